From an optimization exercise on the open Yosys and OpenROAD flow, aimed at small area, a short achievable clock period and few clock cycles per item; shortcuts taken in it are not production practice.
RTL that was checked went through simulation tests only; none was proved equivalent to the original.
Order is by start time. A run may have started before the one above it ended, and the first run may already hold edits.
The series may have gaps, and a smaller design here may also do less where the tests do not look.
Function not checked in runs 13 to 15, 17, 20 to 22, 24, 32 and 33: the RTL went through the layout flow alone.
No activity file was given, so power comes from the tool's default toggle rates.

$ cat design/flow/constraint.sdc
create_clock -name core_clock -period 8.0 [get_ports {clk}]
set_input_delay 1.6000 -clock core_clock [delete_from_list [all_inputs] [get_ports {clk}]]
set_output_delay 1.6000 -clock core_clock [all_outputs]
set_load 0.01 [all_outputs]
$ cat design/flow/run.sh
#!/bin/bash
# synth_recipe.tcl (not shown) runs the flow's synth.tcl, then flattens the netlist and writes it again
# the make line also repeats each setting of config.mk as NAME=value (left out here)
make -C /OpenROAD-flow-scripts/flow DESIGN_CONFIG=/design/flow/config.mk WORK_HOME=/design/flow/orfs CLKGATE_MAP_FILE= SYNTH_SCRIPT=/design/flow/synth_recipe.tcl finish
$ cat design/flow/config.mk
export PLATFORM = sky130hd
export DESIGN_NAME = axis_matvec_mul
export DESIGN_NICKNAME = axis_matvec_mul
export VERILOG_FILES = /design/flow/design.v
export SDC_FILE = /design/flow/constraint.sdc
export NUM_CORES = 4
export LEC_CHECK = 0
export CAP_MARGIN = 20
export CORE_MARGIN = 2
export CORE_UTILIZATION = 40
export SLEW_MARGIN = 20
$ cat design/flow/design.v
module matvec_mul #(
    parameter R=8, C=8, W_X=4, W_K=3,
    localparam W_Y = W_X + W_K + $clog2(C)
  )(
    input  logic [R*C*W_K-1:0] k,
    input  logic [C*W_X-1:0]   x,
    output logic [R*W_Y-1:0]   y
  );
  always_comb begin
    for (int r = 0; r < R; r++) begin
      logic signed [W_Y-1:0] acc;
      acc = '0;
      for (int c = 0; c < C; c++)
        acc = acc + $signed(k[(r*C+c)*W_K +: W_K]) * $signed(x[c*W_X +: W_X]);
      y[r*W_Y +: W_Y] = acc;
    end
  end
endmodule
module axis_matvec_mul #(
    parameter R=8, C=8, W_X=4, W_K=3,
    localparam W_Y = W_X + W_K + $clog2(C)
)(
    input  logic clk, rstn,
    output logic s_axis_kx_tready,
    input  logic s_axis_kx_tvalid,
    input  logic [R*C*W_K + C*W_X -1:0] s_axis_kx_tdata,
    input  logic m_axis_y_tready,
    output logic m_axis_y_tvalid,
    output logic [R*W_Y-1:0] m_axis_y_tdata
);
    logic [R*W_Y-1:0] y;
    matvec_mul #(
        .R(R), .C(C), .W_X(W_X), .W_K(W_K)
    ) MATVEC (
        .k(s_axis_kx_tdata[R*C*W_K-1:0]),
        .x(s_axis_kx_tdata[R*C*W_K +: C*W_X]),
        .y(y)
    );
    assign s_axis_kx_tready = !m_axis_y_tvalid || m_axis_y_tready;
    always_ff @(posedge clk or negedge rstn) begin
        if (!rstn)
            m_axis_y_tvalid <= 1'b0;
        else if (s_axis_kx_tready)
            m_axis_y_tvalid <= s_axis_kx_tvalid;
    end
    always_ff @(posedge clk) begin
        if (s_axis_kx_tready)
            m_axis_y_tdata <= y;
    end
endmodule
==> qor.yml, run 1 <==
outcome:
  outcome: "complete, no violations"
timing:
  fin_skew_ps: 14.2
  slew_viol_final: 0
  slew_headroom_pct: 42.5
  finalSetupTns_ps: 0
  setup_viol: 0
  rsz0062_at_grt: "no"
  period_share_pct: 93.1
  min_period_ps: 7450
  max_freq_mhz: 134
  worstMarginPinSlew_ps: 863
  finalHoldViolations: 0
routing:
  routed_via_density: 4.74
  dr.pass1.iters: 5
  wl_um: 95400
  vias: 24800
  routedWlPerCell_um: 18.3
  remaining_drc_errors: 0
  ant_nets: 0
  drt_iter0_markers: 1181
setup_path:
  worstSetupPathType: "in -> reg"
  reg2regPathDepth: 2
  required_ps: 8160
  worstSetupEndpointType: "flip-flop"
  cp_slowest_stage_delay_ps: 550
  arrival_ps: 7610
  crit_fanout: 15
  critPathLaunchType: "primary input"
  cpMostUsedCell: "fa_1"
  crit_chain: "clkdlybuf4s50_1, buf_4, and2_1, fa_1, ha_1, ha_1, fa_1, xor2_1, fa_1, fa_1, fa_1, inv_1, fa_1, inv_1, ha_1, a21o_1, a21oi_1, a31oi_1, nor2_1, xnor2_1"
  cp_slowest_cell: "clkdlybuf4s50_1"
yosys:
  yosys_warnings: 2
  ys_ff_latch: 81
  syn_area_um2: 36000
  avgSynthCellArea_um2: 9.67
  synthFlopType: "edfxtp_1"
  ys_seq_area_share_pct: 6.74
  synthArstFlopShare_pct: 1.23
  ys_types: 42
  synth_cells: 3724
  synth_edf_count: 80
die:
  ios: 310
  die_x_um: 304
  core_um2: 89600
  rows: 110
  start_util_pct: 40.2
  die_area_um2: 92400
  die_h_um: 304
global_routing:
  busiest_layer: "met2"
  grt.met3_usage_pct: 5.22
  use_met2_pct: 34.5
  antenna_found_initial: 31
  grt_pass1_vias: 26900
  grt-ovfl-total: 0
  grt_max_degree: 47
  grtUsageTotal_pct: 21.8
  gr-usage-met1_pct: 29.7
  grt_first_pass_wirelength_um: 152000
clock_network:
  cts_max_level: 3
  cts_resized: 0
  cts_buffer_depth: 2
  clock_latency_ps: 430
  cts_setup_buffers: 0
  cts_tree: "done"
  cts_sinks: 81
  hold_buffers: 0
  clkTransAtPathRegs_ps: 70
  cts_root_buf: "clkbuf_16"
  numCtsBuffers: 9
cells_and_area:
  fin_cells: 5223
  fillCellCount: 8565
  fin_nets: 5529
  drive_above_1_share_pct: 3.35
  syn_to_final_growth_pct: 14.0
place:
  io_buffer_count: 309
  dp.final_hpwl_um: 83400
  dpl.cell_count: 5194
  routabilityCongestion: 0.877
hold_path:
  hold_class: "reg -> reg"
  hold_depth: 2
flow_run:
  max_cap_viol_count: 0
==> worst paths after layout <==
kind | start | endpoint | slack, ps
max | s_axis_kx_tdata[215] | m_axis_y_tdata[79] | 550
min | m_axis_y_tvalid | m_axis_y_tvalid | 980
max reg2reg | m_axis_y_tvalid | m_axis_y_tdata[7] | 5950
min reg2reg | m_axis_y_tvalid | m_axis_y_tvalid | 980
max in group asynchronous | rstn | m_axis_y_tvalid | 6590
min in group asynchronous | rstn | m_axis_y_tvalid | 1320
==> state kept, by name, indices dropped and copies added, names as in the netlist <==
| name | flops |
|---|---|
| m_axis_y_tdata | 80 |
| m_axis_y_tvalid | 1 |
==> through the flow <==
stage	instance area, um2	setup WS (ps)	util (%)	hold WS (ps)
after global placement	40700	189	45.4	1010
final	41100	550	45.8	979
after detailed placement	40700	132	45.4	1020
after global routing	41000	240	45.8	1070
after CTS	41000	586	45.8	1040
after floorplan	36000	845	-	1300
==> routing by layer <==
metal / vias up / part of all wire (%)
met4: 36 / 2.4
met3: 111 / 7.0
met2: 480 / 45
li1: 11900 / -
met1: 12300 / 45
met5: - / 0.23
==> cell usage in the layout, fill, tap and decap left out, types with 4 or more instances in the layout <==
cell	n
a21o_1	68
a21oi_1	88
a221oi_1	5
a311oi_2	4
and2_1	299
and3_1	4
buf_12	11
buf_2	26
buf_4	38
clkbuf_16	9
clkbuf_8	4
clkdlybuf4s50_1	283
diode_2	13
edfxtp_1	80
fa_1	680
ha_1	592
inv_1	930
mux2_2	22
nand2_1	221
nand2b_1	104
nand3_1	7
nor2_1	79
nor2b_1	61
nor3_1	9
o21ai_0	40
o21ai_1	4
o21bai_1	8
xnor2_1	197
xor2_1	118
==> worst max-delay path: cells and delay by family <==
family | cells | cell delay (ps)
and+or+nand+nor | 2 | 380
buffers and inverters | 4 | 940
xor gates and xnor gates | 2 | 330
adders and majority gates | 9 | 3810
AOI/OAI and AO/OA | 3 | 510
==> cell usage after synthesis, types with 7 or more instances <==
cell type | instances | area [um2]
a21oi_1 | 88 | 440
inv_1 | 930 | 3490
clkbuf_1 | 63 | 236
a21o_1 | 68 | 510
ha_1 | 592 | 7410
xor2_1 | 118 | 1030
o21bai_1 | 8 | 60.1
fa_1 | 680 | 13600
nand2b_1 | 105 | 657
mux2_2 | 22 | 248
nand3_1 | 7 | 35.0
nor2_1 | 79 | 297
nand2_1 | 221 | 830
nor3_1 | 9 | 45.0
and2_1 | 299 | 1870
nor2b_1 | 61 | 382
edfxtp_1 | 80 | 2400
xnor2_1 | 197 | 1730
o21ai_0 | 40 | 200
==> kinds of logic (layout without fill, tap and decap cells) <==
kind of cell	after synthesis	in the layout	synth area share, %
adders and majority gates	1272	1272	58.4
AOI/OAI and AO/OA	237	237	4.24
xor gates and xnor gates	315	315	7.66
other	0	13	0
DFF	81	81	6.74
buffers and inverters	994	1304	10.4
and+or+nand+nor	801	801	11.9
muxes	24	24	0.744
==> area by class of cell <==
class	count	area, um2	share of cell area (%)
multi-input combinational	2649	29900	72.7
clock inverter	2	35.0	0.0853
timing repair buffer	358	3470	8.45
clock buffer	14	284	0.692
tap	1176	1470	3.58
inverter	930	3490	8.50
sequential	81	2430	5.91
antenna	13	32.5	0.0792
Testbench counts, summed over its fixed seeds: cycles 520, items 512.
Power of run 1 is not shown: default switching activity piles up to over one toggle a cycle in this logic, so the estimate is an artifact.
==> run 2: changes to the inputs <==
--- a/design/flow/design.v
+++ b/design/flow/design.v
@@ -1,3 +1,491 @@
+module fa (input logic a, b, c, output logic s, co);
+  assign {co, s} = a + b + c;
+endmodule
+module matvec_row (
+    input  logic [23:0] k,
+    input  logic [31:0] x,
+    output logic [9:0]  y
+);
+    logic p1;
+    logic p2;
+    logic p3;
+    logic p4;
+    logic p5;
+    logic p6;
+    logic p7;
+    logic p8;
+    logic p9;
+    logic p10;
+    logic p11;
+    logic p12;
+    logic p13;
+    logic p14;
+    logic p15;
+    logic p16;
+    logic p17;
+    logic p18;
+    logic p19;
+    logic p20;
+    logic p21;
+    logic p22;
+    logic p23;
+    logic p24;
+    logic p25;
+    logic p26;
+    logic p27;
+    logic p28;
+    logic p29;
+    logic p30;
+    logic p31;
+    logic p32;
+    logic p33;
+    logic p34;
+    logic p35;
+    logic p36;
+    logic p37;
+    logic p38;
+    logic p39;
+    logic p40;
+    logic p41;
+    logic p42;
+    logic p43;
+    logic p44;
+    logic p45;
+    logic p46;
+    logic p47;
+    logic p48;
+    logic p49;
+    logic p50;
+    logic p51;
+    logic p52;
+    logic p53;
+    logic p54;
+    logic p55;
+    logic p56;
+    logic p57;
+    logic p58;
+    logic p59;
+    logic p60;
+    logic p61;
+    logic p62;
+    logic p63;
+    logic p64;
+    logic p65;
+    logic p66;
+    logic p67;
+    logic p68;
+    logic p69;
+    logic p70;
+    logic p71;
+    logic p72;
+    logic p73;
+    logic p74;
+    logic p75;
+    logic p76;
+    logic p77;
+    logic p78;
+    logic p79;
+    logic p80;
+    logic p81;
+    logic p82;
+    logic p83;
+    logic p84;
+    logic p85;
+    logic p86;
+    logic p87;
+    logic p88;
+    logic p89;
+    logic p90;
+    logic p91;
+    logic p92;
+    logic p93;
+    logic p94;
+    logic p95;
+    logic p96;
+    logic s97;
+    logic c98;
+    logic s99;
+    logic c100;
+    logic s101;
+    logic c102;
+    logic s103;
+    logic c104;
+    logic s105;
+    logic c106;
+    logic s107;
+    logic c108;
+    logic s109;
+    logic c110;
+    logic s111;
+    logic c112;
+    logic s113;
+    logic c114;
+    logic s115;
+    logic c116;
+    logic s117;
+    logic c118;
+    logic s119;
+    logic c120;
+    logic s121;
+    logic c122;
+    logic s123;
+    logic c124;
+    logic s125;
+    logic c126;
+    logic s127;
+    logic c128;
+    logic s129;
+    logic c130;
+    logic s131;
+    logic c132;
+    logic s133;
+    logic c134;
+    logic s135;
+    logic c136;
+    logic s137;
+    logic c138;
+    logic s139;
+    logic c140;
+    logic s141;
+    logic c142;
+    logic s143;
+    logic c144;
+    logic s145;
+    logic c146;
+    logic s147;
+    logic c148;
+    logic s149;
+    logic c150;
+    logic s151;
+    logic c152;
+    logic s153;
+    logic c154;
+    logic s155;
+    logic c156;
+    logic s157;
+    logic c158;
+    logic s159;
+    logic c160;
+    logic s161;
+    logic c162;
+    logic s163;
+    logic c164;
+    logic s165;
+    logic c166;
+    logic s167;
+    logic c168;
+    logic s169;
+    logic c170;
+    logic s171;
+    logic c172;
+    logic s173;
+    logic c174;
+    logic s175;
+    logic c176;
+    logic s177;
+    logic c178;
+    logic s179;
+    logic c180;
+    logic s181;
+    logic c182;
+    logic s183;
+    logic c184;
+    logic s185;
+    logic c186;
+    logic s187;
+    logic c188;
+    logic s189;
+    logic c190;
+    logic s191;
+    logic c192;
+    logic s193;
+    logic c194;
+    logic s195;
+    logic c196;
+    logic s197;
+    logic c198;
+    logic s199;
+    logic c200;
+    logic s201;
+    logic c202;
+    logic s203;
+    logic c204;
+    logic s205;
+    logic c206;
+    logic s207;
+    logic c208;
+    logic s209;
+    logic c210;
+    logic s211;
+    logic c212;
+    logic s213;
+    logic c214;
+    logic s215;
+    logic c216;
+    logic s217;
+    logic c218;
+    logic s219;
+    logic c220;
+    logic s221;
+    logic c222;
+    logic s223;
+    logic c224;
+    logic s225;
+    logic c226;
+    logic s227;
+    logic c228;
+    logic s229;
+    logic c230;
+    logic s231;
+    logic c232;
+    logic s233;
+    logic c234;
+    logic s235;
+    logic c236;
+    logic s237;
+    logic c238;
+    logic s239;
+    logic c240;
+    logic s241;
+    logic c242;
+    logic s243;
+    logic c244;
+    logic s245;
+    logic c246;
+    logic s247;
+    logic c248;
+    logic s249;
+    logic c250;
+    logic s251;
+    logic c252;
+    logic s253;
+    logic c254;
+    logic s255;
+    logic c256;
+    logic s257;
+    logic c258;
+    logic s259;
+    logic c260;
+    logic s261;
+    logic c262;
+    logic s263;
+    logic c264;
+    logic s265;
+    logic c266;
+    logic s267;
+    logic c268;
+    logic s269;
+    logic c270;
+    logic s271;
+    logic c272;
+    logic s273;
+    logic c274;
+    logic s275;
+    logic c276;
+    logic s277;
+    logic c278;
+    logic s279;
+    logic c280;
+    logic s281;
+    logic c282;
+    logic s283;
+    assign p1 = k[0] & x[0];
+    assign p2 = k[0] & x[1];
+    assign p3 = k[0] & x[2];
+    assign p4 = ~(k[0] & x[3]);
+    assign p5 = k[1] & x[0];
+    assign p6 = k[1] & x[1];
+    assign p7 = k[1] & x[2];
+    assign p8 = ~(k[1] & x[3]);
+    assign p9 = ~(k[2] & x[0]);
+    assign p10 = ~(k[2] & x[1]);
+    assign p11 = ~(k[2] & x[2]);
+    assign p12 = k[2] & x[3];
+    assign p13 = k[3] & x[4];
+    assign p14 = k[3] & x[5];
+    assign p15 = k[3] & x[6];
+    assign p16 = ~(k[3] & x[7]);
+    assign p17 = k[4] & x[4];
+    assign p18 = k[4] & x[5];
+    assign p19 = k[4] & x[6];
+    assign p20 = ~(k[4] & x[7]);
+    assign p21 = ~(k[5] & x[4]);
+    assign p22 = ~(k[5] & x[5]);
+    assign p23 = ~(k[5] & x[6]);
+    assign p24 = k[5] & x[7];
+    assign p25 = k[6] & x[8];
+    assign p26 = k[6] & x[9];
+    assign p27 = k[6] & x[10];
+    assign p28 = ~(k[6] & x[11]);
+    assign p29 = k[7] & x[8];
+    assign p30 = k[7] & x[9];
+    assign p31 = k[7] & x[10];
+    assign p32 = ~(k[7] & x[11]);
+    assign p33 = ~(k[8] & x[8]);
+    assign p34 = ~(k[8] & x[9]);
+    assign p35 = ~(k[8] & x[10]);
+    assign p36 = k[8] & x[11];
+    assign p37 = k[9] & x[12];
+    assign p38 = k[9] & x[13];
+    assign p39 = k[9] & x[14];
+    assign p40 = ~(k[9] & x[15]);
+    assign p41 = k[10] & x[12];
+    assign p42 = k[10] & x[13];
+    assign p43 = k[10] & x[14];
+    assign p44 = ~(k[10] & x[15]);
+    assign p45 = ~(k[11] & x[12]);
+    assign p46 = ~(k[11] & x[13]);
+    assign p47 = ~(k[11] & x[14]);
+    assign p48 = k[11] & x[15];
+    assign p49 = k[12] & x[16];
+    assign p50 = k[12] & x[17];
+    assign p51 = k[12] & x[18];
+    assign p52 = ~(k[12] & x[19]);
+    assign p53 = k[13] & x[16];
+    assign p54 = k[13] & x[17];
+    assign p55 = k[13] & x[18];
+    assign p56 = ~(k[13] & x[19]);
+    assign p57 = ~(k[14] & x[16]);
+    assign p58 = ~(k[14] & x[17]);
+    assign p59 = ~(k[14] & x[18]);
+    assign p60 = k[14] & x[19];
+    assign p61 = k[15] & x[20];
+    assign p62 = k[15] & x[21];
+    assign p63 = k[15] & x[22];
+    assign p64 = ~(k[15] & x[23]);
+    assign p65 = k[16] & x[20];
+    assign p66 = k[16] & x[21];
+    assign p67 = k[16] & x[22];
+    assign p68 = ~(k[16] & x[23]);
+    assign p69 = ~(k[17] & x[20]);
+    assign p70 = ~(k[17] & x[21]);
+    assign p71 = ~(k[17] & x[22]);
+    assign p72 = k[17] & x[23];
+    assign p73 = k[18] & x[24];
+    assign p74 = k[18] & x[25];
+    assign p75 = k[18] & x[26];
+    assign p76 = ~(k[18] & x[27]);
+    assign p77 = k[19] & x[24];
+    assign p78 = k[19] & x[25];
+    assign p79 = k[19] & x[26];
+    assign p80 = ~(k[19] & x[27]);
+    assign p81 = ~(k[20] & x[24]);
+    assign p82 = ~(k[20] & x[25]);
+    assign p83 = ~(k[20] & x[26]);
+    assign p84 = k[20] & x[27];
+    assign p85 = k[21] & x[28];
+    assign p86 = k[21] & x[29];
+    assign p87 = k[21] & x[30];
+    assign p88 = ~(k[21] & x[31]);
+    assign p89 = k[22] & x[28];
+    assign p90 = k[22] & x[29];
+    assign p91 = k[22] & x[30];
+    assign p92 = ~(k[22] & x[31]);
+    assign p93 = ~(k[23] & x[28]);
+    assign p94 = ~(k[23] & x[29]);
+    assign p95 = ~(k[23] & x[30]);
+    assign p96 = k[23] & x[31];
+    fa u_fa1 (.a(p1), .b(p13), .c(p25), .s(s97), .co(c98));
+    fa u_fa2 (.a(p37), .b(p49), .c(p61), .s(s99), .co(c100));
+    fa u_fa3 (.a(p73), .b(p85), .c(s97), .s(s101), .co(c102));
+    assign s103 = s99 ^ s101;
+    assign c104 = s99 & s101;
+    fa u_fa4 (.a(p14), .b(p17), .c(p2), .s(s105), .co(c106));
+    fa u_fa5 (.a(p26), .b(p29), .c(p38), .s(s107), .co(c108));
+    fa u_fa6 (.a(p41), .b(p5), .c(p50), .s(s109), .co(c110));
+    fa u_fa7 (.a(p53), .b(p62), .c(p65), .s(s111), .co(c112));
+    fa u_fa8 (.a(p74), .b(p77), .c(p86), .s(s113), .co(c114));
+    fa u_fa9 (.a(p89), .b(c100), .c(c98), .s(s115), .co(c116));
+    fa u_fa10 (.a(s105), .b(s107), .c(s109), .s(s117), .co(c118));
+    fa u_fa11 (.a(s111), .b(s113), .c(c102), .s(s119), .co(c120));
+    fa u_fa12 (.a(s115), .b(s117), .c(c104), .s(s121), .co(c122));
+    assign s123 = s119 ^ s121;
+    assign c124 = s119 & s121;
+    fa u_fa13 (.a(p21), .b(p33), .c(p45), .s(s125), .co(c126));
+    fa u_fa14 (.a(p57), .b(p69), .c(p81), .s(s127), .co(c128));
+    fa u_fa15 (.a(p9), .b(p93), .c(p15), .s(s129), .co(c130));
+    fa u_fa16 (.a(p18), .b(p27), .c(p3), .s(s131), .co(c132));
+    fa u_fa17 (.a(p30), .b(p39), .c(p42), .s(s133), .co(c134));
+    fa u_fa18 (.a(p51), .b(p54), .c(p6), .s(s135), .co(c136));
+    fa u_fa19 (.a(p63), .b(p66), .c(p75), .s(s137), .co(c138));
+    fa u_fa20 (.a(p78), .b(p87), .c(p90), .s(s139), .co(c140));
+    fa u_fa21 (.a(c106), .b(c108), .c(c110), .s(s141), .co(c142));
+    fa u_fa22 (.a(c112), .b(c114), .c(s125), .s(s143), .co(c144));
+    fa u_fa23 (.a(s127), .b(s129), .c(s131), .s(s145), .co(c146));
+    fa u_fa24 (.a(s133), .b(s135), .c(s137), .s(s147), .co(c148));
+    fa u_fa25 (.a(s139), .b(c116), .c(c118), .s(s149), .co(c150));
+    fa u_fa26 (.a(s141), .b(s143), .c(s145), .s(s151), .co(c152));
+    fa u_fa27 (.a(s147), .b(c120), .c(s149), .s(s153), .co(c154));
+    fa u_fa28 (.a(s151), .b(c122), .c(c124), .s(s155), .co(c156));
+    assign s157 = s153 ^ s155;
+    assign c158 = s153 & s155;
+    fa u_fa29 (.a(p10), .b(p16), .c(p22), .s(s159), .co(c160));
+    fa u_fa30 (.a(p28), .b(p34), .c(p4), .s(s161), .co(c162));
+    fa u_fa31 (.a(p40), .b(p46), .c(p52), .s(s163), .co(c164));
+    fa u_fa32 (.a(p58), .b(p64), .c(p70), .s(s165), .co(c166));
+    fa u_fa33 (.a(p76), .b(p82), .c(p88), .s(s167), .co(c168));
+    fa u_fa34 (.a(p94), .b(p19), .c(p31), .s(s169), .co(c170));
+    fa u_fa35 (.a(p43), .b(p55), .c(p67), .s(s171), .co(c172));
+    fa u_fa36 (.a(p7), .b(p79), .c(p91), .s(s173), .co(c174));
+    fa u_fa37 (.a(c126), .b(c128), .c(c130), .s(s175), .co(c176));
+    fa u_fa38 (.a(c132), .b(c134), .c(c136), .s(s177), .co(c178));
+    fa u_fa39 (.a(c138), .b(c140), .c(s159), .s(s179), .co(c180));
+    fa u_fa40 (.a(s161), .b(s163), .c(s165), .s(s181), .co(c182));
+    fa u_fa41 (.a(s167), .b(s169), .c(s171), .s(s183), .co(c184));
+    fa u_fa42 (.a(s173), .b(c142), .c(c144), .s(s185), .co(c186));
+    fa u_fa43 (.a(c146), .b(c148), .c(s175), .s(s187), .co(c188));
+    fa u_fa44 (.a(s177), .b(s179), .c(s181), .s(s189), .co(c190));
+    fa u_fa45 (.a(s183), .b(c150), .c(s185), .s(s191), .co(c192));
+    fa u_fa46 (.a(s187), .b(s189), .c(c152), .s(s193), .co(c194));
+    fa u_fa47 (.a(c154), .b(s191), .c(s193), .s(s195), .co(c196));
+    fa u_fa48 (.a(c156), .b(s195), .c(c158), .s(s197), .co(c198));
+    fa u_fa49 (.a(p11), .b(p20), .c(p23), .s(s199), .co(c200));
+    fa u_fa50 (.a(p32), .b(p35), .c(p44), .s(s201), .co(c202));
+    fa u_fa51 (.a(p47), .b(p56), .c(p59), .s(s203), .co(c204));
+    fa u_fa52 (.a(p68), .b(p71), .c(p8), .s(s205), .co(c206));
+    fa u_fa53 (.a(p80), .b(p83), .c(p92), .s(s207), .co(c208));
+    fa u_fa54 (.a(p95), .b(c160), .c(c162), .s(s209), .co(c210));
+    fa u_fa55 (.a(c164), .b(c166), .c(c168), .s(s211), .co(c212));
+    fa u_fa56 (.a(c170), .b(c172), .c(c174), .s(s213), .co(c214));
+    fa u_fa57 (.a(s199), .b(s201), .c(s203), .s(s215), .co(c216));
+    fa u_fa58 (.a(s205), .b(s207), .c(s209), .s(s217), .co(c218));
+    fa u_fa59 (.a(s211), .b(c176), .c(c178), .s(s219), .co(c220));
+    fa u_fa60 (.a(c180), .b(c182), .c(c184), .s(s221), .co(c222));
+    fa u_fa61 (.a(s213), .b(s215), .c(c186), .s(s223), .co(c224));
+    fa u_fa62 (.a(c188), .b(c190), .c(s217), .s(s225), .co(c226));
+    fa u_fa63 (.a(s219), .b(s221), .c(s223), .s(s227), .co(c228));
+    fa u_fa64 (.a(c192), .b(s225), .c(c194), .s(s229), .co(c230));
+    fa u_fa65 (.a(s227), .b(c196), .c(s229), .s(s231), .co(c232));
+    assign s233 = c198 ^ s231;
+    assign c234 = c198 & s231;
+    fa u_fa66 (.a(1'b1), .b(p12), .c(p24), .s(s235), .co(c236));
+    fa u_fa67 (.a(p36), .b(p48), .c(p60), .s(s237), .co(c238));
+    fa u_fa68 (.a(p72), .b(p84), .c(p96), .s(s239), .co(c240));
+    fa u_fa69 (.a(c200), .b(c202), .c(c204), .s(s241), .co(c242));
+    fa u_fa70 (.a(c206), .b(c208), .c(s235), .s(s243), .co(c244));
+    fa u_fa71 (.a(s237), .b(s239), .c(c210), .s(s245), .co(c246));
+    fa u_fa72 (.a(c212), .b(s241), .c(c214), .s(s247), .co(c248));
+    fa u_fa73 (.a(c216), .b(s243), .c(c218), .s(s249), .co(c250));
+    fa u_fa74 (.a(c220), .b(s245), .c(c222), .s(s251), .co(c252));
+    fa u_fa75 (.a(s247), .b(c224), .c(c226), .s(s253), .co(c254));
+    fa u_fa76 (.a(s249), .b(s251), .c(c228), .s(s255), .co(c256));
+    fa u_fa77 (.a(c230), .b(s253), .c(s255), .s(s257), .co(c258));
+    fa u_fa78 (.a(c232), .b(s257), .c(c234), .s(s259), .co(c260));
+    fa u_fa79 (.a(1'b1), .b(c236), .c(c238), .s(s261), .co(c262));
+    fa u_fa80 (.a(c240), .b(c242), .c(c244), .s(s263), .co(c264));
+    fa u_fa81 (.a(s261), .b(c246), .c(c248), .s(s265), .co(c266));
+    fa u_fa82 (.a(s263), .b(c250), .c(c252), .s(s267), .co(c268));
+    fa u_fa83 (.a(s265), .b(c254), .c(s267), .s(s269), .co(c270));
+    fa u_fa84 (.a(c256), .b(s269), .c(c258), .s(s271), .co(c272));
+    assign s273 = c260 ^ s271;
+    assign c274 = c260 & s271;
+    fa u_fa85 (.a(c262), .b(c264), .c(c266), .s(s275), .co(c276));
+    fa u_fa86 (.a(c268), .b(s275), .c(c270), .s(s277), .co(c278));
+    fa u_fa87 (.a(s277), .b(c272), .c(c274), .s(s279), .co(c280));
+    fa u_fa88 (.a(c276), .b(c278), .c(c280), .s(s281), .co(c282));
+    assign s283 = 1'b1 ^ c282;
+    assign y = {s283, s281, s279, s273, s259, s233, s197, s157, s123, s103};
+endmodule
 module matvec_mul #(
     parameter R=8, C=8, W_X=4, W_K=3,
     localparam W_Y = W_X + W_K + $clog2(C)
@@ -6,14 +494,9 @@
     input  logic [C*W_X-1:0]   x,
     output logic [R*W_Y-1:0]   y
   );
-  always_comb begin
-    for (int r = 0; r < R; r++) begin
-      logic signed [W_Y-1:0] acc;
-      acc = '0;
-      for (int c = 0; c < C; c++)
-        acc = acc + $signed(k[(r*C+c)*W_K +: W_K]) * $signed(x[c*W_X +: W_X]);
-      y[r*W_Y +: W_Y] = acc;
-    end
+  genvar r;
+  for (r = 0; r < R; r = r + 1) begin : g_row
+    matvec_row u_row (.k(k[r*C*W_K +: C*W_K]), .x(x), .y(y[r*W_Y +: W_Y]));
   end
 endmodule
 module axis_matvec_mul #(
--- a/design/flow/config.mk
+++ b/design/flow/config.mk
@@ -9,3 +9,5 @@
 export CORE_MARGIN = 2
 export CORE_UTILIZATION = 40
 export SLEW_MARGIN = 20
+export SYNTH_HIERARCHICAL = 1
+export SYNTH_MINIMUM_KEEP_SIZE = 0
==> run 2 against run 1 <==
Against the previous run:
- global-route usage rose by 5.6 points
- critical endpoint is now m_axis_y_tdata[8]
- first-iteration DRC count fell by 10%
- highest routed layer unchanged
- synthesized area fell by 39%
- critical path type unchanged
- synthesized cell count fell by 55%
- still clean on timing, DRC and antenna
==> qor.yml, run 2 <==
clock_network:
  hold_buffers: 0  # unchanged
  clock_latency_ps: 390  # was 430 ps
  cts_root_buf: "clkbuf_16"  # unchanged
  clkTransAtPathRegs_ps: 80  # was 70 ps
  numCtsBuffers: 9  # unchanged
  cts_setup_buffers: 0  # unchanged
  cts_buffer_depth: 2  # unchanged
  cts_resized: 0  # unchanged
  cts_tree: "done"  # unchanged
  cts_max_level: 3  # unchanged
  cts_sinks: 81  # unchanged
timing:
  slew_viol_final: 0  # unchanged
  fin_skew_ps: 10.4  # was 14.2 ps
  slew_headroom_pct: 45.9  # was 42.5%
  setup_viol: 0  # unchanged
  worstMarginPinSlew_ps: 812  # was 863 ps
  rsz0062_at_grt: "no"  # unchanged
  finalHoldViolations: 0  # unchanged
  min_period_ps: 7130  # was 7450 ps
  period_share_pct: 89.1  # was 93.1%
  setup_slack_ps: 874  # was 550 ps
  max_freq_mhz: 140  # was 134 MHz
  finalSetupTns_ps: 0  # unchanged
yosys:
  synth_edf_count: 80  # unchanged
  yosysTopAreaCell: "fa_1"  # unchanged
  synthTopCellsByArea: "fa_1 (64%), edfxtp_1 (11%), and2_1 (9.4%), nand2_1 (5.5%), and2_2 (4.1%)"  # was fa_1 (38%), ha_1 (21%), inv_1 (9.7%), edfxtp_1 (6.7%), and2_1 (5.2%)
  synthFlopType: "edfxtp_1"  # unchanged
  synth_commonest_cells: "fa_1 (704), and2_1 (328), nand2_1 (320), and2_2 (120)"  # was inv_1 (930), fa_1 (680), ha_1 (592), and2_1 (299), nand2_1 (221)
  synthArstFlopShare_pct: 1.23  # unchanged
  yosysMostFrequentCell: "fa_1"  # was inv_1
  ys_ff_latch: 81  # unchanged
  ys_types: 12  # was 42
  yosys_warnings: 7  # was 2
  ys_seq_area_share_pct: 11.1  # was 6.74%
  syn_area_um2: 21900  # was 36,000 um2
  yosys.area.top_type_share_pct: 64.5  # was 37.8%
  avgSynthCellArea_um2: 12.9  # was 9.67 um2
  synth_cells: 1691  # was 3,724
cells_and_area:
  multi_input_area_um2: 18800  # was 29,900 um2
  final_cell_mix: "fa_1 (704), and2_1 (328), nand2_1 (320)"  # was inv_1 (930), fa_1 (680), ha_1 (592)
  design_area_um2: 26100  # was 41,100 um2
  syn_to_final_growth_pct: 19.6  # was 14.0%
  seq_area_um2: 2430  # unchanged
  regMostFlops: "m_axis_y_tdata"  # unchanged
  drive_above_1_share_pct: 8.65  # was 3.35%
  fillCellCount: 4779  # was 8,565
  largest_reg_flops: 80  # unchanged
  fin_nets: 2945  # was 5,529
  final_common_cell: "fa_1"  # was inv_1
  top_regs: "m_axis_y_tdata: 80 flops, m_axis_y_tvalid: 1 flops"  # unchanged
place:
  pre_cts_ws_ps: 478  # was 132 ps
  routabilityCongestion: 0.933  # was 0.877
  io_buffer_count: 309  # unchanged
  placed_area_um2: 25800  # was 40,700 um2
  dp.final_hpwl_um: 55400  # was 83,400 um
die:
  die_x_um: 238  # was 304 um
  core_um2: 53900  # was 89,600 um2
  die_area_um2: 56500  # was 92,400 um2
  die_h_um: 238  # was 304 um
  ios: 310  # unchanged
  rows: 85  # was 110
  start_util_pct: 40.5  # was 40.2%
setup_path:
  cpMostUsedCell: "fa_1"  # unchanged
  cp_slowest_cell: "fa_1"  # was clkdlybuf4s50_1
  critPathLaunchType: "primary input"  # unchanged
  critPathTopFamily: "adder cells"  # unchanged
  arrival_ps: 7260  # was 7610 ps
  worstSetupEndpointType: "flip-flop"  # unchanged
  worstSetupPathType: "in -> reg"  # unchanged
  cp_num_buf_inv: 2  # was 4
  cp_slowest_stage_delay_ps: 620  # was 550 ps
  required_ps: 8130  # was 8160 ps
  crit_fanout: 24  # was 15
  crit_chain: "clkdlybuf4s50_1, buf_4, nand2_1, fa_1, fa_1, fa_1, fa_1, fa_1, fa_1, ha_1, fa_1, ha_1, fa_1, fa_1"  # was clkdlybuf4s50_1, buf_4, and2_1, fa_1, ha_1, ha_1, fa_1, xor2_1, fa_1, fa_1, fa_1, inv_1, fa_1, inv_1, ha_1, a21o_1, a21oi_1, a31oi_1, nor2_1, xnor2_1
routing:
  dr.pass1.iters: 6  # was 5
  ant_nets: 0  # unchanged
  routed_via_density: 5.41  # was 4.74
  drt_iter0_markers: 1062  # was 1,181
  routedWlPerCell_um: 27.1  # was 18.3 um
  remaining_drc_errors: 0  # unchanged
  vias: 14500  # was 24,800
  wl_um: 72600  # was 95,400 um
power_and_ir_drop:
  combPwrFrac_pct: 77.3
  clockPowerShare_pct: 5.9
  internal_power_mw: 5.35
  swShare_pct: 42.2
  power_frac_seq_pct: 16.8
  ir_worst_vdd_mv: 0.240
  p_per_area_nw_per_um2: 355
  p_leak_nw: 10.2
  p_sw_mw: 3.92
global_routing:
  grt_pass1_vias: 17700  # was 26,900
  antenna_found_initial: 15  # was 31
  grt-ovfl-total: 0  # unchanged
  grt_max_degree: 45  # was 47
  grtUsageTotal_pct: 27.4  # was 21.8%
  grt_first_pass_wirelength_um: 111000  # was 152,000 um
outcome:
  outcome: "complete, no violations"  # unchanged
flow_run:
  max_cap_viol_count: 0  # unchanged
hold_path:
  hold_class: "reg -> reg"  # unchanged
-- run 2: cell types whose count changed after synthesis, moves of 99 or more --
cell,before,now
inv_1,930,8
ha_1,592,40
xnor2_1,197,0
and2_2,0,120
xor2_1,118,0
nand2b_1,105,0
nand2_1,221,320
-- run 2: per-layer routing --
metal / track usage [%] / routed length, um / up-vias
li1: - / - / 5666
met1: 35.7 / 27900 / 7865
met2: 44.9 / 35200 / 792
met3: 6.56 / 6830 / 163
met4: 9.64 / 2560 / 16
met5: 0 / 98 / -
-- run 2: cell type report --
cell class	count	share of cell area (%)
Multi-Input combinational cell	1530	72.0
Timing Repair Buffer	343	13.8
Sequential cell	81	9.29
Tap cell	696	3.33
Clock buffer	11	0.890
Clock inverter	5	0.488
Inverter	8	0.115
Antenna cell	6	0.0574
-- run 2: per-stage QoR --
step,total power [mW],instances,hold slack [ps],utilization [%]
6_report,9.27,2680,1100,48.5
5_1_grt,10.6,2676,1210,48.5
4_1_cts,9.58,2674,1160,48.5
3_5_place_dp,9.01,2658,1140,47.8
3_3_place_gp,8.80,2658,1120,47.8
2_1_floorplan,9.75,1699,1120,-
-- run 2: modules after synthesis, one instance, submodules excluded, excerpt --
module	area, um2	flip-flops and latches	cells	copies in the design
axis_matvec_mul	2450	81	83	1
fa	20.0	0	1	704
matvec_row	664	0	113	8
-- run 2: final timing paths --
check	start	to	slack [ps]	cells after the start
max	s_axis_kx_tdata[193]	m_axis_y_tdata[8]	870	14
max reg2reg	m_axis_y_tvalid	m_axis_y_tdata[50]	6070	2
min	m_axis_y_tvalid	m_axis_y_tdata[20]	1100	1
min in group asynchronous	rstn	m_axis_y_tvalid	1340	1
min reg2reg	m_axis_y_tvalid	m_axis_y_tdata[20]	1100	1
max in group asynchronous	rstn	m_axis_y_tvalid	6560	1
-- run 2: power groups by stage --
stage               clock network, mW  logic (mW)  registers, mW
floorplan                           0        8.07           1.68
global placement                    0        7.23           1.57
detailed placement                  0        7.44           1.57
CTS                             0.559        7.46           1.56
global route                    0.570        8.49           1.58
finish                          0.545        7.17           1.56
-- run 2: cells by family after synthesis --
family        count (synthesis)  synth area share [%]
simple gates                770                  19.1
fa+ha+maj                   744                  66.8
buf+inv                      88                  2.88
flops                        81                  11.1
other cells                   8                 0.137
Testbench counts for the RTL of run 2, summed over its fixed seeds: cycles 520, items 512.
==> run 3: changes to the inputs <==
==> design/flow/design.v (replaced) <==
module fa (input logic a, b, c, output logic s, co);
    assign {co, s} = a + b + c;
endmodule
module matvec_row (
    input  logic [23:0] k,
    input  logic [31:0] x,
    output logic [9:0]  y
);
    logic s97;
    logic c97;
    logic s98;
    logic c98;
    logic s99;
    logic c99;
    logic s100;
    logic c100;
    logic s101;
    logic c101;
    logic s102;
    logic c102;
    logic s103;
    logic c103;
    logic s104;
    logic c104;
    logic s105;
    logic c105;
    logic s106;
    logic c106;
    logic s107;
    logic c107;
    logic s108;
    logic c108;
    logic s109;
    logic c109;
    logic s110;
    logic c110;
    logic s111;
    logic c111;
    logic s112;
    logic c112;
    logic s113;
    logic c113;
    logic s114;
    logic c114;
    logic s115;
    logic c115;
    logic s116;
    logic c116;
    logic s117;
    logic c117;
    logic s118;
    logic c118;
    logic s119;
    logic c119;
    logic s120;
    logic c120;
    logic s121;
    logic c121;
    logic s122;
    logic c122;
    logic s123;
    logic c123;
    logic s124;
    logic c124;
    logic s125;
    logic c125;
    logic s126;
    logic c126;
    logic s127;
    logic c127;
    logic s128;
    logic c128;
    logic s129;
    logic c129;
    logic s130;
    logic c130;
    logic s131;
    logic c131;
    logic s132;
    logic c132;
    logic s133;
    logic c133;
    logic s134;
    logic c134;
    logic s135;
    logic c135;
    logic s136;
    logic c136;
    logic s137;
    logic c137;
    logic s138;
    logic c138;
    logic s139;
    logic c139;
    logic s140;
    logic c140;
    logic s141;
    logic c141;
    logic s142;
    logic c142;
    logic s143;
    logic c143;
    logic s144;
    logic c144;
    logic s145;
    logic c145;
    logic s146;
    logic c146;
    logic s147;
    logic c147;
    logic s148;
    logic c148;
    logic s149;
    logic c149;
    logic s150;
    logic c150;
    logic s151;
    logic c151;
    logic s152;
    logic c152;
    logic s153;
    logic c153;
    logic s154;
    logic c154;
    logic s155;
    logic c155;
    logic s156;
    logic c156;
    logic s157;
    logic c157;
    logic s158;
    logic c158;
    logic s159;
    logic c159;
    logic s160;
    logic c160;
    logic s161;
    logic c161;
    logic s162;
    logic c162;
    logic s163;
    logic c163;
    logic s164;
    logic c164;
    logic s165;
    logic c165;
    logic s166;
    logic c166;
    logic s167;
    logic c167;
    logic s168;
    logic c168;
    logic s169;
    logic c169;
    logic s170;
    logic c170;
    logic s171;
    logic c171;
    logic s172;
    logic c172;
    logic s173;
    logic c173;
    logic s174;
    logic c174;
    logic s175;
    logic c175;
    logic s176;
    logic c176;
    logic s177;
    logic c177;
    logic s178;
    logic c178;
    logic s179;
    logic c179;
    logic s180;
    logic c180;
    logic pr0;
    logic pr1;
    logic pr2;
    logic pr3;
    logic pr4;
    logic pr5;
    logic pr6;
    logic pr7;
    logic pr8;
    logic pr9;
    logic pr10;
    logic pv11;
    logic pr12;
    logic pr13;
    logic pr14;
    logic pr15;
    logic pr16;
    logic pr17;
    logic pr18;
    logic pr19;
    logic pr20;
    logic pr21;
    logic pr22;
    logic pv23;
    logic pr24;
    logic pr25;
    logic pr26;
    logic pr27;
    logic pr28;
    logic pr29;
    logic pr30;
    logic pr31;
    logic pr32;
    logic pr33;
    logic pr34;
    logic pr35;
    logic pr36;
    logic pr37;
    logic pr38;
    logic pr39;
    logic pr40;
    logic pr41;
    logic pr42;
    logic pr43;
    logic pr44;
    logic pr45;
    logic pr46;
    logic pr47;
    logic pr48;
    logic pr49;
    logic pr50;
    logic pr51;
    logic pr52;
    logic pr53;
    logic pr54;
    logic pr55;
    logic pr56;
    logic pr57;
    logic pr58;
    logic pr59;
    logic pr60;
    logic pr61;
    logic pr62;
    logic pr63;
    logic pr64;
    logic pr65;
    logic pr66;
    logic pr67;
    logic pr68;
    logic pr69;
    logic pr70;
    logic pr71;
    logic pr72;
    logic pr73;
    logic pr74;
    logic pr75;
    logic pr76;
    logic pr77;
    logic pr78;
    logic pr79;
    logic pr80;
    logic pr81;
    logic pr82;
    logic pr83;
    logic pr84;
    logic pr85;
    logic pr86;
    logic pr87;
    logic pr88;
    logic pr89;
    logic pr90;
    logic pr91;
    logic pr92;
    logic pr93;
    logic pr94;
    logic pr95;
    logic [9:0] ya;
    logic [9:0] yb;
    assign pr0 = ~(k[0] & x[0]);
    assign pr1 = ~(k[0] & x[1]);
    assign pr2 = ~(k[0] & x[2]);
    assign pr3 = k[0] & x[3];
    assign pr4 = ~(k[1] & x[0]);
    assign pr5 = ~(k[1] & x[1]);
    assign pr6 = ~(k[1] & x[2]);
    assign pr7 = ~(k[1] & x[3]);
    assign pr8 = k[2] & x[0];
    assign pr9 = k[2] & x[1];
    assign pr10 = ~(k[2] & x[2]);
    assign pv11 = k[2] & x[3];
    assign pr12 = ~(k[3] & x[4]);
    assign pr13 = ~(k[3] & x[5]);
    assign pr14 = ~(k[3] & x[6]);
    assign pr15 = k[3] & x[7];
    assign pr16 = ~(k[4] & x[4]);
    assign pr17 = ~(k[4] & x[5]);
    assign pr18 = ~(k[4] & x[6]);
    assign pr19 = ~(k[4] & x[7]);
    assign pr20 = k[5] & x[4];
    assign pr21 = k[5] & x[5];
    assign pr22 = ~(k[5] & x[6]);
    assign pv23 = k[5] & x[7];
    assign pr24 = ~(k[6] & x[8]);
    assign pr25 = ~(k[6] & x[9]);
    assign pr26 = ~(k[6] & x[10]);
    assign pr27 = k[6] & x[11];
    assign pr28 = ~(k[7] & x[8]);
    assign pr29 = ~(k[7] & x[9]);
    assign pr30 = ~(k[7] & x[10]);
    assign pr31 = ~(k[7] & x[11]);
    assign pr32 = k[8] & x[8];
    assign pr33 = k[8] & x[9];
    assign pr34 = ~(k[8] & x[10]);
    assign pr35 = ~(k[8] & x[11]);
    assign pr36 = ~(k[9] & x[12]);
    assign pr37 = ~(k[9] & x[13]);
    assign pr38 = ~(k[9] & x[14]);
    assign pr39 = k[9] & x[15];
    assign pr40 = ~(k[10] & x[12]);
    assign pr41 = ~(k[10] & x[13]);
    assign pr42 = ~(k[10] & x[14]);
    assign pr43 = ~(k[10] & x[15]);
    assign pr44 = k[11] & x[12];
    assign pr45 = k[11] & x[13];
    assign pr46 = ~(k[11] & x[14]);
    assign pr47 = ~(k[11] & x[15]);
    assign pr48 = ~(k[12] & x[16]);
    assign pr49 = ~(k[12] & x[17]);
    assign pr50 = ~(k[12] & x[18]);
    assign pr51 = k[12] & x[19];
    assign pr52 = ~(k[13] & x[16]);
    assign pr53 = ~(k[13] & x[17]);
    assign pr54 = ~(k[13] & x[18]);
    assign pr55 = ~(k[13] & x[19]);
    assign pr56 = k[14] & x[16];
    assign pr57 = k[14] & x[17];
    assign pr58 = ~(k[14] & x[18]);
    assign pr59 = ~(k[14] & x[19]);
    assign pr60 = ~(k[15] & x[20]);
    assign pr61 = ~(k[15] & x[21]);
    assign pr62 = ~(k[15] & x[22]);
    assign pr63 = k[15] & x[23];
    assign pr64 = ~(k[16] & x[20]);
    assign pr65 = ~(k[16] & x[21]);
    assign pr66 = ~(k[16] & x[22]);
    assign pr67 = ~(k[16] & x[23]);
    assign pr68 = k[17] & x[20];
    assign pr69 = k[17] & x[21];
    assign pr70 = ~(k[17] & x[22]);
    assign pr71 = ~(k[17] & x[23]);
    assign pr72 = ~(k[18] & x[24]);
    assign pr73 = ~(k[18] & x[25]);
    assign pr74 = ~(k[18] & x[26]);
    assign pr75 = k[18] & x[27];
    assign pr76 = ~(k[19] & x[24]);
    assign pr77 = ~(k[19] & x[25]);
    assign pr78 = ~(k[19] & x[26]);
    assign pr79 = ~(k[19] & x[27]);
    assign pr80 = k[20] & x[24];
    assign pr81 = k[20] & x[25];
    assign pr82 = ~(k[20] & x[26]);
    assign pr83 = ~(k[20] & x[27]);
    assign pr84 = ~(k[21] & x[28]);
    assign pr85 = ~(k[21] & x[29]);
    assign pr86 = ~(k[21] & x[30]);
    assign pr87 = k[21] & x[31];
    assign pr88 = ~(k[22] & x[28]);
    assign pr89 = ~(k[22] & x[29]);
    assign pr90 = ~(k[22] & x[30]);
    assign pr91 = ~(k[22] & x[31]);
    assign pr92 = k[23] & x[28];
    assign pr93 = k[23] & x[29];
    assign pr94 = k[23] & x[30];
    assign pr95 = ~(k[23] & x[31]);
    fa u_fa97 (.a(pr0), .b(pr12), .c(pr24), .s(s97), .co(c97));
    fa u_fa98 (.a(pr36), .b(pr48), .c(pr60), .s(s98), .co(c98));
    fa u_fa99 (.a(pr72), .b(pr84), .c(s97), .s(s99), .co(c99));
    fa u_fa100 (.a(pr1), .b(pr4), .c(pr13), .s(s100), .co(c100));
    fa u_fa101 (.a(pr16), .b(pr25), .c(pr28), .s(s101), .co(c101));
    fa u_fa102 (.a(pr37), .b(pr40), .c(pr49), .s(s102), .co(c102));
    fa u_fa103 (.a(pr52), .b(pr61), .c(pr64), .s(s103), .co(c103));
    fa u_fa104 (.a(pr73), .b(pr76), .c(pr85), .s(s104), .co(c104));
    fa u_fa105 (.a(pr88), .b(c97), .c(c98), .s(s105), .co(c105));
    fa u_fa106 (.a(s100), .b(s101), .c(s102), .s(s106), .co(c106));
    fa u_fa107 (.a(s103), .b(s104), .c(c99), .s(s107), .co(c107));
    fa u_fa108 (.a(s105), .b(s106), .c(s107), .s(s108), .co(c108));
    fa u_fa109 (.a(pr2), .b(pr5), .c(pr8), .s(s109), .co(c109));
    fa u_fa110 (.a(pr14), .b(pr17), .c(pr20), .s(s110), .co(c110));
    fa u_fa111 (.a(pr26), .b(pr29), .c(pr32), .s(s111), .co(c111));
    fa u_fa112 (.a(pr38), .b(pr41), .c(pr44), .s(s112), .co(c112));
    fa u_fa113 (.a(pr50), .b(pr53), .c(pr56), .s(s113), .co(c113));
    fa u_fa114 (.a(pr62), .b(pr65), .c(pr68), .s(s114), .co(c114));
    fa u_fa115 (.a(pr74), .b(pr77), .c(pr80), .s(s115), .co(c115));
    fa u_fa116 (.a(pr86), .b(pr89), .c(pr92), .s(s116), .co(c116));
    fa u_fa117 (.a(c100), .b(c101), .c(c102), .s(s117), .co(c117));
    fa u_fa118 (.a(c103), .b(c104), .c(s109), .s(s118), .co(c118));
    fa u_fa119 (.a(s110), .b(s111), .c(s112), .s(s119), .co(c119));
    fa u_fa120 (.a(s113), .b(s114), .c(s115), .s(s120), .co(c120));
    fa u_fa121 (.a(s116), .b(c105), .c(c106), .s(s121), .co(c121));
    fa u_fa122 (.a(s117), .b(s118), .c(s119), .s(s122), .co(c122));
    fa u_fa123 (.a(s120), .b(c107), .c(s121), .s(s123), .co(c123));
    fa u_fa124 (.a(s122), .b(c108), .c(s123), .s(s124), .co(c124));
    fa u_fa125 (.a(pr3), .b(pr6), .c(pr9), .s(s125), .co(c125));
    fa u_fa126 (.a(pr15), .b(pr18), .c(pr21), .s(s126), .co(c126));
    fa u_fa127 (.a(pr27), .b(pr30), .c(pr33), .s(s127), .co(c127));
    fa u_fa128 (.a(pr39), .b(pr42), .c(pr45), .s(s128), .co(c128));
    fa u_fa129 (.a(pr51), .b(pr54), .c(pr57), .s(s129), .co(c129));
    fa u_fa130 (.a(pr63), .b(pr66), .c(pr69), .s(s130), .co(c130));
    fa u_fa131 (.a(pr75), .b(pr78), .c(pr81), .s(s131), .co(c131));
    fa u_fa132 (.a(pr87), .b(pr90), .c(pr93), .s(s132), .co(c132));
    fa u_fa133 (.a(c109), .b(c110), .c(c111), .s(s133), .co(c133));
    fa u_fa134 (.a(c112), .b(c113), .c(c114), .s(s134), .co(c134));
    fa u_fa135 (.a(c115), .b(c116), .c(s125), .s(s135), .co(c135));
    fa u_fa136 (.a(s126), .b(s127), .c(s128), .s(s136), .co(c136));
    fa u_fa137 (.a(s129), .b(s130), .c(s131), .s(s137), .co(c137));
    fa u_fa138 (.a(s132), .b(c117), .c(c118), .s(s138), .co(c138));
    fa u_fa139 (.a(c119), .b(c120), .c(s133), .s(s139), .co(c139));
    fa u_fa140 (.a(s134), .b(s135), .c(s136), .s(s140), .co(c140));
    fa u_fa141 (.a(s137), .b(c121), .c(c122), .s(s141), .co(c141));
    fa u_fa142 (.a(s138), .b(s139), .c(s140), .s(s142), .co(c142));
    fa u_fa143 (.a(c123), .b(s141), .c(s142), .s(s143), .co(c143));
    fa u_fa144 (.a(pr7), .b(pr10), .c(pr19), .s(s144), .co(c144));
    fa u_fa145 (.a(pr22), .b(pr31), .c(pr34), .s(s145), .co(c145));
    fa u_fa146 (.a(pr43), .b(pr46), .c(pr55), .s(s146), .co(c146));
    fa u_fa147 (.a(pr58), .b(pr67), .c(pr70), .s(s147), .co(c147));
    fa u_fa148 (.a(pr79), .b(pr82), .c(pr91), .s(s148), .co(c148));
    fa u_fa149 (.a(pr94), .b(c125), .c(c126), .s(s149), .co(c149));
    fa u_fa150 (.a(c127), .b(c128), .c(c129), .s(s150), .co(c150));
    fa u_fa151 (.a(c130), .b(c131), .c(c132), .s(s151), .co(c151));
    fa u_fa152 (.a(s144), .b(s145), .c(s146), .s(s152), .co(c152));
    fa u_fa153 (.a(~s147), .b(~s148), .c(c133), .s(s153), .co(c153));
    fa u_fa154 (.a(c134), .b(c135), .c(c136), .s(s154), .co(c154));
    fa u_fa155 (.a(c137), .b(s149), .c(s150), .s(s155), .co(c155));
    fa u_fa156 (.a(s151), .b(~s152), .c(c138), .s(s156), .co(c156));
    fa u_fa157 (.a(c139), .b(s153), .c(c140), .s(s157), .co(c157));
    fa u_fa158 (.a(s154), .b(s155), .c(c141), .s(s158), .co(c158));
    fa u_fa159 (.a(s156), .b(c142), .c(s157), .s(s159), .co(c159));
    fa u_fa160 (.a(s158), .b(c143), .c(s159), .s(s160), .co(c160));
    assign s161 = ~(pv11 ^ pv23);
    assign c161 = pv11 | pv23;
    fa u_fa162 (.a(pr35), .b(pr47), .c(pr59), .s(s162), .co(c162));
    fa u_fa163 (.a(pr71), .b(pr83), .c(pr95), .s(s163), .co(c163));
    fa u_fa164 (.a(~s161), .b(~c144), .c(~c145), .s(s164), .co(c164));
    fa u_fa165 (.a(c146), .b(c147), .c(c148), .s(s165), .co(c165));
    fa u_fa166 (.a(s162), .b(s163), .c(c149), .s(s166), .co(c166));
    fa u_fa167 (.a(c150), .b(c151), .c(~c152), .s(s167), .co(c167));
    fa u_fa168 (.a(s164), .b(~s165), .c(c153), .s(s168), .co(c168));
    fa u_fa169 (.a(c154), .b(c155), .c(s166), .s(s169), .co(c169));
    fa u_fa170 (.a(s167), .b(c156), .c(s168), .s(s170), .co(c170));
    fa u_fa171 (.a(c157), .b(s169), .c(c158), .s(s171), .co(c171));
    fa u_fa172 (.a(s170), .b(c159), .c(s171), .s(s172), .co(c172));
    assign s173 = ~(c161 ^ ~c162);
    assign c173 = c161 | ~c162;
    fa u_fa174 (.a(c163), .b(~s173), .c(c164), .s(s174), .co(c174));
    fa u_fa175 (.a(~c165), .b(c166), .c(c167), .s(s175), .co(c175));
    fa u_fa176 (.a(s174), .b(c168), .c(c169), .s(s176), .co(c176));
    fa u_fa177 (.a(s175), .b(c170), .c(s176), .s(s177), .co(c177));
    fa u_fa178 (.a(c171), .b(s177), .c(c172), .s(s178), .co(c178));
    fa u_fa179 (.a(~c173), .b(c174), .c(c175), .s(s179), .co(c179));
    fa u_fa180 (.a(c176), .b(s179), .c(c177), .s(s180), .co(c180));
    assign ya = {1'b1, ~c179, ~c178, ~s178, ~c160, ~s160, ~c124, ~s124, ~s108, ~s98};
    assign yb = {1'b0, ~c180, ~s180, 1'b0, ~s172, 1'b0, ~s143, 1'b0, 1'b0, ~s99};
    assign y = ya + yb;
endmodule
module matvec_mul #(
    parameter R=8, C=8, W_X=4, W_K=3,
    localparam W_Y = W_X + W_K + $clog2(C)
  )(
    input  logic [R*C*W_K-1:0] k,
    input  logic [C*W_X-1:0]   x,
    output logic [R*W_Y-1:0]   y
  );
  genvar r;
  for (r = 0; r < R; r = r + 1) begin : g_row
    matvec_row u_row (.k(k[r*C*W_K +: C*W_K]), .x(x), .y(y[r*W_Y +: W_Y]));
  end
endmodule
module axis_matvec_mul #(
    parameter R=8, C=8, W_X=4, W_K=3,
    localparam W_Y = W_X + W_K + $clog2(C)
)(
    input  logic clk, rstn,
    output logic s_axis_kx_tready,
    input  logic s_axis_kx_tvalid,
    input  logic [R*C*W_K + C*W_X -1:0] s_axis_kx_tdata,
    input  logic m_axis_y_tready,
    output logic m_axis_y_tvalid,
    output logic [R*W_Y-1:0] m_axis_y_tdata
);
    logic [R*W_Y-1:0] y;
    matvec_mul #(
        .R(R), .C(C), .W_X(W_X), .W_K(W_K)
    ) MATVEC (
        .k(s_axis_kx_tdata[R*C*W_K-1:0]),
        .x(s_axis_kx_tdata[R*C*W_K +: C*W_X]),
        .y(y)
    );
    assign s_axis_kx_tready = !m_axis_y_tvalid || m_axis_y_tready;
    always_ff @(posedge clk or negedge rstn) begin
        if (!rstn)
            m_axis_y_tvalid <= 1'b0;
        else if (s_axis_kx_tready)
            m_axis_y_tvalid <= s_axis_kx_tvalid;
    end
    always_ff @(posedge clk) begin
        if (s_axis_kx_tready)
            m_axis_y_tdata <= y;
    end
endmodule
==> run 3 against run 2 <==
Against the previous run:
- global-route usage decreased by 0.86 points
- via count is 10% higher
- maximum frequency increased by 5.3%
- count of clock-buffer cells in the layout down 1
- highest routed layer unchanged
- critical path depth rose by 2
- sequential share of layout area shrank 0.098 points
- register-to-register slack got worse by 70 ps
- critical endpoint is now m_axis_y_tdata[7]
- still clean
==> qor.yml, run 3 <==
clock_network:
  cts_setup_buffers: 0  # unchanged
  cts_root_buf: "clkbuf_16"  # unchanged
  cts_buffer_depth: 2  # unchanged
  numCtsBuffers: 9  # unchanged
  hold_buffers: 0  # unchanged
  clkTransAtPathRegs_ps: 80  # about the same
  cts_max_level: 3  # unchanged
  clock_latency_ps: 400  # was 390 ps
  cts_sinks: 81  # unchanged
  cts_resized: 0  # unchanged
  cts_tree: "done"  # unchanged
setup_path:
  worstSetupPathType: "in -> reg"  # unchanged
  reg2reg_slack_ps: 6000  # was 6070 ps
  required_ps: 8130  # about the same
  arrival_ps: 6900  # was 7260 ps
  reg2regPathDepth: 2  # unchanged
  critPathLaunchType: "primary input"  # unchanged
  r2r-start: "m_axis_y_tvalid"  # unchanged
  r2r_end: "m_axis_y_tdata[8]"  # was m_axis_y_tdata[50]
  worstSetupEndpointType: "flip-flop"  # unchanged
  crit_fanout: 24  # unchanged
timing:
  slew_headroom_pct: 48.8  # was 45.9%
  period_share_pct: 84.6  # was 89.1%
  slew_viol_final: 0  # unchanged
  worstMarginPinSlew_ps: 769  # was 812 ps
  min_period_ps: 6760  # was 7130 ps
  setup_viol: 0  # unchanged
  fin_skew_ps: 21.2  # was 10.4 ps
  finalHoldViolations: 0  # unchanged
  max_freq_mhz: 148  # was 140 MHz
  finalSetupTns_ps: 0  # unchanged
  rsz0062_at_grt: "no"  # unchanged
outcome:
  outcome: "complete, no violations"  # unchanged
yosys:
  yosysMostFrequentCell: "fa_1"  # unchanged
  synthTopCellsByArea: "fa_1 (60%), edfxtp_1 (11%), nand2_1 (9.9%), and2_1 (5.7%), ha_1 (3.7%)"  # was fa_1 (64%), edfxtp_1 (11%), and2_1 (9.4%), nand2_1 (5.5%), and2_2 (4.1%)
  synth_top_family_by_area: "adder cells"  # unchanged
  synthSimpleGateAreaFrac_pct: 18.4  # was 19.1%
  syn_area_um2: 21800  # was 21,900 um2
  yosys_warnings: 7  # unchanged
  avgSynthCellArea_um2: 11.4  # was 12.9 um2
  synth_compound_area_share_pct: 1.74  # was 0%
  yosysTopAreaCell: "fa_1"  # unchanged
  yosys.area.top_type_share_pct: 60.1  # was 64.5%
  ys_seq_area_share_pct: 11.1  # about the same
  synthArstFlopShare_pct: 1.23  # unchanged
  synth-xor-area-share_pct: 2.24  # was 0%
  synthAdderAreaFrac_pct: 63.8  # was 66.8%
  synthFlopType: "edfxtp_1"  # unchanged
  synthMuxAreaShare_pct: 0  # unchanged
  synth_edf_count: 80  # unchanged
  ys_types: 24  # was 12
  synth_commonest_cells: "fa_1 (656), nand2_1 (576), and2_1 (200), inv_1 (160), edfxtp_1 (80)"  # was fa_1 (704), and2_1 (328), nand2_1 (320), and2_2 (120)
  synth_cells: 1923  # was 1,691
  ys_ff_latch: 81  # unchanged
global_routing:
  grtUsageTotal_pct: 26.5  # was 27.4%
  grt_pass1_vias: 18400  # was 17,700
  grt-ovfl-total: 0  # unchanged
  antenna_found_initial: 5  # was 15
  grt_max_degree: 51  # was 45
  grt_first_pass_wirelength_um: 109000  # was 111,000 um
cells_and_area:
  syn_to_final_growth_pct: 20.9  # was 19.6%
  drive_above_1_share_pct: 3.64  # was 8.65%
  final_util_pct: 49.0  # was 48.5%
  top_regs: "m_axis_y_tdata: 80 flops, m_axis_y_tvalid: 1 flops"  # unchanged
  regMostFlops: "m_axis_y_tdata"  # unchanged
  final_cell_mix: "fa_1 (656), nand2_1 (576), clkdlybuf4s50_1 (309)"  # was fa_1 (704), and2_1 (328), nand2_1 (320)
  fillCellCount: 4845  # was 4,779
  fin_nets: 3226  # was 2,945
  final_common_cell: "fa_1"  # unchanged
  largest_reg_flops: 80  # unchanged
die:
  die_x_um: 238  # about the same
  start_util_pct: 40.5  # about the same
  die_area_um2: 56500  # about the same
  core_um2: 53900  # unchanged
  die_h_um: 238  # about the same
  ios: 310  # unchanged
  rows: 85  # unchanged
routing:
  ant_nets: 0  # unchanged
  routedWlPerCell_um: 23.7  # was 27.1 um
  vias: 16000  # was 14,500
  remaining_drc_errors: 0  # unchanged
  wl_um: 70600  # was 72,600 um
  routed_via_density: 5.35  # was 5.41
  dr.pass1.iters: 5  # was 6
  drt_iter0_markers: 1038  # was 1,062
hold_path:
  holdPathEnd: "m_axis_y_tvalid"  # was m_axis_y_tdata[20]
  min-delay-start: "m_axis_y_tvalid"  # unchanged
  hold_depth: 2  # was 1
  hold_class: "reg -> reg"  # unchanged
flow_run:
  max_cap_viol_count: 0  # unchanged
place:
  io_buffer_count: 309  # unchanged
  routabilityCongestion: 0.900  # was 0.933
  dp.final_hpwl_um: 56400  # was 55,400 um
run 3: changes by cell type after synthesis, moves of 32 or more:
cell     change
nand2_1    +256
inv_1      +152
and2_1     -128
and2_2     -120
buf_4       -80
fa_1        -48
nor2_1      +32
xnor2_1     +32
run 3: per-stage QoR:
stage                     hold slack [ps]  instance area [um2]  cells  worst slack, ps
after global placement                885                26100   2963              941
final                                 892                26400   2981             1240
after CTS                             932                26400   2978             1270
after floorplan                      1120                21800   1923             2000
after global routing                  967                26400   2980             1000
after detailed placement              912                26100   2963              854
run 3: logic make-up (layout without fill, tap and decap cells):
logic type,Yosys count,after routing
other,0,3
AO/OA/AOI/OAI,40,40
flip-flops,81,81
AND/OR/NAND/NOR,866,866
XOR/XNOR,56,56
adder cells (fa/ha/maj),720,720
buffers and inverters,160,519
run 3: Yosys stat by module, one instance, submodules excluded, a selection:
module / cells / area (um2)
matvec_row: 148 / 783
axis_matvec_mul: 83 / 2450
fa: 1 / 20.0
run 3: how the worst max path moves through the flow:
stage / startpoint / to / slack, ps
2_1_floorplan: s_axis_kx_tdata[196] / m_axis_y_tdata[17] / 2000
4_1_cts: s_axis_kx_tdata[206] / m_axis_y_tdata[7] / 1270
3_3_place_gp: s_axis_kx_tdata[217] / m_axis_y_tdata[69] / 940
6_report: s_axis_kx_tdata[202] / m_axis_y_tdata[7] / 1240
5_1_grt: s_axis_kx_tdata[202] / m_axis_y_tdata[9] / 1000
3_5_place_dp: s_axis_kx_tdata[206] / m_axis_y_tdata[7] / 850
run 3: worst max-delay path, stage by stage:
cell	delay, ps
clkdlybuf4s50_1	480
buf_4	400
nand2_1	140
fa_1	580
fa_1	460
fa_1	420
fa_1	400
fa_1	400
fa_1	480
fa_1	490
inv_1	50
ha_1	290
nor2b_2	180
or2_4	240
o311a_1	130
xor2_1	150
run 3: layout make-up:
cell class | instances | area, um2 | share of cell area, %
inverter | 160 | 601 | 2.27
antenna | 3 | 7.51 | 0.0284
clock inverter | 5 | 81.3 | 0.308
sequential | 81 | 2430 | 9.19
timing repair buffer | 344 | 3380 | 12.8
tap | 696 | 871 | 3.30
multi-input combinational | 1682 | 18800 | 71.2
clock buffer | 10 | 229 | 0.867
run 3: layer usage:
layer | GRT usage, % | vias up | wire, um | share of wire, %
met4 | 9.53 | 2 | 2520 | 3.6
met2 | 43.4 | 903 | 34000 | 48
met3 | 6.48 | 115 | 7080 | 10
met1 | 34.5 | 8321 | 27000 | 38
li1 | - | 6621 | - | -
met5 | 0 | - | 16 | 0.023
Testbench counts for the RTL of run 3, summed over its fixed seeds: cycles 520, items 512.
Power of run 3 is not shown: the default activity estimate is doubtful for this run.
==> run 4: changes to the inputs <==
==> design/flow/flow/run.sh (new file) <==
#!/bin/bash
# The standard layout, with each port's buffer a sky130_fd_sc_hd__buf_1
# (the standard flow picks a larger delay buffer).  Each step's full output
# is in orfs/logs; make's own output is in make.log.
set -euo pipefail
export BUFFER_PORTS_ARGS="-buffer_cell sky130_fd_sc_hd__buf_1"
bash standard.sh finish > make.log 2>&1
==> design/flow/standard.sh (new file) <==
#!/bin/bash
# synth_recipe.tcl (not shown) runs the flow's synth.tcl, then flattens the netlist and writes it again
# the make line also repeats each setting of config.mk as NAME=value (left out here)
make -C /OpenROAD-flow-scripts/flow DESIGN_CONFIG=/design/flow/config.mk WORK_HOME=/design/flow/orfs CLKGATE_MAP_FILE= SYNTH_SCRIPT=/design/flow/synth_recipe.tcl "${@:-finish}"
removed: design/flow/run.sh
==> run 4 against run 3 <==
Against the previous run:
- non-clock buffer count shrank 11
- critical path depth down 2
- first-iteration DRC count is 1.4% higher
- cell count barely moved
- via count grew 0.45%
- count of clock-buffer cells in the layout increased by 1
- clock skew is 5.6 ps higher
- flip-flop and latch count unchanged
- die area stayed put
- sequential share of layout area rose by 0.75 points
- critical path type unchanged
- largest cell class unchanged
==> qor.yml, run 4 <==
hold_path:
  hold_class: "reg -> reg"  # unchanged
setup_path:
  reg2reg_slack_ps: 5980  # was 6000 ps
  critPathLaunchType: "primary input"  # unchanged
  required_ps: 8230  # was 8130 ps
  arrival_ps: 6790  # was 6900 ps
  worstSetupEndpointType: "flip-flop"  # unchanged
  crit_fanout: 24  # unchanged
  worstSetupPathType: "in -> reg"  # unchanged
clock_network:
  hold_buffers: 0  # unchanged
  cts_root_buf: "clkbuf_16"  # unchanged
  clkTransAtPathRegs_ps: 90  # was 80 ps
  numCtsBuffers: 9  # unchanged
  cts_max_level: 3  # unchanged
  clock_latency_ps: 420  # was 400 ps
  cts_buffer_depth: 2  # unchanged
  cts_setup_buffers: 0  # unchanged
  cts_tree: "done"  # unchanged
  cts_sinks: 81  # unchanged
  cts_resized: 0  # unchanged
yosys:
  synth_edf_count: 80  # unchanged
  synthFlopType: "edfxtp_1"  # unchanged
  ys_types: 24  # unchanged
  yosysTopAreaCell: "fa_1"  # unchanged
  synth_cells: 1923  # unchanged
  syn_area_um2: 21800  # unchanged
  avgSynthCellArea_um2: 11.4  # unchanged
  synthArstFlopShare_pct: 1.23  # unchanged
  synth_commonest_cells: "fa_1 (656), nand2_1 (576), and2_1 (200), inv_1 (160), edfxtp_1 (80)"  # unchanged
  yosysMostFrequentCell: "fa_1"  # unchanged
  ys_ff_latch: 81  # unchanged
  yosys.area.top_type_share_pct: 60.1  # unchanged
  yosys_warnings: 7  # unchanged
  synthTopCellsByArea: "fa_1 (60%), edfxtp_1 (11%), nand2_1 (9.9%), and2_1 (5.7%), ha_1 (3.7%)"  # unchanged
  ys_seq_area_share_pct: 11.1  # unchanged
timing:
  finalHoldViolations: 0  # unchanged
  min_period_ps: 6570  # was 6760 ps
  worstMarginPinSlew_ps: 983  # was 769 ps
  slew_viol_final: 0  # unchanged
  setup_slack_ps: 1430  # was 1240 ps
  setup_viol: 0  # unchanged
  rsz0062_at_grt: "no"  # unchanged
  fin_hold_ws_ps: 908  # was 892 ps
  slew_headroom_pct: 34.5  # was 48.8%
  finalSetupTns_ps: 0  # unchanged
  max_freq_mhz: 152  # was 148 MHz
  fin_skew_ps: 26.8  # was 21.2 ps
  period_share_pct: 82.1  # was 84.6%
routing:
  wl_um: 71900  # was 70,600 um
  vias: 16000  # about the same
  remaining_drc_errors: 0  # unchanged
  dr.pass1.iters: 5  # unchanged
  routedWlPerCell_um: 24.1  # was 23.7 um
  ant_nets: 0  # unchanged
  routed_via_density: 5.38  # was 5.35
  drt_iter0_markers: 1053  # was 1,038
die:
  ios: 310  # unchanged
  core_um2: 53900  # unchanged
  start_util_pct: 40.5  # unchanged
  die_x_um: 238  # unchanged
  die_h_um: 238  # unchanged
  rows: 85  # unchanged
  die_area_um2: 56500  # unchanged
global_routing:
  gr-usage-met1_pct: 35.9  # was 34.5%
  grt_max_degree: 51  # unchanged
  antenna_found_initial: 17  # was 5
  use_met2_pct: 43.9  # was 43.4%
  grt-ovfl-total: 0  # unchanged
  grt.met3_usage_pct: 5.60  # was 6.48%
  grt_first_pass_wirelength_um: 111000  # was 109,000 um
  busiest_layer: "met2"  # unchanged
  grtUsageTotal_pct: 27.0  # was 26.5%
  grt_pass1_vias: 18700  # was 18,400
cells_and_area:
  final_cell_mix: "fa_1 (656), nand2_1 (576), buf_1 (296)"  # was fa_1 (656), nand2_1 (576), clkdlybuf4s50_1 (309)
  drive_above_1_share_pct: 3.74  # was 3.64%
  syn_to_final_growth_pct: 11.8  # was 20.9%
  fillCellCount: 5124  # was 4,845
  fin_cells: 2983  # was 2,981
  final_common_cell: "fa_1"  # unchanged
  fin_nets: 3215  # was 3,226
  multi_input_area_um2: 18800  # unchanged
  regMostFlops: "m_axis_y_tdata"  # unchanged
  largest_reg_flops: 80  # unchanged
  top_regs: "m_axis_y_tdata: 80 flops, m_axis_y_tvalid: 1 flops"  # unchanged
  seq_area_um2: 2430  # unchanged
place:
  dp.final_hpwl_um: 57200  # was 56,400 um
  io_buffer_count: 309  # unchanged
  dpl.cell_count: 2952  # was 2,963
  routabilityCongestion: 0.874  # was 0.900
  pre_cts_ws_ps: 1030  # was 854 ps
outcome:
  outcome: "complete, no violations"  # unchanged
flow_run:
  max_cap_viol_count: 0  # unchanged
## run 4: cell families (layout without fill, tap and decap cells)
kind of cell | after synthesis | in the layout | synth area share [%]
AND/OR/NAND/NOR | 866 | 866 | 18.4
adder cells (fa/ha/maj) | 720 | 720 | 63.8
buffers and inverters | 160 | 509 | 2.75
flip-flops | 81 | 81 | 11.1
XOR/XNOR | 56 | 56 | 2.24
AO/OA/AOI/OAI | 40 | 40 | 1.74
other | 0 | 15 | 0
## run 4: critical path, stage by stage
cell and delay (ps):
clkbuf_2 650, nand2_1 190, fa_1 610, fa_1 440
fa_1 430, fa_1 410, fa_1 390, fa_1 480
fa_1 400, fa_1 370, inv_1 60, ha_1 270
a31o_2 250, a211oi_1 240
## run 4: final cells by class
class	count	area share [%]
Antenna cell	15	0.154
Clock buffer	11	0.953
Clock inverter	5	0.328
Inverter	160	2.46
Multi-Input combinational cell	1682	77.1
Sequential cell	81	9.94
Tap cell	696	3.57
Timing Repair Buffer	333	5.55
## run 4: modules after synthesis (local to each module, per instance), excerpt
module           area [um2]  copies in the design
matvec_row              783                     8
fa                     20.0                   656
axis_matvec_mul        2450                     1
## run 4: per-stage QoR
stage | area, um2 | utilization, %
floorplan | 21800 | -
CTS | 24400 | 45.2
detailed placement | 24100 | 44.7
finish | 24400 | 45.3
global route | 24400 | 45.3
global placement | 24100 | 44.7
## run 4: metal layers
| layer | vias up | wire length, um |
|---|---|---|
| met5 | - | 26 |
| met4 | 4 | 2310 |
| met3 | 104 | 5970 |
| met2 | 794 | 34900 |
| met1 | 8515 | 28700 |
| li1 | 6617 | - |
## run 4: worst paths after layout
kind	start	end	depth (start not counted)
worst min-delay path	m_axis_y_tvalid	m_axis_y_tvalid	2
min in group asynchronous	rstn	m_axis_y_tvalid	1
worst max register to register	m_axis_y_tvalid	m_axis_y_tdata[65]	2
worst max-delay path	s_axis_kx_tdata[194]	m_axis_y_tdata[9]	14
max in group asynchronous	rstn	m_axis_y_tvalid	1
worst min register to register	m_axis_y_tvalid	m_axis_y_tvalid	2
Power of run 4 is not shown: the default activity estimate is doubtful for this run.
==> run 5: changes to the inputs <==
--- a/design/flow/config.mk
+++ b/design/flow/config.mk
@@ -8,6 +8,7 @@
 export CAP_MARGIN = 20
 export CORE_MARGIN = 2
 export CORE_UTILIZATION = 40
+export SETUP_SLACK_MARGIN = 1.5
 export SLEW_MARGIN = 20
 export SYNTH_HIERARCHICAL = 1
 export SYNTH_MINIMUM_KEEP_SIZE = 0
==> run 5 against run 4 <==
Against the previous run:
- wire length up 0.17%
- critical path depth is 1 lower
- global-route usage unchanged
- critical path type unchanged
- register-to-register slack about the same
- clock skew rose by 0.97 ps
- synthesized cell count stayed put
- maximum frequency increased by 3.2%
- critical endpoint is now m_axis_y_tdata[79]
- first-iteration DRC count increased by 5.6%
- cell count barely moved
- synthesized area unchanged
- final area increased by 0.15%
- sequential share of layout area about the same
==> qor.yml, run 5 <==
outcome:
  outcome: "complete, no violations"  # unchanged
die:
  die_area_um2: 56500  # unchanged
  rows: 85  # unchanged
  start_util_pct: 40.5  # unchanged
  die_h_um: 238  # unchanged
  ios: 310  # unchanged
  core_um2: 53900  # unchanged
  die_x_um: 238  # unchanged
routing:
  routed_via_density: 5.38  # about the same
  drt_iter0_markers: 1112  # was 1,053
  wl_um: 72000  # was 71,900 um
  routedWlPerCell_um: 24.1  # about the same
  vias: 16100  # was 16,000
  remaining_drc_errors: 0  # unchanged
  dr.pass1.iters: 5  # unchanged
  ant_nets: 0  # unchanged
setup_path:
  worstSetupEndpointType: "flip-flop"  # unchanged
  required_ps: 8210  # was 8230 ps
  crit_fanout: 22  # was 24
  r2r_end: "m_axis_y_tdata[65]"  # unchanged
  cp_slowest_cell: "buf_2"  # was clkbuf_2
  reg2reg_slack_ps: 5980  # about the same
  crit_chain: "buf_2, nand2_1, fa_1, fa_1, fa_1, fa_1, fa_1, fa_1, fa_1, inv_1, ha_1, a31o_2, a211oi_1"  # was clkbuf_2, nand2_1, fa_1, fa_1, fa_1, fa_1, fa_1, fa_1, fa_1, fa_1, inv_1, ha_1, a31o_2, a211oi_1
  cp_slowest_stage_delay_ps: 630  # was 650 ps
  arrival_ps: 6570  # was 6790 ps
  cpMostUsedCell: "fa_1"  # unchanged
  r2r-start: "m_axis_y_tvalid"  # unchanged
  setup.worst_path.start: "s_axis_kx_tdata[222]"  # was s_axis_kx_tdata[194]
  reg2regPathDepth: 2  # unchanged
  worstSetupPathType: "in -> reg"  # unchanged
  critPathLaunchType: "primary input"  # unchanged
  crit_end: "m_axis_y_tdata[79]"  # was m_axis_y_tdata[9]
yosys:
  synthArstFlopShare_pct: 1.23  # unchanged
  syn_area_um2: 21800  # unchanged
  synth_cells: 1923  # unchanged
  yosysMostFrequentCell: "fa_1"  # unchanged
  synthFlopType: "edfxtp_1"  # unchanged
  yosys.area.top_type_share_pct: 60.1  # unchanged
  ys_ff_latch: 81  # unchanged
  synthTopCellsByArea: "fa_1 (60%), edfxtp_1 (11%), nand2_1 (9.9%), and2_1 (5.7%), ha_1 (3.7%)"  # unchanged
  yosys_warnings: 7  # unchanged
  synth_commonest_cells: "fa_1 (656), nand2_1 (576), and2_1 (200), inv_1 (160), edfxtp_1 (80)"  # unchanged
  avgSynthCellArea_um2: 11.4  # unchanged
  synth_edf_count: 80  # unchanged
  ys_seq_area_share_pct: 11.1  # unchanged
  yosysTopAreaCell: "fa_1"  # unchanged
  ys_types: 24  # unchanged
cells_and_area:
  fin_nets: 3215  # unchanged
  largest_reg_flops: 80  # unchanged
  final_cell_mix: "fa_1 (656), nand2_1 (576), buf_1 (296)"  # unchanged
  drive_above_1_share_pct: 3.74  # unchanged
  syn_to_final_growth_pct: 12.0  # was 11.8%
  final_util_pct: 45.4  # was 45.3%
  top_regs: "m_axis_y_tdata: 80 flops, m_axis_y_tvalid: 1 flops"  # unchanged
  regMostFlops: "m_axis_y_tdata"  # unchanged
  final_common_cell: "fa_1"  # unchanged
global_routing:
  grt-ovfl-total: 0  # unchanged
  grtUsageTotal_pct: 27.0  # unchanged
  grt_pass1_vias: 18700  # unchanged
  grt_max_degree: 51  # unchanged
  antenna_found_initial: 17  # unchanged
  grt_first_pass_wirelength_um: 111000  # unchanged
clock_network:
  numCtsBuffers: 9  # unchanged
  clkTransAtPathRegs_ps: 90  # about the same
  clock_latency_ps: 420  # about the same
  cts_buffer_depth: 2  # unchanged
  cts_tree: "done"  # unchanged
  hold_buffers: 0  # unchanged
  cts_max_level: 3  # unchanged
  cts_root_buf: "clkbuf_16"  # unchanged
  cts_setup_buffers: 0  # unchanged
  cts_sinks: 81  # unchanged
timing:
  min_period_ps: 6360  # was 6570 ps
  period_share_pct: 79.5  # was 82.1%
  rsz0062_at_grt: "no"  # unchanged
  slew_headroom_pct: 34.9  # was 34.5%
  fin_skew_ps: 27.8  # was 26.8 ps
  setup_viol: 0  # unchanged
  worstMarginPinSlew_ps: 976  # was 983 ps
  max_freq_mhz: 157  # was 152 MHz
  slew_viol_final: 0  # unchanged
  finalHoldViolations: 0  # unchanged
  finalSetupTns_ps: 0  # unchanged
flow_run:
  max_cap_viol_count: 0  # unchanged
place:
  routabilityCongestion: 0.874  # unchanged
  io_buffer_count: 309  # unchanged
  dp.final_hpwl_um: 57200  # unchanged
hold_path:
  hold_class: "reg -> reg"  # unchanged
run 5: worst min path at each step:
stage,startpoint,end,slack (ps),cells after the start
after floorplan,m_axis_y_tvalid,m_axis_y_tvalid,1120,2
after global placement,m_axis_y_tvalid,m_axis_y_tvalid,900,2
after detailed placement,m_axis_y_tvalid,m_axis_y_tvalid,930,2
after CTS,rstn,m_axis_y_tvalid,900,1
after global routing,rstn,m_axis_y_tvalid,920,1
final,m_axis_y_tvalid,m_axis_y_tvalid,910,2
run 5: per-layer routing:
layer	vias to the layer above	part of all wire, %	GRT usage (%)
met5	-	0.036	0
li1	6623	-	-
met1	8541	40	35.9
met4	4	3.1	10.0
met3	99	8.3	5.60
met2	792	49	43.9
run 5: per-module statistics from Yosys (local to each module, per instance), excerpt:
module / cells inside / cell area, um2 / times used
fa: 1 / 20.0 / 656
matvec_row: 148 / 783 / 8
axis_matvec_mul: 83 / 2450 / 1
run 5: repair_timing:
| action | CTS | global route |
|---|---|---|
| setup endpoints to repair | 1 | 24 |
| gates resized for setup | 1 | 19 |
| pin swaps | 0 | 0 |
run 5: worst max-delay path: cells and delay by family:
family	cells	cell delay, ps
AO/OA/AOI/OAI	2	510
AND/OR/NAND/NOR	1	180
adder cells (fa/ha/maj)	8	3540
buffers and inverters	2	710
run 5: cells by family (layout without fill, tap and decap cells):
logic type,count (synthesis),in the layout,share of synthesized area (%)
buffers and inverters,160,509,2.75
DFF,81,81,11.1
AOI/OAI and AO/OA,40,40,1.74
adders and majority gates,720,720,63.8
and+or+nand+nor,866,866,18.4
xor gates and xnor gates,56,56,2.24
other,0,16,0
run 5: per-stage QoR:
step	area, um2	std cells	hold WS [ps]	setup slack (ps)
floorplan	21800	1923	1120	2000
global placement	24100	2952	896	1140
detailed placement	24100	2952	932	1030
CTS	24400	2968	901	1500
global route	24500	2983	915	1500
finish	24500	2984	906	1640
run 5: final cells by class:
type	instances	area, um2
antenna	16	40.0
fill	5117	29500
timing repair buffer	333	1390
sequential	81	2430
clock buffer	11	233
inverter	160	601
clock inverter	5	80.1
tap	696	871
multi-input combinational	1682	18800
Power of run 5 is not shown: the default activity estimate is doubtful for this run.
==> run 6: changes to the inputs <==
--- a/design/flow/config.mk
+++ b/design/flow/config.mk
@@ -8,7 +8,7 @@
 export CAP_MARGIN = 20
 export CORE_MARGIN = 2
 export CORE_UTILIZATION = 40
-export SETUP_SLACK_MARGIN = 1.5
+export SETUP_SLACK_MARGIN = 3
 export SLEW_MARGIN = 20
 export SYNTH_HIERARCHICAL = 1
 export SYNTH_MINIMUM_KEEP_SIZE = 0
==> run 6 against run 5 <==
Against the previous run:
- critical path depth grew 3
- die area is the same
- via count grew 7.5%
- clock skew shrank 13 ps
- count of clock-buffer cells in the layout shrank 1
- final area grew 14%
- sequential share of layout area shrank 1.2 points
- utilization grew 6.2 points
- highest routed layer unchanged
- register-to-register slack gained 70 ps
==> qor.yml, run 6 <==
timing:
  max_freq_mhz: 170  # was 157 MHz
  rsz0062_at_grt: "yes"  # was no
  slew_viol_final: 0  # unchanged
  worstMarginPinSlew_ps: 692  # was 976 ps
  min_period_ps: 5880  # was 6360 ps
  fin_skew_ps: 14.4  # was 27.8 ps
  slew_headroom_pct: 53.9  # was 34.9%
  period_share_pct: 73.6  # was 79.5%
  setup_viol: 0  # unchanged
  finalSetupTns_ps: 0  # unchanged
  finalHoldViolations: 0  # unchanged
global_routing:
  grtUsageTotal_pct: 31.1  # was 27.0%
  antenna_found_initial: 26  # was 17
  grt_max_degree: 43  # was 51
  grt-ovfl-total: 0  # unchanged
  grt_pass1_vias: 19600  # was 18,700
  grt_first_pass_wirelength_um: 123000  # was 111,000 um
routing:
  wl_um: 86500  # was 72,000 um
  routedWlPerCell_um: 28.1  # was 24.1 um
  vias: 17300  # was 16,100
  ant_nets: 0  # unchanged
  dr.pass1.iters: 8  # was 5
  drt_iter0_markers: 1466  # was 1,112
  remaining_drc_errors: 0  # unchanged
  routed_via_density: 5.61  # was 5.38
clock_network:
  cts_tree: "done"  # unchanged
  cts_buffer_depth: 2  # unchanged
  cts_sinks: 81  # unchanged
  numCtsBuffers: 9  # unchanged
  clkTransAtPathRegs_ps: 70  # was 90 ps
  clock_latency_ps: 390  # was 420 ps
  cts_max_level: 3  # unchanged
  cts_root_buf: "clkbuf_16"  # unchanged
yosys:
  avgSynthCellArea_um2: 11.4  # unchanged
  synth_commonest_cells: "fa_1 (656), nand2_1 (576), and2_1 (200), inv_1 (160), edfxtp_1 (80)"  # unchanged
  yosys.area.top_type_share_pct: 60.1  # unchanged
  yosys_warnings: 7  # unchanged
  ys_ff_latch: 81  # unchanged
  synthTopCellsByArea: "fa_1 (60%), edfxtp_1 (11%), nand2_1 (9.9%), and2_1 (5.7%), ha_1 (3.7%)"  # unchanged
  synth_edf_count: 80  # unchanged
  synthFlopType: "edfxtp_1"  # unchanged
  yosysTopAreaCell: "fa_1"  # unchanged
  synth_cells: 1923  # unchanged
  yosysMostFrequentCell: "fa_1"  # unchanged
  ys_seq_area_share_pct: 11.1  # unchanged
  synthArstFlopShare_pct: 1.23  # unchanged
  syn_area_um2: 21800  # unchanged
  ys_types: 24  # unchanged
place:
  routabilityCongestion: 0.900  # was 0.874
  io_buffer_count: 309  # unchanged
  dpl.cell_count: 2955  # was 2,952
  dp.final_hpwl_um: 56600  # was 57,200 um
cells_and_area:
  final_cell_mix: "nand2_1 (569), fa_1 (489), buf_1 (269)"  # was fa_1 (656), nand2_1 (576), buf_1 (296)
  syn_to_final_growth_pct: 27.3  # was 12.0%
  fin_nets: 3301  # was 3,215
  final_util_pct: 51.6  # was 45.4%
  fillCellCount: 4787  # was 5,117
  drive_above_1_share_pct: 21.0  # was 3.74%
  final_common_cell: "nand2_1"  # was fa_1
  fin_cells: 3081  # was 2,984
  top_regs: "m_axis_y_tdata: 80 flops, m_axis_y_tvalid: 1 flops"  # unchanged
  regMostFlops: "m_axis_y_tdata"  # unchanged
  largest_reg_flops: 80  # unchanged
die:
  rows: 85  # unchanged
  core_um2: 53900  # unchanged
  start_util_pct: 40.5  # unchanged
  ios: 310  # unchanged
  die_area_um2: 56500  # unchanged
  die_h_um: 238  # unchanged
  die_x_um: 238  # unchanged
setup_path:
  critPathLaunchType: "primary input"  # unchanged
  crit_fanout: 6  # was 22
  crit_chain: "buf_12, buf_12, and2_4, fa_1, fa_1, fa_2, fa_2, fa_2, fa_1, fa_2, inv_2, ha_4, nor2b_4, or2_4, o311a_1, xor2_1"  # was buf_2, nand2_1, fa_1, fa_1, fa_1, fa_1, fa_1, fa_1, fa_1, inv_1, ha_1, a31o_2, a211oi_1
  r2r-start: "m_axis_y_tvalid"  # unchanged
  cp_slowest_cell: "fa_1"  # was buf_2
  cp_slowest_stage_delay_ps: 540  # was 630 ps
  required_ps: 8140  # was 8210 ps
  worstSetupPathType: "in -> reg"  # unchanged
  reg2regPathDepth: 2  # unchanged
  reg2reg_slack_ps: 6050  # was 5980 ps
  cpMostUsedCell: "fa_2"  # was fa_1
  worstSetupEndpointType: "flip-flop"  # unchanged
  arrival_ps: 6020  # was 6570 ps
  r2r_end: "m_axis_y_tdata[70]"  # was m_axis_y_tdata[65]
outcome:
  outcome: "complete, no violations"  # unchanged
flow_run:
  max_cap_viol_count: 0  # unchanged
hold_path:
  hold_class: "in -> async"  # was reg -> reg
run 6: cell counts after synthesis:
No cell type changed its count.
run 6: metrics by stage:
step,setup slack [ps],hold WS (ps),area (um2)
floorplan,2180,1120,22400
global placement,1350,1100,24600
CTS,2140,932,27000
detailed placement,1260,1120,24600
global route,2020,954,27800
finish,2120,951,27800
run 6: worst max-delay path: cells and delay by family:
kind | cells | cell delay, ps
AOI/OAI and AO/OA | 1 | 140
adders and majority gates | 8 | 3290
xor gates and xnor gates | 1 | 150
and+or+nand+nor | 3 | 530
buffers and inverters | 3 | 320
run 6: repair_timing:
item | in CTS | in global routing
setup endpoints to repair | 56 | 54
pin swaps | 97 | 76
hold buffers | 0 | 0
resized for setup | 314 | 108
cloned | 29 | 8
setup buffers | 24 | 22
run 6: modules after synthesis (local to each module, per instance), excerpt:
module           area, um2  flops+latches  times used  cells
fa                    20.0              0         656      1
axis_matvec_mul       2450             81           1     83
matvec_row             783              0           8    148
run 6: cells by family (layout without fill, tap and decap cells):
logic type                 after synthesis  after routing  share of synthesized area (%)
DFF                                     81             81                           11.1
other                                    0             27                              0
buffers and inverters                  160            595                           2.75
AOI/OAI and AO/OA                       40             40                           1.74
xor gates and xnor gates                56             56                           2.24
adders and majority gates              720            720                           63.8
and+or+nand+nor                        866            866                           18.4
run 6: how the worst max path moves through the flow:
stage | from | to | slack, ps | cells past startpoint
5_1_grt | s_axis_kx_tdata[200] | m_axis_y_tdata[67] | 2020 | 16
2_1_floorplan | s_axis_kx_tdata[204] | m_axis_y_tdata[17] | 2180 | 14
6_report | s_axis_kx_tdata[200] | m_axis_y_tdata[67] | 2120 | 16
3_5_place_dp | s_axis_kx_tdata[206] | m_axis_y_tdata[67] | 1260 | 15
3_3_place_gp | s_axis_kx_tdata[206] | m_axis_y_tdata[17] | 1350 | 15
4_1_cts | s_axis_kx_tdata[200] | m_axis_y_tdata[48] | 2140 | 16
run 6: per-layer routing:
layer	vias up	global-route usage [%]	share of wire, %
li1	6837	-	-
met1	8981	38.1	36
met2	1176	46.5	44
met3	262	13.9	14
met4	14	15.8	5.8
met5	-	0	0.11
run 6: area by class of cell:
cell class | count | area (um2) | area share (%)
sequential | 81 | 2430 | 8.73
antenna | 27 | 67.6 | 0.243
timing repair buffer | 419 | 3660 | 13.2
clock inverter | 6 | 25.0 | 0.0900
multi-input combinational | 1682 | 19900 | 71.7
tap | 696 | 871 | 3.13
clock buffer | 10 | 229 | 0.824
inverter | 160 | 603 | 2.17
Power of run 6 is not shown: the default activity estimate is doubtful for this run.
==> run 7: changes to the inputs <==
--- a/design/flow/config.mk
+++ b/design/flow/config.mk
@@ -8,7 +8,7 @@
 export CAP_MARGIN = 20
 export CORE_MARGIN = 2
 export CORE_UTILIZATION = 40
-export SETUP_SLACK_MARGIN = 3
+export SETUP_SLACK_MARGIN = 2
 export SLEW_MARGIN = 20
 export SYNTH_HIERARCHICAL = 1
 export SYNTH_MINIMUM_KEEP_SIZE = 0
==> run 7 against run 6 <==
Against the previous run:
- largest cell class unchanged
- maximum frequency is 1.7% lower
- still clean
- non-clock buffer count decreased by 43
- worst hold slack got worse by 45 ps
- clock skew grew 13 ps
==> qor.yml, run 7 <==
outcome:
  outcome: "complete, no violations"  # unchanged
yosys:
  yosysMostFrequentCell: "fa_1"  # unchanged
  synth_top_family_by_area: "adder cells"  # unchanged
  yosysTopAreaCell: "fa_1"  # unchanged
  yosys.area.top_type_share_pct: 60.1  # unchanged
  synthMuxAreaShare_pct: 0  # unchanged
  synthTopCellsByArea: "fa_1 (60%), edfxtp_1 (11%), nand2_1 (9.9%), and2_1 (5.7%), ha_1 (3.7%)"  # unchanged
  synth_cells: 1923  # unchanged
  ys_types: 24  # unchanged
  avgSynthCellArea_um2: 11.4  # unchanged
  synthArstFlopShare_pct: 1.23  # unchanged
  ys_seq_area_share_pct: 11.1  # unchanged
  synth_compound_area_share_pct: 1.74  # unchanged
  yosys_warnings: 7  # unchanged
  synth_edf_count: 80  # unchanged
  synthFlopType: "edfxtp_1"  # unchanged
  syn_area_um2: 21800  # unchanged
  synth-xor-area-share_pct: 2.24  # unchanged
  synthAdderAreaFrac_pct: 63.8  # unchanged
  synth_commonest_cells: "fa_1 (656), nand2_1 (576), and2_1 (200), inv_1 (160), edfxtp_1 (80)"  # unchanged
  synthSimpleGateAreaFrac_pct: 18.4  # unchanged
  ys_ff_latch: 81  # unchanged
die:
  start_util_pct: 40.5  # unchanged
  rows: 85  # unchanged
  ios: 310  # unchanged
  die_area_um2: 56500  # unchanged
  die_h_um: 238  # unchanged
  core_um2: 53900  # unchanged
  die_x_um: 238  # unchanged
timing:
  max_freq_mhz: 167  # was 170 MHz
  worstMarginPinSlew_ps: 885  # was 692 ps
  slew_viol_final: 0  # unchanged
  slew_headroom_pct: 41.0  # was 53.9%
  setup_viol: 0  # unchanged
  fin_hold_ws_ps: 906  # was 951 ps
  period_share_pct: 74.8  # was 73.6%
  min_period_ps: 5990  # was 5880 ps
  rsz0062_at_grt: "yes"  # unchanged
  finalHoldViolations: 0  # unchanged
  fin_skew_ps: 27.3  # was 14.4 ps
  finalSetupTns_ps: 0  # unchanged
  setup_slack_ps: 2010  # was 2120 ps
global_routing:
  gr-usage-met1_pct: 38.7  # was 38.1%
  grt.met3_usage_pct: 6.91  # was 13.9%
  busiest_layer: "met2"  # unchanged
  grtUsageTotal_pct: 29.0  # was 31.1%
  grt_max_degree: 51  # was 43
  antenna_found_initial: 19  # was 26
  grt_pass1_vias: 19000  # was 19,600
  grt_first_pass_wirelength_um: 117000  # was 123,000 um
  use_met2_pct: 46.3  # was 46.5%
  grt-ovfl-total: 0  # unchanged
clock_network:
  cts_max_level: 3  # unchanged
  cts_buffer_depth: 2  # unchanged
  cts_tree: "done"  # unchanged
  cts_root_buf: "clkbuf_16"  # unchanged
  cts_sinks: 81  # unchanged
  numCtsBuffers: 9  # unchanged
  clock_latency_ps: 420  # was 390 ps
  clkTransAtPathRegs_ps: 90  # was 70 ps
cells_and_area:
  seq_area_um2: 2430  # unchanged
  fillCellCount: 4965  # was 4,787
  final_cell_mix: "fa_1 (582), nand2_1 (576), buf_1 (278)"  # was nand2_1 (569), fa_1 (489), buf_1 (269)
  syn_to_final_growth_pct: 19.7  # was 27.3%
  final_common_cell: "fa_1"  # was nand2_1
  regMostFlops: "m_axis_y_tdata"  # unchanged
  multi_input_area_um2: 19200  # was 19,900 um2
  largest_reg_flops: 80  # unchanged
  fin_nets: 3258  # was 3,301
  drive_above_1_share_pct: 10.8  # was 21.0%
  top_regs: "m_axis_y_tdata: 80 flops, m_axis_y_tvalid: 1 flops"  # unchanged
routing:
  ant_nets: 0  # unchanged
  routed_via_density: 5.51  # was 5.61
  remaining_drc_errors: 0  # unchanged
  drt_iter0_markers: 1509  # was 1,466
  wl_um: 82300  # was 86,500 um
  vias: 16700  # was 17,300
  routedWlPerCell_um: 27.2  # was 28.1 um
  dr.pass1.iters: 7  # was 8
setup_path:
  arrival_ps: 6150  # was 6020 ps
  crit_fanout: 6  # unchanged
  reg2regPathDepth: 2  # unchanged
  worstSetupPathType: "in -> reg"  # unchanged
  critPathTopFamily: "adder cells"  # unchanged
  crit_chain: "buf_12, buf_12, and2_4, fa_1, fa_1, fa_2, fa_2, fa_2, fa_1, fa_2, inv_2, ha_4, nor2b_4, or2_4, o311a_1, xor2_1"  # unchanged
  r2r-start: "m_axis_y_tvalid"  # unchanged
  reg2reg_slack_ps: 5980  # was 6050 ps
  r2r_end: "m_axis_y_tdata[67]"  # was m_axis_y_tdata[70]
  cp_num_buf_inv: 3  # unchanged
  critPathLaunchType: "primary input"  # unchanged
  cp_slowest_stage_delay_ps: 560  # was 540 ps
  cpMostUsedCell: "fa_2"  # unchanged
  cp_slowest_cell: "fa_2"  # was fa_1
  cp_num_cells: 16  # unchanged
  worstSetupEndpointType: "flip-flop"  # unchanged
  required_ps: 8160  # was 8140 ps
hold_path:
  min-delay-start: "m_axis_y_tvalid"
  hold_depth: 2
  hold_class: "reg -> reg"  # was in -> async
  holdPathEnd: "m_axis_y_tvalid"
place:
  routabilityCongestion: 0.874  # was 0.900
  dp.final_hpwl_um: 57200  # was 56,600 um
  pre_cts_ws_ps: 1030  # was 1260 ps
  io_buffer_count: 309  # unchanged
flow_run:
  max_cap_viol_count: 0  # unchanged
-- run 7: how the worst max path moves through the flow --
stage	slack, ps	to	from
3_3_place_gp	1140	m_axis_y_tdata[67]	s_axis_kx_tdata[194]
3_5_place_dp	1030	m_axis_y_tdata[49]	s_axis_kx_tdata[194]
4_1_cts	1970	m_axis_y_tdata[7]	s_axis_kx_tdata[193]
2_1_floorplan	2000	m_axis_y_tdata[17]	s_axis_kx_tdata[196]
6_report	2010	m_axis_y_tdata[7]	s_axis_kx_tdata[196]
5_1_grt	1920	m_axis_y_tdata[7]	s_axis_kx_tdata[196]
-- run 7: modules after synthesis, one instance, submodules excluded, excerpt --
module,cells,copies in the design,cell area (um2)
axis_matvec_mul,83,1,2450
matvec_row,148,8,783
fa,1,656,20.0
-- run 7: layer usage --
layer / part of all wire (%) / wire [um]
met5: 0.045 / 37
met1: 38 / 31200
met3: 11 / 9140
met4: 4.1 / 3380
met2: 47 / 38500
-- run 7: kinds of logic (layout without fill, tap and decap cells) --
kind of cell	count (synthesis)	after routing
flip-flops	81	81
AO/OA/AOI/OAI	40	40
AND/OR/NAND/NOR	866	866
XOR/XNOR	56	56
other	0	17
adder cells (fa/ha/maj)	720	720
buffers and inverters	160	552
-- run 7: through the flow --
step,utilization (%),cells,area [um2]
floorplan,-,1923,21800
global placement,44.7,2952,24100
finish,48.5,3028,26200
detailed placement,44.7,2952,24100
global route,48.5,3024,26100
CTS,47.1,2991,25400
-- run 7: repair_timing --
action | in CTS | in global routing
buffers inserted | 9 | 7
resized for setup | 146 | 109
endpoints found under the setup margin | 32 | 24
cloned | 14 | 13
pin swaps | 23 | 47
hold buffers | 0 | 0
-- run 7: cell type report --
cell class	instances	share of cell area (%)
Tap cell	696	3.33
Timing Repair Buffer	376	10.2
Multi-Input combinational cell	1682	73.5
Clock buffer	11	0.890
Antenna cell	17	0.163
Inverter	160	2.30
Sequential cell	81	9.28
Clock inverter	5	0.306
-- run 7: worst register-to-register path: stages (launching register included) --
cell      delay, ps
dfrtp_1         420
nand2b_4        410
buf_4           660
Power of run 7 is not shown: the default activity estimate is doubtful for this run.
==> run 8: changes to the inputs <==
--- a/design/flow/config.mk
+++ b/design/flow/config.mk
@@ -7,8 +7,9 @@
 export LEC_CHECK = 0
 export CAP_MARGIN = 20
 export CORE_MARGIN = 2
-export CORE_UTILIZATION = 40
-export SETUP_SLACK_MARGIN = 2
+export CORE_UTILIZATION = 70
+export PLACE_DENSITY = 0.8
+export SETUP_SLACK_MARGIN = 1.5
 export SLEW_MARGIN = 20
 export SYNTH_HIERARCHICAL = 1
 export SYNTH_MINIMUM_KEEP_SIZE = 0
==> run 8 against run 7 <==
Against the previous run:
- worst hold slack worse by 2.2 ps
- utilization is 30 points higher
- critical path depth is 1 lower
- clock skew is 17 ps lower
- non-clock buffer count is 34 lower
- critical endpoint unchanged
==> qor.yml, run 8 <==
cells_and_area:
  design_area_um2: 24000  # was 26,200 um2
  syn_to_final_growth_pct: 10.1  # was 19.7%
  num_antenna_cells: 0  # was 17
  drive_above_1_share_pct: 3.51  # was 10.8%
  fin_nets: 3224  # was 3,258
  fin_cells: 2674  # was 3,028
  seq_area_um2: 2430  # unchanged
  fillCellCount: 2044  # was 4,965
  largest_reg_flops: 80  # unchanged
  top_regs: "m_axis_y_tdata: 80 flops, m_axis_y_tvalid: 1 flops"  # unchanged
  final_util_pct: 78.4  # was 48.5%
  final_cell_mix: "fa_1 (656), nand2_1 (576), buf_1 (309)"  # was fa_1 (582), nand2_1 (576), buf_1 (278)
  final_common_cell: "fa_1"  # unchanged
  multi_input_area_um2: 18800  # was 19,200 um2
  regMostFlops: "m_axis_y_tdata"  # unchanged
clock_network:
  numCtsBuffers: 9  # unchanged
  clock_latency_ps: 380  # was 420 ps
  cts_root_buf: "clkbuf_16"  # unchanged
  cts_buffer_depth: 2  # unchanged
  cts_max_level: 3  # unchanged
  cts_tree: "done"  # unchanged
  clkTransAtPathRegs_ps: 70  # was 90 ps
  cts_sinks: 81  # unchanged
yosys:
  yosys.area.top_type_share_pct: 60.1  # unchanged
  syn_area_um2: 21800  # unchanged
  yosys_warnings: 7  # unchanged
  synth_cells: 1923  # unchanged
  yosysTopAreaCell: "fa_1"  # unchanged
  yosysMostFrequentCell: "fa_1"  # unchanged
  synth_edf_count: 80  # unchanged
  ys_ff_latch: 81  # unchanged
  synthFlopType: "edfxtp_1"  # unchanged
  ys_seq_area_share_pct: 11.1  # unchanged
  avgSynthCellArea_um2: 11.4  # unchanged
  ys_types: 24  # unchanged
  synth_commonest_cells: "fa_1 (656), nand2_1 (576), and2_1 (200), inv_1 (160), edfxtp_1 (80)"  # unchanged
  synthTopCellsByArea: "fa_1 (60%), edfxtp_1 (11%), nand2_1 (9.9%), and2_1 (5.7%), ha_1 (3.7%)"  # unchanged
  synthArstFlopShare_pct: 1.23  # unchanged
die:
  ios: 310  # unchanged
  core_um2: 30700  # was 53,900 um2
  rows: 64  # was 85
  die_x_um: 181  # was 238 um
  die_h_um: 181  # was 238 um
  start_util_pct: 71.2  # was 40.5%
  die_area_um2: 32600  # was 56,500 um2
setup_path:
  r2r-start: "m_axis_y_tvalid"  # unchanged
  cpMostUsedCell: "fa_1"  # was fa_2
  cp_slowest_stage_delay_ps: 820  # was 560 ps
  critPathLaunchType: "primary input"  # unchanged
  worstSetupEndpointType: "flip-flop"  # unchanged
  worstSetupPathType: "in -> reg"  # unchanged
  crit_chain: "buf_1, buf_4, nand2_1, fa_1, fa_1, inv_1, fa_1, fa_1, fa_1, inv_1, ha_1, nor2b_2, or2_4, o311a_1, xor2_1"  # was buf_12, buf_12, and2_4, fa_1, fa_1, fa_2, fa_2, fa_2, fa_1, fa_2, inv_2, ha_4, nor2b_4, or2_4, o311a_1, xor2_1
  crit_fanout: 13  # was 6
  required_ps: 8110  # was 8160 ps
  setup.worst_path.start: "s_axis_kx_tdata[223]"  # was s_axis_kx_tdata[196]
  cp_slowest_cell: "buf_1"  # was fa_2
  arrival_ps: 6520  # was 6150 ps
place:
  placed_area_um2: 23800  # was 24,100 um2
  routabilityCongestion: 0.965  # was 0.874
  dp.final_hpwl_um: 48800  # was 57,200 um
  dpl.cell_count: 2661  # was 2,952
  io_buffer_count: 309  # unchanged
timing:
  max_freq_mhz: 156  # was 167 MHz
  finalHoldViolations: 0  # unchanged
  slew_headroom_pct: 24.1  # was 41.0%
  fin_skew_ps: 10.7  # was 27.3 ps
  slew_viol_final: 0  # unchanged
  period_share_pct: 80.1  # was 74.8%
  worstMarginPinSlew_ps: 1140  # was 885 ps
  rsz0062_at_grt: "yes"  # unchanged
  finalSetupTns_ps: 0  # unchanged
  min_period_ps: 6400  # was 5990 ps
  setup_viol: 0  # unchanged
routing:
  routed_via_density: 6.21  # was 5.51
  vias: 16600  # was 16,700
  routedWlPerCell_um: 23.4  # was 27.2 um
  remaining_drc_errors: 0  # unchanged
  drt_iter0_markers: 1669  # was 1,509
  wl_um: 62600  # was 82,300 um
  ant_nets: 0  # unchanged
  dr.pass1.iters: 6  # was 7
global_routing:
  grt_max_degree: 57  # was 51
  grt-ovfl-total: 0  # unchanged
  antenna_found_initial: 0  # was 19
  grtUsageTotal_pct: 41.3  # was 29.0%
  grt_first_pass_wirelength_um: 100000  # was 117,000 um
  grt_pass1_vias: 18900  # was 19,000
hold_path:
  min-delay-start: "m_axis_y_tvalid"  # unchanged
  hold_class: "reg -> reg"  # unchanged
outcome:
  outcome: "complete, no violations"  # unchanged
flow_run:
  max_cap_viol_count: 0  # unchanged
==> run 8: final timing paths <==
path                                       to  slack, ps  cells after the start
min                        m_axis_y_tdata[19]        900                      1
max in group asynchronous     m_axis_y_tvalid       6930                      1
min reg2reg                m_axis_y_tdata[19]        900                      1
max reg2reg                 m_axis_y_tdata[7]       6040                      2
min in group asynchronous     m_axis_y_tvalid        970                      1
max                         m_axis_y_tdata[7]       1600                     15
==> run 8: stage by stage <==
stage	hold WS [ps]	worst slack [ps]
4_1_cts	913	1640
2_1_floorplan	1120	2000
3_3_place_gp	883	1350
6_report	904	1600
3_5_place_dp	895	1260
5_1_grt	963	1490
==> run 8: worst max-delay path, delay by kind of cell <==
| family | cells | cell delay (ps) |
|---|---|---|
| AOI/OAI and AO/OA | 1 | 140 |
| adders and majority gates | 6 | 2750 |
| buffers and inverters | 4 | 1340 |
| and+or+nand+nor | 3 | 520 |
| xor gates and xnor gates | 1 | 160 |
==> run 8: cell type report <==
| cell class | count | share of cell area [%] |
|---|---|---|
| well taps | 396 | 2.06 |
| clock buffers | 9 | 0.937 |
| flip-flops and latches | 81 | 10.1 |
| inverters | 160 | 2.50 |
| repair buffers | 342 | 5.95 |
| clock inverters | 4 | 0.198 |
| multi-input cells | 1682 | 78.3 |
==> run 8: repair_timing <==
| item | 4_1_cts | 5_1_grt |
|---|---|---|
| setup buffers | 0 | 0 |
| resized for setup | 0 | 6 |
| endpoints found under the setup margin | 0 | 6 |
| hold buffers | 0 | 0 |
==> run 8: logic make-up after synthesis <==
family          synth area share [%]
buf+inv                         2.75
xor+xnor                        2.24
fa+ha+maj                       63.8
flops                           11.1
compound gates                  1.74
simple gates                    18.4
==> run 8: per-layer routing <==
metal  GRT usage, %  vias to the layer above  part of all wire, %
met3           13.9                      250                   15
met2           62.5                     1413                   46
li1               -                     6609                    -
met1           54.6                     8321                   33
met4           19.6                        0                  5.7
met5              0                        -                    0
==> run 8: Yosys stat by module, one instance, submodules excluded, excerpt <==
module | copies in the design | flip-flops and latches
axis_matvec_mul | 1 | 81
fa | 656 | 0
matvec_row | 8 | 0
Power of run 8 is not shown: the default activity estimate is doubtful for this run.
==> run 9: changes to the inputs <==
==> design/flow/flow/run.sh (replaced) <==
#!/bin/bash
# The standard layout, with each port's buffer a sky130_fd_sc_hd__buf_1
# (the standard flow picks a larger delay buffer), and timing repair limited
# to resizing and pin swaps.  Each step's full output is in orfs/logs;
# make's own output is in make.log.
set -euo pipefail
export BUFFER_PORTS_ARGS="-buffer_cell sky130_fd_sc_hd__buf_1"
export SETUP_MOVE_SEQUENCE="unbuffer,sizeup,swap"
export SKIP_GATE_CLONING=1
bash standard.sh finish > make.log 2>&1
--- a/design/flow/config.mk
+++ b/design/flow/config.mk
@@ -7,9 +7,8 @@
 export LEC_CHECK = 0
 export CAP_MARGIN = 20
 export CORE_MARGIN = 2
-export CORE_UTILIZATION = 70
-export PLACE_DENSITY = 0.8
-export SETUP_SLACK_MARGIN = 1.5
+export CORE_UTILIZATION = 40
+export SETUP_SLACK_MARGIN = 2
 export SLEW_MARGIN = 20
 export SYNTH_HIERARCHICAL = 1
 export SYNTH_MINIMUM_KEEP_SIZE = 0
==> run 9 against run 8 <==
Against the previous run:
- still clean
- die area up 73%
- sequential share of layout area is 0.48 points lower
- flip-flop and latch count did not move
- critical path depth up 1
- cell count up 12%
- utilization shrank 32 points
- register-to-register slack got worse by 60 ps
- maximum frequency up 7.4%
- setup slack improved by 440 ps
- via count is 2.8% lower
- synthesized area stayed put
==> qor.yml, run 9 <==
yosys:
  avgSynthCellArea_um2: 11.4  # unchanged
  synthSimpleGateAreaFrac_pct: 18.4  # unchanged
  synthMuxAreaShare_pct: 0  # unchanged
  yosys_warnings: 7  # unchanged
  synth_compound_area_share_pct: 1.74  # unchanged
  syn_area_um2: 21800  # unchanged
  synthFlopType: "edfxtp_1"  # unchanged
  synth_edf_count: 80  # unchanged
  synth_cells: 1923  # unchanged
  yosys.area.top_type_share_pct: 60.1  # unchanged
  ys_ff_latch: 81  # unchanged
  ys_seq_area_share_pct: 11.1  # unchanged
  synthAdderAreaFrac_pct: 63.8  # unchanged
  synth_commonest_cells: "fa_1 (656), nand2_1 (576), and2_1 (200), inv_1 (160), edfxtp_1 (80)"  # unchanged
  yosysMostFrequentCell: "fa_1"  # unchanged
  yosysTopAreaCell: "fa_1"  # unchanged
  synthArstFlopShare_pct: 1.23  # unchanged
  synth-xor-area-share_pct: 2.24  # unchanged
  synthTopCellsByArea: "fa_1 (60%), edfxtp_1 (11%), nand2_1 (9.9%), and2_1 (5.7%), ha_1 (3.7%)"  # unchanged
  ys_types: 24  # unchanged
  synth_top_family_by_area: "adder cells"  # unchanged
routing:
  remaining_drc_errors: 0  # unchanged
  routedWlPerCell_um: 24.3  # was 23.4 um
  routed_via_density: 5.41  # was 6.21
  dr.pass1.iters: 6  # unchanged
  ant_nets: 0  # unchanged
  vias: 16100  # was 16,600
  wl_um: 72500  # was 62,600 um
  drt_iter0_markers: 1028  # was 1,669
timing:
  finalHoldViolations: 0  # unchanged
  slew_viol_final: 0  # unchanged
  fin_skew_ps: 27.1  # was 10.7 ps
  rsz0062_at_grt: "yes"  # unchanged
  finalSetupTns_ps: 0  # unchanged
  period_share_pct: 74.5  # was 80.1%
  setup_viol: 0  # unchanged
  min_period_ps: 5960  # was 6400 ps
  max_freq_mhz: 168  # was 156 MHz
  worstMarginPinSlew_ps: 785  # was 1140 ps
  slew_headroom_pct: 47.7  # was 24.1%
die:
  ios: 310  # unchanged
  die_x_um: 238  # was 181 um
  die_area_um2: 56500  # was 32,600 um2
  core_um2: 53900  # was 30,700 um2
  start_util_pct: 40.5  # was 71.2%
  die_h_um: 238  # was 181 um
  rows: 85  # was 64
setup_path:
  cpMostUsedCell: "fa_2"  # was fa_1
  cp_slowest_cell: "fa_2"  # was buf_1
  arrival_ps: 6140  # was 6520 ps
  cp_slowest_stage_delay_ps: 540  # was 820 ps
  required_ps: 8180  # was 8110 ps
  crit_chain: "buf_2, buf_12, and2_4, fa_1, fa_1, fa_2, fa_2, fa_2, fa_1, fa_2, inv_2, ha_4, nor2b_4, or2_4, o311a_1, xor2_1"  # was buf_1, buf_4, nand2_1, fa_1, fa_1, inv_1, fa_1, fa_1, fa_1, inv_1, ha_1, nor2b_2, or2_4, o311a_1, xor2_1
  crit_fanout: 24  # was 13
  worstSetupEndpointType: "flip-flop"  # unchanged
  critPathLaunchType: "primary input"  # unchanged
  worstSetupPathType: "in -> reg"  # unchanged
place:
  routabilityCongestion: 0.874  # was 0.965
  io_buffer_count: 309  # unchanged
  dp.final_hpwl_um: 57200  # was 48,800 um
global_routing:
  grt_max_degree: 51  # was 57
  use_met2_pct: 44.0  # was 62.5%
  grt_pass1_vias: 18800  # was 18,900
  grt_first_pass_wirelength_um: 111000  # was 100,000 um
  antenna_found_initial: 16  # was 0
  gr-usage-met1_pct: 36.0  # was 54.6%
  busiest_layer: "met2"  # unchanged
  grt.met3_usage_pct: 5.24  # was 13.9%
  grtUsageTotal_pct: 27.0  # was 41.3%
  grt-ovfl-total: 0  # unchanged
clock_network:
  cts_sinks: 81  # unchanged
  clkTransAtPathRegs_ps: 90  # was 70 ps
  cts_max_level: 3  # unchanged
  cts_root_buf: "clkbuf_16"  # unchanged
  hold_buffers: 0  # unchanged
  clock_latency_ps: 420  # was 380 ps
  cts_tree: "done"  # unchanged
  numCtsBuffers: 9  # unchanged
  cts_buffer_depth: 2  # unchanged
  cts_setup_buffers: 0  # unchanged
cells_and_area:
  regMostFlops: "m_axis_y_tdata"  # unchanged
  syn_to_final_growth_pct: 15.6  # was 10.1%
  largest_reg_flops: 80  # unchanged
  top_regs: "m_axis_y_tdata: 80 flops, m_axis_y_tvalid: 1 flops"  # unchanged
  final_cell_mix: "fa_1 (579), nand2_1 (563), buf_1 (288)"  # was fa_1 (656), nand2_1 (576), buf_1 (309)
  fin_nets: 3215  # was 3,224
  drive_above_1_share_pct: 9.90  # was 3.51%
  final_common_cell: "fa_1"  # unchanged
  fillCellCount: 5049  # was 2,044
hold_path:
  hold_class: "reg -> reg"  # unchanged
outcome:
  outcome: "complete, no violations"  # unchanged
flow_run:
  max_cap_viol_count: 0  # unchanged
==> run 9: cell counts after synthesis <==
No cell type changed its count.
==> run 9: worst max-delay path: cells and delay by family <==
family	cells	cell delay [ps]
and+or+nand+nor	3	550
AOI/OAI and AO/OA	1	140
buffers and inverters	3	330
adders and majority gates	8	3350
xor gates and xnor gates	1	160
==> run 9: worst paths after layout <==
kind,start,end,slack (ps),cells past startpoint
setup / recovery,s_axis_kx_tdata[192],m_axis_y_tdata[37],2040,16
hold / removal,m_axis_y_tvalid,m_axis_y_tvalid,910,2
setup reg to reg,m_axis_y_tvalid,m_axis_y_tdata[68],5980,2
hold reg to reg,m_axis_y_tvalid,m_axis_y_tvalid,910,2
max in group asynchronous,rstn,m_axis_y_tvalid,6980,1
min in group asynchronous,rstn,m_axis_y_tvalid,920,1
==> run 9: through the flow <==
stage	hold slack [ps]	utilization [%]	setup slack (ps)	instance area (um2)	std cells
global placement	896	44.7	1140	24100	2952
global route	915	46.8	1920	25200	2983
floorplan	1120	-	2000	21800	1923
finish	909	46.8	2040	25200	2985
CTS	901	46.1	1990	24900	2968
detailed placement	932	44.7	1030	24100	2952
==> run 9: cells by family after synthesis <==
kind of cell	count (synthesis)
compound gates	40
simple gates	866
buf+inv	160
xor+xnor	56
flops	81
fa+ha+maj	720
==> run 9: layout make-up <==
class | instances | area, um2 | share of cell area, %
sequential | 81 | 2430 | 9.61
tap | 696 | 871 | 3.45
inverter | 160 | 601 | 2.38
timing repair buffer | 333 | 1710 | 6.78
clock inverter | 5 | 80.1 | 0.317
antenna | 17 | 42.5 | 0.168
clock buffer | 11 | 233 | 0.922
multi-input combinational | 1682 | 19300 | 76.4
==> run 9: Yosys stat by module, one instance, submodules excluded, a selection <==
module	flip-flops and latches	area [um2]
fa	0	20.0
axis_matvec_mul	81	2450
matvec_row	0	783
==> run 9: what timing repair did <==
| action | 4_1_cts | 5_1_grt |
|---|---|---|
| gates resized for setup | 141 | 92 |
| pin swaps | 23 | 45 |
| setup endpoints to repair | 32 | 24 |
==> run 9: per-layer routing <==
layer  vias up  wire, um
met3       116      5810
met4         2      2340
met1      8617     29000
met5         -        16
li1       6621         -
met2       779     35400
Power of run 9 is not shown: the default activity estimate is doubtful for this run.
==> run 10: changes to the inputs <==
--- a/design/flow/config.mk
+++ b/design/flow/config.mk
@@ -8,7 +8,7 @@
 export CAP_MARGIN = 20
 export CORE_MARGIN = 2
 export CORE_UTILIZATION = 40
-export SETUP_SLACK_MARGIN = 2
+export SETUP_SLACK_MARGIN = 3
 export SLEW_MARGIN = 20
 export SYNTH_HIERARCHICAL = 1
 export SYNTH_MINIMUM_KEEP_SIZE = 0
==> run 10 against run 9 <==
Against the previous run:
- flip-flop and latch count stayed put
- critical path type unchanged
- critical path depth unchanged
- clock skew fell by 13 ps
- global-route usage decreased by 0.56 points
- largest cell class unchanged
- non-clock buffer count increased by 3
- register-to-register slack improved by 80 ps
- die area unchanged
- cell count barely moved
- setup slack better by 77 ps
- synthesized cell count unchanged
==> qor.yml, run 10 <==
global_routing:
  grt-ovfl-total: 0  # unchanged
  antenna_found_initial: 22  # was 16
  grt_first_pass_wirelength_um: 109000  # was 111,000 um
  grt_pass1_vias: 19000  # was 18,800
  grt_max_degree: 43  # was 51
  grtUsageTotal_pct: 26.5  # was 27.0%
timing:
  rsz0062_at_grt: "yes"  # unchanged
  period_share_pct: 73.6  # was 74.5%
  worstMarginPinSlew_ps: 701  # was 785 ps
  setup_slack_ps: 2110  # was 2040 ps
  min_period_ps: 5890  # was 5960 ps
  finalSetupTns_ps: 0  # unchanged
  max_freq_mhz: 170  # was 168 MHz
  finalHoldViolations: 0  # unchanged
  fin_skew_ps: 13.9  # was 27.1 ps
  slew_viol_final: 0  # unchanged
  setup_viol: 0  # unchanged
  slew_headroom_pct: 53.2  # was 47.7%
yosys:
  synth_cells: 1923  # unchanged
  ys_types: 24  # unchanged
  ys_ff_latch: 81  # unchanged
  yosys_warnings: 7  # unchanged
  avgSynthCellArea_um2: 11.4  # unchanged
  ys_seq_area_share_pct: 11.1  # unchanged
  syn_area_um2: 21800  # unchanged
  synth_edf_count: 80  # unchanged
  synthArstFlopShare_pct: 1.23  # unchanged
  yosysTopAreaCell: "fa_1"  # unchanged
  synthFlopType: "edfxtp_1"  # unchanged
  yosys.area.top_type_share_pct: 60.1  # unchanged
  synth_commonest_cells: "fa_1 (656), nand2_1 (576), and2_1 (200), inv_1 (160), edfxtp_1 (80)"  # unchanged
  yosysMostFrequentCell: "fa_1"  # unchanged
  synthTopCellsByArea: "fa_1 (60%), edfxtp_1 (11%), nand2_1 (9.9%), and2_1 (5.7%), ha_1 (3.7%)"  # unchanged
cells_and_area:
  syn_to_final_growth_pct: 18.7  # was 15.6%
  final_common_cell: "nand2_1"  # was fa_1
  drive_above_1_share_pct: 17.0  # was 9.90%
  regMostFlops: "m_axis_y_tdata"  # unchanged
  final_cell_mix: "nand2_1 (556), fa_1 (523), buf_1 (280)"  # was fa_1 (579), nand2_1 (563), buf_1 (288)
  largest_reg_flops: 80  # unchanged
  top_regs: "m_axis_y_tdata: 80 flops, m_axis_y_tvalid: 1 flops"  # unchanged
  fin_nets: 3218  # was 3,215
die:
  ios: 310  # unchanged
  die_x_um: 238  # unchanged
  die_h_um: 238  # unchanged
  start_util_pct: 40.5  # unchanged
  core_um2: 53900  # unchanged
  rows: 85  # unchanged
  die_area_um2: 56500  # unchanged
setup_path:
  crit_fanout: 24  # unchanged
  cp_slowest_cell: "fa_2"  # unchanged
  reg2reg_slack_ps: 6060  # was 5980 ps
  critPathLaunchType: "primary input"  # unchanged
  worstSetupPathType: "in -> reg"  # unchanged
  cpMostUsedCell: "fa_2"  # unchanged
  crit_chain: "buf_6, buf_12, and2_4, fa_1, fa_1, fa_2, fa_2, fa_2, fa_1, fa_2, inv_2, ha_4, nor2b_4, or2_4, o311a_1, xor2_1"  # was buf_2, buf_12, and2_4, fa_1, fa_1, fa_2, fa_2, fa_2, fa_1, fa_2, inv_2, ha_4, nor2b_4, or2_4, o311a_1, xor2_1
  arrival_ps: 6030  # was 6140 ps
  worstSetupEndpointType: "flip-flop"  # unchanged
  cp_slowest_stage_delay_ps: 540  # about the same
  required_ps: 8140  # was 8180 ps
  reg2regPathDepth: 2  # unchanged
routing:
  drt_iter0_markers: 1265  # was 1,028
  ant_nets: 0  # unchanged
  routed_via_density: 5.41  # about the same
  routedWlPerCell_um: 23.9  # was 24.3 um
  vias: 16200  # was 16,100
  dr.pass1.iters: 8  # was 6
  remaining_drc_errors: 0  # unchanged
  wl_um: 71300  # was 72,500 um
clock_network:
  cts_root_buf: "clkbuf_16"  # unchanged
  cts_tree: "done"  # unchanged
  numCtsBuffers: 9  # unchanged
  hold_buffers: 0  # unchanged
  cts_sinks: 81  # unchanged
  clock_latency_ps: 390  # was 420 ps
  clkTransAtPathRegs_ps: 70  # was 90 ps
  cts_max_level: 3  # unchanged
  cts_buffer_depth: 2  # unchanged
outcome:
  outcome: "complete, no violations"  # unchanged
flow_run:
  max_cap_viol_count: 0  # unchanged
place:
  dp.final_hpwl_um: 56600  # was 57,200 um
  pre_cts_ws_ps: 1260  # was 1030 ps
  routabilityCongestion: 0.900  # was 0.874
  io_buffer_count: 309  # unchanged
hold_path:
  hold_class: "in -> async"  # was reg -> reg
## run 10: critical path: cells and delay by family
family | cells | cell delay [ps]
buffers and inverters | 3 | 300
XOR/XNOR | 1 | 140
AO/OA/AOI/OAI | 1 | 130
AND/OR/NAND/NOR | 3 | 550
adder cells (fa/ha/maj) | 8 | 3290
## run 10: metal layers
| layer | up-vias | global-route usage, % | wire length, um | share of wire (%) |
|---|---|---|---|---|
| met5 | - | 0 | 100 | 0.14 |
| met4 | 18 | 9.34 | 2380 | 3.3 |
| met3 | 133 | 6.67 | 6750 | 9.5 |
| met2 | 826 | 42.1 | 33700 | 47 |
| met1 | 8548 | 35.4 | 28400 | 40 |
| li1 | 6628 | - | - | - |
## run 10: worst paths after layout
kind,start,endpoint
worst max-delay path,s_axis_kx_tdata[192],m_axis_y_tdata[47]
worst min-delay path,rstn,m_axis_y_tvalid
worst max register to register,m_axis_y_tvalid,m_axis_y_tdata[70]
worst min register to register,m_axis_y_tvalid,m_axis_y_tdata[71]
max in group asynchronous,rstn,m_axis_y_tvalid
min in group core_clock,m_axis_y_tvalid,m_axis_y_tdata[71]
## run 10: per-module statistics from Yosys, one instance, submodules excluded, a selection
module / cells / times used / cell area, um2
axis_matvec_mul: 83 / 1 / 2450
fa: 1 / 656 / 20.0
matvec_row: 148 / 8 / 783
## run 10: final cells by class
type / count / area (um2)
Fill cell: 5034 / 28000
Multi-Input combinational cell: 1682 / 19900
Sequential cell: 81 / 2430
Timing Repair Buffer: 336 / 1890
Tap cell: 696 / 871
Inverter: 160 / 603
Clock buffer: 10 / 229
Antenna cell: 13 / 32.5
Clock inverter: 6 / 25.0
## run 10: repair_timing
action	CTS	global route
cloned	0	0
pin swaps	98	65
buffers inserted	0	0
setup endpoints to repair	56	49
resized for setup	227	73
## run 10: kinds of logic (layout without fill, tap and decap cells)
kind of cell | count (synthesis) | after routing | synth area share (%)
flops | 81 | 81 | 11.1
xor+xnor | 56 | 56 | 2.24
simple gates | 866 | 866 | 18.4
fa+ha+maj | 720 | 720 | 63.8
other cells | 0 | 13 | 0
buf+inv | 160 | 512 | 2.75
compound gates | 40 | 40 | 1.74
## run 10: stage by stage
stage                     hold WS (ps)  cell area (um2)  util (%)  std cells
final                              950            25900      48.1       2984
after global placement            1100            24600      45.6       2955
after CTS                          932            25700      47.7       2971
after floorplan                   1120            22400         -       1923
after detailed placement          1120            24600      45.6       2955
after global routing               956            25900      48.1       2981
Power of run 10 is not shown: the default activity estimate is doubtful for this run.
==> run 11: changes to the inputs <==
==> design/flow/design.v (replaced) <==
module fa (input logic a, b, c, output logic s, co);
    assign {co, s} = a + b + c;
endmodule
module matvec_row (
    input  logic [23:0] k,
    input  logic [31:0] x,
    input  logic [19:0] z,
    output logic [9:0]  y
);
    logic s97;
    logic c97;
    logic s98;
    logic c98;
    logic s99;
    logic c99;
    logic s100;
    logic c100;
    logic s101;
    logic c101;
    logic s102;
    logic c102;
    logic s103;
    logic c103;
    logic s104;
    logic c104;
    logic s105;
    logic c105;
    logic s106;
    logic c106;
    logic s107;
    logic c107;
    logic s108;
    logic c108;
    logic s109;
    logic c109;
    logic s110;
    logic c110;
    logic s111;
    logic c111;
    logic s112;
    logic c112;
    logic s113;
    logic c113;
    logic s114;
    logic c114;
    logic s115;
    logic c115;
    logic s116;
    logic c116;
    logic s117;
    logic c117;
    logic s118;
    logic c118;
    logic s119;
    logic c119;
    logic s120;
    logic c120;
    logic s121;
    logic c121;
    logic s122;
    logic c122;
    logic s123;
    logic c123;
    logic s124;
    logic c124;
    logic s125;
    logic c125;
    logic s126;
    logic c126;
    logic s127;
    logic c127;
    logic s128;
    logic c128;
    logic s129;
    logic c129;
    logic s130;
    logic c130;
    logic s131;
    logic c131;
    logic s132;
    logic c132;
    logic s133;
    logic c133;
    logic s134;
    logic c134;
    logic s135;
    logic c135;
    logic s136;
    logic c136;
    logic s137;
    logic c137;
    logic s138;
    logic c138;
    logic s139;
    logic c139;
    logic s140;
    logic c140;
    logic s141;
    logic c141;
    logic s142;
    logic c142;
    logic s143;
    logic c143;
    logic s144;
    logic c144;
    logic s145;
    logic c145;
    logic s146;
    logic c146;
    logic s147;
    logic c147;
    logic s148;
    logic c148;
    logic s149;
    logic c149;
    logic s150;
    logic c150;
    logic s151;
    logic c151;
    logic s152;
    logic c152;
    logic s153;
    logic c153;
    logic s154;
    logic c154;
    logic s155;
    logic c155;
    logic s156;
    logic c156;
    logic s157;
    logic c157;
    logic s158;
    logic c158;
    logic s159;
    logic c159;
    logic s160;
    logic c160;
    logic s161;
    logic c161;
    logic s162;
    logic c162;
    logic s163;
    logic c163;
    logic s164;
    logic c164;
    logic s165;
    logic c165;
    logic s166;
    logic c166;
    logic s167;
    logic c167;
    logic s168;
    logic c168;
    logic s169;
    logic c169;
    logic s170;
    logic c170;
    logic s171;
    logic c171;
    logic s172;
    logic c172;
    logic s173;
    logic c173;
    logic s174;
    logic c174;
    logic s175;
    logic c175;
    logic s176;
    logic c176;
    logic s177;
    logic c177;
    logic s178;
    logic c178;
    logic s179;
    logic c179;
    logic s180;
    logic c180;
    logic [9:0] ya;
    logic [9:0] yb;
    logic pr0;
    logic pr1;
    logic pr2;
    logic pr3;
    logic pr4;
    logic pr5;
    logic pr6;
    logic pr7;
    logic pr8;
    logic pr9;
    logic pr10;
    logic pr11;
    logic pr12;
    logic pr13;
    logic pr14;
    logic pr15;
    logic pr16;
    logic pr17;
    logic pr18;
    logic pr19;
    logic pr20;
    logic pr21;
    logic pr22;
    logic pr23;
    logic pr24;
    logic pr25;
    logic pr26;
    logic pr27;
    logic pr28;
    logic pr29;
    logic pr30;
    logic pr31;
    logic pr32;
    logic pr33;
    logic pr34;
    logic pr35;
    logic pr36;
    logic pr37;
    logic pr38;
    logic pr39;
    logic pr40;
    logic pr41;
    logic pr42;
    logic pr43;
    logic pr44;
    logic pr45;
    logic pr46;
    logic pr47;
    logic pr48;
    logic pr49;
    logic pr50;
    logic pr51;
    logic pr52;
    logic pr53;
    logic pr54;
    logic pr55;
    logic pr56;
    logic pr57;
    logic pr58;
    logic pr59;
    logic pr60;
    logic pr61;
    logic pr62;
    logic pr63;
    logic pr64;
    logic pr65;
    logic pr66;
    logic pv67;
    logic pr68;
    logic pr69;
    logic pr70;
    logic pv71;
    logic pr72;
    logic pr73;
    logic pr74;
    logic pr75;
    logic pr76;
    logic pr77;
    logic pr78;
    logic pr79;
    logic pr80;
    logic pr81;
    logic pr82;
    logic pr83;
    logic pr84;
    logic pr85;
    logic pr86;
    logic pr87;
    logic pr88;
    logic pr89;
    logic pr90;
    logic pr91;
    logic pr92;
    logic pr93;
    logic pr94;
    logic pr95;
    assign pr0 = ~(k[0] & x[0]);
    assign pr1 = ~(k[0] & x[1]);
    assign pr2 = ~(k[0] & x[2]);
    assign pr3 = ~(k[0] & x[3]);
    assign pr4 = ~(k[3] & x[4]);
    assign pr5 = ~(k[3] & x[5]);
    assign pr6 = ~(k[3] & x[6]);
    assign pr7 = ~(k[3] & x[7]);
    assign pr8 = ~(k[6] & x[8]);
    assign pr9 = ~(k[6] & x[9]);
    assign pr10 = ~(k[6] & x[10]);
    assign pr11 = ~(k[6] & x[11]);
    assign pr12 = ~(k[9] & x[12]);
    assign pr13 = ~(k[9] & x[13]);
    assign pr14 = ~(k[9] & x[14]);
    assign pr15 = ~(k[9] & x[15]);
    assign pr16 = ~(k[12] & x[16]);
    assign pr17 = ~(k[12] & x[17]);
    assign pr18 = ~(k[12] & x[18]);
    assign pr19 = ~(k[12] & x[19]);
    assign pr20 = ~(k[15] & x[20]);
    assign pr21 = ~(k[15] & x[21]);
    assign pr22 = ~(k[15] & x[22]);
    assign pr23 = ~(k[15] & x[23]);
    assign pr24 = ~(k[18] & x[24]);
    assign pr25 = ~(k[18] & x[25]);
    assign pr26 = ~(k[18] & x[26]);
    assign pr27 = ~(k[18] & x[27]);
    assign pr28 = ~(k[21] & x[28]);
    assign pr29 = ~(k[21] & x[29]);
    assign pr30 = ~(k[21] & x[30]);
    assign pr31 = ~(k[21] & x[31]);
    assign pr32 = ~(k[1] & x[0]);
    assign pr33 = ~(k[1] & x[1]);
    assign pr34 = (k[1] & x[2]);
    assign pr35 = ~(k[1] & x[3]);
    assign pr36 = ~(k[4] & x[4]);
    assign pr37 = ~(k[4] & x[5]);
    assign pr38 = ~(k[4] & x[6]);
    assign pr39 = ~(k[4] & x[7]);
    assign pr40 = ~(k[7] & x[8]);
    assign pr41 = ~(k[7] & x[9]);
    assign pr42 = ~(k[7] & x[10]);
    assign pr43 = ~(k[7] & x[11]);
    assign pr44 = ~(k[10] & x[12]);
    assign pr45 = ~(k[10] & x[13]);
    assign pr46 = ~(k[10] & x[14]);
    assign pr47 = ~(k[10] & x[15]);
    assign pr48 = ~(k[13] & x[16]);
    assign pr49 = ~(k[13] & x[17]);
    assign pr50 = ~(k[13] & x[18]);
    assign pr51 = ~(k[13] & x[19]);
    assign pr52 = ~(k[16] & x[20]);
    assign pr53 = ~(k[16] & x[21]);
    assign pr54 = ~(k[16] & x[22]);
    assign pr55 = ~(k[16] & x[23]);
    assign pr56 = ~(k[19] & x[24]);
    assign pr57 = ~(k[19] & x[25]);
    assign pr58 = ~(k[19] & x[26]);
    assign pr59 = ~(k[19] & x[27]);
    assign pr60 = ~(k[22] & x[28]);
    assign pr61 = (k[22] & x[29]);
    assign pr62 = (k[22] & x[30]);
    assign pr63 = ~(k[22] & x[31]);
    assign pr64 = ~(k[2] & x[0]);
    assign pr65 = ~(k[2] & x[1]);
    assign pr66 = ~(k[2] & x[2]);
    assign pv67 = (k[2] & x[3]);
    assign pr68 = ~(k[5] & x[4]);
    assign pr69 = ~(k[5] & x[5]);
    assign pr70 = ~(k[5] & x[6]);
    assign pv71 = (k[5] & x[7]);
    assign pr72 = ~(k[8] & x[8]);
    assign pr73 = ~(k[8] & x[9]);
    assign pr74 = ~(k[8] & x[10]);
    assign pr75 = ~(k[8] & x[11]);
    assign pr76 = ~(k[11] & x[12]);
    assign pr77 = ~(k[11] & x[13]);
    assign pr78 = ~(k[11] & x[14]);
    assign pr79 = ~(k[11] & x[15]);
    assign pr80 = ~(k[14] & x[16]);
    assign pr81 = ~(k[14] & x[17]);
    assign pr82 = ~(k[14] & x[18]);
    assign pr83 = ~(k[14] & x[19]);
    assign pr84 = ~(k[17] & x[20]);
    assign pr85 = ~(k[17] & x[21]);
    assign pr86 = ~(k[17] & x[22]);
    assign pr87 = ~(k[17] & x[23]);
    assign pr88 = ~(k[20] & x[24]);
    assign pr89 = ~(k[20] & x[25]);
    assign pr90 = ~(k[20] & x[26]);
    assign pr91 = ~(k[20] & x[27]);
    assign pr92 = ~(k[23] & x[28]);
    assign pr93 = ~(k[23] & x[29]);
    assign pr94 = ~(k[23] & x[30]);
    assign pr95 = ~(k[23] & x[31]);
    fa u_fa97 (.a(pr0), .b(pr4), .c(pr8), .s(s97), .co(c97));
    fa u_fa98 (.a(pr12), .b(pr16), .c(pr20), .s(s98), .co(c98));
    fa u_fa99 (.a(pr24), .b(pr28), .c(s97), .s(s99), .co(c99));
    fa u_fa100 (.a(pr1), .b(pr5), .c(pr9), .s(s100), .co(c100));
    fa u_fa101 (.a(pr13), .b(pr17), .c(pr21), .s(s101), .co(c101));
    fa u_fa102 (.a(pr25), .b(pr29), .c(pr32), .s(s102), .co(c102));
    fa u_fa103 (.a(pr36), .b(pr40), .c(pr44), .s(s103), .co(c103));
    fa u_fa104 (.a(pr48), .b(pr52), .c(pr56), .s(s104), .co(c104));
    fa u_fa105 (.a(pr60), .b(c97), .c(c98), .s(s105), .co(c105));
    fa u_fa106 (.a(s100), .b(s101), .c(s102), .s(s106), .co(c106));
    fa u_fa107 (.a(s103), .b(s104), .c(c99), .s(s107), .co(c107));
    fa u_fa108 (.a(s105), .b(s106), .c(s107), .s(s108), .co(c108));
    fa u_fa109 (.a(pr2), .b(pr6), .c(pr10), .s(s109), .co(c109));
    fa u_fa110 (.a(pr14), .b(pr18), .c(pr22), .s(s110), .co(c110));
    fa u_fa111 (.a(pr26), .b(pr30), .c(pr33), .s(s111), .co(c111));
    fa u_fa112 (.a(pr37), .b(pr41), .c(pr45), .s(s112), .co(c112));
    fa u_fa113 (.a(pr49), .b(pr53), .c(pr57), .s(s113), .co(c113));
    fa u_fa114 (.a(pr61), .b(pr64), .c(pr68), .s(s114), .co(c114));
    fa u_fa115 (.a(pr72), .b(pr76), .c(pr80), .s(s115), .co(c115));
    fa u_fa116 (.a(pr84), .b(pr88), .c(pr92), .s(s116), .co(c116));
    fa u_fa117 (.a(c100), .b(c101), .c(c102), .s(s117), .co(c117));
    fa u_fa118 (.a(c103), .b(c104), .c(s109), .s(s118), .co(c118));
    fa u_fa119 (.a(s110), .b(s111), .c(s112), .s(s119), .co(c119));
    fa u_fa120 (.a(~s113), .b(s114), .c(s115), .s(s120), .co(c120));
    fa u_fa121 (.a(s116), .b(~c105), .c(~c106), .s(s121), .co(c121));
    fa u_fa122 (.a(s117), .b(s118), .c(s119), .s(s122), .co(c122));
    fa u_fa123 (.a(s120), .b(~c107), .c(s121), .s(s123), .co(c123));
    fa u_fa124 (.a(~s122), .b(~c108), .c(s123), .s(s124), .co(c124));
    fa u_fa125 (.a(pr3), .b(pr7), .c(pr11), .s(s125), .co(c125));
    fa u_fa126 (.a(pr15), .b(pr19), .c(pr23), .s(s126), .co(c126));
    fa u_fa127 (.a(pr27), .b(pr31), .c(pr34), .s(s127), .co(c127));
    fa u_fa128 (.a(pr38), .b(pr42), .c(pr46), .s(s128), .co(c128));
    fa u_fa129 (.a(pr50), .b(pr54), .c(pr58), .s(s129), .co(c129));
    fa u_fa130 (.a(pr62), .b(pr65), .c(pr69), .s(s130), .co(c130));
    fa u_fa131 (.a(pr73), .b(pr77), .c(pr81), .s(s131), .co(c131));
    fa u_fa132 (.a(pr85), .b(pr89), .c(pr93), .s(s132), .co(c132));
    fa u_fa133 (.a(c109), .b(c110), .c(c111), .s(s133), .co(c133));
    fa u_fa134 (.a(~c112), .b(~c113), .c(c114), .s(s134), .co(c134));
    fa u_fa135 (.a(c115), .b(c116), .c(s125), .s(s135), .co(c135));
    fa u_fa136 (.a(s126), .b(s127), .c(~s128), .s(s136), .co(c136));
    fa u_fa137 (.a(~s129), .b(s130), .c(s131), .s(s137), .co(c137));
    fa u_fa138 (.a(s132), .b(~c117), .c(~c118), .s(s138), .co(c138));
    fa u_fa139 (.a(~c119), .b(c120), .c(~s133), .s(s139), .co(c139));
    fa u_fa140 (.a(s134), .b(s135), .c(s136), .s(s140), .co(c140));
    fa u_fa141 (.a(s137), .b(c121), .c(~c122), .s(s141), .co(c141));
    fa u_fa142 (.a(s138), .b(s139), .c(s140), .s(s142), .co(c142));
    fa u_fa143 (.a(c123), .b(s141), .c(s142), .s(s143), .co(c143));
    fa u_fa144 (.a(pr35), .b(pr39), .c(pr43), .s(s144), .co(c144));
    fa u_fa145 (.a(pr47), .b(pr51), .c(pr55), .s(s145), .co(c145));
    fa u_fa146 (.a(pr59), .b(pr63), .c(pr66), .s(s146), .co(c146));
    fa u_fa147 (.a(pr70), .b(pr74), .c(pr78), .s(s147), .co(c147));
    fa u_fa148 (.a(pr82), .b(pr86), .c(pr90), .s(s148), .co(c148));
    fa u_fa149 (.a(pr94), .b(c125), .c(c126), .s(s149), .co(c149));
    fa u_fa150 (.a(c127), .b(~c128), .c(~c129), .s(s150), .co(c150));
    fa u_fa151 (.a(c130), .b(c131), .c(c132), .s(s151), .co(c151));
    fa u_fa152 (.a(s144), .b(s145), .c(s146), .s(s152), .co(c152));
    fa u_fa153 (.a(s147), .b(s148), .c(~c133), .s(s153), .co(c153));
    fa u_fa154 (.a(c134), .b(c135), .c(c136), .s(s154), .co(c154));
    fa u_fa155 (.a(c137), .b(s149), .c(s150), .s(s155), .co(c155));
    fa u_fa156 (.a(s151), .b(s152), .c(c138), .s(s156), .co(c156));
    fa u_fa157 (.a(c139), .b(s153), .c(c140), .s(s157), .co(c157));
    fa u_fa158 (.a(s154), .b(s155), .c(c141), .s(s158), .co(c158));
    fa u_fa159 (.a(s156), .b(c142), .c(s157), .s(s159), .co(c159));
    fa u_fa160 (.a(s158), .b(c143), .c(s159), .s(s160), .co(c160));
    assign s161 = ~(pv67 ^ pv71);
    assign c161 = pv67 | pv71;
    fa u_fa162 (.a(pr75), .b(pr79), .c(pr83), .s(s162), .co(c162));
    fa u_fa163 (.a(pr87), .b(pr91), .c(pr95), .s(s163), .co(c163));
    fa u_fa164 (.a(s161), .b(c144), .c(c145), .s(s164), .co(c164));
    fa u_fa165 (.a(c146), .b(c147), .c(c148), .s(s165), .co(c165));
    fa u_fa166 (.a(~s162), .b(~s163), .c(c149), .s(s166), .co(c166));
    fa u_fa167 (.a(c150), .b(c151), .c(c152), .s(s167), .co(c167));
    fa u_fa168 (.a(s164), .b(s165), .c(c153), .s(s168), .co(c168));
    fa u_fa169 (.a(c154), .b(c155), .c(s166), .s(s169), .co(c169));
    fa u_fa170 (.a(s167), .b(c156), .c(s168), .s(s170), .co(c170));
    fa u_fa171 (.a(c157), .b(s169), .c(c158), .s(s171), .co(c171));
    fa u_fa172 (.a(s170), .b(c159), .c(s171), .s(s172), .co(c172));
    assign s173 = ~(c161 ^ ~c162);
    assign c173 = c161 | ~c162;
    fa u_fa174 (.a(~c163), .b(s173), .c(c164), .s(s174), .co(c174));
    fa u_fa175 (.a(c165), .b(c166), .c(c167), .s(s175), .co(c175));
    fa u_fa176 (.a(s174), .b(c168), .c(c169), .s(s176), .co(c176));
    fa u_fa177 (.a(s175), .b(c170), .c(s176), .s(s177), .co(c177));
    fa u_fa178 (.a(c171), .b(s177), .c(c172), .s(s178), .co(c178));
    fa u_fa179 (.a(c173), .b(c174), .c(c175), .s(s179), .co(c179));
    fa u_fa180 (.a(c176), .b(s179), .c(c177), .s(s180), .co(c180));
    assign ya = {1'b1, c179, c178, s178, c160, s160, c124, s124, ~s108, ~s98};
    assign yb = {1'b0, c180, s180, 1'b0, s172, 1'b0, s143, 1'b0, 1'b0, ~s99};
    assign y = ya + yb;
endmodule
module matvec_mul #(
    parameter R=8, C=8, W_X=4, W_K=3,
    localparam W_Y = W_X + W_K + $clog2(C)
  )(
    input  logic [R*C*W_K-1:0] k,
    input  logic [C*W_X-1:0]   x,
    output logic [R*W_Y-1:0]   y
  );
  genvar r;
  for (r = 0; r < R; r = r + 1) begin : g_row
    matvec_row u_row (.k(k[r*C*W_K +: C*W_K]), .x(x), .y(y[r*W_Y +: W_Y]));
  end
endmodule
module axis_matvec_mul #(
    parameter R=8, C=8, W_X=4, W_K=3,
    localparam W_Y = W_X + W_K + $clog2(C)
)(
    input  logic clk, rstn,
    output logic s_axis_kx_tready,
    input  logic s_axis_kx_tvalid,
    input  logic [R*C*W_K + C*W_X -1:0] s_axis_kx_tdata,
    input  logic m_axis_y_tready,
    output logic m_axis_y_tvalid,
    output logic [R*W_Y-1:0] m_axis_y_tdata
);
    logic [R*W_Y-1:0] y;
    matvec_mul #(
        .R(R), .C(C), .W_X(W_X), .W_K(W_K)
    ) MATVEC (
        .k(s_axis_kx_tdata[R*C*W_K-1:0]),
        .x(s_axis_kx_tdata[R*C*W_K +: C*W_X]),
        .y(y)
    );
    assign s_axis_kx_tready = !m_axis_y_tvalid || m_axis_y_tready;
    always_ff @(posedge clk or negedge rstn) begin
        if (!rstn)
            m_axis_y_tvalid <= 1'b0;
        else if (s_axis_kx_tready)
            m_axis_y_tvalid <= s_axis_kx_tvalid;
    end
    always_ff @(posedge clk) begin
        if (s_axis_kx_tready)
            m_axis_y_tdata <= y;
    end
endmodule
--- a/design/flow/config.mk
+++ b/design/flow/config.mk
@@ -8,7 +8,7 @@
 export CAP_MARGIN = 20
 export CORE_MARGIN = 2
 export CORE_UTILIZATION = 40
-export SETUP_SLACK_MARGIN = 3
+export SETUP_SLACK_MARGIN = 2
 export SLEW_MARGIN = 20
 export SYNTH_HIERARCHICAL = 1
 export SYNTH_MINIMUM_KEEP_SIZE = 0
==> run 11 against run 10 <==
Against the previous run:
- die area down 1.2%
- first-iteration DRC count up 18%
- wire length up 6.4%
- non-clock buffer count down 3
- worst hold slack better by 8.7 ps
- synthesized cell count up 1.2%
- clock skew about the same
- sequential share of layout area up 0.49 points
- count of clock-buffer cells in the layout unchanged
- setup slack worse by 18 ps
- critical path type unchanged
- critical endpoint is now m_axis_y_tdata[9]
==> qor.yml, run 11 <==
yosys:
  yosysMostFrequentCell: "nand2_1"  # was fa_1
  avgSynthCellArea_um2: 11.1  # was 11.4 um2
  synthFlopType: "edfxtp_1"  # unchanged
  synthArstFlopShare_pct: 1.23  # unchanged
  ys_seq_area_share_pct: 11.2  # was 11.1%
  synthTopCellsByArea: "fa_1 (61%), nand2_1 (13%), edfxtp_1 (11%), inv_1 (3.8%), ha_1 (3.7%)"  # was fa_1 (60%), edfxtp_1 (11%), nand2_1 (9.9%), and2_1 (5.7%), ha_1 (3.7%)
  syn_area_um2: 21600  # was 21,800 um2
  yosys_warnings: 7  # unchanged
  yosys.area.top_type_share_pct: 60.9  # was 60.1%
  synth_cells: 1947  # was 1,923
  synth_edf_count: 80  # unchanged
  ys_ff_latch: 81  # unchanged
  yosysTopAreaCell: "fa_1"  # unchanged
  ys_types: 23  # was 24
  synth_commonest_cells: "nand2_1 (744), fa_1 (656), inv_1 (216), edfxtp_1 (80), ha_1 (64)"  # was fa_1 (656), nand2_1 (576), and2_1 (200), inv_1 (160), edfxtp_1 (80)
die:
  rows: 85  # unchanged
  die_area_um2: 55800  # was 56,500 um2
  ios: 310  # unchanged
  start_util_pct: 40.3  # was 40.5%
  die_h_um: 236  # was 238 um
  core_um2: 53600  # was 53,900 um2
  die_x_um: 236  # was 238 um
cells_and_area:
  fin_cells: 3007  # was 2,984
  top_regs: "m_axis_y_tdata: 80 flops, m_axis_y_tvalid: 1 flops"  # unchanged
  drive_above_1_share_pct: 5.58  # was 17.0%
  multi_input_area_um2: 18500  # was 19,900 um2
  final_common_cell: "nand2_1"  # unchanged
  fillCellCount: 5098  # was 5,034
  largest_reg_flops: 80  # unchanged
  final_cell_mix: "nand2_1 (744), fa_1 (641), buf_1 (277)"  # was nand2_1 (556), fa_1 (523), buf_1 (280)
  syn_to_final_growth_pct: 14.2  # was 18.7%
  fin_nets: 3239  # was 3,218
  regMostFlops: "m_axis_y_tdata"  # unchanged
  seq_area_um2: 2430  # unchanged
setup_path:
  r2r-start: "m_axis_y_tvalid"  # unchanged
  reg2regPathDepth: 2  # unchanged
  worstSetupEndpointType: "flip-flop"  # unchanged
  cpMostUsedCell: "fa_1"  # was fa_2
  worstSetupPathType: "in -> reg"  # unchanged
  critPathTopFamily: "adder cells"  # unchanged
  crit_chain: "clkbuf_8, nand2_1, fa_1, inv_1, fa_1, fa_1, fa_1, fa_1, fa_1, fa_2, ha_4, a31o_2, a211oi_1"  # was buf_6, buf_12, and2_4, fa_1, fa_1, fa_2, fa_2, fa_2, fa_1, fa_2, inv_2, ha_4, nor2b_4, or2_4, o311a_1, xor2_1
  crit_fanout: 24  # unchanged
  cp_num_buf_inv: 2  # was 3
  critPathLaunchType: "primary input"  # unchanged
  cp_slowest_stage_delay_ps: 550  # was 540 ps
  cp_slowest_cell: "fa_1"  # was fa_2
  setup.worst_path.start: "s_axis_kx_tdata[209]"  # was s_axis_kx_tdata[192]
  arrival_ps: 6100  # was 6030 ps
  required_ps: 8200  # was 8140 ps
  cp_num_cells: 13  # was 16
timing:
  setup_viol: 0  # unchanged
  finalSetupTns_ps: 0  # unchanged
  max_freq_mhz: 169  # was 170 MHz
  finalHoldViolations: 0  # unchanged
  worstMarginPinSlew_ps: 757  # was 701 ps
  fin_skew_ps: 13.7  # was 13.9 ps
  period_share_pct: 73.8  # was 73.6%
  min_period_ps: 5900  # was 5890 ps
  slew_headroom_pct: 49.5  # was 53.2%
  slew_viol_final: 0  # unchanged
  rsz0062_at_grt: "yes"  # unchanged
routing:
  routedWlPerCell_um: 25.2  # was 23.9 um
  dr.pass1.iters: 5  # was 8
  remaining_drc_errors: 0  # unchanged
  wl_um: 75800  # was 71,300 um
  drt_iter0_markers: 1487  # was 1,265
  vias: 16800  # was 16,200
  ant_nets: 0  # unchanged
  routed_via_density: 5.58  # was 5.41
place:
  dpl.cell_count: 2976  # was 2,955
  io_buffer_count: 309  # unchanged
  routabilityCongestion: 0.928  # was 0.900
  dp.final_hpwl_um: 58200  # was 56,600 um
clock_network:
  clock_latency_ps: 390  # about the same
  cts_max_level: 3  # unchanged
  cts_sinks: 81  # unchanged
  cts_buffer_depth: 2  # unchanged
  numCtsBuffers: 9  # unchanged
  cts_root_buf: "clkbuf_16"  # unchanged
  cts_tree: "done"  # unchanged
  hold_buffers: 0  # unchanged
  cts_setup_buffers: 0  # unchanged
  clkTransAtPathRegs_ps: 60  # was 70 ps
hold_path:
  min-delay-start: "m_axis_y_tvalid"
  hold_depth: 1
  hold_class: "reg -> reg"  # was in -> async
flow_run:
  max_cap_viol_count: 0  # unchanged
global_routing:
  grt-ovfl-total: 0  # unchanged
  antenna_found_initial: 23  # was 22
  grt_first_pass_wirelength_um: 114000  # was 109,000 um
  grtUsageTotal_pct: 28.1  # was 26.5%
  grt_max_degree: 52  # was 43
  grt_pass1_vias: 18800  # was 19,000
outcome:
  outcome: "complete, no violations"  # unchanged
## run 11: cell types whose count changed after synthesis, sizes merged, moves of 32 or more
cell   previous run  this run
and2            200        24
nand2           576       744
inv             160       216
nor2             32         0
## run 11: modules after synthesis (local to each module, per instance), a selection
module	cells	copies in the design	cell area [um2]	flops+latches
fa	1	656	20.0	0
matvec_row	151	8	749	0
axis_matvec_mul	83	1	2450	81
## run 11: cells by family after synthesis
family | after synthesis | share of synthesized area (%)
AO/OA/AOI/OAI | 80 | 3.62
XOR/XNOR | 56 | 2.27
adder cells (fa/ha/maj) | 720 | 64.6
buffers and inverters | 216 | 3.76
flip-flops | 81 | 11.2
AND/OR/NAND/NOR | 794 | 14.5
## run 11: worst paths after layout
path / to / slack (ps)
setup / recovery: m_axis_y_tdata[9] / 2100
hold / removal: m_axis_y_tdata[20] / 960
setup reg to reg: m_axis_y_tdata[58] / 6090
hold reg to reg: m_axis_y_tdata[20] / 960
max in group asynchronous: m_axis_y_tvalid / 6930
min in group asynchronous: m_axis_y_tvalid / 970
## run 11: layout make-up
class                   count  share of cell area (%)
multi-input cells        1650                    75.1
flip-flops and latches     81                    9.85
clock buffers              10                   0.929
well taps                 696                    3.53
repair buffers            333                    6.97
inverters                 216                    3.29
diodes                     16                   0.163
clock inverters             5                   0.193
## run 11: per-layer routing
metal  wire [um]  vias to the layer above  track usage, %
met5         108                        -               0
met3        9170                      152            8.57
met2       36600                     1051            45.9
li1            -                     6705               -
met4        1950                       18            8.86
met1       28000                     8853            36.0
## run 11: what timing repair did
action,CTS,global route
pin swaps,0,8
gates resized for setup,76,41
endpoints found under the setup margin,32,23
## run 11: through the flow
| stage | hold WS (ps) | util (%) | instance area, um2 | setup slack (ps) |
|---|---|---|---|---|
| 3_5_place_dp | 975 | 44.5 | 23800 | 1050 |
| 4_1_cts | 954 | 45.7 | 24500 | 1970 |
| 5_1_grt | 959 | 45.9 | 24600 | 1990 |
| 3_3_place_gp | 958 | 44.5 | 23800 | 1120 |
| 6_report | 959 | 46.0 | 24600 | 2100 |
| 2_1_floorplan | 1120 | - | 21600 | 2190 |
Testbench counts for the RTL of run 11, summed over its fixed seeds: cycles 520, items 512.
Power of run 11 is not shown: the default activity estimate is doubtful for this run.
==> run 12: changes to the inputs <==
==> design/flow/design.v (replaced) <==
module fa (input logic a, b, c, output logic s, co);
    assign {co, s} = a + b + c;
endmodule
module matvec_row (
    input  logic [23:0] k,
    input  logic [31:0] x,
    output logic [15:0] q
);
    logic s97;
    logic c97;
    logic s98;
    logic c98;
    logic s99;
    logic c99;
    logic s102;
    logic c102;
    logic s103;
    logic c103;
    logic s104;
    logic c104;
    logic s105;
    logic c105;
    logic s106;
    logic c106;
    logic s107;
    logic c107;
    logic s108;
    logic c108;
    logic s109;
    logic c109;
    logic s110;
    logic c110;
    logic s112;
    logic c112;
    logic s113;
    logic c113;
    logic s114;
    logic c114;
    logic s115;
    logic c115;
    logic s116;
    logic c116;
    logic s117;
    logic c117;
    logic s118;
    logic c118;
    logic s119;
    logic c119;
    logic s120;
    logic c120;
    logic s121;
    logic c121;
    logic s122;
    logic c122;
    logic s123;
    logic c123;
    logic s124;
    logic c124;
    logic s125;
    logic c125;
    logic s126;
    logic c126;
    logic s127;
    logic c127;
    logic s129;
    logic c129;
    logic s130;
    logic c130;
    logic s131;
    logic c131;
    logic s132;
    logic c132;
    logic s133;
    logic c133;
    logic s134;
    logic c134;
    logic s135;
    logic c135;
    logic s136;
    logic c136;
    logic s137;
    logic c137;
    logic s138;
    logic c138;
    logic s139;
    logic c139;
    logic s140;
    logic c140;
    logic s141;
    logic c141;
    logic s142;
    logic c142;
    logic s143;
    logic c143;
    logic s144;
    logic c144;
    logic s145;
    logic c145;
    logic s146;
    logic c146;
    logic s147;
    logic c147;
    logic s150;
    logic c150;
    logic s151;
    logic c151;
    logic s152;
    logic c152;
    logic s153;
    logic c153;
    logic s154;
    logic c154;
    logic s155;
    logic c155;
    logic s156;
    logic c156;
    logic s157;
    logic c157;
    logic s158;
    logic c158;
    logic s159;
    logic c159;
    logic s160;
    logic c160;
    logic s161;
    logic c161;
    logic s162;
    logic c162;
    logic s163;
    logic c163;
    logic s164;
    logic c164;
    logic s165;
    logic c165;
    logic s166;
    logic c166;
    logic s168;
    logic c168;
    logic s169;
    logic c169;
    logic s170;
    logic c170;
    logic s171;
    logic c171;
    logic s172;
    logic c172;
    logic s173;
    logic c173;
    logic s174;
    logic c174;
    logic s175;
    logic c175;
    logic s176;
    logic c176;
    logic s177;
    logic c177;
    logic s178;
    logic c178;
    logic s182;
    logic c182;
    logic s183;
    logic c183;
    logic s184;
    logic c184;
    logic s185;
    logic c185;
    logic s189;
    logic c189;
    logic l0n;
    logic l1n;
    logic l2n;
    logic l3p;
    logic l4n;
    logic l5n;
    logic l6n;
    logic l7p;
    logic l8n;
    logic l9n;
    logic l10n;
    logic l11p;
    logic l12n;
    logic l13n;
    logic l14n;
    logic l15p;
    logic l16n;
    logic l17n;
    logic l18n;
    logic l19p;
    logic l20n;
    logic l21n;
    logic l22n;
    logic l23p;
    logic l24n;
    logic l25n;
    logic l26n;
    logic l27p;
    logic l28n;
    logic l29n;
    logic l30n;
    logic l31p;
    logic l32n;
    logic l33n;
    logic l34p;
    logic l35p;
    logic l36n;
    logic l37n;
    logic l38n;
    logic l39p;
    logic l40n;
    logic l41n;
    logic l42n;
    logic l43p;
    logic l44n;
    logic l45n;
    logic l46n;
    logic l47p;
    logic l48n;
    logic l49n;
    logic l50n;
    logic l51p;
    logic l52n;
    logic l53n;
    logic l54n;
    logic l55p;
    logic l56n;
    logic l57n;
    logic l58n;
    logic l59p;
    logic l60n;
    logic l61p;
    logic l62p;
    logic l63p;
    logic l64p;
    logic l65p;
    logic l66p;
    logic l67n;
    logic l68p;
    logic l69p;
    logic l70p;
    logic l71n;
    logic l72p;
    logic l73p;
    logic l74p;
    logic l75n;
    logic l76p;
    logic l77p;
    logic l78p;
    logic l79n;
    logic l80p;
    logic l81p;
    logic l82p;
    logic l83n;
    logic l84p;
    logic l85p;
    logic l86p;
    logic l87n;
    logic l88p;
    logic l89p;
    logic l90p;
    logic l91p;
    logic l92p;
    logic l93p;
    logic l94p;
    logic l95p;
    assign l95p = (k[23] & x[31]);
    assign l94p = ~(k[23] & x[30]);
    assign l93p = ~(k[23] & x[29]);
    assign l92p = ~(k[23] & x[28]);
    assign l91p = (k[20] & x[27]);
    assign l90p = ~(k[20] & x[26]);
    assign l89p = ~(k[20] & x[25]);
    assign l88p = ~(k[20] & x[24]);
    assign l87n = ~(k[17] & x[23]);
    assign l86p = ~(k[17] & x[22]);
    assign l85p = ~(k[17] & x[21]);
    assign l84p = ~(k[17] & x[20]);
    assign l83n = ~(k[14] & x[19]);
    assign l82p = ~(k[14] & x[18]);
    assign l81p = ~(k[14] & x[17]);
    assign l80p = ~(k[14] & x[16]);
    assign l79n = ~(k[11] & x[15]);
    assign l78p = ~(k[11] & x[14]);
    assign l77p = ~(k[11] & x[13]);
    assign l76p = ~(k[11] & x[12]);
    assign l75n = ~(k[8] & x[11]);
    assign l74p = ~(k[8] & x[10]);
    assign l73p = ~(k[8] & x[9]);
    assign l72p = ~(k[8] & x[8]);
    assign l71n = ~(k[5] & x[7]);
    assign l70p = ~(k[5] & x[6]);
    assign l69p = ~(k[5] & x[5]);
    assign l68p = ~(k[5] & x[4]);
    assign l67n = ~(k[2] & x[3]);
    assign l66p = ~(k[2] & x[2]);
    assign l65p = ~(k[2] & x[1]);
    assign l64p = ~(k[2] & x[0]);
    assign l63p = ~(k[22] & x[31]);
    assign l62p = (k[22] & x[30]);
    assign l61p = (k[22] & x[29]);
    assign l60n = ~(k[22] & x[28]);
    assign l59p = ~(k[19] & x[27]);
    assign l58n = ~(k[19] & x[26]);
    assign l57n = ~(k[19] & x[25]);
    assign l56n = ~(k[19] & x[24]);
    assign l55p = ~(k[16] & x[23]);
    assign l54n = ~(k[16] & x[22]);
    assign l53n = ~(k[16] & x[21]);
    assign l52n = ~(k[16] & x[20]);
    assign l51p = ~(k[13] & x[19]);
    assign l50n = ~(k[13] & x[18]);
    assign l49n = ~(k[13] & x[17]);
    assign l48n = ~(k[13] & x[16]);
    assign l47p = ~(k[10] & x[15]);
    assign l46n = ~(k[10] & x[14]);
    assign l45n = ~(k[10] & x[13]);
    assign l44n = ~(k[10] & x[12]);
    assign l43p = ~(k[7] & x[11]);
    assign l42n = ~(k[7] & x[10]);
    assign l41n = ~(k[7] & x[9]);
    assign l40n = ~(k[7] & x[8]);
    assign l39p = ~(k[4] & x[7]);
    assign l38n = ~(k[4] & x[6]);
    assign l37n = ~(k[4] & x[5]);
    assign l36n = ~(k[4] & x[4]);
    assign l35p = ~(k[1] & x[3]);
    assign l34p = (k[1] & x[2]);
    assign l33n = ~(k[1] & x[1]);
    assign l32n = ~(k[1] & x[0]);
    assign l31p = ~(k[21] & x[31]);
    assign l30n = ~(k[21] & x[30]);
    assign l29n = ~(k[21] & x[29]);
    assign l28n = ~(k[21] & x[28]);
    assign l27p = ~(k[18] & x[27]);
    assign l26n = ~(k[18] & x[26]);
    assign l25n = ~(k[18] & x[25]);
    assign l24n = ~(k[18] & x[24]);
    assign l23p = ~(k[15] & x[23]);
    assign l22n = ~(k[15] & x[22]);
    assign l21n = ~(k[15] & x[21]);
    assign l20n = ~(k[15] & x[20]);
    assign l19p = ~(k[12] & x[19]);
    assign l18n = ~(k[12] & x[18]);
    assign l17n = ~(k[12] & x[17]);
    assign l16n = ~(k[12] & x[16]);
    assign l15p = ~(k[9] & x[15]);
    assign l14n = ~(k[9] & x[14]);
    assign l13n = ~(k[9] & x[13]);
    assign l12n = ~(k[9] & x[12]);
    assign l11p = ~(k[6] & x[11]);
    assign l10n = ~(k[6] & x[10]);
    assign l9n = ~(k[6] & x[9]);
    assign l8n = ~(k[6] & x[8]);
    assign l7p = ~(k[3] & x[7]);
    assign l6n = ~(k[3] & x[6]);
    assign l5n = ~(k[3] & x[5]);
    assign l4n = ~(k[3] & x[4]);
    assign l3p = ~(k[0] & x[3]);
    assign l2n = ~(k[0] & x[2]);
    assign l1n = ~(k[0] & x[1]);
    assign l0n = ~(k[0] & x[0]);
    fa u_fa97 (.a(l0n), .b(l4n), .c(l8n), .s(s97), .co(c97));
    fa u_fa98 (.a(l12n), .b(l16n), .c(l20n), .s(s98), .co(c98));
    fa u_fa99 (.a(l24n), .b(l28n), .c(s97), .s(s99), .co(c99));
    fa u_fa102 (.a(l1n), .b(l5n), .c(l9n), .s(s102), .co(c102));
    fa u_fa103 (.a(l13n), .b(l17n), .c(l21n), .s(s103), .co(c103));
    fa u_fa104 (.a(l25n), .b(l29n), .c(l32n), .s(s104), .co(c104));
    fa u_fa105 (.a(l36n), .b(l40n), .c(l44n), .s(s105), .co(c105));
    fa u_fa106 (.a(l48n), .b(l52n), .c(l56n), .s(s106), .co(c106));
    fa u_fa107 (.a(l60n), .b(c97), .c(c98), .s(s107), .co(c107));
    fa u_fa108 (.a(s102), .b(s103), .c(s104), .s(s108), .co(c108));
    fa u_fa109 (.a(s105), .b(s106), .c(c99), .s(s109), .co(c109));
    fa u_fa110 (.a(s107), .b(s108), .c(s109), .s(s110), .co(c110));
    fa u_fa112 (.a(l2n), .b(l6n), .c(l10n), .s(s112), .co(c112));
    fa u_fa113 (.a(l14n), .b(l18n), .c(l22n), .s(s113), .co(c113));
    fa u_fa114 (.a(l26n), .b(l30n), .c(l33n), .s(s114), .co(c114));
    fa u_fa115 (.a(l37n), .b(l41n), .c(l45n), .s(s115), .co(c115));
    fa u_fa116 (.a(l49n), .b(l53n), .c(l57n), .s(s116), .co(c116));
    fa u_fa117 (.a(l61p), .b(l64p), .c(l68p), .s(s117), .co(c117));
    fa u_fa118 (.a(l72p), .b(l76p), .c(l80p), .s(s118), .co(c118));
    fa u_fa119 (.a(l84p), .b(l88p), .c(l92p), .s(s119), .co(c119));
    fa u_fa120 (.a(c102), .b(c103), .c(c104), .s(s120), .co(c120));
    fa u_fa121 (.a(c105), .b(c106), .c(s112), .s(s121), .co(c121));
    fa u_fa122 (.a(s113), .b(s114), .c(s115), .s(s122), .co(c122));
    fa u_fa123 (.a(~s116), .b(s117), .c(s118), .s(s123), .co(c123));
    fa u_fa124 (.a(s119), .b(~c107), .c(~c108), .s(s124), .co(c124));
    fa u_fa125 (.a(s120), .b(s121), .c(s122), .s(s125), .co(c125));
    fa u_fa126 (.a(s123), .b(~c109), .c(s124), .s(s126), .co(c126));
    fa u_fa127 (.a(~s125), .b(~c110), .c(s126), .s(s127), .co(c127));
    fa u_fa129 (.a(l3p), .b(l7p), .c(l11p), .s(s129), .co(c129));
    fa u_fa130 (.a(l15p), .b(l19p), .c(l23p), .s(s130), .co(c130));
    fa u_fa131 (.a(l27p), .b(l31p), .c(l34p), .s(s131), .co(c131));
    fa u_fa132 (.a(l38n), .b(l42n), .c(l46n), .s(s132), .co(c132));
    fa u_fa133 (.a(l50n), .b(l54n), .c(l58n), .s(s133), .co(c133));
    fa u_fa134 (.a(l62p), .b(l65p), .c(l69p), .s(s134), .co(c134));
    fa u_fa135 (.a(l73p), .b(l77p), .c(l81p), .s(s135), .co(c135));
    fa u_fa136 (.a(l85p), .b(l89p), .c(l93p), .s(s136), .co(c136));
    fa u_fa137 (.a(c112), .b(c113), .c(c114), .s(s137), .co(c137));
    fa u_fa138 (.a(~c115), .b(~c116), .c(c117), .s(s138), .co(c138));
    fa u_fa139 (.a(c118), .b(c119), .c(s129), .s(s139), .co(c139));
    fa u_fa140 (.a(s130), .b(s131), .c(~s132), .s(s140), .co(c140));
    fa u_fa141 (.a(~s133), .b(s134), .c(s135), .s(s141), .co(c141));
    fa u_fa142 (.a(s136), .b(~c120), .c(~c121), .s(s142), .co(c142));
    fa u_fa143 (.a(~c122), .b(c123), .c(~s137), .s(s143), .co(c143));
    fa u_fa144 (.a(s138), .b(s139), .c(s140), .s(s144), .co(c144));
    fa u_fa145 (.a(s141), .b(c124), .c(~c125), .s(s145), .co(c145));
    fa u_fa146 (.a(s142), .b(s143), .c(s144), .s(s146), .co(c146));
    fa u_fa147 (.a(c126), .b(s145), .c(s146), .s(s147), .co(c147));
    fa u_fa150 (.a(l35p), .b(l39p), .c(l43p), .s(s150), .co(c150));
    fa u_fa151 (.a(l47p), .b(l51p), .c(l55p), .s(s151), .co(c151));
    fa u_fa152 (.a(l59p), .b(l63p), .c(l66p), .s(s152), .co(c152));
    fa u_fa153 (.a(l70p), .b(l74p), .c(l78p), .s(s153), .co(c153));
    fa u_fa154 (.a(l82p), .b(l86p), .c(l90p), .s(s154), .co(c154));
    fa u_fa155 (.a(l94p), .b(c129), .c(c130), .s(s155), .co(c155));
    fa u_fa156 (.a(c131), .b(~c132), .c(~c133), .s(s156), .co(c156));
    fa u_fa157 (.a(c134), .b(c135), .c(c136), .s(s157), .co(c157));
    fa u_fa158 (.a(s150), .b(s151), .c(s152), .s(s158), .co(c158));
    fa u_fa159 (.a(s153), .b(s154), .c(~c137), .s(s159), .co(c159));
    fa u_fa160 (.a(c138), .b(c139), .c(c140), .s(s160), .co(c160));
    fa u_fa161 (.a(c141), .b(s155), .c(s156), .s(s161), .co(c161));
    fa u_fa162 (.a(s157), .b(s158), .c(c142), .s(s162), .co(c162));
    fa u_fa163 (.a(c143), .b(s159), .c(c144), .s(s163), .co(c163));
    fa u_fa164 (.a(s160), .b(s161), .c(c145), .s(s164), .co(c164));
    fa u_fa165 (.a(s162), .b(c146), .c(s163), .s(s165), .co(c165));
    fa u_fa166 (.a(s164), .b(c147), .c(s165), .s(s166), .co(c166));
    fa u_fa168 (.a(l67n), .b(l71n), .c(l75n), .s(s168), .co(c168));
    fa u_fa169 (.a(l79n), .b(l83n), .c(l87n), .s(s169), .co(c169));
    fa u_fa170 (.a(l91p), .b(l95p), .c(c150), .s(s170), .co(c170));
    fa u_fa171 (.a(c151), .b(c152), .c(c153), .s(s171), .co(c171));
    fa u_fa172 (.a(c154), .b(~s168), .c(~s169), .s(s172), .co(c172));
    fa u_fa173 (.a(c155), .b(c156), .c(c157), .s(s173), .co(c173));
    fa u_fa174 (.a(c158), .b(s170), .c(s171), .s(s174), .co(c174));
    fa u_fa175 (.a(s172), .b(c159), .c(c160), .s(s175), .co(c175));
    fa u_fa176 (.a(c161), .b(s173), .c(s174), .s(s176), .co(c176));
    fa u_fa177 (.a(c162), .b(c163), .c(s175), .s(s177), .co(c177));
    fa u_fa178 (.a(s176), .b(c164), .c(s177), .s(s178), .co(c178));
    fa u_fa182 (.a(~c168), .b(~c169), .c(c170), .s(s182), .co(c182));
    fa u_fa183 (.a(c171), .b(c172), .c(c173), .s(s183), .co(c183));
    fa u_fa184 (.a(c174), .b(s182), .c(c175), .s(s184), .co(c184));
    fa u_fa185 (.a(s183), .b(c176), .c(c177), .s(s185), .co(c185));
    fa u_fa189 (.a(c182), .b(c183), .c(c184), .s(s189), .co(c189));
    assign q = {c189, s189, c185, s185, c178, s184, c166, s178, c165, s166, s147, c127, s127, s110, s99, s98};
endmodule
module matvec_row_sum (
    input  logic [15:0] q,
    output logic [9:0]  y
);
    logic s193;
    logic c193;
    logic s194;
    logic c194;
    logic s195;
    logic c195;
    logic s196;
    logic c196;
    fa u_fa193 (.a(q[7]), .b(q[8]), .c(q[9]), .s(s193), .co(c193));
    fa u_fa194 (.a(q[10]), .b(q[11]), .c(q[12]), .s(s194), .co(c194));
    assign s195 = ~(c193 ^ s194);
    assign c195 = c193 | s194;
    fa u_fa196 (.a(q[13]), .b(q[14]), .c(c194), .s(s196), .co(c196));
    logic [9:0] ya, yb;
    assign ya = {1'b1, q[15], c195, s195, 1'b1, q[6], q[4], q[3], ~q[2], ~q[0]};
    assign yb = {1'b0, c196, s196, 1'b0, s193, 1'b0, q[5], 1'b0, 1'b0, ~q[1]};
    assign y = ya + yb;
endmodule
module matvec_mul #(
    parameter R=8, C=8, W_X=4, W_K=3,
    localparam NQ = 16
  )(
    input  logic [R*C*W_K-1:0] k,
    input  logic [C*W_X-1:0]   x,
    output logic [R*NQ-1:0]    q
  );
  genvar r;
  for (r = 0; r < R; r = r + 1) begin : g_row
    matvec_row u_row (.k(k[r*C*W_K +: C*W_K]), .x(x), .q(q[r*NQ +: NQ]));
  end
endmodule
module matvec_sum #(
    parameter R=8, C=8, W_X=4, W_K=3,
    localparam W_Y = W_X + W_K + $clog2(C),
    localparam NQ = 16
  )(
    input  logic [R*NQ-1:0]    q,
    output logic [R*W_Y-1:0]   y
  );
  genvar r;
  for (r = 0; r < R; r = r + 1) begin : g_row
    matvec_row_sum u_row (.q(q[r*NQ +: NQ]), .y(y[r*W_Y +: W_Y]));
  end
endmodule
module axis_matvec_mul #(
    parameter R=8, C=8, W_X=4, W_K=3,
    localparam W_Y = W_X + W_K + $clog2(C),
    localparam NQ = 16
)(
    input  logic clk, rstn,
    output logic s_axis_kx_tready,
    input  logic s_axis_kx_tvalid,
    input  logic [R*C*W_K + C*W_X -1:0] s_axis_kx_tdata,
    input  logic m_axis_y_tready,
    output logic m_axis_y_tvalid,
    output logic [R*W_Y-1:0] m_axis_y_tdata
);
    logic [R*NQ-1:0] q_d, q;
    matvec_mul #(
        .R(R), .C(C), .W_X(W_X), .W_K(W_K)
    ) MATVEC (
        .k(s_axis_kx_tdata[R*C*W_K-1:0]),
        .x(s_axis_kx_tdata[R*C*W_K +: C*W_X]),
        .q(q_d)
    );
    assign s_axis_kx_tready = !m_axis_y_tvalid || m_axis_y_tready;
    always_ff @(posedge clk or negedge rstn) begin
        if (!rstn)
            m_axis_y_tvalid <= 1'b0;
        else if (s_axis_kx_tready)
            m_axis_y_tvalid <= s_axis_kx_tvalid;
    end
    always_ff @(posedge clk) begin
        if (s_axis_kx_tready)
            q <= q_d;
    end
    matvec_sum #(
        .R(R), .C(C), .W_X(W_X), .W_K(W_K)
    ) SUM (
        .q(q),
        .y(m_axis_y_tdata)
    );
endmodule
--- a/design/flow/config.mk
+++ b/design/flow/config.mk
@@ -8,7 +8,7 @@
 export CAP_MARGIN = 20
 export CORE_MARGIN = 2
 export CORE_UTILIZATION = 40
-export SETUP_SLACK_MARGIN = 2
+export SETUP_SLACK_MARGIN = 3
 export SLEW_MARGIN = 20
 export SYNTH_HIERARCHICAL = 1
 export SYNTH_MINIMUM_KEEP_SIZE = 0
==> run 12 against run 11 <==
Against the previous run:
- first-iteration DRC count rose by 3.6%
- count of clock-buffer cells in the layout rose by 9
- still clean on timing, DRC and antenna
- synthesized area rose by 10%
- wire length rose by 4.6%
- register-to-register slack got worse by 670 ps
- utilization fell by 2.1 points
==> qor.yml, run 12 <==
outcome:
  outcome: "complete, no violations"  # unchanged
routing:
  ant_nets: 0  # unchanged
  routed_via_density: 5.41  # was 5.58
  remaining_drc_errors: 0  # unchanged
  drt_iter0_markers: 1540  # was 1,487
  routedWlPerCell_um: 25.1  # was 25.2 um
  vias: 17100  # was 16,800
  wl_um: 79300  # was 75,800 um
  dr.pass1.iters: 6  # was 5
die:
  ios: 310  # unchanged
  core_um2: 58900  # was 53,600 um2
  die_x_um: 248  # was 236 um
  start_util_pct: 40.4  # was 40.3%
  die_area_um2: 61500  # was 55,800 um2
  rows: 89  # was 85
  die_h_um: 248  # was 236 um
power_and_ir_drop:
  clockPowerShare_pct: 9.1
  p_per_area_nw_per_um2: 356
  p_leak_nw: 10.4
  ir_worst_vdd_mv: 0.717
  internal_power_mw: 4.78
  swShare_pct: 48.0
  power_frac_seq_pct: 17.8
  p_sw_mw: 4.42
  combPwrFrac_pct: 73.1
setup_path:
  cp_slowest_cell: "fa_1"  # unchanged
  cp_slowest_stage_delay_ps: 570  # was 550 ps
  crit_chain: "buf_4, nand2_1, fa_1, inv_1, fa_1, fa_1, fa_1, fa_1, fa_1"  # was clkbuf_8, nand2_1, fa_1, inv_1, fa_1, fa_1, fa_1, fa_1, fa_1, fa_2, ha_4, a31o_2, a211oi_1
  cpMostUsedCell: "fa_1"  # unchanged
  required_ps: 8240  # was 8200 ps
  critPathTopFamily: "adder cells"  # unchanged
  worstSetupEndpointType: "flip-flop"  # unchanged
  cp_num_cells: 9  # was 13
  crit_fanout: 24  # unchanged
  cp_num_buf_inv: 2  # unchanged
  worstSetupPathType: "in -> reg"  # unchanged
  reg2regPathDepth: 3  # was 2
  arrival_ps: 5200  # was 6100 ps
  critPathLaunchType: "primary input"  # unchanged
cells_and_area:
  design_area_um2: 25800  # was 24,600 um2
  syn_to_final_growth_pct: 8.59  # was 14.2%
  regMostFlops: "q"  # was m_axis_y_tdata
  final_common_cell: "nand2_1"  # unchanged
  fin_nets: 3300  # was 3,239
  final_util_pct: 43.9  # was 46.0%
  top_regs: "q: 128 flops, m_axis_y_tvalid: 1 flops"  # was m_axis_y_tdata: 80 flops, m_axis_y_tvalid: 1 flops
  final_cell_mix: "nand2_1 (736), fa_1 (664), buf_1 (277)"  # was nand2_1 (744), fa_1 (641), buf_1 (277)
  fillCellCount: 5609  # was 5,098
  largest_reg_flops: 128  # was 80
  drive_above_1_share_pct: 4.51  # was 5.58%
timing:
  finalHoldViolations: 0  # unchanged
  rsz0062_at_grt: "no"  # was yes
  max_freq_mhz: 202  # was 169 MHz
  min_period_ps: 4960  # was 5900 ps
  fin_hold_ws_ps: 851  # was 959 ps
  slew_viol_final: 0  # unchanged
  fin_skew_ps: 10.6  # was 13.7 ps
  slew_headroom_pct: 46.8  # was 49.5%
  setup_viol: 0  # unchanged
  worstMarginPinSlew_ps: 798  # was 757 ps
  period_share_pct: 62.0  # was 73.8%
  finalSetupTns_ps: 0  # unchanged
yosys:
  yosys.area.top_type_share_pct: 55.9  # was 60.9%
  ys_seq_area_share_pct: 16.3  # was 11.2%
  yosys_warnings: 7  # unchanged
  ys_ff_latch: 129  # was 81
  synth_edf_count: 128  # was 80
  avgSynthCellArea_um2: 11.1  # about the same
  synth_commonest_cells: "nand2_1 (736), fa_1 (664), inv_1 (232), buf_4 (128), edfxtp_1 (128)"  # was nand2_1 (744), fa_1 (656), inv_1 (216), edfxtp_1 (80), ha_1 (64)
  yosysMostFrequentCell: "nand2_1"  # unchanged
  synthArstFlopShare_pct: 0.775  # was 1.23%
  syn_area_um2: 23800  # was 21,600 um2
  yosysTopAreaCell: "fa_1"  # unchanged
  synthTopCellsByArea: "fa_1 (56%), edfxtp_1 (16%), nand2_1 (12%), buf_4 (4.0%), inv_1 (3.7%)"  # was fa_1 (61%), nand2_1 (13%), edfxtp_1 (11%), inv_1 (3.8%), ha_1 (3.7%)
  ys_types: 21  # was 23
  synth_cells: 2147  # was 1,947
  synthFlopType: "edfxtp_1"  # unchanged
clock_network:
  cts_max_level: 4  # was 3
  cts_setup_buffers: 0  # unchanged
  clock_latency_ps: 510  # was 390 ps
  numCtsBuffers: 17  # was 9
  clkTransAtPathRegs_ps: 60  # about the same
  cts_root_buf: "clkbuf_16"  # unchanged
  cts_buffer_depth: 2  # unchanged
  hold_buffers: 0  # unchanged
  cts_tree: "done"  # unchanged
  cts_sinks: 129  # was 81
place:
  placed_area_um2: 25100  # was 23,800 um2
  routabilityCongestion: 0.912  # was 0.928
  io_buffer_count: 309  # unchanged
  dp.final_hpwl_um: 60600  # was 58,200 um
flow_run:
  max_cap_viol_count: 0  # unchanged
global_routing:
  grt-ovfl-total: 0  # unchanged
  antenna_found_initial: 23  # unchanged
  grt_first_pass_wirelength_um: 119000  # was 114,000 um
  grt_pass1_vias: 19400  # was 18,800
  grt_max_degree: 53  # was 52
  grtUsageTotal_pct: 27.2  # was 28.1%
hold_path:
  hold_class: "in -> async"  # was reg -> reg
## run 12: layer usage
layer / vias to the layer above / routed length, um / global-route usage [%]
met5: - / 92 / 0
met3: 249 / 10200 / 9.12
met1: 8836 / 28300 / 33.9
met4: 14 / 3300 / 11.9
li1: 6814 / - / -
met2: 1205 / 37400 / 43.1
## run 12: cell families (layout without fill, tap and decap cells)
group | count (synthesis) | after routing | share of synthesized area, %
buffers and inverters | 360 | 586 | 7.70
other | 0 | 18 | 0
flip-flops | 129 | 129 | 16.3
adder cells (fa/ha/maj) | 712 | 712 | 58.4
XOR/XNOR | 56 | 56 | 2.06
AO/OA/AOI/OAI | 48 | 48 | 1.39
AND/OR/NAND/NOR | 842 | 842 | 14.2
## run 12: power groups by stage
| stage | clock network (mW) | logic, mW | registers [mW] |
|---|---|---|---|
| after floorplan | 0 | 6.25 | 1.61 |
| after global placement | 0 | 6.60 | 1.65 |
| after detailed placement | 0 | 6.83 | 1.66 |
| after CTS | 0.861 | 6.87 | 1.65 |
| after global routing | 0.882 | 7.70 | 1.68 |
| final | 0.834 | 6.73 | 1.64 |
## run 12: repair_timing
| action | 4_1_cts | 5_1_grt |
|---|---|---|
| pin swaps | 0 | 0 |
| endpoints found under the setup margin | 49 | 18 |
| gates resized for setup | 33 | 14 |
## run 12: final timing paths
kind	start	end	slack, ps
worst min register to register	m_axis_y_tvalid	q[3]	930
max in group asynchronous	rstn	m_axis_y_tvalid	7050
min in group core_clock	m_axis_y_tvalid	q[3]	930
worst max-delay path	s_axis_kx_tdata[198]	q[6]	3040
worst max register to register	m_axis_y_tvalid	q[43]	5420
worst min-delay path	rstn	m_axis_y_tvalid	850
## run 12: layout make-up
cell class	instances	area (um2)	share of cell area [%]
clock buffer	19	433	1.68
timing repair buffer	322	1400	5.41
antenna	18	45.0	0.174
inverter	232	871	3.37
clock inverter	13	161	0.625
sequential	129	3870	15.0
tap	773	967	3.74
multi-input combinational	1658	18100	70.0
## run 12: through the flow
| step | std cells | total power, mW | setup WS (ps) |
|---|---|---|---|
| after floorplan | 2147 | 7.86 | 3120 |
| after detailed placement | 3114 | 8.49 | 2170 |
| after global routing | 3153 | 10.3 | 3000 |
| after global placement | 3114 | 8.25 | 2250 |
| final | 3164 | 9.20 | 3040 |
| after CTS | 3146 | 9.37 | 2980 |
## run 12: Yosys stat by module (local to each module, per instance), a selection
module,flip-flops and latches,cell area (um2),times used
axis_matvec_mul,129,3890,1
matvec_row,0,576,8
matvec_row_sum,0,251,8
fa,0,20.0,664
Testbench counts for the RTL of run 12, summed over its fixed seeds: cycles 520, items 512.
==> run 13: changes to the inputs <==
--- a/design/flow/design.v
+++ b/design/flow/design.v
@@ -4,7 +4,7 @@
 module matvec_row (
     input  logic [23:0] k,
     input  logic [31:0] x,
-    output logic [15:0] q
+    output logic [19:0] q
 );
     logic s97;
     logic c97;
@@ -132,10 +132,6 @@
     logic c164;
     logic s165;
     logic c165;
-    logic s166;
-    logic c166;
-    logic s168;
-    logic c168;
     logic s169;
     logic c169;
     logic s170;
@@ -156,16 +152,12 @@
     logic c177;
     logic s178;
     logic c178;
-    logic s182;
-    logic c182;
     logic s183;
     logic c183;
     logic s184;
     logic c184;
     logic s185;
     logic c185;
-    logic s189;
-    logic c189;
     logic l0n;
     logic l1n;
     logic l2n;
@@ -421,27 +413,23 @@
     fa u_fa163 (.a(c143), .b(s159), .c(c144), .s(s163), .co(c163));
     fa u_fa164 (.a(s160), .b(s161), .c(c145), .s(s164), .co(c164));
     fa u_fa165 (.a(s162), .b(c146), .c(s163), .s(s165), .co(c165));
-    fa u_fa166 (.a(s164), .b(c147), .c(s165), .s(s166), .co(c166));
-    fa u_fa168 (.a(l67n), .b(l71n), .c(l75n), .s(s168), .co(c168));
-    fa u_fa169 (.a(l79n), .b(l83n), .c(l87n), .s(s169), .co(c169));
-    fa u_fa170 (.a(l91p), .b(l95p), .c(c150), .s(s170), .co(c170));
-    fa u_fa171 (.a(c151), .b(c152), .c(c153), .s(s171), .co(c171));
-    fa u_fa172 (.a(c154), .b(~s168), .c(~s169), .s(s172), .co(c172));
-    fa u_fa173 (.a(c155), .b(c156), .c(c157), .s(s173), .co(c173));
-    fa u_fa174 (.a(c158), .b(s170), .c(s171), .s(s174), .co(c174));
-    fa u_fa175 (.a(s172), .b(c159), .c(c160), .s(s175), .co(c175));
-    fa u_fa176 (.a(c161), .b(s173), .c(s174), .s(s176), .co(c176));
-    fa u_fa177 (.a(c162), .b(c163), .c(s175), .s(s177), .co(c177));
-    fa u_fa178 (.a(s176), .b(c164), .c(s177), .s(s178), .co(c178));
-    fa u_fa182 (.a(~c168), .b(~c169), .c(c170), .s(s182), .co(c182));
-    fa u_fa183 (.a(c171), .b(c172), .c(c173), .s(s183), .co(c183));
-    fa u_fa184 (.a(c174), .b(s182), .c(c175), .s(s184), .co(c184));
-    fa u_fa185 (.a(s183), .b(c176), .c(c177), .s(s185), .co(c185));
-    fa u_fa189 (.a(c182), .b(c183), .c(c184), .s(s189), .co(c189));
-    assign q = {c189, s189, c185, s185, c178, s184, c166, s178, c165, s166, s147, c127, s127, s110, s99, s98};
+    fa u_fa169 (.a(l67n), .b(l71n), .c(l75n), .s(s169), .co(c169));
+    fa u_fa170 (.a(l79n), .b(l83n), .c(l87n), .s(s170), .co(c170));
+    fa u_fa171 (.a(l91p), .b(l95p), .c(c150), .s(s171), .co(c171));
+    fa u_fa172 (.a(c151), .b(c152), .c(c153), .s(s172), .co(c172));
+    fa u_fa173 (.a(c154), .b(~s169), .c(~s170), .s(s173), .co(c173));
+    fa u_fa174 (.a(c155), .b(c156), .c(c157), .s(s174), .co(c174));
+    fa u_fa175 (.a(c158), .b(s171), .c(s172), .s(s175), .co(c175));
+    fa u_fa176 (.a(s173), .b(c159), .c(c160), .s(s176), .co(c176));
+    fa u_fa177 (.a(c161), .b(s174), .c(s175), .s(s177), .co(c177));
+    fa u_fa178 (.a(c162), .b(c163), .c(s176), .s(s178), .co(c178));
+    fa u_fa183 (.a(~c169), .b(~c170), .c(c171), .s(s183), .co(c183));
+    fa u_fa184 (.a(c172), .b(c173), .c(c174), .s(s184), .co(c184));
+    fa u_fa185 (.a(c175), .b(s183), .c(c176), .s(s185), .co(c185));
+    assign q = {c185, c184, c183, s185, c178, c177, s184, c165, s178, c164, s177, s165, c147, s164, s147, c127, s127, s110, s99, s98};
 endmodule
 module matvec_row_sum (
-    input  logic [15:0] q,
+    input  logic [19:0] q,
     output logic [9:0]  y
 );
     logic s193;
@@ -452,19 +440,32 @@
     logic c195;
     logic s196;
     logic c196;
-    fa u_fa193 (.a(q[7]), .b(q[8]), .c(q[9]), .s(s193), .co(c193));
-    fa u_fa194 (.a(q[10]), .b(q[11]), .c(q[12]), .s(s194), .co(c194));
-    assign s195 = ~(c193 ^ s194);
-    assign c195 = c193 | s194;
-    fa u_fa196 (.a(q[13]), .b(q[14]), .c(c194), .s(s196), .co(c196));
+    logic s197;
+    logic c197;
+    logic s198;
+    logic c198;
+    logic s199;
+    logic c199;
+    logic s200;
+    logic c200;
+    fa u_fa193 (.a(q[6]), .b(q[7]), .c(q[8]), .s(s193), .co(c193));
+    fa u_fa194 (.a(q[9]), .b(q[10]), .c(q[11]), .s(s194), .co(c194));
+    assign s195 = ~(q[12] ^ c193);
+    assign c195 = q[12] | c193;
+    fa u_fa196 (.a(q[13]), .b(q[14]), .c(q[15]), .s(s196), .co(c196));
+    assign s197 = ~(q[16] ^ c194);
+    assign c197 = q[16] | c194;
+    fa u_fa198 (.a(s196), .b(c195), .c(s197), .s(s198), .co(c198));
+    fa u_fa199 (.a(q[17]), .b(q[18]), .c(q[19]), .s(s199), .co(c199));
+    fa u_fa200 (.a(c196), .b(s199), .c(c197), .s(s200), .co(c200));
     logic [9:0] ya, yb;
-    assign ya = {1'b1, q[15], c195, s195, 1'b1, q[6], q[4], q[3], ~q[2], ~q[0]};
-    assign yb = {1'b0, c196, s196, 1'b0, s193, 1'b0, q[5], 1'b0, 1'b0, ~q[1]};
+    assign ya = {1'b1, c199, c198, s198, s194, s193, q[4], q[3], ~q[2], ~q[0]};
+    assign yb = {1'b0, c200, s200, 1'b0, s195, 1'b0, q[5], 1'b0, 1'b0, ~q[1]};
     assign y = ya + yb;
 endmodule
 module matvec_mul #(
     parameter R=8, C=8, W_X=4, W_K=3,
-    localparam NQ = 16
+    localparam NQ = 20
   )(
     input  logic [R*C*W_K-1:0] k,
     input  logic [C*W_X-1:0]   x,
@@ -478,7 +479,7 @@
 module matvec_sum #(
     parameter R=8, C=8, W_X=4, W_K=3,
     localparam W_Y = W_X + W_K + $clog2(C),
-    localparam NQ = 16
+    localparam NQ = 20
   )(
     input  logic [R*NQ-1:0]    q,
     output logic [R*W_Y-1:0]   y
@@ -491,7 +492,7 @@
 module axis_matvec_mul #(
     parameter R=8, C=8, W_X=4, W_K=3,
     localparam W_Y = W_X + W_K + $clog2(C),
-    localparam NQ = 16
+    localparam NQ = 20
 )(
     input  logic clk, rstn,
     output logic s_axis_kx_tready,
==> run 13 against run 12 <==
Against the previous run:
- sequential power grew 9%
- register-to-register slack gained 390 ps
- final area grew 5.0%
- worst hold slack lost 4.3 ps
- global-route usage shrank 0.79 points
- largest cell class unchanged
- largest power group unchanged
==> qor.yml, run 13 <==
outcome:
  outcome: "complete, no violations"  # unchanged
timing:
  fin_hold_ws_ps: 847  # was 851 ps
  setup_slack_ps: 3060  # was 3040 ps
  min_period_ps: 4940  # was 4960 ps
  max_freq_mhz: 202  # about the same
  finalHoldViolations: 0  # unchanged
  period_share_pct: 61.8  # was 62.0%
  setup_viol: 0  # unchanged
  slew_viol_final: 0  # unchanged
  rsz0062_at_grt: "no"  # unchanged
  finalSetupTns_ps: 0  # unchanged
  worstMarginPinSlew_ps: 1120  # was 798 ps
  fin_skew_ps: 7.22  # was 10.6 ps
  slew_headroom_pct: 25.2  # was 46.8%
cells_and_area:
  largest_reg_flops: 160  # was 128
  final_common_cell: "nand2_1"  # unchanged
  fillCellCount: 6017  # was 5,609
  syn_to_final_growth_pct: 6.81  # was 8.59%
  fin_nets: 3364  # was 3,300
  design_area_um2: 27100  # was 25,800 um2
  final_util_pct: 43.1  # was 43.9%
  regMostFlops: "q"  # unchanged
  final_cell_mix: "nand2_1 (728), fa_1 (656), buf_1 (277)"  # was nand2_1 (736), fa_1 (664), buf_1 (277)
  fin_cells: 3287  # was 3,164
  drive_above_1_share_pct: 4.41  # was 4.51%
  top_regs: "q: 160 flops, m_axis_y_tvalid: 1 flops"  # was q: 128 flops, m_axis_y_tvalid: 1 flops
die:
  die_area_um2: 65500  # was 61,500 um2
  start_util_pct: 40.3  # was 40.4%
  core_um2: 63000  # was 58,900 um2
  ios: 310  # unchanged
  die_h_um: 256  # was 248 um
  rows: 92  # was 89
  die_x_um: 256  # was 248 um
yosys:
  yosys_warnings: 7  # unchanged
  ys_seq_area_share_pct: 19.0  # was 16.3%
  avgSynthCellArea_um2: 11.4  # was 11.1 um2
  synthFlopType: "edfxtp_1"  # unchanged
  synthTopCellsByArea: "fa_1 (52%), edfxtp_1 (19%), nand2_1 (11%), buf_4 (4.7%), inv_1 (3.9%)"  # was fa_1 (56%), edfxtp_1 (16%), nand2_1 (12%), buf_4 (4.0%), inv_1 (3.7%)
  synth_edf_count: 160  # was 128
  synth_commonest_cells: "nand2_1 (728), fa_1 (656), inv_1 (264), buf_4 (160), edfxtp_1 (160)"  # was nand2_1 (736), fa_1 (664), inv_1 (232), buf_4 (128), edfxtp_1 (128)
  ys_ff_latch: 161  # was 129
  synth_cells: 2235  # was 2,147
  yosys.area.top_type_share_pct: 51.7  # was 55.9%
  synthArstFlopShare_pct: 0.621  # was 0.775%
  syn_area_um2: 25400  # was 23,800 um2
  ys_types: 24  # was 21
  yosysTopAreaCell: "fa_1"  # unchanged
  yosysMostFrequentCell: "nand2_1"  # unchanged
routing:
  wl_um: 83400  # was 79,300 um
  remaining_drc_errors: 0  # unchanged
  vias: 17900  # was 17,100
  drt_iter0_markers: 1737  # was 1,540
  dr.pass1.iters: 6  # unchanged
  ant_nets: 0  # unchanged
  routed_via_density: 5.46  # was 5.41
  routedWlPerCell_um: 25.4  # was 25.1 um
power_and_ir_drop:
  combPwrFrac_pct: 74.5  # was 73.1%
  swShare_pct: 48.3  # was 48.0%
  p_sw_mw: 4.89  # was 4.42 mW
  clockPowerShare_pct: 8.0  # was 9.1%
  finalPower_mw: 10.1  # was 9.20 mW
  p_per_area_nw_per_um2: 373  # was 356 nW/um2
  ir_worst_vdd_mv: 0.370  # was 0.717 mV
  power_frac_seq_pct: 17.6  # was 17.8%
  internal_power_mw: 5.23  # was 4.78 mW
  p_leak_nw: 11.0  # was 10.4 nW
place:
  dp.final_hpwl_um: 62800  # was 60,600 um
  io_buffer_count: 309  # unchanged
  dpl.cell_count: 3243  # was 3,114
  pre_cts_ws_ps: 2610  # was 2170 ps
  placed_area_um2: 26600  # was 25,100 um2
  routabilityCongestion: 0.951  # was 0.912
clock_network:
  cts_tree: "done"  # unchanged
  numCtsBuffers: 17  # unchanged
  cts_max_level: 4  # unchanged
  clkTransAtPathRegs_ps: 70  # was 60 ps
  cts_sinks: 161  # was 129
  cts_root_buf: "clkbuf_16"  # unchanged
  clock_latency_ps: 500  # was 510 ps
  cts_buffer_depth: 2  # unchanged
global_routing:
  grt_first_pass_wirelength_um: 125000  # was 119,000 um
  grt_pass1_vias: 20200  # was 19,400
  grt_max_degree: 74  # was 53
  antenna_found_initial: 19  # was 23
  grt-ovfl-total: 0  # unchanged
  grtUsageTotal_pct: 26.4  # was 27.2%
setup_path:
  reg2reg_slack_ps: 5810  # was 5420 ps
  cp_num_buf_inv: 2  # unchanged
  reg2regPathDepth: 2  # was 3
  r2r-start: "m_axis_y_tvalid"  # unchanged
  arrival_ps: 5180  # was 5200 ps
  worstSetupEndpointType: "flip-flop"  # unchanged
  critPathTopFamily: "adder cells"  # unchanged
  cp_slowest_stage_delay_ps: 780  # was 570 ps
  cp_slowest_cell: "clkbuf_2"  # was fa_1
  crit_chain: "clkbuf_2, nand2_1, fa_1, inv_1, fa_1, fa_1, fa_1, fa_1"  # was buf_4, nand2_1, fa_1, inv_1, fa_1, fa_1, fa_1, fa_1, fa_1
  r2r_end: "q[109]"  # was q[43]
  required_ps: 8240  # about the same
  crit_fanout: 24  # unchanged
  critPathLaunchType: "primary input"  # unchanged
  cpMostUsedCell: "fa_1"  # unchanged
  worstSetupPathType: "in -> reg"  # unchanged
flow_run:
  max_cap_viol_count: 0  # unchanged
hold_path:
  hold_class: "in -> async"  # unchanged
==> run 13: cell types whose count changed after synthesis, moves of 32 or more <==
cell | previous run | this run
buf_4 | 128 | 160
inv_1 | 232 | 264
nor2_1 | 32 | 0
edfxtp_1 | 128 | 160
==> run 13: area by class of cell <==
class                           count  area (um2)  share of cell area (%)
Timing Repair Buffer              322        1300                    4.78
Clock inverter                     13         114                   0.420
Sequential cell                   161        4830                    17.8
Multi-Input combinational cell   1650       18400                    67.7
Inverter                          264         991                    3.65
Clock buffer                       18         429                    1.58
Tap cell                          846        1060                    3.90
Antenna cell                       13        32.5                   0.120
==> run 13: repair_timing <==
action                                  CTS  global route
hold buffers                              0             0
endpoints found under the setup margin    0             2
setup buffers                             0             0
gates resized for setup                   0             1
==> run 13: cells by family after synthesis <==
| family | synth area share, % |
|---|---|
| and+or+nand+nor | 12.5 |
| adders and majority gates | 54.9 |
| buffers and inverters | 8.63 |
| DFF | 19.0 |
| AOI/OAI and AO/OA | 3.07 |
| xor gates and xnor gates | 1.93 |
==> run 13: how the worst max path moves through the flow <==
stage,startpoint,end,cells past startpoint
2_1_floorplan,s_axis_kx_tdata[221],q[105],7
3_3_place_gp,s_axis_kx_tdata[195],q[5],7
3_5_place_dp,s_axis_kx_tdata[209],q[45],8
4_1_cts,s_axis_kx_tdata[198],q[145],8
5_1_grt,s_axis_kx_tdata[195],q[5],7
6_report,s_axis_kx_tdata[209],q[45],8
==> run 13: routing by layer <==
metal  track usage (%)  vias to the layer above  wire length [um]
met3              8.61                      222             10700
met5                 0                        -               109
met1              33.1                     9343             30200
met4              10.5                       18              2700
met2              42.3                     1240             39700
li1                  -                     7119                 -
==> run 13: per-module statistics from Yosys (local to each module, per instance), a selection <==
module           flops+latches  times used
fa                           0         656
matvec_row_sum               0           8
matvec_row                   0           8
axis_matvec_mul            161           1
==> run 13: power groups by stage <==
stage          combinational, mW  clock [mW]  sequential, mW
2_1_floorplan               6.58           0            1.75
3_3_place_gp                7.46           0            1.79
3_5_place_dp                7.67           0            1.80
4_1_cts                     7.70       0.827            1.78
5_1_grt                     8.53       0.852            1.82
6_report                    7.54       0.805            1.78
==> run 14: changes to the inputs <==
--- a/design/flow/design.v
+++ b/design/flow/design.v
@@ -4,7 +4,7 @@
 module matvec_row (
     input  logic [23:0] k,
     input  logic [31:0] x,
-    output logic [19:0] q
+    output logic [13:0] q
 );
     logic s97;
     logic c97;
@@ -132,6 +132,10 @@
     logic c164;
     logic s165;
     logic c165;
+    logic s166;
+    logic c166;
+    logic s168;
+    logic c168;
     logic s169;
     logic c169;
     logic s170;
@@ -152,12 +156,20 @@
     logic c177;
     logic s178;
     logic c178;
+    logic s179;
+    logic c179;
+    logic s181;
+    logic c181;
+    logic s182;
+    logic c182;
     logic s183;
     logic c183;
     logic s184;
     logic c184;
     logic s185;
     logic c185;
+    logic s188;
+    logic c188;
     logic l0n;
     logic l1n;
     logic l2n;
@@ -413,59 +425,46 @@
     fa u_fa163 (.a(c143), .b(s159), .c(c144), .s(s163), .co(c163));
     fa u_fa164 (.a(s160), .b(s161), .c(c145), .s(s164), .co(c164));
     fa u_fa165 (.a(s162), .b(c146), .c(s163), .s(s165), .co(c165));
-    fa u_fa169 (.a(l67n), .b(l71n), .c(l75n), .s(s169), .co(c169));
-    fa u_fa170 (.a(l79n), .b(l83n), .c(l87n), .s(s170), .co(c170));
-    fa u_fa171 (.a(l91p), .b(l95p), .c(c150), .s(s171), .co(c171));
-    fa u_fa172 (.a(c151), .b(c152), .c(c153), .s(s172), .co(c172));
-    fa u_fa173 (.a(c154), .b(~s169), .c(~s170), .s(s173), .co(c173));
-    fa u_fa174 (.a(c155), .b(c156), .c(c157), .s(s174), .co(c174));
-    fa u_fa175 (.a(c158), .b(s171), .c(s172), .s(s175), .co(c175));
-    fa u_fa176 (.a(s173), .b(c159), .c(c160), .s(s176), .co(c176));
-    fa u_fa177 (.a(c161), .b(s174), .c(s175), .s(s177), .co(c177));
-    fa u_fa178 (.a(c162), .b(c163), .c(s176), .s(s178), .co(c178));
-    fa u_fa183 (.a(~c169), .b(~c170), .c(c171), .s(s183), .co(c183));
-    fa u_fa184 (.a(c172), .b(c173), .c(c174), .s(s184), .co(c184));
-    fa u_fa185 (.a(c175), .b(s183), .c(c176), .s(s185), .co(c185));
-    assign q = {c185, c184, c183, s185, c178, c177, s184, c165, s178, c164, s177, s165, c147, s164, s147, c127, s127, s110, s99, s98};
+    fa u_fa166 (.a(s164), .b(c147), .c(s165), .s(s166), .co(c166));
+    fa u_fa168 (.a(l67n), .b(l71n), .c(l75n), .s(s168), .co(c168));
+    fa u_fa169 (.a(l79n), .b(l83n), .c(l87n), .s(s169), .co(c169));
+    fa u_fa170 (.a(l91p), .b(l95p), .c(c150), .s(s170), .co(c170));
+    fa u_fa171 (.a(c151), .b(c152), .c(c153), .s(s171), .co(c171));
+    fa u_fa172 (.a(c154), .b(~s168), .c(~s169), .s(s172), .co(c172));
+    fa u_fa173 (.a(c155), .b(c156), .c(c157), .s(s173), .co(c173));
+    fa u_fa174 (.a(c158), .b(s170), .c(s171), .s(s174), .co(c174));
+    fa u_fa175 (.a(s172), .b(c159), .c(c160), .s(s175), .co(c175));
+    fa u_fa176 (.a(c161), .b(s173), .c(s174), .s(s176), .co(c176));
+    fa u_fa177 (.a(c162), .b(c163), .c(s175), .s(s177), .co(c177));
+    fa u_fa178 (.a(s176), .b(c164), .c(s177), .s(s178), .co(c178));
+    fa u_fa179 (.a(c165), .b(s178), .c(c166), .s(s179), .co(c179));
+    fa u_fa181 (.a(~c168), .b(~c169), .c(c170), .s(s181), .co(c181));
+    fa u_fa182 (.a(c171), .b(c172), .c(c173), .s(s182), .co(c182));
+    fa u_fa183 (.a(c174), .b(s181), .c(c175), .s(s183), .co(c183));
+    fa u_fa184 (.a(s182), .b(c176), .c(c177), .s(s184), .co(c184));
+    fa u_fa185 (.a(s183), .b(c178), .c(s184), .s(s185), .co(c185));
+    fa u_fa188 (.a(c181), .b(c182), .c(c183), .s(s188), .co(c188));
+    assign q = {c188, c185, s188, c184, s185, c179, s179, s166, s147, c127, s127, s110, s99, s98};
 endmodule
 module matvec_row_sum (
-    input  logic [19:0] q,
+    input  logic [13:0] q,
     output logic [9:0]  y
 );
     logic s193;
     logic c193;
     logic s194;
     logic c194;
-    logic s195;
-    logic c195;
-    logic s196;
-    logic c196;
-    logic s197;
-    logic c197;
-    logic s198;
-    logic c198;
-    logic s199;
-    logic c199;
-    logic s200;
-    logic c200;
-    fa u_fa193 (.a(q[6]), .b(q[7]), .c(q[8]), .s(s193), .co(c193));
-    fa u_fa194 (.a(q[9]), .b(q[10]), .c(q[11]), .s(s194), .co(c194));
-    assign s195 = ~(q[12] ^ c193);
-    assign c195 = q[12] | c193;
-    fa u_fa196 (.a(q[13]), .b(q[14]), .c(q[15]), .s(s196), .co(c196));
-    assign s197 = ~(q[16] ^ c194);
-    assign c197 = q[16] | c194;
-    fa u_fa198 (.a(s196), .b(c195), .c(s197), .s(s198), .co(c198));
-    fa u_fa199 (.a(q[17]), .b(q[18]), .c(q[19]), .s(s199), .co(c199));
-    fa u_fa200 (.a(c196), .b(s199), .c(c197), .s(s200), .co(c200));
+    assign s193 = ~(q[8] ^ q[9]);
+    assign c193 = q[8] | q[9];
+    fa u_fa194 (.a(q[10]), .b(q[11]), .c(q[12]), .s(s194), .co(c194));
     logic [9:0] ya, yb;
-    assign ya = {1'b1, c199, c198, s198, s194, s193, q[4], q[3], ~q[2], ~q[0]};
-    assign yb = {1'b0, c200, s200, 1'b0, s195, 1'b0, q[5], 1'b0, 1'b0, ~q[1]};
+    assign ya = {1'b1, q[13], c193, s193, q[7], q[6], q[4], q[3], ~q[2], ~q[0]};
+    assign yb = {1'b0, c194, s194, 1'b0, 1'b1, 1'b0, q[5], 1'b0, 1'b0, ~q[1]};
     assign y = ya + yb;
 endmodule
 module matvec_mul #(
     parameter R=8, C=8, W_X=4, W_K=3,
-    localparam NQ = 20
+    localparam NQ = 14
   )(
     input  logic [R*C*W_K-1:0] k,
     input  logic [C*W_X-1:0]   x,
@@ -479,7 +478,7 @@
 module matvec_sum #(
     parameter R=8, C=8, W_X=4, W_K=3,
     localparam W_Y = W_X + W_K + $clog2(C),
-    localparam NQ = 20
+    localparam NQ = 14
   )(
     input  logic [R*NQ-1:0]    q,
     output logic [R*W_Y-1:0]   y
@@ -492,7 +491,7 @@
 module axis_matvec_mul #(
     parameter R=8, C=8, W_X=4, W_K=3,
     localparam W_Y = W_X + W_K + $clog2(C),
-    localparam NQ = 20
+    localparam NQ = 14
 )(
     input  logic clk, rstn,
     output logic s_axis_kx_tready,
==> run 14 against run 13 <==
Against the previous run:
- still clean
- wire length fell by 3.2%
- register-to-register slack better by 150 ps
- sequential power shrank 13%
- die area down 8.5%
- critical path depth rose by 2
- utilization increased by 2.6 points
- clock skew is 2.2 ps higher
- clock power grew 2.7%
- maximum frequency is 1.6% lower
- first-iteration DRC count fell by 0.23%
- setup slack lost 83 ps
- largest power group unchanged
==> qor.yml, run 14 <==
yosys:
  yosysTopAreaCell: "fa_1"  # unchanged
  syn_area_um2: 23200  # was 25,400 um2
  synthAdderAreaFrac_pct: 59.9  # was 54.9%
  avgSynthCellArea_um2: 11.0  # was 11.4 um2
  synthFlopType: "edfxtp_1"  # unchanged
  synthMuxAreaShare_pct: 0  # unchanged
  synth_compound_area_share_pct: 1.42  # was 3.07%
  synth_cells: 2115  # was 2,235
  synth-xor-area-share_pct: 2.11  # was 1.93%
  yosys_warnings: 7  # unchanged
  ys_seq_area_share_pct: 14.6  # was 19.0%
  synthTopCellsByArea: "fa_1 (57%), edfxtp_1 (14%), nand2_1 (12%), inv_1 (3.8%), buf_4 (3.6%)"  # was fa_1 (52%), edfxtp_1 (19%), nand2_1 (11%), buf_4 (4.7%), inv_1 (3.9%)
  synthArstFlopShare_pct: 0.885  # was 0.621%
  yosysMostFrequentCell: "nand2_1"  # unchanged
  synth_commonest_cells: "nand2_1 (736), fa_1 (664), inv_1 (232), buf_4 (112), edfxtp_1 (112)"  # was nand2_1 (728), fa_1 (656), inv_1 (264), buf_4 (160), edfxtp_1 (160)
  synth_top_family_by_area: "adder cells"  # unchanged
  synth_edf_count: 112  # was 160
  ys_types: 21  # was 24
  yosys.area.top_type_share_pct: 57.3  # was 51.7%
  ys_ff_latch: 113  # was 161
  synthSimpleGateAreaFrac_pct: 14.6  # was 12.5%
die:
  die_h_um: 245  # was 256 um
  die_x_um: 245  # was 256 um
  rows: 88  # was 92
  start_util_pct: 40.4  # was 40.3%
  ios: 310  # unchanged
  core_um2: 57500  # was 63,000 um2
  die_area_um2: 59900  # was 65,500 um2
cells_and_area:
  design_area_um2: 26300  # was 27,100 um2
  syn_to_final_growth_pct: 13.2  # was 6.81%
  largest_reg_flops: 112  # was 160
  final_cell_mix: "nand2_1 (711), fa_1 (563), buf_1 (254)"  # was nand2_1 (728), fa_1 (656), buf_1 (277)
  regMostFlops: "q"  # unchanged
  fin_nets: 3283  # was 3,364
  final_common_cell: "nand2_1"  # unchanged
  top_regs: "q: 112 flops, m_axis_y_tvalid: 1 flops"  # was q: 160 flops, m_axis_y_tvalid: 1 flops
  drive_above_1_share_pct: 10.9  # was 4.41%
  fin_cells: 3133  # was 3,287
clock_network:
  hold_buffers: 0  # unchanged
  cts_tree: "done"  # unchanged
  clkTransAtPathRegs_ps: 60  # was 70 ps
  cts_max_level: 4  # unchanged
  clock_latency_ps: 490  # was 500 ps
  numCtsBuffers: 17  # unchanged
  cts_buffer_depth: 2  # unchanged
  cts_root_buf: "clkbuf_16"  # unchanged
  cts_sinks: 113  # was 161
timing:
  finalSetupTns_ps: 0  # unchanged
  finalHoldViolations: 0  # unchanged
  min_period_ps: 5030  # was 4940 ps
  setup_viol: 0  # unchanged
  setup_slack_ps: 2970  # was 3060 ps
  slew_viol_final: 0  # unchanged
  rsz0062_at_grt: "yes"  # was no
  worstMarginPinSlew_ps: 684  # was 1120 ps
  max_freq_mhz: 199  # was 202 MHz
  period_share_pct: 62.8  # was 61.8%
  fin_skew_ps: 9.44  # was 7.22 ps
  slew_headroom_pct: 54.4  # was 25.2%
global_routing:
  grtUsageTotal_pct: 28.3  # was 26.4%
  grt_max_degree: 40  # was 74
  grt_pass1_vias: 19400  # was 20,200
  antenna_found_initial: 29  # was 19
  grt_first_pass_wirelength_um: 120000  # was 125,000 um
  grt-ovfl-total: 0  # unchanged
routing:
  routed_via_density: 5.43  # was 5.46
  ant_nets: 0  # unchanged
  vias: 17000  # was 17,900
  drt_iter0_markers: 1733  # was 1,737
  remaining_drc_errors: 0  # unchanged
  wl_um: 80700  # was 83,400 um
  dr.pass1.iters: 6  # unchanged
  routedWlPerCell_um: 25.8  # was 25.4 um
setup_path:
  worstSetupPathType: "in -> reg"  # unchanged
  reg2reg_slack_ps: 5960  # was 5810 ps
  worstSetupEndpointType: "flip-flop"  # unchanged
  crit_fanout: 24  # unchanged
  required_ps: 8230  # was 8240 ps
  arrival_ps: 5260  # was 5180 ps
  critPathLaunchType: "primary input"  # unchanged
power_and_ir_drop:
  internal_power_mw: 4.75  # was 5.23 mW
  combPwrFrac_pct: 72.8  # was 74.5%
  p_sw_mw: 3.99  # was 4.89 mW
  p_leak_nw: 10.5  # was 11.0 nW
  finalPower_mw: 8.73  # was 10.1 mW
  p_per_area_nw_per_um2: 333  # was 373 nW/um2
  ir_worst_vdd_mv: 0.358  # was 0.370 mV
  power_frac_seq_pct: 17.7  # was 17.6%
  swShare_pct: 45.6  # was 48.3%
  clockPowerShare_pct: 9.5  # was 8.0%
place:
  placed_area_um2: 24800  # was 26,600 um2
  dp.final_hpwl_um: 59800  # was 62,800 um
  dpl.cell_count: 3089  # was 3,243
  routabilityCongestion: 0.924  # was 0.951
  pre_cts_ws_ps: 1800  # was 2610 ps
  io_buffer_count: 309  # unchanged
outcome:
  outcome: "complete, no violations"  # unchanged
flow_run:
  max_cap_viol_count: 0  # unchanged
hold_path:
  hold_class: "in -> async"  # unchanged
## run 14: cell families after synthesis
| kind of cell | after synthesis |
|---|---|
| compound gates | 48 |
| xor+xnor | 56 |
| fa+ha+maj | 712 |
| buf+inv | 344 |
| flops | 113 |
| simple gates | 842 |
## run 14: per-stage QoR
stage,utilization [%],hold slack (ps)
after CTS,45.3,841
after global routing,45.6,858
after floorplan,-,1300
after global placement,43.2,1020
final,45.7,872
after detailed placement,43.2,1050
## run 14: path summary, 6_finish.rpt
kind,start,end,cells after the start
setup / recovery,s_axis_kx_tdata[198],q[63],10
hold / removal,rstn,m_axis_y_tvalid,1
min in group core_clock,m_axis_y_tvalid,q[57],2
hold reg to reg,m_axis_y_tvalid,q[57],2
max in group asynchronous,rstn,m_axis_y_tvalid,1
setup reg to reg,m_axis_y_tvalid,q[6],3
## run 14: Yosys stat by module (local to each module, per instance), a selection
module / cells / flip-flops and latches / copies in the design
axis_matvec_mul: 115 / 113 / 1
matvec_row: 132 / 0 / 8
matvec_row_sum: 35 / 0 / 8
fa: 1 / 0 / 664
## run 14: layer usage
layer / track usage, % / share of wire (%) / up-vias
met2: 44.9 / 47 / 1120
met5: 0 / 0.26 / -
met3: 9.52 / 12 / 326
li1: - / - / 6747
met1: 34.7 / 36 / 8773
met4: 13.6 / 5.1 / 34
## run 14: worst max-delay path, stage by stage
cell and delay [ps]:
clkbuf_16 230, nand2_1 110, fa_1 540, inv_1 60, fa_2 410, fa_2 350
fa_1 460, fa_1 500, fa_2 560, fa_1 410
## run 14: cell type report
type / instances / area [um2]
flip-flops and latches: 113 / 3390
well taps: 765 / 957
clock buffers: 20 / 437
repair buffers: 321 / 1980
multi-input cells: 1658 / 18400
inverters: 232 / 871
fillers: 5366 / 31200
clock inverters: 11 / 164
diodes: 13 / 32.5
## run 14: power by group through the flow
| stage | sequential (mW) | clock (mW) | combinational (mW) |
|---|---|---|---|
| after floorplan | 1.53 | 0 | 6.39 |
| after global placement | 1.56 | 0 | 6.27 |
| after detailed placement | 1.56 | 0 | 6.40 |
| after CTS | 1.55 | 0.842 | 6.47 |
| after global routing | 1.58 | 0.865 | 7.31 |
| final | 1.55 | 0.827 | 6.36 |
## run 14: repair_timing
item,in CTS,in global routing
setup buffers,0,0
gates resized for setup,112,74
endpoints found under the setup margin,48,23
endpoints found under the hold margin,0,0
pin swaps,10,23
==> run 15: changes to the inputs <==
--- a/design/flow/config.mk
+++ b/design/flow/config.mk
@@ -8,7 +8,7 @@
 export CAP_MARGIN = 20
 export CORE_MARGIN = 2
 export CORE_UTILIZATION = 40
-export SETUP_SLACK_MARGIN = 3
+export SETUP_SLACK_MARGIN = 3.4
 export SLEW_MARGIN = 20
 export SYNTH_HIERARCHICAL = 1
 export SYNTH_MINIMUM_KEEP_SIZE = 0
==> run 15 against run 14 <==
Against the previous run:
- still clean on timing, DRC and antenna
- maximum frequency rose by 0.44%
- clock skew fell by 0.80 ps
- combinational power barely moved
- cell count barely moved
- synthesized area did not move
- wire length fell by 3.3%
- register-to-register slack improved by 130 ps
- largest power group unchanged
- highest routed layer unchanged
==> qor.yml, run 15 <==
die:
  die_x_um: 245  # unchanged
  rows: 88  # unchanged
  start_util_pct: 40.4  # unchanged
  die_h_um: 245  # unchanged
  ios: 310  # unchanged
  die_area_um2: 59900  # unchanged
  core_um2: 57500  # unchanged
routing:
  routed_via_density: 5.40  # was 5.43
  dr.pass1.iters: 8  # was 6
  wl_um: 78100  # was 80,700 um
  routedWlPerCell_um: 24.9  # was 25.8 um
  drt_iter0_markers: 1585  # was 1,733
  vias: 16900  # was 17,000
  remaining_drc_errors: 0  # unchanged
  ant_nets: 0  # unchanged
timing:
  worstMarginPinSlew_ps: 776  # was 684 ps
  period_share_pct: 62.5  # was 62.8%
  fin_hold_ws_ps: 855  # was 872 ps
  min_period_ps: 5000  # was 5030 ps
  max_freq_mhz: 200  # was 199 MHz
  setup_viol: 0  # unchanged
  slew_headroom_pct: 48.2  # was 54.4%
  slew_viol_final: 0  # unchanged
  fin_skew_ps: 8.64  # was 9.44 ps
  rsz0062_at_grt: "yes"  # unchanged
  finalHoldViolations: 0  # unchanged
  finalSetupTns_ps: 0  # unchanged
global_routing:
  grt_max_degree: 53  # was 40
  antenna_found_initial: 22  # was 29
  grtUsageTotal_pct: 27.1  # was 28.3%
  grt-ovfl-total: 0  # unchanged
  grt_first_pass_wirelength_um: 116000  # was 120,000 um
  grt_pass1_vias: 18900  # was 19,400
yosys:
  synthMuxAreaShare_pct: 0  # unchanged
  yosys.area.top_type_share_pct: 57.3  # unchanged
  ys_ff_latch: 113  # unchanged
  ys_seq_area_share_pct: 14.6  # unchanged
  yosysMostFrequentCell: "nand2_1"  # unchanged
  synth_cells: 2115  # unchanged
  synth_compound_area_share_pct: 1.42  # unchanged
  ys_types: 21  # unchanged
  synthSimpleGateAreaFrac_pct: 14.6  # unchanged
  synthAdderAreaFrac_pct: 59.9  # unchanged
  synth_edf_count: 112  # unchanged
  synth-xor-area-share_pct: 2.11  # unchanged
  avgSynthCellArea_um2: 11.0  # unchanged
  synth_top_family_by_area: "adder cells"  # unchanged
  syn_area_um2: 23200  # unchanged
  yosysTopAreaCell: "fa_1"  # unchanged
  synth_commonest_cells: "nand2_1 (736), fa_1 (664), inv_1 (232), buf_4 (112), edfxtp_1 (112)"  # unchanged
  synthFlopType: "edfxtp_1"  # unchanged
  synthTopCellsByArea: "fa_1 (57%), edfxtp_1 (14%), nand2_1 (12%), inv_1 (3.8%), buf_4 (3.6%)"  # unchanged
  synthArstFlopShare_pct: 0.885  # unchanged
  yosys_warnings: 7  # unchanged
place:
  io_buffer_count: 309  # unchanged
  dpl.cell_count: 3091  # was 3,089
  dp.final_hpwl_um: 58500  # was 59,800 um
  routabilityCongestion: 0.960  # was 0.924
flow_run:
  max_cap_viol_count: 0  # unchanged
power_and_ir_drop:
  ir_worst_vdd_mv: 0.436  # was 0.358 mV
  p_per_area_nw_per_um2: 329  # was 333 nW/um2
  p_leak_nw: 10.6  # was 10.5 nW
  finalPower_mw: 8.74  # was 8.73 mW
clock_network:
  clkTransAtPathRegs_ps: 60  # about the same
  cts_sinks: 113  # unchanged
  cts_tree: "done"  # unchanged
  cts_root_buf: "clkbuf_16"  # unchanged
  numCtsBuffers: 17  # unchanged
  clock_latency_ps: 490  # about the same
  cts_max_level: 4  # unchanged
  cts_buffer_depth: 2  # unchanged
cells_and_area:
  regMostFlops: "q"  # unchanged
  largest_reg_flops: 112  # unchanged
  final_cell_mix: "nand2_1 (695), fa_1 (524), buf_1 (236)"  # was nand2_1 (711), fa_1 (563), buf_1 (254)
  drive_above_1_share_pct: 14.8  # was 10.9%
  top_regs: "q: 112 flops, m_axis_y_tvalid: 1 flops"  # unchanged
  fin_nets: 3285  # was 3,283
  syn_to_final_growth_pct: 14.4  # was 13.2%
  final_common_cell: "nand2_1"  # unchanged
  fin_cells: 3136  # was 3,133
setup_path:
  reg2regPathDepth: 2  # was 3
  worstSetupPathType: "in -> reg"  # unchanged
  reg2reg_slack_ps: 6090  # was 5960 ps
  r2r-start: "m_axis_y_tvalid"  # unchanged
  required_ps: 8230  # about the same
  setup.worst_path.start: "s_axis_kx_tdata[219]"  # was s_axis_kx_tdata[198]
  r2r_end: "q[92]"  # was q[6]
  critPathLaunchType: "primary input"  # unchanged
  arrival_ps: 5230  # was 5260 ps
  crit_end: "q[91]"  # was q[63]
  worstSetupEndpointType: "flip-flop"  # unchanged
  crit_fanout: 16  # was 24
hold_path:
  hold_class: "in -> async"  # unchanged
outcome:
  outcome: "complete, no violations"  # unchanged
[run 15: worst min path at each step]
| stage | endpoint | cells after the start |
|---|---|---|
| 6_report | m_axis_y_tvalid | 1 |
| 5_1_grt | m_axis_y_tvalid | 1 |
| 4_1_cts | m_axis_y_tvalid | 1 |
| 3_5_place_dp | q[27] | 1 |
| 3_3_place_gp | q[27] | 1 |
| 2_1_floorplan | m_axis_y_tvalid | 0 |
[run 15: cell families after synthesis]
kind of cell | after synthesis
buf+inv | 344
fa+ha+maj | 712
xor+xnor | 56
compound gates | 48
simple gates | 842
flops | 113
[run 15: metrics by stage]
| step | cell area [um2] | setup slack [ps] | util [%] |
|---|---|---|---|
| after floorplan | 23500 | 2810 | - |
| after CTS | 26400 | 3030 | 45.9 |
| final | 26500 | 3000 | 46.2 |
| after global placement | 24900 | 1890 | 43.3 |
| after global routing | 26500 | 2950 | 46.2 |
| after detailed placement | 24900 | 1840 | 43.3 |
[run 15: modules after synthesis, one instance, submodules excluded, excerpt]
module / times used / cells inside / flops+latches
axis_matvec_mul: 1 / 115 / 113
fa: 664 / 1 / 0
matvec_row: 8 / 132 / 0
matvec_row_sum: 8 / 35 / 0
[run 15: report_power, final]
part	switching, mW	internal [mW]	total, mW
registers	0.140	1.40	1.54
clock network	0.329	0.516	0.845
logic	3.49	2.86	6.35
[run 15: area by class of cell]
type	instances	area, um2
Antenna cell	13	32.5
Fill cell	5356	30900
Timing Repair Buffer	323	2050
Inverter	232	871
Clock inverter	15	191
Multi-Input combinational cell	1658	18600
Clock buffer	17	425
Tap cell	765	957
Sequential cell	113	3390
[run 15: what timing repair did]
item / 4_1_cts / 5_1_grt
hold buffers: 0 / 0
setup buffers: 0 / 0
endpoints found under the hold margin: 0 / 0
setup endpoints to repair: 87 / 40
gates cloned: 0 / 0
gates resized for setup: 193 / 66
pin swaps: 43 / 18
[run 15: per-layer routing]
layer / vias to the layer above / track usage [%] / part of all wire [%]
met3: 195 / 8.36 / 14
met2: 1185 / 44.0 / 48
met1: 8774 / 34.1 / 35
li1: 6752 / - / -
met4: 20 / 9.94 / 3.4
met5: - / 0 / 0.13
[run 15: critical path, cell delays in order]
cell       delay, ps
clkbuf_16        200
buf_12           180
nand2_4           50
fa_1             550
fa_2             470
fa_2             400
fa_2             350
fa_2             450
fa_2             550
fa_2             430
==> run 16: changes to the inputs <==
==> design/flow/design.v: back to that of run 12 <==
==> design/flow/flow/run.sh (replaced) <==
#!/bin/bash
# The standard layout, with these changes:
# - each port's buffer is a sky130_fd_sc_hd__buf_1 (the standard flow picks a
#   larger delay buffer);
# - timing repair is limited to resizing and pin swaps;
# - after the standard synthesis, the largest buffers are kept out of the
#   resizer's reach, and clock tree synthesis uses sky130_fd_sc_hd__clkbuf_8.
# Each step's full output is in orfs/logs; make's own output is in synth.log
# and make.log.
set -euo pipefail
export BUFFER_PORTS_ARGS="-buffer_cell sky130_fd_sc_hd__buf_1"
export SETUP_MOVE_SEQUENCE="unbuffer,sizeup,swap"
export SKIP_GATE_CLONING=1
bash standard.sh synth > synth.log 2>&1
export DONT_USE_CELLS="sky130_fd_sc_hd__clkbuf_16 sky130_fd_sc_hd__buf_12 sky130_fd_sc_hd__buf_16 sky130_fd_sc_hd__bufinv_16"
export CTS_BUF_LIST="sky130_fd_sc_hd__clkbuf_8"
bash standard.sh finish > make.log 2>&1
--- a/design/flow/config.mk
+++ b/design/flow/config.mk
@@ -8,7 +8,7 @@
 export CAP_MARGIN = 20
 export CORE_MARGIN = 2
 export CORE_UTILIZATION = 40
-export SETUP_SLACK_MARGIN = 3.4
+export SETUP_SLACK_MARGIN = 3
 export SLEW_MARGIN = 20
 export SYNTH_HIERARCHICAL = 1
 export SYNTH_MINIMUM_KEEP_SIZE = 0
==> run 16 against run 15 <==
Against the previous run:
- flip-flop and latch count up 16
- total power up 2.8%
- sequential power up 6%
- still clean
- first-iteration DRC count down 0.69%
- global-route usage about the same
- non-clock buffer count down 1
- maximum frequency down 0.26%
- sequential share of layout area up 2.3 points
- wire length up 1.1%
==> qor.yml, run 16 <==
outcome:
  outcome: "complete, no violations"  # unchanged
routing:
  wl_um: 79000  # was 78,100 um
  ant_nets: 0  # unchanged
  remaining_drc_errors: 0  # unchanged
  routedWlPerCell_um: 25.0  # was 24.9 um
  drt_iter0_markers: 1574  # was 1,585
  routed_via_density: 5.40  # about the same
  vias: 17100  # was 16,900
  dr.pass1.iters: 6  # was 8
setup_path:
  crit_chain: "clkbuf_4, buf_4, nand2_1, fa_1, fa_1, fa_1, fa_1, fa_1, fa_1"  # was clkbuf_16, buf_12, nand2_4, fa_1, fa_2, fa_2, fa_2, fa_2, fa_2, fa_2
  required_ps: 8320  # was 8230 ps
  cp_num_buf_inv: 2  # unchanged
  cp_slowest_stage_delay_ps: 600  # was 550 ps
  cp_num_cells: 9  # was 10
  r2r-start: "m_axis_y_tvalid"  # unchanged
  r2r_end: "q[43]"  # was q[92]
  cpMostUsedCell: "fa_1"  # was fa_2
  critPathTopFamily: "adder cells"  # unchanged
  critPathLaunchType: "primary input"  # unchanged
  crit_fanout: 17  # was 16
  arrival_ps: 5340  # was 5230 ps
  reg2reg_slack_ps: 5430  # was 6090 ps
  worstSetupEndpointType: "flip-flop"  # unchanged
  reg2regPathDepth: 3  # was 2
  worstSetupPathType: "in -> reg"  # unchanged
  cp_slowest_cell: "fa_1"  # unchanged
yosys:
  synth_edf_count: 128  # was 112
  yosys_warnings: 7  # unchanged
  avgSynthCellArea_um2: 11.1  # was 11.0 um2
  yosys.area.top_type_share_pct: 55.9  # was 57.3%
  synth_cells: 2147  # was 2,115
  synthArstFlopShare_pct: 0.775  # was 0.885%
  ys_seq_area_share_pct: 16.3  # was 14.6%
  ys_ff_latch: 129  # was 113
  syn_area_um2: 23800  # was 23,200 um2
  yosysTopAreaCell: "fa_1"  # unchanged
  synthTopCellsByArea: "fa_1 (56%), edfxtp_1 (16%), nand2_1 (12%), buf_4 (4.0%), inv_1 (3.7%)"  # was fa_1 (57%), edfxtp_1 (14%), nand2_1 (12%), inv_1 (3.8%), buf_4 (3.6%)
  yosysMostFrequentCell: "nand2_1"  # unchanged
  synth_commonest_cells: "nand2_1 (736), fa_1 (664), inv_1 (232), buf_4 (128), edfxtp_1 (128)"  # was nand2_1 (736), fa_1 (664), inv_1 (232), buf_4 (112), edfxtp_1 (112)
  ys_types: 21  # unchanged
  synthFlopType: "edfxtp_1"  # unchanged
timing:
  min_period_ps: 5020  # was 5000 ps
  max_freq_mhz: 199  # was 200 MHz
  setup_slack_ps: 2980  # was 3000 ps
  fin_skew_ps: 16.1  # was 8.64 ps
  slew_headroom_pct: 44.4  # was 48.2%
  finalHoldViolations: 0  # unchanged
  setup_viol: 0  # unchanged
  worstMarginPinSlew_ps: 834  # was 776 ps
  slew_viol_final: 0  # unchanged
  rsz0062_at_grt: "yes"  # unchanged
  finalSetupTns_ps: 0  # unchanged
  period_share_pct: 62.7  # was 62.5%
  fin_hold_ws_ps: 774  # was 855 ps
power_and_ir_drop:
  finalPower_mw: 8.98  # was 8.74 mW
  p_leak_nw: 10.3  # was 10.6 nW
  p_sw_mw: 4.39  # was 3.96 mW
  internal_power_mw: 4.59  # was 4.78 mW
  p_per_area_nw_per_um2: 351  # was 329 nW/um2
  clockPowerShare_pct: 6.9  # was 9.7%
  combPwrFrac_pct: 74.8  # was 72.7%
  swShare_pct: 48.9  # was 45.3%
  ir_worst_vdd_mv: 0.717  # was 0.436 mV
  power_frac_seq_pct: 18.2  # was 17.6%
cells_and_area:
  final_util_pct: 43.5  # was 46.2%
  drive_above_1_share_pct: 4.51  # was 14.8%
  fin_cells: 3159  # was 3,136
  final_common_cell: "nand2_1"  # unchanged
  fin_nets: 3300  # was 3,285
  largest_reg_flops: 128  # was 112
  final_cell_mix: "nand2_1 (736), fa_1 (664), buf_1 (277)"  # was nand2_1 (695), fa_1 (524), buf_1 (236)
  regMostFlops: "q"  # unchanged
  design_area_um2: 25600  # was 26,500 um2
  top_regs: "q: 128 flops, m_axis_y_tvalid: 1 flops"  # was q: 112 flops, m_axis_y_tvalid: 1 flops
  syn_to_final_growth_pct: 7.62  # was 14.4%
clock_network:
  cts_max_level: 4  # unchanged
  clkTransAtPathRegs_ps: 80  # was 60 ps
  cts_setup_buffers: 0  # unchanged
  hold_buffers: 0  # unchanged
  cts_buffer_depth: 2  # unchanged
  cts_sinks: 129  # was 113
  cts_resized: 28  # was 193
  numCtsBuffers: 17  # unchanged
  clock_latency_ps: 590  # was 490 ps
  cts_root_buf: "clkbuf_8"  # was clkbuf_16
  cts_tree: "done"  # unchanged
die:
  core_um2: 58900  # was 57,500 um2
  ios: 310  # unchanged
  die_h_um: 248  # was 245 um
  rows: 89  # was 88
  start_util_pct: 40.4  # about the same
  die_area_um2: 61500  # was 59,900 um2
  die_x_um: 248  # was 245 um
place:
  placed_area_um2: 25100  # was 24,900 um2
  dpl.cell_count: 3114  # was 3,091
  dp.final_hpwl_um: 60600  # was 58,500 um
  io_buffer_count: 309  # unchanged
  routabilityCongestion: 0.912  # was 0.960
  pre_cts_ws_ps: 2170  # was 1840 ps
global_routing:
  gr-usage-met1_pct: 33.9  # was 34.1%
  use_met2_pct: 42.7  # was 44.0%
  grt.met3_usage_pct: 8.83  # was 8.36%
  grt-ovfl-total: 0  # unchanged
  antenna_found_initial: 23  # was 22
  grtUsageTotal_pct: 27.1  # about the same
  busiest_layer: "met2"  # unchanged
  grt_max_degree: 53  # unchanged
  grt_first_pass_wirelength_um: 118000  # was 116,000 um
  grt_pass1_vias: 19400  # was 18,900
flow_run:
  max_cap_viol_count: 0  # unchanged
hold_path:
  hold_class: "in -> async"  # unchanged
[run 16: per-module statistics from Yosys, one instance, submodules excluded, a selection]
module / cells inside / flip-flops and latches / copies in the design / area (um2)
matvec_row: 134 / 0 / 8 / 576
matvec_row_sum: 35 / 0 / 8 / 251
axis_matvec_mul: 131 / 129 / 1 / 3890
fa: 1 / 0 / 664 / 20.0
[run 16: worst max-delay path by stage]
stage                                     from      to  slack [ps]
final                     s_axis_kx_tdata[215]   q[54]        2980
after global routing      s_axis_kx_tdata[222]   q[54]        2980
after CTS                 s_axis_kx_tdata[203]   q[54]        3020
after detailed placement  s_axis_kx_tdata[209]   q[54]        2170
after global placement    s_axis_kx_tdata[211]   q[86]        2250
after floorplan           s_axis_kx_tdata[221]  q[102]        3120
[run 16: per-layer routing]
metal | up-vias | wire (um)
li1 | 6804 | -
met1 | 8793 | 28500
met2 | 1183 | 37000
met3 | 265 | 9800
met4 | 24 | 3550
met5 | - | 148
[run 16: cell families after synthesis]
logic type / count (synthesis) / synth area share, %
adders and majority gates: 712 / 58.4
buffers and inverters: 360 / 7.70
and+or+nand+nor: 842 / 14.2
DFF: 129 / 16.3
xor gates and xnor gates: 56 / 2.06
AOI/OAI and AO/OA: 48 / 1.39
[run 16: cell type report]
type | count | area (um2)
Antenna cell | 13 | 32.5
Clock buffer | 17 | 234
Clock inverter | 15 | 169
Fill cell | 5639 | 33300
Inverter | 232 | 871
Multi-Input combinational cell | 1658 | 18100
Sequential cell | 129 | 3870
Tap cell | 773 | 967
Timing Repair Buffer | 322 | 1370
[run 16: power groups by stage]
stage	combinational [mW]	sequential (mW)	clock [mW]
after floorplan	6.25	1.61	0
after global placement	6.60	1.65	0
after detailed placement	6.83	1.66	0
after CTS	6.86	1.64	0.650
after global routing	7.70	1.68	0.669
final	6.72	1.64	0.624
Testbench counts for the RTL of run 16, summed over its fixed seeds: cycles 520, items 512.
==> run 17: changes to the inputs <==
==> design/flow/design.v: back to that of run 14 <==
==> run 17 against run 16 <==
Against the previous run:
- die area decreased by 2.5%
- non-clock buffer count decreased by 1
- wire length increased by 1.9%
- global-route usage increased by 1.1 points
- critical endpoint is now q[21]
- final area increased by 0.60%
- worst hold slack improved by 21 ps
- still clean
- first-iteration DRC count increased by 3.0%
- sequential share of layout area decreased by 2.0 points
- clock power decreased by 1%
==> qor.yml, run 17 <==
outcome:
  outcome: "complete, no violations"  # unchanged
routing:
  wl_um: 80400  # was 79,000 um
  wl_met3_um: 9720  # was 9800 um
  routedWlPerCell_um: 25.6  # was 25.0 um
  routed_via_density: 5.36  # was 5.40
  remaining_drc_errors: 0  # unchanged
  met1_length_um: 28800  # was 28,500 um
  vias: 16800  # was 17,100
  dr.max_layer_used: "met5"  # unchanged
  ant_nets: 0  # unchanged
  dr.pass1.iters: 6  # unchanged
  wl_met2_um: 38100  # was 37,000 um
  drt_iter0_markers: 1621  # was 1,574
yosys:
  syn_area_um2: 23200  # was 23,800 um2
  ys_seq_area_share_pct: 14.6  # was 16.3%
  yosys_warnings: 7  # unchanged
  yosys.area.top_type_share_pct: 57.3  # was 55.9%
  ys_ff_latch: 113  # was 129
  yosysTopAreaCell: "fa_1"  # unchanged
  synthAdderAreaFrac_pct: 59.9  # was 58.4%
  synthArstFlopShare_pct: 0.885  # was 0.775%
  synthSimpleGateAreaFrac_pct: 14.6  # was 14.2%
  synth_edf_count: 112  # was 128
  synth-xor-area-share_pct: 2.11  # was 2.06%
  synthFlopType: "edfxtp_1"  # unchanged
  synthTopCellsByArea: "fa_1 (57%), edfxtp_1 (14%), nand2_1 (12%), inv_1 (3.8%), buf_4 (3.6%)"  # was fa_1 (56%), edfxtp_1 (16%), nand2_1 (12%), buf_4 (4.0%), inv_1 (3.7%)
  synth_cells: 2115  # was 2,147
  synth_commonest_cells: "nand2_1 (736), fa_1 (664), inv_1 (232), buf_4 (112), edfxtp_1 (112)"  # was nand2_1 (736), fa_1 (664), inv_1 (232), buf_4 (128), edfxtp_1 (128)
  yosysMostFrequentCell: "nand2_1"  # unchanged
  synth_compound_area_share_pct: 1.42  # was 1.39%
  synth_top_family_by_area: "adder cells"  # unchanged
  synthMuxAreaShare_pct: 0  # unchanged
  ys_types: 21  # unchanged
  avgSynthCellArea_um2: 11.0  # was 11.1 um2
place:
  routabilityCongestion: 0.924  # was 0.912
  io_buffer_count: 309  # unchanged
  placed_area_um2: 24800  # was 25,100 um2
  pre_cts_ws_ps: 1800  # was 2170 ps
  dp.final_hpwl_um: 59800  # was 60,600 um
timing:
  fin_hold_ws_ps: 795  # was 774 ps
  min_period_ps: 4980  # was 5020 ps
  rsz0062_at_grt: "yes"  # unchanged
  setup_slack_ps: 3020  # was 2980 ps
  finalSetupTns_ps: 0  # unchanged
  period_share_pct: 62.2  # was 62.7%
  slew_headroom_pct: 54.5  # was 44.4%
  finalHoldViolations: 0  # unchanged
  worstMarginPinSlew_ps: 683  # was 834 ps
  setup_viol: 0  # unchanged
  fin_skew_ps: 12.5  # was 16.1 ps
  slew_viol_final: 0  # unchanged
  max_freq_mhz: 201  # was 199 MHz
die:
  die_area_um2: 59900  # was 61,500 um2
  rows: 88  # was 89
  die_h_um: 245  # was 248 um
  die_x_um: 245  # was 248 um
  ios: 310  # unchanged
  core_um2: 57500  # was 58,900 um2
  start_util_pct: 40.4  # about the same
cells_and_area:
  regMostFlops: "q"  # unchanged
  top_regs: "q: 112 flops, m_axis_y_tvalid: 1 flops"  # was q: 128 flops, m_axis_y_tvalid: 1 flops
  final_common_cell: "nand2_1"  # unchanged
  fin_nets: 3283  # was 3,300
  fillCellCount: 5433  # was 5,639
  largest_reg_flops: 112  # was 128
  drive_above_1_share_pct: 8.11  # was 4.51%
  design_area_um2: 25800  # was 25,600 um2
  final_cell_mix: "nand2_1 (736), fa_1 (582), buf_1 (273)"  # was nand2_1 (736), fa_1 (664), buf_1 (277)
  syn_to_final_growth_pct: 11.1  # was 7.62%
clock_network:
  clock_latency_ps: 560  # was 590 ps
  cts_buffer_depth: 2  # unchanged
  cts_root_buf: "clkbuf_8"  # unchanged
  cts_tree: "done"  # unchanged
  cts_sinks: 113  # was 129
  cts_max_level: 4  # unchanged
  hold_buffers: 0  # unchanged
  clkTransAtPathRegs_ps: 70  # was 80 ps
  cts_setup_buffers: 0  # unchanged
  numCtsBuffers: 17  # unchanged
setup_path:
  arrival_ps: 5270  # was 5340 ps
  cp_slowest_cell: "fa_1"  # unchanged
  critPathTopFamily: "adder cells"  # unchanged
  cp_slowest_stage_delay_ps: 550  # was 600 ps
  cpMostUsedCell: "fa_1"  # unchanged
  worstSetupEndpointType: "flip-flop"  # unchanged
  worstSetupPathType: "in -> reg"  # unchanged
  required_ps: 8300  # was 8320 ps
  crit_fanout: 4  # was 17
  cp_num_buf_inv: 2  # unchanged
  critPathLaunchType: "primary input"  # unchanged
  crit_chain: "buf_1, nand2_1, fa_1, inv_1, fa_2, fa_1, fa_1, fa_1, fa_1, fa_1"  # was clkbuf_4, buf_4, nand2_1, fa_1, fa_1, fa_1, fa_1, fa_1, fa_1
flow_run:
  max_cap_viol_count: 0  # unchanged
global_routing:
  grt_first_pass_wirelength_um: 120000  # was 118,000 um
  grt_pass1_vias: 19300  # was 19,400
  grt_max_degree: 40  # was 53
  grt-ovfl-total: 0  # unchanged
  antenna_found_initial: 32  # was 23
  grtUsageTotal_pct: 28.1  # was 27.1%
power_and_ir_drop:
  power_frac_seq_pct: 18.2  # about the same
  p_per_area_nw_per_um2: 329  # was 351 nW/um2
  finalPower_mw: 8.49  # was 8.98 mW
  p_sw_mw: 3.94  # was 4.39 mW
  combPwrFrac_pct: 74.5  # was 74.8%
  clockPowerShare_pct: 7.2  # was 6.9%
  p_leak_nw: 10.3  # about the same
  internal_power_mw: 4.54  # was 4.59 mW
  swShare_pct: 46.5  # was 48.9%
  ir_worst_vdd_mv: 0.355  # was 0.717 mV
hold_path:
  hold_class: "in -> async"  # unchanged
run 17: cell types whose count changed after synthesis:
cell      before  now
buf_4        128  112
edfxtp_1     128  112
run 17: power groups by stage:
| stage | Combinational [mW] | Clock (mW) | Sequential (mW) |
|---|---|---|---|
| 2_1_floorplan | 6.39 | 0 | 1.53 |
| 4_1_cts | 6.45 | 0.638 | 1.55 |
| 6_report | 6.32 | 0.615 | 1.55 |
| 5_1_grt | 7.28 | 0.652 | 1.58 |
| 3_3_place_gp | 6.27 | 0 | 1.56 |
| 3_5_place_dp | 6.40 | 0 | 1.56 |
run 17: cell families after synthesis:
logic type | after synthesis
AND/OR/NAND/NOR | 842
adder cells (fa/ha/maj) | 712
buffers and inverters | 344
flip-flops | 113
XOR/XNOR | 56
AO/OA/AOI/OAI | 48
run 17: repair_timing:
item / CTS / global route
gates resized for setup: 70 / 62
pin swaps: 0 / 9
endpoints found under the setup margin: 40 / 26
run 17: Yosys stat by module (local to each module, per instance), a selection:
module	times used	cells inside	area (um2)	flops+latches
axis_matvec_mul	1	115	3410	113
fa	664	1	20.0	0
matvec_row	8	132	561	0
matvec_row_sum	8	35	251	0
run 17: final cells by class:
class / instances / area (um2) / share of cell area [%]
Tap cell: 765 / 957 / 3.71
Inverter: 232 / 871 / 3.38
Antenna cell: 18 / 45.0 / 0.175
Multi-Input combinational cell: 1658 / 18300 / 71.0
Timing Repair Buffer: 321 / 1790 / 6.96
Clock buffer: 17 / 234 / 0.908
Sequential cell: 113 / 3390 / 13.1
Clock inverter: 14 / 175 / 0.680
run 17: layer usage:
layer	track usage, %	vias to the layer above
met3	10.1	286
li1	-	6749
met5	0	-
met1	34.3	8708
met4	13.3	40
met2	44.6	1049
run 17: path summary, 6_finish.rpt:
path	slack, ps	end	cells after the start	start
setup / recovery	3020	q[21]	10	s_axis_kx_tdata[28]
hold / removal	800	m_axis_y_tvalid	1	rstn
setup reg to reg	5960	q[6]	3	m_axis_y_tvalid
hold reg to reg	1030	q[57]	2	m_axis_y_tvalid
max in group asynchronous	7110	m_axis_y_tvalid	1	rstn
min in group core_clock	1030	q[57]	2	m_axis_y_tvalid
run 17: stage by stage:
stage | instances | util [%]
floorplan | 2115 | -
global placement | 3089 | 43.2
detailed placement | 3089 | 43.2
CTS | 3120 | 44.4
global route | 3127 | 44.8
finish | 3138 | 44.8
==> run 18: changes to the inputs <==
==> design/flow/design.v: back to that of run 12 <==
--- a/design/flow/config.mk
+++ b/design/flow/config.mk
@@ -8,6 +8,8 @@
 export CAP_MARGIN = 20
 export CORE_MARGIN = 2
 export CORE_UTILIZATION = 40
+export CTS_CLUSTER_DIAMETER = 100
+export CTS_CLUSTER_SIZE = 32
 export SETUP_SLACK_MARGIN = 3
 export SLEW_MARGIN = 20
 export SYNTH_HIERARCHICAL = 1
==> run 18 against run 17 <==
Against the previous run:
- critical path depth is 1 lower
- non-clock buffer count up 1
- clock power rose by 1%
- clock skew rose by 3.6 ps
- count of clock-buffer cells in the layout stayed put
- wire length is 1.8% lower
- combinational power up 6.3%
- sequential share of layout area increased by 2.0 points
- critical endpoint is now q[54]
- largest cell class unchanged
==> qor.yml, run 18 <==
die:
  rows: 89  # was 88
  die_x_um: 248  # was 245 um
  core_um2: 58900  # was 57,500 um2
  die_area_um2: 61500  # was 59,900 um2
  ios: 310  # unchanged
  die_h_um: 248  # was 245 um
  start_util_pct: 40.4  # about the same
power_and_ir_drop:
  swShare_pct: 48.9  # was 46.5%
  clockPowerShare_pct: 6.9  # was 7.2%
  p_leak_nw: 10.3  # about the same
  p_per_area_nw_per_um2: 351  # was 329 nW/um2
  combPwrFrac_pct: 74.8  # was 74.5%
  power_frac_seq_pct: 18.2  # about the same
  p_sw_mw: 4.39  # was 3.94 mW
  ir_worst_vdd_mv: 0.717  # was 0.355 mV
  finalPower_mw: 8.98  # was 8.49 mW
  internal_power_mw: 4.59  # was 4.54 mW
timing:
  fin_skew_ps: 16.1  # was 12.5 ps
  slew_headroom_pct: 44.4  # was 54.5%
  setup_slack_ps: 2980  # was 3020 ps
  finalHoldViolations: 0  # unchanged
  rsz0062_at_grt: "yes"  # unchanged
  finalSetupTns_ps: 0  # unchanged
  max_freq_mhz: 199  # was 201 MHz
  slew_viol_final: 0  # unchanged
  period_share_pct: 62.7  # was 62.2%
  setup_viol: 0  # unchanged
  worstMarginPinSlew_ps: 834  # was 683 ps
  min_period_ps: 5020  # was 4980 ps
yosys:
  syn_area_um2: 23800  # was 23,200 um2
  avgSynthCellArea_um2: 11.1  # was 11.0 um2
  synthArstFlopShare_pct: 0.775  # was 0.885%
  yosysTopAreaCell: "fa_1"  # unchanged
  yosysMostFrequentCell: "nand2_1"  # unchanged
  synth_cells: 2147  # was 2,115
  ys_types: 21  # unchanged
  yosys.area.top_type_share_pct: 55.9  # was 57.3%
  yosys_warnings: 7  # unchanged
  ys_ff_latch: 129  # was 113
  synth_commonest_cells: "nand2_1 (736), fa_1 (664), inv_1 (232), buf_4 (128), edfxtp_1 (128)"  # was nand2_1 (736), fa_1 (664), inv_1 (232), buf_4 (112), edfxtp_1 (112)
  synth_edf_count: 128  # was 112
  synthTopCellsByArea: "fa_1 (56%), edfxtp_1 (16%), nand2_1 (12%), buf_4 (4.0%), inv_1 (3.7%)"  # was fa_1 (57%), edfxtp_1 (14%), nand2_1 (12%), inv_1 (3.8%), buf_4 (3.6%)
  synthFlopType: "edfxtp_1"  # unchanged
  ys_seq_area_share_pct: 16.3  # was 14.6%
global_routing:
  grt_first_pass_wirelength_um: 118000  # was 120,000 um
  antenna_found_initial: 23  # was 32
  grt_max_degree: 53  # was 40
  grt_pass1_vias: 19400  # was 19,300
  grt-ovfl-total: 0  # unchanged
  grtUsageTotal_pct: 27.1  # was 28.1%
setup_path:
  worstSetupEndpointType: "flip-flop"  # unchanged
  cpMostUsedCell: "fa_1"  # unchanged
  arrival_ps: 5340  # was 5270 ps
  crit_chain: "clkbuf_4, buf_4, nand2_1, fa_1, fa_1, fa_1, fa_1, fa_1, fa_1"  # was buf_1, nand2_1, fa_1, inv_1, fa_2, fa_1, fa_1, fa_1, fa_1, fa_1
  reg2regPathDepth: 3  # unchanged
  cp_num_buf_inv: 2  # unchanged
  worstSetupPathType: "in -> reg"  # unchanged
  crit_fanout: 17  # was 4
  reg2reg_slack_ps: 5430  # was 5960 ps
  required_ps: 8320  # was 8300 ps
  cp_num_cells: 9  # was 10
  cp_slowest_stage_delay_ps: 600  # was 550 ps
  cp_slowest_cell: "fa_1"  # unchanged
  critPathTopFamily: "adder cells"  # unchanged
  critPathLaunchType: "primary input"  # unchanged
clock_network:
  cts_sinks: 129  # was 113
  cts_root_buf: "clkbuf_8"  # unchanged
  cts_max_level: 4  # unchanged
  cts_buffer_depth: 2  # unchanged
  clkTransAtPathRegs_ps: 80  # was 70 ps
  cts_tree: "done"  # unchanged
  numCtsBuffers: 17  # unchanged
  cts_setup_buffers: 0  # unchanged
  clock_latency_ps: 590  # was 560 ps
place:
  pre_cts_ws_ps: 2170  # was 1800 ps
  placed_area_um2: 25100  # was 24,800 um2
  routabilityCongestion: 0.912  # was 0.924
  dp.final_hpwl_um: 60600  # was 59,800 um
  dpl.cell_count: 3114  # was 3,089
  io_buffer_count: 309  # unchanged
routing:
  dr.pass1.iters: 6  # unchanged
  ant_nets: 0  # unchanged
  routedWlPerCell_um: 25.0  # was 25.6 um
  wl_um: 79000  # was 80,400 um
  routed_via_density: 5.40  # was 5.36
  vias: 17100  # was 16,800
  drt_iter0_markers: 1574  # was 1,621
  remaining_drc_errors: 0  # unchanged
outcome:
  outcome: "complete, no violations"  # unchanged
cells_and_area:
  final_common_cell: "nand2_1"  # unchanged
  fin_nets: 3300  # was 3,283
  drive_above_1_share_pct: 4.51  # was 8.11%
  design_area_um2: 25600  # was 25,800 um2
  final_cell_mix: "nand2_1 (736), fa_1 (664), buf_1 (277)"  # was nand2_1 (736), fa_1 (582), buf_1 (273)
  top_regs: "q: 128 flops, m_axis_y_tvalid: 1 flops"  # was q: 112 flops, m_axis_y_tvalid: 1 flops
  fillCellCount: 5639  # was 5,433
  regMostFlops: "q"  # unchanged
  fin_cells: 3159  # was 3,138
  largest_reg_flops: 128  # was 112
  syn_to_final_growth_pct: 7.62  # was 11.1%
hold_path:
  hold_class: "in -> async"  # unchanged
flow_run:
  max_cap_viol_count: 0  # unchanged
run 18: cell count changes after synthesis, sizes merged:
cell,change
edfxtp,+16
buf,+16
run 18: routing by layer:
layer	vias to the layer above	part of all wire (%)	GRT usage (%)
met5	-	0.19	0
met4	24	4.5	12.6
met3	265	12	8.83
met2	1183	47	42.7
met1	8793	36	33.9
li1	6804	-	-
run 18: area by class of cell:
| class | instances | area [um2] | area share, % |
|---|---|---|---|
| Timing Repair Buffer | 322 | 1370 | 5.36 |
| Antenna cell | 13 | 32.5 | 0.127 |
| Clock buffer | 17 | 234 | 0.913 |
| Clock inverter | 15 | 169 | 0.659 |
| Sequential cell | 129 | 3870 | 15.1 |
| Inverter | 232 | 871 | 3.40 |
| Multi-Input combinational cell | 1658 | 18100 | 70.7 |
| Tap cell | 773 | 967 | 3.78 |
run 18: path summary, 6_finish.rpt:
check / startpoint / to
min in group core_clock: m_axis_y_tvalid / q[3]
min: rstn / m_axis_y_tvalid
max: s_axis_kx_tdata[215] / q[54]
max reg2reg: m_axis_y_tvalid / q[43]
max in group asynchronous: rstn / m_axis_y_tvalid
min reg2reg: m_axis_y_tvalid / q[3]
run 18: cell families after synthesis:
group / share of synthesized area (%)
adder cells (fa/ha/maj): 58.4
flip-flops: 16.3
AND/OR/NAND/NOR: 14.2
XOR/XNOR: 2.06
AO/OA/AOI/OAI: 1.39
buffers and inverters: 7.70
run 18: Yosys stat by module, one instance, submodules excluded, a selection:
module / cells / flops+latches
fa: 1 / 0
axis_matvec_mul: 131 / 129
matvec_row: 134 / 0
matvec_row_sum: 35 / 0
run 18: per-stage QoR:
| step | hold WS, ps | util [%] |
|---|---|---|
| 2_1_floorplan | 1300 | - |
| 3_3_place_gp | 939 | 42.6 |
| 3_5_place_dp | 959 | 42.6 |
| 4_1_cts | 707 | 43.4 |
| 5_1_grt | 738 | 43.5 |
| 6_report | 774 | 43.5 |
run 18: timing repair:
item,in CTS,in global routing
setup endpoints to repair,40,25
hold buffers,0,0
hold endpoints to repair,0,0
gates resized for setup,28,6
run 18: power by group through the flow:
stage	Clock (mW)	Sequential (mW)	Combinational, mW
2_1_floorplan	0	1.61	6.25
3_3_place_gp	0	1.65	6.60
3_5_place_dp	0	1.66	6.83
4_1_cts	0.650	1.64	6.86
5_1_grt	0.669	1.68	7.70
6_report	0.624	1.64	6.72
Testbench counts for the RTL of run 18, summed over its fixed seeds: cycles 520, items 512.
==> run 19: changes to the inputs <==
--- a/design/flow/config.mk
+++ b/design/flow/config.mk
@@ -8,8 +8,8 @@
 export CAP_MARGIN = 20
 export CORE_MARGIN = 2
 export CORE_UTILIZATION = 40
-export CTS_CLUSTER_DIAMETER = 100
-export CTS_CLUSTER_SIZE = 32
+export CTS_CLUSTER_DIAMETER = 200
+export CTS_CLUSTER_SIZE = 50
 export SETUP_SLACK_MARGIN = 3
 export SLEW_MARGIN = 20
 export SYNTH_HIERARCHICAL = 1
==> run 19 against run 18 <==
Against the previous run:
- still clean
- clock skew unchanged
- die area did not move
- sequential power hardly changed
- utilization unchanged
- synthesized area is the same
- wire length is the same
- total power stayed put
- non-clock buffer count stayed put
- combinational power hardly changed
- critical path type unchanged
- largest cell class unchanged
- highest routed layer unchanged
==> qor.yml, run 19 <==
yosys:
  avgSynthCellArea_um2: 11.1  # unchanged
  yosys_warnings: 7  # unchanged
  synth_cells: 2147  # unchanged
  ys_types: 21  # unchanged
  ys_seq_area_share_pct: 16.3  # unchanged
  yosys.area.top_type_share_pct: 55.9  # unchanged
  synth_edf_count: 128  # unchanged
  synthArstFlopShare_pct: 0.775  # unchanged
  yosysMostFrequentCell: "nand2_1"  # unchanged
  syn_area_um2: 23800  # unchanged
  synth_commonest_cells: "nand2_1 (736), fa_1 (664), inv_1 (232), buf_4 (128), edfxtp_1 (128)"  # unchanged
  yosysTopAreaCell: "fa_1"  # unchanged
  ys_ff_latch: 129  # unchanged
  synthTopCellsByArea: "fa_1 (56%), edfxtp_1 (16%), nand2_1 (12%), buf_4 (4.0%), inv_1 (3.7%)"  # unchanged
  synthFlopType: "edfxtp_1"  # unchanged
timing:
  rsz0062_at_grt: "yes"  # unchanged
  fin_hold_ws_ps: 774  # unchanged
  min_period_ps: 5020  # unchanged
  fin_skew_ps: 16.1  # unchanged
  max_freq_mhz: 199  # unchanged
  setup_viol: 0  # unchanged
  slew_viol_final: 0  # unchanged
  slew_headroom_pct: 44.4  # unchanged
  finalHoldViolations: 0  # unchanged
  finalSetupTns_ps: 0  # unchanged
  period_share_pct: 62.7  # unchanged
  worstMarginPinSlew_ps: 834  # unchanged
global_routing:
  grt-ovfl-total: 0  # unchanged
  grt_pass1_vias: 19400  # unchanged
  use_met2_pct: 42.7  # unchanged
  antenna_found_initial: 23  # unchanged
  busiest_layer: "met2"  # unchanged
  grt_max_degree: 53  # unchanged
  grt_first_pass_wirelength_um: 118000  # unchanged
  gr-usage-met1_pct: 33.9  # unchanged
  grt.met3_usage_pct: 8.83  # unchanged
  grtUsageTotal_pct: 27.1  # unchanged
power_and_ir_drop:
  ir_worst_vdd_mv: 0.717  # unchanged
  p_leak_nw: 10.3  # unchanged
  p_per_area_nw_per_um2: 351  # unchanged
die:
  rows: 89  # unchanged
  die_area_um2: 61500  # unchanged
  start_util_pct: 40.4  # unchanged
  die_h_um: 248  # unchanged
  core_um2: 58900  # unchanged
  die_x_um: 248  # unchanged
  ios: 310  # unchanged
place:
  routabilityCongestion: 0.912  # unchanged
  placed_area_um2: 25100  # unchanged
  io_buffer_count: 309  # unchanged
  dp.final_hpwl_um: 60600  # unchanged
setup_path:
  required_ps: 8320  # about the same
  crit_fanout: 17  # unchanged
  cp_slowest_cell: "fa_1"  # unchanged
  worstSetupEndpointType: "flip-flop"  # unchanged
  cpMostUsedCell: "fa_1"  # unchanged
  arrival_ps: 5340  # about the same
  cp_slowest_stage_delay_ps: 600  # about the same
  reg2regPathDepth: 3  # unchanged
  worstSetupPathType: "in -> reg"  # unchanged
  r2r-start: "m_axis_y_tvalid"  # unchanged
  r2r_end: "q[43]"  # unchanged
  crit_chain: "clkbuf_4, buf_4, nand2_1, fa_1, fa_1, fa_1, fa_1, fa_1, fa_1"  # unchanged
  reg2reg_slack_ps: 5430  # about the same
  critPathLaunchType: "primary input"  # unchanged
clock_network:
  cts_tree: "done"  # unchanged
  cts_root_buf: "clkbuf_8"  # unchanged
  cts_max_level: 4  # unchanged
  numCtsBuffers: 17  # unchanged
  cts_sinks: 129  # unchanged
  hold_buffers: 0  # unchanged
  cts_buffer_depth: 2  # unchanged
  clkTransAtPathRegs_ps: 80  # about the same
  clock_latency_ps: 590  # about the same
cells_and_area:
  drive_above_1_share_pct: 4.51  # unchanged
  regMostFlops: "q"  # unchanged
  largest_reg_flops: 128  # unchanged
  final_common_cell: "nand2_1"  # unchanged
  top_regs: "q: 128 flops, m_axis_y_tvalid: 1 flops"  # unchanged
  syn_to_final_growth_pct: 7.62  # unchanged
  fin_nets: 3300  # unchanged
  design_area_um2: 25600  # unchanged
  final_util_pct: 43.5  # unchanged
  final_cell_mix: "nand2_1 (736), fa_1 (664), buf_1 (277)"  # unchanged
routing:
  routed_via_density: 5.40  # unchanged
  dr.pass1.iters: 6  # unchanged
  routedWlPerCell_um: 25.0  # unchanged
  wl_um: 79000  # unchanged
  vias: 17100  # unchanged
  remaining_drc_errors: 0  # unchanged
  drt_iter0_markers: 1574  # unchanged
  ant_nets: 0  # unchanged
hold_path:
  hold_class: "in -> async"  # unchanged
flow_run:
  max_cap_viol_count: 0  # unchanged
outcome:
  outcome: "complete, no violations"  # unchanged
[run 19: cell counts after synthesis]
No cell type changed its count.
[run 19: stage by stage]
stage	power (mW)	setup WS, ps	std cells
floorplan	7.86	3120	2147
global placement	8.25	2250	3114
detailed placement	8.49	2170	3114
CTS	9.15	3020	3146
global route	10.0	2980	3153
finish	8.98	2980	3159
[run 19: kinds of logic after synthesis]
| family | synth area share, % |
|---|---|
| AOI/OAI and AO/OA | 1.39 |
| xor gates and xnor gates | 2.06 |
| adders and majority gates | 58.4 |
| buffers and inverters | 7.70 |
| DFF | 16.3 |
| and+or+nand+nor | 14.2 |
[run 19: timing repair]
action | 4_1_cts | 5_1_grt
hold endpoints to repair | 0 | 0
buffers inserted | 0 | 0
setup endpoints to repair | 40 | 25
resized for setup | 28 | 6
gates cloned | 0 | 0
[run 19: critical path: cells and delay by family]
kind,cells,cell delay (ps)
and+or+nand+nor,1,110
adders and majority gates,6,2890
buffers and inverters,2,720
[run 19: report_power, final]
part	switching, mW	internal (mW)	leakage [nW]
combinational	3.89	2.83	8.85
sequential	0.185	1.45	1.30
clock	0.319	0.305	0.204
total	4.39	4.59	10.3
[run 19: worst max-delay path by stage]
| stage | start | end | slack (ps) |
|---|---|---|---|
| floorplan | s_axis_kx_tdata[221] | q[102] | 3120 |
| global placement | s_axis_kx_tdata[211] | q[86] | 2250 |
| detailed placement | s_axis_kx_tdata[209] | q[54] | 2170 |
| CTS | s_axis_kx_tdata[203] | q[54] | 3020 |
| global route | s_axis_kx_tdata[222] | q[54] | 2980 |
| finish | s_axis_kx_tdata[215] | q[54] | 2980 |
[run 19: routing by layer]
metal / share of wire, % / vias to the layer above
met3: 12 / 265
met1: 36 / 8793
met2: 47 / 1183
li1: - / 6804
met4: 4.5 / 24
met5: 0.19 / -
[run 19: area by class of cell]
type                       count  area, um2
fill                        5639      33300
multi-input combinational   1658      18100
sequential                   129       3870
timing repair buffer         322       1370
tap                          773        967
inverter                     232        871
clock buffer                  17        234
clock inverter                15        169
antenna                       13       32.5
[run 19: Yosys stat by module, one instance, submodules excluded, excerpt]
module,times used,cell area (um2),flip-flops and latches,cells
fa,664,20.0,0,1
matvec_row,8,576,0,134
matvec_row_sum,8,251,0,35
axis_matvec_mul,1,3890,129,131
==> run 20: changes to the inputs <==
--- a/design/flow/design.v
+++ b/design/flow/design.v
@@ -4,7 +4,7 @@
 module matvec_row (
     input  logic [23:0] k,
     input  logic [31:0] x,
-    output logic [15:0] q
+    output logic [17:0] q
 );
     logic s97;
     logic c97;
@@ -132,10 +132,6 @@
     logic c164;
     logic s165;
     logic c165;
-    logic s166;
-    logic c166;
-    logic s168;
-    logic c168;
     logic s169;
     logic c169;
     logic s170;
@@ -156,14 +152,14 @@
     logic c177;
     logic s178;
     logic c178;
-    logic s182;
-    logic c182;
     logic s183;
     logic c183;
     logic s184;
     logic c184;
     logic s185;
     logic c185;
+    logic s186;
+    logic c186;
     logic s189;
     logic c189;
     logic l0n;
@@ -421,27 +417,25 @@
     fa u_fa163 (.a(c143), .b(s159), .c(c144), .s(s163), .co(c163));
     fa u_fa164 (.a(s160), .b(s161), .c(c145), .s(s164), .co(c164));
     fa u_fa165 (.a(s162), .b(c146), .c(s163), .s(s165), .co(c165));
-    fa u_fa166 (.a(s164), .b(c147), .c(s165), .s(s166), .co(c166));
-    fa u_fa168 (.a(l67n), .b(l71n), .c(l75n), .s(s168), .co(c168));
-    fa u_fa169 (.a(l79n), .b(l83n), .c(l87n), .s(s169), .co(c169));
-    fa u_fa170 (.a(l91p), .b(l95p), .c(c150), .s(s170), .co(c170));
-    fa u_fa171 (.a(c151), .b(c152), .c(c153), .s(s171), .co(c171));
-    fa u_fa172 (.a(c154), .b(~s168), .c(~s169), .s(s172), .co(c172));
-    fa u_fa173 (.a(c155), .b(c156), .c(c157), .s(s173), .co(c173));
-    fa u_fa174 (.a(c158), .b(s170), .c(s171), .s(s174), .co(c174));
-    fa u_fa175 (.a(s172), .b(c159), .c(c160), .s(s175), .co(c175));
-    fa u_fa176 (.a(c161), .b(s173), .c(s174), .s(s176), .co(c176));
-    fa u_fa177 (.a(c162), .b(c163), .c(s175), .s(s177), .co(c177));
-    fa u_fa178 (.a(s176), .b(c164), .c(s177), .s(s178), .co(c178));
-    fa u_fa182 (.a(~c168), .b(~c169), .c(c170), .s(s182), .co(c182));
-    fa u_fa183 (.a(c171), .b(c172), .c(c173), .s(s183), .co(c183));
-    fa u_fa184 (.a(c174), .b(s182), .c(c175), .s(s184), .co(c184));
-    fa u_fa185 (.a(s183), .b(c176), .c(c177), .s(s185), .co(c185));
-    fa u_fa189 (.a(c182), .b(c183), .c(c184), .s(s189), .co(c189));
-    assign q = {c189, s189, c185, s185, c178, s184, c166, s178, c165, s166, s147, c127, s127, s110, s99, s98};
+    fa u_fa169 (.a(l67n), .b(l71n), .c(l75n), .s(s169), .co(c169));
+    fa u_fa170 (.a(l79n), .b(l83n), .c(l87n), .s(s170), .co(c170));
+    fa u_fa171 (.a(l91p), .b(l95p), .c(c150), .s(s171), .co(c171));
+    fa u_fa172 (.a(c151), .b(c152), .c(c153), .s(s172), .co(c172));
+    fa u_fa173 (.a(c154), .b(~s169), .c(~s170), .s(s173), .co(c173));
+    fa u_fa174 (.a(c155), .b(c156), .c(c157), .s(s174), .co(c174));
+    fa u_fa175 (.a(c158), .b(s171), .c(s172), .s(s175), .co(c175));
+    fa u_fa176 (.a(s173), .b(c159), .c(c160), .s(s176), .co(c176));
+    fa u_fa177 (.a(c161), .b(s174), .c(s175), .s(s177), .co(c177));
+    fa u_fa178 (.a(c162), .b(c163), .c(s176), .s(s178), .co(c178));
+    fa u_fa183 (.a(~c169), .b(~c170), .c(c171), .s(s183), .co(c183));
+    fa u_fa184 (.a(c172), .b(c173), .c(c174), .s(s184), .co(c184));
+    fa u_fa185 (.a(c175), .b(s183), .c(c176), .s(s185), .co(c185));
+    fa u_fa186 (.a(s184), .b(c177), .c(c178), .s(s186), .co(c186));
+    fa u_fa189 (.a(c183), .b(c184), .c(c185), .s(s189), .co(c189));
+    assign q = {c189, s189, c186, s186, s185, s178, c165, c164, s177, s165, c147, s164, s147, c127, s127, s110, s99, s98};
 endmodule
 module matvec_row_sum (
-    input  logic [15:0] q,
+    input  logic [17:0] q,
     output logic [9:0]  y
 );
     logic s193;
@@ -452,19 +446,26 @@
     logic c195;
     logic s196;
     logic c196;
-    fa u_fa193 (.a(q[7]), .b(q[8]), .c(q[9]), .s(s193), .co(c193));
-    fa u_fa194 (.a(q[10]), .b(q[11]), .c(q[12]), .s(s194), .co(c194));
-    assign s195 = ~(c193 ^ s194);
-    assign c195 = c193 | s194;
-    fa u_fa196 (.a(q[13]), .b(q[14]), .c(c194), .s(s196), .co(c196));
+    logic s197;
+    logic c197;
+    logic s198;
+    logic c198;
+    fa u_fa193 (.a(q[6]), .b(q[7]), .c(q[8]), .s(s193), .co(c193));
+    fa u_fa194 (.a(q[9]), .b(q[10]), .c(q[11]), .s(s194), .co(c194));
+    assign s195 = ~(q[12] ^ c193);
+    assign c195 = q[12] | c193;
+    assign s196 = ~(q[13] ^ q[14]);
+    assign c196 = q[13] | q[14];
+    fa u_fa197 (.a(s196), .b(c194), .c(c195), .s(s197), .co(c197));
+    fa u_fa198 (.a(q[15]), .b(q[16]), .c(c196), .s(s198), .co(c198));
     logic [9:0] ya, yb;
-    assign ya = {1'b1, q[15], c195, s195, 1'b1, q[6], q[4], q[3], ~q[2], ~q[0]};
-    assign yb = {1'b0, c196, s196, 1'b0, s193, 1'b0, q[5], 1'b0, 1'b0, ~q[1]};
+    assign ya = {1'b1, q[17], c197, s197, s194, s193, q[4], q[3], ~q[2], ~q[0]};
+    assign yb = {1'b0, c198, s198, 1'b0, s195, 1'b0, q[5], 1'b0, 1'b0, ~q[1]};
     assign y = ya + yb;
 endmodule
 module matvec_mul #(
     parameter R=8, C=8, W_X=4, W_K=3,
-    localparam NQ = 16
+    localparam NQ = 18
   )(
     input  logic [R*C*W_K-1:0] k,
     input  logic [C*W_X-1:0]   x,
@@ -478,7 +479,7 @@
 module matvec_sum #(
     parameter R=8, C=8, W_X=4, W_K=3,
     localparam W_Y = W_X + W_K + $clog2(C),
-    localparam NQ = 16
+    localparam NQ = 18
   )(
     input  logic [R*NQ-1:0]    q,
     output logic [R*W_Y-1:0]   y
@@ -491,7 +492,7 @@
 module axis_matvec_mul #(
     parameter R=8, C=8, W_X=4, W_K=3,
     localparam W_Y = W_X + W_K + $clog2(C),
-    localparam NQ = 16
+    localparam NQ = 18
 )(
     input  logic clk, rstn,
     output logic s_axis_kx_tready,
--- a/design/flow/config.mk
+++ b/design/flow/config.mk
@@ -8,9 +8,7 @@
 export CAP_MARGIN = 20
 export CORE_MARGIN = 2
 export CORE_UTILIZATION = 40
-export CTS_CLUSTER_DIAMETER = 200
-export CTS_CLUSTER_SIZE = 50
-export SETUP_SLACK_MARGIN = 3
+export SETUP_SLACK_MARGIN = 3.2
 export SLEW_MARGIN = 20
 export SYNTH_HIERARCHICAL = 1
 export SYNTH_MINIMUM_KEEP_SIZE = 0
==> run 20 against run 19 <==
Against the previous run:
- still clean on timing, DRC and antenna
- first-iteration DRC count rose by 9.8%
- flip-flop and latch count rose by 16
- sequential power rose by 4%
- clock power fell by 2%
- critical path type unchanged
- largest power group unchanged
==> qor.yml, run 20 <==
outcome:
  outcome: "complete, no violations"  # unchanged
routing:
  ant_nets: 0  # unchanged
  routedWlPerCell_um: 25.6  # was 25.0 um
  wl_um: 83100  # was 79,000 um
  dr.max_layer_used: "met5"  # unchanged
  wl_met3_um: 10200  # was 9800 um
  met1_length_um: 30900  # was 28,500 um
  drt_iter0_markers: 1729  # was 1,574
  routed_via_density: 5.49  # was 5.40
  wl_met2_um: 38500  # was 37,000 um
  dr.pass1.iters: 6  # unchanged
  vias: 17800  # was 17,100
  remaining_drc_errors: 0  # unchanged
global_routing:
  grt-ovfl-total: 0  # unchanged
  grt_pass1_vias: 20100  # was 19,400
  grt_first_pass_wirelength_um: 124000  # was 118,000 um
  antenna_found_initial: 32  # was 23
  grt_max_degree: 55  # was 53
  grtUsageTotal_pct: 27.3  # was 27.1%
yosys:
  synth_edf_count: 144  # was 128
  yosys.area.top_type_share_pct: 53.0  # was 55.9%
  ys_seq_area_share_pct: 17.5  # was 16.3%
  synthMuxAreaShare_pct: 0  # unchanged
  synth_compound_area_share_pct: 3.15  # was 1.39%
  synth_commonest_cells: "nand2_1 (728), fa_1 (656), inv_1 (264), buf_4 (144), edfxtp_1 (144)"  # was nand2_1 (736), fa_1 (664), inv_1 (232), buf_4 (128), edfxtp_1 (128)
  ys_types: 24  # was 21
  synthArstFlopShare_pct: 0.690  # was 0.775%
  ys_ff_latch: 145  # was 129
  syn_area_um2: 24800  # was 23,800 um2
  synthAdderAreaFrac_pct: 56.2  # was 58.4%
  yosysTopAreaCell: "fa_1"  # unchanged
  synthFlopType: "edfxtp_1"  # unchanged
  synth_cells: 2203  # was 2,147
  yosysMostFrequentCell: "nand2_1"  # unchanged
  yosys_warnings: 7  # unchanged
  synthSimpleGateAreaFrac_pct: 12.8  # was 14.2%
  synth-xor-area-share_pct: 1.98  # was 2.06%
  avgSynthCellArea_um2: 11.3  # was 11.1 um2
  synthTopCellsByArea: "fa_1 (53%), edfxtp_1 (17%), nand2_1 (11%), buf_4 (4.4%), inv_1 (4.0%)"  # was fa_1 (56%), edfxtp_1 (16%), nand2_1 (12%), buf_4 (4.0%), inv_1 (3.7%)
  synth_top_family_by_area: "adder cells"  # unchanged
cells_and_area:
  final_util_pct: 43.5  # about the same
  largest_reg_flops: 144  # was 128
  final_common_cell: "nand2_1"  # unchanged
  regMostFlops: "q"  # unchanged
  design_area_um2: 26800  # was 25,600 um2
  seq_area_um2: 4350  # was 3870 um2
  multi_input_area_um2: 18500  # was 18,100 um2
  fin_nets: 3362  # was 3,300
  fin_cells: 3240  # was 3,159
  drive_above_1_share_pct: 6.02  # was 4.51%
  final_cell_mix: "nand2_1 (728), fa_1 (653), buf_1 (271)"  # was nand2_1 (736), fa_1 (664), buf_1 (277)
  top_regs: "q: 144 flops, m_axis_y_tvalid: 1 flops"  # was q: 128 flops, m_axis_y_tvalid: 1 flops
  syn_to_final_growth_pct: 7.94  # was 7.62%
  fillCellCount: 5887  # was 5,639
clock_network:
  clock_latency_ps: 590  # about the same
  cts_max_level: 4  # unchanged
  cts_tree: "done"  # unchanged
  cts_root_buf: "clkbuf_8"  # unchanged
  clkTransAtPathRegs_ps: 110  # was 80 ps
  cts_sinks: 145  # was 129
  cts_setup_buffers: 0  # unchanged
  numCtsBuffers: 17  # unchanged
  cts_buffer_depth: 2  # unchanged
timing:
  finalSetupTns_ps: 0  # unchanged
  fin_skew_ps: 20.4  # was 16.1 ps
  min_period_ps: 4780  # was 5020 ps
  rsz0062_at_grt: "yes"  # unchanged
  finalHoldViolations: 0  # unchanged
  setup_viol: 0  # unchanged
  slew_viol_final: 0  # unchanged
  max_freq_mhz: 209  # was 199 MHz
  period_share_pct: 59.8  # was 62.7%
  setup_slack_ps: 3220  # was 2980 ps
  fin_hold_ws_ps: 749  # was 774 ps
  worstMarginPinSlew_ps: 786  # was 834 ps
  slew_headroom_pct: 47.6  # was 44.4%
place:
  dp.final_hpwl_um: 64100  # was 60,600 um
  io_buffer_count: 309  # unchanged
  dpl.cell_count: 3185  # was 3,114
  placed_area_um2: 26100  # was 25,100 um2
  pre_cts_ws_ps: 2270  # was 2170 ps
  routabilityCongestion: 0.946  # was 0.912
die:
  start_util_pct: 40.3  # was 40.4%
  core_um2: 61500  # was 58,900 um2
  ios: 310  # unchanged
  rows: 91  # was 89
  die_h_um: 253  # was 248 um
  die_area_um2: 64000  # was 61,500 um2
  die_x_um: 253  # was 248 um
setup_path:
  arrival_ps: 5110  # was 5340 ps
  r2r-start: "m_axis_y_tvalid"  # unchanged
  worstSetupEndpointType: "flip-flop"  # unchanged
  reg2reg_slack_ps: 5890  # was 5430 ps
  critPathLaunchType: "primary input"  # unchanged
  reg2regPathDepth: 2  # was 3
  worstSetupPathType: "in -> reg"  # unchanged
  r2r_end: "q[86]"  # was q[43]
  required_ps: 8320  # about the same
  crit_fanout: 16  # was 17
power_and_ir_drop:
  p_sw_mw: 4.79  # was 4.39 mW
  clockPowerShare_pct: 6.2  # was 6.9%
  ir_worst_vdd_mv: 0.598  # was 0.717 mV
  internal_power_mw: 5.02  # was 4.59 mW
  combPwrFrac_pct: 76.5  # was 74.8%
  swShare_pct: 48.9  # about the same
  power_frac_seq_pct: 17.3  # was 18.2%
  finalPower_mw: 9.81  # was 8.98 mW
  p_leak_nw: 10.9  # was 10.3 nW
  p_per_area_nw_per_um2: 366  # was 351 nW/um2
hold_path:
  hold_class: "in -> async"  # unchanged
flow_run:
  max_cap_viol_count: 0  # unchanged
-- run 20: cell count changes in the layout (fill, tap and decap cells not counted), sizes merged, moves of 13 or more --
cell,previous run,this run
a31o,0,16
buf,292,305
a21oi,24,0
ha,48,64
edfxtp,128,144
nor2,32,0
o21ai,24,8
inv,236,275
-- run 20: cells by family (layout without fill, tap and decap cells) --
kind of cell,after synthesis,after routing
other,0,23
xor gates and xnor gates,56,56
AOI/OAI and AO/OA,80,80
and+or+nand+nor,794,794
buffers and inverters,408,632
adders and majority gates,720,720
DFF,145,145
-- run 20: critical path, cell delays in order --
cell and delay (ps):
clkbuf_2 330, buf_8 290, nand2_1 120, fa_1 450, fa_1 490, inv_1 50, fa_1 400, fa_1 480
fa_1 440, fa_1 460
-- run 20: repair_timing --
action,in CTS,in global routing
hold buffers,0,0
endpoints found under the setup margin,30,21
cloned,0,0
pin swaps,1,3
gates resized for setup,34,29
-- run 20: routing by layer --
| layer | track usage [%] | up-vias |
|---|---|---|
| met5 | 0 | - |
| met4 | 12.0 | 24 |
| met3 | 9.22 | 256 |
| met2 | 42.7 | 1137 |
| met1 | 34.6 | 9268 |
| li1 | - | 7096 |
-- run 20: Yosys stat by module (local to each module, per instance), excerpt --
| module | flip-flops and latches | area (um2) |
|---|---|---|
| axis_matvec_mul | 145 | 4370 |
| fa | 0 | 20.0 |
| matvec_row | 0 | 591 |
| matvec_row_sum | 0 | 322 |
-- run 20: worst max-delay path by stage --
stage | from | end | slack, ps | depth (start not counted)
after floorplan | s_axis_kx_tdata[221] | q[104] | 3250 | 8
final | s_axis_kx_tdata[218] | q[140] | 3220 | 10
after detailed placement | s_axis_kx_tdata[209] | q[122] | 2270 | 10
after global routing | q[6] | m_axis_y_tdata[9] | 3160 | 9
after CTS | q[6] | m_axis_y_tdata[9] | 3190 | 9
after global placement | s_axis_kx_tdata[209] | q[122] | 2320 | 10
-- run 20: final cells by class --
class | instances | share of cell area (%)
Multi-Input combinational cell | 1650 | 69.1
Sequential cell | 145 | 16.2
Timing Repair Buffer | 336 | 5.65
Inverter | 264 | 3.70
Tap cell | 790 | 3.69
Clock buffer | 17 | 0.874
Clock inverter | 15 | 0.523
Antenna cell | 23 | 0.215
-- run 20: power by group through the flow --
stage	clock (mW)	sequential (mW)	combinational (mW)
after floorplan	0	1.67	6.36
after global placement	0	1.71	7.10
after detailed placement	0	1.72	7.29
after CTS	0.636	1.71	7.42
after global routing	0.662	1.74	8.41
final	0.610	1.70	7.50
==> run 21: changes to the inputs <==
--- a/design/flow/design.v
+++ b/design/flow/design.v
@@ -4,7 +4,7 @@
 module matvec_row (
     input  logic [23:0] k,
     input  logic [31:0] x,
-    output logic [17:0] q
+    output logic [16:0] q
 );
     logic s97;
     logic c97;
@@ -152,14 +152,16 @@
     logic c177;
     logic s178;
     logic c178;
+    logic s179;
+    logic c179;
+    logic s182;
+    logic c182;
     logic s183;
     logic c183;
     logic s184;
     logic c184;
     logic s185;
     logic c185;
-    logic s186;
-    logic c186;
     logic s189;
     logic c189;
     logic l0n;
@@ -427,15 +429,16 @@
     fa u_fa176 (.a(s173), .b(c159), .c(c160), .s(s176), .co(c176));
     fa u_fa177 (.a(c161), .b(s174), .c(s175), .s(s177), .co(c177));
     fa u_fa178 (.a(c162), .b(c163), .c(s176), .s(s178), .co(c178));
-    fa u_fa183 (.a(~c169), .b(~c170), .c(c171), .s(s183), .co(c183));
-    fa u_fa184 (.a(c172), .b(c173), .c(c174), .s(s184), .co(c184));
-    fa u_fa185 (.a(c175), .b(s183), .c(c176), .s(s185), .co(c185));
-    fa u_fa186 (.a(s184), .b(c177), .c(c178), .s(s186), .co(c186));
-    fa u_fa189 (.a(c183), .b(c184), .c(c185), .s(s189), .co(c189));
-    assign q = {c189, s189, c186, s186, s185, s178, c165, c164, s177, s165, c147, s164, s147, c127, s127, s110, s99, s98};
+    fa u_fa179 (.a(s177), .b(c164), .c(s178), .s(s179), .co(c179));
+    fa u_fa182 (.a(~c169), .b(~c170), .c(c171), .s(s182), .co(c182));
+    fa u_fa183 (.a(c172), .b(c173), .c(c174), .s(s183), .co(c183));
+    fa u_fa184 (.a(c175), .b(s182), .c(c176), .s(s184), .co(c184));
+    fa u_fa185 (.a(s183), .b(c177), .c(c178), .s(s185), .co(c185));
+    fa u_fa189 (.a(c182), .b(c183), .c(c184), .s(s189), .co(c189));
+    assign q = {c189, s189, c185, s185, c179, s184, s179, c165, s165, c147, s164, s147, c127, s127, s110, s99, s98};
 endmodule
 module matvec_row_sum (
-    input  logic [17:0] q,
+    input  logic [16:0] q,
     output logic [9:0]  y
 );
     logic s193;
@@ -448,24 +451,21 @@
     logic c196;
     logic s197;
     logic c197;
-    logic s198;
-    logic c198;
     fa u_fa193 (.a(q[6]), .b(q[7]), .c(q[8]), .s(s193), .co(c193));
-    fa u_fa194 (.a(q[9]), .b(q[10]), .c(q[11]), .s(s194), .co(c194));
-    assign s195 = ~(q[12] ^ c193);
-    assign c195 = q[12] | c193;
-    assign s196 = ~(q[13] ^ q[14]);
-    assign c196 = q[13] | q[14];
-    fa u_fa197 (.a(s196), .b(c194), .c(c195), .s(s197), .co(c197));
-    fa u_fa198 (.a(q[15]), .b(q[16]), .c(c196), .s(s198), .co(c198));
+    assign s194 = ~(q[9] ^ q[10]);
+    assign c194 = q[9] | q[10];
+    fa u_fa195 (.a(q[11]), .b(q[12]), .c(q[13]), .s(s195), .co(c195));
+    assign s196 = ~(c194 ^ s195);
+    assign c196 = c194 | s195;
+    fa u_fa197 (.a(q[14]), .b(q[15]), .c(c195), .s(s197), .co(c197));
     logic [9:0] ya, yb;
-    assign ya = {1'b1, q[17], c197, s197, s194, s193, q[4], q[3], ~q[2], ~q[0]};
-    assign yb = {1'b0, c198, s198, 1'b0, s195, 1'b0, q[5], 1'b0, 1'b0, ~q[1]};
+    assign ya = {1'b1, q[16], c196, s196, c193, s193, q[4], q[3], ~q[2], ~q[0]};
+    assign yb = {1'b0, c197, s197, 1'b0, s194, 1'b0, q[5], 1'b0, 1'b0, ~q[1]};
     assign y = ya + yb;
 endmodule
 module matvec_mul #(
     parameter R=8, C=8, W_X=4, W_K=3,
-    localparam NQ = 18
+    localparam NQ = 17
   )(
     input  logic [R*C*W_K-1:0] k,
     input  logic [C*W_X-1:0]   x,
@@ -479,7 +479,7 @@
 module matvec_sum #(
     parameter R=8, C=8, W_X=4, W_K=3,
     localparam W_Y = W_X + W_K + $clog2(C),
-    localparam NQ = 18
+    localparam NQ = 17
   )(
     input  logic [R*NQ-1:0]    q,
     output logic [R*W_Y-1:0]   y
@@ -492,7 +492,7 @@
 module axis_matvec_mul #(
     parameter R=8, C=8, W_X=4, W_K=3,
     localparam W_Y = W_X + W_K + $clog2(C),
-    localparam NQ = 18
+    localparam NQ = 17
 )(
     input  logic clk, rstn,
     output logic s_axis_kx_tready,
==> run 21 against run 20 <==
Against the previous run:
- maximum frequency fell by 0.20%
- clock power rose by 3%
- critical path depth fell by 1
- critical path type unchanged
- largest power group unchanged
==> qor.yml, run 21 <==
routing:
  dr.pass1.iters: 6  # unchanged
  remaining_drc_errors: 0  # unchanged
  routed_via_density: 5.40  # was 5.49
  wl_um: 80500  # was 83,100 um
  drt_iter0_markers: 1418  # was 1,729
  routedWlPerCell_um: 25.1  # was 25.6 um
  ant_nets: 0  # unchanged
  vias: 17300  # was 17,800
timing:
  setup_viol: 0  # unchanged
  max_freq_mhz: 209  # about the same
  finalHoldViolations: 0  # unchanged
  fin_skew_ps: 13.2  # was 20.4 ps
  finalSetupTns_ps: 0  # unchanged
  worstMarginPinSlew_ps: 732  # was 786 ps
  rsz0062_at_grt: "yes"  # unchanged
  slew_viol_final: 0  # unchanged
  min_period_ps: 4790  # was 4780 ps
  fin_hold_ws_ps: 784  # was 749 ps
  period_share_pct: 59.9  # was 59.8%
  slew_headroom_pct: 51.2  # was 47.6%
yosys:
  yosysTopAreaCell: "fa_1"  # unchanged
  ys_seq_area_share_pct: 16.8  # was 17.5%
  synthFlopType: "edfxtp_1"  # unchanged
  ys_types: 25  # was 24
  synthArstFlopShare_pct: 0.730  # was 0.690%
  synthAdderAreaFrac_pct: 57.0  # was 56.2%
  yosysMostFrequentCell: "nand2_1"  # unchanged
  synth_top_family_by_area: "adder cells"  # unchanged
  avgSynthCellArea_um2: 11.2  # was 11.3 um2
  synthSimpleGateAreaFrac_pct: 13.4  # was 12.8%
  ys_ff_latch: 137  # was 145
  yosys.area.top_type_share_pct: 53.7  # was 53.0%
  yosys_warnings: 7  # unchanged
  synth_edf_count: 136  # was 144
  synth-xor-area-share_pct: 2.01  # was 1.98%
  syn_area_um2: 24500  # was 24,800 um2
  synthTopCellsByArea: "fa_1 (54%), edfxtp_1 (17%), nand2_1 (11%), buf_4 (4.2%), inv_1 (3.8%)"  # was fa_1 (53%), edfxtp_1 (17%), nand2_1 (11%), buf_4 (4.4%), inv_1 (4.0%)
  synth_compound_area_share_pct: 2.82  # was 3.15%
  synth_commonest_cells: "nand2_1 (728), fa_1 (656), inv_1 (248), buf_4 (136), edfxtp_1 (136)"  # was nand2_1 (728), fa_1 (656), inv_1 (264), buf_4 (144), edfxtp_1 (144)
  synthMuxAreaShare_pct: 0  # unchanged
  synth_cells: 2179  # was 2,203
clock_network:
  clkTransAtPathRegs_ps: 90  # was 110 ps
  cts_root_buf: "clkbuf_8"  # unchanged
  cts_sinks: 137  # was 145
  cts_tree: "done"  # unchanged
  clock_latency_ps: 560  # was 590 ps
  cts_setup_buffers: 0  # unchanged
  numCtsBuffers: 17  # unchanged
  cts_buffer_depth: 2  # unchanged
  cts_max_level: 4  # unchanged
  hold_buffers: 0  # unchanged
power_and_ir_drop:
  p_per_area_nw_per_um2: 346  # was 366 nW/um2
  finalPower_mw: 9.15  # was 9.81 mW
  p_leak_nw: 10.8  # was 10.9 nW
  internal_power_mw: 4.78  # was 5.02 mW
  swShare_pct: 47.7  # was 48.9%
  ir_worst_vdd_mv: 0.314  # was 0.598 mV
  combPwrFrac_pct: 75.2  # was 76.5%
  power_frac_seq_pct: 18.0  # was 17.3%
  clockPowerShare_pct: 6.9  # was 6.2%
  p_sw_mw: 4.37  # was 4.79 mW
cells_and_area:
  final_cell_mix: "nand2_1 (728), fa_1 (647), buf_1 (268)"  # was nand2_1 (728), fa_1 (653), buf_1 (271)
  syn_to_final_growth_pct: 8.14  # was 7.94%
  fin_cells: 3203  # was 3,240
  largest_reg_flops: 136  # was 144
  fillCellCount: 5799  # was 5,887
  fin_nets: 3341  # was 3,362
  top_regs: "q: 136 flops, m_axis_y_tvalid: 1 flops"  # was q: 144 flops, m_axis_y_tvalid: 1 flops
  final_common_cell: "nand2_1"  # unchanged
  regMostFlops: "q"  # unchanged
  drive_above_1_share_pct: 6.32  # was 6.02%
outcome:
  outcome: "complete, no violations"  # unchanged
place:
  io_buffer_count: 309  # unchanged
  dpl.cell_count: 3156  # was 3,185
  routabilityCongestion: 0.964  # was 0.946
  dp.final_hpwl_um: 63100  # was 64,100 um
setup_path:
  worstSetupPathType: "in -> reg"  # unchanged
  required_ps: 8310  # was 8320 ps
  critPathLaunchType: "primary input"  # unchanged
  crit_fanout: 18  # was 16
  arrival_ps: 5110  # about the same
  worstSetupEndpointType: "flip-flop"  # unchanged
  reg2regPathDepth: 2  # unchanged
global_routing:
  antenna_found_initial: 24  # was 32
  grt-ovfl-total: 0  # unchanged
  grt_first_pass_wirelength_um: 120000  # was 124,000 um
  grtUsageTotal_pct: 26.5  # was 27.3%
  grt_max_degree: 52  # was 55
  grt_pass1_vias: 19500  # was 20,100
die:
  die_x_um: 251  # was 253 um
  ios: 310  # unchanged
  core_um2: 60400  # was 61,500 um2
  die_h_um: 251  # was 253 um
  start_util_pct: 40.5  # was 40.3%
  die_area_um2: 63100  # was 64,000 um2
  rows: 90  # was 91
flow_run:
  max_cap_viol_count: 0  # unchanged
hold_path:
  hold_class: "in -> async"  # unchanged
## run 21: changes by cell type after synthesis
| cell | change |
|---|---|
| buf_4 | -8 |
| inv_1 | -16 |
| a21o_2 | +8 |
| and2b_2 | +8 |
| o2111a_1 | -8 |
| a31oi_1 | +8 |
| o211a_1 | +8 |
| edfxtp_1 | -8 |
| and4b_1 | -8 |
| a31o_2 | -8 |
| and4b_4 | +8 |
| a41oi_2 | -8 |
## run 21: metrics by stage
step | util, % | area [um2] | setup slack [ps]
floorplan | - | 24500 | 3200
global placement | 42.7 | 25800 | 2330
detailed placement | 42.7 | 25800 | 2270
CTS | 43.6 | 26300 | 3200
global route | 43.8 | 26400 | 3180
finish | 43.8 | 26400 | 3210
## run 21: what timing repair did
action / CTS / global route
setup endpoints to repair: 44 / 32
gates resized for setup: 36 / 42
hold endpoints to repair: 0 / 0
pin swaps: 1 / 6
cloned: 0 / 0
## run 21: cell families (layout without fill, tap and decap cells)
logic type	count (synthesis)	in the layout
compound gates	80	80
xor+xnor	56	56
fa+ha+maj	720	720
buf+inv	384	611
flops	137	137
other cells	0	15
simple gates	802	802
## run 21: layout make-up
cell class	count	area (um2)	share of cell area, %
Multi-Input combinational cell	1658	18500	69.8
Sequential cell	137	4110	15.5
Timing Repair Buffer	331	1500	5.69
Tap cell	782	978	3.70
Inverter	248	931	3.52
Clock buffer	17	234	0.885
Clock inverter	15	179	0.677
Antenna cell	15	37.5	0.142
## run 21: path summary, 6_finish.rpt
path	from	end	slack (ps)
worst min-delay path	rstn	m_axis_y_tvalid	780
worst min register to register	m_axis_y_tvalid	m_axis_y_tvalid	1000
worst max register to register	m_axis_y_tvalid	q[84]	5960
max in group asynchronous	rstn	m_axis_y_tvalid	7120
min in group core_clock	m_axis_y_tvalid	m_axis_y_tvalid	1000
worst max-delay path	s_axis_kx_tdata[195]	q[112]	3210
## run 21: Yosys stat by module (local to each module, per instance), a selection
module | flops+latches | cells inside
matvec_row | 0 | 135
axis_matvec_mul | 137 | 139
matvec_row_sum | 0 | 38
fa | 0 | 1
## run 21: critical path: stages
cell	delay [ps]
buf_4	320
buf_4	250
nand2_1	120
fa_1	590
fa_1	440
fa_1	410
fa_1	410
fa_1	540
fa_1	400
## run 21: power by group through the flow
stage / registers (mW) / logic (mW) / clock network, mW
after floorplan: 1.63 / 6.08 / 0
after global placement: 1.66 / 6.68 / 0
after detailed placement: 1.67 / 6.81 / 0
after CTS: 1.65 / 6.87 / 0.656
after global routing: 1.69 / 7.80 / 0.675
final: 1.65 / 6.88 / 0.628
## run 21: routing by layer
layer  global-route usage (%)  routed length (um)
met5                        0                 108
met4                     10.2                2350
met3                     8.95                9170
met2                     41.9               38500
met1                     33.8               30400
==> run 22: changes to the inputs <==
--- a/design/flow/flow/run.sh
+++ b/design/flow/flow/run.sh
@@ -1,7 +1,9 @@
 #!/bin/bash
 # The standard layout, with these changes:
 # - each port's buffer is a sky130_fd_sc_hd__buf_1 (the standard flow picks a
-#   larger delay buffer);
+#   larger delay buffer), except that after global placement the buffers of
+#   the X ports (s_axis_kx_tdata[223:192], 24 loads each) become
+#   $X_PORT_BUFFER (flow/post_gpl.tcl);
 # - timing repair is limited to resizing and pin swaps;
 # - after the standard synthesis, the largest buffers are kept out of the
 #   resizer's reach, and clock tree synthesis uses sky130_fd_sc_hd__clkbuf_8.
@@ -14,4 +16,6 @@
 bash standard.sh synth > synth.log 2>&1
 export DONT_USE_CELLS="sky130_fd_sc_hd__clkbuf_16 sky130_fd_sc_hd__buf_12 sky130_fd_sc_hd__buf_16 sky130_fd_sc_hd__bufinv_16"
 export CTS_BUF_LIST="sky130_fd_sc_hd__clkbuf_8"
+export POST_GLOBAL_PLACE_TCL="$PWD/flow/post_gpl.tcl"
+export X_PORT_BUFFER="${X_PORT_BUFFER:-sky130_fd_sc_hd__buf_8}"
 bash standard.sh finish > make.log 2>&1
==> design/flow/flow/post_gpl.tcl (new file) <==
set cell sky130_fd_sc_hd__buf_8
if { [info exists ::env(X_PORT_BUFFER)] } { set cell $::env(X_PORT_BUFFER) }
set block [ord::get_db_block]
set n 0
foreach bterm [$block getBTerms] {
  if { [regexp {^s_axis_kx_tdata\[(\d+)\]$} [$bterm getName] -> idx] && $idx >= 192 } {
    set net [$bterm getNet]
    foreach iterm [$net getITerms] {
      set inst [$iterm getInst]
      if { [string match "*buf*" [[$inst getMaster] getName]] } {
        replace_cell [$inst getName] $cell
        incr n
      }
    }
  }
}
puts "post_gpl: resized $n X port buffers to $cell"
==> run 22 against run 21 <==
Against the previous run:
- first-iteration DRC count is 11% higher
- setup slack better by 35 ps
- register-to-register slack hardly changed
- combinational power hardly changed
- clock power is 5.7% higher
- total power is 0.25% higher
- sequential share of layout area is 0.13 points lower
- critical path type unchanged
==> qor.yml, run 22 <==
outcome:
  outcome: "complete, no violations"  # unchanged
yosys:
  ys_types: 25  # unchanged
  synth_edf_count: 136  # unchanged
  synthMuxAreaShare_pct: 0  # unchanged
  synthAdderAreaFrac_pct: 57.0  # unchanged
  yosysTopAreaCell: "fa_1"  # unchanged
  yosysMostFrequentCell: "nand2_1"  # unchanged
  synthTopCellsByArea: "fa_1 (54%), edfxtp_1 (17%), nand2_1 (11%), buf_4 (4.2%), inv_1 (3.8%)"  # unchanged
  ys_ff_latch: 137  # unchanged
  synthSimpleGateAreaFrac_pct: 13.4  # unchanged
  synth_cells: 2179  # unchanged
  synth_commonest_cells: "nand2_1 (728), fa_1 (656), inv_1 (248), buf_4 (136), edfxtp_1 (136)"  # unchanged
  avgSynthCellArea_um2: 11.2  # unchanged
  synthFlopType: "edfxtp_1"  # unchanged
  yosys.area.top_type_share_pct: 53.7  # unchanged
  synth_compound_area_share_pct: 2.82  # unchanged
  ys_seq_area_share_pct: 16.8  # unchanged
  synth_top_family_by_area: "adder cells"  # unchanged
  yosys_warnings: 7  # unchanged
  syn_area_um2: 24500  # unchanged
  synthArstFlopShare_pct: 0.730  # unchanged
  synth-xor-area-share_pct: 2.01  # unchanged
place:
  placed_area_um2: 26100  # was 25,800 um2
  io_buffer_count: 309  # unchanged
  dp.final_hpwl_um: 63200  # was 63,100 um
  dpl.cell_count: 3156  # unchanged
  pre_cts_ws_ps: 2620  # was 2270 ps
routing:
  wl_um: 80700  # was 80,500 um
  routed_via_density: 5.43  # was 5.40
  remaining_drc_errors: 0  # unchanged
  ant_nets: 0  # unchanged
  drt_iter0_markers: 1567  # was 1,418
  vias: 17400  # was 17,300
  routedWlPerCell_um: 25.2  # was 25.1 um
  dr.pass1.iters: 5  # was 6
timing:
  setup_viol: 0  # unchanged
  min_period_ps: 4760  # was 4790 ps
  finalHoldViolations: 0  # unchanged
  slew_headroom_pct: 51.3  # was 51.2%
  max_freq_mhz: 210  # was 209 MHz
  period_share_pct: 59.5  # was 59.9%
  setup_slack_ps: 3240  # was 3210 ps
  finalSetupTns_ps: 0  # unchanged
  fin_skew_ps: 12.0  # was 13.2 ps
  slew_viol_final: 0  # unchanged
  rsz0062_at_grt: "yes"  # unchanged
  worstMarginPinSlew_ps: 730  # was 732 ps
setup_path:
  critPathTopFamily: "adder cells"  # unchanged
  cpMostUsedCell: "fa_1"  # unchanged
  critPathLaunchType: "primary input"  # unchanged
  required_ps: 8310  # about the same
  cp_num_buf_inv: 3  # was 2
  crit_fanout: 24  # was 18
  crit_chain: "buf_8, buf_4, nand2_1, fa_1, fa_1, inv_1, fa_2, fa_1, fa_1, fa_1"  # was buf_4, buf_4, nand2_1, fa_1, fa_1, fa_1, fa_1, fa_1, fa_1
  reg2reg_slack_ps: 5960  # about the same
  cp_slowest_cell: "fa_1"  # unchanged
  arrival_ps: 5070  # was 5110 ps
  worstSetupEndpointType: "flip-flop"  # unchanged
  cp_slowest_stage_delay_ps: 540  # was 590 ps
  worstSetupPathType: "in -> reg"  # unchanged
power_and_ir_drop:
  finalPower_mw: 9.17  # was 9.15 mW
  p_per_area_nw_per_um2: 344  # was 346 nW/um2
  p_leak_nw: 10.9  # was 10.8 nW
  ir_worst_vdd_mv: 0.367  # was 0.314 mV
cells_and_area:
  largest_reg_flops: 136  # unchanged
  final_common_cell: "nand2_1"  # unchanged
  fin_cells: 3207  # was 3,203
  syn_to_final_growth_pct: 9.05  # was 8.14%
  fillCellCount: 5846  # was 5,799
  final_cell_mix: "nand2_1 (728), fa_1 (648), buf_1 (271)"  # was nand2_1 (728), fa_1 (647), buf_1 (268)
  fin_nets: 3341  # unchanged
  design_area_um2: 26700  # was 26,400 um2
  top_regs: "q: 136 flops, m_axis_y_tvalid: 1 flops"  # unchanged
  regMostFlops: "q"  # unchanged
  drive_above_1_share_pct: 6.15  # was 6.32%
clock_network:
  cts_buffer_depth: 2  # unchanged
  clock_latency_ps: 560  # about the same
  numCtsBuffers: 17  # unchanged
  clkTransAtPathRegs_ps: 90  # about the same
  cts_sinks: 137  # unchanged
  cts_tree: "done"  # unchanged
  cts_max_level: 4  # unchanged
  cts_setup_buffers: 0  # unchanged
  cts_root_buf: "clkbuf_8"  # unchanged
  hold_buffers: 0  # unchanged
die:
  core_um2: 60400  # unchanged
  start_util_pct: 40.5  # unchanged
  ios: 310  # unchanged
  die_h_um: 251  # unchanged
  die_area_um2: 63100  # unchanged
  rows: 90  # unchanged
  die_x_um: 251  # unchanged
global_routing:
  grtUsageTotal_pct: 26.6  # was 26.5%
  grt-ovfl-total: 0  # unchanged
  grt_pass1_vias: 19600  # was 19,500
  grt_max_degree: 52  # unchanged
  antenna_found_initial: 26  # was 24
  grt_first_pass_wirelength_um: 121000  # was 120,000 um
flow_run:
  max_cap_viol_count: 0  # unchanged
hold_path:
  hold_class: "in -> async"  # unchanged
==> run 22: changes by cell type in the layout (fill, tap and decap cells not counted), moves of 2 or more <==
cell	before	now
clkbuf_4	16	0
clkbuf_2	8	3
buf_4	23	21
buf_8	1	32
diode_2	15	19
clkinv_4	4	2
buf_6	12	1
buf_1	268	271
==> run 22: final cells by class <==
cell class	instances	area, um2	area share (%)
antenna	19	47.5	0.178
clock buffer	17	234	0.877
clock inverter	15	203	0.760
inverter	248	931	3.49
multi-input combinational	1658	18500	69.3
sequential	137	4110	15.4
tap	782	978	3.67
timing repair buffer	331	1700	6.36
==> run 22: kinds of logic (layout without fill, tap and decap cells) <==
group	after synthesis	after routing
adders and majority gates	720	720
buffers and inverters	384	611
other	0	19
AOI/OAI and AO/OA	80	80
xor gates and xnor gates	56	56
DFF	137	137
and+or+nand+nor	802	802
==> run 22: modules after synthesis (local to each module, per instance), excerpt <==
module / cell area, um2 / times used
axis_matvec_mul: 4130 / 1
matvec_row: 583 / 8
matvec_row_sum: 315 / 8
fa: 20.0 / 656
==> run 22: metal layers <==
metal / track usage [%] / vias to the layer above / share of wire [%]
met5: 0 / - / 0.15
met4: 11.2 / 18 / 3.6
met3: 7.57 / 204 / 11
met2: 42.2 / 1063 / 47
met1: 34.3 / 9109 / 38
li1: - / 7016 / -
==> run 22: worst paths after layout <==
check                                      from  cells after the start               to
max reg2reg                     m_axis_y_tvalid                      2            q[27]
min reg2reg                     m_axis_y_tvalid                      2  m_axis_y_tvalid
min in group core_clock         m_axis_y_tvalid                      2  m_axis_y_tvalid
max in group asynchronous                  rstn                      1  m_axis_y_tvalid
min                                        rstn                      1  m_axis_y_tvalid
max                        s_axis_kx_tdata[222]                     10            q[95]
==> run 22: what timing repair did <==
item | in CTS | in global routing
hold endpoints to repair | 0 | 0
endpoints found under the setup margin | 3 | 18
gates resized for setup | 4 | 13
pin swaps | 0 | 5
==> run 22: worst register-to-register path: stages (launching register included) <==
cell	delay [ps]
dfrtp_1	420
nand2b_4	520
buf_4	680
==> run 22: per-stage QoR <==
stage	hold WS (ps)	utilization, %
after floorplan	1300	-
after global placement	977	42.7
after detailed placement	1010	43.3
after CTS	717	44.0
after global routing	736	44.2
final	781	44.2
==> run 22: report_power, final <==
part | switching, mW | leakage (nW) | internal, mW
Clock | 0.325 | 0.209 | 0.339
Combinational | 3.87 | 9.31 | 3.00
Sequential | 0.168 | 1.38 | 1.48
Total | 4.36 | 10.9 | 4.81
==> run 23: changes to the inputs <==
==> design/flow/design.v: back to that of run 12 <==
==> run 23 against run 22 <==
Against the previous run:
- still clean on timing, DRC and antenna
- die area decreased by 2.6%
- cell count is 1.6% lower
- global-route usage is 0.56 points higher
- final area decreased by 2.2%
- setup slack better by 69 ps
- wire length decreased by 1.8%
- flip-flop and latch count is 8 lower
- largest cell class unchanged
- largest power group unchanged
==> qor.yml, run 23 <==
setup_path:
  arrival_ps: 5030  # was 5070 ps
  worstSetupPathType: "in -> reg"  # unchanged
  cpMostUsedCell: "fa_1"  # unchanged
  cp_slowest_stage_delay_ps: 610  # was 540 ps
  critPathLaunchType: "primary input"  # unchanged
  required_ps: 8340  # was 8310 ps
  worstSetupEndpointType: "flip-flop"  # unchanged
  reg2reg_slack_ps: 5340  # was 5960 ps
  setup.worst_path.start: "s_axis_kx_tdata[223]"  # was s_axis_kx_tdata[222]
  critPathTopFamily: "adder cells"  # unchanged
  r2r_end: "q[26]"  # was q[27]
  crit_fanout: 24  # unchanged
  crit_chain: "buf_8, buf_6, nand2_1, fa_1, fa_1, fa_1, fa_1, fa_1, fa_1"  # was buf_8, buf_4, nand2_1, fa_1, fa_1, inv_1, fa_2, fa_1, fa_1, fa_1
  cp_slowest_cell: "fa_1"  # unchanged
  reg2regPathDepth: 3  # was 2
  r2r-start: "m_axis_y_tvalid"  # unchanged
  cp_num_buf_inv: 2  # was 3
routing:
  dr.pass1.iters: 5  # unchanged
  routed_via_density: 5.42  # was 5.43
  remaining_drc_errors: 0  # unchanged
  drt_iter0_markers: 1581  # was 1,567
  vias: 17100  # was 17,400
  ant_nets: 0  # unchanged
  wl_um: 79200  # was 80,700 um
  routedWlPerCell_um: 25.1  # was 25.2 um
cells_and_area:
  syn_to_final_growth_pct: 9.52  # was 9.05%
  top_regs: "q: 128 flops, m_axis_y_tvalid: 1 flops"  # was q: 136 flops, m_axis_y_tvalid: 1 flops
  final_cell_mix: "nand2_1 (736), fa_1 (608), buf_1 (276)"  # was nand2_1 (728), fa_1 (648), buf_1 (271)
  final_util_pct: 44.2  # about the same
  drive_above_1_share_pct: 7.00  # was 6.15%
  fin_cells: 3157  # was 3,207
  design_area_um2: 26100  # was 26,700 um2
  fin_nets: 3298  # was 3,341
  largest_reg_flops: 128  # was 136
  final_common_cell: "nand2_1"  # unchanged
  regMostFlops: "q"  # unchanged
flow_run:
  max_cap_viol_count: 0  # unchanged
place:
  dpl.cell_count: 3112  # was 3,156
  placed_area_um2: 25500  # was 26,100 um2
  io_buffer_count: 309  # unchanged
  dp.final_hpwl_um: 60000  # was 63,200 um
power_and_ir_drop:
  p_per_area_nw_per_um2: 352  # was 344 nW/um2
  p_leak_nw: 10.4  # was 10.9 nW
  finalPower_mw: 9.17  # about the same
  ir_worst_vdd_mv: 0.633  # was 0.367 mV
yosys:
  synthAdderAreaFrac_pct: 58.4  # was 57.0%
  synth_compound_area_share_pct: 1.39  # was 2.82%
  synth_commonest_cells: "nand2_1 (736), fa_1 (664), inv_1 (232), buf_4 (128), edfxtp_1 (128)"  # was nand2_1 (728), fa_1 (656), inv_1 (248), buf_4 (136), edfxtp_1 (136)
  yosys.area.top_type_share_pct: 55.9  # was 53.7%
  avgSynthCellArea_um2: 11.1  # was 11.2 um2
  synth_edf_count: 128  # was 136
  synth-xor-area-share_pct: 2.06  # was 2.01%
  ys_types: 21  # was 25
  synthMuxAreaShare_pct: 0  # unchanged
  synthArstFlopShare_pct: 0.775  # was 0.730%
  synth_cells: 2147  # was 2,179
  yosysTopAreaCell: "fa_1"  # unchanged
  synthTopCellsByArea: "fa_1 (56%), edfxtp_1 (16%), nand2_1 (12%), buf_4 (4.0%), inv_1 (3.7%)"  # was fa_1 (54%), edfxtp_1 (17%), nand2_1 (11%), buf_4 (4.2%), inv_1 (3.8%)
  ys_seq_area_share_pct: 16.3  # was 16.8%
  synthSimpleGateAreaFrac_pct: 14.2  # was 13.4%
  ys_ff_latch: 129  # was 137
  synthFlopType: "edfxtp_1"  # unchanged
  syn_area_um2: 23800  # was 24,500 um2
  synth_top_family_by_area: "adder cells"  # unchanged
  yosys_warnings: 7  # unchanged
  yosysMostFrequentCell: "nand2_1"  # unchanged
timing:
  slew_viol_final: 0  # unchanged
  finalSetupTns_ps: 0  # unchanged
  min_period_ps: 4690  # was 4760 ps
  worstMarginPinSlew_ps: 832  # was 730 ps
  max_freq_mhz: 213  # was 210 MHz
  slew_headroom_pct: 44.6  # was 51.3%
  finalHoldViolations: 0  # unchanged
  rsz0062_at_grt: "no"  # was yes
  setup_viol: 0  # unchanged
  period_share_pct: 58.6  # was 59.5%
  fin_skew_ps: 16.3  # was 12.0 ps
die:
  core_um2: 58900  # was 60,400 um2
  die_x_um: 248  # was 251 um
  die_area_um2: 61500  # was 63,100 um2
  rows: 89  # was 90
  ios: 310  # unchanged
  die_h_um: 248  # was 251 um
  start_util_pct: 40.4  # was 40.5%
clock_network:
  clkTransAtPathRegs_ps: 100  # was 90 ps
  hold_buffers: 0  # unchanged
  cts_root_buf: "clkbuf_8"  # unchanged
  cts_tree: "done"  # unchanged
  cts_buffer_depth: 2  # unchanged
  cts_sinks: 129  # was 137
  clock_latency_ps: 580  # was 560 ps
  cts_setup_buffers: 0  # unchanged
  numCtsBuffers: 17  # unchanged
  cts_max_level: 4  # unchanged
outcome:
  outcome: "complete, no violations"  # unchanged
global_routing:
  antenna_found_initial: 21  # was 26
  grt-ovfl-total: 0  # unchanged
  grt_max_degree: 54  # was 52
  grt_first_pass_wirelength_um: 118000  # was 121,000 um
  grt_pass1_vias: 19300  # was 19,600
  grtUsageTotal_pct: 27.1  # was 26.6%
hold_path:
  hold_class: "in -> async"  # unchanged
-- run 23: changes by cell type after synthesis, sizes merged, moves of 16 or more --
cell | previous run | this run
ha | 64 | 48
nor2 | 0 | 32
a31oi | 16 | 0
a21oi | 0 | 24
o21ai | 8 | 24
a21o | 16 | 0
inv | 248 | 232
-- run 23: cell families after synthesis --
logic type,count (synthesis)
and+or+nand+nor,842
DFF,129
adders and majority gates,712
xor gates and xnor gates,56
buffers and inverters,360
AOI/OAI and AO/OA,48
-- run 23: what timing repair did --
item                                    4_1_cts  5_1_grt
endpoints found under the hold margin         0        0
gates resized for setup                       1        8
pin swaps                                     0        1
endpoints found under the setup margin        1       17
-- run 23: Yosys stat by module (local to each module, per instance), a selection --
module / times used / flops+latches / area (um2) / cells inside
axis_matvec_mul: 1 / 129 / 3890 / 131
matvec_row: 8 / 0 / 576 / 134
matvec_row_sum: 8 / 0 / 251 / 35
fa: 664 / 0 / 20.0 / 1
-- run 23: worst max path at each step --
stage	to	slack, ps	depth (start not counted)
6_report	q[54]	3310	9
4_1_cts	m_axis_y_tdata[58]	3230	8
5_1_grt	m_axis_y_tdata[78]	3210	8
3_5_place_dp	q[6]	2620	9
2_1_floorplan	q[102]	3200	8
3_3_place_gp	q[86]	2220	8
-- run 23: metal layers --
metal,global-route usage [%],routed length [um],part of all wire [%]
met5,0,150,0.19
met4,10.8,2920,3.7
met3,8.23,9580,12
met2,43.8,38200,48
met1,34.3,28400,36
-- run 23: power breakdown --
part | switching, mW | leakage (nW) | internal [mW]
logic | 3.94 | 8.91 | 2.91
registers | 0.177 | 1.30 | 1.45
clock network | 0.331 | 0.209 | 0.367
total | 4.44 | 10.4 | 4.73
-- run 23: worst register-to-register path, cell delays in order, from the launching register on --
cell and delay, ps:
dfrtp_1 410, nand2b_4 340, buf_4 680, buf_4 800
-- run 23: per-stage QoR --
stage	hold WS [ps]	setup WS, ps
floorplan	1300	3200
global placement	897	2220
detailed placement	919	2620
CTS	708	3230
global route	736	3210
finish	756	3310
-- run 23: layout make-up --
class | instances | area, um2
repair buffers | 320 | 1620
diodes | 14 | 35.0
fillers | 5620 | 32800
inverters | 232 | 871
well taps | 773 | 967
clock inverters | 14 | 214
clock buffers | 17 | 234
flip-flops and latches | 129 | 3870
multi-input cells | 1658 | 18300
Testbench counts for the RTL of run 23, summed over its fixed seeds: cycles 520, items 512.
==> run 24: changes to the inputs <==
==> design/flow/design.v: back to that of run 14 <==
==> run 24 against run 23 <==
Against the previous run:
- still clean
- largest power group unchanged
- highest routed layer unchanged
- total power is 9.1% lower
- wire length decreased by 2.5%
- maximum frequency fell by 4.4%
==> qor.yml, run 24 <==
cells_and_area:
  regMostFlops: "q"  # unchanged
  final_common_cell: "nand2_1"  # unchanged
  fillCellCount: 5387  # was 5,620
  final_util_pct: 45.7  # was 44.2%
  final_cell_mix: "nand2_1 (690), fa_1 (541), inv_1 (230)"  # was nand2_1 (736), fa_1 (608), buf_1 (276)
  drive_above_1_share_pct: 15.2  # was 7.00%
  multi_input_area_um2: 18600  # was 18,300 um2
  design_area_um2: 26300  # was 26,100 um2
  largest_reg_flops: 112  # was 128
  seq_area_um2: 3390  # was 3870 um2
  fin_nets: 3285  # was 3,298
  top_regs: "q: 112 flops, m_axis_y_tvalid: 1 flops"  # was q: 128 flops, m_axis_y_tvalid: 1 flops
  syn_to_final_growth_pct: 13.2  # was 9.52%
global_routing:
  grt_pass1_vias: 18900  # was 19,300
  grt_first_pass_wirelength_um: 115000  # was 118,000 um
  grtUsageTotal_pct: 26.8  # was 27.1%
  grt_max_degree: 53  # was 54
  antenna_found_initial: 21  # unchanged
  grt-ovfl-total: 0  # unchanged
timing:
  finalHoldViolations: 0  # unchanged
  finalSetupTns_ps: 0  # unchanged
  rsz0062_at_grt: "yes"  # was no
  slew_headroom_pct: 48.0  # was 44.6%
  slew_viol_final: 0  # unchanged
  max_freq_mhz: 204  # was 213 MHz
  fin_hold_ws_ps: 796  # was 756 ps
  worstMarginPinSlew_ps: 781  # was 832 ps
  setup_viol: 0  # unchanged
  min_period_ps: 4910  # was 4690 ps
  fin_skew_ps: 16.4  # was 16.3 ps
  period_share_pct: 61.3  # was 58.6%
setup_path:
  worstSetupPathType: "in -> reg"  # unchanged
  crit_chain: "buf_12, buf_16, and2_1, fa_2, fa_2, fa_2, fa_1, fa_1, fa_2, fa_1"  # was buf_8, buf_6, nand2_1, fa_1, fa_1, fa_1, fa_1, fa_1, fa_1
  crit_fanout: 16  # was 24
  worstSetupEndpointType: "flip-flop"  # unchanged
  required_ps: 8300  # was 8340 ps
  cp_num_buf_inv: 2  # unchanged
  cpMostUsedCell: "fa_2"  # was fa_1
  arrival_ps: 5210  # was 5030 ps
  cp_slowest_cell: "fa_2"  # was fa_1
  critPathLaunchType: "primary input"  # unchanged
  critPathTopFamily: "adder cells"  # unchanged
  cp_slowest_stage_delay_ps: 560  # was 610 ps
place:
  placed_area_um2: 25200  # was 25,500 um2
  io_buffer_count: 309  # unchanged
  dp.final_hpwl_um: 58500  # was 60,000 um
clock_network:
  cts_buffer_depth: 2  # unchanged
  clock_latency_ps: 550  # was 580 ps
  clkTransAtPathRegs_ps: 90  # was 100 ps
  cts_root_buf: "clkbuf_8"  # unchanged
  cts_max_level: 4  # unchanged
  numCtsBuffers: 17  # unchanged
  cts_sinks: 113  # was 129
  cts_tree: "done"  # unchanged
  hold_buffers: 0  # unchanged
  cts_setup_buffers: 0  # unchanged
outcome:
  outcome: "complete, no violations"  # unchanged
power_and_ir_drop:
  p_leak_nw: 10.6  # was 10.4 nW
  ir_worst_vdd_mv: 0.435  # was 0.633 mV
  p_per_area_nw_per_um2: 317  # was 352 nW/um2
die:
  die_x_um: 245  # was 248 um
  rows: 88  # was 89
  die_h_um: 245  # was 248 um
  core_um2: 57500  # was 58,900 um2
  die_area_um2: 59900  # was 61,500 um2
  start_util_pct: 40.4  # about the same
  ios: 310  # unchanged
yosys:
  syn_area_um2: 23200  # was 23,800 um2
  yosys_warnings: 7  # unchanged
  synthArstFlopShare_pct: 0.885  # was 0.775%
  avgSynthCellArea_um2: 11.0  # was 11.1 um2
  synthTopCellsByArea: "fa_1 (57%), edfxtp_1 (14%), nand2_1 (12%), inv_1 (3.8%), buf_4 (3.6%)"  # was fa_1 (56%), edfxtp_1 (16%), nand2_1 (12%), buf_4 (4.0%), inv_1 (3.7%)
  ys_ff_latch: 113  # was 129
  synth_cells: 2115  # was 2,147
  synthFlopType: "edfxtp_1"  # unchanged
  ys_types: 21  # unchanged
  yosys.area.top_type_share_pct: 57.3  # was 55.9%
  yosysTopAreaCell: "fa_1"  # unchanged
  yosysMostFrequentCell: "nand2_1"  # unchanged
  synth_commonest_cells: "nand2_1 (736), fa_1 (664), inv_1 (232), buf_4 (112), edfxtp_1 (112)"  # was nand2_1 (736), fa_1 (664), inv_1 (232), buf_4 (128), edfxtp_1 (128)
  ys_seq_area_share_pct: 14.6  # was 16.3%
  synth_edf_count: 112  # was 128
flow_run:
  max_cap_viol_count: 0  # unchanged
routing:
  vias: 16800  # was 17,100
  ant_nets: 0  # unchanged
  dr.pass1.iters: 6  # was 5
  routedWlPerCell_um: 24.6  # was 25.1 um
  drt_iter0_markers: 1539  # was 1,581
  routed_via_density: 5.36  # was 5.42
  wl_um: 77300  # was 79,200 um
  remaining_drc_errors: 0  # unchanged
hold_path:
  hold_class: "in -> async"  # unchanged
[run 24: area by class of cell]
cell class | instances | area share (%)
flip-flops and latches | 113 | 12.9
diodes | 14 | 0.133
repair buffers | 323 | 7.78
well taps | 765 | 3.64
clock buffers | 17 | 0.891
inverters | 232 | 3.31
clock inverters | 15 | 0.543
multi-input cells | 1658 | 70.8
[run 24: cell families (layout without fill, tap and decap cells)]
kind of cell             count (synthesis)  count (layout)  share of synthesized area [%]
AO/OA/AOI/OAI                           48              48                           1.42
XOR/XNOR                                56              56                           2.11
adder cells (fa/ha/maj)                712             712                           59.9
buffers and inverters                  344             587                           7.38
flip-flops                             113             113                           14.6
other                                    0              14                              0
AND/OR/NAND/NOR                        842             842                           14.6
[run 24: layer usage]
metal | part of all wire (%) | track usage, % | wire length (um) | vias to the layer above
met5 | 0.17 | 0 | 131 | -
met1 | 36 | 33.8 | 28000 | 8731
met4 | 3.4 | 10.2 | 2670 | 22
met2 | 48 | 43.6 | 37300 | 1099
met3 | 12 | 7.99 | 9170 | 221
li1 | - | - | - | 6749
[run 24: through the flow]
step	setup slack [ps]	power [mW]	instances
6_report	3090	8.34	3137
5_1_grt	3070	9.37	3129
4_1_cts	3160	8.50	3123
3_5_place_dp	2280	7.86	3091
3_3_place_gp	1890	7.62	3091
2_1_floorplan	2810	8.16	2115
[run 24: final timing paths]
kind                                            from               to  slack, ps  cells after the start
worst max-delay path            s_axis_kx_tdata[221]            q[63]       3090                     10
worst min-delay path                            rstn  m_axis_y_tvalid        800                      1
worst max register to register       m_axis_y_tvalid            q[91]       6090                      2
worst min register to register       m_axis_y_tvalid            q[27]        950                      1
max in group asynchronous                       rstn  m_axis_y_tvalid       7100                      1
min in group core_clock              m_axis_y_tvalid            q[27]        950                      1
[run 24: power breakdown]
part,switching (mW),internal (mW),total (mW),leakage [nW]
sequential,0.141,1.40,1.54,1.14
combinational,3.44,2.80,6.23,9.26
clock,0.297,0.272,0.569,0.187
total,3.87,4.47,8.34,10.6
[run 24: per-module statistics from Yosys, one instance, submodules excluded, a selection]
module | copies in the design | cells inside | flip-flops and latches | cell area, um2
axis_matvec_mul | 1 | 115 | 113 | 3410
matvec_row | 8 | 132 | 0 | 561
matvec_row_sum | 8 | 35 | 0 | 251
fa | 664 | 1 | 0 | 20.0
[run 24: worst reg2reg max path: stages (launching register included)]
cell	delay, ps
dfrtp_1	410
nand2b_4	370
buf_4	680
[run 24: timing repair]
item	in CTS	in global routing
endpoints found under the setup margin	31	28
hold endpoints to repair	0	0
pin swaps	27	40
resized for setup	104	116
==> run 25: changes to the inputs <==
==> design/flow/design.v: back to that of run 12 <==
--- a/design/flow/config.mk
+++ b/design/flow/config.mk
@@ -8,7 +8,7 @@
 export CAP_MARGIN = 20
 export CORE_MARGIN = 2
 export CORE_UTILIZATION = 40
-export SETUP_SLACK_MARGIN = 3.2
+export SETUP_SLACK_MARGIN = 3.6
 export SLEW_MARGIN = 20
 export SYNTH_HIERARCHICAL = 1
 export SYNTH_MINIMUM_KEEP_SIZE = 0
==> run 25 against run 24 <==
Against the previous run:
- clock skew is 1.2 ps lower
- highest routed layer unchanged
- clock power is 2% higher
- setup slack better by 270 ps
- synthesized area is 2.6% higher
- via count is 1.8% higher
- largest cell class unchanged
- worst hold slack worse by 23 ps
- sequential power is 6% higher
- still clean on timing, DRC and antenna
- wire length is 4.4% higher
- sequential share of layout area is 1.3 points higher
==> qor.yml, run 25 <==
setup_path:
  worstSetupPathType: "in -> reg"  # unchanged
  critPathTopFamily: "adder cells"  # unchanged
  worstSetupEndpointType: "flip-flop"  # unchanged
  cpMostUsedCell: "fa_2"  # unchanged
  crit_chain: "buf_16, buf_16, nand2_4, fa_2, fa_2, fa_2, fa_2, fa_1, fa_2"  # was buf_12, buf_16, and2_1, fa_2, fa_2, fa_2, fa_1, fa_1, fa_2, fa_1
  cp_slowest_cell: "fa_2"  # unchanged
  required_ps: 8300  # about the same
  cp_slowest_stage_delay_ps: 610  # was 560 ps
  crit_fanout: 14  # was 16
  arrival_ps: 4930  # was 5210 ps
  critPathLaunchType: "primary input"  # unchanged
  cp_num_buf_inv: 2  # unchanged
place:
  placed_area_um2: 25600  # was 25,200 um2
  io_buffer_count: 309  # unchanged
  dp.final_hpwl_um: 62200  # was 58,500 um
die:
  die_area_um2: 61500  # was 59,900 um2
  rows: 89  # was 88
  ios: 310  # unchanged
  die_h_um: 248  # was 245 um
  core_um2: 58900  # was 57,500 um2
  die_x_um: 248  # was 245 um
  start_util_pct: 40.4  # about the same
cells_and_area:
  seq_area_um2: 3870  # was 3390 um2
  design_area_um2: 27300  # was 26,300 um2
  syn_to_final_growth_pct: 14.5  # was 13.2%
  largest_reg_flops: 128  # was 112
  fin_nets: 3308  # was 3,285
  final_common_cell: "nand2_1"  # unchanged
  drive_above_1_share_pct: 16.3  # was 15.2%
  top_regs: "q: 128 flops, m_axis_y_tvalid: 1 flops"  # was q: 112 flops, m_axis_y_tvalid: 1 flops
  fillCellCount: 5410  # was 5,387
  final_cell_mix: "nand2_1 (689), fa_1 (538), inv_1 (229)"  # was nand2_1 (690), fa_1 (541), inv_1 (230)
  regMostFlops: "q"  # unchanged
  multi_input_area_um2: 18800  # was 18,600 um2
yosys:
  yosys.area.top_type_share_pct: 55.9  # was 57.3%
  avgSynthCellArea_um2: 11.1  # was 11.0 um2
  ys_seq_area_share_pct: 16.3  # was 14.6%
  yosys_warnings: 7  # unchanged
  syn_area_um2: 23800  # was 23,200 um2
  synth_edf_count: 128  # was 112
  ys_ff_latch: 129  # was 113
  yosysTopAreaCell: "fa_1"  # unchanged
  yosysMostFrequentCell: "nand2_1"  # unchanged
  synth_commonest_cells: "nand2_1 (736), fa_1 (664), inv_1 (232), buf_4 (128), edfxtp_1 (128)"  # was nand2_1 (736), fa_1 (664), inv_1 (232), buf_4 (112), edfxtp_1 (112)
  synth_cells: 2147  # was 2,115
  ys_types: 21  # unchanged
  synthTopCellsByArea: "fa_1 (56%), edfxtp_1 (16%), nand2_1 (12%), buf_4 (4.0%), inv_1 (3.7%)"  # was fa_1 (57%), edfxtp_1 (14%), nand2_1 (12%), inv_1 (3.8%), buf_4 (3.6%)
  synthFlopType: "edfxtp_1"  # unchanged
  synthArstFlopShare_pct: 0.775  # was 0.885%
global_routing:
  busiest_layer: "met2"  # unchanged
  grt_max_degree: 67  # was 53
  grt.met3_usage_pct: 9.60  # was 7.99%
  use_met2_pct: 44.4  # was 43.6%
  antenna_found_initial: 28  # was 21
  grt-ovfl-total: 0  # unchanged
  grt_pass1_vias: 19500  # was 18,900
  grtUsageTotal_pct: 27.4  # was 26.8%
  grt_first_pass_wirelength_um: 119000  # was 115,000 um
  gr-usage-met1_pct: 33.4  # was 33.8%
timing:
  slew_headroom_pct: 33.8  # was 48.0%
  min_period_ps: 4630  # was 4910 ps
  fin_hold_ws_ps: 773  # was 796 ps
  finalHoldViolations: 0  # unchanged
  rsz0062_at_grt: "yes"  # unchanged
  setup_viol: 0  # unchanged
  max_freq_mhz: 216  # was 204 MHz
  slew_viol_final: 0  # unchanged
  period_share_pct: 57.9  # was 61.3%
  worstMarginPinSlew_ps: 993  # was 781 ps
  fin_skew_ps: 15.2  # was 16.4 ps
  finalSetupTns_ps: 0  # unchanged
outcome:
  outcome: "complete, no violations"  # unchanged
power_and_ir_drop:
  p_leak_nw: 10.9  # was 10.6 nW
  p_per_area_nw_per_um2: 358  # was 317 nW/um2
  ir_worst_vdd_mv: 0.523  # was 0.435 mV
clock_network:
  clkTransAtPathRegs_ps: 80  # was 90 ps
  cts_buffer_depth: 2  # unchanged
  cts_tree: "done"  # unchanged
  cts_root_buf: "clkbuf_8"  # unchanged
  cts_max_level: 4  # unchanged
  numCtsBuffers: 17  # unchanged
  clock_latency_ps: 560  # was 550 ps
  cts_sinks: 129  # was 113
routing:
  drt_iter0_markers: 1329  # was 1,539
  remaining_drc_errors: 0  # unchanged
  routed_via_density: 5.41  # was 5.36
  ant_nets: 0  # unchanged
  routedWlPerCell_um: 25.5  # was 24.6 um
  wl_um: 80700  # was 77,300 um
  dr.pass1.iters: 6  # unchanged
  vias: 17100  # was 16,800
flow_run:
  max_cap_viol_count: 0  # unchanged
hold_path:
  hold_class: "reg -> reg"  # was in -> async
run 25: cell count changes after synthesis:
cell	before	now
buf_4	112	128
edfxtp_1	112	128
run 25: timing repair:
item	4_1_cts	5_1_grt
gates resized for setup	232	111
pin swaps	73	63
hold buffers	0	0
setup buffers	0	0
setup endpoints to repair	82	51
run 25: kinds of logic after synthesis:
kind of cell	synth area share [%]
XOR/XNOR	2.06
adder cells (fa/ha/maj)	58.4
AND/OR/NAND/NOR	14.2
buffers and inverters	7.70
AO/OA/AOI/OAI	1.39
flip-flops	16.3
run 25: path summary, 6_finish.rpt:
check / startpoint / endpoint / slack [ps] / cells past startpoint
min in group asynchronous: rstn / m_axis_y_tvalid / 800 / 1
max in group asynchronous: rstn / m_axis_y_tvalid / 7110 / 1
worst max-delay path: s_axis_kx_tdata[207] / q[54] / 3370 / 9
worst min-delay path: m_axis_y_tvalid / q[52] / 770 / 1
worst min register to register: m_axis_y_tvalid / q[52] / 770 / 1
worst max register to register: m_axis_y_tvalid / q[17] / 6120 / 2
run 25: metal layers:
layer  part of all wire, %  wire length, um  vias up
met3                    12             9860      242
li1                      -                -     6829
met5                  0.26              210        -
met2                    48            39000     1106
met4                   3.9             3120       34
met1                    35            28500     8912
run 25: modules after synthesis (local to each module, per instance), a selection:
module | cells inside | area, um2 | flops+latches
axis_matvec_mul | 131 | 3890 | 129
matvec_row | 134 | 576 | 0
matvec_row_sum | 35 | 251 | 0
fa | 1 | 20.0 | 0
run 25: where the power goes:
part / internal (mW) / switching (mW)
clock: 0.271 / 0.312
combinational: 3.39 / 4.14
sequential: 1.45 / 0.186
total: 5.11 / 4.64
run 25: metrics by stage:
| step | util (%) | setup slack (ps) | power, mW | instances |
|---|---|---|---|---|
| 3_5_place_dp | 43.5 | 2580 | 8.54 | 3122 |
| 5_1_grt | 46.2 | 3360 | 10.9 | 3157 |
| 6_report | 46.3 | 3370 | 9.75 | 3166 |
| 4_1_cts | 45.7 | 3400 | 9.71 | 3154 |
| 3_3_place_gp | 43.0 | 2310 | 8.32 | 3122 |
| 2_1_floorplan | - | 3210 | 8.06 | 2147 |
run 25: final cells by class:
type                    count  area share [%]
flip-flops and latches    129            14.2
well taps                 773            3.55
repair buffers            330            8.45
multi-input cells        1658            69.1
clock buffers              17           0.859
diodes                     12           0.110
clock inverters            15           0.523
inverters                 232            3.20
Testbench counts for the RTL of run 25, summed over its fixed seeds: cycles 520, items 512.
==> run 26: changes to the inputs <==
--- a/design/flow/flow/run.sh
+++ b/design/flow/flow/run.sh
@@ -6,7 +6,8 @@
 #   $X_PORT_BUFFER (flow/post_gpl.tcl);
 # - timing repair is limited to resizing and pin swaps;
 # - after the standard synthesis, the largest buffers are kept out of the
-#   resizer's reach, and clock tree synthesis uses sky130_fd_sc_hd__clkbuf_8.
+#   resizer's reach, and clock tree synthesis uses sky130_fd_sc_hd__clkbuf_8
+#   and inserts no dummy loads.
 # Each step's full output is in orfs/logs; make's own output is in synth.log
 # and make.log.
 set -euo pipefail
@@ -15,7 +16,7 @@
 export SKIP_GATE_CLONING=1
 bash standard.sh synth > synth.log 2>&1
 export DONT_USE_CELLS="sky130_fd_sc_hd__clkbuf_16 sky130_fd_sc_hd__buf_12 sky130_fd_sc_hd__buf_16 sky130_fd_sc_hd__bufinv_16"
-export CTS_BUF_LIST="sky130_fd_sc_hd__clkbuf_8"
+export CTS_ARGS="-sink_clustering_enable -repair_clock_nets -buf_list sky130_fd_sc_hd__clkbuf_8 -dont_use_dummy_load"
 export POST_GLOBAL_PLACE_TCL="$PWD/flow/post_gpl.tcl"
 export X_PORT_BUFFER="${X_PORT_BUFFER:-sky130_fd_sc_hd__buf_8}"
 bash standard.sh finish > make.log 2>&1
--- a/design/flow/config.mk
+++ b/design/flow/config.mk
@@ -8,7 +8,7 @@
 export CAP_MARGIN = 20
 export CORE_MARGIN = 2
 export CORE_UTILIZATION = 40
-export SETUP_SLACK_MARGIN = 3.6
+export SETUP_SLACK_MARGIN = 3.2
 export SLEW_MARGIN = 20
 export SYNTH_HIERARCHICAL = 1
 export SYNTH_MINIMUM_KEEP_SIZE = 0
==> run 26 against run 25 <==
Against the previous run:
- clock power decreased by about 20%
- final area decreased by 5.1%
- maximum frequency decreased by 1.3%
- critical endpoint is now q[86]
==> qor.yml, run 26 <==
timing:
  slew_viol_final: 0  # unchanged
  setup_slack_ps: 3300  # was 3370 ps
  worstMarginPinSlew_ps: 796  # was 993 ps
  max_freq_mhz: 213  # was 216 MHz
  slew_headroom_pct: 46.9  # was 33.8%
  fin_skew_ps: 27.1  # was 15.2 ps
  period_share_pct: 58.7  # was 57.9%
  finalHoldViolations: 0  # unchanged
  setup_viol: 0  # unchanged
  rsz0062_at_grt: "no"  # was yes
  finalSetupTns_ps: 0  # unchanged
  min_period_ps: 4700  # was 4630 ps
routing:
  remaining_drc_errors: 0  # unchanged
  routedWlPerCell_um: 25.1  # was 25.5 um
  ant_nets: 0  # unchanged
  routed_via_density: 5.40  # was 5.41
  vias: 17000  # was 17,100
  drt_iter0_markers: 1596  # was 1,329
  wl_um: 79100  # was 80,700 um
  dr.pass1.iters: 5  # was 6
power_and_ir_drop:
  p_per_area_nw_per_um2: 346  # was 358 nW/um2
  p_leak_nw: 10.3  # was 10.9 nW
  ir_worst_vdd_mv: 0.642  # was 0.523 mV
cells_and_area:
  drive_above_1_share_pct: 6.49  # was 16.3%
  top_regs: "q: 128 flops, m_axis_y_tvalid: 1 flops"  # unchanged
  regMostFlops: "q"  # unchanged
  final_common_cell: "nand2_1"  # unchanged
  fillCellCount: 5633  # was 5,410
  syn_to_final_growth_pct: 8.63  # was 14.5%
  fin_nets: 3298  # was 3,308
  final_cell_mix: "nand2_1 (736), fa_1 (608), buf_1 (277)"  # was nand2_1 (689), fa_1 (538), inv_1 (229)
  largest_reg_flops: 128  # unchanged
  seq_area_um2: 3870  # unchanged
  multi_input_area_um2: 18300  # was 18,800 um2
yosys:
  syn_area_um2: 23800  # unchanged
  synthTopCellsByArea: "fa_1 (56%), edfxtp_1 (16%), nand2_1 (12%), buf_4 (4.0%), inv_1 (3.7%)"  # unchanged
  synth_commonest_cells: "nand2_1 (736), fa_1 (664), inv_1 (232), buf_4 (128), edfxtp_1 (128)"  # unchanged
  yosys_warnings: 7  # unchanged
  ys_seq_area_share_pct: 16.3  # unchanged
  synth_edf_count: 128  # unchanged
  synth_compound_area_share_pct: 1.39  # unchanged
  ys_types: 21  # unchanged
  synthSimpleGateAreaFrac_pct: 14.2  # unchanged
  synthMuxAreaShare_pct: 0  # unchanged
  synth_cells: 2147  # unchanged
  ys_ff_latch: 129  # unchanged
  yosys.area.top_type_share_pct: 55.9  # unchanged
  yosysMostFrequentCell: "nand2_1"  # unchanged
  synthFlopType: "edfxtp_1"  # unchanged
  synthAdderAreaFrac_pct: 58.4  # unchanged
  synth_top_family_by_area: "adder cells"  # unchanged
  synth-xor-area-share_pct: 2.06  # unchanged
  synthArstFlopShare_pct: 0.775  # unchanged
  avgSynthCellArea_um2: 11.1  # unchanged
  yosysTopAreaCell: "fa_1"  # unchanged
global_routing:
  grt_pass1_vias: 19300  # was 19,500
  grt_first_pass_wirelength_um: 118000  # was 119,000 um
  grtUsageTotal_pct: 27.1  # was 27.4%
  grt-ovfl-total: 0  # unchanged
  antenna_found_initial: 22  # was 28
  grt_max_degree: 54  # was 67
setup_path:
  cpMostUsedCell: "fa_1"  # was fa_2
  crit_fanout: 15  # was 14
  critPathTopFamily: "adder cells"  # unchanged
  cp_slowest_stage_delay_ps: 510  # was 610 ps
  arrival_ps: 5010  # was 4930 ps
  reg2reg_slack_ps: 5340  # was 6120 ps
  critPathLaunchType: "primary input"  # unchanged
  required_ps: 8310  # was 8300 ps
  cp_slowest_cell: "fa_1"  # was fa_2
  crit_chain: "buf_8, buf_4, nand2_1, fa_1, fa_1, fa_1, fa_1, fa_1, fa_1"  # was buf_16, buf_16, nand2_4, fa_2, fa_2, fa_2, fa_2, fa_1, fa_2
  cp_num_buf_inv: 2  # unchanged
  worstSetupEndpointType: "flip-flop"  # unchanged
  worstSetupPathType: "in -> reg"  # unchanged
place:
  dp.final_hpwl_um: 60000  # was 62,200 um
  io_buffer_count: 309  # unchanged
  pre_cts_ws_ps: 2620  # was 2580 ps
clock_network:
  clkTransAtPathRegs_ps: 80  # about the same
  cts_root_buf: "clkbuf_8"  # unchanged
  hold_buffers: 0  # unchanged
  cts_tree: "done"  # unchanged
  cts_max_level: 4  # unchanged
  cts_buffer_depth: 2  # unchanged
  cts_sinks: 129  # unchanged
  clock_latency_ps: 570  # was 560 ps
  numCtsBuffers: 17  # unchanged
die:
  die_h_um: 248  # unchanged
  die_area_um2: 61500  # unchanged
  core_um2: 58900  # unchanged
  die_x_um: 248  # unchanged
  rows: 89  # unchanged
  ios: 310  # unchanged
  start_util_pct: 40.4  # unchanged
hold_path:
  hold_class: "in -> async"  # was reg -> reg
flow_run:
  max_cap_viol_count: 0  # unchanged
outcome:
  outcome: "complete, no violations"  # unchanged
-- run 26: kinds of logic (layout without fill, tap and decap cells) --
group           count (synthesis)  in the layout
fa+ha+maj                     712            712
buf+inv                       360            569
flops                         129            129
other cells                     0             15
xor+xnor                       56             56
simple gates                  842            842
compound gates                 48             48
-- run 26: cell type report --
class | count | share of cell area, %
diodes | 15 | 0.145
clock buffers | 17 | 0.905
inverters | 232 | 3.37
multi-input cells | 1658 | 70.6
flip-flops and latches | 129 | 15.0
well taps | 773 | 3.74
repair buffers | 320 | 6.27
-- run 26: stage by stage --
step	utilization, %	cell area [um2]	std cells	power (mW)	hold WS [ps]
2_1_floorplan	-	23900	2147	7.92	1300
3_5_place_dp	43.4	25500	3112	8.60	919
3_3_place_gp	42.8	25200	3112	8.34	897
6_report	43.9	25900	3144	8.93	767
5_1_grt	43.9	25800	3138	10.0	738
4_1_cts	43.8	25800	3129	9.12	708
-- run 26: path summary, 6_finish.rpt --
check / from / end / depth (start not counted)
worst max-delay path: s_axis_kx_tdata[220] / q[86] / 9
worst min register to register: m_axis_y_tvalid / q[6] / 1
min in group core_clock: m_axis_y_tvalid / q[6] / 1
worst max register to register: m_axis_y_tvalid / q[26] / 3
max in group asynchronous: rstn / m_axis_y_tvalid / 1
worst min-delay path: rstn / m_axis_y_tvalid / 1
-- run 26: modules after synthesis (local to each module, per instance), a selection --
module | cell area (um2) | copies in the design | cells inside
axis_matvec_mul | 3890 | 1 | 131
fa | 20.0 | 664 | 1
matvec_row | 576 | 8 | 134
matvec_row_sum | 251 | 8 | 35
-- run 26: layer usage --
layer	routed length, um	GRT usage (%)	vias to the layer above
li1	-	-	6787
met3	9220	8.40	211
met4	2720	11.2	22
met1	28800	34.3	8869
met5	142	0	-
met2	38100	43.3	1076
-- run 26: what timing repair did --
action                     CTS  global route
resized for setup            1             7
setup endpoints to repair    1            17
pin swaps                    0             1
hold endpoints to repair     0             0
buffers inserted             0             0
-- run 26: report_power, final --
part	switching, mW	total [mW]	internal [mW]
Combinational	3.94	6.84	2.90
Clock	0.279	0.465	0.186
Sequential	0.176	1.63	1.45
Total	4.39	8.93	4.54
==> run 27: changes to the inputs <==
--- a/design/flow/config.mk
+++ b/design/flow/config.mk
@@ -8,7 +8,7 @@
 export CAP_MARGIN = 20
 export CORE_MARGIN = 2
 export CORE_UTILIZATION = 40
-export SETUP_SLACK_MARGIN = 3.2
+export SETUP_SLACK_MARGIN = 2.8
 export SLEW_MARGIN = 20
 export SYNTH_HIERARCHICAL = 1
 export SYNTH_MINIMUM_KEEP_SIZE = 0
==> run 27 against run 26 <==
Against the previous run:
- still clean on timing, DRC and antenna
- synthesized area is the same
- non-clock buffer count grew 2
- clock power shrank 2%
- die area is the same
- combinational power shrank 1%
- total power shrank 0.93%
- flip-flop and latch count is the same
- synthesized cell count is the same
- final area shrank 0.62%
- utilization shrank 0.27 points
- count of clock-buffer cells in the layout is the same
- global-route usage shrank 0.052 points
- critical path type unchanged
==> qor.yml, run 27 <==
setup_path:
  worstSetupEndpointType: "flip-flop"  # unchanged
  crit_chain: "buf_8, buf_4, nand2_1, fa_1, fa_1, fa_1, fa_1, fa_1, fa_1"  # unchanged
  cpMostUsedCell: "fa_1"  # unchanged
  setup.worst_path.start: "s_axis_kx_tdata[211]"  # was s_axis_kx_tdata[220]
  r2r_end: "q[40]"  # was q[26]
  reg2reg_slack_ps: 5400  # was 5340 ps
  cp_num_cells: 9  # unchanged
  critPathLaunchType: "primary input"  # unchanged
  reg2regPathDepth: 3  # unchanged
  crit_fanout: 16  # was 15
  crit_end: "q[38]"  # was q[86]
  worstSetupPathType: "in -> reg"  # unchanged
  cp_slowest_stage_delay_ps: 600  # was 510 ps
  required_ps: 8310  # about the same
  r2r-start: "m_axis_y_tvalid"  # unchanged
  arrival_ps: 5130  # was 5010 ps
  critPathTopFamily: "adder cells"  # unchanged
  cp_slowest_cell: "fa_1"  # unchanged
  cp_num_buf_inv: 2  # unchanged
yosys:
  synthArstFlopShare_pct: 0.775  # unchanged
  synthTopCellsByArea: "fa_1 (56%), edfxtp_1 (16%), nand2_1 (12%), buf_4 (4.0%), inv_1 (3.7%)"  # unchanged
  syn_area_um2: 23800  # unchanged
  synth_commonest_cells: "nand2_1 (736), fa_1 (664), inv_1 (232), buf_4 (128), edfxtp_1 (128)"  # unchanged
  synth_cells: 2147  # unchanged
  yosys_warnings: 7  # unchanged
  ys_types: 21  # unchanged
  yosysTopAreaCell: "fa_1"  # unchanged
  ys_seq_area_share_pct: 16.3  # unchanged
  yosysMostFrequentCell: "nand2_1"  # unchanged
  ys_ff_latch: 129  # unchanged
  synthFlopType: "edfxtp_1"  # unchanged
  yosys.area.top_type_share_pct: 55.9  # unchanged
  synth_edf_count: 128  # unchanged
  avgSynthCellArea_um2: 11.1  # unchanged
die:
  die_area_um2: 61500  # unchanged
  ios: 310  # unchanged
  die_x_um: 248  # unchanged
  start_util_pct: 40.4  # unchanged
  die_h_um: 248  # unchanged
  rows: 89  # unchanged
  core_um2: 58900  # unchanged
cells_and_area:
  regMostFlops: "q"  # unchanged
  top_regs: "q: 128 flops, m_axis_y_tvalid: 1 flops"  # unchanged
  final_util_pct: 43.6  # was 43.9%
  fin_nets: 3300  # was 3,298
  final_cell_mix: "nand2_1 (736), fa_1 (664), buf_1 (277)"  # was nand2_1 (736), fa_1 (608), buf_1 (277)
  final_common_cell: "nand2_1"  # unchanged
  drive_above_1_share_pct: 4.07  # was 6.49%
  syn_to_final_growth_pct: 7.95  # was 8.63%
  largest_reg_flops: 128  # unchanged
routing:
  drt_iter0_markers: 1701  # was 1,596
  wl_met3_um: 9290  # was 9220 um
  remaining_drc_errors: 0  # unchanged
  dr.pass1.iters: 7  # was 5
  met1_length_um: 29200  # was 28,800 um
  routed_via_density: 5.47  # was 5.40
  wl_um: 79100  # about the same
  vias: 17200  # was 17,000
  routedWlPerCell_um: 25.2  # was 25.1 um
  dr.max_layer_used: "met5"  # unchanged
  wl_met2_um: 37600  # was 38,100 um
  ant_nets: 0  # unchanged
timing:
  finalHoldViolations: 0  # unchanged
  worstMarginPinSlew_ps: 805  # was 796 ps
  finalSetupTns_ps: 0  # unchanged
  fin_skew_ps: 15.8  # was 27.1 ps
  period_share_pct: 60.3  # was 58.7%
  max_freq_mhz: 207  # was 213 MHz
  setup_viol: 0  # unchanged
  setup_slack_ps: 3180  # was 3300 ps
  slew_headroom_pct: 46.3  # was 46.9%
  slew_viol_final: 0  # unchanged
  fin_hold_ws_ps: 795  # was 767 ps
  min_period_ps: 4820  # was 4700 ps
  rsz0062_at_grt: "no"  # unchanged
power_and_ir_drop:
  p_leak_nw: 10.4  # was 10.3 nW
  p_per_area_nw_per_um2: 344  # was 346 nW/um2
  ir_worst_vdd_mv: 0.725  # was 0.642 mV
  finalPower_mw: 8.85  # was 8.93 mW
global_routing:
  grt_pass1_vias: 19300  # about the same
  grtUsageTotal_pct: 27.0  # was 27.1%
  antenna_found_initial: 21  # was 22
  grt_max_degree: 53  # was 54
  grt_first_pass_wirelength_um: 118000  # about the same
  grt-ovfl-total: 0  # unchanged
place:
  pre_cts_ws_ps: 2630  # was 2620 ps
  io_buffer_count: 309  # unchanged
  dp.final_hpwl_um: 60600  # was 60,000 um
clock_network:
  cts_setup_buffers: 0  # unchanged
  cts_root_buf: "clkbuf_8"  # unchanged
  cts_resized: 0  # was 1
  cts_tree: "done"  # unchanged
  cts_max_level: 4  # unchanged
  cts_sinks: 129  # unchanged
  clock_latency_ps: 570  # about the same
  clkTransAtPathRegs_ps: 80  # about the same
  cts_buffer_depth: 2  # unchanged
  hold_buffers: 0  # unchanged
  numCtsBuffers: 17  # unchanged
flow_run:
  max_cap_viol_count: 0  # unchanged
hold_path:
  hold_class: "in -> async"  # unchanged
outcome:
  outcome: "complete, no violations"  # unchanged
[run 27: layer usage]
layer / vias to the layer above / track usage, %
li1: 6790 / -
met4: 20 / 11.1
met5: - / 0
met3: 247 / 8.62
met1: 8961 / 34.3
met2: 1176 / 43.0
[run 27: cell type report]
class | instances | area [um2]
tap | 773 | 967
fill | 5615 | 33200
antenna | 14 | 35.0
sequential | 129 | 3870
clock buffer | 17 | 234
timing repair buffer | 322 | 1620
inverter | 232 | 871
multi-input combinational | 1658 | 18100
[run 27: how the worst min path moves through the flow]
stage / slack [ps] / endpoint / startpoint / depth (start not counted)
2_1_floorplan: 1300 / m_axis_y_tvalid / rstn / 0
3_3_place_gp: 940 / q[3] / m_axis_y_tvalid / 1
3_5_place_dp: 960 / q[3] / m_axis_y_tvalid / 1
4_1_cts: 720 / m_axis_y_tvalid / rstn / 1
5_1_grt: 750 / m_axis_y_tvalid / rstn / 1
6_report: 790 / m_axis_y_tvalid / rstn / 1
[run 27: Yosys stat by module, one instance, submodules excluded, excerpt]
module	cell area, um2	flip-flops and latches	cells inside
axis_matvec_mul	3890	129	131
matvec_row	576	0	134
matvec_row_sum	251	0	35
fa	20.0	0	1
[run 27: logic make-up (layout without fill, tap and decap cells)]
group,after synthesis,after routing,share of synthesized area [%]
simple gates,842,842,14.2
fa+ha+maj,712,712,58.4
buf+inv,360,571,7.70
flops,129,129,16.3
xor+xnor,56,56,2.06
compound gates,48,48,1.39
other cells,0,14,0
[run 27: stage by stage]
step | cell area, um2 | instances
3_5_place_dp | 25400 | 3114
5_1_grt | 25700 | 3136
4_1_cts | 25700 | 3131
2_1_floorplan | 23800 | 2147
6_report | 25700 | 3145
3_3_place_gp | 25100 | 3114
[run 27: power breakdown]
group	total, mW	leakage [nW]	switching [mW]	internal, mW
sequential	1.64	1.30	0.185	1.45
combinational	6.76	8.94	3.90	2.85
clock	0.456	0.122	0.270	0.186
total	8.85	10.4	4.36	4.49
[run 27: worst reg2reg max path: cells and delay by family, from the launching register on]
family                 cells  cell delay (ps)
AND/OR/NAND/NOR            1              370
flip-flops                 1              400
buffers and inverters      2             1370
==> run 28: changes to the inputs <==
--- a/design/flow/config.mk
+++ b/design/flow/config.mk
@@ -8,7 +8,7 @@
 export CAP_MARGIN = 20
 export CORE_MARGIN = 2
 export CORE_UTILIZATION = 40
-export SETUP_SLACK_MARGIN = 2.8
+export SETUP_SLACK_MARGIN = 3.0
 export SLEW_MARGIN = 20
 export SYNTH_HIERARCHICAL = 1
 export SYNTH_MINIMUM_KEEP_SIZE = 0
==> run 28 against run 27 <==
Against the previous run:
- still clean
- final area did not move
- via count did not move
- largest power group unchanged
- sequential share of layout area did not move
- critical endpoint unchanged
==> qor.yml, run 28 <==
power_and_ir_drop:
  p_leak_nw: 10.4  # unchanged
  internal_power_mw: 4.49  # unchanged
  power_frac_seq_pct: 18.5  # about the same
  clockPowerShare_pct: 5.1  # about the same
  p_per_area_nw_per_um2: 344  # unchanged
  ir_worst_vdd_mv: 0.725  # unchanged
  combPwrFrac_pct: 76.3  # about the same
  swShare_pct: 49.2  # unchanged
  p_sw_mw: 4.36  # unchanged
timing:
  fin_hold_ws_ps: 795  # unchanged
  min_period_ps: 4820  # unchanged
  slew_viol_final: 0  # unchanged
  rsz0062_at_grt: "no"  # unchanged
  setup_viol: 0  # unchanged
  max_freq_mhz: 207  # unchanged
  period_share_pct: 60.3  # unchanged
  worstMarginPinSlew_ps: 805  # unchanged
  finalHoldViolations: 0  # unchanged
  fin_skew_ps: 15.8  # unchanged
  finalSetupTns_ps: 0  # unchanged
  slew_headroom_pct: 46.3  # unchanged
die:
  die_area_um2: 61500  # unchanged
  rows: 89  # unchanged
  core_um2: 58900  # unchanged
  ios: 310  # unchanged
  start_util_pct: 40.4  # unchanged
  die_h_um: 248  # unchanged
  die_x_um: 248  # unchanged
place:
  dp.final_hpwl_um: 60600  # unchanged
  io_buffer_count: 309  # unchanged
setup_path:
  r2r_end: "q[40]"  # unchanged
  r2r-start: "m_axis_y_tvalid"  # unchanged
  cp_num_buf_inv: 2  # unchanged
  critPathTopFamily: "adder cells"  # unchanged
  critPathLaunchType: "primary input"  # unchanged
  required_ps: 8310  # about the same
  worstSetupEndpointType: "flip-flop"  # unchanged
  crit_chain: "buf_8, buf_4, nand2_1, fa_1, fa_1, fa_1, fa_1, fa_1, fa_1"  # unchanged
  arrival_ps: 5130  # about the same
  reg2reg_slack_ps: 5400  # about the same
  crit_fanout: 16  # unchanged
  cp_slowest_stage_delay_ps: 600  # about the same
  cp_slowest_cell: "fa_1"  # unchanged
  worstSetupPathType: "in -> reg"  # unchanged
  reg2regPathDepth: 3  # unchanged
  cpMostUsedCell: "fa_1"  # unchanged
yosys:
  synth_edf_count: 128  # unchanged
  syn_area_um2: 23800  # unchanged
  synth_commonest_cells: "nand2_1 (736), fa_1 (664), inv_1 (232), buf_4 (128), edfxtp_1 (128)"  # unchanged
  yosys_warnings: 7  # unchanged
  yosysTopAreaCell: "fa_1"  # unchanged
  synthArstFlopShare_pct: 0.775  # unchanged
  synthTopCellsByArea: "fa_1 (56%), edfxtp_1 (16%), nand2_1 (12%), buf_4 (4.0%), inv_1 (3.7%)"  # unchanged
  ys_types: 21  # unchanged
  yosys.area.top_type_share_pct: 55.9  # unchanged
  avgSynthCellArea_um2: 11.1  # unchanged
  yosysMostFrequentCell: "nand2_1"  # unchanged
  synth_cells: 2147  # unchanged
  ys_ff_latch: 129  # unchanged
  ys_seq_area_share_pct: 16.3  # unchanged
  synthFlopType: "edfxtp_1"  # unchanged
clock_network:
  clkTransAtPathRegs_ps: 80  # about the same
  hold_buffers: 0  # unchanged
  cts_buffer_depth: 2  # unchanged
  cts_root_buf: "clkbuf_8"  # unchanged
  clock_latency_ps: 570  # about the same
  cts_resized: 0  # unchanged
  numCtsBuffers: 17  # unchanged
  cts_max_level: 4  # unchanged
  cts_tree: "done"  # unchanged
  cts_sinks: 129  # unchanged
  cts_setup_buffers: 0  # unchanged
routing:
  ant_nets: 0  # unchanged
  wl_um: 79100  # unchanged
  remaining_drc_errors: 0  # unchanged
  routed_via_density: 5.47  # unchanged
  vias: 17200  # unchanged
  drt_iter0_markers: 1701  # unchanged
  routedWlPerCell_um: 25.2  # unchanged
  dr.pass1.iters: 7  # unchanged
cells_and_area:
  top_regs: "q: 128 flops, m_axis_y_tvalid: 1 flops"  # unchanged
  final_cell_mix: "nand2_1 (736), fa_1 (664), buf_1 (277)"  # unchanged
  syn_to_final_growth_pct: 7.95  # unchanged
  drive_above_1_share_pct: 4.07  # unchanged
  final_common_cell: "nand2_1"  # unchanged
  largest_reg_flops: 128  # unchanged
  regMostFlops: "q"  # unchanged
  fin_nets: 3300  # unchanged
global_routing:
  grt-ovfl-total: 0  # unchanged
  grt_pass1_vias: 19300  # unchanged
  antenna_found_initial: 21  # unchanged
  grt_first_pass_wirelength_um: 118000  # unchanged
  grtUsageTotal_pct: 27.0  # unchanged
  grt_max_degree: 53  # unchanged
flow_run:
  max_cap_viol_count: 0  # unchanged
hold_path:
  hold_class: "in -> async"  # unchanged
outcome:
  outcome: "complete, no violations"  # unchanged
run 28: cell counts after synthesis:
No cell type changed its count.
run 28: cell families after synthesis:
group | Yosys count | synth area share [%]
buffers and inverters | 360 | 7.70
AOI/OAI and AO/OA | 48 | 1.39
and+or+nand+nor | 842 | 14.2
adders and majority gates | 712 | 58.4
DFF | 129 | 16.3
xor gates and xnor gates | 56 | 2.06
run 28: how the worst max path moves through the flow:
| stage | startpoint | end | slack, ps | cells after the start |
|---|---|---|---|---|
| final | s_axis_kx_tdata[211] | q[38] | 3180 | 9 |
| after global routing | q[26] | m_axis_y_tdata[18] | 3120 | 8 |
| after CTS | q[26] | m_axis_y_tdata[18] | 3230 | 8 |
| after detailed placement | s_axis_kx_tdata[211] | q[38] | 2630 | 9 |
| after global placement | s_axis_kx_tdata[211] | q[86] | 2250 | 9 |
| after floorplan | s_axis_kx_tdata[221] | q[102] | 3120 | 8 |
run 28: power by group through the flow:
stage          logic, mW  clock network [mW]  registers (mW)
2_1_floorplan       6.25                   0            1.61
3_3_place_gp        6.60                   0            1.65
3_5_place_dp        6.86                   0            1.66
4_1_cts             6.87               0.481            1.65
5_1_grt             7.70               0.498            1.68
6_report            6.76               0.456            1.64
run 28: worst reg2reg max path, stage by stage (launching register included):
cell	delay [ps]
dfrtp_1	400
nand2b_4	370
buf_4	620
buf_4	750
run 28: layout make-up:
class / instances / area [um2]
diodes: 14 / 35.0
clock buffers: 17 / 234
fillers: 5615 / 33200
inverters: 232 / 871
multi-input cells: 1658 / 18100
flip-flops and latches: 129 / 3870
well taps: 773 / 967
repair buffers: 322 / 1620
run 28: metrics by stage:
| step | worst slack, ps | power (mW) | utilization [%] | cell area [um2] | instances |
|---|---|---|---|---|---|
| after global routing | 3120 | 9.87 | 43.6 | 25700 | 3136 |
| after detailed placement | 2630 | 8.51 | 43.2 | 25400 | 3114 |
| after global placement | 2250 | 8.25 | 42.6 | 25100 | 3114 |
| final | 3180 | 8.85 | 43.6 | 25700 | 3145 |
| after CTS | 3230 | 9.00 | 43.6 | 25700 | 3131 |
| after floorplan | 3120 | 7.86 | - | 23800 | 2147 |
run 28: per-module statistics from Yosys, one instance, submodules excluded, excerpt:
module | flip-flops and latches | cells inside
axis_matvec_mul | 129 | 131
fa | 0 | 1
matvec_row | 0 | 134
matvec_row_sum | 0 | 35
run 28: metal layers:
metal	track usage, %	vias to the layer above	part of all wire [%]
met5	0	-	0.15
met4	11.1	20	3.8
met3	8.62	247	12
met2	43.0	1176	47
met1	34.3	8961	37
li1	-	6790	-
==> run 29: changes to the inputs <==
==> design/flow/flow/run.sh (replaced) <==
#!/bin/bash
# The standard layout, with these changes:
# - each port's buffer is first a sky130_fd_sc_hd__buf_8, so that global
#   placement adds no buffers behind it; after global placement
#   (flow/post_gpl2.tcl) the buffers of the X ports (s_axis_kx_tdata[223:192],
#   24 loads each) stay $X_PORT_BUFFER and all other port buffers become
#   sky130_fd_sc_hd__buf_1 (the standard flow picks a larger delay buffer);
# - timing repair is limited to resizing and pin swaps;
# - after the standard synthesis, the largest buffers are kept out of the
#   resizer's reach, and clock tree synthesis uses sky130_fd_sc_hd__clkbuf_8
#   and inserts no dummy loads.
# Each step's full output is in orfs/logs; make's own output is in synth.log
# and make.log.
set -euo pipefail
export BUFFER_PORTS_ARGS="-buffer_cell sky130_fd_sc_hd__buf_8"
export SETUP_MOVE_SEQUENCE="unbuffer,sizeup,swap"
export SKIP_GATE_CLONING=1
bash standard.sh synth > synth.log 2>&1
export DONT_USE_CELLS="sky130_fd_sc_hd__clkbuf_16 sky130_fd_sc_hd__buf_12 sky130_fd_sc_hd__buf_16 sky130_fd_sc_hd__bufinv_16"
export CTS_ARGS="-sink_clustering_enable -repair_clock_nets -buf_list sky130_fd_sc_hd__clkbuf_8 -dont_use_dummy_load"
export POST_GLOBAL_PLACE_TCL="$PWD/flow/post_gpl2.tcl"
export X_PORT_BUFFER="${X_PORT_BUFFER:-sky130_fd_sc_hd__buf_6}"
bash standard.sh finish > make.log 2>&1
==> design/flow/flow/post_gpl2.tcl (new file) <==
set xcell sky130_fd_sc_hd__buf_8
if { [info exists ::env(X_PORT_BUFFER)] } { set xcell $::env(X_PORT_BUFFER) }
set small sky130_fd_sc_hd__buf_1
set block [ord::get_db_block]
set nx 0
set ns 0
foreach bterm [$block getBTerms] {
  set name [$bterm getName]
  if { $name == "clk" } { continue }
  set isx [expr { [regexp {^s_axis_kx_tdata\[(\d+)\]$} $name -> idx] && $idx >= 192 }]
  set net [$bterm getNet]
  foreach iterm [$net getITerms] {
    set inst [$iterm getInst]
    set master [[$inst getMaster] getName]
    if { ![string match "*buf*" $master] } { continue }
    if { $isx } {
      if { $master != $xcell } { replace_cell [$inst getName] $xcell }
      incr nx
    } else {
      if { $master != $small } { replace_cell [$inst getName] $small }
      incr ns
    }
  }
}
puts "post_gpl: $nx X port buffers are $xcell, $ns other port buffers are $small"
--- a/design/flow/config.mk
+++ b/design/flow/config.mk
@@ -8,7 +8,7 @@
 export CAP_MARGIN = 20
 export CORE_MARGIN = 2
 export CORE_UTILIZATION = 40
-export SETUP_SLACK_MARGIN = 3.0
+export SETUP_SLACK_MARGIN = 3.2
 export SLEW_MARGIN = 20
 export SYNTH_HIERARCHICAL = 1
 export SYNTH_MINIMUM_KEEP_SIZE = 0
removed: design/flow/flow/post_gpl.tcl
==> run 29 against run 28 <==
Against the previous run:
- sequential power about the same
- first-iteration DRC count decreased by 6.9%
- clock power is 4.8% lower
- register-to-register slack got worse by 80 ps
- synthesized cell count is the same
- total power increased by 0.15%
- global-route usage decreased by 0.12 points
- worst hold slack gained 5.4 ps
- sequential share of layout area rose by 0.051 points
- combinational power is 0.6% higher
- still clean on timing, DRC and antenna
==> qor.yml, run 29 <==
global_routing:
  grt_first_pass_wirelength_um: 117000  # was 118,000 um
  grt_max_degree: 64  # was 53
  antenna_found_initial: 16  # was 21
  grt_pass1_vias: 19100  # was 19,300
  grt-ovfl-total: 0  # unchanged
  grtUsageTotal_pct: 26.9  # was 27.0%
timing:
  fin_skew_ps: 14.8  # was 15.8 ps
  max_freq_mhz: 213  # was 207 MHz
  min_period_ps: 4690  # was 4820 ps
  setup_viol: 0  # unchanged
  slew_headroom_pct: 42.8  # was 46.3%
  period_share_pct: 58.7  # was 60.3%
  finalSetupTns_ps: 0  # unchanged
  finalHoldViolations: 0  # unchanged
  slew_viol_final: 0  # unchanged
  rsz0062_at_grt: "no"  # unchanged
  worstMarginPinSlew_ps: 858  # was 805 ps
cells_and_area:
  regMostFlops: "q"  # unchanged
  syn_to_final_growth_pct: 7.59  # was 7.95%
  top_regs: "q: 128 flops, m_axis_y_tvalid: 1 flops"  # unchanged
  drive_above_1_share_pct: 6.05  # was 4.07%
  fillCellCount: 5649  # was 5,615
  final_common_cell: "nand2_1"  # unchanged
  largest_reg_flops: 128  # unchanged
  fin_nets: 3289  # was 3,300
  final_cell_mix: "nand2_1 (736), fa_1 (608), buf_1 (276)"  # was nand2_1 (736), fa_1 (664), buf_1 (277)
die:
  die_x_um: 248  # unchanged
  die_h_um: 248  # unchanged
  die_area_um2: 61500  # unchanged
  ios: 310  # unchanged
  core_um2: 58900  # unchanged
  rows: 89  # unchanged
  start_util_pct: 40.4  # unchanged
setup_path:
  crit_fanout: 24  # was 16
  required_ps: 8280  # was 8310 ps
  worstSetupEndpointType: "flip-flop"  # unchanged
  reg2regPathDepth: 3  # unchanged
  worstSetupPathType: "in -> reg"  # unchanged
  arrival_ps: 4970  # was 5130 ps
  critPathLaunchType: "primary input"  # unchanged
yosys:
  ys_types: 21  # unchanged
  ys_seq_area_share_pct: 16.3  # unchanged
  yosys_warnings: 7  # unchanged
  yosys.area.top_type_share_pct: 55.9  # unchanged
  synth_cells: 2147  # unchanged
  yosysMostFrequentCell: "nand2_1"  # unchanged
  avgSynthCellArea_um2: 11.1  # unchanged
  synthTopCellsByArea: "fa_1 (56%), edfxtp_1 (16%), nand2_1 (12%), buf_4 (4.0%), inv_1 (3.7%)"  # unchanged
  synth_edf_count: 128  # unchanged
  syn_area_um2: 23800  # unchanged
  synthArstFlopShare_pct: 0.775  # unchanged
  synthFlopType: "edfxtp_1"  # unchanged
  ys_ff_latch: 129  # unchanged
  synth_commonest_cells: "nand2_1 (736), fa_1 (664), inv_1 (232), buf_4 (128), edfxtp_1 (128)"  # unchanged
  yosysTopAreaCell: "fa_1"  # unchanged
clock_network:
  numCtsBuffers: 17  # unchanged
  clkTransAtPathRegs_ps: 70  # was 80 ps
  cts_max_level: 4  # unchanged
  cts_sinks: 129  # unchanged
  cts_buffer_depth: 2  # unchanged
  cts_root_buf: "clkbuf_8"  # unchanged
  cts_tree: "done"  # unchanged
  hold_buffers: 0  # unchanged
  clock_latency_ps: 540  # was 570 ps
power_and_ir_drop:
  p_leak_nw: 10.2  # was 10.4 nW
  p_per_area_nw_per_um2: 346  # was 344 nW/um2
  ir_worst_vdd_mv: 0.424  # was 0.725 mV
  finalPower_mw: 8.86  # was 8.85 mW
hold_path:
  hold_class: "in -> async"  # unchanged
routing:
  wl_um: 78300  # was 79,100 um
  ant_nets: 0  # unchanged
  routedWlPerCell_um: 25.1  # was 25.2 um
  remaining_drc_errors: 0  # unchanged
  vias: 16800  # was 17,200
  drt_iter0_markers: 1583  # was 1,701
  dr.pass1.iters: 6  # was 7
  routed_via_density: 5.38  # was 5.47
place:
  dp.final_hpwl_um: 58800  # was 60,600 um
  io_buffer_count: 309  # unchanged
outcome:
  outcome: "complete, no violations"  # unchanged
flow_run:
  max_cap_viol_count: 0  # unchanged
-- run 29: cell counts after synthesis --
Identical to the previous run, type by type.
-- run 29: path summary, 6_finish.rpt --
check	startpoint	slack [ps]	end
max	s_axis_kx_tdata[218]	3310	q[22]
min	rstn	800	m_axis_y_tvalid
max reg2reg	m_axis_y_tvalid	5320	q[29]
min reg2reg	m_axis_y_tvalid	930	q[3]
max in group asynchronous	rstn	7100	m_axis_y_tvalid
min in group core_clock	m_axis_y_tvalid	930	q[3]
-- run 29: per-layer routing --
layer | vias to the layer above | part of all wire, % | global-route usage, %
li1 | 6755 | - | -
met1 | 8748 | 36 | 33.7
met2 | 1071 | 48 | 43.3
met3 | 219 | 13 | 9.67
met4 | 26 | 3.3 | 9.30
met5 | - | 0.21 | 0
-- run 29: cell families (layout without fill, tap and decap cells) --
group	Yosys count	in the layout	share of synthesized area, %
buffers and inverters	360	560	7.70
adders and majority gates	712	712	58.4
DFF	129	129	16.3
and+or+nand+nor	842	842	14.2
AOI/OAI and AO/OA	48	48	1.39
other	0	4	0
xor gates and xnor gates	56	56	2.06
-- run 29: power by group --
| group | total [mW] | switching [mW] | internal (mW) | leakage (nW) |
|---|---|---|---|---|
| combinational | 6.80 | 3.93 | 2.87 | 8.81 |
| clock | 0.434 | 0.248 | 0.186 | 0.122 |
| sequential | 1.63 | 0.176 | 1.45 | 1.30 |
-- run 29: through the flow --
step | util [%] | instances | area (um2) | hold slack [ps] | worst slack (ps)
5_1_grt | 43.5 | 3121 | 25600 | 748 | 3210
3_5_place_dp | 43.1 | 3103 | 25400 | 934 | 2770
2_1_floorplan | - | 2147 | 23900 | 1300 | 3200
3_3_place_gp | 48.6 | 3103 | 28600 | 963 | 2880
6_report | 43.5 | 3124 | 25600 | 800 | 3310
4_1_cts | 43.5 | 3120 | 25600 | 709 | 3240
-- run 29: timing repair --
action | in CTS | in global routing
setup buffers | 0 | 0
setup endpoints to repair | 0 | 1
gates resized for setup | 0 | 2
-- run 29: final cells by class --
type / instances / area [um2] / area share, %
inverters: 232 / 871 / 3.40
clock buffers: 17 / 234 / 0.914
flip-flops and latches: 129 / 3870 / 15.1
multi-input cells: 1658 / 18200 / 71.2
well taps: 773 / 967 / 3.78
diodes: 4 / 10.0 / 0.0391
repair buffers: 311 / 1420 / 5.53
-- run 29: per-module statistics from Yosys (local to each module, per instance), a selection --
module	cells	flip-flops and latches	times used
matvec_row	134	0	8
axis_matvec_mul	131	129	1
fa	1	0	664
matvec_row_sum	35	0	8
-- run 29: worst max-delay path, cell delays in order --
cell and delay, ps:
buf_6 320, nand2_1 150, fa_1 450, fa_1 420, inv_1 110, fa_1 450
fa_1 490, fa_1 520, fa_1 420
==> run 30: changes to the inputs <==
--- a/design/flow/flow/run.sh
+++ b/design/flow/flow/run.sh
@@ -19,5 +19,5 @@
 export DONT_USE_CELLS="sky130_fd_sc_hd__clkbuf_16 sky130_fd_sc_hd__buf_12 sky130_fd_sc_hd__buf_16 sky130_fd_sc_hd__bufinv_16"
 export CTS_ARGS="-sink_clustering_enable -repair_clock_nets -buf_list sky130_fd_sc_hd__clkbuf_8 -dont_use_dummy_load"
 export POST_GLOBAL_PLACE_TCL="$PWD/flow/post_gpl2.tcl"
-export X_PORT_BUFFER="${X_PORT_BUFFER:-sky130_fd_sc_hd__buf_6}"
+export X_PORT_BUFFER="${X_PORT_BUFFER:-sky130_fd_sc_hd__buf_8}"
 bash standard.sh finish > make.log 2>&1
==> run 30 against run 29 <==
Against the previous run:
- utilization is 0.20 points higher
- maximum frequency is 1.6% higher
- global-route usage is 0.10 points lower
- wire length is 0.51% lower
- count of clock-buffer cells in the layout stayed put
- first-iteration DRC count is 16% lower
- worst hold slack worse by 8.0 ps
- synthesized area stayed put
- sequential power hardly changed
- sequential share of layout area is 0.071 points lower
- register-to-register slack better by 50 ps
- combinational power hardly changed
- critical endpoint is now m_axis_y_tdata[58]
==> qor.yml, run 30 <==
timing:
  worstMarginPinSlew_ps: 844  # was 858 ps
  slew_headroom_pct: 43.7  # was 42.8%
  rsz0062_at_grt: "no"  # unchanged
  finalSetupTns_ps: 0  # unchanged
  setup_viol: 0  # unchanged
  finalHoldViolations: 0  # unchanged
  slew_viol_final: 0  # unchanged
  fin_skew_ps: 19.6  # was 14.8 ps
  max_freq_mhz: 216  # was 213 MHz
  min_period_ps: 4620  # was 4690 ps
  period_share_pct: 57.8  # was 58.7%
cells_and_area:
  top_regs: "q: 128 flops, m_axis_y_tvalid: 1 flops"  # unchanged
  syn_to_final_growth_pct: 8.10  # was 7.59%
  largest_reg_flops: 128  # unchanged
  regMostFlops: "q"  # unchanged
  final_util_pct: 43.7  # was 43.5%
  final_common_cell: "nand2_1"  # unchanged
  final_cell_mix: "nand2_1 (736), fa_1 (608), buf_1 (275)"  # was nand2_1 (736), fa_1 (608), buf_1 (276)
  drive_above_1_share_pct: 6.14  # was 6.05%
  fin_nets: 3289  # unchanged
clock_network:
  cts_setup_buffers: 0  # unchanged
  cts_root_buf: "clkbuf_8"  # unchanged
  cts_resized: 0  # unchanged
  cts_max_level: 4  # unchanged
  cts_tree: "done"  # unchanged
  cts_buffer_depth: 2  # unchanged
  clock_latency_ps: 550  # was 540 ps
  hold_buffers: 0  # unchanged
  clkTransAtPathRegs_ps: 70  # about the same
  numCtsBuffers: 17  # unchanged
  cts_sinks: 129  # unchanged
setup_path:
  cpMostUsedCell: "fa_1"  # unchanged
  cp_slowest_cell: "fa_1"  # unchanged
  r2r_end: "q[29]"  # unchanged
  worstSetupPathType: "reg -> out"  # was in -> reg
  r2r-start: "m_axis_y_tvalid"  # unchanged
  arrival_ps: 3020  # was 4970 ps
  required_ps: 6400  # was 8280 ps
  reg2reg_slack_ps: 5370  # was 5320 ps
  worstSetupEndpointType: "output port"  # was flip-flop
  crit_chain: "fa_1, fa_1, ha_1, nor2b_1, nor2_1, a21oi_2, xor2_1, buf_2"  # was buf_6, nand2_1, fa_1, fa_1, inv_1, fa_1, fa_1, fa_1, fa_1
  reg2regPathDepth: 3  # unchanged
  crit_fanout: 2  # was 24
  critPathTopFamily: "adder cells"  # unchanged
  critPathLaunchType: "flip-flop"  # was primary input
  cp_num_buf_inv: 1  # was 2
  cp_slowest_stage_delay_ps: 450  # was 520 ps
  cp_num_cells: 8  # was 9
flow_run:
  max_cap_viol_count: 0  # unchanged
power_and_ir_drop:
  ir_worst_vdd_mv: 0.486  # was 0.424 mV
  p_leak_nw: 10.3  # was 10.2 nW
  p_per_area_nw_per_um2: 345  # was 346 nW/um2
yosys:
  synthArstFlopShare_pct: 0.775  # unchanged
  ys_ff_latch: 129  # unchanged
  ys_types: 21  # unchanged
  yosysMostFrequentCell: "nand2_1"  # unchanged
  synthTopCellsByArea: "fa_1 (56%), edfxtp_1 (16%), nand2_1 (12%), buf_4 (4.0%), inv_1 (3.7%)"  # unchanged
  synth_edf_count: 128  # unchanged
  yosys_warnings: 7  # unchanged
  yosysTopAreaCell: "fa_1"  # unchanged
  synth_commonest_cells: "nand2_1 (736), fa_1 (664), inv_1 (232), buf_4 (128), edfxtp_1 (128)"  # unchanged
  synth_cells: 2147  # unchanged
  ys_seq_area_share_pct: 16.3  # unchanged
  syn_area_um2: 23800  # unchanged
  yosys.area.top_type_share_pct: 55.9  # unchanged
  avgSynthCellArea_um2: 11.1  # unchanged
  synthFlopType: "edfxtp_1"  # unchanged
die:
  die_x_um: 248  # unchanged
  die_area_um2: 61500  # unchanged
  start_util_pct: 40.4  # unchanged
  rows: 89  # unchanged
  die_h_um: 248  # unchanged
  ios: 310  # unchanged
  core_um2: 58900  # unchanged
global_routing:
  grtUsageTotal_pct: 26.8  # was 26.9%
  grt_pass1_vias: 19000  # was 19,100
  grt_first_pass_wirelength_um: 117000  # about the same
  antenna_found_initial: 11  # was 16
  grt-ovfl-total: 0  # unchanged
  grt_max_degree: 64  # unchanged
routing:
  remaining_drc_errors: 0  # unchanged
  wl_um: 77900  # was 78,300 um
  routed_via_density: 5.37  # was 5.38
  routedWlPerCell_um: 24.9  # was 25.1 um
  ant_nets: 0  # unchanged
  dr.pass1.iters: 5  # was 6
  vias: 16800  # about the same
  drt_iter0_markers: 1335  # was 1,583
place:
  dp.final_hpwl_um: 58800  # about the same
  io_buffer_count: 309  # unchanged
hold_path:
  hold_class: "in -> async"  # unchanged
outcome:
  outcome: "complete, no violations"  # unchanged
## run 30: cell types whose count changed in the layout (fill, tap and decap cells not counted)
| cell | previous run | this run |
|---|---|---|
| a21oi_1 | 16 | 15 |
| a21oi_2 | 8 | 9 |
| buf_1 | 276 | 275 |
| buf_6 | 32 | 0 |
| buf_8 | 0 | 32 |
| clkbuf_2 | 0 | 1 |
| diode_2 | 4 | 2 |
## run 30: cell type report
| type | count | area, um2 |
|---|---|---|
| Clock buffer | 17 | 234 |
| Tap cell | 773 | 967 |
| Sequential cell | 129 | 3870 |
| Multi-Input combinational cell | 1658 | 18200 |
| Fill cell | 5621 | 33200 |
| Timing Repair Buffer | 311 | 1540 |
| Inverter | 232 | 871 |
| Antenna cell | 2 | 5.00 |
## run 30: power by group
group	switching, mW	total, mW	internal (mW)
Combinational	3.92	6.81	2.89
Sequential	0.177	1.63	1.45
Clock	0.249	0.434	0.186
Total	4.35	8.87	4.53
## run 30: per-layer routing
metal	global-route usage [%]	up-vias	wire, um	part of all wire [%]
li1	-	6750	-	-
met1	33.6	8741	28000	36
met2	42.9	1067	37400	48
met3	9.65	187	9750	13
met4	9.76	18	2650	3.4
met5	0	-	110	0.14
## run 30: worst max-delay path by stage
stage | from | end
detailed placement | s_axis_kx_tdata[218] | q[22]
global route | q[90] | m_axis_y_tdata[59]
CTS | q[90] | m_axis_y_tdata[58]
finish | q[90] | m_axis_y_tdata[58]
global placement | s_axis_kx_tdata[195] | q[38]
floorplan | s_axis_kx_tdata[221] | q[102]
## run 30: Yosys stat by module (local to each module, per instance), excerpt
| module | cells | cell area (um2) | copies in the design |
|---|---|---|---|
| axis_matvec_mul | 131 | 3890 | 1 |
| matvec_row | 134 | 576 | 8 |
| matvec_row_sum | 35 | 251 | 8 |
| fa | 1 | 20.0 | 664 |
## run 30: per-stage QoR
step	area, um2	power (mW)	hold slack, ps	cells	setup WS (ps)
after floorplan	23900	7.92	1300	2147	3200
after global placement	28600	10.7	963	3103	2880
after detailed placement	25500	8.58	937	3103	2830
after CTS	25700	9.05	738	3120	3280
after global routing	25700	9.98	740	3120	3210
final	25700	8.87	792	3122	3380
## run 30: logic make-up after synthesis
group           share of synthesized area, %
simple gates                            14.2
fa+ha+maj                               58.4
buf+inv                                 7.70
flops                                   16.3
xor+xnor                                2.06
compound gates                          1.39
==> run 31: changes to the inputs <==
--- a/design/flow/config.mk
+++ b/design/flow/config.mk
@@ -8,7 +8,7 @@
 export CAP_MARGIN = 20
 export CORE_MARGIN = 2
 export CORE_UTILIZATION = 40
-export SETUP_SLACK_MARGIN = 3.2
+export SETUP_SLACK_MARGIN = 3.4
 export SLEW_MARGIN = 20
 export SYNTH_HIERARCHICAL = 1
 export SYNTH_MINIMUM_KEEP_SIZE = 0
==> run 31 against run 30 <==
Against the previous run:
- largest power group unchanged
- clock power rose by 3%
- wire length shrank 0.53%
- setup slack better by 51 ps
- clock skew is essentially flat
- critical path depth is 1 higher
- still clean
- flip-flop and latch count unchanged
- utilization rose by 0.30 points
- total power rose by 2.9%
- cell count barely moved
- largest cell class unchanged
- synthesized area unchanged
- non-clock buffer count did not move
==> qor.yml, run 31 <==
routing:
  routed_via_density: 5.41  # was 5.37
  vias: 16900  # was 16,800
  wl_um: 77500  # was 77,900 um
  remaining_drc_errors: 0  # unchanged
  drt_iter0_markers: 1542  # was 1,335
  ant_nets: 0  # unchanged
  routedWlPerCell_um: 24.8  # was 24.9 um
  dr.pass1.iters: 5  # unchanged
cells_and_area:
  drive_above_1_share_pct: 7.54  # was 6.14%
  fillCellCount: 5643  # was 5,621
  largest_reg_flops: 128  # unchanged
  regMostFlops: "q"  # unchanged
  top_regs: "q: 128 flops, m_axis_y_tvalid: 1 flops"  # unchanged
  fin_cells: 3125  # was 3,122
  fin_nets: 3289  # unchanged
  final_common_cell: "nand2_1"  # unchanged
  syn_to_final_growth_pct: 8.84  # was 8.10%
  final_cell_mix: "nand2_1 (736), fa_1 (606), buf_1 (259)"  # was nand2_1 (736), fa_1 (608), buf_1 (275)
clock_network:
  clkTransAtPathRegs_ps: 80  # was 70 ps
  cts_root_buf: "clkbuf_8"  # unchanged
  clock_latency_ps: 550  # about the same
  numCtsBuffers: 17  # unchanged
  cts_sinks: 129  # unchanged
  cts_tree: "done"  # unchanged
  cts_buffer_depth: 2  # unchanged
  hold_buffers: 0  # unchanged
  cts_setup_buffers: 0  # unchanged
  cts_max_level: 4  # unchanged
setup_path:
  critPathLaunchType: "primary input"  # was flip-flop
  worstSetupPathType: "in -> reg"  # was reg -> out
  r2r-start: "m_axis_y_tvalid"  # unchanged
  r2r_end: "q[43]"  # was q[29]
  required_ps: 8300  # was 6400 ps
  reg2reg_slack_ps: 5590  # was 5370 ps
  worstSetupEndpointType: "flip-flop"  # was output port
  reg2regPathDepth: 3  # unchanged
  crit_fanout: 24  # was 2
  arrival_ps: 4870  # was 3020 ps
global_routing:
  grt_max_degree: 76  # was 64
  grtUsageTotal_pct: 26.4  # was 26.8%
  grt-ovfl-total: 0  # unchanged
  antenna_found_initial: 7  # was 11
  grt_pass1_vias: 19100  # was 19,000
  grt_first_pass_wirelength_um: 115000  # was 117,000 um
power_and_ir_drop:
  p_leak_nw: 10.4  # was 10.3 nW
  power_frac_seq_pct: 17.9  # was 18.4%
  p_sw_mw: 4.46  # was 4.35 mW
  ir_worst_vdd_mv: 0.421  # was 0.486 mV
  internal_power_mw: 4.68  # was 4.53 mW
  combPwrFrac_pct: 77.2  # was 76.7%
  p_per_area_nw_per_um2: 353  # was 345 nW/um2
  swShare_pct: 48.8  # was 49.0%
  finalPower_mw: 9.14  # was 8.87 mW
  clockPowerShare_pct: 4.9  # about the same
timing:
  finalSetupTns_ps: 0  # unchanged
  setup_viol: 0  # unchanged
  fin_skew_ps: 19.1  # was 19.6 ps
  max_freq_mhz: 219  # was 216 MHz
  worstMarginPinSlew_ps: 1030  # was 844 ps
  period_share_pct: 57.1  # was 57.8%
  slew_headroom_pct: 31.6  # was 43.7%
  slew_viol_final: 0  # unchanged
  finalHoldViolations: 0  # unchanged
  min_period_ps: 4570  # was 4620 ps
  rsz0062_at_grt: "yes"  # was no
yosys:
  synthTopCellsByArea: "fa_1 (56%), edfxtp_1 (16%), nand2_1 (12%), buf_4 (4.0%), inv_1 (3.7%)"  # unchanged
  ys_ff_latch: 129  # unchanged
  synth_commonest_cells: "nand2_1 (736), fa_1 (664), inv_1 (232), buf_4 (128), edfxtp_1 (128)"  # unchanged
  yosys_warnings: 7  # unchanged
  avgSynthCellArea_um2: 11.1  # unchanged
  ys_types: 21  # unchanged
  ys_seq_area_share_pct: 16.3  # unchanged
  yosysMostFrequentCell: "nand2_1"  # unchanged
  synthArstFlopShare_pct: 0.775  # unchanged
  synthFlopType: "edfxtp_1"  # unchanged
  synth_cells: 2147  # unchanged
  synth_edf_count: 128  # unchanged
  yosysTopAreaCell: "fa_1"  # unchanged
  yosys.area.top_type_share_pct: 55.9  # unchanged
  syn_area_um2: 23800  # unchanged
place:
  dp.final_hpwl_um: 58400  # was 58,800 um
  io_buffer_count: 309  # unchanged
  dpl.cell_count: 3103  # unchanged
die:
  ios: 310  # unchanged
  start_util_pct: 40.4  # unchanged
  die_area_um2: 61500  # unchanged
  die_h_um: 248  # unchanged
  core_um2: 58900  # unchanged
  die_x_um: 248  # unchanged
  rows: 89  # unchanged
flow_run:
  max_cap_viol_count: 0  # unchanged
outcome:
  outcome: "complete, no violations"  # unchanged
hold_path:
  hold_class: "in -> async"  # unchanged
[run 31: area by class of cell]
type,count,area [um2],area share [%]
diodes,5,12.5,0.0483
clock buffers,17,234,0.903
inverters,232,871,3.36
multi-input cells,1658,18300,70.7
flip-flops and latches,129,3870,14.9
well taps,773,967,3.73
repair buffers,311,1630,6.28
[run 31: how the worst max path moves through the flow]
stage | startpoint | end | slack, ps | depth (start not counted)
after detailed placement | s_axis_kx_tdata[172] | q[118] | 2830 | 9
after global routing | q[26] | m_axis_y_tdata[18] | 3370 | 8
after floorplan | s_axis_kx_tdata[194] | q[102] | 3200 | 8
final | s_axis_kx_tdata[218] | q[38] | 3430 | 9
after CTS | q[108] | m_axis_y_tdata[68] | 3290 | 8
after global placement | s_axis_kx_tdata[207] | q[22] | 2900 | 8
[run 31: per-stage QoR]
step	util, %	instance area, um2	setup WS (ps)	hold slack, ps
6_report	44.0	25900	3430	792
5_1_grt	44.0	25900	3370	751
4_1_cts	43.7	25800	3290	733
3_5_place_dp	43.3	25500	2830	1040
3_3_place_gp	48.6	28600	2900	1070
2_1_floorplan	-	23900	3200	1300
[run 31: cells by family after synthesis]
group	synth area share, %
AOI/OAI and AO/OA	1.39
xor gates and xnor gates	2.06
adders and majority gates	58.4
buffers and inverters	7.70
DFF	16.3
and+or+nand+nor	14.2
[run 31: repair_timing]
action                                 in CTS  in global routing
pin swaps                                   5                  3
endpoints found under the hold margin       0                  0
resized for setup                           9                 44
setup endpoints to repair                   4                 22
[run 31: worst max-delay path: stages]
cell and delay [ps]:
buf_8 250, nand2_1 140, fa_1 460, fa_1 490, inv_1 50, fa_2 550
fa_2 450, fa_2 360, fa_1 460
[run 31: Yosys stat by module (local to each module, per instance), a selection]
module           copies in the design  flip-flops and latches
matvec_row                          8                       0
fa                                664                       0
axis_matvec_mul                     1                     129
matvec_row_sum                      8                       0
[run 31: power by group through the flow]
stage / registers [mW] / clock network (mW) / logic (mW)
global route: 1.67 / 0.487 / 8.02
global placement: 1.64 / 0 / 8.98
CTS: 1.64 / 0.469 / 7.04
floorplan: 1.61 / 0 / 6.31
finish: 1.63 / 0.446 / 7.06
detailed placement: 1.65 / 0 / 6.93
[run 31: per-layer routing]
layer / vias to the layer above / track usage, % / share of wire [%]
met1: 8805 / 33.3 / 36
met3: 181 / 8.96 / 13
li1: 6756 / - / -
met5: - / 0 / 0.050
met2: 1168 / 42.2 / 47
met4: 6 / 9.60 / 3.7
==> run 32: changes to the inputs <==
--- a/design/flow/design.v
+++ b/design/flow/design.v
@@ -200,7 +200,7 @@
     logic l31p;
     logic l32n;
     logic l33n;
-    logic l34p;
+    logic l34n;
     logic l35p;
     logic l36n;
     logic l37n;
@@ -228,7 +228,7 @@
     logic l59p;
     logic l60n;
     logic l61p;
-    logic l62p;
+    logic l62n;
     logic l63p;
     logic l64p;
     logic l65p;
@@ -259,12 +259,12 @@
     logic l90p;
     logic l91p;
     logic l92p;
-    logic l93p;
+    logic l93n;
     logic l94p;
     logic l95p;
     assign l95p = (k[23] & x[31]);
     assign l94p = ~(k[23] & x[30]);
-    assign l93p = ~(k[23] & x[29]);
+    assign l93n = (k[23] & x[29]);
     assign l92p = ~(k[23] & x[28]);
     assign l91p = (k[20] & x[27]);
     assign l90p = ~(k[20] & x[26]);
@@ -295,7 +295,7 @@
     assign l65p = ~(k[2] & x[1]);
     assign l64p = ~(k[2] & x[0]);
     assign l63p = ~(k[22] & x[31]);
-    assign l62p = (k[22] & x[30]);
+    assign l62n = ~(k[22] & x[30]);
     assign l61p = (k[22] & x[29]);
     assign l60n = ~(k[22] & x[28]);
     assign l59p = ~(k[19] & x[27]);
@@ -323,7 +323,7 @@
     assign l37n = ~(k[4] & x[5]);
     assign l36n = ~(k[4] & x[4]);
     assign l35p = ~(k[1] & x[3]);
-    assign l34p = (k[1] & x[2]);
+    assign l34n = ~(k[1] & x[2]);
     assign l33n = ~(k[1] & x[1]);
     assign l32n = ~(k[1] & x[0]);
     assign l31p = ~(k[21] & x[31]);
@@ -375,35 +375,35 @@
     fa u_fa114 (.a(l26n), .b(l30n), .c(l33n), .s(s114), .co(c114));
     fa u_fa115 (.a(l37n), .b(l41n), .c(l45n), .s(s115), .co(c115));
     fa u_fa116 (.a(l49n), .b(l53n), .c(l57n), .s(s116), .co(c116));
-    fa u_fa117 (.a(l61p), .b(l64p), .c(l68p), .s(s117), .co(c117));
-    fa u_fa118 (.a(l72p), .b(l76p), .c(l80p), .s(s118), .co(c118));
-    fa u_fa119 (.a(l84p), .b(l88p), .c(l92p), .s(s119), .co(c119));
+    fa u_fa117 (.a(l64p), .b(l68p), .c(l72p), .s(s117), .co(c117));
+    fa u_fa118 (.a(l76p), .b(l80p), .c(l84p), .s(s118), .co(c118));
+    fa u_fa119 (.a(l61p), .b(l88p), .c(l92p), .s(s119), .co(c119));
     fa u_fa120 (.a(c102), .b(c103), .c(c104), .s(s120), .co(c120));
     fa u_fa121 (.a(c105), .b(c106), .c(s112), .s(s121), .co(c121));
     fa u_fa122 (.a(s113), .b(s114), .c(s115), .s(s122), .co(c122));
-    fa u_fa123 (.a(~s116), .b(s117), .c(s118), .s(s123), .co(c123));
-    fa u_fa124 (.a(s119), .b(~c107), .c(~c108), .s(s124), .co(c124));
+    fa u_fa123 (.a(s117), .b(s118), .c(s119), .s(s123), .co(c123));
+    fa u_fa124 (.a(s116), .b(c107), .c(c108), .s(s124), .co(c124));
     fa u_fa125 (.a(s120), .b(s121), .c(s122), .s(s125), .co(c125));
-    fa u_fa126 (.a(s123), .b(~c109), .c(s124), .s(s126), .co(c126));
-    fa u_fa127 (.a(~s125), .b(~c110), .c(s126), .s(s127), .co(c127));
+    fa u_fa126 (.a(~s123), .b(c109), .c(s124), .s(s126), .co(c126));
+    fa u_fa127 (.a(s125), .b(c110), .c(s126), .s(s127), .co(c127));
     fa u_fa129 (.a(l3p), .b(l7p), .c(l11p), .s(s129), .co(c129));
     fa u_fa130 (.a(l15p), .b(l19p), .c(l23p), .s(s130), .co(c130));
-    fa u_fa131 (.a(l27p), .b(l31p), .c(l34p), .s(s131), .co(c131));
-    fa u_fa132 (.a(l38n), .b(l42n), .c(l46n), .s(s132), .co(c132));
-    fa u_fa133 (.a(l50n), .b(l54n), .c(l58n), .s(s133), .co(c133));
-    fa u_fa134 (.a(l62p), .b(l65p), .c(l69p), .s(s134), .co(c134));
-    fa u_fa135 (.a(l73p), .b(l77p), .c(l81p), .s(s135), .co(c135));
-    fa u_fa136 (.a(l85p), .b(l89p), .c(l93p), .s(s136), .co(c136));
+    fa u_fa131 (.a(l34n), .b(l38n), .c(l42n), .s(s131), .co(c131));
+    fa u_fa132 (.a(l46n), .b(l50n), .c(l54n), .s(s132), .co(c132));
+    fa u_fa133 (.a(l27p), .b(l31p), .c(l65p), .s(s133), .co(c133));
+    fa u_fa134 (.a(l69p), .b(l73p), .c(l77p), .s(s134), .co(c134));
+    fa u_fa135 (.a(l81p), .b(l85p), .c(l89p), .s(s135), .co(c135));
+    fa u_fa136 (.a(l58n), .b(l62n), .c(l93n), .s(s136), .co(c136));
     fa u_fa137 (.a(c112), .b(c113), .c(c114), .s(s137), .co(c137));
-    fa u_fa138 (.a(~c115), .b(~c116), .c(c117), .s(s138), .co(c138));
-    fa u_fa139 (.a(c118), .b(c119), .c(s129), .s(s139), .co(c139));
-    fa u_fa140 (.a(s130), .b(s131), .c(~s132), .s(s140), .co(c140));
-    fa u_fa141 (.a(~s133), .b(s134), .c(s135), .s(s141), .co(c141));
-    fa u_fa142 (.a(s136), .b(~c120), .c(~c121), .s(s142), .co(c142));
-    fa u_fa143 (.a(~c122), .b(c123), .c(~s137), .s(s143), .co(c143));
-    fa u_fa144 (.a(s138), .b(s139), .c(s140), .s(s144), .co(c144));
-    fa u_fa145 (.a(s141), .b(c124), .c(~c125), .s(s145), .co(c145));
-    fa u_fa146 (.a(s142), .b(s143), .c(s144), .s(s146), .co(c146));
+    fa u_fa138 (.a(c117), .b(c118), .c(c119), .s(s138), .co(c138));
+    fa u_fa139 (.a(c115), .b(c116), .c(s131), .s(s139), .co(c139));
+    fa u_fa140 (.a(s129), .b(s130), .c(s133), .s(s140), .co(c140));
+    fa u_fa141 (.a(~s132), .b(s134), .c(s135), .s(s141), .co(c141));
+    fa u_fa142 (.a(s136), .b(c120), .c(c121), .s(s142), .co(c142));
+    fa u_fa143 (.a(c122), .b(~c123), .c(s137), .s(s143), .co(c143));
+    fa u_fa144 (.a(s138), .b(s140), .c(s141), .s(s144), .co(c144));
+    fa u_fa145 (.a(s139), .b(c124), .c(c125), .s(s145), .co(c145));
+    fa u_fa146 (.a(s142), .b(s143), .c(~s144), .s(s146), .co(c146));
     fa u_fa147 (.a(c126), .b(s145), .c(s146), .s(s147), .co(c147));
     fa u_fa150 (.a(l35p), .b(l39p), .c(l43p), .s(s150), .co(c150));
     fa u_fa151 (.a(l47p), .b(l51p), .c(l55p), .s(s151), .co(c151));
@@ -411,32 +411,32 @@
     fa u_fa153 (.a(l70p), .b(l74p), .c(l78p), .s(s153), .co(c153));
     fa u_fa154 (.a(l82p), .b(l86p), .c(l90p), .s(s154), .co(c154));
     fa u_fa155 (.a(l94p), .b(c129), .c(c130), .s(s155), .co(c155));
-    fa u_fa156 (.a(c131), .b(~c132), .c(~c133), .s(s156), .co(c156));
-    fa u_fa157 (.a(c134), .b(c135), .c(c136), .s(s157), .co(c157));
+    fa u_fa156 (.a(c131), .b(c132), .c(c136), .s(s156), .co(c156));
+    fa u_fa157 (.a(c133), .b(c134), .c(c135), .s(s157), .co(c157));
     fa u_fa158 (.a(s150), .b(s151), .c(s152), .s(s158), .co(c158));
-    fa u_fa159 (.a(s153), .b(s154), .c(~c137), .s(s159), .co(c159));
-    fa u_fa160 (.a(c138), .b(c139), .c(c140), .s(s160), .co(c160));
-    fa u_fa161 (.a(c141), .b(s155), .c(s156), .s(s161), .co(c161));
-    fa u_fa162 (.a(s157), .b(s158), .c(c142), .s(s162), .co(c162));
-    fa u_fa163 (.a(c143), .b(s159), .c(c144), .s(s163), .co(c163));
-    fa u_fa164 (.a(s160), .b(s161), .c(c145), .s(s164), .co(c164));
-    fa u_fa165 (.a(s162), .b(c146), .c(s163), .s(s165), .co(c165));
-    fa u_fa166 (.a(s164), .b(c147), .c(s165), .s(s166), .co(c166));
+    fa u_fa159 (.a(s153), .b(s154), .c(c138), .s(s159), .co(c159));
+    fa u_fa160 (.a(c137), .b(c139), .c(s156), .s(s160), .co(c160));
+    fa u_fa161 (.a(c140), .b(c141), .c(s155), .s(s161), .co(c161));
+    fa u_fa162 (.a(s157), .b(s158), .c(s159), .s(s162), .co(c162));
+    fa u_fa163 (.a(c142), .b(c143), .c(s160), .s(s163), .co(c163));
+    fa u_fa164 (.a(c144), .b(s161), .c(s162), .s(s164), .co(c164));
+    fa u_fa165 (.a(c145), .b(c146), .c(s163), .s(s165), .co(c165));
+    fa u_fa166 (.a(s164), .b(~c147), .c(~s165), .s(s166), .co(c166));
     fa u_fa168 (.a(l67n), .b(l71n), .c(l75n), .s(s168), .co(c168));
     fa u_fa169 (.a(l79n), .b(l83n), .c(l87n), .s(s169), .co(c169));
-    fa u_fa170 (.a(l91p), .b(l95p), .c(c150), .s(s170), .co(c170));
-    fa u_fa171 (.a(c151), .b(c152), .c(c153), .s(s171), .co(c171));
+    fa u_fa170 (.a(c150), .b(c151), .c(c152), .s(s170), .co(c170));
+    fa u_fa171 (.a(l91p), .b(l95p), .c(c153), .s(s171), .co(c171));
     fa u_fa172 (.a(c154), .b(~s168), .c(~s169), .s(s172), .co(c172));
-    fa u_fa173 (.a(c155), .b(c156), .c(c157), .s(s173), .co(c173));
+    fa u_fa173 (.a(c155), .b(~c156), .c(c157), .s(s173), .co(c173));
     fa u_fa174 (.a(c158), .b(s170), .c(s171), .s(s174), .co(c174));
-    fa u_fa175 (.a(s172), .b(c159), .c(c160), .s(s175), .co(c175));
-    fa u_fa176 (.a(c161), .b(s173), .c(s174), .s(s176), .co(c176));
-    fa u_fa177 (.a(c162), .b(c163), .c(s175), .s(s177), .co(c177));
+    fa u_fa175 (.a(c159), .b(c161), .c(s173), .s(s175), .co(c175));
+    fa u_fa176 (.a(s172), .b(~c160), .c(s174), .s(s176), .co(c176));
+    fa u_fa177 (.a(c162), .b(~c163), .c(s175), .s(s177), .co(c177));
     fa u_fa178 (.a(s176), .b(c164), .c(s177), .s(s178), .co(c178));
-    fa u_fa182 (.a(~c168), .b(~c169), .c(c170), .s(s182), .co(c182));
-    fa u_fa183 (.a(c171), .b(c172), .c(c173), .s(s183), .co(c183));
-    fa u_fa184 (.a(c174), .b(s182), .c(c175), .s(s184), .co(c184));
-    fa u_fa185 (.a(s183), .b(c176), .c(c177), .s(s185), .co(c185));
+    fa u_fa182 (.a(~c168), .b(~c169), .c(c171), .s(s182), .co(c182));
+    fa u_fa183 (.a(c170), .b(c172), .c(c173), .s(s183), .co(c183));
+    fa u_fa184 (.a(c174), .b(c175), .c(s183), .s(s184), .co(c184));
+    fa u_fa185 (.a(s182), .b(c176), .c(c177), .s(s185), .co(c185));
     fa u_fa189 (.a(c182), .b(c183), .c(c184), .s(s189), .co(c189));
     assign q = {c189, s189, c185, s185, c178, s184, c166, s178, c165, s166, s147, c127, s127, s110, s99, s98};
 endmodule
@@ -452,14 +452,15 @@
     logic c195;
     logic s196;
     logic c196;
-    fa u_fa193 (.a(q[7]), .b(q[8]), .c(q[9]), .s(s193), .co(c193));
-    fa u_fa194 (.a(q[10]), .b(q[11]), .c(q[12]), .s(s194), .co(c194));
-    assign s195 = ~(c193 ^ s194);
-    assign c195 = c193 | s194;
+    assign s193 = ~(~q[7] ^ q[9]);
+    assign c193 = ~q[7] | q[9];
+    assign s194 = ~(q[10] ^ q[11]);
+    assign c194 = q[10] | q[11];
+    fa u_fa195 (.a(q[12]), .b(c193), .c(s194), .s(s195), .co(c195));
     fa u_fa196 (.a(q[13]), .b(q[14]), .c(c194), .s(s196), .co(c196));
     logic [9:0] ya, yb;
-    assign ya = {1'b1, q[15], c195, s195, 1'b1, q[6], q[4], q[3], ~q[2], ~q[0]};
-    assign yb = {1'b0, c196, s196, 1'b0, s193, 1'b0, q[5], 1'b0, 1'b0, ~q[1]};
+    assign ya = {1'b1, q[15], c195, s195, q[8], q[6], ~q[4], ~q[3], ~q[2], ~q[0]};
+    assign yb = {1'b0, c196, s196, 1'b0, s193, 1'b0, ~q[5], 1'b0, 1'b0, ~q[1]};
     assign y = ya + yb;
 endmodule
 module matvec_mul #(
--- a/design/flow/config.mk
+++ b/design/flow/config.mk
@@ -8,7 +8,7 @@
 export CAP_MARGIN = 20
 export CORE_MARGIN = 2
 export CORE_UTILIZATION = 40
-export SETUP_SLACK_MARGIN = 3.4
+export SETUP_SLACK_MARGIN = 3.2
 export SLEW_MARGIN = 20
 export SYNTH_HIERARCHICAL = 1
 export SYNTH_MINIMUM_KEEP_SIZE = 0
==> run 32 against run 31 <==
Against the previous run:
- clock power grew 2%
- flip-flop and latch count did not move
- synthesized area is 0.46% higher
- sequential power about the same
- maximum frequency fell by 3.1%
- wire length up 3.1%
- via count increased by 1.3%
- global-route usage is 0.49 points higher
- largest cell class unchanged
==> qor.yml, run 32 <==
place:
  pre_cts_ws_ps: 2690  # was 2830 ps
  dp.final_hpwl_um: 60100  # was 58,400 um
  io_buffer_count: 309  # unchanged
  placed_area_um2: 25500  # about the same
  dpl.cell_count: 3103  # unchanged
yosys:
  synthArstFlopShare_pct: 0.775  # unchanged
  ys_seq_area_share_pct: 16.2  # was 16.3%
  synthFlopType: "edfxtp_1"  # unchanged
  synth_edf_count: 128  # unchanged
  synthTopCellsByArea: "fa_1 (55%), edfxtp_1 (16%), nand2_1 (12%), buf_4 (4.0%), ha_1 (3.3%)"  # was fa_1 (56%), edfxtp_1 (16%), nand2_1 (12%), buf_4 (4.0%), inv_1 (3.7%)
  yosysMostFrequentCell: "nand2_1"  # unchanged
  ys_types: 27  # was 21
  synth_cells: 2147  # unchanged
  yosys.area.top_type_share_pct: 54.9  # was 55.9%
  yosys_warnings: 7  # unchanged
  ys_ff_latch: 129  # unchanged
  avgSynthCellArea_um2: 11.1  # about the same
  synth_commonest_cells: "nand2_1 (744), fa_1 (656), inv_1 (200), buf_4 (128), edfxtp_1 (128)"  # was nand2_1 (736), fa_1 (664), inv_1 (232), buf_4 (128), edfxtp_1 (128)
  yosysTopAreaCell: "fa_1"  # unchanged
  syn_area_um2: 23900  # was 23,800 um2
global_routing:
  grt_pass1_vias: 19500  # was 19,100
  grt-ovfl-total: 0  # unchanged
  grt_max_degree: 49  # was 76
  grt.met3_usage_pct: 8.42  # was 8.96%
  antenna_found_initial: 10  # was 7
  busiest_layer: "met2"  # unchanged
  grtUsageTotal_pct: 26.9  # was 26.4%
  grt_first_pass_wirelength_um: 121000  # was 115,000 um
  use_met2_pct: 43.2  # was 42.2%
  gr-usage-met1_pct: 34.3  # was 33.3%
timing:
  fin_skew_ps: 16.4  # was 19.1 ps
  finalSetupTns_ps: 0  # unchanged
  min_period_ps: 4720  # was 4570 ps
  max_freq_mhz: 212  # was 219 MHz
  setup_slack_ps: 3280  # was 3430 ps
  slew_headroom_pct: 53.1  # was 31.6%
  period_share_pct: 59.0  # was 57.1%
  fin_hold_ws_ps: 799  # was 792 ps
  worstMarginPinSlew_ps: 704  # was 1030 ps
  setup_viol: 0  # unchanged
  rsz0062_at_grt: "no"  # was yes
  finalHoldViolations: 0  # unchanged
  slew_viol_final: 0  # unchanged
clock_network:
  cts_setup_buffers: 0  # unchanged
  cts_max_level: 4  # unchanged
  clock_latency_ps: 560  # was 550 ps
  cts_resized: 0  # was 9
  cts_buffer_depth: 2  # unchanged
  numCtsBuffers: 17  # unchanged
  cts_root_buf: "clkbuf_8"  # unchanged
  hold_buffers: 0  # unchanged
  clkTransAtPathRegs_ps: 80  # about the same
  cts_sinks: 129  # unchanged
  cts_tree: "done"  # unchanged
die:
  die_area_um2: 61700  # was 61,500 um2
  die_x_um: 248  # about the same
  core_um2: 59000  # was 58,900 um2
  start_util_pct: 40.5  # was 40.4%
  die_h_um: 248  # about the same
  ios: 310  # unchanged
  rows: 89  # unchanged
outcome:
  outcome: "complete, no violations"  # unchanged
setup_path:
  arrival_ps: 5020  # was 4870 ps
  worstSetupEndpointType: "flip-flop"  # unchanged
  critPathLaunchType: "primary input"  # unchanged
  crit_fanout: 4  # was 24
  worstSetupPathType: "in -> reg"  # unchanged
  required_ps: 8310  # was 8300 ps
routing:
  routed_via_density: 5.48  # was 5.41
  wl_um: 79800  # was 77,500 um
  vias: 17100  # was 16,900
  remaining_drc_errors: 0  # unchanged
  ant_nets: 0  # unchanged
  dr.pass1.iters: 5  # unchanged
  routedWlPerCell_um: 25.6  # was 24.8 um
  drt_iter0_markers: 1571  # was 1,542
cells_and_area:
  largest_reg_flops: 128  # unchanged
  fin_cells: 3123  # was 3,125
  seq_area_um2: 3870  # unchanged
  final_util_pct: 43.7  # was 44.0%
  final_common_cell: "nand2_1"  # unchanged
  multi_input_area_um2: 18400  # was 18,300 um2
  fillCellCount: 5644  # was 5,643
  final_cell_mix: "nand2_1 (729), fa_1 (634), buf_1 (277)"  # was nand2_1 (736), fa_1 (606), buf_1 (259)
  drive_above_1_share_pct: 4.52  # was 7.54%
  top_regs: "q: 128 flops, m_axis_y_tvalid: 1 flops"  # unchanged
  syn_to_final_growth_pct: 7.84  # was 8.84%
  regMostFlops: "q"  # unchanged
  design_area_um2: 25800  # was 25,900 um2
  fin_nets: 3297  # was 3,289
power_and_ir_drop:
  finalPower_mw: 8.48  # was 9.14 mW
  p_per_area_nw_per_um2: 329  # was 353 nW/um2
  ir_worst_vdd_mv: 0.306  # was 0.421 mV
  p_leak_nw: 9.71  # was 10.4 nW
flow_run:
  max_cap_viol_count: 0  # unchanged
hold_path:
  hold_class: "in -> async"  # unchanged
==> run 32: final cells by class <==
type / count / share of cell area (%)
diodes: 3 / 0.0291
flip-flops and latches: 129 / 15.0
multi-input cells: 1690 / 71.4
repair buffers: 311 / 5.95
inverters: 200 / 2.91
well taps: 773 / 3.75
clock buffers: 17 / 0.907
==> run 32: report_power, final <==
group          internal [mW]  total [mW]  switching [mW]
registers               1.44        1.60           0.159
logic                   2.77        6.43            3.66
clock network          0.186       0.453           0.267
total                   4.40        8.48            4.08
==> run 32: worst paths after layout <==
path / start / end / slack [ps] / depth (start not counted)
setup / recovery: s_axis_kx_tdata[26] / q[22] / 3280 / 10
hold / removal: rstn / m_axis_y_tvalid / 800 / 1
setup reg to reg: m_axis_y_tvalid / q[38] / 6090 / 2
hold reg to reg: m_axis_y_tvalid / m_axis_y_tvalid / 950 / 2
max in group asynchronous: rstn / m_axis_y_tvalid / 7100 / 1
min in group core_clock: m_axis_y_tvalid / m_axis_y_tvalid / 950 / 2
==> run 32: critical path: stages <==
cell,delay [ps]
buf_1,330
nand2_1,140
fa_1,480
fa_1,560
fa_1,550
inv_1,50
fa_2,340
fa_1,500
inv_1,50
fa_1,430
==> run 32: metal layers <==
| layer | share of wire [%] | wire length (um) |
|---|---|---|
| met4 | 3.1 | 2460 |
| met2 | 48 | 38100 |
| met5 | 0.22 | 179 |
| met3 | 12 | 9560 |
| met1 | 37 | 29500 |
==> run 32: cell families after synthesis <==
logic type      Yosys count  share of synthesized area, %
fa+ha+maj               720                          58.3
compound gates           48                          1.38
simple gates            866                          15.0
buf+inv                 328                          7.16
flops                   129                          16.2
xor+xnor                 56                          2.05
==> run 32: Yosys stat by module (local to each module, per instance), excerpt <==
module | flip-flops and latches | area (um2)
axis_matvec_mul | 129 | 3890
matvec_row_sum | 0 | 322
fa | 0 | 20.0
matvec_row | 0 | 539
==> run 33: changes to the inputs <==
--- a/design/flow/design.v
+++ b/design/flow/design.v
@@ -4,7 +4,7 @@
 module matvec_row (
     input  logic [23:0] k,
     input  logic [31:0] x,
-    output logic [15:0] q
+    output logic [14:0] q
 );
     logic s97;
     logic c97;
@@ -164,8 +164,10 @@
     logic c184;
     logic s185;
     logic c185;
-    logic s189;
-    logic c189;
+    logic s186;
+    logic c186;
+    logic s188;
+    logic c188;
     logic l0n;
     logic l1n;
     logic l2n;
@@ -200,7 +202,7 @@
     logic l31p;
     logic l32n;
     logic l33n;
-    logic l34n;
+    logic l34p;
     logic l35p;
     logic l36n;
     logic l37n;
@@ -228,7 +230,7 @@
     logic l59p;
     logic l60n;
     logic l61p;
-    logic l62n;
+    logic l62p;
     logic l63p;
     logic l64p;
     logic l65p;
@@ -259,12 +261,12 @@
     logic l90p;
     logic l91p;
     logic l92p;
-    logic l93n;
+    logic l93p;
     logic l94p;
     logic l95p;
     assign l95p = (k[23] & x[31]);
     assign l94p = ~(k[23] & x[30]);
-    assign l93n = (k[23] & x[29]);
+    assign l93p = ~(k[23] & x[29]);
     assign l92p = ~(k[23] & x[28]);
     assign l91p = (k[20] & x[27]);
     assign l90p = ~(k[20] & x[26]);
@@ -295,7 +297,7 @@
     assign l65p = ~(k[2] & x[1]);
     assign l64p = ~(k[2] & x[0]);
     assign l63p = ~(k[22] & x[31]);
-    assign l62n = ~(k[22] & x[30]);
+    assign l62p = (k[22] & x[30]);
     assign l61p = (k[22] & x[29]);
     assign l60n = ~(k[22] & x[28]);
     assign l59p = ~(k[19] & x[27]);
@@ -323,7 +325,7 @@
     assign l37n = ~(k[4] & x[5]);
     assign l36n = ~(k[4] & x[4]);
     assign l35p = ~(k[1] & x[3]);
-    assign l34n = ~(k[1] & x[2]);
+    assign l34p = (k[1] & x[2]);
     assign l33n = ~(k[1] & x[1]);
     assign l32n = ~(k[1] & x[0]);
     assign l31p = ~(k[21] & x[31]);
@@ -375,35 +377,35 @@
     fa u_fa114 (.a(l26n), .b(l30n), .c(l33n), .s(s114), .co(c114));
     fa u_fa115 (.a(l37n), .b(l41n), .c(l45n), .s(s115), .co(c115));
     fa u_fa116 (.a(l49n), .b(l53n), .c(l57n), .s(s116), .co(c116));
-    fa u_fa117 (.a(l64p), .b(l68p), .c(l72p), .s(s117), .co(c117));
-    fa u_fa118 (.a(l76p), .b(l80p), .c(l84p), .s(s118), .co(c118));
-    fa u_fa119 (.a(l61p), .b(l88p), .c(l92p), .s(s119), .co(c119));
+    fa u_fa117 (.a(l61p), .b(l64p), .c(l68p), .s(s117), .co(c117));
+    fa u_fa118 (.a(l72p), .b(l76p), .c(l80p), .s(s118), .co(c118));
+    fa u_fa119 (.a(l84p), .b(l88p), .c(l92p), .s(s119), .co(c119));
     fa u_fa120 (.a(c102), .b(c103), .c(c104), .s(s120), .co(c120));
     fa u_fa121 (.a(c105), .b(c106), .c(s112), .s(s121), .co(c121));
     fa u_fa122 (.a(s113), .b(s114), .c(s115), .s(s122), .co(c122));
-    fa u_fa123 (.a(s117), .b(s118), .c(s119), .s(s123), .co(c123));
-    fa u_fa124 (.a(s116), .b(c107), .c(c108), .s(s124), .co(c124));
+    fa u_fa123 (.a(~s116), .b(s117), .c(s118), .s(s123), .co(c123));
+    fa u_fa124 (.a(s119), .b(~c107), .c(~c108), .s(s124), .co(c124));
     fa u_fa125 (.a(s120), .b(s121), .c(s122), .s(s125), .co(c125));
-    fa u_fa126 (.a(~s123), .b(c109), .c(s124), .s(s126), .co(c126));
-    fa u_fa127 (.a(s125), .b(c110), .c(s126), .s(s127), .co(c127));
+    fa u_fa126 (.a(s123), .b(~c109), .c(s124), .s(s126), .co(c126));
+    fa u_fa127 (.a(~s125), .b(~c110), .c(s126), .s(s127), .co(c127));
     fa u_fa129 (.a(l3p), .b(l7p), .c(l11p), .s(s129), .co(c129));
     fa u_fa130 (.a(l15p), .b(l19p), .c(l23p), .s(s130), .co(c130));
-    fa u_fa131 (.a(l34n), .b(l38n), .c(l42n), .s(s131), .co(c131));
-    fa u_fa132 (.a(l46n), .b(l50n), .c(l54n), .s(s132), .co(c132));
-    fa u_fa133 (.a(l27p), .b(l31p), .c(l65p), .s(s133), .co(c133));
-    fa u_fa134 (.a(l69p), .b(l73p), .c(l77p), .s(s134), .co(c134));
-    fa u_fa135 (.a(l81p), .b(l85p), .c(l89p), .s(s135), .co(c135));
-    fa u_fa136 (.a(l58n), .b(l62n), .c(l93n), .s(s136), .co(c136));
+    fa u_fa131 (.a(l27p), .b(l31p), .c(l34p), .s(s131), .co(c131));
+    fa u_fa132 (.a(l38n), .b(l42n), .c(l46n), .s(s132), .co(c132));
+    fa u_fa133 (.a(l50n), .b(l54n), .c(l58n), .s(s133), .co(c133));
+    fa u_fa134 (.a(l62p), .b(l65p), .c(l69p), .s(s134), .co(c134));
+    fa u_fa135 (.a(l73p), .b(l77p), .c(l81p), .s(s135), .co(c135));
+    fa u_fa136 (.a(l85p), .b(l89p), .c(l93p), .s(s136), .co(c136));
     fa u_fa137 (.a(c112), .b(c113), .c(c114), .s(s137), .co(c137));
-    fa u_fa138 (.a(c117), .b(c118), .c(c119), .s(s138), .co(c138));
-    fa u_fa139 (.a(c115), .b(c116), .c(s131), .s(s139), .co(c139));
-    fa u_fa140 (.a(s129), .b(s130), .c(s133), .s(s140), .co(c140));
-    fa u_fa141 (.a(~s132), .b(s134), .c(s135), .s(s141), .co(c141));
-    fa u_fa142 (.a(s136), .b(c120), .c(c121), .s(s142), .co(c142));
-    fa u_fa143 (.a(c122), .b(~c123), .c(s137), .s(s143), .co(c143));
-    fa u_fa144 (.a(s138), .b(s140), .c(s141), .s(s144), .co(c144));
-    fa u_fa145 (.a(s139), .b(c124), .c(c125), .s(s145), .co(c145));
-    fa u_fa146 (.a(s142), .b(s143), .c(~s144), .s(s146), .co(c146));
+    fa u_fa138 (.a(~c115), .b(~c116), .c(c117), .s(s138), .co(c138));
+    fa u_fa139 (.a(c118), .b(c119), .c(s129), .s(s139), .co(c139));
+    fa u_fa140 (.a(s130), .b(s131), .c(~s132), .s(s140), .co(c140));
+    fa u_fa141 (.a(~s133), .b(s134), .c(s135), .s(s141), .co(c141));
+    fa u_fa142 (.a(s136), .b(~c120), .c(~c121), .s(s142), .co(c142));
+    fa u_fa143 (.a(~c122), .b(c123), .c(~s137), .s(s143), .co(c143));
+    fa u_fa144 (.a(s138), .b(s139), .c(s140), .s(s144), .co(c144));
+    fa u_fa145 (.a(s141), .b(c124), .c(~c125), .s(s145), .co(c145));
+    fa u_fa146 (.a(s142), .b(s143), .c(s144), .s(s146), .co(c146));
     fa u_fa147 (.a(c126), .b(s145), .c(s146), .s(s147), .co(c147));
     fa u_fa150 (.a(l35p), .b(l39p), .c(l43p), .s(s150), .co(c150));
     fa u_fa151 (.a(l47p), .b(l51p), .c(l55p), .s(s151), .co(c151));
@@ -411,37 +413,38 @@
     fa u_fa153 (.a(l70p), .b(l74p), .c(l78p), .s(s153), .co(c153));
     fa u_fa154 (.a(l82p), .b(l86p), .c(l90p), .s(s154), .co(c154));
     fa u_fa155 (.a(l94p), .b(c129), .c(c130), .s(s155), .co(c155));
-    fa u_fa156 (.a(c131), .b(c132), .c(c136), .s(s156), .co(c156));
-    fa u_fa157 (.a(c133), .b(c134), .c(c135), .s(s157), .co(c157));
+    fa u_fa156 (.a(c131), .b(~c132), .c(~c133), .s(s156), .co(c156));
+    fa u_fa157 (.a(c134), .b(c135), .c(c136), .s(s157), .co(c157));
     fa u_fa158 (.a(s150), .b(s151), .c(s152), .s(s158), .co(c158));
-    fa u_fa159 (.a(s153), .b(s154), .c(c138), .s(s159), .co(c159));
-    fa u_fa160 (.a(c137), .b(c139), .c(s156), .s(s160), .co(c160));
-    fa u_fa161 (.a(c140), .b(c141), .c(s155), .s(s161), .co(c161));
-    fa u_fa162 (.a(s157), .b(s158), .c(s159), .s(s162), .co(c162));
-    fa u_fa163 (.a(c142), .b(c143), .c(s160), .s(s163), .co(c163));
-    fa u_fa164 (.a(c144), .b(s161), .c(s162), .s(s164), .co(c164));
-    fa u_fa165 (.a(c145), .b(c146), .c(s163), .s(s165), .co(c165));
-    fa u_fa166 (.a(s164), .b(~c147), .c(~s165), .s(s166), .co(c166));
+    fa u_fa159 (.a(s153), .b(s154), .c(~c137), .s(s159), .co(c159));
+    fa u_fa160 (.a(c138), .b(c139), .c(c140), .s(s160), .co(c160));
+    fa u_fa161 (.a(c141), .b(s155), .c(s156), .s(s161), .co(c161));
+    fa u_fa162 (.a(s157), .b(s158), .c(c142), .s(s162), .co(c162));
+    fa u_fa163 (.a(c143), .b(s159), .c(c144), .s(s163), .co(c163));
+    fa u_fa164 (.a(s160), .b(s161), .c(c145), .s(s164), .co(c164));
+    fa u_fa165 (.a(s162), .b(c146), .c(s163), .s(s165), .co(c165));
+    fa u_fa166 (.a(s164), .b(c147), .c(s165), .s(s166), .co(c166));
     fa u_fa168 (.a(l67n), .b(l71n), .c(l75n), .s(s168), .co(c168));
     fa u_fa169 (.a(l79n), .b(l83n), .c(l87n), .s(s169), .co(c169));
-    fa u_fa170 (.a(c150), .b(c151), .c(c152), .s(s170), .co(c170));
-    fa u_fa171 (.a(l91p), .b(l95p), .c(c153), .s(s171), .co(c171));
+    fa u_fa170 (.a(l91p), .b(l95p), .c(c150), .s(s170), .co(c170));
+    fa u_fa171 (.a(c151), .b(c152), .c(c153), .s(s171), .co(c171));
     fa u_fa172 (.a(c154), .b(~s168), .c(~s169), .s(s172), .co(c172));
-    fa u_fa173 (.a(c155), .b(~c156), .c(c157), .s(s173), .co(c173));
+    fa u_fa173 (.a(c155), .b(c156), .c(c157), .s(s173), .co(c173));
     fa u_fa174 (.a(c158), .b(s170), .c(s171), .s(s174), .co(c174));
-    fa u_fa175 (.a(c159), .b(c161), .c(s173), .s(s175), .co(c175));
-    fa u_fa176 (.a(s172), .b(~c160), .c(s174), .s(s176), .co(c176));
-    fa u_fa177 (.a(c162), .b(~c163), .c(s175), .s(s177), .co(c177));
+    fa u_fa175 (.a(s172), .b(c159), .c(c160), .s(s175), .co(c175));
+    fa u_fa176 (.a(c161), .b(s173), .c(s174), .s(s176), .co(c176));
+    fa u_fa177 (.a(c162), .b(c163), .c(s175), .s(s177), .co(c177));
     fa u_fa178 (.a(s176), .b(c164), .c(s177), .s(s178), .co(c178));
-    fa u_fa182 (.a(~c168), .b(~c169), .c(c171), .s(s182), .co(c182));
-    fa u_fa183 (.a(c170), .b(c172), .c(c173), .s(s183), .co(c183));
-    fa u_fa184 (.a(c174), .b(c175), .c(s183), .s(s184), .co(c184));
-    fa u_fa185 (.a(s182), .b(c176), .c(c177), .s(s185), .co(c185));
-    fa u_fa189 (.a(c182), .b(c183), .c(c184), .s(s189), .co(c189));
-    assign q = {c189, s189, c185, s185, c178, s184, c166, s178, c165, s166, s147, c127, s127, s110, s99, s98};
+    fa u_fa182 (.a(~c168), .b(~c169), .c(c170), .s(s182), .co(c182));
+    fa u_fa183 (.a(c171), .b(c172), .c(c173), .s(s183), .co(c183));
+    fa u_fa184 (.a(c174), .b(s182), .c(c175), .s(s184), .co(c184));
+    fa u_fa185 (.a(s183), .b(c176), .c(c177), .s(s185), .co(c185));
+    fa u_fa186 (.a(s184), .b(c178), .c(s185), .s(s186), .co(c186));
+    fa u_fa188 (.a(c182), .b(c183), .c(c184), .s(s188), .co(c188));
+    assign q = {c188, c186, s188, c185, s186, c166, s178, c165, s166, s147, c127, s127, s110, s99, s98};
 endmodule
 module matvec_row_sum (
-    input  logic [15:0] q,
+    input  logic [14:0] q,
     output logic [9:0]  y
 );
     logic s193;
@@ -450,22 +453,18 @@
     logic c194;
     logic s195;
     logic c195;
-    logic s196;
-    logic c196;
-    assign s193 = ~(~q[7] ^ q[9]);
-    assign c193 = ~q[7] | q[9];
-    assign s194 = ~(q[10] ^ q[11]);
-    assign c194 = q[10] | q[11];
-    fa u_fa195 (.a(q[12]), .b(c193), .c(s194), .s(s195), .co(c195));
-    fa u_fa196 (.a(q[13]), .b(q[14]), .c(c194), .s(s196), .co(c196));
+    fa u_fa193 (.a(q[7]), .b(q[8]), .c(q[9]), .s(s193), .co(c193));
+    assign s194 = ~(q[10] ^ c193);
+    assign c194 = q[10] | c193;
+    fa u_fa195 (.a(q[11]), .b(q[12]), .c(q[13]), .s(s195), .co(c195));
     logic [9:0] ya, yb;
-    assign ya = {1'b1, q[15], c195, s195, q[8], q[6], ~q[4], ~q[3], ~q[2], ~q[0]};
-    assign yb = {1'b0, c196, s196, 1'b0, s193, 1'b0, ~q[5], 1'b0, 1'b0, ~q[1]};
+    assign ya = {1'b1, q[14], c194, s194, 1'b1, q[6], q[4], q[3], ~q[2], ~q[0]};
+    assign yb = {1'b0, c195, s195, 1'b0, s193, 1'b0, q[5], 1'b0, 1'b0, ~q[1]};
     assign y = ya + yb;
 endmodule
 module matvec_mul #(
     parameter R=8, C=8, W_X=4, W_K=3,
-    localparam NQ = 16
+    localparam NQ = 15
   )(
     input  logic [R*C*W_K-1:0] k,
     input  logic [C*W_X-1:0]   x,
@@ -479,7 +478,7 @@
 module matvec_sum #(
     parameter R=8, C=8, W_X=4, W_K=3,
     localparam W_Y = W_X + W_K + $clog2(C),
-    localparam NQ = 16
+    localparam NQ = 15
   )(
     input  logic [R*NQ-1:0]    q,
     output logic [R*W_Y-1:0]   y
@@ -492,7 +491,7 @@
 module axis_matvec_mul #(
     parameter R=8, C=8, W_X=4, W_K=3,
     localparam W_Y = W_X + W_K + $clog2(C),
-    localparam NQ = 16
+    localparam NQ = 15
 )(
     input  logic clk, rstn,
     output logic s_axis_kx_tready,
==> run 33 against run 32 <==
Against the previous run:
- non-clock buffer count stayed put
- maximum frequency is 1.4% lower
- setup slack worse by 68 ps
- count of clock-buffer cells in the layout stayed put
- register-to-register slack worse by 570 ps
- via count is 2.6% lower
- cell count is 0.22% lower
- largest power group unchanged
==> qor.yml, run 33 <==
outcome:
  outcome: "complete, no violations"  # unchanged
yosys:
  ys_seq_area_share_pct: 15.4  # was 16.2%
  yosys.area.top_type_share_pct: 56.6  # was 54.9%
  synthArstFlopShare_pct: 0.826  # was 0.775%
  synth_cells: 2131  # was 2,147
  synthTopCellsByArea: "fa_1 (57%), edfxtp_1 (15%), nand2_1 (12%), buf_4 (3.8%), inv_1 (3.7%)"  # was fa_1 (55%), edfxtp_1 (16%), nand2_1 (12%), buf_4 (4.0%), ha_1 (3.3%)
  synth_edf_count: 120  # was 128
  synthFlopType: "edfxtp_1"  # unchanged
  synthAdderAreaFrac_pct: 59.1  # was 58.3%
  yosys_warnings: 7  # unchanged
  yosysMostFrequentCell: "nand2_1"  # unchanged
  avgSynthCellArea_um2: 11.0  # was 11.1 um2
  syn_area_um2: 23500  # was 23,900 um2
  synthMuxAreaShare_pct: 0  # unchanged
  synth_top_family_by_area: "adder cells"  # unchanged
  synth_compound_area_share_pct: 1.41  # was 1.38%
  ys_ff_latch: 121  # was 129
  yosysTopAreaCell: "fa_1"  # unchanged
  synth_commonest_cells: "nand2_1 (736), fa_1 (664), inv_1 (232), buf_4 (120), edfxtp_1 (120)"  # was nand2_1 (744), fa_1 (656), inv_1 (200), buf_4 (128), edfxtp_1 (128)
  synthSimpleGateAreaFrac_pct: 14.4  # was 15.0%
  ys_types: 21  # was 27
  synth-xor-area-share_pct: 2.09  # was 2.05%
routing:
  ant_nets: 0  # unchanged
  routed_via_density: 5.35  # was 5.48
  dr.pass1.iters: 6  # was 5
  vias: 16700  # was 17,100
  wl_um: 78100  # was 79,800 um
  routedWlPerCell_um: 25.1  # was 25.6 um
  drt_iter0_markers: 1343  # was 1,571
  remaining_drc_errors: 0  # unchanged
place:
  io_buffer_count: 309  # unchanged
  dpl.cell_count: 3087  # was 3,103
  dp.final_hpwl_um: 58900  # was 60,100 um
clock_network:
  cts_tree: "done"  # unchanged
  numCtsBuffers: 17  # unchanged
  clkTransAtPathRegs_ps: 80  # about the same
  clock_latency_ps: 550  # was 560 ps
  cts_root_buf: "clkbuf_8"  # unchanged
  cts_max_level: 4  # unchanged
  cts_buffer_depth: 2  # unchanged
  cts_sinks: 121  # was 129
  cts_setup_buffers: 0  # unchanged
cells_and_area:
  final_cell_mix: "nand2_1 (730), fa_1 (543), buf_1 (238)"  # was nand2_1 (729), fa_1 (634), buf_1 (277)
  regMostFlops: "q"  # unchanged
  largest_reg_flops: 120  # was 128
  final_common_cell: "nand2_1"  # unchanged
  fin_nets: 3281  # was 3,297
  fin_cells: 3116  # was 3,123
  top_regs: "q: 120 flops, m_axis_y_tvalid: 1 flops"  # was q: 128 flops, m_axis_y_tvalid: 1 flops
  fillCellCount: 5541  # was 5,644
  drive_above_1_share_pct: 10.7  # was 4.52%
  syn_to_final_growth_pct: 10.0  # was 7.84%
timing:
  finalSetupTns_ps: 0  # unchanged
  max_freq_mhz: 209  # was 212 MHz
  slew_headroom_pct: 51.0  # was 53.1%
  setup_viol: 0  # unchanged
  fin_hold_ws_ps: 798  # was 799 ps
  finalHoldViolations: 0  # unchanged
  min_period_ps: 4790  # was 4720 ps
  worstMarginPinSlew_ps: 734  # was 704 ps
  period_share_pct: 59.8  # was 59.0%
  fin_skew_ps: 28.8  # was 16.4 ps
  rsz0062_at_grt: "yes"  # was no
  slew_viol_final: 0  # unchanged
die:
  die_area_um2: 60700  # was 61,700 um2
  die_h_um: 246  # was 248 um
  core_um2: 57900  # was 59,000 um2
  start_util_pct: 40.6  # was 40.5%
  ios: 310  # unchanged
  die_x_um: 246  # was 248 um
  rows: 88  # was 89
power_and_ir_drop:
  combPwrFrac_pct: 76.1  # was 75.8%
  swShare_pct: 47.7  # was 48.2%
  ir_worst_vdd_mv: 0.414  # was 0.306 mV
  p_leak_nw: 10.3  # was 9.71 nW
  p_sw_mw: 4.01  # was 4.08 mW
  clockPowerShare_pct: 5.3  # about the same
  p_per_area_nw_per_um2: 326  # was 329 nW/um2
  power_frac_seq_pct: 18.7  # was 18.8%
  internal_power_mw: 4.41  # was 4.40 mW
flow_run:
  max_cap_viol_count: 0  # unchanged
setup_path:
  crit_fanout: 24  # was 4
  worstSetupPathType: "in -> reg"  # unchanged
  critPathLaunchType: "primary input"  # unchanged
  worstSetupEndpointType: "flip-flop"  # unchanged
  required_ps: 8290  # was 8310 ps
  arrival_ps: 5070  # was 5020 ps
global_routing:
  grt_max_degree: 52  # was 49
  grt_pass1_vias: 18900  # was 19,500
  grtUsageTotal_pct: 26.9  # about the same
  grt-ovfl-total: 0  # unchanged
  antenna_found_initial: 15  # was 10
  grt_first_pass_wirelength_um: 116000  # was 121,000 um
hold_path:
  hold_class: "in -> async"  # unchanged
[run 33: stage by stage]
| stage | instance area (um2) | power (mW) | setup slack, ps | util [%] |
|---|---|---|---|---|
| after global routing | 25800 | 9.48 | 3190 | 44.6 |
| after CTS | 25600 | 8.62 | 3200 | 44.3 |
| after floorplan | 23800 | 7.81 | 2950 | - |
| after detailed placement | 25400 | 8.15 | 2550 | 43.8 |
| final | 25900 | 8.42 | 3210 | 44.6 |
| after global placement | 28500 | 9.84 | 2660 | 49.2 |
[run 33: timing repair]
item / 4_1_cts / 5_1_grt
hold buffers: 0 / 0
setup endpoints to repair: 1 / 14
pin swaps: 0 / 1
resized for setup: 2 / 69
[run 33: critical path, cell delays in order]
cell     delay, ps
buf_8          240
nand2_1        150
fa_1           490
fa_2           410
fa_2           360
fa_1           530
fa_2           450
fa_2           350
fa_1           450
[run 33: kinds of logic (layout without fill, tap and decap cells)]
kind of cell             after synthesis  in the layout
AND/OR/NAND/NOR                      842            842
XOR/XNOR                              56             56
adder cells (fa/ha/maj)              712            712
other                                  0             12
flip-flops                           121            121
AO/OA/AOI/OAI                         48             48
buffers and inverters                352            560
[run 33: metal layers]
metal	wire length, um	up-vias	track usage (%)
met2	37600	1086	43.6
met3	10300	157	10.3
met1	28100	8696	33.4
met5	71	-	0
li1	-	6735	-
met4	1980	12	8.45
[run 33: worst paths after layout]
kind	from	end	slack [ps]	cells past startpoint
min in group core_clock	m_axis_y_tvalid	q[57]	950	1
hold reg to reg	m_axis_y_tvalid	q[57]	950	1
max in group asynchronous	rstn	m_axis_y_tvalid	7100	1
setup reg to reg	m_axis_y_tvalid	q[32]	5520	3
hold / removal	rstn	m_axis_y_tvalid	800	1
setup / recovery	s_axis_kx_tdata[200]	q[40]	3210	9
[run 33: per-module statistics from Yosys, one instance, submodules excluded, a selection]
module           area (um2)  flip-flops and latches  times used  cells inside
matvec_row_sum          251                       0           8            35
matvec_row              568                       0           8           133
fa                     20.0                       0         664             1
axis_matvec_mul        3650                     121           1           123
[run 33: final cells by class]
type	count	area (um2)	area share, %
sequential	121	3630	14.0
timing repair buffer	311	1720	6.65
inverter	232	871	3.37
antenna	12	30.0	0.116
multi-input combinational	1658	18400	71.2
tap	765	957	3.70
clock buffer	17	234	0.905
[run 33: power by group through the flow]
stage                     Clock [mW]  Sequential [mW]  Combinational (mW)
after floorplan                    0             1.56                6.26
after detailed placement           0             1.59                6.56
after CTS                      0.467             1.58                6.58
final                          0.442             1.57                6.41
after global routing           0.481             1.61                7.39
after global placement             0             1.58                8.26
==> run 34: changes to the inputs <==
==> design/flow/design.v: back to that of run 12 <==
--- a/design/flow/config.mk
+++ b/design/flow/config.mk
@@ -7,7 +7,8 @@
 export LEC_CHECK = 0
 export CAP_MARGIN = 20
 export CORE_MARGIN = 2
-export CORE_UTILIZATION = 40
+export CORE_UTILIZATION = 60
+export PLACE_DENSITY = 0.8
 export SETUP_SLACK_MARGIN = 3.2
 export SLEW_MARGIN = 20
 export SYNTH_HIERARCHICAL = 1
==> run 34 against run 33 <==
Against the previous run:
- still clean on timing, DRC and antenna
- combinational power rose by 4.8%
- sequential power grew 4%
- wire length shrank 9.1%
- global-route usage up 9.5 points
- critical path depth is 1 lower
- worst hold slack better by 39 ps
- critical path type unchanged
==> qor.yml, run 34 <==
power_and_ir_drop:
  p_leak_nw: 10.3  # about the same
  combPwrFrac_pct: 76.4  # was 76.1%
  power_frac_seq_pct: 18.6  # was 18.7%
  ir_worst_vdd_mv: 0.438  # was 0.414 mV
  clockPowerShare_pct: 5.1  # was 5.3%
  swShare_pct: 48.6  # was 47.7%
  p_sw_mw: 4.28  # was 4.01 mW
  p_per_area_nw_per_um2: 346  # was 326 nW/um2
  internal_power_mw: 4.52  # was 4.41 mW
cells_and_area:
  final_common_cell: "nand2_1"  # unchanged
  fillCellCount: 3082  # was 5,541
  largest_reg_flops: 128  # was 120
  syn_to_final_growth_pct: 6.88  # was 10.0%
  drive_above_1_share_pct: 6.01  # was 10.7%
  fin_nets: 3289  # was 3,281
  final_cell_mix: "nand2_1 (736), fa_1 (608), buf_1 (277)"  # was nand2_1 (730), fa_1 (543), buf_1 (238)
  final_util_pct: 65.4  # was 44.6%
  top_regs: "q: 128 flops, m_axis_y_tvalid: 1 flops"  # was q: 120 flops, m_axis_y_tvalid: 1 flops
  regMostFlops: "q"  # unchanged
timing:
  setup_slack_ps: 3350  # was 3210 ps
  setup_viol: 0  # unchanged
  slew_viol_final: 0  # unchanged
  finalHoldViolations: 0  # unchanged
  min_period_ps: 4650  # was 4790 ps
  slew_headroom_pct: 49.5  # was 51.0%
  worstMarginPinSlew_ps: 757  # was 734 ps
  max_freq_mhz: 215  # was 209 MHz
  period_share_pct: 58.2  # was 59.8%
  finalSetupTns_ps: 0  # unchanged
  fin_skew_ps: 23.8  # was 28.8 ps
  rsz0062_at_grt: "no"  # was yes
clock_network:
  clock_latency_ps: 510  # was 550 ps
  numCtsBuffers: 17  # unchanged
  hold_buffers: 0  # unchanged
  cts_root_buf: "clkbuf_8"  # unchanged
  cts_resized: 0  # was 2
  cts_setup_buffers: 0  # unchanged
  cts_sinks: 129  # was 121
  cts_max_level: 4  # unchanged
  cts_tree: "done"  # unchanged
  cts_buffer_depth: 2  # unchanged
  clkTransAtPathRegs_ps: 70  # was 80 ps
setup_path:
  worstSetupPathType: "in -> reg"  # unchanged
  worstSetupEndpointType: "flip-flop"  # unchanged
  crit_fanout: 4  # was 24
  required_ps: 8250  # was 8290 ps
  arrival_ps: 4910  # was 5070 ps
  cp_slowest_cell: "fa_1"  # unchanged
  crit_chain: "buf_1, nand2_1, fa_1, fa_1, fa_1, fa_1, fa_1, fa_1"  # was buf_8, nand2_1, fa_1, fa_2, fa_2, fa_1, fa_2, fa_2, fa_1
  critPathTopFamily: "adder cells"  # unchanged
  cpMostUsedCell: "fa_1"  # was fa_2
  critPathLaunchType: "primary input"  # unchanged
  cp_num_buf_inv: 1  # unchanged
  cp_slowest_stage_delay_ps: 590  # was 530 ps
routing:
  routed_via_density: 5.98  # was 5.35
  vias: 17200  # was 16,700
  wl_um: 70900  # was 78,100 um
  remaining_drc_errors: 0  # unchanged
  ant_nets: 0  # unchanged
  routedWlPerCell_um: 24.7  # was 25.1 um
  drt_iter0_markers: 1885  # was 1,343
  dr.pass1.iters: 6  # unchanged
outcome:
  outcome: "complete, no violations"  # unchanged
global_routing:
  antenna_found_initial: 10  # was 15
  grt_pass1_vias: 19400  # was 18,900
  busiest_layer: "met2"  # unchanged
  grtUsageTotal_pct: 36.5  # was 26.9%
  use_met2_pct: 59.3  # was 43.6%
  grt-ovfl-total: 0  # unchanged
  grt.met3_usage_pct: 10.6  # was 10.3%
  gr-usage-met1_pct: 45.0  # was 33.4%
  grt_max_degree: 81  # was 52
  grt_first_pass_wirelength_um: 109000  # was 116,000 um
die:
  rows: 72  # was 88
  die_area_um2: 41300  # was 60,700 um2
  ios: 310  # unchanged
  die_x_um: 203  # was 246 um
  start_util_pct: 61.2  # was 40.6%
  die_h_um: 203  # was 246 um
  core_um2: 38900  # was 57,900 um2
hold_path:
  hold_class: "in -> async"  # unchanged
yosys:
  synthFlopType: "edfxtp_1"  # unchanged
  ys_types: 21  # unchanged
  avgSynthCellArea_um2: 11.1  # was 11.0 um2
  yosysMostFrequentCell: "nand2_1"  # unchanged
  synth_cells: 2147  # was 2,131
  yosysTopAreaCell: "fa_1"  # unchanged
  synthTopCellsByArea: "fa_1 (56%), edfxtp_1 (16%), nand2_1 (12%), buf_4 (4.0%), inv_1 (3.7%)"  # was fa_1 (57%), edfxtp_1 (15%), nand2_1 (12%), buf_4 (3.8%), inv_1 (3.7%)
  yosys_warnings: 7  # unchanged
  synth_edf_count: 128  # was 120
  syn_area_um2: 23800  # was 23,500 um2
  yosys.area.top_type_share_pct: 55.9  # was 56.6%
  synth_commonest_cells: "nand2_1 (736), fa_1 (664), inv_1 (232), buf_4 (128), edfxtp_1 (128)"  # was nand2_1 (736), fa_1 (664), inv_1 (232), buf_4 (120), edfxtp_1 (120)
  synthArstFlopShare_pct: 0.775  # was 0.826%
  ys_seq_area_share_pct: 16.3  # was 15.4%
  ys_ff_latch: 129  # was 121
flow_run:
  max_cap_viol_count: 0  # unchanged
place:
  dp.final_hpwl_um: 53600  # was 58,900 um
  pre_cts_ws_ps: 2840  # was 2550 ps
  io_buffer_count: 309  # unchanged
## run 34: changes by cell type in the layout (fill, tap and decap cells not counted), moves of 4 or more
cell and change:
fa_1 +65, fa_2 -65, buf_1 +39, clkbuf_2 -38, buf_8 +21, buf_12 -17, edfxtp_1 +8, nand2_1 +6
nand2_2 -6, diode_2 -4
## run 34: worst paths after layout
| kind | end | cells after the start | start | slack (ps) |
|---|---|---|---|---|
| worst min-delay path | m_axis_y_tvalid | 1 | rstn | 840 |
| worst min register to register | m_axis_y_tvalid | 2 | m_axis_y_tvalid | 990 |
| max in group asynchronous | m_axis_y_tvalid | 1 | rstn | 7060 |
| min in group core_clock | m_axis_y_tvalid | 2 | m_axis_y_tvalid | 990 |
| worst max-delay path | q[54] | 8 | s_axis_kx_tdata[90] | 3350 |
| worst max register to register | q[75] | 3 | m_axis_y_tvalid | 5750 |
## run 34: Yosys stat by module (local to each module, per instance), excerpt
module,times used,area (um2)
fa,664,20.0
axis_matvec_mul,1,3890
matvec_row,8,576
matvec_row_sum,8,251
## run 34: power by group through the flow
stage                     Clock [mW]  Sequential, mW  Combinational [mW]
after floorplan                    0            1.61                6.31
after global placement             0            1.63                8.73
after CTS                      0.452            1.64                6.81
after global routing           0.474            1.68                7.64
final                          0.447            1.63                6.72
after detailed placement           0            1.65                6.79
## run 34: logic make-up after synthesis
group	after synthesis	synth area share, %
AO/OA/AOI/OAI	48	1.39
XOR/XNOR	56	2.06
adder cells (fa/ha/maj)	712	58.4
buffers and inverters	360	7.70
flip-flops	129	16.3
AND/OR/NAND/NOR	842	14.2
## run 34: worst reg2reg max path, delay by kind of cell (launching register included)
family / cells / cell delay (ps)
DFF: 1 / 410
buffers and inverters: 2 / 960
and+or+nand+nor: 1 / 520
## run 34: area by class of cell
cell class                      instances  area, um2  area share, %
Antenna cell                            8       20.0         0.0787
Clock buffer                           17        234          0.920
Inverter                              232        871           3.42
Multi-Input combinational cell       1658      18200           71.7
Sequential cell                       129       3870           15.2
Tap cell                              518        648           2.55
Timing Repair Buffer                  311       1560           6.11
## run 34: metal layers
metal / part of all wire, % / up-vias
met5: 0.038 / -
met2: 48 / 1398
met1: 33 / 8703
met3: 14 / 316
li1: - / 6763
met4: 5.5 / 4
## run 34: through the flow
stage / total power [mW] / instances / hold WS (ps) / instance area [um2]
after floorplan: 7.92 / 2147 / 1300 / 23900
after global placement: 10.4 / 2847 / 1040 / 28300
after detailed placement: 8.44 / 2847 / 1030 / 25200
after CTS: 8.90 / 2864 / 814 / 25400
after global routing: 9.79 / 2873 / 822 / 25400
final: 8.80 / 2873 / 837 / 25400
Testbench counts for the RTL of run 34, summed over its fixed seeds: cycles 520, items 512.
==> run 35: changes to the inputs <==
--- a/design/flow/flow/run.sh
+++ b/design/flow/flow/run.sh
@@ -13,7 +13,7 @@
 # and make.log.
 set -euo pipefail
 export BUFFER_PORTS_ARGS="-buffer_cell sky130_fd_sc_hd__buf_8"
-export SETUP_MOVE_SEQUENCE="unbuffer,sizeup,swap"
+export SETUP_MOVE_SEQUENCE="unbuffer,sizeup,swap,buffer"
 export SKIP_GATE_CLONING=1
 bash standard.sh synth > synth.log 2>&1
 export DONT_USE_CELLS="sky130_fd_sc_hd__clkbuf_16 sky130_fd_sc_hd__buf_12 sky130_fd_sc_hd__buf_16 sky130_fd_sc_hd__bufinv_16"
--- a/design/flow/config.mk
+++ b/design/flow/config.mk
@@ -7,8 +7,7 @@
 export LEC_CHECK = 0
 export CAP_MARGIN = 20
 export CORE_MARGIN = 2
-export CORE_UTILIZATION = 60
-export PLACE_DENSITY = 0.8
+export CORE_UTILIZATION = 40
 export SETUP_SLACK_MARGIN = 3.2
 export SLEW_MARGIN = 20
 export SYNTH_HIERARCHICAL = 1
==> run 35 against run 34 <==
Against the previous run:
- still clean
- maximum frequency up 0.73%
- utilization down 22 points
- wire length grew 9.8%
- setup slack better by 34 ps
- clock power decreased by 3%
- die area rose by 49%
- critical path type is now reg -> out
- largest power group unchanged
==> qor.yml, run 35 <==
yosys:
  synthFlopType: "edfxtp_1"  # unchanged
  synthTopCellsByArea: "fa_1 (56%), edfxtp_1 (16%), nand2_1 (12%), buf_4 (4.0%), inv_1 (3.7%)"  # unchanged
  ys_types: 21  # unchanged
  synth_cells: 2147  # unchanged
  ys_ff_latch: 129  # unchanged
  ys_seq_area_share_pct: 16.3  # unchanged
  yosysTopAreaCell: "fa_1"  # unchanged
  synth_edf_count: 128  # unchanged
  synth_commonest_cells: "nand2_1 (736), fa_1 (664), inv_1 (232), buf_4 (128), edfxtp_1 (128)"  # unchanged
  avgSynthCellArea_um2: 11.1  # unchanged
  synthArstFlopShare_pct: 0.775  # unchanged
  syn_area_um2: 23800  # unchanged
  yosysMostFrequentCell: "nand2_1"  # unchanged
  yosys.area.top_type_share_pct: 55.9  # unchanged
  yosys_warnings: 7  # unchanged
power_and_ir_drop:
  p_leak_nw: 10.3  # about the same
  finalPower_mw: 8.87  # was 8.80 mW
  ir_worst_vdd_mv: 0.486  # was 0.438 mV
  p_per_area_nw_per_um2: 345  # was 346 nW/um2
timing:
  setup_slack_ps: 3380  # was 3350 ps
  slew_viol_final: 0  # unchanged
  period_share_pct: 57.8  # was 58.2%
  slew_headroom_pct: 43.7  # was 49.5%
  min_period_ps: 4620  # was 4650 ps
  max_freq_mhz: 216  # was 215 MHz
  finalHoldViolations: 0  # unchanged
  finalSetupTns_ps: 0  # unchanged
  worstMarginPinSlew_ps: 844  # was 757 ps
  fin_skew_ps: 19.6  # was 23.8 ps
  setup_viol: 0  # unchanged
  rsz0062_at_grt: "no"  # unchanged
setup_path:
  cp_slowest_stage_delay_ps: 450  # was 590 ps
  worstSetupPathType: "reg -> out"  # was in -> reg
  critPathTopFamily: "adder cells"  # unchanged
  worstSetupEndpointType: "output port"  # was flip-flop
  crit_fanout: 2  # was 4
  reg2reg_slack_ps: 5370  # was 5750 ps
  cpMostUsedCell: "fa_1"  # unchanged
  required_ps: 6400  # was 8250 ps
  arrival_ps: 3020  # was 4910 ps
  cp_slowest_cell: "fa_1"  # unchanged
  crit_chain: "fa_1, fa_1, ha_1, nor2b_1, nor2_1, a21oi_2, xor2_1, buf_2"  # was buf_1, nand2_1, fa_1, fa_1, fa_1, fa_1, fa_1, fa_1
  cp_num_buf_inv: 1  # unchanged
  critPathLaunchType: "flip-flop"  # was primary input
cells_and_area:
  final_cell_mix: "nand2_1 (736), fa_1 (608), buf_1 (275)"  # was nand2_1 (736), fa_1 (608), buf_1 (277)
  regMostFlops: "q"  # unchanged
  final_util_pct: 43.7  # was 65.4%
  drive_above_1_share_pct: 6.14  # was 6.01%
  fillCellCount: 5621  # was 3,082
  top_regs: "q: 128 flops, m_axis_y_tvalid: 1 flops"  # unchanged
  fin_cells: 3122  # was 2,873
  final_common_cell: "nand2_1"  # unchanged
  seq_area_um2: 3870  # unchanged
  multi_input_area_um2: 18200  # about the same
  largest_reg_flops: 128  # unchanged
  syn_to_final_growth_pct: 8.10  # was 6.88%
  fin_nets: 3289  # unchanged
flow_run:
  max_cap_viol_count: 0  # unchanged
routing:
  remaining_drc_errors: 0  # unchanged
  routedWlPerCell_um: 24.9  # was 24.7 um
  drt_iter0_markers: 1335  # was 1,885
  vias: 16800  # was 17,200
  routed_via_density: 5.37  # was 5.98
  dr.pass1.iters: 5  # was 6
  ant_nets: 0  # unchanged
  wl_um: 77900  # was 70,900 um
global_routing:
  grt_max_degree: 64  # was 81
  grt_first_pass_wirelength_um: 117000  # was 109,000 um
  grtUsageTotal_pct: 26.8  # was 36.5%
  antenna_found_initial: 11  # was 10
  grt_pass1_vias: 19000  # was 19,400
  grt-ovfl-total: 0  # unchanged
die:
  die_x_um: 248  # was 203 um
  die_h_um: 248  # was 203 um
  start_util_pct: 40.4  # was 61.2%
  core_um2: 58900  # was 38,900 um2
  ios: 310  # unchanged
  die_area_um2: 61500  # was 41,300 um2
  rows: 89  # was 72
clock_network:
  hold_buffers: 0  # unchanged
  numCtsBuffers: 17  # unchanged
  clock_latency_ps: 550  # was 510 ps
  cts_tree: "done"  # unchanged
  cts_buffer_depth: 2  # unchanged
  cts_sinks: 129  # unchanged
  cts_max_level: 4  # unchanged
  clkTransAtPathRegs_ps: 70  # about the same
  cts_root_buf: "clkbuf_8"  # unchanged
place:
  io_buffer_count: 309  # unchanged
  pre_cts_ws_ps: 2830  # was 2840 ps
  dpl.cell_count: 3103  # was 2,847
  dp.final_hpwl_um: 58800  # was 53,600 um
hold_path:
  hold_class: "in -> async"  # unchanged
outcome:
  outcome: "complete, no violations"  # unchanged
==> run 35: cell types whose count changed in the layout (fill, tap and decap cells not counted) <==
cell | previous run | this run
a21oi_2 | 8 | 9
buf_16 | 1 | 0
clkbuf_2 | 0 | 1
diode_2 | 8 | 2
a21oi_1 | 16 | 15
buf_2 | 0 | 1
buf_4 | 1 | 2
buf_1 | 277 | 275
==> run 35: area by class of cell <==
| class | count | share of cell area (%) |
|---|---|---|
| sequential | 129 | 15.0 |
| multi-input combinational | 1658 | 70.9 |
| antenna | 2 | 0.0195 |
| inverter | 232 | 3.38 |
| timing repair buffer | 311 | 5.98 |
| tap | 773 | 3.76 |
| clock buffer | 17 | 0.909 |
==> run 35: timing repair <==
action	CTS	global route
setup endpoints to repair	0	2
endpoints found under the hold margin	0	0
gates resized for setup	0	4
setup buffers	0	0
==> run 35: metrics by stage <==
| stage | area [um2] | hold slack (ps) |
|---|---|---|
| floorplan | 23900 | 1300 |
| CTS | 25700 | 738 |
| detailed placement | 25500 | 937 |
| global route | 25700 | 740 |
| global placement | 28600 | 963 |
| finish | 25700 | 792 |
==> run 35: per-module statistics from Yosys (local to each module, per instance), a selection <==
module / times used / flops+latches / cells
fa: 664 / 0 / 1
matvec_row: 8 / 0 / 134
axis_matvec_mul: 1 / 129 / 131
matvec_row_sum: 8 / 0 / 35
==> run 35: worst reg2reg max path, stage by stage (launching register included) <==
cell	delay [ps]
dfrtp_1	410
nand2b_4	370
buf_4	580
buf_4	810
==> run 35: final timing paths <==
path | cells past startpoint | to | from
min reg2reg | 1 | q[2] | m_axis_y_tvalid
min in group core_clock | 1 | q[2] | m_axis_y_tvalid
max | 8 | m_axis_y_tdata[58] | q[90]
max reg2reg | 3 | q[29] | m_axis_y_tvalid
min | 1 | m_axis_y_tvalid | rstn
max in group asynchronous | 1 | m_axis_y_tvalid | rstn
==> run 35: routing by layer <==
layer / vias up / wire length, um / track usage [%] / part of all wire [%]
met3: 187 / 9750 / 9.65 / 13
met1: 8741 / 28000 / 33.6 / 36
met5: - / 110 / 0 / 0.14
li1: 6750 / - / - / -
met4: 18 / 2650 / 9.76 / 3.4
met2: 1067 / 37400 / 42.9 / 48
==> run 35: cells by family (layout without fill, tap and decap cells) <==
kind of cell | Yosys count | count (layout) | synth area share (%)
flops | 129 | 129 | 16.3
xor+xnor | 56 | 56 | 2.06
compound gates | 48 | 48 | 1.39
other cells | 0 | 2 | 0
simple gates | 842 | 842 | 14.2
fa+ha+maj | 712 | 712 | 58.4
buf+inv | 360 | 560 | 7.70
==> run 35: power breakdown <==
part | switching [mW] | internal, mW | leakage, nW
registers | 0.177 | 1.45 | 1.30
logic | 3.92 | 2.89 | 8.86
clock network | 0.249 | 0.186 | 0.122
total | 4.35 | 4.53 | 10.3

[static timing again, ports no longer ideal]
No port has a modelled driver above. Below, the same layouts with a new extraction and two added sets of constraints.
Step 1: set_driving_cell puts a clkbuf_16 on clk and a buf_2 on each other input, an assumption about the parent block.
Step 2, shift: input delay + t, output delay - t, t = (earliest + latest rising clock arrival at the registers) / 2. This alone moves slack from input paths to output paths.
Three values: ideal, step 1, step 2; two values: the first two.
| run | t (ns) | setup slack, ns | clock arrival spread, ns | slew at the worst register clock pin (ns) | worst slew at a driven data input, ns |
|---|---|---|---|---|---|
| run 1 | 0.481 | 0.550 / 0.584 / 0.104 | 0.025 / 0.025 | 0.08 / 0.08 | 0.15 |
| run 2 | 0.450 | 0.874 / 0.908 / 0.459 | 0.015 / 0.015 | 0.08 / 0.08 | 0.11 |
| run 3 | 0.453 | 1.235 / 1.272 / 0.820 | 0.023 / 0.023 | 0.08 / 0.08 | 0.12 |
| run 4 | 0.463 | 1.434 / 1.467 / 1.004 | 0.028 / 0.028 | 0.09 / 0.09 | 0.12 |
| run 5 | 0.464 | 1.641 / 1.665 / 1.201 | 0.029 / 0.029 | 0.09 / 0.09 | 0.12 |
| run 6 | 0.443 | 2.115 / 2.122 / 1.679 | 0.014 / 0.015 | 0.07 / 0.07 | 0.14 |
| run 7 | 0.466 | 2.014 / 2.020 / 1.554 | 0.029 / 0.029 | 0.09 / 0.09 | 0.11 |
| run 8 | 0.427 | 1.596 / 1.618 / 1.190 | 0.015 / 0.015 | 0.08 / 0.08 | 0.06 |
| run 9 | 0.463 | 2.037 / 2.067 / 1.605 | 0.029 / 0.029 | 0.09 / 0.09 | 0.11 |
| run 10 | 0.446 | 2.114 / 2.136 / 1.690 | 0.014 / 0.014 | 0.07 / 0.07 | 0.12 |
| run 11 | 0.435 | 2.095 / 2.102 / 1.667 | 0.015 / 0.016 | 0.07 / 0.07 | 0.12 |
| run 12 | 0.561 | 3.042 / 3.076 / 2.515 | 0.012 / 0.012 | 0.07 / 0.07 | 0.11 |
| run 13 | 0.558 | 3.057 / 3.092 / 2.534 | 0.012 / 0.013 | 0.07 / 0.07 | 0.13 |
| run 14 | 0.538 | 2.974 / 2.960 / 2.421 | 0.015 / 0.015 | 0.07 / 0.07 | 0.12 |
| run 15 | 0.550 | 2.996 / 3.000 / 2.451 | 0.013 / 0.013 | 0.07 / 0.07 | 0.13 |
| run 16 | 0.633 | 2.983 / 3.009 / 2.377 | 0.018 / 0.017 | 0.09 / 0.09 | 0.11 |
| run 17 | 0.607 | 3.023 / 2.993 / 2.387 | 0.021 / 0.021 | 0.09 / 0.09 | 0.14 |
| run 18 | 0.633 | 2.983 / 3.009 / 2.377 | 0.018 / 0.017 | 0.09 / 0.09 | 0.11 |
| run 19 | 0.633 | 2.983 / 3.009 / 2.377 | 0.018 / 0.017 | 0.09 / 0.09 | 0.11 |
| run 20 | 0.635 | 3.215 / 3.210 / 2.595 | 0.026 / 0.026 | 0.11 / 0.11 | 0.12 |
| run 21 | 0.612 | 3.205 / 3.235 / 2.623 | 0.024 / 0.024 | 0.10 / 0.10 | 0.14 |
| run 22 | 0.616 | 3.241 / 3.237 / 2.621 | 0.019 / 0.020 | 0.10 / 0.10 | 0.13 |
| run 23 | 0.637 | 3.310 / 3.286 / 2.680 | 0.024 / 0.023 | 0.10 / 0.10 | 0.12 |
| run 24 | 0.595 | 3.094 / 3.081 / 2.485 | 0.020 / 0.021 | 0.09 / 0.09 | 0.12 |
| run 25 | 0.609 | 3.367 / 3.324 / 2.716 | 0.016 / 0.015 | 0.09 / 0.09 | 0.13 |
| run 26 | 0.621 | 3.303 / 3.287 / 2.682 | 0.030 / 0.031 | 0.09 / 0.09 | 0.11 |
| run 27 | 0.611 | 3.177 / 3.181 / 2.570 | 0.022 / 0.021 | 0.08 / 0.08 | 0.12 |
| run 28 | 0.611 | 3.177 / 3.181 / 2.570 | 0.022 / 0.021 | 0.08 / 0.08 | 0.12 |
| run 29 | 0.595 | 3.306 / 3.262 / 2.728 | 0.019 / 0.019 | 0.08 / 0.08 | 0.11 |
| run 30 | 0.601 | 3.379 / 3.322 / 2.788 | 0.023 / 0.022 | 0.08 / 0.08 | 0.12 |
| run 31 | 0.600 | 3.430 / 3.420 / 2.836 | 0.028 / 0.028 | 0.09 / 0.09 | 0.12 |
| run 32 | 0.611 | 3.283 / 3.283 / 2.684 | 0.020 / 0.020 | 0.08 / 0.08 | 0.13 |
| run 33 | 0.595 | 3.215 / 3.216 / 2.622 | 0.029 / 0.029 | 0.08 / 0.08 | 0.14 |
| run 34 | 0.552 | 3.346 / 3.351 / 2.799 | 0.029 / 0.030 | 0.08 / 0.08 | 0.12 |
| run 35 | 0.601 | 3.379 / 3.322 / 2.788 | 0.023 / 0.022 | 0.08 / 0.08 | 0.12 |
After both steps setup and hold are still met in every run listed. For run 25, which loses most, drivers alone change the setup slack by -0.043 ns; drivers and shift together by -0.651 ns.
